Context: an optimization exercise on an open-source flow, tuned for small area, a short achievable clock period and few clock cycles per item. The choices shown serve that exercise and are no tape-out recipe.
RTL that was checked went through simulation tests only; none was proved equivalent to the original.
The runs stand in the order in which they began. Some may have run side by side, so a run need not build on the results above it, and the first need not be the original design.
Not every run is shown, and edits may drop behaviour that the tests do not exercise.
The RTL of runs 4 to 8, 10 to 13, 15 to 17, 19, 21, 23, 31 and 34 to 37 was laid out without a check of its function.
No activity file was given, so power comes from the tool's default toggle rates.

$ cat flow/design.v
module hsv_front (
    input  [23:0] rgb,
    output [7:0]  max,
    output [7:0]  d,
    output [7:0]  x,
    output [1:0]  sel,    
    output        neg     
);
    wire [7:0] r = rgb[23:16];
    wire [7:0] g = rgb[15:8];
    wire [7:0] b = rgb[7:0];
    wire r_ge_g = r >= g;
    wire r_ge_b = r >= b;
    wire g_ge_b = g >= b;
    wire rmax = r_ge_g & r_ge_b;
    wire gmax = ~rmax & g_ge_b;
    assign max = rmax ? r : (gmax ? g : b);
    wire [7:0] min = (r <= g && r <= b) ? r : (g <= b ? g : b);
    assign d = max - min;
    assign x = rmax ? (g_ge_b ? g - b : b - g) :
               gmax ? (r_ge_b ? r - b : b - r) :
                      (r_ge_g ? r - g : g - r);
    assign sel = rmax ? 2'd0 : (gmax ? 2'd1 : 2'd2);
    assign neg = rmax ? ~g_ge_b : gmax ? r_ge_b & (r != b) : ~r_ge_g;
endmodule
module hsv_back (
    input  [7:0]  max,
    input  [7:0]  d,
    input  [7:0]  x,
    input  [1:0]  sel,
    input         neg,
    output [24:0] hsv
);
    reg [13:0] hr;
    reg [5:0]  hq;
    integer k;
    always @(*) begin
        hr = 14'd60 * x;
        for (k = 5; k >= 0; k = k - 1) begin
            hq[k] = 1'b0;
            if ((hr >> k) >= d) begin
                hr = hr - ({6'd0, d} << k);
                hq[k] = 1'b1;
            end
        end
    end
    reg [15:0] sr;
    reg [7:0]  sq;
    always @(*) begin
        sr = 16'd255 * d;
        for (k = 7; k >= 0; k = k - 1) begin
            sq[k] = 1'b0;
            if ((sr >> k) >= max) begin
                sr = sr - ({8'd0, max} << k);
                sq[k] = 1'b1;
            end
        end
    end
    wire nz = d != 8'd0;
    wire [8:0] base = sel == 2'd0 ? (neg ? 9'd360 : 9'd0) :
                      sel == 2'd1 ? 9'd120 : 9'd240;
    wire [8:0] h = neg ? base - {3'd0, hq} : base + {3'd0, hq};
    assign hsv = {nz ? h : 9'd0, nz ? sq : 8'd0, max};
endmodule
module rgb2hsv_clk (
    input pclk,
    input rst,  
    input enable,  
    input[23:0] RGB24,
    output[24:0] HSV25,
    output reg hsv_done
);
wire [7:0] f_max, f_d, f_x;
wire [1:0] f_sel;
wire       f_neg;
hsv_front u_front (
    .rgb(RGB24), .max(f_max), .d(f_d), .x(f_x), .sel(f_sel), .neg(f_neg)
);
reg [7:0] max_q, d_q, x_q;
reg [1:0] sel_q;
reg       neg_q;
always @(posedge pclk) begin
    max_q <= f_max;
    d_q   <= f_d;
    x_q   <= f_x;
    sel_q <= f_sel;
    neg_q <= f_neg;
    hsv_done <= enable & ~rst;
end
hsv_back u_back (
    .max(max_q), .d(d_q), .x(x_q), .sel(sel_q), .neg(neg_q), .hsv(HSV25)
);
endmodule
$ cat flow/run.sh
#!/bin/bash
# synth_recipe.tcl (not shown) runs the flow's synth.tcl, then flattens the netlist and writes it again
# the make line also repeats each setting of config.mk as NAME=value (left out here)
make -C /OpenROAD-flow-scripts/flow DESIGN_CONFIG=/design/flow/config.mk WORK_HOME=/design/flow/orfs CLKGATE_MAP_FILE= SYNTH_SCRIPT=/design/flow/synth_recipe.tcl finish
$ cat flow/config.mk
export PLATFORM = sky130hd
export DESIGN_NAME = rgb2hsv_clk
export DESIGN_NICKNAME = rgb2hsv_clk
export VERILOG_FILES = /design/flow/design.v
export SDC_FILE = /design/flow/constraint.sdc
export NUM_CORES = 4
export LEC_CHECK = 0
export CAP_MARGIN = 20
export CORE_MARGIN = 2
export CORE_UTILIZATION = 40
export SLEW_MARGIN = 20
$ cat flow/constraint.sdc
create_clock -name core_clock -period 8.0 [get_ports {pclk}]
set_input_delay 1.6000 -clock core_clock [delete_from_list [all_inputs] [get_ports {pclk}]]
set_output_delay 1.6000 -clock core_clock [all_outputs]
set_load 0.01 [all_outputs]
==> run summary, run 1 <==
- The run finished, with violations left.
- The layout checks failed on setup timing.
- The repair_antennas step left the layout with diodes totalling 0.
- The via count is 15200.
- The most instantiated flip-flop cell in the synthesis netlist is sky130_fd_sc_hd__dfxtp_1.
- The net count after synthesis is 1981.
- The area enclosed by the die boundary is 33400 sq um.
- The Yosys step of the flow raised 2 warnings.
- The number of global-route vias before repair was between 15000 and 20000.
- Based on the critical path, the design can be clocked at up to between 0.04 and 0.05 GHz.
- The cell repeated most along the worst path is sky130_fd_sc_hd__buf_4.
- The worst hold slack after final layout is approximately 1900 ps.
- The first global-routing pass estimated 72200 microns of wire.
- The effective utilization at floorplan is about 41%.
- Setup violations remaining at the end of the flow were counted as 16.
- Summed over all layers, the global routing overflow is 0.
- The total instance count after detailed placement is 2648.
- The synthesized netlist occupies a cell area of 12800 sq um.
- The worst path in the final design needs a cycle of 20290 ps, including I/O delays and setup.
- For this run, asynchronously set or reset flops after synthesis account for 0%.
- The multi-input combinational cells in the finished layout cover a total of 12800 sq um.
- The worst pin sits at a relative slew slack of 21.0%.
- The netlist uses slightly above 90 different library cells.
- The pin slew with the least headroom to its limit is 1190 ps.
- The pin count of the biggest net entering global routing is 37.
- The critical path in this run is classified as flip-flop to output pin.
- The initial antenna violation count is 0.
- After filler insertion, the fill cell instance count of the layout stands at ~2500.
- The count of antenna-violating nets left after detailed routing is 0.
- The detailed-route wire length per cell is 15.7 microns.
- The startpoint class of the critical path is a flip-flop.
- The first detailed-routing pass took 5 iterations.
- The maximum fanout along the worst path is 6.
- The boundary pin count is between 50 and 60.
- The total count of hold-check failures in the final report was 0.
- At the worst endpoint, the arrival time is around 19000 ps.
- At the placement stage, the worst setup path has a slack of -12550 ps.
- In this run the tool buffered the top-level ports with 52 buffer cells.
- The largest individual stage delay along the critical path comes from the cell sky130_fd_sc_hd__fa_2.
- After synthesis the netlist holds a flip-flop and latch count of 28.
- The starting DRC count in detailed routing is about 600.
- Once layout is complete, the cells apart from fillers number 2864.
- Of the cells placed in the final design, the portion with a size suffix greater than 1 is 42.6%.
- The placed wire-length estimate is about 34000 microns.
- The share of the synthesized area in the top cell type is a little over a fifth.
- Yosys attributes the largest share of cell area to sky130_fd_sc_hd__ha_1 (22%), sky130_fd_sc_hd__fa_1 (8.8%), sky130_fd_sc_hd__xnor2_1 (5.2%), sky130_fd_sc_hd__o21ai_0 (4.9%), sky130_fd_sc_hd__inv_1 (4.8%).
- The horizontal die dimension is 183 microns.
- After layout, the worst path uses 254% of the clock period.
- At the end of routability-driven placement, the weighted congestion stood at roughly 0.95.
- In the post-route analysis, the smallest setup slack over all paths is -12290 ps.
- The commonest cells after synthesis are sky130_fd_sc_hd__ha_1 (222), sky130_fd_sc_hd__inv_1 (165), sky130_fd_sc_hd__nand2_1 (137).
- Summed over all layers, the routed wires come to 45000 microns.
- Summing the sequential cell areas from Yosys gives 4.38% of the chip area.
- Global routing used 25.9% of the available tracks.
- The max-slew violation count was 0.
- The worst min-delay path class is primary input to flip-flop.
- The clock tree from TritonCTS is yes.
- The library cell with the highest instance count after synthesis is sky130_fd_sc_hd__ha_1.
- Setup repair after global routing could not meet its margin everywhere.
- Dividing the detail-routed via count by the number of cells gives 5.29.
- The total core area is 31600 sq um.
- The vertical extent of the die is 183 microns.
- The sequential standard cell area is 578 sq um.
- STA classifies the critical path endpoint as an output pin.
- The area growth from synthesis to final layout is 64.1%.
- In this run the number of H-tree levels came out at 1.
- No sink is reached through more buffers than the 2 on the longest clock path.
- A synthesized cell averages ~7.6 sq um.
- The number of synthesized flops with an enable pin is 0.
- The cell accounting for the most synthesized area is sky130_fd_sc_hd__ha_1.
- Clock-pin slew was measured on the worst setup and hold paths at around 70 ps.
- The required time of the worst setup path is 6400 ps.
- In the routed design, unresolved DRC markers number 0.
- On the worst path, the slowest cell contributes a delay of 600 ps.
- In the final design database the tool counted 2768 nets.
- Max-cap violations in this run came to 0.
- The clock tree root driver cell is sky130_fd_sc_hd__clkbuf_16.
- The cell count after synthesis came out at between 1500 and 2000.
- The clock buffer count from CTS is 3.
- The total clock sinks is 28.
- The number of standard-cell rows in the floorplan is 65.
## sequential cells by signal (all words and copies together) (netlist names)
register / count
max_q: 8
x_q: 8
d_q: 8
neg_q: 1
hsv_done: 1
sel_q: 2
## metrics by stage
step,utilization [%],instance area (sq um),TNS (ps)
2_1_floorplan,-,13300,-121450
3_3_place_gp,58.0,18300,-123740
3_5_place_dp,58.0,18300,-128760
4_1_cts,63.9,20200,-117890
5_1_grt,66.5,21000,-133110
6_report,66.5,21000,-123300
## critical path: cells and delay by family (launching register included)
kind | cells | cell delay (ps)
AND/OR/NAND/NOR | 28 | 4010
flip-flops | 1 | 330
AO/OA/AOI/OAI | 37 | 5420
buffers and inverters | 25 | 2920
adder cells (fa/ha/maj) | 12 | 4020
XOR/XNOR | 1 | 140
multiplexers | 5 | 1510
## timing repair
action,CTS,global route
gates resized for setup,182,125
buffers inserted,176,45
hold buffers,0,0
cloned,3,0
pin swaps,104,97
setup endpoints to repair,16,16
## cells by family after synthesis
kind of cell	after synthesis	synth area share, %
buffers and inverters	196	5.86
AND/OR/NAND/NOR	507	20.5
AO/OA/AOI/OAI	458	23.2
XOR/XNOR	125	8.56
flip-flops	28	4.38
multiplexers	84	6.98
adder cells (fa/ha/maj)	278	30.5
## per-layer routing
| metal | vias to the layer above | GRT usage (%) | share of wire (%) |
|---|---|---|---|
| li1 | 7554 | - | - |
| met5 | - | 0 | 0 |
| met4 | 0 | 9.25 | 3.3 |
| met3 | 112 | 1.47 | 2.6 |
| met2 | 352 | 48.7 | 52 |
| met1 | 7136 | 31.1 | 43 |
## area by class of cell
class | instances | area share [%]
Inverter | 165 | 2.99
Clock buffer | 3 | 0.358
Sequential cell | 28 | 2.75
Tap cell | 402 | 2.40
Clock inverter | 1 | 0.143
Timing Repair Buffer | 812 | 30.4
Multi-Input combinational cell | 1453 | 61.0
## path summary, 6_finish.rpt
| kind | from | to | slack, ps | cells after the start |
|---|---|---|---|---|
| setup / recovery | d_q[6] | HSV25[8] | -12290 | 108 |
| hold / removal | rst | hsv_done | 1850 | 2 |
## layout by cell type (no fill, tap or decap), types with 33 or more instances in the layout
master	synthesis	routed
sky130_fd_sc_hd__fa_1	56	48
sky130_fd_sc_hd__a21oi_1	116	90
sky130_fd_sc_hd__clkdlybuf4s50_1	0	36
sky130_fd_sc_hd__buf_6	1	48
sky130_fd_sc_hd__mux2i_1	51	48
sky130_fd_sc_hd__xnor2_1	76	66
sky130_fd_sc_hd__o21ai_0	125	86
sky130_fd_sc_hd__nor2b_1	57	48
sky130_fd_sc_hd__xor2_1	49	47
sky130_fd_sc_hd__buf_4	1	714
sky130_fd_sc_hd__nand2b_1	33	33
sky130_fd_sc_hd__nand2_1	137	130
sky130_fd_sc_hd__nor2_1	109	92
sky130_fd_sc_hd__ha_1	222	195
sky130_fd_sc_hd__nand4_1	33	33
sky130_fd_sc_hd__a21o_1	59	58
sky130_fd_sc_hd__inv_1	165	148
Testbench counts, summed over its fixed seeds: cycles 4,792, items 2,400.
Power of run 1 is left out: the tool's default activity adds up to more than one toggle a clock period on the data nets, which glitch-free logic cannot reach.
==> run 2: changes to the inputs <==
==> flow/design.v (replaced) <==
module div_step #(
    parameter R = 8,
    parameter L = 8,
    parameter M1 = 0
) (
    input  [R+L-1:0] rq,       
    input  [R-1:0]   dv,       
    output [R+L-1:0] rq_next
);
    wire [R:0]   t    = rq[R+L-1:L-1];        
    wire [R+1:0] diff = {1'b0, t} + {2'b11, ~dv} + (M1 ? 1'b0 : 1'b1);    
    wire         ge   = ~diff[R+1];
    wire [R-1:0] rem  = ge ? diff[R-1:0] : t[R-1:0];
    assign rq_next = {rem, rq[L-2:0], ge};
endmodule
module rgb2hsv_clk (
    input pclk,
    input rst,  
    input enable,  
    input[23:0] RGB24,
    output[24:0] HSV25,
    output reg hsv_done
);
localparam LAST = 4'd9;
reg [23:0] rgb_q;
reg [3:0]  cnt;
reg [7:0]  vmax;      
reg [7:0]  dm1;       
reg [15:0] srq;       
reg [13:0] hrq;       
reg [1:0]  sel;       
reg        neg;       
always @(posedge pclk) begin
    rgb_q <= RGB24;
    if (rst) begin
        cnt <= 4'd0;
        hsv_done <= 1'b0;
    end else begin
        if (enable)
            cnt <= 4'd1;
        else if (cnt == LAST)
            cnt <= 4'd0;
        else if (cnt != 4'd0)
            cnt <= cnt + 4'd1;
        hsv_done <= cnt == LAST;
    end
end
wire [7:0] r = rgb_q[23:16];
wire [7:0] g = rgb_q[15:8];
wire [7:0] b = rgb_q[7:0];
wire r_ge_g = r >= g;
wire r_ge_b = r >= b;
wire g_ge_b = g >= b;
wire rmax = r_ge_g & r_ge_b;
wire gmax = ~rmax & g_ge_b;
wire [7:0] mx  = rmax ? r : (gmax ? g : b);
wire [7:0] mid = rmax ? (g_ge_b ? g : b) : gmax ? (r_ge_b ? r : b) : (r_ge_g ? r : g);
wire [7:0] mn  = rmax ? (g_ge_b ? b : g) : gmax ? (r_ge_b ? b : r) : (r_ge_g ? g : r);
wire [7:0] f_dm1 = mx + ~mn;
wire [7:0] f_x   = mid - mn;
wire [1:0] f_sel = rmax ? 2'd0 : (gmax ? 2'd1 : 2'd2);
wire f_neg = rmax ? ~g_ge_b : gmax ? r_ge_b & (r != b) : ~r_ge_g;
wire [15:0] s_next;
div_step #(.R(8), .L(8)) u_s (.rq(srq), .dv(vmax), .rq_next(s_next));
wire [13:0] h_next;
div_step #(.R(8), .L(6), .M1(1)) u_h (.rq(hrq), .dv(dm1), .rq_next(h_next));
wire [13:0] h60 = {hrq[7:0], 6'd0} - {4'd0, hrq[7:0], 2'd0};
wire [5:0]  hq = hrq[5:0];
wire [8:0]  base = sel == 2'd0 ? (neg ? 9'd360 : 9'd0) :
                   sel == 2'd1 ? 9'd120 : 9'd240;
wire [8:0]  hue = neg ? base - {3'd0, hq} : base + {3'd0, hq};
always @(posedge pclk) begin
    if (cnt == 4'd1) begin
        vmax <= mx;
        dm1  <= f_dm1;
        sel  <= f_sel;
        neg  <= f_neg;
        srq  <= {f_dm1, ~f_dm1};
        hrq  <= {6'd0, f_x};
    end else begin
        srq <= s_next;
        if (cnt == 4'd2)
            hrq <= h60;
        else if (cnt == LAST)
            hrq <= {5'd0, hue};
        else
            hrq <= h_next;
    end
end
wire nz = ~&dm1;
assign HSV25 = {hrq[8:0], srq[7:0] & {8{nz}}, vmax};
endmodule
==> run 2 against run 1 <==
Compared with the run above: now clean on timing, DRC and antenna; non-clock buffer count is 758 lower; first-iteration DRC count is 42% lower; area after synthesis shrank 54%; maximum frequency grew to 4.4 times the previous value; final area is 68% lower; critical path depth decreased by 94; flip-flop and latch count rose by 50; wire length fell by 66%; critical endpoint is now srq[6]; largest cell class unchanged.
==> run summary, run 2 <==
- The flow ran to the end and the layout has no timing, DRC or antenna violations.
- The root buffer cell chosen for the clock tree is sky130_fd_sc_hd__clkbuf_16.
- The level count of the clock H-tree is 3 (+2).
- The startpoint-to-endpoint class of the critical path is flip-flop to flip-flop.
- The final worst-path setup slack is 3420 ps (+15710 ps).
- The synthesized netlist cell count was 694 (-59%).
- The final cell area excluding filler cells is 6820 sq um (-68%).
- The placed wire-length estimate was 12200 microns (-64%).
- The pin slew with the least headroom to its limit is 987 ps (-199 ps).
- The critical path buffer and inverter count is 2 (-92%).
- The compound-gate portion of the synthesized area was 23.6% (+0.41 points).
- The starting DRC count in detailed routing was 349 (-42%).
- The worst-case vdd ir drop is 127 uV.
- The global-route wire length before repair is 25100 microns (-65%).
- The worst max-slew margin expressed relative to the limit is 34.2% (+13 points).
- sky130_fd_sc_hd__dfxtp_1 takes more of the synthesized area than any other cell.
- The total clock sinks came to 78 (+180%).
- The pin count of the biggest net entering global routing is 37 (unchanged).
- The total routing usage reported by global routing is 19.8% (-6.1 points).
- The buffers inserted during post-CTS setup optimization was 0 (-100%).
- The total core area was 14500 sq um (-54%).
- The number of input and output port buffers inserted is 52 (unchanged).
- In this run the power density over the cells is 335 nW/um^2.
- TritonCTS built the clock tree.
- For this design the static power due to leakage is 2.92 nW.
- In the post-synthesis netlist, the cell with the most instances is sky130_fd_sc_hd__ha_1.
- The dominant combinational cell family by area after synthesis is compound AO/OA/AOI/OAI gates.
- The post-place setup slack is 3520 ps (+16080 ps).
- The layout cell share with drive strength beyond 1 came to 6.88% (-36 points).
- The worst register-to-register path ends at srq[6].
- The clock buffer count from CTS is 9 (+6).
- The post-cts repair resize count is 0 (-100%).
- In this run the critical register-to-register path is launched from rgb_q[1].
- The worst min-delay path class is flip-flop to flip-flop.
- The leading cell type in the layout, fill and taps excluded is sky130_fd_sc_hd__ha_1.
- The number of synthesized flops with an enable pin is 20 (+20).
- For this design, the slowest cell found on the critical path is sky130_fd_sc_hd__o21ai_2.
- The max-slew violation count came to 0 (unchanged).
- The worst-case clock buffer depth is 2 (unchanged).
- By area the synthesized netlist is led by sky130_fd_sc_hd__dfxtp_1 (20%), sky130_fd_sc_hd__ha_1 (14%), sky130_fd_sc_hd__edfxtp_1 (10%), sky130_fd_sc_hd__xnor2_1 (4.7%), sky130_fd_sc_hd__nor2_1 (3.9%).
- The worst setup path is launched from a flip-flop.
- The boundary pin count came to 53 (unchanged).
- The initial antenna violation count was 0 (unchanged).
- The total count of hold-check failures in the final report was 0 (unchanged).
- The count of synthesis-stage warnings from yosys is 1 (-1).
- The detailed-route wire length per cell is 16.9 microns (+7.8%).
- The library cells used most frequently in the layout, excluding fill and tap cells, are sky130_fd_sc_hd__ha_1 (66), sky130_fd_sc_hd__nor2_1 (62), sky130_fd_sc_hd__inv_1 (59).
- The horizontal die dimension is 126 microns (-31%).
- The post-synthesis share of cell area spent on and, or, nand and nor gates is 14.7% (-5.8 points).
- The count of final setup violators came to 0 (-16).
- The area enclosed by the die boundary is 15900 sq um (-53%).
- The kind of cell with the highest combined delay along the critical path is compound AO/OA/AOI/OAI gates.
- The final weighted congestion in routability-driven placement is 0.996 (+4.5%).
- The final worst-path cycle share is 57.3% (-200 points).
- The worst reg-to-reg setup slack is 3420 ps.
- The share of the synthesized netlist area taken by xor and xnor gates is 7.07% (-1.5 points).
- The register bank with the most flops is rgb_q.
- Walking the worst path, the cells encountered are inv_1 > ha_1 > nor2b_1 > o211ai_2 > a31oi_2 > o21ai_2 > o21ai_0 > a222oi_1 > inv_1 > ha_1 > o21ai_0 > a31oi_2 > mux2_2 > a211o_1.
- The data arrival at the endpoint of the critical path is 4810 ps (-13880 ps).
- The effective utilization at floorplan is 40.9% (+0.38 points).
- The startpoint of the most critical hold path is srq[1].
- The number of global-route vias before repair is 5019 (-67%).
- The length of the first detailed-routing pass in iterations is 5 (unchanged).
- The area of the mapped netlist came to 5940 sq um (-54%).
- The number of standard-cell rows in the floorplan came to 44 (-32%).
- The fmax was 0.218 GHz (+340%).
- The hold-fix buffer count after cts was 0 (unchanged).
- The met1 layer usage reported by global route is 24.2% (-6.9 points).
- The detail-routed via count per cell came to 5.69 (+7.6%).
- The count of antenna-violating nets left after detailed routing came to 0 (unchanged).
- The antenna diode count is 0 (unchanged).
- The detailed-route DRC error count is 0 (unchanged).
- The fraction of synthesized area in multiplexers is 3.66% (-3.3 points).
- The via count was 5188 (-66%).
- The final setup skew is between 5 and 6 ps.
- The final net count is 817 (-70%).
- The final-layout fill cell count is 1436 (-43%).
- The time the final worst path needs with I/O delays and setup is 4580 ps (-15710 ps).
- The instance count along the most critical hold path came to 1 (-1).
- The number of distinct standard cells referenced by the synthesized netlist is 74 (-19%).
- The register bit total from synthesis was 78 (+180%).
- The cell area after placement is 6530 sq um (-64%).
- The required time of the worst setup path came to 8230 ps (+1830 ps).
- The fraction of registers with async set or reset after synthesis is 0% (unchanged).
- The largest registers in the layout are rgb_q: 24 flops, srq: 16 flops, hrq: 14 flops.
- The maximum fanout along the worst path is 21 (+15).
- The path depth of the worst reg2reg path is 14.
- The met2 capacity usage during global routing is 33.8% (-15 points).
- The leftover overflow at the end of global routing is 0 (unchanged).
- The most instantiated flip-flop cell in the synthesis netlist is sky130_fd_sc_hd__dfxtp_1.
- The share of the synthesized area in the top cell type is 19.5% (-2.2 points).
- The critical path capture point type is a flip-flop.
- The routed wire length came to 15400 microns (-66%).
- The sequential fraction of the synthesis area is 29.6% (+25 points).
- The register with the most flip-flops in the layout has 24 of them.
- The clock transition at the registers of the reported paths is 60 ps (about the same).
- The maximum single-stage delay on the critical path is 700 ps (+100 ps).
- The commonest cells after synthesis are sky130_fd_sc_hd__ha_1 (66), sky130_fd_sc_hd__nor2_1 (62), sky130_fd_sc_hd__inv_1 (59).
- The post-synthesis share of cell area spent on full adders, half adders and majority gates is 14.6% (-16 points).
- The met3 track demand over resource in global routing is 4.33% (+2.9 points).
- The post-route core utilization is 46.9% (-20 points).
- The vertical extent of the die is 126 microns (-31%).
- For hold timing, the worst endpoint is srq[2].
- The area growth from synthesis to final layout is 14.7%.
- The number of max-cap violations is 0 (unchanged).
- The clock latency reported for the late side of the worst-skew pair is 340 ps.
- The net count after synthesis is 789 (-60%).
- The final sum of negative setup slack came to 0 ps (+123300 ps).
- Setup repair after global routing left no endpoint under its margin.
- The average cell area after synthesis is 8.57 sq um (+12%).
- The total power of the final layout is 0.00229 W.
- The peak-usage layer in the global routing report is met2.
## run 2: worst max path at each step
stage	startpoint	to	slack [ps]	cells past startpoint
finish	rgb_q[1]	srq[6]	3420	14
global route	rgb_q[1]	hrq[7]	3070	14
CTS	rgb_q[1]	srq[6]	3480	14
detailed placement	rgb_q[1]	srq[6]	3520	14
global placement	rgb_q[1]	srq[6]	3580	14
floorplan	rgb_q[1]	hrq[7]	4100	16
## run 2: cell families (layout without fill, tap and decap cells)
group	count (synthesis)	count (layout)
DFF	78	78
AOI/OAI and AO/OA	200	200
xor gates and xnor gates	48	48
muxes	20	20
buffers and inverters	96	129
and+or+nand+nor	184	184
adders and majority gates	68	68
## run 2: final cells by class
type	count	area (sq um)	area share (%)
multi-input cells	520	3780	55.4
flip-flops and latches	78	1760	25.8
repair buffers	54	536	7.85
well taps	184	230	3.38
clock buffers	10	229	3.36
inverters	59	221	3.25
clock inverters	6	61.3	0.899
## run 2: worst register-to-register path: cells and delay by family, from the launching register on
family | cells | cell delay [ps]
compound gates | 8 | 2610
fa+ha+maj | 2 | 570
buf+inv | 2 | 280
flops | 1 | 550
mux | 1 | 310
simple gates | 1 | 140
## run 2: metrics by stage
| step | cells | hold WS, ps |
|---|---|---|
| 2_1_floorplan | 694 | 417 |
| 3_3_place_gp | 895 | 437 |
| 3_5_place_dp | 895 | 434 |
| 4_1_cts | 911 | 452 |
| 5_1_grt | 911 | 462 |
| 6_report | 911 | 451 |
## run 2: power by group
part	total, W	switching (W)	internal [W]
logic	0.00126	0.000645	0.000610
registers	0.000628	0.000108	0.000520
clock network	0.000404	0.000163	0.000241
total	0.00229	0.000917	0.00137
## run 2: per-layer routing
layer,part of all wire [%],routed length (microns),up-vias
li1,-,-,2549
met1,44,6720,2442
met2,48,7440,163
met3,5.2,799,34
met4,3.0,470,0
met5,0,0,-
Testbench counts for the RTL of run 2, summed over its fixed seeds: cycles 26,392, items 2,400.
==> run 3: changes to the inputs <==
--- a/flow/config.mk
+++ b/flow/config.mk
@@ -9,3 +9,4 @@
 export CORE_MARGIN = 2
 export CORE_UTILIZATION = 40
+export SETUP_SLACK_MARGIN = 5.0
 export SLEW_MARGIN = 20
==> run 3 against run 2 <==
Compared with the run above: wire length grew 19%; maximum frequency rose by 30%; worst hold slack got worse by 2.4 ps; highest routed layer unchanged; final cell count increased by 11%; power up 19%; flip-flop and latch count unchanged; core utilization grew 13 points; synthesized cell count unchanged.
==> run summary, run 3 <==
- The flow ran to the end and the layout has no timing, DRC or antenna violations.
- The routed wire length came to 18400 microns (+19%).
- The max-slew violation count is 0 (unchanged).
- The clock transition at the registers of the reported paths is 60 ps (about the same).
- The effective utilization at floorplan is 40.9% (unchanged).
- The fraction of registers with async set or reset after synthesis is 0% (unchanged).
- The net count after synthesis is 789 (unchanged).
- The internal power consumption is 0.00164 W (+20%).
- The count of antenna-violating nets left after detailed routing is 0 (unchanged).
- The hold-fix buffer count after cts was 0 (unchanged).
- The boundary pin count is 53 (unchanged).
- TritonCTS built the clock tree.
- The leakage power is 3.62 nW (+24%).
- The placed wire-length estimate was 12200 microns (+0.43%).
- The startpoint-to-endpoint class of the critical path is flip-flop to flip-flop.
- The synthesized netlist cell count came to 694 (unchanged).
- The required time of the worst setup path is 8270 ps (+40 ps).
- The switching portion of total power is 39.7% (-0.34 points).
- The count of synthesis-stage warnings from yosys is 1 (unchanged).
- The peak-usage layer in the global routing report is met2.
- The library cell with the highest instance count after synthesis is sky130_fd_sc_hd__ha_1.
- By area the synthesized netlist is led by sky130_fd_sc_hd__dfxtp_1 (20%), sky130_fd_sc_hd__ha_1 (14%), sky130_fd_sc_hd__edfxtp_1 (10%), sky130_fd_sc_hd__xnor2_1 (4.7%), sky130_fd_sc_hd__nor2_1 (3.9%).
- The total clock sinks was 78 (unchanged).
- The power per cell area came to 314 nW/um^2 (-6.5%).
- After synthesis, the most frequently instantiated cells are sky130_fd_sc_hd__ha_1 (66), sky130_fd_sc_hd__nor2_1 (62), sky130_fd_sc_hd__inv_1 (59).
- The global-route wire length before repair was 27800 microns (+11%).
- The final sum of negative setup slack is 0 ps (unchanged).
- The via count came to 5758 (+11%).
- The worst max-slew margin expressed relative to the limit was 50.8% (+17 points).
- In the layout the commonest cells are sky130_fd_sc_hd__buf_4 (80), sky130_fd_sc_hd__nor2_1 (53), sky130_fd_sc_hd__inv_1 (47).
- The clock latency reported for the late side of the worst-skew pair is 350 ps (about the same).
- The biggest area contributor in the post-synthesis netlist is sky130_fd_sc_hd__dfxtp_1.
- STA classifies the critical path startpoint as a flip-flop.
- The most instantiated flip-flop cell in the synthesis netlist is sky130_fd_sc_hd__dfxtp_1.
- The final net count is 916 (+12%).
- The initial antenna violation count is 0 (unchanged).
- The met3 track demand over resource in global routing was 4.25% (-0.085 points).
- The total count of hold-check failures in the final report was 0 (unchanged).
- The pin slew with the least headroom to its limit is 737 ps (-250 ps).
- The length of the first detailed-routing pass in iterations is 5 (unchanged).
- The leftover overflow at the end of global routing was 0 (unchanged).
- The maximum fanout along the worst path is 8 (-62%).
- The starting DRC count in detailed routing is 386 (+11%).
- The detailed-route DRC error count is 0 (unchanged).
- The fmax is 0.285 GHz (+30%).
- The reported net switching power is 0.00108 W (+18%).
- The level count of the clock H-tree was 3 (unchanged).
- The antenna diode count came to 0 (unchanged).
- The final setup skew was 6.15 ps (+0.617 ps).
- The average cell area after synthesis is 8.57 sq um (unchanged).
- The sequential fraction of the synthesis area is 29.6% (unchanged).
- The critical path capture point type is a flip-flop.
- The worst-case clock buffer depth is 2 (unchanged).
- The total core area is 14500 sq um (unchanged).
- The pin count of the biggest net entering global routing was 37 (unchanged).
- The time the final worst path needs with I/O delays and setup was 3510 ps (-1070 ps).
- The met2 capacity usage during global routing came to 37.4% (+3.6 points).
- The number of max-cap violations is 0 (unchanged).
- The layout cell share with drive strength beyond 1 is 36.9% (+30 points).
- The number of input and output port buffers inserted is 52 (unchanged).
- The combinational power share was 59.8% (+4.9 points).
- Relative to the synthesized area, the layout overhead comes to 46.1%.
- The met1 layer usage reported by global route is 25.9% (+1.6 points).
- The number of standard-cell rows in the floorplan was 44 (unchanged).
- The count of final setup violators came to 0 (unchanged).
- The total power of the final layout is 0.00272 W (+19%).
- The data arrival at the endpoint of the critical path is 3780 ps (-1030 ps).
- The number of global-route vias before repair was 5516 (+9.9%).
- Setup repair after global routing could not meet its margin everywhere.
- The total routing usage reported by global routing was 21.7% (+1.9 points).
- The clock network fraction of total power is 16.3% (-1.4 points).
- Leaving out fill and tap cells, the most frequent cell in the layout is sky130_fd_sc_hd__buf_4.
- The relative contribution of sequential cells to total power is 23.8% (-3.7 points).
- The final weighted congestion in routability-driven placement is 0.903 (-9.3%).
- The area of the mapped netlist was 5940 sq um (unchanged).
- The horizontal die dimension is 126 microns (unchanged).
- The clock buffer count from CTS is 9 (unchanged).
- The number of distinct standard cells referenced by the synthesized netlist is 74 (unchanged).
- The share of the synthesized area in the top cell type was 19.5% (unchanged).
- The largest registers in the layout are rgb_q: 24 flops, srq: 16 flops, hrq: 14 flops.
- The vertical extent of the die is 126 microns (unchanged).
- The clock tree root driver cell is sky130_fd_sc_hd__clkbuf_16.
- The detailed-route wire length per cell was 18.2 microns (+7.3%).
- The worst-case vdd ir drop is 135 uV (+6.3%).
- The register bit total from synthesis was 78 (unchanged).
- The number of synthesized flops with an enable pin is 20 (unchanged).
- The final worst-path cycle share came to 43.9% (-13 points).
- Ranked by flip-flop count, first place goes to rgb_q.
- The detail-routed via count per cell is 5.70 (+0.11%).
- The area enclosed by the die boundary is 15900 sq um (unchanged).
- In this run the worst hold path is classified as flip-flop to flip-flop.
- The number of flip-flops in the largest register came to 24 (unchanged).
- The post-route core utilization is 59.7% (+13 points).
-- run 3: cell counts after synthesis --
No cell type changed its count.
-- run 3: stage by stage --
stage                     setup WS (ps)  hold slack, ps  cells  area [sq um]
after global placement             3590             433    895          6760
after detailed placement           3430             433    895          6760
after global routing               4350             478   1010          8680
after CTS                          4560             450    962          7930
final                              4490             449   1010          8680
after floorplan                    4700             417    694          6260
-- run 3: timing repair --
action / in CTS / in global routing
resized for setup: 130 / 100
endpoints found under the setup margin: 54 / 43
gates cloned: 1 / 0
pin swaps: 36 / 64
buffers inserted: 50 / 48
-- run 3: cells by family (layout without fill, tap and decap cells) --
family | Yosys count | in the layout | share of synthesized area (%)
and+or+nand+nor | 184 | 184 | 14.7
DFF | 78 | 78 | 29.6
xor gates and xnor gates | 48 | 48 | 7.07
adders and majority gates | 68 | 68 | 14.6
buffers and inverters | 96 | 227 | 6.76
muxes | 20 | 20 | 3.66
AOI/OAI and AO/OA | 200 | 201 | 23.6
-- run 3: worst max-delay path, stage by stage (launching register included) --
cell,delay [ps]
sky130_fd_sc_hd__dfxtp_4,420
sky130_fd_sc_hd__inv_2,100
sky130_fd_sc_hd__ha_1,290
sky130_fd_sc_hd__nand2_1,50
sky130_fd_sc_hd__o21ai_1,190
sky130_fd_sc_hd__a21o_2,250
sky130_fd_sc_hd__nand3_1,170
sky130_fd_sc_hd__o22a_2,320
sky130_fd_sc_hd__o22ai_1,260
sky130_fd_sc_hd__a21oi_2,50
sky130_fd_sc_hd__ha_1,360
sky130_fd_sc_hd__and2_1,200
sky130_fd_sc_hd__a32oi_2,250
sky130_fd_sc_hd__o21ai_2,100
sky130_fd_sc_hd__o2111a_1,250
sky130_fd_sc_hd__nor3_2,170
-- run 3: power groups by stage --
stage	logic [W]	clock network (W)	registers [W]
after floorplan	0.00104	0	0.000583
after global placement	0.00126	0	0.000639
after detailed placement	0.00128	0	0.000640
after CTS	0.00143	0.000454	0.000637
after global routing	0.00178	0.000468	0.000660
final	0.00163	0.000445	0.000648
-- run 3: area by class of cell --
| cell class | instances | area, sq um |
|---|---|---|
| clock buffers | 9 | 225 |
| clock inverters | 7 | 96.3 |
| fillers | 1208 | 5850 |
| inverters | 59 | 236 |
| multi-input cells | 521 | 4700 |
| flip-flops and latches | 78 | 1840 |
| well taps | 184 | 230 |
| repair buffers | 152 | 1360 |
-- run 3: path summary, 6_finish.rpt --
kind	startpoint	to	slack [ps]	cells past startpoint
worst max-delay path	rgb_q[9]	hrq[7]	4490	15
worst min-delay path	srq[2]	srq[3]	450	1
worst max register to register	rgb_q[9]	hrq[7]	4490	15
worst min register to register	srq[2]	srq[3]	450	1
-- run 3: layer usage --
layer | up-vias | part of all wire [%]
li1 | 2759 | -
met1 | 2755 | 41
met2 | 196 | 51
met3 | 48 | 4.4
met4 | 0 | 3.6
met5 | - | 0
==> run 4: changes to the inputs <==
--- a/flow/design.v
+++ b/flow/design.v
@@ -22,5 +22,5 @@
     output reg hsv_done
 );
-localparam LAST = 4'd9;
+localparam LAST = 4'd10;
 reg [23:0] rgb_q;
 reg [3:0]  cnt;
@@ -57,8 +57,8 @@
 wire [7:0] mid = rmax ? (g_ge_b ? g : b) : gmax ? (r_ge_b ? r : b) : (r_ge_g ? r : g);
 wire [7:0] mn  = rmax ? (g_ge_b ? b : g) : gmax ? (r_ge_b ? b : r) : (r_ge_g ? g : r);
-wire [7:0] f_dm1 = mx + ~mn;
-wire [7:0] f_x   = mid - mn;
 wire [1:0] f_sel = rmax ? 2'd0 : (gmax ? 2'd1 : 2'd2);
 wire f_neg = rmax ? ~g_ge_b : gmax ? r_ge_b & (r != b) : ~r_ge_g;
+wire [7:0] f_dm1 = vmax + ~srq[15:8];
+wire [7:0] f_x   = srq[7:0] - srq[15:8];
 wire [15:0] s_next;
 div_step #(.R(8), .L(8)) u_s (.rq(srq), .dv(vmax), .rq_next(s_next));
@@ -73,18 +73,21 @@
     if (cnt == 4'd1) begin
         vmax <= mx;
-        dm1  <= f_dm1;
         sel  <= f_sel;
         neg  <= f_neg;
+        srq  <= {mn, mid};
+    end else if (cnt == 4'd2) begin
+        dm1  <= f_dm1;
         srq  <= {f_dm1, ~f_dm1};
-        hrq  <= {6'd0, f_x};
     end else begin
         srq <= s_next;
-        if (cnt == 4'd2)
-            hrq <= h60;
-        else if (cnt == LAST)
-            hrq <= {5'd0, hue};
-        else
-            hrq <= h_next;
     end
+    if (cnt == 4'd2)
+        hrq <= {6'd0, f_x};
+    else if (cnt == 4'd3)
+        hrq <= h60;
+    else if (cnt == LAST)
+        hrq <= {5'd0, hue};
+    else
+        hrq <= h_next;
 end
 wire nz = ~&dm1;
--- a/flow/config.mk
+++ b/flow/config.mk
@@ -9,4 +9,4 @@
 export CORE_MARGIN = 2
 export CORE_UTILIZATION = 40
-export SETUP_SLACK_MARGIN = 5.0
+export SETUP_SLACK_MARGIN = 4.5
 export SLEW_MARGIN = 20
==> run 4 against run 3 <==
Compared with the run above: clock power down 15%; highest routed layer unchanged; via count shrank 15%; power is 6.9% lower; maximum frequency grew 6.5%.
==> run summary, run 4 <==
- The number of global-route vias before repair is 4748 (-14%).
- The required time of the worst setup path is 6400 ps (-1870 ps).
- The average cell area after synthesis came to 8.60 sq um (+0.40%).
- The effective utilization at floorplan is 41.1% (+0.18 points).
- The switching portion of total power was 42.6% (+2.8 points).
- The total clock sinks is 78 (unchanged).
- The number of logic stages on the critical path including buffering was 4 (-11).
- The antenna diode count is 0 (unchanged).
- The number of input and output port buffers inserted came to 52 (unchanged).
- The initial antenna violation count is 0 (unchanged).
- After synthesis, the cell types taking the most area are sky130_fd_sc_hd__dfxtp_1 (20%), sky130_fd_sc_hd__ha_1 (15%), sky130_fd_sc_hd__edfxtp_1 (11%), sky130_fd_sc_hd__a21oi_1 (5.1%), sky130_fd_sc_hd__xnor2_1 (5.1%).
- The count of antenna-violating nets left after detailed routing came to 0 (unchanged).
- The startpoint class of the critical path is a flip-flop.
- The library cell used most frequently in the layout, excluding fill and tap cells, is sky130_fd_sc_hd__nor2_1.
- The signal on the critical path passes through nand4_1 > nor2_4 > nor2b_1 > clkdlybuf4s50_1.
- The worst max-slew margin expressed relative to the limit is 31.6% (-19 points).
- The end point of the critical path is HSV25[11].
- The reported net switching power is 0.00108 W (-0.28%).
- The final worst-path setup slack is 4700 ps (+214 ps).
- The hold-fix buffer count after cts is 0 (unchanged).
- Tracing the worst setup path back leads to its startpoint at dm1[7].
- The number of max-cap violations is 0 (unchanged).
- The total routing usage reported by global routing came to 19.4% (-2.3 points).
- The placed wire-length estimate is 11200 microns (-8.0%).
- The clock tree from TritonCTS is yes.
- The number of standard-cell rows in the floorplan came to 43 (-2.3%).
- The cell type group with the largest total delay on the critical path is simple AND/OR/NAND/NOR gates.
- sky130_fd_sc_hd__dfxtp_1 takes more of the synthesized area than any other cell.
- The detailed-route DRC error count is 0 (unchanged).
- The detail-routed via count per cell is 5.53 (-3.0%).
- The net count after synthesis was 762 (-3.4%).
- The number of flip-flops in the largest register is 24 (unchanged).
- The fmax is 0.303 GHz (+6.5%).
- The fraction of registers with async set or reset after synthesis is 0% (unchanged).
- In the layout the commonest cells are sky130_fd_sc_hd__nor2_1 (70), sky130_fd_sc_hd__ha_1 (68), sky130_fd_sc_hd__inv_1 (62).
- The tightest min-delay check is of the flip-flop to flip-flop type.
- In the final layout, the registers with the most flip-flops are rgb_q: 24 flops, srq: 16 flops, hrq: 14 flops.
- The count of synthesis-stage warnings from yosys was 1 (unchanged).
- The horizontal die dimension is 123 microns (-2.0%).
- The critical path buffer and inverter count came to 1 (unchanged).
- The final worst-path cycle share was 41.2% (-2.7 points).
- The synthesized netlist cell count was 663 (-4.5%).
- The clock transition at the registers of the reported paths is 60 ps (about the same).
- The total count of hold-check failures in the final report is 0 (unchanged).
- The routed wire length was 14100 microns (-23%).
- The power per cell area is 384 nW/um^2 (+22%).
- The boundary pin count came to 53 (unchanged).
- The worst-case clock buffer depth is 2 (unchanged).
- The length of the first detailed-routing pass in iterations is 5 (unchanged).
- The final-layout fill cell count is 1330 (+10%).
- The data arrival at the endpoint of the critical path is 1700 ps (-2080 ps).
- The area growth from synthesis to final layout is 15.7%.
- The run finished with no timing, DRC or antenna violations.
- The final sum of negative setup slack is 0 ps (unchanged).
- The final net count came to 800 (-13%).
- The worst register-to-register path begins at hrq[0].
- The vertical extent of the die is 123 microns (-2.0%).
- The pin slew with the least headroom to its limit came to 1020 ps (+286 ps).
- The level count of the clock H-tree came to 3 (unchanged).
- The register bit total from synthesis is 78 (unchanged).
- The number of distinct standard cells referenced by the synthesized netlist was 69 (-6.8%).
- The worst-case vdd ir drop is 156 uV (+16%).
- The clock latency reported for the late side of the worst-skew pair is 340 ps (about the same).
- The path depth of the worst reg2reg path is 12 (-3).
- The area of the mapped netlist is 5700 sq um (-4.1%).
- The internal power consumption was 0.00145 W (-11%).
- The area enclosed by the die boundary is 15200 sq um (-4.0%).
- The global-route wire length before repair is 23000 microns (-17%).
- The max-slew violation count was 0 (unchanged).
- The maximum single-stage delay on the critical path is 490 ps (+70 ps).
- The startpoint-to-endpoint class of the critical path is flip-flop to output pin.
- The relative contribution of sequential cells to total power is 25.9% (+2.1 points).
- The maximum fanout along the worst path is 8 (unchanged).
- The clock network fraction of total power is 15.0% (-1.3 points).
- The combinational power share is 59.2% (-0.6 points).
- The time the final worst path needs with I/O delays and setup is 3300 ps (-214 ps).
- The root buffer cell chosen for the clock tree is sky130_fd_sc_hd__clkbuf_16.
- The clock buffer count from CTS is 9 (unchanged).
- Among all flip-flop cells after synthesis, the most frequent one is sky130_fd_sc_hd__dfxtp_1.
- The final setup skew is 5.78 ps (-0.368 ps).
- The pin count of the biggest net entering global routing is 32 (-14%).
- The starting DRC count in detailed routing is 277 (-28%).
- The sequential fraction of the synthesis area is 30.9% (+1.3 points).
- The via count was 4899 (-15%).
- The slowest stage of the critical path is the sky130_fd_sc_hd__clkdlybuf4s50_1 cell.
- The post-place setup slack is 4680 ps (+1250 ps).
- The share of the synthesized area in the top cell type came to 20.4% (+0.83 points).
- The leftover overflow at the end of global routing is 0 (unchanged).
- The total core area came to 13900 sq um (-4.5%).
- The critical path capture point type is an output pin.
- Setup repair after global routing left no endpoint under its margin.
- The commonest cells after synthesis are sky130_fd_sc_hd__nor2_1 (71), sky130_fd_sc_hd__ha_1 (68), sky130_fd_sc_hd__inv_1 (62).
- In this run the critical register-to-register path is captured at hrq[7].
- The detailed-route wire length per cell was 15.9 microns (-12%).
- The worst reg-to-reg setup slack is 4810 ps (+320 ps).
- The layout cell share with drive strength beyond 1 was 4.25% (-33 points).
- The count of final setup violators came to 0 (unchanged).
- The number of synthesized flops with an enable pin was 20 (unchanged).
- The final weighted congestion in routability-driven placement is 0.837 (-7.3%).
- By instance count, the leading cell after synthesis is sky130_fd_sc_hd__nor2_1.
- The leakage power is 2.87 nW (-21%).
- Ranked by flip-flop count, first place goes to rgb_q.
[run 4: cell count changes after synthesis, sizes merged, moves of 6 or more]
| cell | delta |
|---|---|
| clkbuf | -11 |
| o22ai | +11 |
| a22oi | -6 |
| nor2 | +9 |
| mux2 | -8 |
| nand2 | -16 |
| nand2b | +8 |
| nor3 | -6 |
| xor2 | -7 |
| a21oi | +15 |
| a21o | -6 |
| a31oi | -10 |
[run 4: cell families after synthesis]
kind of cell / count (synthesis) / share of synthesized area, %
compound gates: 199 / 22.8
simple gates: 166 / 13.8
buf+inv: 89 / 6.71
flops: 78 / 30.9
fa+ha+maj: 72 / 16.3
xor+xnor: 42 / 6.45
mux: 17 / 3.05
[run 4: area by class of cell]
class / instances / area [sq um] / area share, %
clock inverters: 5 / 32.5 / 0.493
inverters: 63 / 236 / 3.58
multi-input cells: 496 / 3570 / 54.1
clock buffers: 11 / 243 / 3.68
well taps: 180 / 225 / 3.41
repair buffers: 53 / 528 / 8.00
flip-flops and latches: 78 / 1760 / 26.7
[run 4: worst min-delay path by stage]
stage / depth (start not counted) / startpoint / to
2_1_floorplan: 2 / rgb_q[14] / srq[6]
3_3_place_gp: 2 / rgb_q[11] / srq[3]
3_5_place_dp: 2 / rgb_q[12] / srq[4]
4_1_cts: 2 / rgb_q[12] / srq[4]
5_1_grt: 2 / rgb_q[12] / srq[4]
6_report: 2 / rgb_q[12] / srq[4]
[run 4: worst reg2reg max path, cell delays in order, from the launching register on]
cell                       delay (ps)
sky130_fd_sc_hd__edfxtp_1         560
sky130_fd_sc_hd__inv_1            120
sky130_fd_sc_hd__ha_1             270
sky130_fd_sc_hd__nor3b_1          390
sky130_fd_sc_hd__nor2_1           100
sky130_fd_sc_hd__xnor2_1          140
sky130_fd_sc_hd__ha_1             340
sky130_fd_sc_hd__nand2_1           70
sky130_fd_sc_hd__o311ai_1         400
sky130_fd_sc_hd__nor3_1            90
sky130_fd_sc_hd__a21oi_1          180
sky130_fd_sc_hd__xor2_1           120
sky130_fd_sc_hd__a211o_1          290
[run 4: power groups by stage]
stage                     clock network [W]  logic (W)  registers, W
final                              0.000379    0.00150      0.000655
after global routing               0.000403    0.00168      0.000667
after detailed placement                  0    0.00149      0.000662
after CTS                          0.000387    0.00150      0.000655
after floorplan                           0    0.00119      0.000601
after global placement                    0    0.00147      0.000662
[run 4: routing by layer]
metal | wire length, microns | vias to the layer above | part of all wire [%] | global-route usage (%)
met5 | 0 | - | 0 | 0
li1 | - | 2445 | - | -
met1 | 6220 | 2293 | 44 | 23.7
met3 | 673 | 26 | 4.8 | 3.64
met2 | 6840 | 135 | 48 | 33.8
met4 | 379 | 0 | 2.7 | 7.03
[run 4: timing repair]
| action | CTS | global route |
|---|---|---|
| endpoints found under the setup margin | 8 | 14 |
| gates resized for setup | 1 | 2 |
| buffers inserted | 0 | 0 |
[run 4: per-stage QoR]
stage          power (W)  util (%)  hold slack (ps)  instances  area, sq um
2_1_floorplan    0.00179         -              461        663         5700
3_3_place_gp     0.00213      45.4              498        870         6310
3_5_place_dp     0.00215      45.4              497        870         6310
4_1_cts          0.00254      47.4              503        886         6590
5_1_grt          0.00275      47.5              519        886         6600
6_report         0.00253      47.5              504        886         6600
==> run 5: changes to the inputs <==
==> flow/design.v (replaced) <==
module div_step #(
    parameter R = 8,
    parameter L = 8,
    parameter M1 = 0
) (
    input  [R+L-1:0] rq,       
    input  [R-1:0]   dv,       
    output [R+L-1:0] rq_next
);
    wire [R:0]   t    = rq[R+L-1:L-1];        
    wire [R+1:0] diff = {1'b0, t} + {2'b11, ~dv} + (M1 ? 1'b0 : 1'b1);    
    wire         ge   = ~diff[R+1];
    wire [R-1:0] rem  = ge ? diff[R-1:0] : t[R-1:0];
    assign rq_next = {rem, rq[L-2:0], ge};
endmodule
module rgb2hsv_clk (
    input pclk,
    input rst,  
    input enable,  
    input[23:0] RGB24,
    output[24:0] HSV25,
    output reg hsv_done
);
localparam LAST = 3'd5;
reg [23:0] rgb_q;
reg [2:0]  cnt;
reg [7:0]  vmax;      
reg [7:0]  dm1;       
reg [15:0] srq;       
reg [13:0] hrq;       
reg [1:0]  sel;       
reg        neg;       
always @(posedge pclk) begin
    rgb_q <= RGB24;
    if (rst) begin
        cnt <= 3'd0;
        hsv_done <= 1'b0;
    end else begin
        if (enable)
            cnt <= 3'd1;
        else if (cnt == LAST)
            cnt <= 3'd0;
        else if (cnt != 3'd0)
            cnt <= cnt + 3'd1;
        hsv_done <= cnt == LAST;
    end
end
wire [7:0] r = rgb_q[23:16];
wire [7:0] g = rgb_q[15:8];
wire [7:0] b = rgb_q[7:0];
wire r_ge_g = r >= g;
wire r_ge_b = r >= b;
wire g_ge_b = g >= b;
wire rmax = r_ge_g & r_ge_b;
wire gmax = ~rmax & g_ge_b;
wire [7:0] mx  = rmax ? r : (gmax ? g : b);
wire [7:0] mid = rmax ? (g_ge_b ? g : b) : gmax ? (r_ge_b ? r : b) : (r_ge_g ? r : g);
wire [7:0] mn  = rmax ? (g_ge_b ? b : g) : gmax ? (r_ge_b ? b : r) : (r_ge_g ? g : r);
wire [7:0] f_dm1 = mx + ~mn;
wire [7:0] f_x   = mid - mn;
wire [1:0] f_sel = rmax ? 2'd0 : (gmax ? 2'd1 : 2'd2);
wire f_neg = rmax ? ~g_ge_b : gmax ? r_ge_b & (r != b) : ~r_ge_g;
wire [15:0] s_mid, s_next;
div_step #(.R(8), .L(8)) u_s0 (.rq(srq),   .dv(vmax), .rq_next(s_mid));
div_step #(.R(8), .L(8)) u_s1 (.rq(s_mid), .dv(vmax), .rq_next(s_next));
wire [13:0] h_mid, h_next;
div_step #(.R(8), .L(6), .M1(1)) u_h0 (.rq(hrq),   .dv(dm1), .rq_next(h_mid));
div_step #(.R(8), .L(6), .M1(1)) u_h1 (.rq(h_mid), .dv(dm1), .rq_next(h_next));
wire [13:0] h60 = {hrq[7:0], 6'd0} - {4'd0, hrq[7:0], 2'd0};
always @(posedge pclk) begin
    if (cnt == 3'd1) begin
        vmax <= mx;
        dm1  <= f_dm1;
        sel  <= f_sel;
        neg  <= f_neg;
        srq  <= {f_dm1, ~f_dm1};
        hrq  <= {6'd0, f_x};
    end else begin
        srq <= s_next;
        if (cnt == 3'd2)
            hrq <= h60;
        else
            hrq <= h_next;
    end
end
wire [5:0] hq = hrq[5:0];
wire [8:0] base = sel == 2'd0 ? (neg ? 9'd360 : 9'd0) :
                  sel == 2'd1 ? 9'd120 : 9'd240;
wire [8:0] hue = neg ? base - {3'd0, hq} : base + {3'd0, hq};
wire nz = ~&dm1;
assign HSV25 = {hue, srq[7:0] & {8{nz}}, vmax};
endmodule
==> run 5 against run 4 <==
Compared with the run above: clock power increased by 16%; first-iteration DRC count increased by 110%; worst hold slack worse by 55 ps; power grew 83%; maximum frequency down 23%; core utilization increased by 17 points; worst setup slack worse by 1000 ps; critical path depth rose by 8; wire length up 61%; clock skew up 1.2 ps; final area increased by 57%; sequential share of layout area shrank 9.1 points; critical endpoint is now HSV25[23].
==> run summary, run 5 <==
- The number of input and output port buffers inserted is 52 (unchanged).
- The worst-case vdd ir drop was 224 uV (+43%).
- The final setup skew was 6.96 ps (+1.17 ps).
- The total clock sinks came to 77 (-1.3%).
- The horizontal die dimension came to 132 microns (+7.1%).
- The sequential fraction of the synthesis area is 26.4% (-4.5 points).
- The area of the mapped netlist was 6570 sq um (+15%).
- The number of max-cap violations is 0 (unchanged).
- The detail-routed via count per cell is 5.80 (+4.8%).
- The via count came to 6954 (+42%).
- The final standard cell count with taps included and fillers excluded is 1200 (+35%).
- In this run the critical register-to-register path is captured at srq[15].
- The total core area is 15900 sq um (+15%).
- The register bit total from synthesis came to 77 (-1.3%).
- The count of final setup violators is 0 (unchanged).
- The routed wire length is 22800 microns (+61%).
- The instance count along the most critical hold path is 2 (unchanged).
- By area the synthesized netlist is led by sky130_fd_sc_hd__dfxtp_1 (18%), sky130_fd_sc_hd__ha_1 (15%), sky130_fd_sc_hd__edfxtp_1 (8.7%), sky130_fd_sc_hd__a21oi_1 (5.1%), sky130_fd_sc_hd__xnor2_1 (4.4%).
- The footprint of the multi-input gates is 5740 sq um (+61%).
- Traced cell by cell, the critical path runs through or3_4 > nand2_2 > xor2_1 > ha_1 > buf_4 > buf_6 > a21o_1 > a21oi_2 > o21bai_1 > a21oi_1 > xnor2_1 > buf_2.
- The worst min-delay path class is flip-flop to flip-flop.
- The area growth from synthesis to final layout is 57.3%.
- The clock buffer count from CTS is 9 (unchanged).
- The synthesized netlist cell count is 773 (+17%).
- The number of global-route vias before repair is 6867 (+45%).
- The time the final worst path needs with I/O delays and setup is 4310 ps (+1010 ps).
- The vertical extent of the die is 132 microns (+7.1%).
- The data arrival at the endpoint of the critical path came to 2710 ps (+1010 ps).
- The leftover overflow at the end of global routing is 0 (unchanged).
- The fraction of registers with async set or reset after synthesis is 0% (unchanged).
- The power per cell area came to 449 nW/um^2 (+17%).
- The clock tree root driver cell is sky130_fd_sc_hd__clkbuf_16.
- The boundary pin count is 53 (unchanged).
- The clock transition at the registers of the reported paths is 70 ps (about the same).
- The critical path in this run is classified as flip-flop to output pin.
- The area enclosed by the die boundary was 17500 sq um (+15%).
- The pin slew with the least headroom to its limit is 723 ps (-301 ps).
- The starting DRC count in detailed routing is 594 (+110%).
- The largest registers in the layout are rgb_q: 24 flops, srq: 16 flops, hrq: 14 flops.
- The worst max-slew margin expressed relative to the limit is 51.8% (+20 points).
- After synthesis, the most frequently instantiated cells are sky130_fd_sc_hd__ha_1 (81), sky130_fd_sc_hd__nor2_1 (75), sky130_fd_sc_hd__inv_1 (68).
- The number of standard-cell rows in the floorplan was 46 (+7.0%).
- The critical path capture point type is an output pin.
- The clock latency reported for the late side of the worst-skew pair is 340 ps (about the same).
- The required time of the worst setup path came to 6400 ps (about the same).
- The final worst-path cycle share is 53.9% (+13 points).
- The detailed-route wire length per cell is 19.0 microns (+19%).
- The maximum single-stage delay on the critical path is 390 ps (-100 ps).
- The flow ran to the end and the layout has no timing, DRC or antenna violations.
- The number of synthesized flops with an enable pin is 19 (-5.0%).
- Counting flops per register, the top entry is rgb_q.
- The net count after synthesis was 887 (+16%).
- The cell type group with the largest total delay on the critical path is compound AO/OA/AOI/OAI gates.
- The pin count of the biggest net entering global routing came to 32 (unchanged).
- The fmax is 0.232 GHz (-23%).
- The final weighted congestion in routability-driven placement was 0.927 (+11%).
- The launch point of the worst reg-to-reg path is srq[8].
- The number of flip-flops in the largest register came to 24 (unchanged).
- The largest individual stage delay along the critical path comes from the cell sky130_fd_sc_hd__or3_4.
- The effective utilization at floorplan is 41.2% (+0.10 points).
- The final sum of negative setup slack is 0 ps (unchanged).
- The leakage power was 4.33 nW (+51%).
- The final-layout fill cell count is 1212 (-8.9%).
- The total count of hold-check failures in the final report is 0 (unchanged).
- The worst setup path is launched from a flip-flop.
- The biggest area contributor in the post-synthesis netlist is sky130_fd_sc_hd__dfxtp_1.
- The critical path buffer and inverter count was 3 (+2).
- The detailed-route DRC error count is 0 (unchanged).
- The layout cell share with drive strength beyond 1 is 42.7% (+38 points).
- The library cell with the highest instance count after synthesis is sky130_fd_sc_hd__ha_1.
- The antenna diode count was 0 (unchanged).
- The number of distinct standard cells referenced by the synthesized netlist is 81 (+17%).
- The final net count is 1093 (+37%).
- The average cell area after synthesis is 8.49 sq um (-1.2%).
- The maximum fanout along the worst path is 4 (-4).
- In this run the most critical hold path is launched from srq[2].
- The count of antenna-violating nets left after detailed routing is 0 (unchanged).
- The placed wire-length estimate is 13400 microns (+19%).
- The count of synthesis-stage warnings from yosys is 1 (unchanged).
- TritonCTS built the clock tree.
- Leaving out fill and tap cells, the most frequent cells in the layout are sky130_fd_sc_hd__buf_4 (136), sky130_fd_sc_hd__nor2_1 (62), sky130_fd_sc_hd__inv_1 (48), sky130_fd_sc_hd__ha_1 (48), sky130_fd_sc_hd__a21oi_1 (42).
- The sequential standard cell area is 1810 sq um (+3.0%).
- The total routing usage reported by global routing was 24.1% (+4.7 points).
- The path depth of the worst reg2reg path is 17 (+5).
- The initial antenna violation count is 0 (unchanged).
- The length of the first detailed-routing pass in iterations came to 5 (unchanged).
- The worst min-delay path endpoint is srq[4].
- Setup repair after global routing could not meet its margin everywhere.
- The total instance count after detailed placement is 1021 (+17%).
- The level count of the clock H-tree is 3 (unchanged).
- The global-route wire length before repair is 34000 microns (+48%).
- The worst reg-to-reg setup slack is 3870 ps (-940 ps).
- The max-slew violation count is 0 (unchanged).
- The share of the synthesized area in the top cell type is 17.7% (-2.7 points).
- The most instantiated flip-flop cell in the synthesis netlist is sky130_fd_sc_hd__dfxtp_1.
- The worst-case clock buffer depth is 2 (unchanged).
- The number of logic stages on the critical path including buffering is 12 (+8).
- The leading cell type in the layout, fill and taps excluded is sky130_fd_sc_hd__buf_4.
-- run 5: cell types whose count changed after synthesis, moves of 7 or more --
cell,change
sky130_fd_sc_hd__ha_1,+13
sky130_fd_sc_hd__o22ai_1,-12
sky130_fd_sc_hd__nand2_1,+10
sky130_fd_sc_hd__xor2_1,+10
sky130_fd_sc_hd__a21oi_1,+9
sky130_fd_sc_hd__buf_4,-8
sky130_fd_sc_hd__a211oi_1,+7
sky130_fd_sc_hd__a21o_1,+7
sky130_fd_sc_hd__nor2b_1,+7
-- run 5: cell families after synthesis --
| family | share of synthesized area (%) |
|---|---|
| flops | 26.4 |
| buf+inv | 5.68 |
| fa+ha+maj | 17.3 |
| simple gates | 14.8 |
| mux | 3.05 |
| xor+xnor | 6.94 |
| compound gates | 25.9 |
-- run 5: timing repair --
action / 4_1_cts / 5_1_grt
setup endpoints to repair: 52 / 46
gates cloned: 1 / 2
hold buffers: 0 / 0
setup buffers: 118 / 42
hold endpoints to repair: 0 / 0
pin swaps: 83 / 77
gates resized for setup: 194 / 124
-- run 5: worst max path at each step --
stage / startpoint / endpoint
6_report: hrq[1] / HSV25[23]
4_1_cts: hrq[1] / HSV25[24]
3_3_place_gp: dm1[1] / hrq[6]
3_5_place_dp: dm1[1] / hrq[6]
5_1_grt: hrq[1] / HSV25[24]
2_1_floorplan: vmax[1] / srq[15]
-- run 5: through the flow --
| step | cell area (sq um) | utilization [%] | power, W | setup slack (ps) | hold slack (ps) |
|---|---|---|---|---|---|
| 4_1_cts | 9400 | 59.0 | 0.00413 | 3670 | 455 |
| 2_1_floorplan | 6780 | - | 0.00259 | 3760 | 417 |
| 6_report | 10300 | 64.8 | 0.00464 | 3690 | 449 |
| 5_1_grt | 10300 | 64.8 | 0.00498 | 3550 | 479 |
| 3_3_place_gp | 7450 | 46.7 | 0.00307 | 3220 | 429 |
| 3_5_place_dp | 7450 | 46.7 | 0.00313 | 3110 | 440 |
-- run 5: tightest hold or removal path, delay by kind of cell (launching register included) --
| family | cells | cell delay (ps) |
|---|---|---|
| compound gates | 1 | 50 |
| simple gates | 1 | 50 |
| flops | 1 | 310 |
-- run 5: cell type report --
type / count / share of cell area (%)
Multi-Input combinational cell: 604 / 55.6
Tap cell: 216 / 2.62
Timing Repair Buffer: 217 / 18.3
Clock inverter: 3 / 0.194
Clock buffer: 13 / 2.94
Sequential cell: 77 / 17.6
Inverter: 70 / 2.71
-- run 5: metal layers --
layer	track usage (%)	wire [microns]	vias to the layer above
met4	11.2	1240	0
met5	0	0	-
met2	42.2	11200	334
met1	28.6	9100	3294
met3	4.42	1230	115
li1	-	-	3211
-- run 5: power breakdown --
group | total [W] | leakage (nW) | internal, W | switching, W
sequential | 0.000641 | 0.676 | 0.000533 | 0.000108
combinational | 0.00356 | 3.50 | 0.00182 | 0.00174
clock | 0.000438 | 0.155 | 0.000267 | 0.000171
==> run 6: changes to the inputs <==
--- a/flow/config.mk
+++ b/flow/config.mk
@@ -9,4 +9,4 @@
 export CORE_MARGIN = 2
 export CORE_UTILIZATION = 40
-export SETUP_SLACK_MARGIN = 4.5
+export SETUP_SLACK_MARGIN = 4.0
 export SLEW_MARGIN = 20
==> run 6 against run 5 <==
Compared with the run above: still clean; critical path depth did not move; sequential share of layout area increased by 2.5 points; final area shrank 14%; clock skew rose by 1.0 ps; synthesized cell count unchanged; register-to-register slack about the same; first-iteration DRC count is 37% lower; non-clock buffer count is 81 lower; die area unchanged; via count is 11% lower; global-route usage is 3.8 points lower; area after synthesis did not move; critical endpoint is now HSV25[24].
==> run summary, run 6 <==
- The net count after synthesis is 887 (unchanged).
- The total length of routed met3 wires came to 894 microns (-27%).
- The area of the mapped netlist is 6570 sq um (unchanged).
- The library cell with the highest instance count after synthesis is sky130_fd_sc_hd__ha_1.
- The number of standard-cell rows in the floorplan is 46 (unchanged).
- The fraction of synthesized area in multiplexers was 3.05% (unchanged).
- The layout cell share with drive strength beyond 1 is 28.2% (-14 points).
- The total clock sinks is 77 (unchanged).
- The final sum of negative setup slack is 0 ps (unchanged).
- The number of flip-flops in the largest register is 24 (unchanged).
- The final net count is 1012 (-7.4%).
- The global-route wire length before repair was 29000 microns (-15%).
- The worst register-to-register path begins at vmax[1].
- The worst reg-to-reg setup slack is 3860 ps (about the same).
- The count of antenna-violating nets left after detailed routing was 0 (unchanged).
- The number of input and output port buffers inserted is 52 (unchanged).
- The compound-gate portion of the synthesized area is 25.9% (unchanged).
- The required time of the worst setup path came to 6400 ps (about the same).
- The fraction of registers with async set or reset after synthesis is 0% (unchanged).
- The routed wire length is 18600 microns (-19%).
- In the synthesized netlist, the cells that appear most often are sky130_fd_sc_hd__ha_1 (81), sky130_fd_sc_hd__nor2_1 (75), sky130_fd_sc_hd__inv_1 (68).
- Setup repair after global routing could not meet its margin everywhere.
- The sequential fraction of the synthesis area came to 26.4% (unchanged).
- The vertical extent of the die is 132 microns (unchanged).
- The maximum fanout along the worst path is 4 (unchanged).
- The synthesized netlist cell count is 773 (unchanged).
- The total routing usage reported by global routing was 20.3% (-3.8 points).
- The fmax is 0.231 GHz (-0.54%).
- The max-slew violation count was 0 (unchanged).
- The cell accounting for the most synthesized area is sky130_fd_sc_hd__dfxtp_1.
- Relative to the synthesized area, the layout overhead comes to 35.7%.
- The area enclosed by the die boundary was 17500 sq um (unchanged).
- After synthesis, the largest family of logic cells by area is compound AO/OA/AOI/OAI gates.
- The detailed-route DRC error count is 0 (unchanged).
- The worst register-to-register path ends at srq[15].
- The via count is 6209 (-11%).
- The instance count along the most critical hold path was 2 (unchanged).
- The clock tree from TritonCTS is yes.
- The startpoint-to-endpoint class of the critical path is flip-flop to output pin.
- The clock buffer count from CTS is 9 (unchanged).
- The final weighted congestion in routability-driven placement came to 0.905 (-2.3%).
- The cell area after placement came to 7340 sq um (-1.4%).
- The post-synthesis share of cell area spent on and, or, nand and nor gates came to 14.8% (unchanged).
- The worst-case clock buffer depth is 2 (unchanged).
- Signal routing reaches up to met4.
- The time the final worst path needs with I/O delays and setup was 4330 ps (+23.3 ps).
- The placed wire-length estimate came to 13000 microns (-2.4%).
- The number of distinct standard cells referenced by the synthesized netlist was 81 (unchanged).
- The level count of the clock H-tree is 3 (unchanged).
- The leftover overflow at the end of global routing is 0 (unchanged).
- The clock latency reported for the late side of the worst-skew pair is 340 ps (about the same).
- Leaving out fill and tap cells, the most frequent cell in the layout is sky130_fd_sc_hd__buf_4.
- The worst hold path belongs to the class flip-flop to flip-flop.
- The worst min-delay path endpoint is srq[6].
- The pin count of the biggest net entering global routing is 31 (-3.1%).
- The total core area is 15900 sq um (unchanged).
- For this run, the leading register cell type out of synthesis is sky130_fd_sc_hd__dfxtp_1.
- The share of the synthesized area in the top cell type is 17.7% (unchanged).
- The share of the synthesized netlist area taken by xor and xnor gates is 6.94% (unchanged).
- The antenna diode count came to 0 (unchanged).
- The length of the first detailed-routing pass in iterations is 7 (+2).
- The starting DRC count in detailed routing was 373 (-37%).
- The critical path capture point type is an output pin.
- The data arrival at the endpoint of the critical path is 2730 ps (+20 ps).
- The flow ran to the end and the layout has no timing, DRC or antenna violations.
- The worst max-slew margin expressed relative to the limit came to 56.8% (+5.0 points).
- The met2 layer wire length in the routed design came to 9180 microns (-18%).
- The boundary pin count is 53 (unchanged).
- The clock transition at the registers of the reported paths was 60 ps (about the same).
- The wire length on met1 is 8030 microns (-12%).
- The number of synthesized flops with an enable pin came to 19 (unchanged).
- The horizontal die dimension is 132 microns (unchanged).
- The path depth of the worst reg2reg path is 20 (+3).
- The final worst-path cycle share is 54.1% (+0.29 points).
- The detailed-route wire length per cell is 16.6 microns (-13%).
- The pin slew with the least headroom to its limit is 648 ps (-74.8 ps).
- The average cell area after synthesis is 8.49 sq um (unchanged).
- The library cells used most frequently in the layout, excluding fill and tap cells, are sky130_fd_sc_hd__buf_4 (74), sky130_fd_sc_hd__nor2_1 (70), sky130_fd_sc_hd__ha_1 (67).
- The detail-routed via count per cell is 5.55 (-4.3%).
- STA classifies the critical path startpoint as a flip-flop.
- The effective utilization at floorplan is 41.2% (unchanged).
- The number of max-cap violations is 0 (unchanged).
- The largest registers in the layout are rgb_q: 24 flops, srq: 16 flops, hrq: 14 flops.
- The final setup skew is 7.98 ps (+1.02 ps).
- The final-layout fill cell count was 1402 (+16%).
- The register bit total from synthesis was 77 (unchanged).
- The count of synthesis-stage warnings from yosys is 1 (unchanged).
- The clock tree root driver cell is sky130_fd_sc_hd__clkbuf_16.
- The post-synthesis share of cell area spent on full adders, half adders and majority gates came to 17.3% (unchanged).
- Sorting the synthesized cells by area gives the leading types as sky130_fd_sc_hd__dfxtp_1 (18%), sky130_fd_sc_hd__ha_1 (15%), sky130_fd_sc_hd__edfxtp_1 (8.7%), sky130_fd_sc_hd__a21oi_1 (5.1%), sky130_fd_sc_hd__xnor2_1 (4.4%).
- The count of final setup violators is 0 (unchanged).
- The initial antenna violation count came to 0 (unchanged).
- rgb_q holds more flip-flops than any other register.
- The final cell area excluding filler cells is 8910 sq um (-14%).
- The startpoint of the most critical hold path is srq[4].
- The total count of hold-check failures in the final report is 0 (unchanged).
- The number of global-route vias before repair is 5880 (-14%).
run 6: how the worst max path moves through the flow:
stage / depth (start not counted) / endpoint / from / slack (ps)
5_1_grt: 14 / HSV25[24] / hrq[0] / 3520
2_1_floorplan: 20 / srq[15] / vmax[1] / 3760
6_report: 12 / HSV25[24] / hrq[1] / 3670
3_5_place_dp: 21 / hrq[6] / dm1[1] / 2930
3_3_place_gp: 21 / hrq[6] / dm1[1] / 3120
4_1_cts: 12 / HSV25[24] / hrq[1] / 3700
run 6: cell type report:
| class | count | area (sq um) | share of cell area (%) |
|---|---|---|---|
| clock buffers | 13 | 282 | 3.16 |
| clock inverters | 3 | 16.3 | 0.183 |
| inverters | 70 | 269 | 3.02 |
| multi-input cells | 604 | 5100 | 57.3 |
| flip-flops and latches | 77 | 1790 | 20.0 |
| well taps | 216 | 270 | 3.03 |
| repair buffers | 136 | 1180 | 13.3 |
run 6: kinds of logic (layout without fill, tap and decap cells):
logic type               Yosys count  in the layout
adder cells (fa/ha/maj)           87             87
flip-flops                        77             77
AO/OA/AOI/OAI                    242            243
XOR/XNOR                          52             52
buffers and inverters             93            222
multiplexers                      19             19
AND/OR/NAND/NOR                  203            203
run 6: per-layer routing:
layer	vias to the layer above	track usage [%]
met4	0	5.74
li1	3050	-
met1	2916	25.4
met3	39	3.84
met2	204	35.4
met5	-	0
run 6: stage by stage:
| stage | hold slack (ps) | instances | util (%) | worst slack (ps) |
|---|---|---|---|---|
| after CTS | 468 | 1073 | 50.9 | 3700 |
| after detailed placement | 454 | 1021 | 46.1 | 2930 |
| after floorplan | 417 | 773 | - | 3760 |
| after global placement | 431 | 1021 | 46.1 | 3120 |
| final | 460 | 1119 | 55.9 | 3670 |
| after global routing | 478 | 1119 | 55.9 | 3520 |
run 6: repair_timing:
| item | 4_1_cts | 5_1_grt |
|---|---|---|
| hold buffers | 0 | 0 |
| buffers inserted | 34 | 46 |
| pin swaps | 40 | 57 |
| gates cloned | 2 | 0 |
| gates resized for setup | 77 | 103 |
| setup endpoints to repair | 40 | 33 |
run 6: worst max-delay path: stages, from the launching register on:
cell and delay, ps:
sky130_fd_sc_hd__dfxtp_4 360, sky130_fd_sc_hd__or3_4 400, sky130_fd_sc_hd__nand2_4 90, sky130_fd_sc_hd__xor2_2 170, sky130_fd_sc_hd__ha_4 230, sky130_fd_sc_hd__a31oi_2 210
sky130_fd_sc_hd__nor2b_1 70, sky130_fd_sc_hd__o21ai_1 150, sky130_fd_sc_hd__nand2b_1 100, sky130_fd_sc_hd__a21o_1 180, sky130_fd_sc_hd__a21oi_2 140, sky130_fd_sc_hd__xor2_1 140
sky130_fd_sc_hd__buf_2 140
Power of run 6 is not shown: the default activity estimate is doubtful for this run.
==> run 7: changes to the inputs <==
==> flow/design.v (replaced) <==
module div_step #(
    parameter R = 8,
    parameter L = 8,
    parameter M1 = 0
) (
    input  [R+L-1:0] rq,       
    input  [R-1:0]   dv,       
    input            qinv,
    output [R+L-1:0] rq_next
);
    wire [R:0]   t    = rq[R+L-1:L-1];        
    wire [R+1:0] diff = {1'b0, t} + {2'b11, ~dv} + (M1 ? 1'b0 : 1'b1);    
    wire         ge   = ~diff[R+1];
    wire [R-1:0] rem  = ge ? diff[R-1:0] : t[R-1:0];
    assign rq_next = {rem, rq[L-2:0], ge ^ qinv};
endmodule
module rgb2hsv_clk (
    input pclk,
    input rst,  
    input enable,  
    input[23:0] RGB24,
    output[24:0] HSV25,
    output reg hsv_done
);
localparam LAST = 4'd10;
reg [23:0] rgb_q;
reg [3:0]  cnt;
reg [7:0]  vmax;      
reg [7:0]  dm1;       
reg [15:0] srq;       
reg [13:0] hrq;       
reg [1:0]  sel;       
reg        neg;       
reg        nz;        
always @(posedge pclk) begin
    rgb_q <= RGB24;
    if (rst) begin
        cnt <= 4'd0;
        hsv_done <= 1'b0;
    end else begin
        if (enable)
            cnt <= 4'd1;
        else if (cnt == LAST)
            cnt <= 4'd0;
        else if (cnt != 4'd0)
            cnt <= cnt + 4'd1;
        hsv_done <= cnt == LAST;
    end
end
wire [7:0] r = rgb_q[23:16];
wire [7:0] g = rgb_q[15:8];
wire [7:0] b = rgb_q[7:0];
wire r_ge_g = r >= g;
wire r_ge_b = r >= b;
wire g_ge_b = g >= b;
wire rmax = r_ge_g & r_ge_b;
wire gmax = ~rmax & g_ge_b;
wire [7:0] mx  = rmax ? r : (gmax ? g : b);
wire [7:0] mid = rmax ? (g_ge_b ? g : b) : gmax ? (r_ge_b ? r : b) : (r_ge_g ? r : g);
wire [7:0] mn  = rmax ? (g_ge_b ? b : g) : gmax ? (r_ge_b ? b : r) : (r_ge_g ? g : r);
wire [1:0] f_sel = rmax ? 2'd0 : (gmax ? 2'd1 : 2'd2);
wire f_neg = rmax ? ~g_ge_b : gmax ? r_ge_b & (r != b) : ~r_ge_g;
wire [7:0] f_dm1 = vmax + ~srq[15:8];
wire [7:0] f_x   = srq[7:0] - srq[15:8];
wire [15:0] s_next;
div_step #(.R(8), .L(8)) u_s (.rq(srq), .dv(vmax), .qinv(1'b0), .rq_next(s_next));
wire [13:0] h_next;
div_step #(.R(8), .L(6), .M1(1)) u_h (.rq(hrq), .dv(dm1), .qinv(neg), .rq_next(h_next));
wire [13:0] h60 = {hrq[7:0], 6'd0} - {4'd0, hrq[7:0], 2'd0};
wire [5:0]  hq = hrq[5:0];
wire [8:0]  base = sel == 2'd0 ? (neg ? 9'd297 : 9'd0) :
                   sel == 2'd1 ? (neg ? 9'd57 : 9'd120) :
                                 (neg ? 9'd177 : 9'd240);
wire [8:0]  hue = base + {3'd0, hq};
always @(posedge pclk) begin
    if (cnt == 4'd1) begin
        vmax <= mx;
        sel  <= f_sel;
        neg  <= f_neg;
        srq  <= {mn, mid};
    end else if (cnt == 4'd2) begin
        dm1  <= f_dm1;
        nz   <= ~&f_dm1;
        srq  <= {f_dm1, ~f_dm1};
    end else begin
        srq <= s_next;
    end
    if (cnt == 4'd2)
        hrq <= {6'd0, f_x};
    else if (cnt == 4'd3)
        hrq <= h60;
    else if (cnt == LAST)
        hrq <= {5'd0, hue};
    else
        hrq <= h_next;
end
assign HSV25 = {hrq[8:0], srq[7:0] & {8{nz}}, vmax};
endmodule
--- a/flow/config.mk
+++ b/flow/config.mk
@@ -9,4 +9,4 @@
 export CORE_MARGIN = 2
 export CORE_UTILIZATION = 40
-export SETUP_SLACK_MARGIN = 4.0
+export SETUP_SLACK_MARGIN = 4.5
 export SLEW_MARGIN = 20
==> run 7 against run 6 <==
Compared with the run above: flip-flop and latch count is 2 higher; critical path depth fell by 10; worst hold slack better by 73 ps.
==> run summary, run 7 <==
- The total core area is 13800 sq um (-13%).
- The required time of the worst setup path is 6400 ps (about the same).
- The final weighted congestion in routability-driven placement is 0.896 (-1.0%).
- The post-place setup slack is 5120 ps (+2190 ps).
- The length of the first detailed-routing pass in iterations was 5 (-2).
- The count of final setup violators is 0 (unchanged).
- The area of the mapped netlist came to 5630 sq um (-14%).
- The cell type group with the largest total delay on the critical path is buffers and inverters.
- The level count of the clock H-tree is 3 (unchanged).
- The leftover overflow at the end of global routing came to 0 (unchanged).
- Sorting the synthesized cells by area gives the leading types as sky130_fd_sc_hd__dfxtp_1 (21%), sky130_fd_sc_hd__ha_1 (15%), sky130_fd_sc_hd__edfxtp_1 (11%), sky130_fd_sc_hd__a21oi_1 (6.0%), sky130_fd_sc_hd__inv_1 (4.1%).
- The worst-case clock buffer depth was 2 (unchanged).
- The antenna diode count is 0 (unchanged).
- The total routing usage reported by global routing is 20.2% (about the same).
- The clock buffer count from CTS was 9 (unchanged).
- The count of synthesis-stage warnings from yosys is 1 (unchanged).
- The area growth from synthesis to final layout is 16.0%.
- The slowest stage cell on the critical path is sky130_fd_sc_hd__clkdlybuf4s50_1.
- The fraction of registers with async set or reset after synthesis is 0% (unchanged).
- The average cell area after synthesis was 8.65 sq um (+1.9%).
- The worst hold slack after final layout was 533 ps (+73.1 ps).
- The synthesized netlist cell count was 651 (-16%).
- The layout cell share with drive strength beyond 1 is 4.45% (-24 points).
- The maximum fanout along the worst path is 8 (+4).
- The time the final worst path needs with I/O delays and setup came to 3210 ps (-1120 ps).
- Overall power consumption after layout is estimated at 0.00244 W.
- The number of flip-flops in the largest register was 24 (unchanged).
- The data arrival at the endpoint of the critical path is 1610 ps (-1120 ps).
- The final net count is 791 (-22%).
- The number of distinct standard cells referenced by the synthesized netlist is 69 (-15%).
- The startpoint class of the critical path is a flip-flop.
- The worst min-delay path class is flip-flop to flip-flop.
- rgb_q holds more flip-flops than any other register.
- The number of standard-cell rows in the floorplan is 43 (-6.5%).
- The worst max-slew margin expressed relative to the limit is 31.8% (-25 points).
- The detailed-route wire length per cell is 16.1 microns (-2.7%).
- The clock transition at the registers of the reported paths is 60 ps (about the same).
- The hold-fix buffer count after cts is 0 (unchanged).
- The total clock sinks was 79 (+2.6%).
- sky130_fd_sc_hd__ha_1 is the most common cell in the netlist.
- Setup repair after global routing left no endpoint under its margin.
- The number of input and output port buffers inserted is 52 (unchanged).
- The number of synthesized flops with an enable pin was 20 (+1).
- The pin count of the biggest net entering global routing is 25 (-19%).
- The final worst-path setup slack was 4790 ps (+1120 ps).
- The placed wire-length estimate is 11100 microns (-15%).
- The buffers inserted during post-CTS setup optimization is 0 (-100%).
- STA classifies the critical path endpoint as an output pin.
- The boundary pin count was 53 (unchanged).
- The final worst-path cycle share is 40.2% (-14 points).
- The sequential fraction of the synthesis area is 31.6% (+5.3 points).
- The startpoint-to-endpoint class of the critical path is flip-flop to output pin.
- In the layout the commonest cells are sky130_fd_sc_hd__ha_1 (68), sky130_fd_sc_hd__a21oi_1 (67), sky130_fd_sc_hd__inv_1 (61), sky130_fd_sc_hd__nor2_1 (61), sky130_fd_sc_hd__dfxtp_1 (59).
- The pin slew with the least headroom to its limit is 1020 ps (+370 ps).
- The vertical extent of the die is 123 microns (-7.2%).
- Leaving out fill and tap cells, the most frequent cell in the layout is sky130_fd_sc_hd__ha_1.
- Dividing total power by cell area gives a power density of 373 nW/um^2.
- The register bit total from synthesis was 79 (+2.6%).
- The detail-routed via count per cell came to 5.50 (-0.85%).
- The clock latency reported for the late side of the worst-skew pair is 360 ps (+20 ps).
- The effective utilization at floorplan is 40.7% (-0.45 points).
- The initial antenna violation count is 0 (unchanged).
- Traced cell by cell, the critical path runs through and2_1 > clkdlybuf4s50_1.
- The via count came to 4825 (-22%).
- The maximum single-stage delay on the critical path is 550 ps (+150 ps).
- The commonest cells after synthesis are sky130_fd_sc_hd__ha_1 (68), sky130_fd_sc_hd__a21oi_1 (67), sky130_fd_sc_hd__inv_1 (61), sky130_fd_sc_hd__nor2_1 (61), sky130_fd_sc_hd__dfxtp_1 (59).
- TritonCTS built the clock tree.
- The detailed-route DRC error count is 0 (unchanged).
- Across the VDD grid, the largest voltage drop is 130 uV.
- The starting DRC count in detailed routing is 286 (-23%).
- The number of max-cap violations is 0 (unchanged).
- The net count after synthesis is 750 (-15%).
- In the final layout, the registers with the most flip-flops are rgb_q: 24 flops, srq: 16 flops, hrq: 14 flops.
- The cell accounting for the most synthesized area is sky130_fd_sc_hd__dfxtp_1.
- The post-cts repair resize count is 0 (-100%).
- The number of global-route vias before repair is 4889 (-17%).
- The critical path buffer and inverter count is 1 (unchanged).
- The final sum of negative setup slack came to 0 ps (unchanged).
- The fmax was 0.311 GHz (+35%).
- The final setup skew was 9.76 ps (+1.77 ps).
- The count of antenna-violating nets left after detailed routing was 0 (unchanged).
- The global-route wire length before repair came to 23700 microns (-18%).
- The share of the synthesized area in the top cell type is 21.0% (+3.3 points).
- The horizontal die dimension was 123 microns (-7.2%).
- For this design the static power due to leakage is 2.82 nW.
- The run finished with no timing, DRC or antenna violations.
- The routed wire length is 14100 microns (-24%).
- The total count of hold-check failures in the final report is 0 (unchanged).
- The most used flip-flop cell after synthesis is sky130_fd_sc_hd__dfxtp_1.
- The area enclosed by the die boundary is 15000 sq um (-14%).
- The clock tree root driver cell is sky130_fd_sc_hd__clkbuf_16.
- The max-slew violation count is 0 (unchanged).
-- run 7: changes by cell type in the layout (fill, tap and decap cells not counted), sizes merged, moves of 7 or more --
cell   before  now
nor2b      18    8
nor2       76   63
mux2        8    1
buf        88    1
xnor2      33   26
nand2      45   37
and2        1   10
nor3       16    5
a31oi       6   13
inv        69   61
ha         81   68
-- run 7: per-stage QoR --
| stage | utilization (%) | instances | instance area [sq um] |
|---|---|---|---|
| after floorplan | - | 651 | 5630 |
| after global placement | 45.2 | 861 | 6250 |
| after detailed placement | 45.2 | 861 | 6250 |
| after CTS | 47.2 | 877 | 6530 |
| after global routing | 47.2 | 877 | 6530 |
| final | 47.2 | 877 | 6530 |
-- run 7: final timing paths --
kind         startpoint  depth (start not counted)  slack [ps]        end
max                  nz                          2        4790  HSV25[14]
min              cnt[1]                          2         530     cnt[1]
max reg2reg      cnt[3]                          6        5080    srq[15]
min reg2reg      cnt[1]                          2         530     cnt[1]
-- run 7: worst register-to-register path: cells and delay by family, from the launching register on --
kind,cells,cell delay (ps)
simple gates,4,1480
flops,1,360
buf+inv,1,860
compound gates,1,90
-- run 7: cell families after synthesis --
group,synth area share (%)
XOR/XNOR,6.07
AND/OR/NAND/NOR,12.8
adder cells (fa/ha/maj),16.5
multiplexers,1.87
flip-flops,31.6
AO/OA/AOI/OAI,24.6
buffers and inverters,6.53
-- run 7: final cells by class --
cell class                 instances  area (sq um)
fill                            1345          7290
multi-input combinational        488          3480
sequential                        79          1780
timing repair buffer              53           528
clock buffer                      13           240
inverter                          61           229
tap                              180           225
clock inverter                     3          46.3
-- run 7: report_power, final --
part           total [W]  internal (W)  switching [W]
clock           0.000402      0.000242       0.000159
combinational    0.00138      0.000650       0.000733
sequential      0.000652      0.000527       0.000125
-- run 7: routing by layer --
metal / GRT usage, % / wire length [microns] / up-vias
li1: - / - / 2418
met5: 0 / 0 / -
met4: 8.12 / 294 / 0
met1: 23.7 / 6100 / 2247
met2: 36.1 / 7040 / 137
met3: 4.04 / 710 / 23
==> run 8: changes to the inputs <==
--- a/flow/config.mk
+++ b/flow/config.mk
@@ -9,4 +9,4 @@
 export CORE_MARGIN = 2
 export CORE_UTILIZATION = 40
-export SETUP_SLACK_MARGIN = 4.5
+export SETUP_SLACK_MARGIN = 5.0
 export SLEW_MARGIN = 20
==> run 8 against run 7 <==
Compared with the run above: die area is the same; largest power group unchanged; synthesized cell count stayed put; clock power barely moved; sequential power up 0.9%; highest routed layer unchanged; worst hold slack got worse by 1.7 ps; worst setup slack better by 250 ps; wire length rose by 0.52%; flip-flop and latch count is the same; global-route usage is 0.069 points higher; critical path type unchanged.
==> run summary, run 8 <==
- The run finished with no timing, DRC or antenna violations.
- The worst min-delay path class is flip-flop to flip-flop.
- The max-slew violation count was 0 (unchanged).
- The post-route core utilization is 47.7% (+0.46 points).
- The count of synthesis-stage warnings from yosys is 1 (unchanged).
- The startpoint class of the critical path is a flip-flop.
- The capturing point of the worst reg2reg path is srq[15].
- The total routing usage reported by global routing was 20.3% (+0.069 points).
- The clock transition at the registers of the reported paths was 60 ps (about the same).
- The detailed-route DRC error count is 0 (unchanged).
- The initial antenna violation count is 0 (unchanged).
- The instance count along the most critical hold path came to 2 (unchanged).
- The net count after synthesis came to 750 (unchanged).
- The worst reg-to-reg setup slack is 5210 ps (+130 ps).
- The number of synthesized flops with an enable pin is 20 (unchanged).
- Traced cell by cell, the critical path runs through buf_4 > and2_1 > dlygate4sd2_1.
- The fmax was 0.337 GHz (+8.3%).
- The root buffer cell chosen for the clock tree is sky130_fd_sc_hd__clkbuf_16.
- The placed wire-length estimate is 11100 microns (unchanged).
- The average cell area after synthesis was 8.65 sq um (unchanged).
- Counting flops per register, the top entry is rgb_q.
- By area the synthesized netlist is led by sky130_fd_sc_hd__dfxtp_1 (21%), sky130_fd_sc_hd__ha_1 (15%), sky130_fd_sc_hd__edfxtp_1 (11%), sky130_fd_sc_hd__a21oi_1 (6.0%), sky130_fd_sc_hd__inv_1 (4.1%).
- The layout cell share with drive strength beyond 1 is 6.41% (+2.0 points).
- The boundary pin count is 53 (unchanged).
- The required time of the worst setup path is 6400 ps (about the same).
- The maximum fanout along the worst path was 2 (-6).
- The final worst-path setup slack is 5030 ps (+247 ps).
- The startpoint of the most critical hold path is cnt[1].
- The worst-case clock buffer depth is 2 (unchanged).
- The final sum of negative setup slack is 0 ps (unchanged).
- The most instantiated flip-flop cell in the synthesis netlist is sky130_fd_sc_hd__dfxtp_1.
- The antenna diode count is 0 (unchanged).
- The final weighted congestion in routability-driven placement is 0.896 (unchanged).
- The post-place setup slack is 5120 ps (unchanged).
- The clock latency reported for the late side of the worst-skew pair is 350 ps (about the same).
- The total count of hold-check failures in the final report is 0 (unchanged).
- The total core area was 13800 sq um (unchanged).
- The number of max-cap violations was 0 (unchanged).
- The final setup skew is 7.00 ps (-2.75 ps).
- The hold-fix buffer count after cts is 0 (unchanged).
- The horizontal die dimension is 123 microns (unchanged).
- The global-route wire length before repair is 23700 microns (+0.26%).
- The level count of the clock H-tree was 3 (unchanged).
- The number of standard-cell rows in the floorplan came to 43 (unchanged).
- The total clock sinks is 79 (unchanged).
- Setup repair after global routing could not meet its margin everywhere.
- The detailed-route wire length per cell was 16.1 microns (about the same).
- The cell accounting for the most synthesized area is sky130_fd_sc_hd__dfxtp_1.
- The via count came to 4861 (+0.75%).
- The length of the first detailed-routing pass in iterations is 5 (unchanged).
- The library cell used most frequently in the layout, excluding fill and tap cells, is sky130_fd_sc_hd__ha_1.
- The library cell with the highest instance count after synthesis is sky130_fd_sc_hd__ha_1.
- The path depth of the worst reg2reg path was 6 (unchanged).
- The number of input and output port buffers inserted is 52 (unchanged).
- The worst-case vdd ir drop came to 132 uV (+1.6%).
- The effective utilization at floorplan is 40.7% (unchanged).
- The launch point of the worst reg-to-reg path is cnt[3].
- The cell type group with the largest total delay on the critical path is buffers and inverters.
- The worst setup path is captured at an output pin.
- The power per cell area is 371 nW/um^2 (-0.63%).
- The starting DRC count in detailed routing was 238 (-17%).
- The area of the mapped netlist was 5630 sq um (unchanged).
- The number of distinct standard cells referenced by the synthesized netlist is 69 (unchanged).
- The path with the worst hold slack has its endpoint at cnt[1].
- The maximum single-stage delay on the critical path is 430 ps (-120 ps).
- The time the final worst path needs with I/O delays and setup is 2970 ps (-247 ps).
- The clock buffer count from CTS came to 9 (unchanged).
- The register bit total from synthesis is 79 (unchanged).
- The slowest stage cell on the critical path is sky130_fd_sc_hd__edfxtp_1.
- The sequential fraction of the synthesis area was 31.6% (unchanged).
- The final net count is 796 (+0.63%).
- In the layout the commonest cells are sky130_fd_sc_hd__ha_1 (68), sky130_fd_sc_hd__a21oi_1 (67), sky130_fd_sc_hd__inv_1 (61).
- The area enclosed by the die boundary was 15000 sq um (unchanged).
- The critical path buffer and inverter count is 2 (+1).
- The worst max-slew margin expressed relative to the limit was 38.9% (+7.1 points).
- The number of flip-flops in the largest register is 24 (unchanged).
- The pin count of the biggest net entering global routing is 25 (unchanged).
- The routed wire length is 14200 microns (+0.52%).
- The final worst-path cycle share is 37.1% (-3.1 points).
- The detail-routed via count per cell is 5.51 (+0.17%).
- The leakage power is 2.85 nW (+1.3%).
- The leftover overflow at the end of global routing is 0 (unchanged).
- The vertical extent of the die is 123 microns (unchanged).
- The data arrival at the endpoint of the critical path came to 1370 ps (-240 ps).
- The share of the synthesized area in the top cell type was 21.0% (unchanged).
- The largest registers in the layout are rgb_q: 24 flops, srq: 16 flops, hrq: 14 flops.
- The fraction of registers with async set or reset after synthesis is 0% (unchanged).
- The count of final setup violators is 0 (unchanged).
- The pin slew with the least headroom to its limit is 915 ps (-103 ps).
- Sorting the synthesized cells by how often they occur yields sky130_fd_sc_hd__ha_1 (68), sky130_fd_sc_hd__a21oi_1 (67), sky130_fd_sc_hd__inv_1 (61), sky130_fd_sc_hd__nor2_1 (61), sky130_fd_sc_hd__dfxtp_1 (59).
- The area growth from synthesis to final layout is 17.1%.
- The startpoint-to-endpoint class of the critical path is flip-flop to output pin.
- The count of antenna-violating nets left after detailed routing is 0 (unchanged).
- The number of global-route vias before repair is 4889 (unchanged).
- TritonCTS built the clock tree.
- The synthesized netlist cell count came to 651 (unchanged).
run 8: repair_timing:
item	4_1_cts	5_1_grt
pin swaps	0	1
endpoints found under the setup margin	16	23
buffers inserted	3	2
gates resized for setup	16	7
run 8: worst max path at each step:
stage | slack (ps) | end | depth (start not counted) | start
finish | 5030 | HSV25[13] | 3 | nz
detailed placement | 5120 | dm1[7] | 5 | cnt[1]
global placement | 5140 | HSV25[13] | 2 | nz
global route | 4990 | HSV25[13] | 3 | nz
CTS | 5020 | HSV25[3] | 1 | vmax[3]
floorplan | 5540 | hrq[7] | 10 | sel[1]
run 8: final cells by class:
type | count | area [sq um]
inverter | 61 | 229
tap | 180 | 225
sequential | 79 | 1800
multi-input combinational | 488 | 3490
clock buffer | 13 | 240
clock inverter | 3 | 46.3
fill | 1340 | 7230
timing repair buffer | 58 | 573
run 8: where the power goes:
part           leakage (nW)  internal (W)  switching (W)
clock network         0.134      0.000242       0.000157
registers             0.680      0.000534       0.000124
logic                  2.04      0.000651       0.000736
run 8: worst reg2reg max path: cells and delay by family, from the launching register on:
family / cells / cell delay [ps]
AOI/OAI and AO/OA: 1 / 90
buffers and inverters: 1 / 890
DFF: 1 / 360
and+or+nand+nor: 4 / 1320
run 8: metrics by stage:
stage	hold WS [ps]	area, sq um	total power, W	std cells
3_5_place_dp	530	6250	0.00203	861
6_report	531	6600	0.00244	882
4_1_cts	537	6570	0.00244	880
2_1_floorplan	480	5630	0.00169	651
5_1_grt	573	6600	0.00266	882
3_3_place_gp	512	6250	0.00201	861
run 8: cell families (layout without fill, tap and decap cells):
logic type	count (synthesis)	in the layout	synth area share, %
AO/OA/AOI/OAI	211	211	24.6
XOR/XNOR	39	39	6.07
adder cells (fa/ha/maj)	72	72	16.5
buffers and inverters	84	135	6.53
flip-flops	79	79	31.6
multiplexers	10	10	1.87
AND/OR/NAND/NOR	156	156	12.8
run 8: per-layer routing:
metal | vias up | global-route usage (%) | part of all wire [%]
li1 | 2426 | - | -
met1 | 2260 | 23.6 | 43
met2 | 149 | 36.6 | 50
met3 | 26 | 4.04 | 4.4
met4 | 0 | 7.83 | 2.4
met5 | - | 0 | 0
==> run 9: changes to the inputs <==
--- a/flow/design.v
+++ b/flow/design.v
@@ -6,4 +6,5 @@
     input  [R+L-1:0] rq,       
     input  [R-1:0]   dv,       
+    input            qen,
     input            qinv,
     output [R+L-1:0] rq_next
@@ -13,5 +14,5 @@
     wire         ge   = ~diff[R+1];
     wire [R-1:0] rem  = ge ? diff[R-1:0] : t[R-1:0];
-    assign rq_next = {rem, rq[L-2:0], ge ^ qinv};
+    assign rq_next = {rem, rq[L-2:0], (ge & qen) ^ qinv};
 endmodule
 module rgb2hsv_clk (
@@ -25,5 +26,6 @@
 localparam LAST = 4'd10;
 reg [23:0] rgb_q;
-reg [3:0]  cnt;
+reg [3:0]  cnt;       
+reg        c1, c2, c3, c10;    
 reg [7:0]  vmax;      
 reg [7:0]  dm1;       
@@ -35,4 +37,8 @@
 always @(posedge pclk) begin
     rgb_q <= RGB24;
+    c1  <= enable;
+    c2  <= c1;
+    c3  <= c2;
+    c10 <= cnt == LAST - 4'd1;
     if (rst) begin
         cnt <= 4'd0;
@@ -64,7 +70,7 @@
 wire [7:0] f_x   = srq[7:0] - srq[15:8];
 wire [15:0] s_next;
-div_step #(.R(8), .L(8)) u_s (.rq(srq), .dv(vmax), .qinv(1'b0), .rq_next(s_next));
+div_step #(.R(8), .L(8)) u_s (.rq(srq), .dv(vmax), .qen(nz), .qinv(1'b0), .rq_next(s_next));
 wire [13:0] h_next;
-div_step #(.R(8), .L(6), .M1(1)) u_h (.rq(hrq), .dv(dm1), .qinv(neg), .rq_next(h_next));
+div_step #(.R(8), .L(6), .M1(1)) u_h (.rq(hrq), .dv(dm1), .qen(1'b1), .qinv(neg), .rq_next(h_next));
 wire [13:0] h60 = {hrq[7:0], 6'd0} - {4'd0, hrq[7:0], 2'd0};
 wire [5:0]  hq = hrq[5:0];
@@ -74,10 +80,10 @@
 wire [8:0]  hue = base + {3'd0, hq};
 always @(posedge pclk) begin
-    if (cnt == 4'd1) begin
+    if (c1) begin
         vmax <= mx;
         sel  <= f_sel;
         neg  <= f_neg;
         srq  <= {mn, mid};
-    end else if (cnt == 4'd2) begin
+    end else if (c2) begin
         dm1  <= f_dm1;
         nz   <= ~&f_dm1;
@@ -86,13 +92,13 @@
         srq <= s_next;
     end
-    if (cnt == 4'd2)
+    if (c2)
         hrq <= {6'd0, f_x};
-    else if (cnt == 4'd3)
+    else if (c3)
         hrq <= h60;
-    else if (cnt == LAST)
+    else if (c10)
         hrq <= {5'd0, hue};
     else
         hrq <= h_next;
 end
-assign HSV25 = {hrq[8:0], srq[7:0] & {8{nz}}, vmax};
+assign HSV25 = {hrq[8:0], srq[7:0], vmax};
 endmodule
==> run 9 against run 8 <==
Compared with the run above: area after synthesis grew 3.8%; wire length grew 6.1%; clock-buffer cell count shrank 2; global-route usage shrank 0.74 points; critical path depth shrank 2; register-to-register slack lost 20 ps; combinational power is essentially flat; final area grew 2.9%; non-clock buffer count shrank 3; maximum frequency shrank 0.34%; critical path type unchanged.
==> run summary, run 9 <==
- By area the synthesized netlist is led by sky130_fd_sc_hd__dfxtp_1 (22%), sky130_fd_sc_hd__ha_1 (15%), sky130_fd_sc_hd__edfxtp_1 (10%), sky130_fd_sc_hd__inv_1 (4.4%), sky130_fd_sc_hd__nor2_1 (4.2%).
- The final worst-path cycle share is 37.2% (+0.13 points).
- The synthesized netlist cell count is 663 (+1.8%).
- The count of antenna-violating nets left after detailed routing is 0 (unchanged).
- The share of the synthesized netlist area taken by xor and xnor gates came to 4.64% (-1.4 points).
- The clock latency reported for the late side of the worst-skew pair was 350 ps (about the same).
- The worst-case clock buffer depth is 2 (unchanged).
- The required time of the worst setup path is 6400 ps (about the same).
- The maximum single-stage delay on the critical path came to 580 ps (+150 ps).
- After synthesis, the most frequently instantiated cells are sky130_fd_sc_hd__inv_1 (69), sky130_fd_sc_hd__ha_1 (68), sky130_fd_sc_hd__nor2_1 (65).
- The starting DRC count in detailed routing came to 360 (+51%).
- The pin count of the biggest net entering global routing is 37 (+48%).
- The hold-fix buffer count after cts is 0 (unchanged).
- The final setup skew was 6.64 ps (-0.359 ps).
- The final weighted congestion in routability-driven placement is 0.909 (+1.5%).
- The worst max-slew margin expressed relative to the limit is 28.1% (-11 points).
- The library cell with the highest instance count after synthesis is sky130_fd_sc_hd__inv_1.
- The path depth of the worst reg2reg path is 8 (+2).
- The time the final worst path needs with I/O delays and setup was 2980 ps (+10.1 ps).
- The number of logic stages on the critical path including buffering is 1 (-2).
- The cell type group with the largest total delay on the critical path is buffers and inverters.
- The count of final setup violators is 0 (unchanged).
- The effective utilization at floorplan was 40.5% (-0.18 points).
- The tree is rooted in a sky130_fd_sc_hd__clkbuf_16.
- The fraction of synthesized area in multiplexers is 2.50% (+0.64 points).
- The length of the first detailed-routing pass in iterations is 5 (unchanged).
- The critical path buffer and inverter count is 1 (-1).
- The boundary pin count was 53 (unchanged).
- The average cell area after synthesis was 8.82 sq um (+2.0%).
- The number of distinct standard cells referenced by the synthesized netlist is 76 (+10%).
- The final net count was 795 (-0.13%).
- The fmax is 0.336 GHz (-0.34%).
- The area enclosed by the die boundary is 15600 sq um (+3.7%).
- The routed wire length is 15100 microns (+6.1%).
- The number of synthesized flops with an enable pin was 20 (unchanged).
- The post-synthesis share of cell area spent on full adders, half adders and majority gates is 15.9% (-0.61 points).
- The clock buffer count from CTS is 9 (unchanged).
- From synthesis to final layout, the design area changed by 16.1%.
- The level count of the clock H-tree was 3 (unchanged).
- TritonCTS built the clock tree.
- The top cell types in the final layout, fill and taps aside, are sky130_fd_sc_hd__inv_1 (69), sky130_fd_sc_hd__ha_1 (68), sky130_fd_sc_hd__nor2_1 (65).
- The number of max-cap violations came to 0 (unchanged).
- The total power of the final layout is 0.00252 W (+3.2%).
- The data arrival at the endpoint of the critical path came to 1380 ps (about the same).
- The antenna diode count is 0 (unchanged).
- In the final layout, the registers with the most flip-flops are rgb_q: 24 flops, srq: 16 flops, hrq: 14 flops.
- The pin slew with the least headroom to its limit came to 1070 ps (+160 ps).
- The startpoint-to-endpoint class of the critical path is flip-flop to output pin.
- The startpoint of the most critical hold path is cnt[2].
- The sequential fraction of the synthesis area was 31.8% (+0.20 points).
- The run finished with no timing, DRC or antenna violations.
- The share of the synthesized area in the top cell type is 21.6% (+0.59 points).
- The worst reg-to-reg setup slack came to 5190 ps (-20 ps).
- The number of standard-cell rows in the floorplan came to 44 (+2.3%).
- In the synthesized netlist the dominant register cell turns out to be sky130_fd_sc_hd__dfxtp_1.
- The total clock sinks is 83 (+5.1%).
- The maximum fanout along the worst path is 3 (+1).
- The total count of hold-check failures in the final report was 0 (unchanged).
- The leakage power is 2.91 nW (+2.1%).
- The compound-gate portion of the synthesized area is 24.1% (-0.42 points).
- The register bank with the most flops is rgb_q.
- The max-slew violation count came to 0 (unchanged).
- The number of global-route vias before repair is 4844 (-0.92%).
- The area of the mapped netlist is 5850 sq um (+3.8%).
- The register bit total from synthesis is 83 (+5.1%).
- The layout cell share with drive strength beyond 1 is 6.56% (+0.15 points).
- The net count after synthesis is 762 (+1.6%).
- The startpoint class of the critical path is a flip-flop.
- The leftover overflow at the end of global routing is 0 (unchanged).
- The fraction of registers with async set or reset after synthesis is 0% (unchanged).
- The final sum of negative setup slack was 0 ps (unchanged).
- The placed wire-length estimate came to 11700 microns (+5.8%).
- The detailed-route wire length per cell was 17.0 microns (+5.7%).
- The post-synthesis share of cell area spent on and, or, nand and nor gates is 13.3% (+0.45 points).
- The total routing usage reported by global routing came to 19.6% (-0.74 points).
- The global-route wire length before repair came to 24700 microns (+3.8%).
- The capturing point of the worst reg2reg path is vmax[7].
- The clock transition at the registers of the reported paths is 70 ps (about the same).
- The path with the worst hold slack has its endpoint at hsv_done.
- In this run the critical register-to-register path is launched from rgb_q[1].
- Setup repair after global routing left no endpoint under its margin.
- After synthesis, the largest family of logic cells by area is compound AO/OA/AOI/OAI gates.
- Of all cell types, the one taking the most synthesized area is sky130_fd_sc_hd__dfxtp_1.
- The power per cell area is 371 nW/um^2 (+0.26%).
- The worst-case vdd ir drop is 123 uV (-6.6%).
- The critical path capture point type is an output pin.
- The instance count along the most critical hold path is 1 (-1).
- The number of input and output port buffers inserted is 52 (unchanged).
- The post-route core utilization is 47.1% (-0.63 points).
- The horizontal die dimension is 125 microns (+1.8%).
- The total core area is 14400 sq um (+4.3%).
- Traced cell by cell, the critical path runs through clkdlybuf4s50_1.
- The library cell used most frequently in the layout, excluding fill and tap cells, is sky130_fd_sc_hd__inv_1.
- The initial antenna violation count is 0 (unchanged).
- The slowest stage of the critical path is the sky130_fd_sc_hd__clkdlybuf4s50_1 cell.
- The vertical extent of the die came to 125 microns (+1.8%).
- The detailed-route DRC error count is 0 (unchanged).
- The min-delay analysis places its worst path in the category flip-flop to flip-flop.
- The count of synthesis-stage warnings from yosys is 1 (unchanged).
- The number of flip-flops in the largest register came to 24 (unchanged).
- The detail-routed via count per cell came to 5.64 (+2.4%).
- The via count is 4993 (+2.7%).
run 9: cell types whose count changed after synthesis, sizes merged, moves of 5 or more:
| cell | previous run | this run |
|---|---|---|
| nand2 | 37 | 31 |
| a31oi | 13 | 7 |
| inv | 61 | 69 |
| a21oi | 69 | 41 |
| clkbuf | 7 | 13 |
| a211oi | 12 | 17 |
| o21bai | 7 | 2 |
| xor2 | 13 | 8 |
| nand3 | 9 | 16 |
run 9: report_power, final:
group | switching (W) | internal, W | leakage [nW] | total [W]
Clock | 0.000181 | 0.000302 | 0.169 | 0.000482
Sequential | 0.000117 | 0.000550 | 0.718 | 0.000667
Combinational | 0.000759 | 0.000614 | 2.03 | 0.00137
run 9: area by class of cell:
| class | instances | area, sq um |
|---|---|---|
| Inverter | 69 | 259 |
| Multi-Input combinational cell | 478 | 3540 |
| Clock inverter | 5 | 81.3 |
| Fill cell | 1419 | 7630 |
| Sequential cell | 83 | 1870 |
| Timing Repair Buffer | 55 | 548 |
| Clock buffer | 11 | 264 |
| Tap cell | 184 | 230 |
run 9: through the flow:
step / worst slack [ps] / area, sq um / hold WS, ps / cells
after floorplan: 5560 / 5850 / 329 / 663
after global placement: 5270 / 6420 / 492 / 868
after detailed placement: 5240 / 6420 / 509 / 868
after CTS: 5010 / 6780 / 518 / 885
after global routing: 5000 / 6790 / 540 / 885
final: 5020 / 6790 / 512 / 885
run 9: per-layer routing:
layer | part of all wire, % | track usage (%) | wire length [microns] | vias up
li1 | - | - | - | 2450
met1 | 44 | 25.3 | 6680 | 2354
met2 | 48 | 33.4 | 7230 | 167
met3 | 5.5 | 2.66 | 835 | 22
met4 | 2.2 | 7.45 | 326 | 0
met5 | 0 | 0 | 0 | -
run 9: logic make-up (layout without fill, tap and decap cells):
family	Yosys count	in the layout
AOI/OAI and AO/OA	200	200
xor gates and xnor gates	31	31
adders and majority gates	72	72
buffers and inverters	102	140
DFF	83	83
muxes	14	14
and+or+nand+nor	161	161
run 9: how the worst max path moves through the flow:
stage | start | end | slack (ps)
6_report | vmax[3] | HSV25[3] | 5020
5_1_grt | rgb_q[1] | vmax[1] | 5000
4_1_cts | hrq[3] | HSV25[19] | 5010
3_5_place_dp | rgb_q[1] | vmax[7] | 5240
3_3_place_gp | hrq[2] | HSV25[18] | 5270
2_1_floorplan | neg | hrq[7] | 5560
run 9: timing repair:
item / 4_1_cts / 5_1_grt
pin swaps: 0 / 0
resized for setup: 5 / 4
setup buffers: 1 / 0
setup endpoints to repair: 6 / 4
Testbench counts for the RTL of run 9, summed over its fixed seeds: cycles 28,792, items 2,400.
==> run 10: changes to the inputs <==
--- a/flow/design.v
+++ b/flow/design.v
@@ -6,5 +6,4 @@
     input  [R+L-1:0] rq,       
     input  [R-1:0]   dv,       
-    input            qen,
     input            qinv,
     output [R+L-1:0] rq_next
@@ -14,5 +13,5 @@
     wire         ge   = ~diff[R+1];
     wire [R-1:0] rem  = ge ? diff[R-1:0] : t[R-1:0];
-    assign rq_next = {rem, rq[L-2:0], (ge & qen) ^ qinv};
+    assign rq_next = {rem, rq[L-2:0], ge ^ qinv};
 endmodule
 module rgb2hsv_clk (
@@ -26,6 +25,5 @@
 localparam LAST = 4'd10;
 reg [23:0] rgb_q;
-reg [3:0]  cnt;       
-reg        c1, c2, c3, c10;    
+reg [3:0]  cnt;
 reg [7:0]  vmax;      
 reg [7:0]  dm1;       
@@ -37,8 +35,4 @@
 always @(posedge pclk) begin
     rgb_q <= RGB24;
-    c1  <= enable;
-    c2  <= c1;
-    c3  <= c2;
-    c10 <= cnt == LAST - 4'd1;
     if (rst) begin
         cnt <= 4'd0;
@@ -70,7 +64,7 @@
 wire [7:0] f_x   = srq[7:0] - srq[15:8];
 wire [15:0] s_next;
-div_step #(.R(8), .L(8)) u_s (.rq(srq), .dv(vmax), .qen(nz), .qinv(1'b0), .rq_next(s_next));
+div_step #(.R(8), .L(8)) u_s (.rq(srq), .dv(vmax), .qinv(1'b0), .rq_next(s_next));
 wire [13:0] h_next;
-div_step #(.R(8), .L(6), .M1(1)) u_h (.rq(hrq), .dv(dm1), .qen(1'b1), .qinv(neg), .rq_next(h_next));
+div_step #(.R(8), .L(6), .M1(1)) u_h (.rq(hrq), .dv(dm1), .qinv(neg), .rq_next(h_next));
 wire [13:0] h60 = {hrq[7:0], 6'd0} - {4'd0, hrq[7:0], 2'd0};
 wire [5:0]  hq = hrq[5:0];
@@ -80,10 +74,10 @@
 wire [8:0]  hue = base + {3'd0, hq};
 always @(posedge pclk) begin
-    if (c1) begin
+    if (cnt == 4'd1) begin
         vmax <= mx;
         sel  <= f_sel;
         neg  <= f_neg;
         srq  <= {mn, mid};
-    end else if (c2) begin
+    end else if (cnt == 4'd2) begin
         dm1  <= f_dm1;
         nz   <= ~&f_dm1;
@@ -92,13 +86,13 @@
         srq <= s_next;
     end
-    if (c2)
+    if (cnt == 4'd2)
         hrq <= {6'd0, f_x};
-    else if (c3)
+    else if (cnt == 4'd3)
         hrq <= h60;
-    else if (c10)
+    else if (cnt == LAST)
         hrq <= {5'd0, hue};
     else
         hrq <= h_next;
 end
-assign HSV25 = {hrq[8:0], srq[7:0], vmax};
+assign HSV25 = {hrq[8:0], srq[7:0] & {8{nz}}, vmax};
 endmodule
==> flow/flow/run.sh (new file) <==
#!/bin/bash
# Layout flow: the standard ORFS flow, with the ORFS variables listed in
# flow/make_args.txt added to its make command line (e.g. a tighter
# SETUP_SLACK_MARGIN for the timing repair).  If flow/abc.script exists,
# synthesis uses it as ABC's mapping script; everything else, and every
# later step, is the standard flow.  Each step's full output goes to a log
# file in this folder; ORFS's own logs stay under orfs/logs.
set -euo pipefail
ARGS=$(grep -v '^#' flow/make_args.txt | tr '\n' ' ')
if [[ -f flow/abc.script ]]; then
  mkdir -p scripts_abc
  for f in "$FLOW_HOME"/scripts/*; do ln -sf "$f" scripts_abc/; done
  rm -f scripts_abc/abc_speed.script
  cp flow/abc.script scripts_abc/abc_speed.script
  bash standard.sh SCRIPTS_DIR="$PWD/scripts_abc" $ARGS synth > synth.log 2>&1
fi
bash standard.sh $ARGS finish > finish.log 2>&1
==> flow/flow/make_args.txt (new file) <==
SETUP_SLACK_MARGIN=6.0
==> flow/standard.sh (new file) <==
#!/bin/bash
# synth_recipe.tcl (not shown) runs the flow's synth.tcl, then flattens the netlist and writes it again
# the make line also repeats each setting of config.mk as NAME=value (left out here)
make -C /OpenROAD-flow-scripts/flow DESIGN_CONFIG=/design/flow/config.mk WORK_HOME=/design/flow/orfs CLKGATE_MAP_FILE= SYNTH_SCRIPT=/design/flow/synth_recipe.tcl "${@:-finish}"
--- a/flow/config.mk
+++ b/flow/config.mk
@@ -9,4 +9,3 @@
 export CORE_MARGIN = 2
 export CORE_UTILIZATION = 40
-export SETUP_SLACK_MARGIN = 5.0
 export SLEW_MARGIN = 20
removed: flow/run.sh
==> run 10 against run 9 <==
Compared with the run above: register-to-register slack improved by 280 ps; die area fell by 3.6%; worst setup slack improved by 170 ps; clock power fell by 15%; final cell count rose by 13%; final area rose by 28%; clock-buffer cell count rose by 3; largest power group unchanged; core utilization rose by 16 points; flip-flop and latch count fell by 4; worst hold slack improved by 7.4 ps; maximum frequency rose by 6.2%; via count rose by 11%; still clean; largest cell class unchanged.
==> run summary, run 10 <==
- In the layout the commonest cells are sky130_fd_sc_hd__buf_4 (83), sky130_fd_sc_hd__buf_6 (50), sky130_fd_sc_hd__inv_1 (46).
- The cell area after placement is 6510 sq um (+1.3%).
- The total routing usage reported by global routing was 22.7% (+3.1 points).
- The via count is 5562 (+11%).
- The boundary pin count came to 53 (unchanged).
- The initial antenna violation count is 1 (+1).
- The final net count came to 910 (+14%).
- The detailed-route DRC error count is 0 (unchanged).
- STA classifies the critical path endpoint as an output pin.
- The library cell used most frequently in the layout, excluding fill and tap cells, is sky130_fd_sc_hd__buf_4.
- The worst-case vdd ir drop is 159 uV (+29%).
- The clock latency reported for the late side of the worst-skew pair is 350 ps (about the same).
- Setup repair after global routing could not meet its margin everywhere.
- The clock transition at the registers of the reported paths is 60 ps (about the same).
- The worst min-delay path class is flip-flop to flip-flop.
- The sequential fraction of the synthesis area was 31.6% (-0.20 points).
- The register bank with the most flops is rgb_q.
- The instance count along the most critical hold path was 2 (+1).
- The placed wire-length estimate is 11100 microns (-5.3%).
- The max-slew violation count came to 0 (unchanged).
- The startpoint of the most critical hold path is hrq[12].
- The worst max-slew margin expressed relative to the limit came to 59.6% (+31 points).
- The global-route wire length before repair was 26400 microns (+7.1%).
- The detail-routed via count per cell is 5.58 (-1.0%).
- The fmax is 0.357 GHz (+6.2%).
- The leakage power came to 3.65 nW (+25%).
- The area of the mapped netlist is 5630 sq um (-3.7%).
- The data arrival at the endpoint of the critical path is 1200 ps (-180 ps).
- The largest registers in the layout are rgb_q: 24 flops, srq: 16 flops, hrq: 14 flops.
- The final worst-path setup slack is 5200 ps (+173 ps).
- The final setup skew is 5.78 ps (-0.864 ps).
- The final worst-path cycle share is 35.0% (-2.2 points).
- The total power of the final layout is 0.00320 W (+27%).
- The library cell with the highest instance count after synthesis is sky130_fd_sc_hd__ha_1.
- The total clock sinks is 79 (-4.8%).
- The tree is rooted in a sky130_fd_sc_hd__clkbuf_16.
- The number of global-route vias before repair is 5425 (+12%).
- Yosys attributes the largest share of cell area to sky130_fd_sc_hd__dfxtp_1 (21%), sky130_fd_sc_hd__ha_1 (15%), sky130_fd_sc_hd__edfxtp_1 (11%), sky130_fd_sc_hd__a21oi_1 (6.0%), sky130_fd_sc_hd__inv_1 (4.1%).
- The total core area is 13800 sq um (-4.1%).
- The count of antenna-violating nets left after detailed routing is 0 (unchanged).
- The count of synthesis-stage warnings from yosys is 1 (unchanged).
- The time the final worst path needs with I/O delays and setup is 2800 ps (-173 ps).
- The number of flip-flops in the largest register is 24 (unchanged).
- The area enclosed by the die boundary came to 15000 sq um (-3.6%).
- The average cell area after synthesis is 8.65 sq um (-1.9%).
- The clock buffer count from CTS is 9 (unchanged).
- The starting DRC count in detailed routing was 369 (+2.5%).
- The power per cell area was 369 nW/um^2 (-0.61%).
- The maximum fanout along the worst path is 5 (+2).
- The final weighted congestion in routability-driven placement is 0.838 (-7.9%).
- The register bit total from synthesis is 79 (-4.8%).
- The number of distinct standard cells referenced by the synthesized netlist is 69 (-9.2%).
- The pin count of the biggest net entering global routing is 25 (-32%).
- The effective utilization at floorplan is 40.7% (+0.18 points).
- The capturing point of the worst reg2reg path is hrq[7].
- The net count after synthesis is 750 (-1.6%).
- The share of the synthesized area in the top cell type came to 21.0% (-0.59 points).
- The most instantiated flip-flop cell in the synthesis netlist is sky130_fd_sc_hd__dfxtp_1.
- The detailed-route wire length per cell was 17.5 microns (+2.8%).
- The post-route core utilization is 62.7% (+16 points).
- The horizontal die dimension is 123 microns (-1.8%).
- The number of input and output port buffers inserted came to 52 (unchanged).
- The post-place setup slack came to 5040 ps (-209 ps).
- The startpoint-to-endpoint class of the critical path is flip-flop to output pin.
- The final sum of negative setup slack is 0 ps (unchanged).
- The worst-case clock buffer depth is 2 (unchanged).
- The path depth of the worst reg2reg path was 10 (+2).
- The level count of the clock H-tree is 3 (unchanged).
- The length of the first detailed-routing pass in iterations is 5 (unchanged).
- The cell accounting for the most synthesized area is sky130_fd_sc_hd__dfxtp_1.
- The number of max-cap violations is 0 (unchanged).
- The worst reg-to-reg setup slack came to 5470 ps (+280 ps).
- The hold-fix buffer count after cts came to 0 (unchanged).
- The vertical extent of the die was 123 microns (-1.8%).
- The routed wire length is 17400 microns (+16%).
- The number of standard-cell rows in the floorplan came to 43 (-2.3%).
- The fraction of registers with async set or reset after synthesis is 0% (unchanged).
- The required time of the worst setup path is 6400 ps (about the same).
- The clock tree from TritonCTS is yes.
- The commonest cells after synthesis are sky130_fd_sc_hd__ha_1 (68), sky130_fd_sc_hd__a21oi_1 (67), sky130_fd_sc_hd__inv_1 (61), sky130_fd_sc_hd__nor2_1 (61), sky130_fd_sc_hd__dfxtp_1 (59).
- The pin slew with the least headroom to its limit came to 604 ps (-471 ps).
- STA classifies the critical path startpoint as a flip-flop.
- The total count of hold-check failures in the final report was 0 (unchanged).
- The area growth from synthesis to final layout is 54.0%.
- The leftover overflow at the end of global routing is 0 (unchanged).
- The final cell area excluding filler cells is 8670 sq um (+28%).
- The worst min-delay path endpoint is hrq[13].
- The number of synthesized flops with an enable pin came to 20 (unchanged).
- The synthesized netlist cell count is 651 (-1.8%).
- The startpoint identified for the worst register-to-register timing path is neg.
- The run finished with no timing, DRC or antenna violations.
- The layout cell share with drive strength beyond 1 is 46.4% (+40 points).
- The count of final setup violators was 0 (unchanged).
- The antenna diode count came to 0 (unchanged).
-- run 10: cell count changes in the layout (fill, tap and decap cells not counted), moves of 15 or more --
| cell | change |
|---|---|
| sky130_fd_sc_hd__a211oi_1 | -16 |
| sky130_fd_sc_hd__a21oi_2 | +27 |
| sky130_fd_sc_hd__buf_4 | +80 |
| sky130_fd_sc_hd__buf_6 | +50 |
| sky130_fd_sc_hd__clkdlybuf4s50_1 | -26 |
| sky130_fd_sc_hd__dfxtp_1 | -30 |
| sky130_fd_sc_hd__ha_1 | -27 |
| sky130_fd_sc_hd__ha_4 | +20 |
| sky130_fd_sc_hd__inv_1 | -23 |
| sky130_fd_sc_hd__nor2_1 | -21 |
| sky130_fd_sc_hd__o21ai_0 | -15 |
-- run 10: routing by layer --
layer / global-route usage, % / wire [microns]
met3: 4.65 / 775
met2: 41.6 / 9090
met4: 7.04 / 592
met5: 0 / 8
met1: 26.3 / 6970
-- run 10: worst max path at each step --
stage,to,cells past startpoint,slack [ps],start
after floorplan,hrq[7],10,5570,sel[1]
after global placement,HSV25[8],2,5040,nz
after detailed placement,HSV25[11],2,5040,nz
after CTS,HSV25[10],3,5190,nz
after global routing,HSV25[15],3,5160,nz
final,HSV25[10],3,5200,nz
-- run 10: timing repair --
action | CTS | global route
setup buffers | 88 | 27
cloned | 1 | 1
gates resized for setup | 284 | 77
endpoints found under the setup margin | 90 | 88
pin swaps | 77 | 54
endpoints found under the hold margin | 0 | 0
-- run 10: logic make-up (layout without fill, tap and decap cells) --
| logic type | count (synthesis) | count (layout) | synth area share [%] |
|---|---|---|---|
| XOR/XNOR | 39 | 39 | 6.07 |
| AND/OR/NAND/NOR | 156 | 156 | 12.8 |
| flip-flops | 79 | 79 | 31.6 |
| buffers and inverters | 84 | 249 | 6.53 |
| AO/OA/AOI/OAI | 211 | 211 | 24.6 |
| adder cells (fa/ha/maj) | 72 | 72 | 16.5 |
| multiplexers | 10 | 10 | 1.87 |
-- run 10: layout make-up --
type / count / area, sq um
clock buffers: 14 / 285
inverters: 61 / 239
well taps: 180 / 225
fillers: 1094 / 5150
clock inverters: 2 / 12.5
repair buffers: 172 / 1550
flip-flops and latches: 79 / 1860
multi-input cells: 488 / 4500
-- run 10: power breakdown --
group / switching [W] / leakage [nW] / internal, W
combinational: 0.00103 / 2.82 / 0.00113
sequential: 0.0000949 / 0.685 / 0.000541
clock: 0.000163 / 0.144 / 0.000246
total: 0.00129 / 3.65 / 0.00192
-- run 10: critical path: stages, from the launching register on --
cell and delay [ps]:
sky130_fd_sc_hd__edfxtp_1 440, sky130_fd_sc_hd__buf_12 170, sky130_fd_sc_hd__and2_4 130, sky130_fd_sc_hd__buf_6 110
-- run 10: per-stage QoR --
stage                     hold WS (ps)  std cells
after global placement             511        863
after detailed placement           518        863
after CTS                          528        968
final                              519        996
after floorplan                    480        651
after global routing               551        996
==> run 11: changes to the inputs <==
==> flow/flow/make_args.txt (replaced) <==
SETUP_SLACK_MARGIN=5.5
==> run 11 against run 10 <==
Compared with the run above: via count fell by 8.1%; maximum frequency shrank 0.81%; register-to-register slack better by 50 ps; clock power down 2%; critical path depth is the same; area after synthesis unchanged; clock skew grew 3.3 ps.
==> run summary, run 11 <==
- The flow ran to the end and the layout has no timing, DRC or antenna violations.
- The final worst-path cycle share came to 35.3% (+0.29 points).
- The clock latency reported for the late side of the worst-skew pair is 350 ps (about the same).
- The maximum single-stage delay on the critical path is 440 ps (about the same).
- The total count of hold-check failures in the final report is 0 (unchanged).
- The launch point of the critical path is nz.
- The boundary pin count is 53 (unchanged).
- The hold-fix buffer count after cts is 0 (unchanged).
- The count of synthesis-stage warnings from yosys is 1 (unchanged).
- The library cell with the highest instance count after synthesis is sky130_fd_sc_hd__ha_1.
- The total routing usage reported by global routing is 21.1% (-1.6 points).
- The horizontal die dimension was 123 microns (unchanged).
- The final-layout fill cell count is 1275 (+17%).
- The leftover overflow at the end of global routing was 0 (unchanged).
- The final net count is 841 (-7.6%).
- The pin slew with the least headroom to its limit is 698 ps (+93.5 ps).
- The detailed-route DRC error count is 0 (unchanged).
- The worst reg-to-reg setup slack came to 5520 ps (+50 ps).
- The clock tree root driver cell is sky130_fd_sc_hd__clkbuf_16.
- The data arrival at the endpoint of the critical path is 1230 ps (+30 ps).
- The count of antenna-violating nets left after detailed routing was 0 (unchanged).
- By area, the combinational part of the netlist is dominated by compound AO/OA/AOI/OAI gates.
- The fmax was 0.354 GHz (-0.81%).
- The antenna diode count came to 0 (unchanged).
- The effective utilization at floorplan is 40.7% (unchanged).
- The routed wire length is 15200 microns (-13%).
- The area of the mapped netlist came to 5630 sq um (unchanged).
- The sequential standard cell area is 1820 sq um (-2.3%).
- The startpoint identified for the worst register-to-register timing path is vmax[1].
- The leakage power came to 3.16 nW (-13%).
- The final standard cell count with taps included and fillers excluded is 927 (-6.9%).
- The clock transition at the registers of the reported paths was 60 ps (about the same).
- The placed wire-length estimate is 11100 microns (-0.21%).
- The number of flip-flops in the largest register is 24 (unchanged).
- The top cell types in the final layout, fill and taps aside, are sky130_fd_sc_hd__ha_1 (64), sky130_fd_sc_hd__a21oi_1 (61), sky130_fd_sc_hd__inv_1 (59).
- The global-route wire length before repair is 24600 microns (-7.0%).
- The worst setup path is of the flip-flop to output pin kind.
- The startpoint of the most critical hold path is cnt[1].
- The vertical extent of the die came to 123 microns (unchanged).
- The instance count along the most critical hold path is 2 (unchanged).
- The endpoint identified for the worst register-to-register timing path is srq[0].
- The post-synthesis share of cell area spent on full adders, half adders and majority gates is 16.5% (unchanged).
- The clock buffer count from CTS is 9 (unchanged).
- The leading cell type in the layout, fill and taps excluded is sky130_fd_sc_hd__ha_1.
- The footprint of the multi-input gates came to 3750 sq um (-17%).
- The number of global-route vias before repair is 5061 (-6.7%).
- The startpoint class of the critical path is a flip-flop.
- In the final layout, the registers with the most flip-flops are rgb_q: 24 flops, srq: 16 flops, hrq: 14 flops.
- The number of standard-cell rows in the floorplan is 43 (unchanged).
- The number of max-cap violations is 0 (unchanged).
- The number of input and output port buffers inserted came to 52 (unchanged).
- The total clock sinks came to 79 (unchanged).
- TritonCTS built the clock tree.
- The worst hold slack after final layout is 531 ps (+11.7 ps).
- The final setup skew came to 9.11 ps (+3.33 ps).
- The worst min-delay path endpoint is cnt[1].
- The post-synthesis share of cell area spent on and, or, nand and nor gates was 12.8% (unchanged).
- The average cell area after synthesis is 8.65 sq um (unchanged).
- The number of synthesized flops with an enable pin is 20 (unchanged).
- The starting DRC count in detailed routing came to 261 (-29%).
- The sequential fraction of the synthesis area was 31.6% (unchanged).
- Setup repair after global routing could not meet its margin everywhere.
- The final cell area excluding filler cells is 7210 sq um (-17%).
- Walking the worst path, the cells encountered are buf_12 > and2_4 > buf_6.
- The worst-case clock buffer depth is 2 (unchanged).
- The pin count of the biggest net entering global routing is 25 (unchanged).
- The count of final setup violators is 0 (unchanged).
- The fraction of registers with async set or reset after synthesis is 0% (unchanged).
- The length of the first detailed-routing pass in iterations is 5 (unchanged).
- rgb_q holds more flip-flops than any other register.
- The fraction of synthesized area in multiplexers is 1.87% (unchanged).
- The synthesized netlist cell count is 651 (unchanged).
- The power per cell area was 372 nW/um^2 (+0.65%).
- The worst setup path is captured at an output pin.
- The share of the synthesized area in the top cell type is 21.0% (unchanged).
- The detail-routed via count per cell is 5.51 (-1.3%).
- The required time of the worst setup path is 6400 ps (about the same).
- Ranked by total cell area, the synthesized netlist is headed by sky130_fd_sc_hd__dfxtp_1 (21%), sky130_fd_sc_hd__ha_1 (15%), sky130_fd_sc_hd__edfxtp_1 (11%), sky130_fd_sc_hd__a21oi_1 (6.0%), sky130_fd_sc_hd__inv_1 (4.1%).
- The final weighted congestion in routability-driven placement is 0.896 (+6.9%).
- The worst-case vdd ir drop was 131 uV (-18%).
- The share of the synthesized netlist area taken by xor and xnor gates came to 6.07% (unchanged).
- The path depth of the worst reg2reg path is 11 (+1).
- The most used flip-flop cell after synthesis is sky130_fd_sc_hd__dfxtp_1.
- The total instance count after detailed placement came to 861 (-0.23%).
- The area enclosed by the die boundary is 15000 sq um (unchanged).
- The cell accounting for the most synthesized area is sky130_fd_sc_hd__dfxtp_1.
- The max-slew violation count is 0 (unchanged).
- The compound-gate portion of the synthesized area was 24.6% (unchanged).
- The final sum of negative setup slack is 0 ps (unchanged).
- The worst min-delay path class is flip-flop to flip-flop.
- The area growth from synthesis to layout is 28.0%.
- The slowest stage of the critical path belongs to the cell sky130_fd_sc_hd__edfxtp_1.
- The register bit total from synthesis was 79 (unchanged).
- The maximum fanout along the worst path is 6 (+1).
- The detailed-route wire length per cell is 16.4 microns (-6.3%).
- The net count after synthesis is 750 (unchanged).
- The number of distinct standard cells referenced by the synthesized netlist came to 69 (unchanged).
- The total power of the final layout was 0.00268 W (-16%).
- The commonest cells after synthesis are sky130_fd_sc_hd__ha_1 (68), sky130_fd_sc_hd__a21oi_1 (67), sky130_fd_sc_hd__inv_1 (61), sky130_fd_sc_hd__nor2_1 (61), sky130_fd_sc_hd__dfxtp_1 (59).
- The via count is 5110 (-8.1%).
- The level count of the clock H-tree is 3 (unchanged).
- The cell area after placement was 6250 sq um (-4.0%).
- The layout cell share with drive strength beyond 1 is 21.8% (-25 points).
- The initial antenna violation count came to 0 (-1).
- The total core area is 13800 sq um (unchanged).
- The time the final worst path needs with I/O delays and setup is 2830 ps (+22.9 ps).
- The worst max-slew margin expressed relative to the limit is 53.5% (-6.1 points).
==> run 11: layout make-up <==
class                      count  area share, %
clock buffer                  13           3.33
clock inverter                 3          0.642
inverter                      61           3.30
multi-input combinational    488           52.0
sequential                    79           25.2
tap                          180           3.12
timing repair buffer         102           12.3
timing repair inverter         1         0.0694
==> run 11: kinds of logic (layout without fill, tap and decap cells) <==
kind of cell / Yosys count / count (layout)
AO/OA/AOI/OAI: 211 / 211
XOR/XNOR: 39 / 39
adder cells (fa/ha/maj): 72 / 72
buffers and inverters: 84 / 180
flip-flops: 79 / 79
multiplexers: 10 / 10
AND/OR/NAND/NOR: 156 / 156
==> run 11: worst max path at each step <==
| stage | end | depth (start not counted) |
|---|---|---|
| after floorplan | hrq[7] | 10 |
| after detailed placement | dm1[7] | 5 |
| after CTS | HSV25[15] | 3 |
| final | HSV25[8] | 3 |
| after global routing | HSV25[11] | 3 |
| after global placement | HSV25[13] | 2 |
==> run 11: routing by layer <==
| layer | track usage [%] | vias up | wire (microns) |
|---|---|---|---|
| met5 | 0 | - | 0 |
| met4 | 9.20 | 0 | 408 |
| met3 | 4.28 | 31 | 825 |
| met2 | 37.5 | 181 | 7590 |
| met1 | 24.3 | 2379 | 6390 |
| li1 | - | 2519 | - |
==> run 11: power breakdown <==
part / internal [W] / switching, W
clock: 0.000242 / 0.000157
combinational: 0.000793 / 0.000862
sequential: 0.000541 / 0.0000845
total: 0.00158 / 0.00110
==> run 11: critical path: cells and delay by family (launching register included) <==
| kind | cells | cell delay [ps] |
|---|---|---|
| simple gates | 1 | 150 |
| buf+inv | 2 | 280 |
| flops | 1 | 440 |
==> run 11: what timing repair did <==
| action | in CTS | in global routing |
|---|---|---|
| setup endpoints to repair | 62 | 37 |
| resized for setup | 162 | 42 |
| gates cloned | 1 | 0 |
| pin swaps | 7 | 21 |
| setup buffers | 24 | 25 |
==> run 11: per-stage QoR <==
| step | worst slack [ps] | util, % |
|---|---|---|
| after floorplan | 5540 | - |
| after global placement | 5140 | 45.2 |
| after detailed placement | 5120 | 45.2 |
| after CTS | 5160 | 49.5 |
| after global routing | 5140 | 52.1 |
| final | 5170 | 52.1 |
==> run 12: changes to the inputs <==
==> flow/flow/abc.script (new file) <==
&get -n
&st
&syn2
&dch -f
&nf -R 1000
&put
==> flow/flow/make_args.txt (replaced) <==
SETUP_SLACK_MARGIN=5.0
ADDER_MAP_FILE=
==> run 12 against run 11 <==
Compared with the run above: synthesized cell count down 2.6%; die area down 11%; final area down 14%; highest routed layer unchanged; critical endpoint is now HSV25[13]; clock skew down 6.9 ps; wire length down 9.0%; power down 16%.
==> run summary, run 12 <==
- The run finished with no timing, DRC or antenna violations.
- On the critical path, the stage with the largest delay is an instance of sky130_fd_sc_hd__edfxtp_1.
- The length of the first detailed-routing pass in iterations was 5 (unchanged).
- The clock tree from TritonCTS is yes.
- The worst max-slew margin expressed relative to the limit came to 36.5% (-17 points).
- The worst-case vdd ir drop is 139 uV (+5.9%).
- The data arrival at the endpoint of the critical path is 1400 ps (+170 ps).
- The number of synthesized flops with an enable pin came to 20 (unchanged).
- The post-place setup slack was 4390 ps (-730 ps).
- The fmax is 0.333 GHz (-5.8%).
- The power per cell area is 362 nW/um^2 (-2.5%).
- The placed wire-length estimate is 10200 microns (-7.9%).
- The average cell area after synthesis was 7.85 sq um (-9.3%).
- The antenna diode count is 0 (unchanged).
- The count of final setup violators was 0 (unchanged).
- The final worst-path setup slack was 5000 ps (-173 ps).
- The final sum of negative setup slack is 0 ps (unchanged).
- The boundary pin count is 53 (unchanged).
- The number of flip-flops in the largest register was 24 (unchanged).
- The total routing usage reported by global routing was 21.6% (+0.52 points).
- The initial antenna violation count is 0 (unchanged).
- The net count after synthesis is 661 (-12%).
- The register bit total from synthesis is 79 (unchanged).
- The share of the synthesized area in the top cell type is 23.7% (+2.8 points).
- The global-route wire length before repair came to 22700 microns (-7.8%).
- The total count of hold-check failures in the final report is 0 (unchanged).
- The area of the mapped netlist is 4980 sq um (-12%).
- By count the netlist is led by sky130_fd_sc_hd__nor2_1 (80), sky130_fd_sc_hd__a21oi_1 (69), sky130_fd_sc_hd__dfxtp_1 (59).
- The leftover overflow at the end of global routing is 0 (unchanged).
- Yosys attributes the largest share of cell area to sky130_fd_sc_hd__dfxtp_1 (24%), sky130_fd_sc_hd__edfxtp_1 (12%), sky130_fd_sc_hd__xnor2_1 (9.0%), sky130_fd_sc_hd__a21oi_1 (6.9%), sky130_fd_sc_hd__nor2_1 (6.0%).
- The final worst-path cycle share is 37.5% (+2.2 points).
- The final setup skew is 2.25 ps (-6.86 ps).
- The count of synthesis-stage warnings from yosys is 1 (unchanged).
- The footprint of the multi-input gates came to 3030 sq um (-19%).
- The most instantiated flip-flop cell in the synthesis netlist is sky130_fd_sc_hd__dfxtp_1.
- The horizontal die dimension is 116 microns (-5.8%).
- The cell repeated most along the worst path is sky130_fd_sc_hd__buf_4.
- The maximum fanout along the worst path is 3 (-3).
- The max-slew violation count is 0 (unchanged).
- Relative to the synthesized area, the layout overhead comes to 24.6%.
- The worst-case clock buffer depth is 2 (unchanged).
- The largest registers in the layout are rgb_q: 24 flops, srq: 16 flops, hrq: 14 flops.
- The detailed-route wire length per cell is 15.6 microns (-4.8%).
- The total power of the final layout is 0.00225 W (-16%).
- The final-layout fill cell count is 1187 (-6.9%).
- The detailed-route DRC error count is 0 (unchanged).
- The time the final worst path needs with I/O delays and setup is 3000 ps (+173 ps).
- The total core area was 12100 sq um (-13%).
- The effective utilization at floorplan is 41.3% (+0.53 points).
- The number of standard-cell rows in the floorplan is 40 (-7.0%).
- The count of antenna-violating nets left after detailed routing is 0 (unchanged).
- The fraction of registers with async set or reset after synthesis came to 0% (unchanged).
- The worst setup path is launched from a flip-flop.
- The clock latency reported for the late side of the worst-skew pair is 340 ps (about the same).
- Leaving out fill and tap cells, the most frequent cell in the layout is sky130_fd_sc_hd__nor2_1.
- The number of global-route vias before repair was 4680 (-7.5%).
- STA classifies the critical path endpoint as an output pin.
- The routed wire length is 13800 microns (-9.0%).
- In the layout the commonest cells are sky130_fd_sc_hd__nor2_1 (80), sky130_fd_sc_hd__a21oi_1 (68), sky130_fd_sc_hd__o21ai_0 (52).
- By instance count, the leading cell after synthesis is sky130_fd_sc_hd__nor2_1.
- The clock buffer count from CTS was 9 (unchanged).
- The critical path buffer and inverter count came to 3 (+1).
- The setup path with the least slack is of type flip-flop to output pin.
- Among cell families on the critical path, the largest total delay comes from buffers and inverters.
- The total clock sinks is 79 (unchanged).
- The leakage power is 2.23 nW (-29%).
- The starting DRC count in detailed routing is 307 (+18%).
- Setup repair after global routing could not meet its margin everywhere.
- The clock tree root driver cell is sky130_fd_sc_hd__clkbuf_16.
- The final weighted congestion in routability-driven placement is 0.915 (+2.1%).
- The number of max-cap violations is 0 (unchanged).
- The layout cell share with drive strength beyond 1 is 9.61% (-12 points).
- The synthesized netlist cell count is 634 (-2.6%).
- The sequential standard cell area was 1810 sq um (-0.55%).
- The worst min-delay path class is flip-flop to flip-flop.
- The number of input and output port buffers inserted was 52 (unchanged).
- The vertical extent of the die is 116 microns (-5.8%).
- The pin count of the biggest net entering global routing came to 35 (+40%).
- The detail-routed via count per cell is 5.57 (+1.1%).
- The required time of the worst setup path is 6400 ps (about the same).
- The level count of the clock H-tree is 3 (unchanged).
- The register bank with the most flops is rgb_q.
- The hold-fix buffer count after cts is 0 (unchanged).
- The clock transition at the registers of the reported paths was 60 ps (about the same).
- The via count came to 4937 (-3.4%).
- The number of distinct standard cells referenced by the synthesized netlist is 45 (-35%).
- The maximum single-stage delay on the critical path is 410 ps (-30 ps).
- The critical path goes through buf_4 > buf_4 > and2_0 > clkdlybuf4s15_1.
- The area enclosed by the die boundary is 13300 sq um (-11%).
- The pin slew with the least headroom to its limit is 946 ps (+248 ps).
- The final net count came to 740 (-12%).
- The sequential fraction of the synthesis area is 35.8% (+4.2 points).
- The synthesized design spends more area on one cell type than any other, namely sky130_fd_sc_hd__dfxtp_1.
[run 12: metrics by stage]
step	hold slack (ps)	utilization, %	std cells	area (sq um)
2_1_floorplan	494	-	634	4980
3_3_place_gp	539	46.9	847	5660
3_5_place_dp	537	46.9	847	5660
4_1_cts	546	50.2	872	6050
5_1_grt	599	51.4	886	6200
6_report	550	51.4	886	6200
[run 12: cell families after synthesis]
family	Yosys count	synth area share, %
XOR/XNOR	77	13.6
flip-flops	79	35.8
AO/OA/AOI/OAI	207	25.0
AND/OR/NAND/NOR	213	19.8
buffers and inverters	52	4.60
adder cells (fa/ha/maj)	6	1.21
[run 12: cell type report]
type	instances	share of cell area [%]
multi-input combinational	503	48.9
clock buffer	9	3.63
inverter	43	2.64
clock inverter	7	0.888
sequential	79	29.1
tap	168	3.39
timing repair buffer	77	11.5
[run 12: what timing repair did]
item | in CTS | in global routing
setup buffers | 9 | 14
pin swaps | 2 | 3
resized for setup | 35 | 26
setup endpoints to repair | 40 | 36
[run 12: path summary, 6_finish.rpt]
check	start	end	slack, ps	cells after the start
setup / recovery	nz	HSV25[13]	5000	4
hold / removal	srq[0]	srq[1]	550	2
setup reg to reg	rgb_q[10]	srq[1]	5060	12
hold reg to reg	srq[0]	srq[1]	550	2
[run 12: power by group]
group / leakage (nW) / internal, W / total, W / switching (W)
registers: 0.679 / 0.000534 / 0.000705 / 0.000172
clock network: 0.133 / 0.000213 / 0.000389 / 0.000176
logic: 1.42 / 0.000547 / 0.00115 / 0.000605
total: 2.23 / 0.00129 / 0.00225 / 0.000953
[run 12: layer usage]
layer	GRT usage, %	part of all wire [%]	vias up
li1	-	-	2424
met1	25.7	42	2295
met5	0	0	-
met2	38.1	50	184
met4	9.80	3.0	0
met3	3.61	5.1	34
[run 12: worst register-to-register path, cell delays in order (launching register included)]
cell and delay [ps]:
sky130_fd_sc_hd__dfxtp_1 400, sky130_fd_sc_hd__clkinv_1 180, sky130_fd_sc_hd__a22o_1 260, sky130_fd_sc_hd__a2111oi_1 420
sky130_fd_sc_hd__a31oi_1 160, sky130_fd_sc_hd__o31ai_2 230, sky130_fd_sc_hd__buf_4 180, sky130_fd_sc_hd__nand2_2 110
sky130_fd_sc_hd__nand2b_2 190, sky130_fd_sc_hd__nand2_1 220, sky130_fd_sc_hd__o22a_1 260, sky130_fd_sc_hd__o21ai_0 80
sky130_fd_sc_hd__a22oi_1 80
==> run 13: changes to the inputs <==
==> flow/flow/make_args.txt (replaced) <==
SETUP_SLACK_MARGIN=5.0
==> run 13 against run 12 <==
Compared with the run above: still clean on timing, DRC and antenna; clock-buffer cell count increased by 4; combinational power is 12% higher; clock power grew about 10%; via count is 6.2% lower; maximum frequency decreased by 1.5%; worst hold slack got worse by 11 ps; first-iteration DRC count down 33%; final cell count fell by 4.3%; final area grew 2.4%; highest routed layer unchanged.
==> run summary, run 13 <==
- The initial antenna violation count was 0 (unchanged).
- Setup repair after global routing could not meet its margin everywhere.
- After synthesis, the largest family of logic cells by area is compound AO/OA/AOI/OAI gates.
- The layout cell share with drive strength beyond 1 is 8.43% (-1.2 points).
- The total length of routed met3 wires is 637 microns (-9.1%).
- The number of synthesized flops with an enable pin is 20 (unchanged).
- The detail-routed via count per cell came to 5.46 (-2.0%).
- The clock buffer count from CTS came to 9 (unchanged).
- The final worst-path cycle share is 38.1% (+0.59 points).
- The area of the mapped netlist is 5200 sq um (+4.5%).
- The number of max-cap violations is 0 (unchanged).
- The register bit total from synthesis is 79 (unchanged).
- In this run the worst setup path begins at nz.
- The global-route wire length before repair was 22400 microns (-1.1%).
- The number of distinct standard cells referenced by the synthesized netlist is 41 (-8.9%).
- The total count of hold-check failures in the final report is 0 (unchanged).
- The number of flip-flops in the largest register is 24 (unchanged).
- The data arrival at the endpoint of the critical path is 1450 ps (+50 ps).
- The most used flip-flop cell after synthesis is sky130_fd_sc_hd__dfxtp_1.
- The boundary pin count is 53 (unchanged).
- The antenna diode count came to 0 (unchanged).
- The total routing usage reported by global routing is 19.9% (-1.7 points).
- The worst reg-to-reg setup slack is 5200 ps (+140 ps).
- The total instance count after detailed placement is 818 (-3.4%).
- The sequential fraction of the synthesis area came to 34.3% (-1.5 points).
- The path depth of the worst reg2reg path is 12 (unchanged).
- The effective utilization at floorplan is 41.0% (-0.23 points).
- The commonest cells after synthesis are sky130_fd_sc_hd__a21oi_1 (78), sky130_fd_sc_hd__ha_1 (68), sky130_fd_sc_hd__clkinv_1 (59), sky130_fd_sc_hd__dfxtp_1 (59), sky130_fd_sc_hd__nor2_1 (50).
- The final sum of negative setup slack is 0 ps (unchanged).
- The largest registers in the layout are rgb_q: 24 flops, srq: 16 flops, hrq: 14 flops.
- The average cell area after synthesis is 8.66 sq um (+10%).
- The compound-gate portion of the synthesized area was 23.2% (-1.8 points).
- The worst-case vdd ir drop is 150 uV (+8.1%).
- The via count came to 4631 (-6.2%).
- The max-slew violation count is 0 (unchanged).
- The leakage power is 2.58 nW (+15%).
- The worst setup path is captured at an output pin.
- The final net count is 770 (+4.1%).
- The time the final worst path needs with I/O delays and setup was 3050 ps (+47.2 ps).
- The worst max-slew margin expressed relative to the limit is 34.9% (-1.7 points).
- The clock transition at the registers of the reported paths was 60 ps (about the same).
- The run finished with no timing, DRC or antenna violations.
- The met2 layer wire length in the routed design was 6720 microns (-2.3%).
- The number of standard-cell rows in the floorplan is 41 (+2.5%).
- TritonCTS built the clock tree.
- The fmax is 0.328 GHz (-1.5%).
- The startpoint identified for the worst register-to-register timing path is rgb_q[7].
- The number of global-route vias before repair is 4727 (+1.0%).
- The post-synthesis share of cell area spent on full adders, half adders and majority gates came to 17.9% (+17 points).
- The end point of the critical path is HSV25[10].
- The net count after synthesis is 699 (+5.7%).
- The power per cell area was 374 nW/um^2 (+3.3%).
- The count of antenna-violating nets left after detailed routing is 0 (unchanged).
- The synthesized netlist cell count was 600 (-5.4%).
- The count of final setup violators is 0 (unchanged).
- The leading cell type in the layout, fill and taps excluded is sky130_fd_sc_hd__a21oi_1.
- The total clock sinks is 79 (unchanged).
- The final standard cell count with taps included and fillers excluded is 848 (-4.3%).
- The fraction of registers with async set or reset after synthesis came to 0% (unchanged).
- The fraction of synthesized area in multiplexers came to 0% (unchanged).
- The share of the synthesized area in the top cell type is 22.7% (-1.0 points).
- In this run the critical register-to-register path is captured at vmax[7].
- In the layout the commonest cells are sky130_fd_sc_hd__a21oi_1 (78), sky130_fd_sc_hd__ha_1 (68), sky130_fd_sc_hd__clkinv_1 (58).
- The share of the synthesized netlist area taken by xor and xnor gates is 7.08% (-6.5 points).
- The final setup skew is 5.54 ps (+3.29 ps).
- The total core area is 12700 sq um (+5.1%).
- The vertical extent of the die was 118 microns (+2.1%).
- The startpoint-to-endpoint class of the critical path is flip-flop to output pin.
- The placed wire-length estimate is 10400 microns (+1.4%).
- The library cell with the highest instance count after synthesis is sky130_fd_sc_hd__a21oi_1.
- The required time of the worst setup path is 6400 ps (about the same).
- The length of the first detailed-routing pass in iterations is 5 (unchanged).
- The detailed-route wire length per cell is 15.9 microns (+2.0%).
- The detailed-route DRC error count is 0 (unchanged).
- The leftover overflow at the end of global routing is 0 (unchanged).
- From synthesis to final layout, the design area changed by 22.1%.
- The worst hold path belongs to the class flip-flop to flip-flop.
- The clock tree root driver cell is sky130_fd_sc_hd__clkbuf_16.
- In the post-synthesis netlist, the biggest area contributors are sky130_fd_sc_hd__dfxtp_1 (23%), sky130_fd_sc_hd__ha_1 (16%), sky130_fd_sc_hd__edfxtp_1 (12%), sky130_fd_sc_hd__a21oi_1 (7.5%), sky130_fd_sc_hd__clkinv_1 (4.3%).
- The pin slew with the least headroom to its limit is 976 ps (+30.4 ps).
- The wire length on met1 is 5800 microns (-0.75%).
- The worst-case clock buffer depth is 2 (unchanged).
- The count of synthesis-stage warnings from yosys is 1 (unchanged).
- The pin count of the biggest net entering global routing is 32 (-8.6%).
- The final weighted congestion in routability-driven placement came to 0.939 (+2.6%).
- The horizontal die dimension was 118 microns (+2.1%).
- The routed wire length is 13500 microns (-2.4%).
- The cell accounting for the most synthesized area is sky130_fd_sc_hd__dfxtp_1.
- Routed signal wires occupy layers up through met4.
- The register bank with the most flops is rgb_q.
- The clock latency reported for the late side of the worst-skew pair is 340 ps (about the same).
- The number of input and output port buffers inserted is 52 (unchanged).
- The worst hold slack after final layout came to 539 ps (-10.7 ps).
- The starting DRC count in detailed routing came to 206 (-33%).
- The maximum fanout along the worst path is 4 (+1).
- The area enclosed by the die boundary is 13900 sq um (+4.3%).
- The level count of the clock H-tree is 3 (unchanged).
- The startpoint class of the critical path is a flip-flop.
- The post-synthesis share of cell area spent on and, or, nand and nor gates is 12.0% (-7.8 points).
==> run 13: worst min path at each step <==
stage	from	to	slack, ps	cells past startpoint
floorplan	srq[3]	srq[4]	480	2
global placement	cnt[1]	cnt[1]	520	2
detailed placement	cnt[3]	cnt[3]	530	2
CTS	cnt[1]	cnt[1]	540	2
global route	cnt[3]	cnt[3]	580	2
finish	cnt[3]	cnt[3]	540	2
==> run 13: worst max-delay path, cell delays in order, from the launching register on <==
cell	delay [ps]
sky130_fd_sc_hd__edfxtp_1	400
sky130_fd_sc_hd__buf_4	160
sky130_fd_sc_hd__buf_4	140
sky130_fd_sc_hd__and2_0	140
sky130_fd_sc_hd__dlygate4sd2_1	280
==> run 13: through the flow <==
step	util [%]	setup WS (ps)	instance area (sq um)	power, W
6_report	50.1	4950	6350	0.00238
3_5_place_dp	46.5	4530	5900	0.00192
4_1_cts	49.5	4890	6270	0.00237
3_3_place_gp	46.5	4680	5900	0.00189
2_1_floorplan	-	5080	5210	0.00159
5_1_grt	50.1	4900	6350	0.00257
==> run 13: where the power goes <==
group,internal (W),switching [W],total (W)
clock network,0.000270,0.000159,0.000429
registers,0.000530,0.000122,0.000652
logic,0.000596,0.000698,0.00129
total,0.00140,0.000980,0.00238
==> run 13: timing repair <==
| item | in CTS | in global routing |
|---|---|---|
| hold buffers | 0 | 0 |
| resized for setup | 24 | 26 |
| pin swaps | 0 | 2 |
| buffers inserted | 5 | 9 |
| endpoints found under the setup margin | 36 | 26 |
==> run 13: metal layers <==
metal	vias to the layer above	track usage [%]
met5	-	0
met4	0	7.15
met3	33	4.89
met2	136	35.5
met1	2146	23.0
li1	2316	-
==> run 13: area by class of cell <==
class                   count  area [sq um]
fillers                  1236          6320
multi-input cells         453          3180
flip-flops and latches     79          1790
repair buffers             69           617
clock buffers              13           272
inverters                  59           225
well taps                 172           215
clock inverters             3          45.0
==> run 13: cells by family (layout without fill, tap and decap cells) <==
logic type                 Yosys count  in the layout
AOI/OAI and AO/OA                  199            199
and+or+nand+nor                    140            140
DFF                                 79             79
adders and majority gates           72             72
xor gates and xnor gates            42             42
buffers and inverters               68            144
==> run 14: changes to the inputs <==
--- a/flow/design.v
+++ b/flow/design.v
@@ -6,4 +6,5 @@
     input  [R+L-1:0] rq,       
     input  [R-1:0]   dv,       
+    input            qen,
     input            qinv,
     output [R+L-1:0] rq_next
@@ -13,5 +14,5 @@
     wire         ge   = ~diff[R+1];
     wire [R-1:0] rem  = ge ? diff[R-1:0] : t[R-1:0];
-    assign rq_next = {rem, rq[L-2:0], ge ^ qinv};
+    assign rq_next = {rem, rq[L-2:0], (ge & qen) ^ qinv};
 endmodule
 module rgb2hsv_clk (
@@ -25,5 +26,6 @@
 localparam LAST = 4'd10;
 reg [23:0] rgb_q;
-reg [3:0]  cnt;
+reg [3:0]  cnt;       
+reg        c1, c2, c3, c10;    
 reg [7:0]  vmax;      
 reg [7:0]  dm1;       
@@ -35,4 +37,8 @@
 always @(posedge pclk) begin
     rgb_q <= RGB24;
+    c1  <= enable;
+    c2  <= c1;
+    c3  <= c2;
+    c10 <= cnt == LAST - 4'd1;
     if (rst) begin
         cnt <= 4'd0;
@@ -64,7 +70,7 @@
 wire [7:0] f_x   = srq[7:0] - srq[15:8];
 wire [15:0] s_next;
-div_step #(.R(8), .L(8)) u_s (.rq(srq), .dv(vmax), .qinv(1'b0), .rq_next(s_next));
+div_step #(.R(8), .L(8)) u_s (.rq(srq), .dv(vmax), .qen(nz), .qinv(1'b0), .rq_next(s_next));
 wire [13:0] h_next;
-div_step #(.R(8), .L(6), .M1(1)) u_h (.rq(hrq), .dv(dm1), .qinv(neg), .rq_next(h_next));
+div_step #(.R(8), .L(6), .M1(1)) u_h (.rq(hrq), .dv(dm1), .qen(1'b1), .qinv(neg), .rq_next(h_next));
 wire [13:0] h60 = {hrq[7:0], 6'd0} - {4'd0, hrq[7:0], 2'd0};
 wire [5:0]  hq = hrq[5:0];
@@ -74,10 +80,10 @@
 wire [8:0]  hue = base + {3'd0, hq};
 always @(posedge pclk) begin
-    if (cnt == 4'd1) begin
+    if (c1) begin
         vmax <= mx;
         sel  <= f_sel;
         neg  <= f_neg;
         srq  <= {mn, mid};
-    end else if (cnt == 4'd2) begin
+    end else if (c2) begin
         dm1  <= f_dm1;
         nz   <= ~&f_dm1;
@@ -86,13 +92,13 @@
         srq <= s_next;
     end
-    if (cnt == 4'd2)
+    if (c2)
         hrq <= {6'd0, f_x};
-    else if (cnt == 4'd3)
+    else if (c3)
         hrq <= h60;
-    else if (cnt == LAST)
+    else if (c10)
         hrq <= {5'd0, hue};
     else
         hrq <= h_next;
 end
-assign HSV25 = {hrq[8:0], srq[7:0] & {8{nz}}, vmax};
+assign HSV25 = {hrq[8:0], srq[7:0], vmax};
 endmodule
==> flow/flow/run.sh (replaced) <==
#!/bin/bash
# Layout flow: the standard ORFS flow, with the ORFS variables listed in
# flow/make_args.txt (one VAR=value per line) added to its make command line,
# e.g. a tighter SETUP_SLACK_MARGIN for the timing repair.  If flow/abc.script
# exists, synthesis uses it as ABC's mapping script; everything else, and
# every later step, is the standard flow.  Each step's full output goes to a
# log file in this folder; ORFS's own logs stay under orfs/logs.
set -euo pipefail
ARGS=()
while IFS= read -r line; do
  [[ -z "$line" || "$line" == \#* ]] && continue
  ARGS+=("$line")
done < flow/make_args.txt
if [[ -f flow/abc.script ]]; then
  mkdir -p scripts_abc
  for f in "$FLOW_HOME"/scripts/*; do ln -sf "$f" scripts_abc/; done
  rm -f scripts_abc/abc_speed.script
  cp flow/abc.script scripts_abc/abc_speed.script
  bash standard.sh SCRIPTS_DIR="$PWD/scripts_abc" "${ARGS[@]}" synth > synth.log 2>&1
fi
bash standard.sh "${ARGS[@]}" finish > finish.log 2>&1
==> flow/flow/make_args.txt (replaced) <==
SETUP_SLACK_MARGIN=5.0
ADDER_MAP_FILE=
BUFFER_PORTS_ARGS=-buffer_cell sky130_fd_sc_hd__buf_1
==> run 14 against run 13 <==
Compared with the run above: worst hold slack worse by 36 ps; die area fell by 2.4%; flip-flop and latch count increased by 4; register-to-register slack got worse by 70 ps; maximum frequency rose by 6.0%; first-iteration DRC count is 74% higher; final cell count increased by 2.4%; worst setup slack improved by 170 ps; largest power group unchanged.
==> run summary, run 14 <==
- The max-slew violation count is 0 (unchanged).
- The peak-usage layer in the global routing report is met2.
- The initial antenna violation count came to 1 (+1).
- The library cell used most frequently in the layout, excluding fill and tap cells, is sky130_fd_sc_hd__nor2_1.
- After synthesis, the largest family of logic cells by area is compound AO/OA/AOI/OAI gates.
- The final worst-path setup slack is 5130 ps (+171 ps).
- The hold-fix buffer count after cts is 0 (unchanged).
- The worst-case clock buffer depth is 2 (unchanged).
- The leftover overflow at the end of global routing is 0 (unchanged).
- The pin slew with the least headroom to its limit came to 774 ps (-203 ps).
- The average cell area after synthesis is 7.96 sq um (-8.1%).
- The final weighted congestion in routability-driven placement is 0.893 (-4.9%).
- The maximum fanout along the worst path is 9 (+5).
- The cell type group with the largest total delay on the critical path is compound AO/OA/AOI/OAI gates.
- The area of the mapped netlist is 5070 sq um (-2.4%).
- The met3 track demand over resource in global routing is 4.93% (+0.037 points).
- The share of the synthesized area in the top cell type is 24.9% (+2.1 points).
- The length of the first detailed-routing pass in iterations came to 5 (unchanged).
- The run finished with no timing, DRC or antenna violations.
- The fraction of registers with async set or reset after synthesis came to 0% (unchanged).
- The worst max-slew margin expressed relative to the limit is 48.3% (+13 points).
- Walking the worst path, the cells encountered are nor2b_1 > a21o_1 > nand2_1 > nand3_1 > nand2_1 > maj3_1 > a21oi_1 > a21oi_1 > nor3_4 > buf_12 > nor2_1 > xor2_1 > a21boi_0 > o22ai_1.
- The clock latency reported for the late side of the worst-skew pair is 350 ps (about the same).
- The most instantiated flip-flop cell in the synthesis netlist is sky130_fd_sc_hd__dfxtp_1.
- The total clock sinks is 83 (+5.1%).
- The tree is rooted in a sky130_fd_sc_hd__clkbuf_16.
- Setup repair after global routing could not meet its margin everywhere.
- The leakage power was 2.02 nW (-22%).
- The maximum single-stage delay on the critical path is 440 ps (+40 ps).
- The effective utilization at floorplan is 40.5% (-0.51 points).
- The power per cell area came to 368 nW/um^2 (-1.6%).
- The vertical extent of the die is 117 microns (-1.2%).
- The time the final worst path needs with I/O delays and setup was 2870 ps (-171 ps).
- The fraction of synthesized area in multiplexers is 0% (unchanged).
- The final setup skew was 6.83 ps (+1.29 ps).
- The startpoint identified for the worst hold timing path is cnt[1].
- The worst min-delay path class is flip-flop to flip-flop.
- The layout cell share with drive strength beyond 1 is 5.17% (-3.3 points).
- The register bit total from synthesis is 83 (+5.1%).
- The number of distinct standard cells referenced by the synthesized netlist came to 47 (+15%).
- The synthesized netlist cell count is 637 (+6.2%).
- The number of input and output port buffers inserted is 52 (unchanged).
- After synthesis, the most frequently instantiated cells are sky130_fd_sc_hd__nor2_1 (83), sky130_fd_sc_hd__dfxtp_1 (63), sky130_fd_sc_hd__nand2_1 (56).
- The total core area is 12500 sq um (-1.2%).
- The detail-routed via count per cell is 5.53 (+1.3%).
- The detailed-route wire length per cell came to 15.3 microns (-4.0%).
- The total routing usage reported by global routing was 20.2% (+0.27 points).
- The final net count is 719 (-6.6%).
- Among all cell types in the netlist, the one instantiated most often is sky130_fd_sc_hd__nor2_1.
- The register bank with the most flops is rgb_q.
- The launch point of the critical path is vmax[0].
- The number of max-cap violations is 0 (unchanged).
- The area enclosed by the die boundary was 13600 sq um (-2.4%).
- The met2 capacity usage during global routing is 34.0% (-1.6 points).
- The required time of the worst setup path is 8210 ps (+1810 ps).
- The top cell types in the final layout, fill and taps aside, are sky130_fd_sc_hd__nor2_1 (83), sky130_fd_sc_hd__dfxtp_1 (62), sky130_fd_sc_hd__o21ai_0 (53).
- The data arrival at the endpoint of the critical path came to 3080 ps (+1630 ps).
- The clock tree from TritonCTS is yes.
- By area the synthesized netlist is led by sky130_fd_sc_hd__dfxtp_1 (25%), sky130_fd_sc_hd__edfxtp_1 (12%), sky130_fd_sc_hd__xnor2_1 (8.6%), sky130_fd_sc_hd__nor2_1 (6.1%), sky130_fd_sc_hd__o21ai_0 (5.3%).
- The total count of hold-check failures in the final report came to 0 (unchanged).
- The compound-gate portion of the synthesized area is 23.8% (+0.60 points).
- The sequential fraction of the synthesis area was 36.7% (+2.4 points).
- The final sum of negative setup slack came to 0 ps (unchanged).
- The startpoint-to-endpoint class of the critical path is flip-flop to flip-flop.
- The slowest stage cell on the critical path is sky130_fd_sc_hd__maj3_1.
- The largest registers in the layout are rgb_q: 24 flops, srq: 16 flops, hrq: 14 flops.
- The launch point of the worst reg-to-reg path is vmax[0].
- The net count after synthesis is 664 (-5.0%).
- Summed over all instances, the cell type with the most area after synthesis is sky130_fd_sc_hd__dfxtp_1.
- The global-route wire length before repair is 21300 microns (-4.9%).
- The level count of the clock H-tree is 3 (unchanged).
- The count of final setup violators came to 0 (unchanged).
- The area growth from synthesis to final layout is 13.8%.
- The number of flip-flops in the largest register is 24 (unchanged).
- The clock buffer count from CTS is 9 (unchanged).
- The via count is 4802 (+3.7%).
- The clock transition at the registers of the reported paths is 60 ps (about the same).
- The total power of the final layout came to 0.00213 W (-11%).
- The count of antenna-violating nets left after detailed routing came to 0 (unchanged).
- The post-place setup slack was 4490 ps (-39.7 ps).
- The post-synthesis share of cell area spent on full adders, half adders and majority gates is 1.58% (-16 points).
- The placed wire-length estimate is 9850 microns (-4.9%).
- The number of synthesized flops with an enable pin was 20 (unchanged).
- The starting DRC count in detailed routing is 358 (+74%).
- The horizontal die dimension is 117 microns (-1.2%).
- The pin count of the biggest net entering global routing came to 41 (+28%).
- The number of global-route vias before repair is 4369 (-7.6%).
- The count of synthesis-stage warnings from yosys is 1 (unchanged).
- The critical path capture point type is a flip-flop.
- The share of the synthesized netlist area taken by xor and xnor gates is 12.8% (+5.7 points).
- The fmax is 0.348 GHz (+6.0%).
- The critical path buffer and inverter count is 1 (-2).
- The antenna diode count is 0 (unchanged).
- The routed wire length is 13300 microns (-1.7%).
- The number of standard-cell rows in the floorplan is 41 (unchanged).
- The startpoint class of the critical path is a flip-flop.
- The final worst-path cycle share is 35.9% (-2.1 points).
- The post-synthesis share of cell area spent on and, or, nand and nor gates came to 19.5% (+7.5 points).
- The worst-case vdd ir drop is 155 uV (+3.5%).
- The detailed-route DRC error count was 0 (unchanged).
- The post-route core utilization is 46.1% (-4.0 points).
- The met1 layer usage reported by global route is 25.2% (+2.2 points).
- The boundary pin count is 53 (unchanged).
run 14: cell types whose count changed in the layout (fill, tap and decap cells not counted), sizes merged, moves of 27 or more:
cell / delta
xnor2: +27
ha: -68
clkdlybuf4s50: -44
buf: +44
nor2: +33
a21oi: -28
run 14: layout make-up:
class / instances / area, sq um
multi-input combinational: 495 / 2980
inverter: 42 / 161
clock inverter: 3 / 41.3
tap: 172 / 215
fill: 1268 / 6740
clock buffer: 12 / 236
sequential: 83 / 1860
timing repair buffer: 61 / 275
run 14: cell families (layout without fill, tap and decap cells):
logic type,Yosys count,in the layout
XOR/XNOR,74,74
buffers and inverters,59,118
flip-flops,83,83
AO/OA/AOI/OAI,196,196
AND/OR/NAND/NOR,217,217
adder cells (fa/ha/maj),8,8
run 14: worst register-to-register path: stages, from the launching register on:
cell and delay, ps:
sky130_fd_sc_hd__edfxtp_1 420, sky130_fd_sc_hd__nor2b_1 230, sky130_fd_sc_hd__a21o_1 140, sky130_fd_sc_hd__nand2_1 90, sky130_fd_sc_hd__nand3_1 90, sky130_fd_sc_hd__nand2_1 100, sky130_fd_sc_hd__maj3_1 440, sky130_fd_sc_hd__a21oi_1 250
sky130_fd_sc_hd__a21oi_1 110, sky130_fd_sc_hd__nor3_4 170, sky130_fd_sc_hd__buf_12 160, sky130_fd_sc_hd__nor2_1 60, sky130_fd_sc_hd__xor2_1 130, sky130_fd_sc_hd__a21boi_0 220, sky130_fd_sc_hd__o22ai_1 130
run 14: power by group:
group	internal [W]	switching, W
clock	0.000240	0.000160
combinational	0.000440	0.000579
sequential	0.000539	0.000169
run 14: timing repair:
action | in CTS | in global routing
gates cloned | 0 | 0
gates resized for setup | 8 | 10
endpoints found under the setup margin | 20 | 27
buffers inserted | 0 | 5
pin swaps | 0 | 3
run 14: worst paths after layout:
check                                to  slack, ps  depth (start not counted)
worst max-delay path            srq[14]       5130                         14
worst min-delay path                c10        500                          1
worst max register to register  srq[14]       5130                         14
worst min register to register      c10        500                          1
run 14: through the flow:
stage / hold slack (ps) / cells / cell area (sq um)
floorplan: 447 / 637 / 5070
global placement: 490 / 848 / 5390
detailed placement: 480 / 848 / 5390
CTS: 501 / 863 / 5690
global route: 555 / 868 / 5770
finish: 503 / 868 / 5770
run 14: metal layers:
metal  up-vias  part of all wire, %  wire length (microns)
met1      2241                   44                   5850
met4         2                  2.3                    299
li1       2386                    -                      -
met5         -                 0.12                     16
met2       145                   49                   6470
met3        28                  4.8                    644
Testbench counts for the RTL of run 14, summed over its fixed seeds: cycles 28,792, items 2,400.
==> run 15: changes to the inputs <==
--- a/flow/design.v
+++ b/flow/design.v
@@ -24,8 +24,6 @@
     output reg hsv_done
 );
-localparam LAST = 4'd10;
 reg [23:0] rgb_q;
-reg [3:0]  cnt;       
-reg        c1, c2, c3, c10;    
+reg [2:0]  cnt;       
 reg [7:0]  vmax;      
 reg [7:0]  dm1;       
@@ -37,19 +35,15 @@
 always @(posedge pclk) begin
     rgb_q <= RGB24;
-    c1  <= enable;
-    c2  <= c1;
-    c3  <= c2;
-    c10 <= cnt == LAST - 4'd1;
     if (rst) begin
-        cnt <= 4'd0;
+        cnt <= 3'd0;
         hsv_done <= 1'b0;
     end else begin
         if (enable)
-            cnt <= 4'd1;
-        else if (cnt == LAST)
-            cnt <= 4'd0;
-        else if (cnt != 4'd0)
-            cnt <= cnt + 4'd1;
-        hsv_done <= cnt == LAST;
+            cnt <= 3'd1;
+        else if (cnt == 3'd5)
+            cnt <= 3'd0;
+        else if (cnt != 3'd0)
+            cnt <= cnt + 3'd1;
+        hsv_done <= cnt == 3'd5;
     end
 end
@@ -67,12 +61,16 @@
 wire [1:0] f_sel = rmax ? 2'd0 : (gmax ? 2'd1 : 2'd2);
 wire f_neg = rmax ? ~g_ge_b : gmax ? r_ge_b & (r != b) : ~r_ge_g;
-wire [7:0] f_dm1 = vmax + ~srq[15:8];
-wire [7:0] f_x   = srq[7:0] - srq[15:8];
-wire [15:0] s_next;
-div_step #(.R(8), .L(8)) u_s (.rq(srq), .dv(vmax), .qen(nz), .qinv(1'b0), .rq_next(s_next));
-wire [13:0] h_next;
-div_step #(.R(8), .L(6), .M1(1)) u_h (.rq(hrq), .dv(dm1), .qen(1'b1), .qinv(neg), .rq_next(h_next));
+wire [7:0] f_dm1 = mx + ~mn;
+wire [7:0] f_x   = mid - mn;
+wire [15:0] s_mid, s_next;
+div_step #(.R(8), .L(8)) u_s0 (.rq(srq),   .dv(vmax), .qen(nz), .qinv(1'b0), .rq_next(s_mid));
+div_step #(.R(8), .L(8)) u_s1 (.rq(s_mid), .dv(vmax), .qen(nz), .qinv(1'b0), .rq_next(s_next));
+wire        hc2 = cnt == 3'd2;
 wire [13:0] h60 = {hrq[7:0], 6'd0} - {4'd0, hrq[7:0], 2'd0};
-wire [5:0]  hq = hrq[5:0];
+wire [13:0] h_in = hc2 ? h60 : hrq;
+wire [13:0] h_mid, h_next;
+div_step #(.R(8), .L(6), .M1(1)) u_h0 (.rq(h_in),  .dv(dm1), .qen(1'b1), .qinv(neg), .rq_next(h_mid));
+div_step #(.R(8), .L(6), .M1(1)) u_h1 (.rq(h_mid), .dv(dm1), .qen(1'b1), .qinv(neg), .rq_next(h_next));
+wire [5:0]  hq = h_mid[5:0];
 wire [8:0]  base = sel == 2'd0 ? (neg ? 9'd297 : 9'd0) :
                    sel == 2'd1 ? (neg ? 9'd57 : 9'd120) :
@@ -80,24 +78,21 @@
 wire [8:0]  hue = base + {3'd0, hq};
 always @(posedge pclk) begin
-    if (c1) begin
+    if (cnt == 3'd1) begin
         vmax <= mx;
         sel  <= f_sel;
         neg  <= f_neg;
-        srq  <= {mn, mid};
-    end else if (c2) begin
         dm1  <= f_dm1;
         nz   <= ~&f_dm1;
         srq  <= {f_dm1, ~f_dm1};
+        hrq  <= {6'd0, f_x};
     end else begin
         srq <= s_next;
+        if (hc2)
+            hrq <= h_mid;
+        else if (cnt == 3'd5)
+            hrq <= {5'd0, hue};
+        else
+            hrq <= h_next;
     end
-    if (c2)
-        hrq <= {6'd0, f_x};
-    else if (c3)
-        hrq <= h60;
-    else if (c10)
-        hrq <= {5'd0, hue};
-    else
-        hrq <= h_next;
 end
 assign HSV25 = {hrq[8:0], srq[7:0], vmax};
==> flow/flow/make_args.txt (replaced) <==
SETUP_SLACK_MARGIN=4.5
BUFFER_PORTS_ARGS=-buffer_cell sky130_fd_sc_hd__buf_1
CTS_BUF_LIST=sky130_fd_sc_hd__clkbuf_4 sky130_fd_sc_hd__clkbuf_8
removed: flow/flow/abc.script
==> run 15 against run 14 <==
Compared with the run above: final cell count rose by 27%; still clean; via count rose by 27%; critical path type unchanged; die area rose by 26%; clock skew rose by 3.3 ps; worst hold slack got worse by 32 ps; largest cell class unchanged; synthesized cell count rose by 19%; area after synthesis rose by 27%; core utilization rose by 9.2 points; wire length rose by 42%.
==> run summary, run 15 <==
- The initial antenna violation count is 0 (-1).
- The cell area after placement is 7060 sq um (+31%).
- The length of the first detailed-routing pass in iterations was 5 (unchanged).
- The number of distinct standard cells referenced by the synthesized netlist was 70 (+49%).
- By area the synthesized netlist is led by sky130_fd_sc_hd__dfxtp_1 (18%), sky130_fd_sc_hd__ha_1 (16%), sky130_fd_sc_hd__edfxtp_1 (9.3%), sky130_fd_sc_hd__a21oi_1 (4.4%), sky130_fd_sc_hd__inv_1 (3.9%).
- The clock tree root driver cell is sky130_fd_sc_hd__clkbuf_8.
- The final sum of negative setup slack came to 0 ps (unchanged).
- The antenna diode count came to 0 (unchanged).
- The number of standard-cell rows in the floorplan came to 46 (+12%).
- The number of max-cap violations was 0 (unchanged).
- The routed wire length is 18800 microns (+42%).
- The library cell used most frequently in the layout, excluding fill and tap cells, is sky130_fd_sc_hd__buf_4.
- The hold-fix buffer count after cts was 0 (unchanged).
- The layout cell share with drive strength beyond 1 is 33.9% (+29 points).
- The total core area was 15800 sq um (+26%).
- The number of flip-flops in the largest register is 24 (unchanged).
- The area enclosed by the die boundary is 17200 sq um (+26%).
- The fraction of registers with async set or reset after synthesis came to 0% (unchanged).
- The count of antenna-violating nets left after detailed routing is 0 (unchanged).
- The effective utilization at floorplan is 40.8% (+0.32 points).
- The final setup skew is 10.1 ps (+3.29 ps).
- The flow ran to the end and the layout has no timing, DRC or antenna violations.
- TritonCTS built the clock tree.
- The fmax is 0.198 GHz (-43%).
- The vertical extent of the die was 131 microns (+12%).
- rgb_q holds more flip-flops than any other register.
- The time the final worst path needs with I/O delays and setup was 5050 ps (+2180 ps).
- The final cell area excluding filler cells is 8760 sq um (+52%).
- The area of the mapped netlist is 6460 sq um (+27%).
- By instance count, the leading cell after synthesis is sky130_fd_sc_hd__ha_1.
- Setup repair after global routing could not meet its margin everywhere.
- The placed wire-length estimate is 12900 microns (+31%).
- The boundary pin count is 53 (unchanged).
- The final worst-path cycle share is 63.2% (+27 points).
- The count of synthesis-stage warnings from yosys was 1 (unchanged).
- The number of global-route vias before repair is 6124 (+40%).
- The worst-case clock buffer depth is 2 (unchanged).
- The average cell area after synthesis is 8.52 sq um (+7.0%).
- The synthesized netlist cell count is 759 (+19%).
- The total routing usage reported by global routing is 21.6% (+1.4 points).
- The share of the synthesized area in the top cell type is 18.0% (-6.9 points).
- The data arrival at the endpoint of the critical path is 5290 ps (+2210 ps).
- The critical path in this run is classified as flip-flop to flip-flop.
- The net count after synthesis is 876 (+32%).
- The register bit total from synthesis is 78 (-6.0%).
- The count of final setup violators came to 0 (unchanged).
- The sequential fraction of the synthesis area is 27.2% (-9.5 points).
- The clock buffer count from CTS came to 9 (unchanged).
- The leftover overflow at the end of global routing is 0 (unchanged).
- The horizontal die dimension is 131 microns (+12%).
- The starting DRC count in detailed routing is 383 (+7.0%).
- The detail-routed via count per cell is 5.53 (about the same).
- The total count of hold-check failures in the final report is 0 (unchanged).
- The library cells used most frequently in the layout, excluding fill and tap cells, are sky130_fd_sc_hd__buf_4 (84), sky130_fd_sc_hd__nor2_1 (61), sky130_fd_sc_hd__ha_1 (61).
- The maximum fanout along the worst path is 6 (-3).
- The total instance count after detailed placement is 992 (+17%).
- The number of synthesized flops with an enable pin is 20 (unchanged).
- The clock latency reported for the late side of the worst-skew pair is 380 ps (+30 ps).
- The required time of the worst setup path is 8240 ps (+30 ps).
- For this run, the leading register cell type out of synthesis is sky130_fd_sc_hd__dfxtp_1.
- The pin slew with the least headroom to its limit was 948 ps (+174 ps).
- The pin count of the biggest net entering global routing was 42 (+2.4%).
- The final net count came to 999 (+39%).
- Relative to the synthesized area, the layout overhead comes to 35.5%.
- The detailed-route DRC error count came to 0 (unchanged).
- The largest registers in the layout are rgb_q: 24 flops, srq: 16 flops, hrq: 14 flops.
- The cell accounting for the most synthesized area is sky130_fd_sc_hd__dfxtp_1.
- The number of input and output port buffers inserted is 52 (unchanged).
- The max-slew violation count is 0 (unchanged).
- The worst min-delay path class is flip-flop to flip-flop.
- The global-route wire length before repair is 30200 microns (+42%).
- The detailed-route wire length per cell is 17.1 microns (+11%).
- STA classifies the critical path startpoint as a flip-flop.
- The via count is 6098 (+27%).
- The final standard cell count with taps included and fillers excluded came to 1103 (+27%).
- The worst max-slew margin expressed relative to the limit came to 36.8% (-12 points).
- The level count of the clock H-tree is 3 (unchanged).
- STA classifies the critical path endpoint as a flip-flop.
- The final weighted congestion in routability-driven placement is 0.880 (-1.5%).
- Ranked by instance count, the synthesized netlist is headed by sky130_fd_sc_hd__ha_1 (84), sky130_fd_sc_hd__inv_1 (68), sky130_fd_sc_hd__nor2_1 (68).
- The clock transition at the registers of the reported paths was 90 ps (+30 ps).
- The total clock sinks is 78 (-6.0%).
[run 15: changes by cell type after synthesis, sizes merged, moves of 9 or more]
cell    before  now
ha           0   84
inv          0   69
clkinv      42    0
xnor2       50   29
clkbuf       0   18
o21a         0   16
a21o         2   17
nor2        83   68
o22ai       27   13
xor2        24   11
mux2         0   12
mux2i        0   12
o221ai      11    2
[run 15: area by class of cell]
cell class                 instances  area, sq um
tap                              216          270
multi-input combinational        575         5190
clock inverter                     6         93.8
clock buffer                      10          131
timing repair buffer             149          972
sequential                        78         1830
inverter                          69          272
fill                            1421         7070
[run 15: final timing paths]
kind	from	end	slack, ps	cells past startpoint
worst min register to register	srq[0]	srq[2]	470	1
worst max-delay path	hrq[6]	hrq[13]	2950	26
worst min-delay path	srq[0]	srq[2]	470	1
worst max register to register	hrq[6]	hrq[13]	2950	26
[run 15: cells by family after synthesis]
logic type	synth area share, %
AOI/OAI and AO/OA	24.0
and+or+nand+nor	14.0
buffers and inverters	7.26
adders and majority gates	18.1
DFF	27.2
xor gates and xnor gates	5.42
muxes	4.01
[run 15: through the flow]
stage / hold WS (ps) / utilization, % / setup WS [ps]
after floorplan: 442 / - / 3270
after global placement: 462 / 44.6 / 2560
after detailed placement: 452 / 44.6 / 2430
after CTS: 473 / 52.4 / 3050
after global routing: 504 / 55.4 / 2680
final: 470 / 55.4 / 2950
[run 15: timing repair]
item                                    CTS  global route
resized for setup                       111            69
endpoints found under the setup margin   37            32
gates cloned                              1             0
pin swaps                                60            38
buffers inserted                         74            20
[run 15: per-layer routing]
layer	track usage, %	up-vias	wire length, microns
met5	0	-	0
met4	9.48	0	527
met3	3.70	36	753
met2	37.6	159	9540
met1	26.1	2929	8000
li1	-	2974	-
[run 15: critical path: stages (launching register included)]
cell                       delay (ps)
sky130_fd_sc_hd__dfxtp_4          380
sky130_fd_sc_hd__inv_4             40
sky130_fd_sc_hd__ha_4             140
sky130_fd_sc_hd__or3_4            380
sky130_fd_sc_hd__a21o_4           210
sky130_fd_sc_hd__a311oi_2         300
sky130_fd_sc_hd__xnor2_1          160
sky130_fd_sc_hd__o21ai_1          100
sky130_fd_sc_hd__ha_1             350
sky130_fd_sc_hd__a21oi_2          180
sky130_fd_sc_hd__o211ai_1         130
sky130_fd_sc_hd__and3_4           170
sky130_fd_sc_hd__nand4b_4         240
sky130_fd_sc_hd__clkinv_4         130
sky130_fd_sc_hd__mux2i_4          250
sky130_fd_sc_hd__inv_2             70
sky130_fd_sc_hd__ha_4             230
sky130_fd_sc_hd__a211oi_4         230
sky130_fd_sc_hd__o21ai_2          100
sky130_fd_sc_hd__nand2_1           80
sky130_fd_sc_hd__a21oi_2           70
sky130_fd_sc_hd__a211oi_4         270
sky130_fd_sc_hd__buf_4            180
sky130_fd_sc_hd__buf_6            120
sky130_fd_sc_hd__nor2_2            40
sky130_fd_sc_hd__a211oi_1         270
sky130_fd_sc_hd__nor3_1            80
Power of run 15 is not shown: the default activity estimate is doubtful for this run.
==> run 16: changes to the inputs <==
==> flow/design.v (replaced) <==
module div_step #(
    parameter R = 8,
    parameter L = 8,
    parameter M1 = 0
) (
    input  [R+L-1:0] rq,       
    input  [R-1:0]   dv,       
    input            qen,
    input            qinv,
    output [R+L-1:0] rq_next
);
    wire [R:0]   t    = rq[R+L-1:L-1];        
    wire [R+1:0] diff = {1'b0, t} + {2'b11, ~dv} + (M1 ? 1'b0 : 1'b1);    
    wire         ge   = ~diff[R+1];
    wire [R-1:0] rem  = ge ? diff[R-1:0] : t[R-1:0];
    assign rq_next = {rem, rq[L-2:0], (ge & qen) ^ qinv};
endmodule
module rgb2hsv_clk (
    input pclk,
    input rst,  
    input enable,  
    input[23:0] RGB24,
    output[24:0] HSV25,
    output reg hsv_done
);
localparam LAST = 4'd10;
reg [3:0]  cnt;       
reg        c1, c2;    
reg [7:0]  vmax;      
reg [7:0]  dm1;       
reg [15:0] srq;       
reg [13:0] hrq;       
reg [1:0]  sel;       
reg        neg;       
reg        nz;        
always @(posedge pclk) begin
    c1 <= enable;
    c2 <= c1;
    if (rst) begin
        cnt <= 4'd0;
        hsv_done <= 1'b0;
    end else begin
        if (enable)
            cnt <= 4'd1;
        else if (cnt == LAST)
            cnt <= 4'd0;
        else if (cnt != 4'd0)
            cnt <= cnt + 4'd1;
        hsv_done <= cnt == LAST;
    end
end
wire [7:0] r = srq[15:8];
wire [7:0] g = srq[7:0];
wire [7:0] b = hrq[7:0];
wire r_ge_g = r >= g;
wire r_ge_b = r >= b;
wire g_ge_b = g >= b;
wire rmax = r_ge_g & r_ge_b;
wire gmax = ~rmax & g_ge_b;
wire [7:0] mx  = rmax ? r : (gmax ? g : b);
wire [7:0] mid = rmax ? (g_ge_b ? g : b) : gmax ? (r_ge_b ? r : b) : (r_ge_g ? r : g);
wire [7:0] mn  = rmax ? (g_ge_b ? b : g) : gmax ? (r_ge_b ? b : r) : (r_ge_g ? g : r);
wire [1:0] f_sel = rmax ? 2'd0 : (gmax ? 2'd1 : 2'd2);
wire f_neg = rmax ? ~g_ge_b : gmax ? r_ge_b & (r != b) : ~r_ge_g;
wire [7:0] f_dm1 = vmax + ~srq[15:8];
wire [7:0] f_x   = srq[7:0] - srq[15:8];
wire [15:0] s_next;
div_step #(.R(8), .L(8)) u_s (.rq(srq), .dv(vmax), .qen(nz), .qinv(1'b0), .rq_next(s_next));
wire [13:0] h_next;
div_step #(.R(8), .L(6), .M1(1)) u_h (.rq(hrq), .dv(dm1), .qen(1'b1), .qinv(neg), .rq_next(h_next));
wire [13:0] h60 = {hrq[7:0], 6'd0} - {4'd0, hrq[7:0], 2'd0};
wire [5:0]  hq = hrq[5:0];
wire [8:0]  base = sel == 2'd0 ? (neg ? 9'd297 : 9'd0) :
                   sel == 2'd1 ? (neg ? 9'd57 : 9'd120) :
                                 (neg ? 9'd177 : 9'd240);
wire [8:0]  hue = base + {3'd0, hq};
always @(posedge pclk) begin
    if (enable) begin
        srq  <= RGB24[23:8];
    end else if (c1) begin
        vmax <= mx;
        sel  <= f_sel;
        neg  <= f_neg;
        srq  <= {mn, mid};
    end else if (c2) begin
        dm1  <= f_dm1;
        nz   <= ~&f_dm1;
        srq  <= {f_dm1, ~f_dm1};
    end else begin
        srq <= s_next;
    end
    if (enable)
        hrq <= {6'd0, RGB24[7:0]};
    else if (c2)
        hrq <= {6'd0, f_x};
    else if (cnt == 4'd3)
        hrq <= h60;
    else if (cnt == LAST)
        hrq <= {5'd0, hue};
    else
        hrq <= h_next;
end
assign HSV25 = {hrq[8:0], srq[7:0], vmax};
endmodule
==> flow/flow/make_args.txt (replaced) <==
SETUP_SLACK_MARGIN=5.0
BUFFER_PORTS_ARGS=-buffer_cell sky130_fd_sc_hd__buf_1
CTS_BUF_LIST=sky130_fd_sc_hd__clkbuf_4 sky130_fd_sc_hd__clkbuf_8
==> run 16 against run 15 <==
Compared with the run above: final area down 31%; register-to-register slack improved by 2100 ps; worst setup slack improved by 2100 ps; critical endpoint is now srq[0]; first-iteration DRC count rose by 15%; clock skew grew 2.8 ps; critical path type is now primary input to flip-flop; still clean on timing, DRC and antenna.
==> run summary, run 16 <==
- The count of synthesis-stage warnings from yosys is 1 (unchanged).
- In the layout the commonest cells are sky130_fd_sc_hd__nor2_1 (70), sky130_fd_sc_hd__ha_1 (60), sky130_fd_sc_hd__a21oi_1 (54).
- The clock buffer count from CTS is 9 (unchanged).
- The detail-routed via count per cell is 5.84 (+5.6%).
- The worst min-delay path class is flip-flop to flip-flop.
- The horizontal die dimension is 119 microns (-9.4%).
- The clock latency reported for the late side of the worst-skew pair is 360 ps (-20 ps).
- The number of max-cap violations was 0 (unchanged).
- The net count after synthesis is 714 (-18%).
- The final setup skew was 12.9 ps (+2.81 ps).
- The data arrival at the endpoint of the critical path was 3030 ps (-2260 ps).
- The maximum single-stage delay on the critical path is 300 ps (-80 ps).
- The slowest stage cell on the critical path is sky130_fd_sc_hd__a221o_1.
- The largest registers in the layout are srq: 16 flops, hrq: 14 flops.
- The boundary pin count was 53 (unchanged).
- The area enclosed by the die boundary is 14100 sq um (-18%).
- The endpoint identified for the worst register-to-register timing path is srq[0].
- The number of flip-flops in the largest register is 16 (-33%).
- The final-layout fill cell count is 1306 (-8.1%).
- The run finished with no timing, DRC or antenna violations.
- The cell area after placement came to 5550 sq um (-21%).
- The total count of hold-check failures in the final report was 0 (unchanged).
- The worst max-slew margin expressed relative to the limit was 49.3% (+13 points).
- The pin count of the biggest net entering global routing came to 38 (-9.5%).
- The cell accounting for the most synthesized area is sky130_fd_sc_hd__edfxtp_1.
- By area the synthesized netlist is led by sky130_fd_sc_hd__edfxtp_1 (21%), sky130_fd_sc_hd__ha_1 (14%), sky130_fd_sc_hd__dfxtp_1 (8.0%), sky130_fd_sc_hd__a21oi_1 (5.4%), sky130_fd_sc_hd__nor2_1 (5.0%).
- The count of antenna-violating nets left after detailed routing was 0 (unchanged).
- The critical path capture point type is a flip-flop.
- The vertical extent of the die is 119 microns (-9.4%).
- Walking the worst path, the cells encountered are clkbuf_8 > inv_1 > nand2_4 > clkinvlp_4 > buf_4 > a221o_1.
- The pin slew with the least headroom to its limit came to 757 ps (-191 ps).
- The length of the first detailed-routing pass in iterations is 5 (unchanged).
- The footprint of the multi-input gates is 3490 sq um (-33%).
- The sequential standard cell area is 1510 sq um (-17%).
- Among all flip-flop cells after synthesis, the most frequent one is sky130_fd_sc_hd__edfxtp_1.
- The max-slew violation count is 0 (unchanged).
- The setup path with the least slack is of type primary input to flip-flop.
- The number of global-route vias before repair is 4831 (-21%).
- By count the netlist is led by sky130_fd_sc_hd__nor2_1 (70), sky130_fd_sc_hd__ha_1 (60), sky130_fd_sc_hd__a21oi_1 (57).
- The hold-fix buffer count after cts is 0 (unchanged).
- The share of the synthesized area in the top cell type is 20.5% (+2.5 points).
- The sequential fraction of the synthesis area was 28.5% (+1.2 points).
- The leading cell type in the layout, fill and taps excluded is sky130_fd_sc_hd__nor2_1.
- The launch point of the worst reg-to-reg path is hrq[6].
- Ranked by flip-flop count, first place goes to srq.
- By instance count, the leading cell after synthesis is sky130_fd_sc_hd__nor2_1.
- The path depth of the worst reg2reg path is 10 (-62%).
- The number of input and output port buffers inserted was 52 (unchanged).
- The post-route core utilization is 47.7% (-7.7 points).
- The number of synthesized flops with an enable pin came to 36 (+80%).
- The worst hold path begins at c1.
- For hold timing, the worst endpoint is c2.
- The instance count along the most critical hold path is 0 (-1).
- The starting DRC count in detailed routing was 442 (+15%).
- The register bit total from synthesis came to 57 (-27%).
- The worst-case clock buffer depth is 2 (unchanged).
- The antenna diode count is 0 (unchanged).
- The leftover overflow at the end of global routing is 0 (unchanged).
- The initial antenna violation count is 0 (unchanged).
- The number of distinct standard cells referenced by the synthesized netlist is 62 (-11%).
- The final sum of negative setup slack was 0 ps (unchanged).
- The fraction of registers with async set or reset after synthesis was 0% (unchanged).
- The global-route wire length before repair is 25500 microns (-16%).
- The time the final worst path needs with I/O delays and setup is 2940 ps (-2120 ps).
- The total core area is 12700 sq um (-20%).
- The final weighted congestion in routability-driven placement came to 0.902 (+2.6%).
- The fmax was 0.341 GHz (+72%).
- The maximum fanout along the worst path is 37 (+31).
- The count of final setup violators is 0 (unchanged).
- The worst setup path is launched from a primary input.
- The detailed-route wire length per cell is 19.4 microns (+14%).
- The routed wire length was 16700 microns (-11%).
- The average cell area after synthesis is 8.46 sq um (-0.64%).
- The total clock sinks is 57 (-27%).
- The total routing usage reported by global routing is 23.2% (+1.6 points).
- The detailed-route DRC error count is 0 (unchanged).
- The final worst-path cycle share is 36.7% (-26 points).
- The worst reg-to-reg setup slack is 5090 ps (+2140 ps).
- The clock tree root driver cell is sky130_fd_sc_hd__clkbuf_8.
- The final cell area excluding filler cells is 6070 sq um (-31%).
- The final net count is 773 (-23%).
- From synthesis to final layout, the design area changed by 15.1%.
- The number of standard-cell rows in the floorplan is 41 (-11%).
- The effective utilization at floorplan came to 41.4% (+0.60 points).
- The placed wire-length estimate is 12200 microns (-5.1%).
- The required time of the worst setup path was 8100 ps (-140 ps).
- TritonCTS built the clock tree.
- Setup repair after global routing left no endpoint under its margin.
- The clock transition at the registers of the reported paths is 80 ps (about the same).
- The synthesized netlist cell count is 623 (-18%).
- The via count is 5015 (-18%).
- The layout cell share with drive strength beyond 1 is 11.6% (-22 points).
- The level count of the clock H-tree was 3 (unchanged).
- The area of the mapped netlist came to 5270 sq um (-18%).
run 16: cell types whose count changed in the layout (fill, tap and decap cells not counted), sizes merged, moves of 11 or more:
cell    before  now
dfxtp       58   21
edfxtp      20   36
buf        149   78
nand2       49   32
ha          84   60
a21o        17    6
inv         70   51
run 16: logic make-up (layout without fill, tap and decap cells):
kind of cell    Yosys count  after routing  share of synthesized area (%)
simple gates            181            181                           16.8
fa+ha+maj                64             64                           15.8
compound gates          183            183                           22.4
buf+inv                  85            149                           6.86
mux                      22             22                           4.53
flops                    57             57                           28.5
xor+xnor                 31             31                           5.15
run 16: stage by stage:
| step | cells | hold WS [ps] | setup slack, ps |
|---|---|---|---|
| 2_1_floorplan | 623 | 401 | 4900 |
| 3_3_place_gp | 818 | 470 | 3910 |
| 3_5_place_dp | 818 | 462 | 3740 |
| 4_1_cts | 843 | 495 | 5000 |
| 5_1_grt | 859 | 534 | 5010 |
| 6_report | 859 | 518 | 5060 |
run 16: critical path: cells and delay by family:
kind	cells	cell delay, ps
buf+inv	4	920
compound gates	1	300
simple gates	1	200
run 16: routing by layer:
| layer | vias up | part of all wire (%) | track usage, % |
|---|---|---|---|
| met5 | - | 0 | 0 |
| met4 | 0 | 2.1 | 7.07 |
| met3 | 24 | 7.0 | 4.17 |
| met2 | 194 | 46 | 38.1 |
| met1 | 2414 | 45 | 30.9 |
| li1 | 2383 | - | - |
run 16: how the worst max path moves through the flow:
| stage | cells after the start | slack (ps) | startpoint | endpoint |
|---|---|---|---|---|
| floorplan | 6 | 4900 | enable | srq[0] |
| global placement | 5 | 3910 | enable | srq[14] |
| detailed placement | 5 | 3740 | enable | srq[14] |
| CTS | 11 | 5000 | hrq[6] | srq[0] |
| global route | 10 | 5010 | hrq[6] | srq[0] |
| finish | 6 | 5060 | enable | srq[0] |
run 16: final cells by class:
cell class                      instances  area share, %
Inverter                               53           3.44
Timing Repair Buffer                   79           7.14
Clock inverter                          6           1.11
Timing Repair inverter                  1         0.0825
Sequential cell                        57           24.9
Tap cell                              172           3.55
Clock buffer                           10           2.27
Multi-Input combinational cell        481           57.5
run 16: repair_timing:
| action | 4_1_cts | 5_1_grt |
|---|---|---|
| resized for setup | 20 | 10 |
| endpoints found under the setup margin | 45 | 45 |
| pin swaps | 1 | 3 |
| setup buffers | 8 | 16 |
| gates cloned | 1 | 0 |
Power of run 16 is not shown: the default activity estimate is doubtful for this run.
==> run 17: changes to the inputs <==
==> flow/flow/abc.script (new file) <==
&get -n
&st
&syn2
&dch -f
&nf -R 1000
&put
==> flow/flow/make_args.txt (replaced) <==
SETUP_SLACK_MARGIN=5.0
ADDER_MAP_FILE=
BUFFER_PORTS_ARGS=-buffer_cell sky130_fd_sc_hd__buf_1
CTS_BUF_LIST=sky130_fd_sc_hd__clkbuf_4 sky130_fd_sc_hd__clkbuf_8
==> run 17 against run 16 <==
Compared with the run above: still clean; critical path depth is 9 higher; wire length shrank 4.7%; via count down 2.5%; global-route usage increased by 3.2 points; die area is 15% lower; non-clock buffer count increased by 28; clock-buffer cell count unchanged; first-iteration DRC count grew 6.3%; area after synthesis shrank 15%.
==> run summary, run 17 <==
- The run finished with no timing, DRC or antenna violations.
- The footprint of the multi-input gates is 3070 sq um (-12%).
- The routed wire length is 15900 microns (-4.7%).
- The boundary pin count is 53 (unchanged).
- The leading cell type in the layout, fill and taps excluded is sky130_fd_sc_hd__nand2_1.
- The worst max-slew margin expressed relative to the limit is 23.3% (-26 points).
- In this run the worst hold path is classified as flip-flop to flip-flop.
- The count of final setup violators is 0 (unchanged).
- The time the final worst path needs with I/O delays and setup is 3170 ps (+235 ps).
- The signal on the critical path passes through nor2b_2 > maj3_2 > a21boi_2 > a21oi_2 > o21ai_2 > o21ai_2 > maj3_2 > a221oi_4 > a21oi_2 > a211oi_4 > buf_12 > nor2_4 > xnor2_2 > o21ai_1 > a221o_1.
- The clock buffer count from CTS is 9 (unchanged).
- The maximum fanout along the worst path is 8 (-78%).
- TritonCTS built the clock tree.
- The pin slew with the least headroom to its limit is 1140 ps (+387 ps).
- The data arrival at the endpoint of the critical path is 3270 ps (+240 ps).
- The number of max-cap violations is 0 (unchanged).
- The initial antenna violation count is 0 (unchanged).
- The slowest stage cell on the critical path is sky130_fd_sc_hd__edfxtp_1.
- The starting DRC count in detailed routing is 470 (+6.3%).
- The number of standard-cell rows in the floorplan is 38 (-7.3%).
- The sequential standard cell area is 1520 sq um (+0.75%).
- The largest registers in the layout are srq: 16 flops, hrq: 14 flops.
- Counting instances in the post-synthesis netlist gives the leading cell types as sky130_fd_sc_hd__nand2_1 (64), sky130_fd_sc_hd__a21oi_1 (61), sky130_fd_sc_hd__nor2_1 (52).
- The number of input and output port buffers inserted is 52 (unchanged).
- The area enclosed by the die boundary came to 12100 sq um (-15%).
- The detail-routed via count per cell is 6.00 (+2.9%).
- In the layout the commonest cells are sky130_fd_sc_hd__nand2_1 (62), sky130_fd_sc_hd__buf_4 (52), sky130_fd_sc_hd__buf_1 (51).
- The cell accounting for the most synthesized area is sky130_fd_sc_hd__edfxtp_1.
- The worst setup path is launched from a flip-flop.
- The register bit total from synthesis is 57 (unchanged).
- Among all cell types in the netlist, the one instantiated most often is sky130_fd_sc_hd__nand2_1.
- The final net count is 696 (-10%).
- The effective utilization at floorplan is 41.1% (-0.30 points).
- The level count of the clock H-tree was 3 (unchanged).
- The layout cell share with drive strength beyond 1 is 23.1% (+12 points).
- The number of global-route vias before repair is 4590 (-5.0%).
- The antenna diode count is 0 (unchanged).
- The total core area was 10900 sq um (-14%).
- The final weighted congestion in routability-driven placement was 0.908 (+0.68%).
- The final-layout fill cell count is 1048 (-20%).
- The leftover overflow at the end of global routing is 0 (unchanged).
- The sequential fraction of the synthesis area came to 33.5% (+5.0 points).
- The most instantiated flip-flop cell in the synthesis netlist is sky130_fd_sc_hd__edfxtp_1.
- In the post-synthesis netlist, the biggest area contributors are sky130_fd_sc_hd__edfxtp_1 (24%), sky130_fd_sc_hd__dfxtp_1 (9.4%), sky130_fd_sc_hd__xnor2_1 (9.0%), sky130_fd_sc_hd__a21oi_1 (6.8%), sky130_fd_sc_hd__o21ai_0 (5.6%).
- The vertical extent of the die is 110 microns (-7.6%).
- srq holds more flip-flops than any other register.
- The count of synthesis-stage warnings from yosys is 1 (unchanged).
- Setup repair after global routing could not meet its margin everywhere.
- The number of distinct standard cells referenced by the synthesized netlist is 47 (-24%).
- The pin count of the biggest net entering global routing is 41 (+7.9%).
- The worst-case clock buffer depth is 2 (unchanged).
- Compared with the post-synthesis result, the final layout area differs by 29.4%.
- The share of the synthesized area in the top cell type was 24.1% (+3.6 points).
- The placed wire-length estimate is 10400 microns (-15%).
- The number of flip-flops in the largest register was 16 (unchanged).
- The fmax is 0.315 GHz (-7.4%).
- The detailed-route wire length per cell is 19.5 microns (+0.60%).
- The worst setup path is of the flip-flop to flip-flop kind.
- The length of the first detailed-routing pass in iterations is 8 (+3).
- The total clock sinks is 57 (unchanged).
- The synthesized netlist cell count is 559 (-10%).
- The max-slew violation count is 0 (unchanged).
- The final setup skew is 14.7 ps (+1.77 ps).
- The average cell area after synthesis came to 8.01 sq um (-5.3%).
- The fraction of registers with async set or reset after synthesis is 0% (unchanged).
- The required time of the worst setup path is 8100 ps (about the same).
- The clock transition at the registers of the reported paths is 80 ps (about the same).
- The via count is 4888 (-2.5%).
- The final sum of negative setup slack is 0 ps (unchanged).
- The number of synthesized flops with an enable pin is 36 (unchanged).
- The final worst-path cycle share is 39.6% (+2.9 points).
- The net count after synthesis is 586 (-18%).
- The count of antenna-violating nets left after detailed routing was 0 (unchanged).
- The maximum single-stage delay on the critical path is 440 ps (+140 ps).
- The total routing usage reported by global routing came to 26.4% (+3.2 points).
- The total count of hold-check failures in the final report is 0 (unchanged).
- STA classifies the critical path endpoint as a flip-flop.
- The area of the mapped netlist is 4480 sq um (-15%).
- The horizontal die dimension is 110 microns (-7.6%).
- The cell sitting at the root of the clock tree is a sky130_fd_sc_hd__clkbuf_8.
- The global-route wire length before repair is 24000 microns (-5.7%).
- The clock latency reported for the late side of the worst-skew pair is 360 ps (about the same).
- The detailed-route DRC error count came to 0 (unchanged).
run 17: cell count changes after synthesis, moves of 10 or more:
cell / before / now
sky130_fd_sc_hd__xnor2_1: 21 / 46
sky130_fd_sc_hd__o211ai_1: 3 / 15
sky130_fd_sc_hd__a211oi_1: 16 / 6
sky130_fd_sc_hd__clkbuf_1: 18 / 0
sky130_fd_sc_hd__xor2_1: 10 / 28
sky130_fd_sc_hd__mux2i_1: 16 / 5
sky130_fd_sc_hd__nand2_1: 32 / 64
sky130_fd_sc_hd__ha_1: 60 / 0
sky130_fd_sc_hd__inv_1: 52 / 0
sky130_fd_sc_hd__clkinv_1: 0 / 41
sky130_fd_sc_hd__nor2_1: 70 / 52
run 17: metrics by stage:
step | hold slack, ps | setup WS [ps] | std cells | area [sq um] | utilization [%]
floorplan | 365 | 4830 | 559 | 4530 | -
global placement | 393 | 3940 | 744 | 4850 | 44.6
detailed placement | 380 | 3850 | 744 | 4850 | 44.6
CTS | 435 | 4790 | 795 | 5420 | 49.8
global route | 463 | 4710 | 814 | 5800 | 53.2
finish | 448 | 4830 | 814 | 5800 | 53.2
run 17: cell type report:
class                           count  share of cell area (%)
Inverter                           41                    3.17
Tap cell                          140                    3.02
Multi-Input combinational cell    453                    52.9
Timing Repair Buffer              107                    11.0
Clock buffer                       10                    2.27
Clock inverter                      6                    1.45
Sequential cell                    57                    26.2
run 17: cells by family after synthesis:
group,share of synthesized area [%]
AO/OA/AOI/OAI,26.5
XOR/XNOR,14.5
adder cells (fa/ha/maj),2.01
buffers and inverters,4.94
flip-flops,33.5
multiplexers,1.37
AND/OR/NAND/NOR,17.2
run 17: final timing paths:
check | endpoint | startpoint | slack, ps | cells after the start
worst min register to register | c2 | c1 | 450 | 0
worst min-delay path | c2 | c1 | 450 | 0
worst max-delay path | srq[12] | srq[7] | 4830 | 15
worst max register to register | srq[12] | srq[7] | 4830 | 15
run 17: what timing repair did:
| item | in CTS | in global routing |
|---|---|---|
| setup endpoints to repair | 73 | 50 |
| buffers inserted | 35 | 18 |
| gates cloned | 0 | 1 |
| gates resized for setup | 37 | 61 |
| hold buffers | 0 | 0 |
| pin swaps | 21 | 39 |
run 17: layer usage:
| layer | wire length (microns) | global-route usage [%] | up-vias | share of wire (%) |
|---|---|---|---|---|
| met5 | 0 | 0 | - | 0 |
| met4 | 512 | 9.31 | 0 | 3.2 |
| met3 | 1370 | 5.33 | 45 | 8.6 |
| met2 | 7550 | 43.2 | 250 | 48 |
| met1 | 6450 | 34.3 | 2320 | 41 |
| li1 | - | - | 2273 | - |
run 17: worst max-delay path, delay by kind of cell, from the launching register on:
family | cells | cell delay (ps)
XOR/XNOR | 1 | 130
flip-flops | 1 | 440
buffers and inverters | 1 | 180
adder cells (fa/ha/maj) | 2 | 560
AO/OA/AOI/OAI | 9 | 1380
AND/OR/NAND/NOR | 2 | 210
Power of run 17 is not shown: the default activity estimate is doubtful for this run.
==> run 18: changes to the inputs <==
--- a/flow/design.v
+++ b/flow/design.v
@@ -25,6 +25,7 @@
 );
 localparam LAST = 4'd10;
+reg [23:0] rgb_q;
 reg [3:0]  cnt;       
-reg        c1, c2;    
+reg        c1, c2, c3, c10;    
 reg [7:0]  vmax;      
 reg [7:0]  dm1;       
@@ -35,6 +36,9 @@
 reg        nz;        
 always @(posedge pclk) begin
-    c1 <= enable;
-    c2 <= c1;
+    rgb_q <= RGB24;
+    c1  <= enable;
+    c2  <= c1;
+    c3  <= c2;
+    c10 <= cnt == LAST - 4'd1;
     if (rst) begin
         cnt <= 4'd0;
@@ -50,7 +54,7 @@
     end
 end
-wire [7:0] r = srq[15:8];
-wire [7:0] g = srq[7:0];
-wire [7:0] b = hrq[7:0];
+wire [7:0] r = rgb_q[23:16];
+wire [7:0] g = rgb_q[15:8];
+wire [7:0] b = rgb_q[7:0];
 wire r_ge_g = r >= g;
 wire r_ge_b = r >= b;
@@ -76,7 +80,5 @@
 wire [8:0]  hue = base + {3'd0, hq};
 always @(posedge pclk) begin
-    if (enable) begin
-        srq  <= RGB24[23:8];
-    end else if (c1) begin
+    if (c1) begin
         vmax <= mx;
         sel  <= f_sel;
@@ -90,11 +92,9 @@
         srq <= s_next;
     end
-    if (enable)
-        hrq <= {6'd0, RGB24[7:0]};
-    else if (c2)
+    if (c2)
         hrq <= {6'd0, f_x};
-    else if (cnt == 4'd3)
+    else if (c3)
         hrq <= h60;
-    else if (cnt == LAST)
+    else if (c10)
         hrq <= {5'd0, hue};
     else
==> run 18 against run 17 <==
Compared with the run above: still clean; maximum frequency rose by 10%; non-clock buffer count decreased by 45; clock-buffer cell count increased by 2; final area fell by 2.1%; worst setup slack better by 300 ps; critical path type unchanged; critical endpoint is now srq[14].
==> run summary, run 18 <==
- Dividing total power by cell area gives a power density of 356 nW/um^2.
- The run finished with no timing, DRC or antenna violations.
- The initial antenna violation count is 0 (unchanged).
- The register bit total from synthesis is 83 (+46%).
- The end point of the critical path is srq[14].
- The final weighted congestion in routability-driven placement came to 0.893 (-1.7%).
- The total core area is 12500 sq um (+15%).
- The worst max-slew margin expressed relative to the limit is 48.6% (+25 points).
- The global-route wire length before repair is 21200 microns (-12%).
- The pin count of the biggest net entering global routing was 41 (unchanged).
- For this design the static power due to leakage is 1.99 nW.
- TritonCTS built the clock tree.
- The maximum fanout along the worst path is 5 (-3).
- In the final layout, the registers with the most flip-flops are rgb_q: 24 flops, srq: 16 flops, hrq: 14 flops.
- Leaving out fill and tap cells, the most frequent cells in the layout are sky130_fd_sc_hd__nor2_1 (83), sky130_fd_sc_hd__dfxtp_1 (62), sky130_fd_sc_hd__o21ai_0 (53).
- The level count of the clock H-tree is 3 (unchanged).
- The count of synthesis-stage warnings from yosys is 1 (unchanged).
- The cell area after placement is 5390 sq um (+11%).
- In the synthesized netlist, the cells that appear most often are sky130_fd_sc_hd__nor2_1 (83), sky130_fd_sc_hd__dfxtp_1 (63), sky130_fd_sc_hd__nand2_1 (56).
- The final net count came to 720 (+3.4%).
- The count of antenna-violating nets left after detailed routing was 0 (unchanged).
- The library cell with the highest instance count after synthesis is sky130_fd_sc_hd__nor2_1.
- CTS placed an instance of sky130_fd_sc_hd__clkbuf_8 at the clock tree root.
- The sequential fraction of the synthesis area is 36.7% (+3.2 points).
- The final setup skew is 9.71 ps (-4.99 ps).
- The internal power consumption is 0.00113 W.
- The worst reg-to-reg setup slack is 5130 ps (+300 ps).
- The final worst-path cycle share is 35.9% (-3.7 points).
- Setup repair after global routing could not meet its margin everywhere.
- In this run, flip-flops and latches consume 35.0% of the power.
- The layout cell share with drive strength beyond 1 came to 5.45% (-18 points).
- The average cell area after synthesis was 7.96 sq um (-0.63%).
- The number of synthesized flops with an enable pin is 20 (-44%).
- The number of standard-cell rows in the floorplan came to 41 (+7.9%).
- The clock latency reported for the late side of the worst-skew pair was 370 ps (about the same).
- The vertical extent of the die is 117 microns (+6.2%).
- The endpoint identified for the worst register-to-register timing path is srq[14].
- The antenna diode count was 0 (unchanged).
- The critical path is of the flip-flop to flip-flop type.
- The path depth of the worst reg2reg path is 14 (-1).
- The reported net switching power is 0.000891 W.
- STA classifies the critical path startpoint as a flip-flop.
- The required time of the worst setup path is 8230 ps (+130 ps).
- The number of global-route vias before repair is 4373 (-4.7%).
- The total routing usage reported by global routing is 20.0% (-6.4 points).
- In this run the critical register-to-register path is launched from vmax[0].
- The leftover overflow at the end of global routing was 0 (unchanged).
- The cell accounting for the most synthesized area is sky130_fd_sc_hd__dfxtp_1.
- The detail-routed via count per cell is 5.44 (-9.4%).
- The clock buffer count from CTS is 9 (unchanged).
- Tracing the worst setup path back leads to its startpoint at vmax[0].
- The worst-case vdd ir drop is 138 uV.
- The boundary pin count is 53 (unchanged).
- The pin slew with the least headroom to its limit is 771 ps (-374 ps).
- The total count of hold-check failures in the final report is 0 (unchanged).
- The clock network fraction of total power is between 10% and 20%.
- By area the synthesized netlist is led by sky130_fd_sc_hd__dfxtp_1 (25%), sky130_fd_sc_hd__edfxtp_1 (12%), sky130_fd_sc_hd__xnor2_1 (8.6%), sky130_fd_sc_hd__nor2_1 (6.1%), sky130_fd_sc_hd__o21ai_0 (5.3%).
- The count of final setup violators is 0 (unchanged).
- The horizontal die dimension is 117 microns (+6.2%).
- The total clock sinks was 83 (+46%).
- The data arrival at the endpoint of the critical path was 3100 ps (-170 ps).
- The effective utilization at floorplan came to 40.5% (-0.62 points).
- The final sum of negative setup slack is 0 ps (unchanged).
- The detailed-route wire length per cell is 15.2 microns (-22%).
- The fraction of registers with async set or reset after synthesis is 0% (unchanged).
- The number of flip-flops in the largest register was 24 (+8).
- The starting DRC count in detailed routing came to 261 (-44%).
- The net count after synthesis is 664 (+13%).
- The synthesized netlist cell count was 637 (+14%).
- The number of input and output port buffers inserted is 52 (unchanged).
- The detailed-route DRC error count is 0 (unchanged).
- The path class of the tightest hold or removal check is flip-flop to flip-flop.
- The final cell area excluding filler cells is 5670 sq um (-2.1%).
- The clock transition at the registers of the reported paths is 80 ps (about the same).
- The number of max-cap violations is 0 (unchanged).
- The via count came to 4729 (-3.3%).
- The area enclosed by the die boundary is 13600 sq um (+13%).
- The max-slew violation count came to 0 (unchanged).
- The worst-case clock buffer depth is 2 (unchanged).
- The share of total power dissipated in combinational logic is around 50%.
- The area of the mapped netlist is 5070 sq um (+13%).
- STA classifies the critical path endpoint as a flip-flop.
- The routed wire length came to 13200 microns (-17%).
- The switching portion of total power is 44.1%.
- The hold-fix buffer count after cts came to 0 (unchanged).
- The time the final worst path needs with I/O delays and setup is 2870 ps (-299 ps).
- The share of the synthesized area in the top cell type is 24.9% (+0.73 points).
- The library cell used most frequently in the layout, excluding fill and tap cells, is sky130_fd_sc_hd__nor2_1.
- The area growth from synthesis to layout is 11.8%.
- The length of the first detailed-routing pass in iterations came to 4 (-4).
- The placed wire-length estimate was 9850 microns (-5.0%).
- The number of distinct standard cells referenced by the synthesized netlist is 47 (unchanged).
- The fmax is 0.348 GHz (+10%).
- The register with the most flip-flops in the final layout is rgb_q.
- Among all flip-flop cells after synthesis, the most frequent one is sky130_fd_sc_hd__dfxtp_1.
## run 18: changes by cell type after synthesis, moves of 7 or more
cell / delta
sky130_fd_sc_hd__dfxtp_1: +42
sky130_fd_sc_hd__nor2_1: +31
sky130_fd_sc_hd__o22ai_1: +20
sky130_fd_sc_hd__edfxtp_1: -16
sky130_fd_sc_hd__o211ai_1: -12
sky130_fd_sc_hd__a21oi_1: -11
sky130_fd_sc_hd__nor2b_1: +10
sky130_fd_sc_hd__o221ai_1: +9
sky130_fd_sc_hd__buf_4: +8
sky130_fd_sc_hd__nand2_1: -8
sky130_fd_sc_hd__a221oi_1: -7
sky130_fd_sc_hd__a222oi_1: -7
## run 18: repair_timing
item                       in CTS  in global routing
buffers inserted                0                  6
hold endpoints to repair        0                  0
setup endpoints to repair      19                 27
pin swaps                       0                  2
gates resized for setup         8                  9
## run 18: layer usage
metal	vias up	GRT usage, %	wire (microns)
met4	0	8.16	286
met3	23	4.31	583
li1	2383	-	-
met1	2184	25.0	5940
met2	139	33.5	6400
met5	-	0	0
## run 18: area by class of cell
type,count,area [sq um]
clock buffer,12,146
clock inverter,3,41.3
fill,1277,6840
inverter,42,158
multi-input combinational,495,2980
sequential,83,1870
tap,172,215
timing repair buffer,62,270
## run 18: how the worst min path moves through the flow
stage               slack, ps  endpoint  cells past startpoint    from
floorplan                 450       c10                      1  cnt[1]
global placement          490       c10                      1  cnt[1]
finish                    510       c10                      1  cnt[1]
global route              560       c10                      1  cnt[1]
detailed placement        480       c10                      1  cnt[1]
CTS                       510       c10                      1  cnt[1]
## run 18: cell families after synthesis
family,count (synthesis),share of synthesized area [%]
AO/OA/AOI/OAI,196,23.8
XOR/XNOR,74,12.8
adder cells (fa/ha/maj),8,1.58
buffers and inverters,59,5.62
flip-flops,83,36.7
AND/OR/NAND/NOR,217,19.5
## run 18: per-stage QoR
step / std cells / util (%) / hold slack [ps] / total power, W / setup slack (ps)
after global routing: 869 / 45.3 / 560 / 0.00218 / 4880
after CTS: 863 / 44.7 / 506 / 0.00200 / 4980
after floorplan: 637 / - / 447 / 0.00147 / 5190
after detailed placement: 848 / 43.0 / 480 / 0.00169 / 4490
after global placement: 848 / 43.0 / 490 / 0.00168 / 4510
final: 869 / 45.3 / 507 / 0.00202 / 5130
## run 18: power by group through the flow
stage | registers, W | clock network [W] | logic [W]
4_1_cts | 0.000704 | 0.000306 | 0.000991
2_1_floorplan | 0.000666 | 0 | 0.000805
3_5_place_dp | 0.000712 | 0 | 0.000979
3_3_place_gp | 0.000707 | 0 | 0.000973
5_1_grt | 0.000725 | 0.000322 | 0.00113
6_report | 0.000707 | 0.000297 | 0.00102
## run 18: critical path, cell delays in order, from the launching register on
cell,delay [ps]
sky130_fd_sc_hd__edfxtp_1,430
sky130_fd_sc_hd__nor2b_1,230
sky130_fd_sc_hd__a21o_1,140
sky130_fd_sc_hd__nand2_1,90
sky130_fd_sc_hd__nand3_1,80
sky130_fd_sc_hd__nand2_1,110
sky130_fd_sc_hd__maj3_1,440
sky130_fd_sc_hd__a21oi_1,250
sky130_fd_sc_hd__a21oi_1,110
sky130_fd_sc_hd__nor3_4,170
sky130_fd_sc_hd__buf_4,140
sky130_fd_sc_hd__nor2_1,40
sky130_fd_sc_hd__xor2_1,130
sky130_fd_sc_hd__a21boi_0,230
sky130_fd_sc_hd__o22ai_1,130
Testbench counts for the RTL of run 18, summed over its fixed seeds: cycles 28,792, items 2,400.
==> run 19: changes to the inputs <==
--- a/flow/design.v
+++ b/flow/design.v
@@ -24,8 +24,8 @@
     output reg hsv_done
 );
-localparam LAST = 4'd10;
-reg [23:0] rgb_q;
+localparam LAST = 4'd9;
 reg [3:0]  cnt;       
-reg        c1, c2, c3, c10;    
+reg        c1;        
+reg        r_ge_g, r_ge_b, g_ge_b;    
 reg [7:0]  vmax;      
 reg [7:0]  dm1;       
@@ -34,11 +34,9 @@
 reg [1:0]  sel;       
 reg        neg;       
-reg        nz;        
 always @(posedge pclk) begin
-    rgb_q <= RGB24;
-    c1  <= enable;
-    c2  <= c1;
-    c3  <= c2;
-    c10 <= cnt == LAST - 4'd1;
+    c1 <= enable;
+    r_ge_g <= RGB24[23:16] >= RGB24[15:8];
+    r_ge_b <= RGB24[23:16] >= RGB24[7:0];
+    g_ge_b <= RGB24[15:8] >= RGB24[7:0];
     if (rst) begin
         cnt <= 4'd0;
@@ -54,10 +52,7 @@
     end
 end
-wire [7:0] r = rgb_q[23:16];
-wire [7:0] g = rgb_q[15:8];
-wire [7:0] b = rgb_q[7:0];
-wire r_ge_g = r >= g;
-wire r_ge_b = r >= b;
-wire g_ge_b = g >= b;
+wire [7:0] r = srq[15:8];
+wire [7:0] g = srq[7:0];
+wire [7:0] b = hrq[7:0];
 wire rmax = r_ge_g & r_ge_b;
 wire gmax = ~rmax & g_ge_b;
@@ -67,6 +62,7 @@
 wire [1:0] f_sel = rmax ? 2'd0 : (gmax ? 2'd1 : 2'd2);
 wire f_neg = rmax ? ~g_ge_b : gmax ? r_ge_b & (r != b) : ~r_ge_g;
-wire [7:0] f_dm1 = vmax + ~srq[15:8];
-wire [7:0] f_x   = srq[7:0] - srq[15:8];
+wire [7:0] f_dm1 = mx + ~mn;
+wire [7:0] f_x   = mid - mn;
+wire nz = ~&dm1;
 wire [15:0] s_next;
 div_step #(.R(8), .L(8)) u_s (.rq(srq), .dv(vmax), .qen(nz), .qinv(1'b0), .rq_next(s_next));
@@ -80,21 +76,22 @@
 wire [8:0]  hue = base + {3'd0, hq};
 always @(posedge pclk) begin
-    if (c1) begin
+    if (enable) begin
+        srq  <= RGB24[23:8];
+    end else if (c1) begin
         vmax <= mx;
         sel  <= f_sel;
         neg  <= f_neg;
-        srq  <= {mn, mid};
-    end else if (c2) begin
         dm1  <= f_dm1;
-        nz   <= ~&f_dm1;
         srq  <= {f_dm1, ~f_dm1};
     end else begin
         srq <= s_next;
     end
-    if (c2)
+    if (enable)
+        hrq <= {6'd0, RGB24[7:0]};
+    else if (c1)
         hrq <= {6'd0, f_x};
-    else if (c3)
+    else if (cnt == 4'd2)
         hrq <= h60;
-    else if (c10)
+    else if (cnt == LAST)
         hrq <= {5'd0, hue};
     else
==> flow/flow/make_args.txt (replaced) <==
SETUP_SLACK_MARGIN=5.0
BUFFER_PORTS_ARGS=-buffer_cell sky130_fd_sc_hd__buf_1
CTS_BUF_LIST=sky130_fd_sc_hd__clkbuf_4 sky130_fd_sc_hd__clkbuf_8
removed: flow/flow/abc.script
==> run 19 against run 18 <==
Compared with the run above: still clean on timing, DRC and antenna; synthesized cell count increased by 17%; global-route usage increased by 5.6 points; maximum frequency decreased by 3.6%; clock-buffer cell count unchanged; final cell count increased by 11%; first-iteration DRC count increased by 120%; largest power group unchanged; highest routed layer unchanged.
==> run summary, run 19 <==
- The flow ran to the end and the layout has no timing, DRC or antenna violations.
- The data arrival at the endpoint of the critical path is 3220 ps (+120 ps).
- The count of final setup violators came to 0 (unchanged).
- The critical path capture point type is a flip-flop.
- The max-slew violation count is 0 (unchanged).
- The most instantiated flip-flop cell in the synthesis netlist is sky130_fd_sc_hd__dfxtp_1.
- The layout cell share with drive strength beyond 1 came to 10.8% (+5.3 points).
- The final sum of negative setup slack is 0 ps (unchanged).
- The total clock sinks is 58 (-30%).
- The tree is rooted in a sky130_fd_sc_hd__clkbuf_8.
- The average cell area after synthesis is 7.96 sq um (about the same).
- The sequential fraction of the synthesis area was 22.9% (-14 points).
- The final-layout fill cell count is 1490 (+17%).
- The area of the mapped netlist is 5910 sq um (+17%).
- The total routing usage reported by global routing is 25.6% (+5.6 points).
- The fmax came to 0.336 GHz (-3.6%).
- The total core area is 14500 sq um (+16%).
- In this run the critical register-to-register path is launched from g_ge_b.
- The register bit total from synthesis came to 58 (-30%).
- The hold-fix buffer count after cts is 0 (unchanged).
- The count of antenna-violating nets left after detailed routing is 0 (unchanged).
- The worst reg-to-reg setup slack was 5020 ps (-110 ps).
- The combinational power share came to 62.4% (+12 points).
- The leftover overflow at the end of global routing came to 0 (unchanged).
- The worst-case clock buffer depth is 2 (unchanged).
- The level count of the clock H-tree came to 3 (unchanged).
- The detailed-route wire length per cell is 21.0 microns (+38%).
- The effective utilization at floorplan is 40.8% (+0.30 points).
- The number of input and output port buffers inserted is 52 (unchanged).
- The required time of the worst setup path came to 8240 ps (about the same).
- The switching portion of total power is 49.4% (+5.3 points).
- The length of the first detailed-routing pass in iterations came to 5 (+1).
- Leaving out fill and tap cells, the most frequent cells in the layout are sky130_fd_sc_hd__ha_1 (65), sky130_fd_sc_hd__inv_1 (58), sky130_fd_sc_hd__nor2_1 (57).
- The worst setup path is of the flip-flop to flip-flop kind.
- The pin count of the biggest net entering global routing is 28 (-32%).
- The path depth of the worst reg2reg path is 12 (-2).
- The antenna diode count came to 0 (unchanged).
- The boundary pin count was 53 (unchanged).
- The initial antenna violation count was 0 (unchanged).
- The total count of hold-check failures in the final report is 0 (unchanged).
- The placed wire-length estimate is 15200 microns (+54%).
- The horizontal die dimension was 126 microns (+7.7%).
- The final setup skew is 9.91 ps (+0.204 ps).
- The count of synthesis-stage warnings from yosys is 1 (unchanged).
- The number of max-cap violations was 0 (unchanged).
- The worst hold slack after final layout is 592 ps (+85.5 ps).
- In the post-synthesis netlist, the cell with the most instances is sky130_fd_sc_hd__ha_1.
- The clock transition at the registers of the reported paths was 70 ps (about the same).
- The routed wire length was 20300 microns (+54%).
- The leakage power came to 2.81 nW (+41%).
- The internal power consumption was 0.00126 W (+11%).
- The number of flip-flops in the largest register was 16 (-33%).
- Sorting the synthesized cells by area gives the leading types as sky130_fd_sc_hd__ha_1 (14%), sky130_fd_sc_hd__dfxtp_1 (13%), sky130_fd_sc_hd__edfxtp_1 (9.7%), sky130_fd_sc_hd__a21oi_1 (5.0%), sky130_fd_sc_hd__xnor2_1 (4.7%).
- The number of standard-cell rows in the floorplan is 44 (+7.3%).
- The register bank with the most flops is srq.
- The via count came to 5856 (+24%).
- The clock tree from TritonCTS is yes.
- In the synthesized netlist, the cells that appear most often are sky130_fd_sc_hd__ha_1 (67), sky130_fd_sc_hd__nor2_1 (61), sky130_fd_sc_hd__a21oi_1 (59), sky130_fd_sc_hd__inv_1 (59).
- The final weighted congestion in routability-driven placement is 0.927 (+3.8%).
- The time the final worst path needs with I/O delays and setup is 2980 ps (+106 ps).
- The leading cell type in the layout, fill and taps excluded is sky130_fd_sc_hd__ha_1.
- The total power of the final layout was 0.00249 W (+23%).
- The worst setup path is launched from a flip-flop.
- The starting DRC count in detailed routing was 574 (+120%).
- The end point of the critical path is srq[15].
- The global-route wire length before repair came to 31400 microns (+48%).
- The clock buffer count from CTS was 9 (unchanged).
- The reported net switching power is 0.00123 W (+38%).
- The synthesized netlist cell count is 743 (+17%).
- The maximum fanout along the worst path was 9 (+4).
- The fraction of registers with async set or reset after synthesis is 0% (unchanged).
- The area growth from synthesis to final layout is 13.5%.
- The post-route core utilization was 46.3% (+1.0 points).
- The pin slew with the least headroom to its limit came to 870 ps (+99.6 ps).
- The net count after synthesis is 839 (+26%).
- The detail-routed via count per cell is 6.07 (+12%).
- The clock latency reported for the late side of the worst-skew pair is 360 ps (about the same).
- The worst min-delay path class is flip-flop to flip-flop.
- The share of the synthesized area in the top cell type was 14.2% (-11 points).
- The final net count is 871 (+21%).
- The worst-case vdd ir drop is 157 uV (+14%).
- The area enclosed by the die boundary came to 15800 sq um (+16%).
- The number of synthesized flops with an enable pin is 19 (-5.0%).
- The clock network fraction of total power is 11.2% (-3.5 points).
- The relative contribution of sequential cells to total power came to 26.4% (-8.6 points).
- The most critical setup path has its startpoint at g_ge_b.
- The number of distinct standard cells referenced by the synthesized netlist was 76 (+62%).
- The final worst-path cycle share is 37.2% (+1.3 points).
- Setup repair after global routing could not meet its margin everywhere.
- The power per cell area is 371 nW/um^2 (+4.1%).
- The detailed-route DRC error count came to 0 (unchanged).
- The vertical extent of the die is 126 microns (+7.7%).
- The number of global-route vias before repair is 5683 (+30%).
- The worst max-slew margin expressed relative to the limit came to 42.0% (-6.6 points).
- The cell accounting for the most synthesized area is sky130_fd_sc_hd__ha_1.
- In the final layout, the registers with the most flip-flops are srq: 16 flops, hrq: 14 flops.
- The worst register-to-register path ends at srq[15].
==> run 19: changes by cell type after synthesis, sizes merged, moves of 12 or more <==
cell / before / now
ha: 0 / 67
dfxtp: 63 / 39
inv: 0 / 61
xnor2: 50 / 32
clkbuf: 0 / 32
nand2: 56 / 39
o22ai: 27 / 8
a21o: 2 / 21
xor2: 24 / 12
nor2: 83 / 61
mux2i: 0 / 15
clkinv: 42 / 0
==> run 19: layer usage <==
metal	vias up	GRT usage, %	share of wire, %
met5	-	0	0
met4	0	10.5	3.6
met3	46	4.84	6.8
met2	230	41.6	46
met1	2804	33.4	43
li1	2776	-	-
==> run 19: cells by family (layout without fill, tap and decap cells) <==
logic type	Yosys count	count (layout)	share of synthesized area, %
xor gates and xnor gates	44	44	6.52
adders and majority gates	69	69	14.9
muxes	15	15	2.54
buffers and inverters	108	145	7.54
DFF	58	58	22.9
and+or+nand+nor	209	209	18.1
AOI/OAI and AO/OA	240	240	27.6
==> run 19: worst min path at each step <==
stage | start | endpoint | slack [ps] | cells past startpoint
CTS | hrq[10] | hrq[11] | 600 | 2
global route | hrq[10] | hrq[11] | 630 | 2
finish | hrq[10] | hrq[11] | 590 | 2
floorplan | hrq[10] | hrq[11] | 510 | 2
global placement | hrq[9] | hrq[10] | 580 | 2
detailed placement | hrq[10] | hrq[11] | 580 | 2
==> run 19: critical path, cell delays in order (launching register included) <==
cell and delay [ps]:
sky130_fd_sc_hd__dfxtp_4 400, sky130_fd_sc_hd__buf_12 140, sky130_fd_sc_hd__nand2b_4 160, sky130_fd_sc_hd__o22a_1 150, sky130_fd_sc_hd__o21ai_2 90, sky130_fd_sc_hd__ha_4 310
sky130_fd_sc_hd__inv_1 70, sky130_fd_sc_hd__a211oi_2 240, sky130_fd_sc_hd__a2111oi_4 130, sky130_fd_sc_hd__or4b_4 570, sky130_fd_sc_hd__a31oi_4 200, sky130_fd_sc_hd__xnor2_2 90
sky130_fd_sc_hd__a221o_1 310
==> run 19: area by class of cell <==
| cell class | count | area (sq um) | area share (%) |
|---|---|---|---|
| clock buffers | 12 | 146 | 2.18 |
| clock inverters | 4 | 42.5 | 0.634 |
| inverters | 61 | 240 | 3.58 |
| multi-input cells | 577 | 4300 | 64.1 |
| flip-flops and latches | 58 | 1370 | 20.5 |
| well taps | 184 | 230 | 3.43 |
| repair buffers | 67 | 365 | 5.45 |
| repair inverters | 1 | 7.51 | 0.112 |
==> run 19: timing repair <==
| action | CTS | global route |
|---|---|---|
| pin swaps | 2 | 7 |
| cloned | 2 | 1 |
| gates resized for setup | 33 | 33 |
| setup endpoints to repair | 47 | 22 |
| setup buffers | 3 | 7 |
==> run 19: through the flow <==
step,area (sq um),cells,setup WS (ps)
5_1_grt,6710,964,4950
4_1_cts,6510,956,4880
2_1_floorplan,5950,743,4940
3_5_place_dp,6150,935,3780
3_3_place_gp,6150,935,4010
6_report,6710,964,5020
==> run 19: power groups by stage <==
stage | Clock (W) | Sequential (W) | Combinational, W
6_report | 0.000278 | 0.000658 | 0.00155
2_1_floorplan | 0 | 0.000497 | 0.00119
3_3_place_gp | 0 | 0.000648 | 0.00140
5_1_grt | 0.000293 | 0.000672 | 0.00171
4_1_cts | 0.000283 | 0.000647 | 0.00146
3_5_place_dp | 0 | 0.000650 | 0.00143
==> run 20: changes to the inputs <==
--- a/flow/design.v
+++ b/flow/design.v
@@ -24,8 +24,8 @@
     output reg hsv_done
 );
-localparam LAST = 4'd9;
+localparam LAST = 4'd10;
+reg [23:0] rgb_q;
 reg [3:0]  cnt;       
-reg        c1;        
-reg        r_ge_g, r_ge_b, g_ge_b;    
+reg        c1, c2, c3, c10;    
 reg [7:0]  vmax;      
 reg [7:0]  dm1;       
@@ -34,9 +34,11 @@
 reg [1:0]  sel;       
 reg        neg;       
+reg        nz;        
 always @(posedge pclk) begin
-    c1 <= enable;
-    r_ge_g <= RGB24[23:16] >= RGB24[15:8];
-    r_ge_b <= RGB24[23:16] >= RGB24[7:0];
-    g_ge_b <= RGB24[15:8] >= RGB24[7:0];
+    rgb_q <= RGB24;
+    c1  <= enable;
+    c2  <= c1;
+    c3  <= c2;
+    c10 <= cnt == LAST - 4'd1;
     if (rst) begin
         cnt <= 4'd0;
@@ -52,7 +54,10 @@
     end
 end
-wire [7:0] r = srq[15:8];
-wire [7:0] g = srq[7:0];
-wire [7:0] b = hrq[7:0];
+wire [7:0] r = rgb_q[23:16];
+wire [7:0] g = rgb_q[15:8];
+wire [7:0] b = rgb_q[7:0];
+wire r_ge_g = r >= g;
+wire r_ge_b = r >= b;
+wire g_ge_b = g >= b;
 wire rmax = r_ge_g & r_ge_b;
 wire gmax = ~rmax & g_ge_b;
@@ -62,7 +67,6 @@
 wire [1:0] f_sel = rmax ? 2'd0 : (gmax ? 2'd1 : 2'd2);
 wire f_neg = rmax ? ~g_ge_b : gmax ? r_ge_b & (r != b) : ~r_ge_g;
-wire [7:0] f_dm1 = mx + ~mn;
-wire [7:0] f_x   = mid - mn;
-wire nz = ~&dm1;
+wire [7:0] f_dm1 = vmax + ~srq[15:8];
+wire [7:0] f_x   = srq[7:0] - srq[15:8];
 wire [15:0] s_next;
 div_step #(.R(8), .L(8)) u_s (.rq(srq), .dv(vmax), .qen(nz), .qinv(1'b0), .rq_next(s_next));
@@ -76,22 +80,21 @@
 wire [8:0]  hue = base + {3'd0, hq};
 always @(posedge pclk) begin
-    if (enable) begin
-        srq  <= RGB24[23:8];
-    end else if (c1) begin
+    if (c1) begin
         vmax <= mx;
         sel  <= f_sel;
         neg  <= f_neg;
+        srq  <= {mn, mid};
+    end else if (c2) begin
         dm1  <= f_dm1;
+        nz   <= ~&f_dm1;
         srq  <= {f_dm1, ~f_dm1};
     end else begin
         srq <= s_next;
     end
-    if (enable)
-        hrq <= {6'd0, RGB24[7:0]};
-    else if (c1)
+    if (c2)
         hrq <= {6'd0, f_x};
-    else if (cnt == 4'd2)
+    else if (c3)
         hrq <= h60;
-    else if (cnt == LAST)
+    else if (c10)
         hrq <= {5'd0, hue};
     else
==> flow/flow/abc.script (new file) <==
&get -n
&st
&syn2
&dch -f
&nf -R 1000
&put
buffer -c
upsize -c
dnsize -c
==> flow/flow/make_args.txt (replaced) <==
SETUP_SLACK_MARGIN=5.0
ADDER_MAP_FILE=
BUFFER_PORTS_ARGS=-buffer_cell sky130_fd_sc_hd__buf_1
CTS_BUF_LIST=sky130_fd_sc_hd__clkbuf_4 sky130_fd_sc_hd__clkbuf_8
==> run 20 against run 19 <==
Compared with the run above: still clean; worst hold slack got worse by 82 ps; maximum frequency increased by 6.2%; sequential power rose by 7.8%; final cell count fell by 10%; register-to-register slack improved by 220 ps; final area shrank 15%; core utilization shrank 2.9 points; die area shrank 8.9%; first-iteration DRC count decreased by 52%; critical path type is now flip-flop to output pin.
==> run summary, run 20 <==
- The count of synthesis-stage warnings from yosys is 1 (unchanged).
- The final sum of negative setup slack came to 0 ps (unchanged).
- The number of logic stages on the critical path including buffering came to 1 (-11).
- The synthesized netlist cell count came to 675 (-9.2%).
- In the final layout, the registers with the most flip-flops are rgb_q: 24 flops, srq: 16 flops, hrq: 14 flops.
- Counting flops per register, the top entry is rgb_q.
- The pin count of the biggest net entering global routing is 41 (+46%).
- The total core area is 13200 sq um (-8.9%).
- The time the final worst path needs with I/O delays and setup is 2800 ps (-173 ps).
- In the layout the commonest cells are sky130_fd_sc_hd__nor2_1 (82), sky130_fd_sc_hd__dfxtp_1 (62), sky130_fd_sc_hd__buf_1 (52).
- The placed wire-length estimate was 10100 microns (-34%).
- The antenna diode count came to 0 (unchanged).
- The total routing usage reported by global routing was 19.4% (-6.2 points).
- The number of standard-cell rows in the floorplan is 42 (-4.5%).
- The worst reg-to-reg setup slack was 5240 ps (+220 ps).
- The end point of the critical path is HSV25[18].
- The horizontal die dimension came to 120 microns (-4.6%).
- The count of antenna-violating nets left after detailed routing is 0 (unchanged).
- The compound-gate portion of the synthesized area was 23.3% (-4.2 points).
- The area growth from synthesis to layout is 6.81%.
- The share of the synthesized netlist area taken by xor and xnor gates is 12.1% (+5.6 points).
- STA classifies the critical path startpoint as a flip-flop.
- The final net count was 713 (-18%).
- Walking the worst path, the cells encountered are buf_1.
- The fraction of registers with async set or reset after synthesis is 0% (unchanged).
- The detailed-route wire length per cell is 15.3 microns (-27%).
- After synthesis, the cell types taking the most area are sky130_fd_sc_hd__dfxtp_1 (23%), sky130_fd_sc_hd__edfxtp_1 (11%), sky130_fd_sc_hd__xnor2_1 (8.2%), sky130_fd_sc_hd__nor2_1 (5.7%), sky130_fd_sc_hd__o21ai_0 (4.8%).
- The layout cell share with drive strength beyond 1 was 7.96% (-2.8 points).
- The total instance count after detailed placement is 851 (-9.0%).
- The post-route core utilization came to 43.5% (-2.9 points).
- The capturing point of the worst reg2reg path is srq[2].
- The total count of hold-check failures in the final report is 0 (unchanged).
- The post-synthesis share of cell area spent on and, or, nand and nor gates was 19.9% (+1.8 points).
- The worst-case vdd ir drop is 165 uV (+5.1%).
- The share of the synthesized area in the top cell type was 23.5% (+9.3 points).
- The pin slew with the least headroom to its limit is 867 ps (-3.52 ps).
- The maximum fanout along the worst path came to 12 (+3).
- The leftover overflow at the end of global routing is 0 (unchanged).
- The level count of the clock H-tree is 3 (unchanged).
- The library cell with the highest instance count after synthesis is sky130_fd_sc_hd__nor2_1.
- The critical path capture point type is an output pin.
- By count the netlist is led by sky130_fd_sc_hd__nor2_1 (82), sky130_fd_sc_hd__dfxtp_1 (63), sky130_fd_sc_hd__o21ai_0 (51).
- The maximum single-stage delay on the critical path was 610 ps (+40 ps).
- The register bit total from synthesis is 83 (+43%).
- The total clock sinks came to 83 (+43%).
- The area of the mapped netlist came to 5370 sq um (-9.2%).
- The starting DRC count in detailed routing is 273 (-52%).
- The number of global-route vias before repair was 4582 (-19%).
- The net count after synthesis is 702 (-16%).
- The routed wire length came to 13300 microns (-34%).
- The final setup skew is 12.4 ps (+2.44 ps).
- The launch point of the critical path is hrq[2].
- The average cell area after synthesis is 7.95 sq um (about the same).
- The post-place setup slack came to 5100 ps (+1320 ps).
- The fraction of synthesized area in multiplexers is 0% (-2.5 points).
- The most used flip-flop cell after synthesis is sky130_fd_sc_hd__dfxtp_1.
- Setup repair after global routing left no endpoint under its margin.
- The post-synthesis share of cell area spent on full adders, half adders and majority gates is 1.59% (-13 points).
- The number of input and output port buffers inserted is 52 (unchanged).
- The slowest stage cell on the critical path is sky130_fd_sc_hd__dfxtp_1.
- The clock latency reported for the late side of the worst-skew pair is 390 ps (+30 ps).
- The final standard cell count with taps included and fillers excluded is 867 (-10%).
- The required time of the worst setup path is 6400 ps (-1840 ps).
- After synthesis, the largest family of logic cells by area is compound AO/OA/AOI/OAI gates.
- The run finished with no timing, DRC or antenna violations.
- The detail-routed via count per cell is 5.41 (-11%).
- The sequential fraction of the synthesis area was 34.7% (+12 points).
- The count of final setup violators was 0 (unchanged).
- The final worst-path cycle share is 35.1% (-2.2 points).
- The effective utilization at floorplan is 40.7% (-0.13 points).
- The number of distinct standard cells referenced by the synthesized netlist is 72 (-5.3%).
- The clock tree from TritonCTS is yes.
- The worst-case clock buffer depth is 2 (unchanged).
- The worst max-slew margin expressed relative to the limit is 42.1% (+0.16 points).
- The global-route wire length before repair is 22300 microns (-29%).
- The startpoint-to-endpoint class of the critical path is flip-flop to output pin.
- The cell family contributing the most delay on the critical path is flip-flops.
- The buffers inserted during post-CTS setup optimization was 0 (-3).
- The area enclosed by the die boundary was 14400 sq um (-8.9%).
- The launch point of the worst reg-to-reg path is rgb_q[7].
- The tree is rooted in a sky130_fd_sc_hd__clkbuf_8.
- The number of max-cap violations was 0 (unchanged).
- The data arrival at the endpoint of the critical path is 1200 ps (-2020 ps).
- The vertical extent of the die is 120 microns (-4.6%).
- In this run the worst hold path is classified as flip-flop to flip-flop.
- The fmax is 0.357 GHz (+6.2%).
- The final worst-path setup slack is 5200 ps (+173 ps).
- The leakage power is 2.14 nW (-24%).
- The detailed-route DRC error count is 0 (unchanged).
- The final weighted congestion in routability-driven placement came to 0.973 (+5.1%).
- The clock buffer count from CTS was 9 (unchanged).
- The library cell used most frequently in the layout, excluding fill and tap cells, is sky130_fd_sc_hd__nor2_1.
- The path depth of the worst reg2reg path came to 12 (unchanged).
- The initial antenna violation count is 0 (unchanged).
- The cell accounting for the most synthesized area is sky130_fd_sc_hd__dfxtp_1.
- The via count is 4693 (-20%).
- The critical path buffer and inverter count is 1 (-1).
- The number of flip-flops in the largest register was 24 (+8).
- The number of synthesized flops with an enable pin came to 20 (+1).
- The length of the first detailed-routing pass in iterations is 5 (unchanged).
- The boundary pin count was 53 (unchanged).
- The power per cell area is 359 nW/um^2 (-3.1%).
- The clock transition at the registers of the reported paths is 90 ps (+20 ps).
- The max-slew violation count was 0 (unchanged).
## run 20: layer usage
| layer | GRT usage, % | vias up | part of all wire [%] |
|---|---|---|---|
| met5 | 0 | - | 0 |
| met4 | 6.69 | 0 | 2.5 |
| met3 | 3.90 | 29 | 4.0 |
| met2 | 32.8 | 119 | 49 |
| met1 | 24.7 | 2184 | 44 |
| li1 | - | 2361 | - |
## run 20: area by class of cell
class                           count  area, sq um
Clock buffer                        9          124
Clock inverter                      7         92.6
Fill cell                        1334         7460
Inverter                           42          158
Multi-Input combinational cell    495         3060
Sequential cell                    83         1860
Tap cell                          176          220
Timing Repair Buffer               55          218
## run 20: power by group
group / total [W] / switching (W) / internal, W
Clock: 0.000331 / 0.000178 / 0.000153
Sequential: 0.000709 / 0.000171 / 0.000537
Combinational: 0.00102 / 0.000577 / 0.000443
Total: 0.00206 / 0.000927 / 0.00113
## run 20: stage by stage
step | area (sq um) | power [W] | hold WS [ps]
2_1_floorplan | 5370 | 0.00155 | 329
5_1_grt | 5730 | 0.00224 | 549
4_1_cts | 5730 | 0.00207 | 517
6_report | 5730 | 0.00206 | 510
3_5_place_dp | 5510 | 0.00173 | 492
3_3_place_gp | 5510 | 0.00172 | 502
## run 20: worst reg2reg max path, delay by kind of cell, from the launching register on
kind                   cells  cell delay [ps]
DFF                        1              440
and+or+nand+nor            4              910
AOI/OAI and AO/OA          7             1190
buffers and inverters      1              110
## run 20: cell families after synthesis
group	after synthesis
xor+xnor	74
simple gates	217
flops	83
fa+ha+maj	8
compound gates	196
buf+inv	97
## run 20: timing repair
action | CTS | global route
hold buffers | 0 | 0
setup endpoints to repair | 0 | 11
gates resized for setup | 0 | 2
## run 20: worst min-delay path by stage
stage	cells after the start	start	to
3_3_place_gp	1	cnt[1]	c10
3_5_place_dp	1	cnt[1]	c10
2_1_floorplan	0	c2	c3
5_1_grt	1	cnt[0]	hsv_done
6_report	1	cnt[1]	c10
4_1_cts	1	cnt[1]	c10
Testbench counts for the RTL of run 20, summed over its fixed seeds: cycles 28,792, items 2,400.
==> run 21: changes to the inputs <==
--- a/flow/design.v
+++ b/flow/design.v
@@ -24,8 +24,8 @@
     output reg hsv_done
 );
-localparam LAST = 4'd10;
-reg [23:0] rgb_q;
+localparam LAST = 4'd9;
 reg [3:0]  cnt;       
-reg        c1, c2, c3, c10;    
+reg        c1;        
+reg        r_ge_g, r_ge_b, g_ge_b;    
 reg [7:0]  vmax;      
 reg [7:0]  dm1;       
@@ -34,11 +34,9 @@
 reg [1:0]  sel;       
 reg        neg;       
-reg        nz;        
 always @(posedge pclk) begin
-    rgb_q <= RGB24;
-    c1  <= enable;
-    c2  <= c1;
-    c3  <= c2;
-    c10 <= cnt == LAST - 4'd1;
+    c1 <= enable;
+    r_ge_g <= RGB24[23:16] >= RGB24[15:8];
+    r_ge_b <= RGB24[23:16] >= RGB24[7:0];
+    g_ge_b <= RGB24[15:8] >= RGB24[7:0];
     if (rst) begin
         cnt <= 4'd0;
@@ -54,10 +52,7 @@
     end
 end
-wire [7:0] r = rgb_q[23:16];
-wire [7:0] g = rgb_q[15:8];
-wire [7:0] b = rgb_q[7:0];
-wire r_ge_g = r >= g;
-wire r_ge_b = r >= b;
-wire g_ge_b = g >= b;
+wire [7:0] r = srq[15:8];
+wire [7:0] g = srq[7:0];
+wire [7:0] b = hrq[7:0];
 wire rmax = r_ge_g & r_ge_b;
 wire gmax = ~rmax & g_ge_b;
@@ -67,6 +62,7 @@
 wire [1:0] f_sel = rmax ? 2'd0 : (gmax ? 2'd1 : 2'd2);
 wire f_neg = rmax ? ~g_ge_b : gmax ? r_ge_b & (r != b) : ~r_ge_g;
-wire [7:0] f_dm1 = vmax + ~srq[15:8];
-wire [7:0] f_x   = srq[7:0] - srq[15:8];
+wire [7:0] f_dm1 = mx + ~mn;
+wire [7:0] f_x   = mid - mn;
+wire nz = ~&dm1;
 wire [15:0] s_next;
 div_step #(.R(8), .L(8)) u_s (.rq(srq), .dv(vmax), .qen(nz), .qinv(1'b0), .rq_next(s_next));
@@ -80,21 +76,22 @@
 wire [8:0]  hue = base + {3'd0, hq};
 always @(posedge pclk) begin
-    if (c1) begin
+    if (enable) begin
+        srq  <= RGB24[23:8];
+    end else if (c1) begin
         vmax <= mx;
         sel  <= f_sel;
         neg  <= f_neg;
-        srq  <= {mn, mid};
-    end else if (c2) begin
         dm1  <= f_dm1;
-        nz   <= ~&f_dm1;
         srq  <= {f_dm1, ~f_dm1};
     end else begin
         srq <= s_next;
     end
-    if (c2)
+    if (enable)
+        hrq <= {6'd0, RGB24[7:0]};
+    else if (c1)
         hrq <= {6'd0, f_x};
-    else if (c3)
+    else if (cnt == 4'd2)
         hrq <= h60;
-    else if (c10)
+    else if (cnt == LAST)
         hrq <= {5'd0, hue};
     else
==> flow/flow/abc.script (replaced) <==
&get -n
&st
&syn2
&dch -f
&nf -R 1000
&put
==> run 21 against run 20 <==
Compared with the run above: sequential share of layout area down 9.8 points; worst hold slack better by 60 ps; worst setup slack worse by 190 ps; power up 2.2%; critical path type is now flip-flop to flip-flop; largest cell class unchanged; highest routed layer unchanged.
==> run summary, run 21 <==
- The cell accounting for the most synthesized area is sky130_fd_sc_hd__dfxtp_1.
- The total count of hold-check failures in the final report is 0 (unchanged).
- The time the final worst path needs with I/O delays and setup came to 2990 ps (+185 ps).
- The via count is 5599 (+19%).
- The critical path buffer and inverter count is 4 (+3).
- The antenna diode count is 0 (unchanged).
- The path depth of the worst reg2reg path was 14 (+2).
- The clock latency reported for the late side of the worst-skew pair came to 380 ps (about the same).
- The detailed-route wire length per cell is 18.9 microns (+23%).
- The detailed-route DRC error count is 0 (unchanged).
- Setup repair after global routing could not meet its margin everywhere.
- The max-slew violation count is 0 (unchanged).
- The fraction of synthesized area in multiplexers is 0.829% (+0.83 points).
- The register bit total from synthesis is 58 (-30%).
- In the final layout, the registers with the most flip-flops are srq: 16 flops, hrq: 14 flops.
- The run finished with no timing, DRC or antenna violations.
- The number of synthesized flops with an enable pin is 19 (-5.0%).
- The compound-gate portion of the synthesized area came to 27.6% (+4.3 points).
- The vertical extent of the die came to 116 microns (-3.6%).
- The count of final setup violators is 0 (unchanged).
- The maximum single-stage delay on the critical path is 430 ps (-180 ps).
- The cell area after placement was 5380 sq um (-2.4%).
- The level count of the clock H-tree is 3 (unchanged).
- The sequential fraction of the synthesis area is 27.1% (-7.5 points).
- The clock buffer count from CTS is 9 (unchanged).
- Ranked by instance count, the synthesized netlist is headed by sky130_fd_sc_hd__nor2_1 (95), sky130_fd_sc_hd__nand2_1 (75), sky130_fd_sc_hd__a21oi_1 (65).
- The share of the synthesized area in the top cell type is 15.7% (-7.8 points).
- The clock transition at the registers of the reported paths is 80 ps (about the same).
- The final setup skew is 14.9 ps (+2.58 ps).
- The routed wire length was 18000 microns (+35%).
- The count of antenna-violating nets left after detailed routing came to 0 (unchanged).
- The number of input and output port buffers inserted came to 52 (unchanged).
- The slowest stage cell on the critical path is sky130_fd_sc_hd__dfxtp_4.
- The number of flip-flops in the largest register came to 16 (-33%).
- The leftover overflow at the end of global routing is 0 (unchanged).
- The starting DRC count in detailed routing was 606 (+120%).
- The pin count of the biggest net entering global routing is 43 (+4.9%).
- The leakage power is 2.09 nW (-2.3%).
- The number of distinct standard cells referenced by the synthesized netlist was 52 (-28%).
- The library cell used most frequently in the layout, excluding fill and tap cells, is sky130_fd_sc_hd__nor2_1.
- The number of global-route vias before repair was 5208 (+14%).
- The post-route core utilization came to 50.8% (+7.3 points).
- The clock tree root driver cell is sky130_fd_sc_hd__clkbuf_8.
- The final net count is 804 (+13%).
- The worst hold path begins at srq[6].
- The cell type group with the largest total delay on the critical path is compound AO/OA/AOI/OAI gates.
- The critical path capture point type is a flip-flop.
- In this run the critical register-to-register path is captured at dm1[7].
- The final sum of negative setup slack was 0 ps (unchanged).
- The launch point of the worst reg-to-reg path is r_ge_b.
- The synthesized netlist cell count is 688 (+1.9%).
- STA classifies the critical path startpoint as a flip-flop.
- The net count after synthesis was 715 (+1.9%).
- The worst min-delay path class is flip-flop to flip-flop.
- The post-synthesis share of cell area spent on full adders, half adders and majority gates came to 1.01% (-0.58 points).
- The hold-fix buffer count after cts is 0 (unchanged).
- The most instantiated flip-flop cell in the synthesis netlist is sky130_fd_sc_hd__dfxtp_1.
- The boundary pin count was 53 (unchanged).
- The worst reg-to-reg setup slack is 5010 ps (-230 ps).
- Traced cell by cell, the critical path runs through buf_4 > clkinv_1 > nor2_1 > nor2_1 > nor3_1 > a311oi_2 > o221a_1 > o31ai_4 > nor2b_4 > a311oi_4 > o311ai_2 > xor2_1 > buf_4 > clkinv_1.
- The share of the synthesized netlist area taken by xor and xnor gates is 14.1% (+2.0 points).
- The final cell area excluding filler cells is 6120 sq um (+6.8%).
- The number of standard-cell rows in the floorplan is 40 (-4.8%).
- The total core area is 12100 sq um (-8.6%).
- The dominant combinational cell family by area after synthesis is compound AO/OA/AOI/OAI gates.
- The maximum fanout along the worst path is 7 (-5).
- The final worst-path cycle share is 37.4% (+2.3 points).
- TritonCTS built the clock tree.
- The data arrival at the endpoint of the critical path is 3130 ps (+1930 ps).
- The area enclosed by the die boundary is 13400 sq um (-7.0%).
- Counting flops per register, the top entry is srq.
- The critical path is of the flip-flop to flip-flop type.
- The horizontal die dimension is 116 microns (-3.6%).
- The global-route wire length before repair is 27400 microns (+22%).
- The fmax was 0.335 GHz (-6.2%).
- The worst min-delay path endpoint is srq[7].
- The worst-case vdd ir drop came to 140 uV (-15%).
- The length of the first detailed-routing pass in iterations was 5 (unchanged).
- The layout cell share with drive strength beyond 1 was 16.2% (+8.3 points).
- The initial antenna violation count came to 0 (unchanged).
- The number of max-cap violations came to 0 (unchanged).
- The power per cell area is 344 nW/um^2 (-4.3%).
- The worst-case clock buffer depth is 2 (unchanged).
- The area of the mapped netlist is 4980 sq um (-7.2%).
- The average cell area after synthesis is 7.24 sq um (-9.0%).
- The area growth from synthesis to final layout is 23.0%.
- The required time of the worst setup path was 8140 ps (+1740 ps).
- The post-synthesis share of cell area spent on and, or, nand and nor gates is 24.6% (+4.7 points).
- The instance count along the most critical hold path is 2 (+1).
- The total clock sinks came to 58 (-30%).
- By area the synthesized netlist is led by sky130_fd_sc_hd__dfxtp_1 (16%), sky130_fd_sc_hd__edfxtp_1 (11%), sky130_fd_sc_hd__xnor2_1 (7.9%), sky130_fd_sc_hd__nor2_1 (7.2%), sky130_fd_sc_hd__a21oi_1 (6.5%).
- The fraction of registers with async set or reset after synthesis is 0% (unchanged).
- The worst max-slew margin expressed relative to the limit came to 41.3% (-0.81 points).
- The detail-routed via count per cell was 5.89 (+8.9%).
- The top cell types in the final layout, fill and taps aside, are sky130_fd_sc_hd__nor2_1 (81), sky130_fd_sc_hd__nand2_1 (68), sky130_fd_sc_hd__a21oi_1 (60).
- The library cell with the highest instance count after synthesis is sky130_fd_sc_hd__nor2_1.
- The count of synthesis-stage warnings from yosys is 1 (unchanged).
- The placed wire-length estimate is 12500 microns (+24%).
- The pin slew with the least headroom to its limit is 880 ps (+12.9 ps).
- The effective utilization at floorplan came to 41.3% (+0.58 points).
- The final weighted congestion in routability-driven placement is 0.997 (+2.4%).
- The total routing usage reported by global routing is 26.9% (+7.5 points).
run 21: changes by cell type in the layout (fill, tap and decap cells not counted), moves of 6 or more:
cell / before / now
sky130_fd_sc_hd__clkinv_1: 0 / 40
sky130_fd_sc_hd__inv_1: 39 / 0
sky130_fd_sc_hd__dfxtp_1: 62 / 25
sky130_fd_sc_hd__buf_4: 3 / 32
sky130_fd_sc_hd__nand2_1: 48 / 68
sky130_fd_sc_hd__nor3_1: 10 / 27
sky130_fd_sc_hd__a21oi_1: 47 / 60
sky130_fd_sc_hd__xor2_1: 24 / 35
sky130_fd_sc_hd__nor2_2: 1 / 11
sky130_fd_sc_hd__o21ai_0: 51 / 42
sky130_fd_sc_hd__dfxtp_4: 0 / 8
sky130_fd_sc_hd__a31oi_1: 8 / 14
sky130_fd_sc_hd__nor2b_1: 13 / 19
sky130_fd_sc_hd__o221ai_1: 11 / 5
run 21: power breakdown:
group | internal, W | switching, W | leakage (nW) | total [W]
Combinational | 0.000537 | 0.000715 | 1.49 | 0.00125
Sequential | 0.000403 | 0.000173 | 0.507 | 0.000576
Clock | 0.000142 | 0.000136 | 0.0889 | 0.000279
Total | 0.00108 | 0.00102 | 2.09 | 0.00211
run 21: tightest hold or removal path: cells and delay by family (launching register included):
family          cells  cell delay (ps)
flops               1              370
simple gates        1               90
compound gates      1               70
run 21: layer usage:
layer  GRT usage, %  up-vias  part of all wire (%)
met3           5.70       52                   8.3
met1           35.3     2604                    42
met4           13.6        0                   3.9
met5              0        -                     0
met2           41.8      284                    46
li1               -     2659                     -
run 21: layout make-up:
class / count / area (sq um)
fill: 1213 / 5940
multi-input combinational: 577 / 3690
sequential: 58 / 1390
timing repair buffer: 87 / 465
tap: 168 / 210
inverter: 44 / 179
clock buffer: 9 / 124
clock inverter: 7 / 70.1
run 21: repair_timing:
item	CTS	global route
gates cloned	0	0
setup endpoints to repair	50	43
setup buffers	18	13
resized for setup	58	38
pin swaps	10	33
run 21: cell families (layout without fill, tap and decap cells):
| family | after synthesis | in the layout |
|---|---|---|
| XOR/XNOR | 80 | 80 |
| multiplexers | 4 | 4 |
| AND/OR/NAND/NOR | 268 | 268 |
| buffers and inverters | 53 | 147 |
| adder cells (fa/ha/maj) | 5 | 5 |
| AO/OA/AOI/OAI | 220 | 220 |
| flip-flops | 58 | 58 |
run 21: how the worst max path moves through the flow:
stage	cells after the start	from	to	slack, ps
floorplan	17	hrq[5]	hrq[6]	5020
global placement	5	enable	vmax[4]	4150
detailed placement	5	enable	vmax[2]	3970
CTS	15	r_ge_b	srq[15]	4990
global route	13	r_ge_b	hrq[6]	4850
finish	14	r_ge_b	dm1[7]	5010
run 21: stage by stage:
stage	cells	total power, W	hold slack (ps)	worst slack [ps]
4_1_cts	937	0.00196	571	4990
6_report	950	0.00211	570	5010
3_5_place_dp	903	0.00159	570	3970
2_1_floorplan	688	0.00131	529	5020
3_3_place_gp	903	0.00157	559	4150
5_1_grt	950	0.00224	620	4850
==> run 22: changes to the inputs <==
--- a/flow/design.v
+++ b/flow/design.v
@@ -24,8 +24,8 @@
     output reg hsv_done
 );
-localparam LAST = 4'd9;
+localparam LAST = 4'd10;
+reg [23:0] rgb_q;
 reg [3:0]  cnt;       
-reg        c1;        
-reg        r_ge_g, r_ge_b, g_ge_b;    
+reg        c1, c2;    
 reg [7:0]  vmax;      
 reg [7:0]  dm1;       
@@ -35,8 +35,7 @@
 reg        neg;       
 always @(posedge pclk) begin
-    c1 <= enable;
-    r_ge_g <= RGB24[23:16] >= RGB24[15:8];
-    r_ge_b <= RGB24[23:16] >= RGB24[7:0];
-    g_ge_b <= RGB24[15:8] >= RGB24[7:0];
+    rgb_q <= RGB24;
+    c1  <= enable;
+    c2  <= c1;
     if (rst) begin
         cnt <= 4'd0;
@@ -52,7 +51,10 @@
     end
 end
-wire [7:0] r = srq[15:8];
-wire [7:0] g = srq[7:0];
-wire [7:0] b = hrq[7:0];
+wire [7:0] r = rgb_q[23:16];
+wire [7:0] g = rgb_q[15:8];
+wire [7:0] b = rgb_q[7:0];
+wire r_ge_g = r >= g;
+wire r_ge_b = r >= b;
+wire g_ge_b = g >= b;
 wire rmax = r_ge_g & r_ge_b;
 wire gmax = ~rmax & g_ge_b;
@@ -62,6 +64,6 @@
 wire [1:0] f_sel = rmax ? 2'd0 : (gmax ? 2'd1 : 2'd2);
 wire f_neg = rmax ? ~g_ge_b : gmax ? r_ge_b & (r != b) : ~r_ge_g;
-wire [7:0] f_dm1 = mx + ~mn;
-wire [7:0] f_x   = mid - mn;
+wire [7:0] f_dm1 = vmax + ~srq[15:8];
+wire [7:0] f_x   = srq[7:0] - srq[15:8];
 wire nz = ~&dm1;
 wire [15:0] s_next;
@@ -76,10 +78,10 @@
 wire [8:0]  hue = base + {3'd0, hq};
 always @(posedge pclk) begin
-    if (enable) begin
-        srq  <= RGB24[23:8];
-    end else if (c1) begin
+    if (c1) begin
         vmax <= mx;
         sel  <= f_sel;
         neg  <= f_neg;
+        srq  <= {mn, mid};
+    end else if (c2) begin
         dm1  <= f_dm1;
         srq  <= {f_dm1, ~f_dm1};
@@ -87,9 +89,7 @@
         srq <= s_next;
     end
-    if (enable)
-        hrq <= {6'd0, RGB24[7:0]};
-    else if (c1)
+    if (c2)
         hrq <= {6'd0, f_x};
-    else if (cnt == 4'd2)
+    else if (cnt == 4'd3)
         hrq <= h60;
     else if (cnt == LAST)
==> flow/flow/abc.script (replaced) <==
&get -n
&st
&syn2
&dch -f
&nf -R 1000
&put
buffer -c
upsize -c
dnsize -c
==> run 22 against run 21 <==
Compared with the run above: highest routed layer unchanged; worst setup slack better by 140 ps; first-iteration DRC count down 55%; critical path type is now flip-flop to output pin; critical endpoint is now HSV25[21]; via count down 17%; area after synthesis up 6.6%; largest power group unchanged.
==> run summary, run 22 <==
- The number of global-route vias before repair was 4509 (-13%).
- The pin count of the biggest net entering global routing is 40 (-7.0%).
- The leakage power was 2.08 nW (-0.63%).
- The combinational power share came to 49.3% (-10 points).
- The required time of the worst setup path is 6400 ps (-1740 ps).
- From synthesis to final layout, the design area changed by 7.03%.
- The initial antenna violation count was 0 (unchanged).
- The clock transition at the registers of the reported paths is 80 ps (about the same).
- The total instance count after detailed placement is 843 (-6.6%).
- The global-route wire length before repair is 21400 microns (-22%).
- The power per cell area came to 347 nW/um^2 (+1.0%).
- The count of antenna-violating nets left after detailed routing came to 0 (unchanged).
- The most instantiated flip-flop cell in the synthesis netlist is sky130_fd_sc_hd__dfxtp_1.
- Setup repair after global routing left no endpoint under its margin.
- TritonCTS built the clock tree.
- The worst max-slew margin expressed relative to the limit was 46.6% (+5.2 points).
- The number of flip-flops in the largest register was 24 (+8).
- The final net count is 705 (-12%).
- The hold-fix buffer count after cts is 0 (unchanged).
- The area enclosed by the die boundary is 14200 sq um (+6.4%).
- The max-slew violation count is 0 (unchanged).
- The final setup skew is 17.9 ps (+2.96 ps).
- The number of distinct standard cells referenced by the synthesized netlist was 67 (+29%).
- The total count of hold-check failures in the final report is 0 (unchanged).
- The detail-routed via count per cell is 5.43 (-7.9%).
- The worst min-delay path class is flip-flop to flip-flop.
- The synthesized netlist cell count is 665 (-3.3%).
- The fraction of registers with async set or reset after synthesis is 0% (unchanged).
- The maximum single-stage delay on the critical path is 660 ps (+230 ps).
- The data arrival at the endpoint of the critical path is 1250 ps (-1880 ps).
- The sequential standard cell area is 1790 sq um (+29%).
- The clock tree root driver cell is sky130_fd_sc_hd__clkbuf_8.
- The total routing usage reported by global routing is 18.8% (-8.1 points).
- In the post-synthesis netlist, the biggest area contributors are sky130_fd_sc_hd__dfxtp_1 (23%), sky130_fd_sc_hd__edfxtp_1 (11%), sky130_fd_sc_hd__xnor2_1 (7.9%), sky130_fd_sc_hd__xor2_1 (6.3%), sky130_fd_sc_hd__nor2_1 (5.8%).
- The area of the mapped netlist is 5310 sq um (+6.6%).
- The total clock sinks was 80 (+38%).
- The clock buffer count from CTS is 9 (unchanged).
- The library cells used most frequently in the layout, excluding fill and tap cells, are sky130_fd_sc_hd__nor2_1 (82), sky130_fd_sc_hd__dfxtp_1 (61), sky130_fd_sc_hd__buf_1 (52).
- The share of the synthesized area in the top cell type came to 23.0% (+7.3 points).
- The footprint of the multi-input gates came to 3130 sq um (-15%).
- The number of synthesized flops with an enable pin is 19 (unchanged).
- The time the final worst path needs with I/O delays and setup is 2850 ps (-142 ps).
- The library cell with the highest instance count after synthesis is sky130_fd_sc_hd__nor2_1.
- The met3 track demand over resource in global routing is 3.93% (-1.8 points).
- On the critical path the largest part of the delay comes from flip-flops.
- The met1 layer usage reported by global route was 23.3% (-12 points).
- The net count after synthesis is 692 (-3.2%).
- The worst-case clock buffer depth came to 2 (unchanged).
- The register bank with the most flops is rgb_q.
- The detailed-route wire length per cell is 15.3 microns (-19%).
- The horizontal die dimension is 119 microns (+3.1%).
- The number of input and output port buffers inserted is 52 (unchanged).
- The startpoint-to-endpoint class of the critical path is flip-flop to output pin.
- The boundary pin count was 53 (unchanged).
- The antenna diode count came to 0 (unchanged).
- met2 is the most crowded layer.
- The slowest stage cell on the critical path is sky130_fd_sc_hd__dfxtp_1.
- The maximum fanout along the worst path is 14 (+7).
- The cell accounting for the most synthesized area is sky130_fd_sc_hd__dfxtp_1.
- The routed wire length came to 13100 microns (-27%).
- The sequential fraction of the synthesis area is 33.8% (+6.6 points).
- The critical path buffer and inverter count is 1 (-3).
- The flow ran to the end and the layout has no timing, DRC or antenna violations.
- The placed wire-length estimate is 9950 microns (-20%).
- The reported net switching power is 0.000871 W (-15%).
- The number of max-cap violations is 0 (unchanged).
- The effective utilization at floorplan is 40.6% (-0.71 points).
- The clock network fraction of total power came to 15.9% (+2.7 points).
- The commonest cells after synthesis are sky130_fd_sc_hd__nor2_1 (82), sky130_fd_sc_hd__dfxtp_1 (61), sky130_fd_sc_hd__a21oi_1 (49), sky130_fd_sc_hd__nand2_1 (49), sky130_fd_sc_hd__xnor2_1 (48).
- The detailed-route DRC error count is 0 (unchanged).
- The met2 capacity usage during global routing was 32.3% (-9.5 points).
- The total core area is 13100 sq um (+8.5%).
- Traced cell by cell, the critical path runs through buf_1.
- The layout cell share with drive strength beyond 1 is 6.88% (-9.4 points).
- The final sum of negative setup slack is 0 ps (unchanged).
- The final standard cell count with taps included and fillers excluded is 859 (-9.6%).
- The length of the first detailed-routing pass in iterations came to 5 (unchanged).
- The post-cts repair resize count is 0 (-100%).
- The final weighted congestion in routability-driven placement is 0.909 (-8.8%).
- The fmax is 0.351 GHz (+5.0%).
- The buffers inserted during post-CTS setup optimization is 0 (-18).
- The switching portion of total power is 44.1% (-4.5 points).
- The average cell area after synthesis is 7.98 sq um (+10%).
- The count of final setup violators is 0 (unchanged).
- The level count of the clock H-tree is 3 (unchanged).
- The clock latency reported for the late side of the worst-skew pair is 390 ps (about the same).
- The pin slew with the least headroom to its limit was 802 ps (-78.1 ps).
- The count of synthesis-stage warnings from yosys is 1 (unchanged).
- The leading cell type in the layout, fill and taps excluded is sky130_fd_sc_hd__nor2_1.
- The final-layout fill cell count came to 1360 (+12%).
- The relative contribution of sequential cells to total power came to 34.7% (+7.4 points).
- The worst-case vdd ir drop is 133 uV (-4.4%).
- The final worst-path cycle share came to 35.6% (-1.8 points).
- The largest registers in the layout are rgb_q: 24 flops, srq: 16 flops, hrq: 14 flops.
- The via count is 4664 (-17%).
- The leftover overflow at the end of global routing is 0 (unchanged).
- The starting DRC count in detailed routing came to 273 (-55%).
- The vertical extent of the die was 119 microns (+3.1%).
- The critical path capture point type is an output pin.
- The number of standard-cell rows in the floorplan is 42 (+5.0%).
- The register bit total from synthesis is 80 (+38%).
- STA classifies the critical path startpoint as a flip-flop.
- The internal power consumption is 0.00110 W (+2.0%).
## run 22: cell count changes in the layout (fill, tap and decap cells not counted), moves of 11 or more
cell and change:
sky130_fd_sc_hd__a21oi_1 -11, sky130_fd_sc_hd__buf_4 -29, sky130_fd_sc_hd__clkinv_1 -40, sky130_fd_sc_hd__dfxtp_1 +36
sky130_fd_sc_hd__inv_1 +32, sky130_fd_sc_hd__nand2_1 -19, sky130_fd_sc_hd__nor3_1 -15
## run 22: final timing paths
| kind | end | slack, ps | startpoint | cells after the start |
|---|---|---|---|---|
| min reg2reg | srq[2] | 530 | srq[1] | 2 |
| max reg2reg | hrq[8] | 5250 | dm1[3] | 12 |
| max | HSV25[21] | 5150 | hrq[5] | 1 |
| min | srq[2] | 530 | srq[1] | 2 |
## run 22: area by class of cell
class | count | area share (%)
Multi-Input combinational cell | 499 | 55.0
Clock buffer | 10 | 2.31
Clock inverter | 6 | 1.21
Inverter | 33 | 2.20
Timing Repair Buffer | 55 | 3.83
Sequential cell | 80 | 31.5
Tap cell | 176 | 3.88
## run 22: routing by layer
metal  share of wire (%)  routed length, microns
met3                 4.7                     623
met1                  44                    5840
met5                   0                       0
met4                 1.3                     166
met2                  50                    6510
## run 22: power by group through the flow
stage / Combinational (W) / Sequential [W] / Clock (W)
2_1_floorplan: 0.000887 / 0.000604 / 0
3_3_place_gp: 0.000957 / 0.000688 / 0
3_5_place_dp: 0.000972 / 0.000695 / 0
4_1_cts: 0.000978 / 0.000685 / 0.000323
5_1_grt: 0.00109 / 0.000702 / 0.000336
6_report: 0.000974 / 0.000685 / 0.000315
## run 22: logic make-up after synthesis
logic type | after synthesis | share of synthesized area [%]
compound gates | 185 | 22.1
xor+xnor | 86 | 14.2
fa+ha+maj | 15 | 2.92
buf+inv | 86 | 7.57
flops | 80 | 33.8
simple gates | 213 | 19.5
## run 22: metrics by stage
stage | total power [W] | setup slack (ps) | instance area (sq um) | utilization (%) | hold WS (ps)
finish | 0.00197 | 5150 | 5680 | 43.4 | 533
global route | 0.00213 | 5040 | 5680 | 43.4 | 571
CTS | 0.00199 | 5140 | 5670 | 43.4 | 544
detailed placement | 0.00167 | 5260 | 5470 | 41.8 | 538
global placement | 0.00165 | 5330 | 5470 | 41.8 | 539
floorplan | 0.00149 | 5630 | 5310 | - | 491
Testbench counts for the RTL of run 22, summed over its fixed seeds: cycles 28,792, items 2,400.
==> run 23: changes to the inputs <==
--- a/flow/design.v
+++ b/flow/design.v
@@ -24,8 +24,8 @@
     output reg hsv_done
 );
-localparam LAST = 4'd10;
-reg [23:0] rgb_q;
+localparam LAST = 4'd9;
 reg [3:0]  cnt;       
-reg        c1, c2;    
+reg        c1;        
+reg        r_ge_g, r_ge_b, g_ge_b;    
 reg [7:0]  vmax;      
 reg [7:0]  dm1;       
@@ -35,7 +35,8 @@
 reg        neg;       
 always @(posedge pclk) begin
-    rgb_q <= RGB24;
-    c1  <= enable;
-    c2  <= c1;
+    c1 <= enable;
+    r_ge_g <= RGB24[23:16] >= RGB24[15:8];
+    r_ge_b <= RGB24[23:16] >= RGB24[7:0];
+    g_ge_b <= RGB24[15:8] >= RGB24[7:0];
     if (rst) begin
         cnt <= 4'd0;
@@ -51,10 +52,7 @@
     end
 end
-wire [7:0] r = rgb_q[23:16];
-wire [7:0] g = rgb_q[15:8];
-wire [7:0] b = rgb_q[7:0];
-wire r_ge_g = r >= g;
-wire r_ge_b = r >= b;
-wire g_ge_b = g >= b;
+wire [7:0] r = srq[15:8];
+wire [7:0] g = srq[7:0];
+wire [7:0] b = hrq[7:0];
 wire rmax = r_ge_g & r_ge_b;
 wire gmax = ~rmax & g_ge_b;
@@ -64,6 +62,6 @@
 wire [1:0] f_sel = rmax ? 2'd0 : (gmax ? 2'd1 : 2'd2);
 wire f_neg = rmax ? ~g_ge_b : gmax ? r_ge_b & (r != b) : ~r_ge_g;
-wire [7:0] f_dm1 = vmax + ~srq[15:8];
-wire [7:0] f_x   = srq[7:0] - srq[15:8];
+wire [7:0] f_dm1 = mx + ~mn;
+wire [7:0] f_x   = mid - mn;
 wire nz = ~&dm1;
 wire [15:0] s_next;
@@ -78,10 +76,10 @@
 wire [8:0]  hue = base + {3'd0, hq};
 always @(posedge pclk) begin
-    if (c1) begin
+    if (enable) begin
+        srq  <= RGB24[23:8];
+    end else if (c1) begin
         vmax <= mx;
         sel  <= f_sel;
         neg  <= f_neg;
-        srq  <= {mn, mid};
-    end else if (c2) begin
         dm1  <= f_dm1;
         srq  <= {f_dm1, ~f_dm1};
@@ -89,7 +87,9 @@
         srq <= s_next;
     end
-    if (c2)
+    if (enable)
+        hrq <= {6'd0, RGB24[7:0]};
+    else if (c1)
         hrq <= {6'd0, f_x};
-    else if (cnt == 4'd3)
+    else if (cnt == 4'd2)
         hrq <= h60;
     else if (cnt == LAST)
==> run 23 against run 22 <==
Compared with the run above: still clean on timing, DRC and antenna; power grew 7.6%; worst setup slack worse by 170 ps; worst hold slack improved by 55 ps; wire length grew 52%; flip-flop and latch count is 22 lower; sequential power is 16% lower; clock power is about 20% lower; via count grew 25%; critical path depth grew 16; non-clock buffer count is 50 higher; critical path type is now flip-flop to flip-flop; critical endpoint is now hrq[7]; highest routed layer unchanged.
==> run summary, run 23 <==
- The library cell used most frequently in the layout, excluding fill and tap cells, is sky130_fd_sc_hd__nor2_1.
- The pin slew with the least headroom to its limit is 1060 ps (+263 ps).
- The share of the synthesized area in the top cell type is 14.7% (-8.3 points).
- The clock latency reported for the late side of the worst-skew pair is 360 ps (-30 ps).
- The count of final setup violators is 0 (unchanged).
- The routed wire length came to 20000 microns (+52%).
- Counting flops per register, the top entry is srq.
- The data arrival at the endpoint of the critical path is 3260 ps (+2010 ps).
- The area enclosed by the die boundary came to 14200 sq um (-0.16%).
- The path depth of the worst reg2reg path was 17 (+5).
- The detailed-route wire length per cell is 20.5 microns (+34%).
- The worst-case vdd ir drop is 116 uV (-13%).
- In this run the critical register-to-register path is launched from dm1[0].
- The worst reg-to-reg setup slack came to 4980 ps (-270 ps).
- The signal on the critical path passes through nand2b_4 > a21o_1 > and2_4 > o221a_4 > a21oi_4 > nand2_1 > nand2_1 > o21ai_2 > nor4b_2 > a21oi_2 > a21oi_2 > nor3_4 > nor2_1 > xnor2_1 > a21oi_1 > o31ai_2 > a2bb2oi_1.
- The number of distinct standard cells referenced by the synthesized netlist is 74 (+10%).
- The final setup skew came to 9.78 ps (-8.12 ps).
- The global-route wire length before repair is 29300 microns (+37%).
- The via count is 5816 (+25%).
- The net count after synthesis is 766 (+11%).
- The total core area is 13100 sq um (unchanged).
- The total clock sinks is 58 (-28%).
- The footprint of the multi-input gates is 3720 sq um (+19%).
- The placed wire-length estimate was 14000 microns (+41%).
- The effective utilization at floorplan is 40.5% (-0.067 points).
- The starting DRC count in detailed routing is 522 (+91%).
- The critical path is of the flip-flop to flip-flop type.
- The power per cell area is 334 nW/um^2 (-3.8%).
- The worst hold slack after final layout came to 588 ps (+55.2 ps).
- The worst-case clock buffer depth is 2 (unchanged).
- The pin count of the biggest net entering global routing was 43 (+7.5%).
- The library cells used most frequently in the layout, excluding fill and tap cells, are sky130_fd_sc_hd__nor2_1 (86), sky130_fd_sc_hd__nand2_1 (70), sky130_fd_sc_hd__a21oi_1 (61).
- The layout cell share with drive strength beyond 1 is 18.0% (+11 points).
- The final-layout fill cell count is 1304 (-4.1%).
- The number of synthesized flops with an enable pin is 19 (unchanged).
- The maximum fanout along the worst path came to 5 (-9).
- The number of logic stages on the critical path including buffering was 17 (+16).
- By instance count, the leading cell after synthesis is sky130_fd_sc_hd__nor2_1.
- The area growth from synthesis to final layout is 20.0%.
- In the final layout, the registers with the most flip-flops are srq: 16 flops, hrq: 14 flops.
- The required time of the worst setup path is 8240 ps (+1840 ps).
- The boundary pin count is 53 (unchanged).
- The run finished with no timing, DRC or antenna violations.
- The maximum single-stage delay on the critical path is 420 ps (-240 ps).
- The number of max-cap violations is 0 (unchanged).
- The count of antenna-violating nets left after detailed routing is 0 (unchanged).
- The register bit total from synthesis was 58 (-28%).
- The endpoint identified for the worst register-to-register timing path is hrq[7].
- The time the final worst path needs with I/O delays and setup was 3020 ps (+171 ps).
- The leftover overflow at the end of global routing is 0 (unchanged).
- The final worst-path cycle share came to 37.7% (+2.1 points).
- The number of global-route vias before repair is 5253 (+17%).
- The clock tree from TritonCTS is yes.
- The number of input and output port buffers inserted is 52 (unchanged).
- The sequential fraction of the synthesis area is 25.5% (-8.3 points).
- The fmax was 0.331 GHz (-5.7%).
- The level count of the clock H-tree was 3 (unchanged).
- The critical path buffer and inverter count is 0 (-1).
- Setup repair after global routing could not meet its margin everywhere.
- The most instantiated flip-flop cell in the synthesis netlist is sky130_fd_sc_hd__dfxtp_1.
- The fraction of registers with async set or reset after synthesis is 0% (unchanged).
- The slowest stage cell on the critical path is sky130_fd_sc_hd__edfxtp_1.
- The total count of hold-check failures in the final report was 0 (unchanged).
- The leakage power is 2.37 nW (+14%).
- The worst max-slew margin expressed relative to the limit is 28.1% (-18 points).
- The vertical extent of the die is 119 microns (about the same).
- The antenna diode count came to 0 (unchanged).
- The final weighted congestion in routability-driven placement is 0.935 (+2.8%).
- The most critical setup path has its endpoint at hrq[7].
- The hold-fix buffer count after cts is 0 (unchanged).
- The detailed-route DRC error count is 0 (unchanged).
- The cell type group with the largest total delay on the critical path is compound AO/OA/AOI/OAI gates.
- The clock buffer count from CTS was 9 (unchanged).
- Sorting the synthesized cells by how often they occur yields sky130_fd_sc_hd__nor2_1 (92), sky130_fd_sc_hd__nand2_1 (71), sky130_fd_sc_hd__a21oi_1 (62).
- The startpoint class of the critical path is a flip-flop.
- The final sum of negative setup slack is 0 ps (unchanged).
- The average cell area after synthesis is 7.17 sq um (-10%).
- The synthesized netlist cell count is 739 (+11%).
- The clock transition at the registers of the reported paths came to 70 ps (about the same).
- In this run the clock root is driven by a sky130_fd_sc_hd__clkbuf_8.
- The horizontal die dimension is 119 microns (about the same).
- The total routing usage reported by global routing is 26.8% (+8.0 points).
- The sequential standard cell area was 1390 sq um (-23%).
- The count of synthesis-stage warnings from yosys is 1 (unchanged).
- The detail-routed via count per cell was 5.95 (+9.6%).
- The worst min-delay path class is flip-flop to flip-flop.
- The final net count came to 824 (+17%).
- The startpoint of the most critical hold path is srq[6].
- The max-slew violation count is 0 (unchanged).
- Of all cell types, the one taking the most synthesized area is sky130_fd_sc_hd__dfxtp_1.
- The initial antenna violation count was 1 (+1).
- The launch point of the critical path is dm1[0].
- The length of the first detailed-routing pass in iterations is 5 (unchanged).
- The critical path capture point type is a flip-flop.
- Yosys attributes the largest share of cell area to sky130_fd_sc_hd__dfxtp_1 (15%), sky130_fd_sc_hd__edfxtp_1 (11%), sky130_fd_sc_hd__xnor2_1 (7.4%), sky130_fd_sc_hd__nor2_1 (6.5%), sky130_fd_sc_hd__a21oi_1 (5.9%).
- The number of standard-cell rows in the floorplan is 42 (unchanged).
- The number of flip-flops in the largest register is 16 (-33%).
- The area of the mapped netlist came to 5300 sq um (-0.17%).
## run 23: where the power goes
| part | leakage, nW | internal [W] | switching [W] |
|---|---|---|---|
| registers | 0.506 | 0.000402 | 0.000171 |
| logic | 1.77 | 0.000558 | 0.000739 |
| clock network | 0.0934 | 0.000125 | 0.000128 |
| total | 2.37 | 0.00109 | 0.00104 |
## run 23: worst min-delay path: stages, from the launching register on
cell and delay (ps):
sky130_fd_sc_hd__dfxtp_1 370, sky130_fd_sc_hd__nand2b_1 100, sky130_fd_sc_hd__a31oi_1 70
## run 23: what timing repair did
| item | 4_1_cts | 5_1_grt |
|---|---|---|
| setup buffers | 11 | 33 |
| pin swaps | 3 | 31 |
| gates resized for setup | 34 | 42 |
| setup endpoints to repair | 51 | 45 |
| gates cloned | 0 | 3 |
## run 23: cells by family after synthesis
kind of cell / after synthesis / share of synthesized area, %
AO/OA/AOI/OAI: 220 / 26.9
XOR/XNOR: 80 / 13.2
adder cells (fa/ha/maj): 5 / 0.992
buffers and inverters: 104 / 8.69
flip-flops: 58 / 25.5
multiplexers: 4 / 0.779
AND/OR/NAND/NOR: 268 / 23.9
## run 23: stage by stage
step           area (sq um)  utilization (%)  instances  worst slack (ps)  power, W
2_1_floorplan          5300                -        739              5270   0.00138
3_3_place_gp           5480             41.9        915              4140   0.00166
3_5_place_dp           5480             41.9        915              4120   0.00166
4_1_cts                5880             44.9        941              4980   0.00197
5_1_grt                6360             48.6        977              4800   0.00226
6_report               6360             48.6        977              4980   0.00212
## run 23: area by class of cell
type | count | area share, %
Tap cell | 176 | 3.46
Inverter | 44 | 2.80
Clock inverter | 3 | 0.256
Sequential cell | 58 | 21.8
Timing Repair Buffer | 105 | 10.8
Clock buffer | 12 | 2.40
Multi-Input combinational cell | 579 | 58.5
## run 23: layer usage
metal	wire length, microns	track usage [%]
met4	511	8.63
met5	0	0
met2	9140	42.5
met1	8870	36.7
met3	1470	5.08
## run 23: how the worst min path moves through the flow
stage          endpoint  cells past startpoint
6_report         srq[7]                      2
5_1_grt          srq[7]                      2
4_1_cts          srq[7]                      2
3_5_place_dp     cnt[3]                      2
3_3_place_gp     cnt[3]                      2
2_1_floorplan    cnt[3]                      2
==> run 24: changes to the inputs <==
--- a/flow/design.v
+++ b/flow/design.v
@@ -24,8 +24,8 @@
     output reg hsv_done
 );
-localparam LAST = 4'd9;
+localparam LAST = 4'd10;
+reg [23:0] rgb_q;
 reg [3:0]  cnt;       
-reg        c1;        
-reg        r_ge_g, r_ge_b, g_ge_b;    
+reg        c1, c2;    
 reg [7:0]  vmax;      
 reg [7:0]  dm1;       
@@ -35,8 +35,7 @@
 reg        neg;       
 always @(posedge pclk) begin
-    c1 <= enable;
-    r_ge_g <= RGB24[23:16] >= RGB24[15:8];
-    r_ge_b <= RGB24[23:16] >= RGB24[7:0];
-    g_ge_b <= RGB24[15:8] >= RGB24[7:0];
+    rgb_q <= RGB24;
+    c1  <= enable;
+    c2  <= c1;
     if (rst) begin
         cnt <= 4'd0;
@@ -52,7 +51,10 @@
     end
 end
-wire [7:0] r = srq[15:8];
-wire [7:0] g = srq[7:0];
-wire [7:0] b = hrq[7:0];
+wire [7:0] r = rgb_q[23:16];
+wire [7:0] g = rgb_q[15:8];
+wire [7:0] b = rgb_q[7:0];
+wire r_ge_g = r >= g;
+wire r_ge_b = r >= b;
+wire g_ge_b = g >= b;
 wire rmax = r_ge_g & r_ge_b;
 wire gmax = ~rmax & g_ge_b;
@@ -62,6 +64,6 @@
 wire [1:0] f_sel = rmax ? 2'd0 : (gmax ? 2'd1 : 2'd2);
 wire f_neg = rmax ? ~g_ge_b : gmax ? r_ge_b & (r != b) : ~r_ge_g;
-wire [7:0] f_dm1 = mx + ~mn;
-wire [7:0] f_x   = mid - mn;
+wire [7:0] f_dm1 = vmax + ~srq[15:8];
+wire [7:0] f_x   = srq[7:0] - srq[15:8];
 wire nz = ~&dm1;
 wire [15:0] s_next;
@@ -76,10 +78,10 @@
 wire [8:0]  hue = base + {3'd0, hq};
 always @(posedge pclk) begin
-    if (enable) begin
-        srq  <= RGB24[23:8];
-    end else if (c1) begin
+    if (c1) begin
         vmax <= mx;
         sel  <= f_sel;
         neg  <= f_neg;
+        srq  <= {mn, mid};
+    end else if (c2) begin
         dm1  <= f_dm1;
         srq  <= {f_dm1, ~f_dm1};
@@ -87,9 +89,7 @@
         srq <= s_next;
     end
-    if (enable)
-        hrq <= {6'd0, RGB24[7:0]};
-    else if (c1)
+    if (c2)
         hrq <= {6'd0, f_x};
-    else if (cnt == 4'd2)
+    else if (cnt == 4'd3)
         hrq <= h60;
     else if (cnt == LAST)
==> flow/flow/make_args.txt (replaced) <==
SETUP_SLACK_MARGIN=5.0
ADDER_MAP_FILE=
CORE_UTILIZATION=55
BUFFER_PORTS_ARGS=-buffer_cell sky130_fd_sc_hd__buf_1
CTS_BUF_LIST=sky130_fd_sc_hd__clkbuf_4 sky130_fd_sc_hd__clkbuf_8
==> run 24 against run 23 <==
Compared with the run above: still clean; clock skew increased by 9.2 ps; clock-buffer cell count decreased by 2; die area decreased by 26%; combinational power decreased by 25%; via count decreased by 21%; worst hold slack got worse by 38 ps; maximum frequency increased by 7.4%; sequential share of layout area increased by 9.7 points; power decreased by 3.1%; flip-flop and latch count increased by 22; largest cell class unchanged; highest routed layer unchanged.
==> run summary, run 24 <==
- The run finished with no timing, DRC or antenna violations.
- The worst-case clock buffer depth is 2 (unchanged).
- More flip-flops sit in one register than any other, and that register is rgb_q.
- The endpoint identified for the worst register-to-register timing path is srq[14].
- The number of standard-cell rows in the floorplan was 35 (-17%).
- The clock tree from TritonCTS is yes.
- The worst hold slack after final layout came to 550 ps (-38.4 ps).
- The number of max-cap violations is 0 (unchanged).
- The area growth from synthesis to final layout is 7.33%.
- The clock transition at the registers of the reported paths came to 90 ps (+20 ps).
- The register bit total from synthesis is 80 (+38%).
- The sequential fraction of the synthesis area came to 33.8% (+8.3 points).
- The routed wire length is 12600 microns (-37%).
- The placed wire-length estimate came to 9550 microns (-32%).
- The detail-routed via count per cell was 5.64 (-5.2%).
- The antenna diode count came to 0 (unchanged).
- The cell type group with the largest total delay on the critical path is flip-flops.
- The number of distinct standard cells referenced by the synthesized netlist was 67 (-9.5%).
- The net count after synthesis is 692 (-9.7%).
- The path depth of the worst reg2reg path is 13 (-4).
- The area enclosed by the die boundary is 10500 sq um (-26%).
- The total core area is 9280 sq um (-29%).
- The leftover overflow at the end of global routing is 0 (unchanged).
- The global-route wire length before repair is 20800 microns (-29%).
- Leaving out fill and tap cells, the most frequent cells in the layout are sky130_fd_sc_hd__nor2_1 (82), sky130_fd_sc_hd__dfxtp_1 (61), sky130_fd_sc_hd__buf_1 (52).
- The final setup skew is 19.0 ps (+9.21 ps).
- The maximum single-stage delay on the critical path came to 660 ps (+240 ps).
- The critical path buffer and inverter count came to 1 (+1).
- The area of the mapped netlist was 5310 sq um (+0.17%).
- The time the final worst path needs with I/O delays and setup is 2810 ps (-208 ps).
- The vertical extent of the die is 102 microns (-14%).
- Setup repair after global routing left no endpoint under its margin.
- The worst setup path is launched from a flip-flop.
- The initial antenna violation count is 0 (-1).
- The leakage power was 2.12 nW (-10%).
- The maximum fanout along the worst path is 14 (+9).
- The total routing usage reported by global routing came to 25.3% (-1.6 points).
- The level count of the clock H-tree came to 3 (unchanged).
- The power per cell area is 361 nW/um^2 (+8.2%).
- The instance count along the most critical hold path was 2 (unchanged).
- The worst min-delay path class is flip-flop to flip-flop.
- The met2 layer wire length in the routed design is 6570 microns (-28%).
- The max-slew violation count is 0 (unchanged).
- The average cell area after synthesis is 7.98 sq um (+11%).
- The worst max-slew margin expressed relative to the limit is 47.3% (+19 points).
- The count of antenna-violating nets left after detailed routing is 0 (unchanged).
- The share of the synthesized area in the top cell type came to 23.0% (+8.3 points).
- The layout cell share with drive strength beyond 1 is 7.16% (-11 points).
- The number of flip-flops in the largest register is 24 (+8).
- By area the synthesized netlist is led by sky130_fd_sc_hd__dfxtp_1 (23%), sky130_fd_sc_hd__edfxtp_1 (11%), sky130_fd_sc_hd__xnor2_1 (7.9%), sky130_fd_sc_hd__xor2_1 (6.3%), sky130_fd_sc_hd__nor2_1 (5.8%).
- The leading cell type in the layout, fill and taps excluded is sky130_fd_sc_hd__nor2_1.
- The clock buffer count from CTS is 9 (unchanged).
- Among all cell types in the netlist, the one instantiated most often is sky130_fd_sc_hd__nor2_1.
- The final net count is 706 (-14%).
- The commonest cells after synthesis are sky130_fd_sc_hd__nor2_1 (82), sky130_fd_sc_hd__dfxtp_1 (61), sky130_fd_sc_hd__a21oi_1 (49), sky130_fd_sc_hd__nand2_1 (49), sky130_fd_sc_hd__xnor2_1 (48).
- The wire length on met1 came to 5360 microns (-40%).
- The most instantiated flip-flop cell in the synthesis netlist is sky130_fd_sc_hd__dfxtp_1.
- The fmax is 0.356 GHz (+7.4%).
- The effective utilization at floorplan is 57.2% (+17 points).
- The hold-fix buffer count after cts is 0 (unchanged).
- The required time of the worst setup path is 6400 ps (-1840 ps).
- The pin count of the biggest net entering global routing came to 40 (-7.0%).
- The horizontal die dimension is 102 microns (-14%).
- The signal on the critical path passes through buf_1.
- The critical path capture point type is an output pin.
- The worst-case vdd ir drop is 129 uV (+12%).
- The detailed-route wire length per cell is 15.5 microns (-24%).
- The buffers inserted during post-CTS setup optimization is 0 (-11).
- The count of synthesis-stage warnings from yosys was 1 (unchanged).
- The total clock sinks is 80 (+38%).
- The data arrival at the endpoint of the critical path is 1210 ps (-2050 ps).
- The pin slew with the least headroom to its limit was 790 ps (-274 ps).
- The detailed-route DRC error count is 0 (unchanged).
- The length of the first detailed-routing pass in iterations is 4 (-1).
- The final-layout fill cell count is 864 (-34%).
- The launch point of the worst reg-to-reg path is srq[7].
- The largest registers in the layout are rgb_q: 24 flops, srq: 16 flops, hrq: 14 flops.
- The final worst-path cycle share is 35.1% (-2.6 points).
- Among all stages on the critical path, the largest delay is contributed by sky130_fd_sc_hd__dfxtp_1.
- The boundary pin count is 53 (unchanged).
- The worst min-delay path endpoint is srq[2].
- The synthesized netlist cell count came to 665 (-10%).
- The number of input and output port buffers inserted was 52 (unchanged).
- The count of final setup violators is 0 (unchanged).
- The total count of hold-check failures in the final report is 0 (unchanged).
- The startpoint of the most critical hold path is srq[1].
- The via count is 4589 (-21%).
- The clock latency reported for the late side of the worst-skew pair is 360 ps (about the same).
- The critical path in this run is classified as flip-flop to output pin.
- The number of synthesized flops with an enable pin is 19 (unchanged).
- After detailed routing, no signal wire sits above met4.
- The total length of routed met3 wires is 444 microns (-70%).
- The starting DRC count in detailed routing came to 246 (-53%).
- The clock tree root driver cell is sky130_fd_sc_hd__clkbuf_8.
- The final weighted congestion in routability-driven placement was 0.878 (-6.1%).
- The cell accounting for the most synthesized area is sky130_fd_sc_hd__dfxtp_1.
- The number of global-route vias before repair is 4459 (-15%).
- The fraction of registers with async set or reset after synthesis is 0% (unchanged).
- The worst reg-to-reg setup slack is 5260 ps (+280 ps).
- The final sum of negative setup slack came to 0 ps (unchanged).
[run 24: cell count changes after synthesis, moves of 6 or more]
cell	delta
sky130_fd_sc_hd__buf_2	-7
sky130_fd_sc_hd__inv_1	-7
sky130_fd_sc_hd__nand2b_1	+6
sky130_fd_sc_hd__maj3_1	+8
sky130_fd_sc_hd__a31oi_1	-10
sky130_fd_sc_hd__buf_1	-7
sky130_fd_sc_hd__nor3_1	-14
sky130_fd_sc_hd__nor2b_1	-10
sky130_fd_sc_hd__nor2_1	-10
sky130_fd_sc_hd__o31ai_1	-8
sky130_fd_sc_hd__nand2_1	-22
sky130_fd_sc_hd__dfxtp_1	+22
sky130_fd_sc_hd__a21oi_1	-13
[run 24: timing repair]
item                                    4_1_cts  5_1_grt
endpoints found under the setup margin        0        1
gates resized for setup                       0        1
endpoints found under the hold margin         0        0
[run 24: cell type report]
type	count	area, sq um	area share (%)
Clock inverter	6	140	2.46
Inverter	33	125	2.20
Multi-Input combinational cell	499	3120	54.8
Tap cell	129	161	2.83
Timing Repair Buffer	56	225	3.95
Clock buffer	10	131	2.31
Sequential cell	80	1790	31.5
[run 24: cells by family after synthesis]
logic type	synth area share, %
AOI/OAI and AO/OA	22.1
xor gates and xnor gates	14.2
adders and majority gates	2.92
buffers and inverters	7.57
DFF	33.8
and+or+nand+nor	19.5
[run 24: metal layers]
layer / track usage, % / vias up
met5: 0 / -
met3: 3.97 / 23
met1: 29.3 / 2157
met4: 11.1 / 0
li1: - / 2309
met2: 46.0 / 100
[run 24: power breakdown]
group	switching [W]	internal, W	leakage (nW)
Clock	0.000155	0.000246	0.136
Sequential	0.000162	0.000520	0.695
Combinational	0.000541	0.000434	1.29
Total	0.000859	0.00120	2.12
[run 24: worst max-delay path by stage]
stage / cells after the start / startpoint / endpoint / slack [ps]
floorplan: 13 / vmax[0] / srq[14] / 5630
global placement: 12 / rgb_q[21] / srq[1] / 5290
detailed placement: 13 / rgb_q[16] / srq[1] / 5280
CTS: 1 / hrq[5] / HSV25[21] / 5180
global route: 13 / rgb_q[8] / srq[2] / 5020
finish: 1 / hrq[5] / HSV25[21] / 5190
[run 24: metrics by stage]
| stage | instance area [sq um] | worst slack [ps] | total power (W) | utilization, % | std cells |
|---|---|---|---|---|---|
| 2_1_floorplan | 5310 | 5630 | 0.00149 | - | 665 |
| 3_3_place_gp | 5420 | 5290 | 0.00164 | 58.4 | 797 |
| 3_5_place_dp | 5420 | 5280 | 0.00166 | 58.4 | 797 |
| 4_1_cts | 5690 | 5180 | 0.00206 | 61.3 | 813 |
| 5_1_grt | 5700 | 5020 | 0.00221 | 61.4 | 813 |
| 6_report | 5700 | 5190 | 0.00206 | 61.4 | 813 |
Testbench counts for the RTL of run 24, summed over its fixed seeds: cycles 28,792, items 2,400.
==> run 25: changes to the inputs <==
==> flow/flow/make_args.txt (replaced) <==
SETUP_SLACK_MARGIN=5.5
ADDER_MAP_FILE=
BUFFER_PORTS_ARGS=-buffer_cell sky130_fd_sc_hd__buf_1
CTS_BUF_LIST=sky130_fd_sc_hd__clkbuf_4 sky130_fd_sc_hd__clkbuf_8
==> run 25 against run 24 <==
Compared with the run above: sequential share of layout area is 2.9 points lower; still clean on timing, DRC and antenna; first-iteration DRC count is 37% higher; register-to-register slack better by 130 ps.
==> run summary, run 25 <==
- The count of final setup violators came to 0 (unchanged).
- The area enclosed by the die boundary is 14200 sq um (+36%).
- The worst setup path is launched from a flip-flop.
- The wire length on met1 is 6170 microns (+15%).
- Counting stages on the worst path, the most repeated cell is sky130_fd_sc_hd__buf_6.
- The final setup skew came to 17.4 ps (-1.55 ps).
- The initial antenna violation count is 0 (unchanged).
- The placed wire-length estimate was 9950 microns (+4.2%).
- The startpoint-to-endpoint class of the critical path is flip-flop to output pin.
- The number of distinct standard cells referenced by the synthesized netlist is 67 (unchanged).
- The clock buffer count from CTS was 9 (unchanged).
- The worst setup path is captured at an output pin.
- The boundary pin count is 53 (unchanged).
- The routed wire length is 14600 microns (+15%).
- The number of global-route vias before repair is 4720 (+5.9%).
- The total count of hold-check failures in the final report is 0 (unchanged).
- Yosys attributes the largest share of cell area to sky130_fd_sc_hd__dfxtp_1 (23%), sky130_fd_sc_hd__edfxtp_1 (11%), sky130_fd_sc_hd__xnor2_1 (7.9%), sky130_fd_sc_hd__xor2_1 (6.3%), sky130_fd_sc_hd__nor2_1 (5.8%).
- In the layout the commonest cells are sky130_fd_sc_hd__nor2_1 (78), sky130_fd_sc_hd__buf_4 (57), sky130_fd_sc_hd__nand2_1 (47), sky130_fd_sc_hd__a21oi_1 (47), sky130_fd_sc_hd__xnor2_1 (45).
- The slowest stage of the critical path belongs to the cell sky130_fd_sc_hd__edfxtp_1.
- The final weighted congestion in routability-driven placement came to 0.909 (+3.6%).
- The horizontal die dimension is 119 microns (+17%).
- For this run, the leading register cell type out of synthesis is sky130_fd_sc_hd__dfxtp_1.
- The relative contribution of sequential cells to total power came to 28.9% (-4.2 points).
- The total clock sinks was 80 (unchanged).
- The required time of the worst setup path is 6400 ps (about the same).
- The switching portion of total power is 42.6% (+0.90 points).
- The number of flip-flops in the largest register is 24 (unchanged).
- The largest registers in the layout are rgb_q: 24 flops, srq: 16 flops, hrq: 14 flops.
- The max-slew violation count is 0 (unchanged).
- The combinational power share is 57.2% (+9.8 points).
- The detailed-route DRC error count came to 0 (unchanged).
- The antenna diode count is 0 (unchanged).
- The final worst-path cycle share is 33.1% (-2.0 points).
- The length of the first detailed-routing pass in iterations is 5 (+1).
- The pin slew with the least headroom to its limit is 758 ps (-32.8 ps).
- The register bank with the most flops is rgb_q.
- Signal routing reaches up to met4.
- The worst-case clock buffer depth was 2 (unchanged).
- The pin count of the biggest net entering global routing is 40 (unchanged).
- The cell accounting for the most synthesized area is sky130_fd_sc_hd__dfxtp_1.
- The area of the mapped netlist was 5310 sq um (unchanged).
- By count the netlist is led by sky130_fd_sc_hd__nor2_1 (82), sky130_fd_sc_hd__dfxtp_1 (61), sky130_fd_sc_hd__a21oi_1 (49), sky130_fd_sc_hd__nand2_1 (49), sky130_fd_sc_hd__xnor2_1 (48).
- The sequential fraction of the synthesis area is 33.8% (unchanged).
- The total routing usage reported by global routing was 19.8% (-5.5 points).
- The signal on the critical path passes through buf_6 > buf_6.
- The global-route wire length before repair is 22400 microns (+7.5%).
- The run finished with no timing, DRC or antenna violations.
- The fraction of registers with async set or reset after synthesis came to 0% (unchanged).
- The power per cell area came to 345 nW/um^2 (-4.5%).
- The number of max-cap violations is 0 (unchanged).
- The net count after synthesis came to 692 (unchanged).
- The vertical extent of the die is 119 microns (+17%).
- The clock network fraction of total power is 13.9% (-5.6 points).
- The leakage power came to 2.54 nW (+20%).
- The worst max-slew margin expressed relative to the limit is 49.3% (+2.0 points).
- The clock tree root driver cell is sky130_fd_sc_hd__clkbuf_8.
- The met2 layer wire length in the routed design is 7310 microns (+11%).
- The maximum single-stage delay on the critical path is 420 ps (-240 ps).
- The maximum fanout along the worst path is 2 (-12).
- The level count of the clock H-tree is 3 (unchanged).
- The time the final worst path needs with I/O delays and setup came to 2650 ps (-160 ps).
- The area growth from synthesis to final layout is 23.2%.
- The number of synthesized flops with an enable pin is 19 (unchanged).
- The final sum of negative setup slack is 0 ps (unchanged).
- The total core area came to 13100 sq um (+41%).
- The final net count is 767 (+8.6%).
- The internal power consumption came to 0.00130 W (+8.0%).
- The clock tree from TritonCTS is yes.
- The layout cell share with drive strength beyond 1 is 25.4% (+18 points).
- The count of antenna-violating nets left after detailed routing is 0 (unchanged).
- The clock transition at the registers of the reported paths is 80 ps (about the same).
- The count of synthesis-stage warnings from yosys is 1 (unchanged).
- The reported net switching power was 0.000962 W (+12%).
- The average cell area after synthesis is 7.98 sq um (unchanged).
- The number of standard-cell rows in the floorplan is 42 (+20%).
- The worst-case vdd ir drop is 135 uV (+4.8%).
- The total length of routed met3 wires is 769 microns (+73%).
- The leftover overflow at the end of global routing is 0 (unchanged).
- The via count was 5023 (+9.5%).
- The synthesized netlist cell count is 665 (unchanged).
- The leading cell type in the layout, fill and taps excluded is sky130_fd_sc_hd__nor2_1.
- The worst min-delay path class is flip-flop to flip-flop.
- The number of input and output port buffers inserted is 52 (unchanged).
- The detail-routed via count per cell came to 5.45 (-3.4%).
- Setup repair after global routing could not meet its margin everywhere.
- The library cell with the highest instance count after synthesis is sky130_fd_sc_hd__nor2_1.
- The data arrival at the endpoint of the critical path is 1050 ps (-160 ps).
- The share of the synthesized area in the top cell type is 23.0% (unchanged).
- The starting DRC count in detailed routing is 337 (+37%).
- The effective utilization at floorplan is 40.6% (-17 points).
- The register bit total from synthesis is 80 (unchanged).
- The post-route core utilization is 50.0% (-11 points).
- The detailed-route wire length per cell is 15.8 microns (+1.7%).
- The fmax is 0.377 GHz (+6.0%).
- The clock latency reported for the late side of the worst-skew pair is 390 ps (+30 ps).
==> run 25: cell counts after synthesis <==
Identical to the previous run, type by type.
==> run 25: layout make-up <==
class                      count  area [sq um]
fill                        1249          6540
tap                          176           220
inverter                      33           125
sequential                    80          1870
clock inverter                 6          68.8
clock buffer                  10           131
multi-input combinational    501          3370
timing repair buffer         115           759
==> run 25: cell families after synthesis <==
kind of cell	after synthesis	synth area share (%)
DFF	80	33.8
buffers and inverters	86	7.57
AOI/OAI and AO/OA	185	22.1
xor gates and xnor gates	86	14.2
adders and majority gates	15	2.92
and+or+nand+nor	213	19.5
==> run 25: final timing paths <==
kind                   from  endpoint  slack (ps)  cells past startpoint
setup reg to reg     srq[7]    srq[8]        5390                     13
hold reg to reg   rgb_q[10]   srq[10]         590                      2
setup / recovery    vmax[2]  HSV25[2]        5350                      2
hold / removal    rgb_q[10]   srq[10]         590                      2
==> run 25: metrics by stage <==
step	worst slack [ps]	power, W	hold WS, ps	std cells	area (sq um)
2_1_floorplan	5630	0.00149	491	665	5310
3_3_place_gp	5330	0.00165	539	843	5470
3_5_place_dp	5260	0.00167	538	843	5470
4_1_cts	5380	0.00215	526	893	6130
5_1_grt	5290	0.00242	619	921	6540
6_report	5350	0.00226	586	921	6540
==> run 25: what timing repair did <==
action                                  4_1_cts  5_1_grt
pin swaps                                    12       34
hold endpoints to repair                      0        0
gates resized for setup                      74       53
buffers inserted                             33       27
endpoints found under the setup margin       50       35
cloned                                        1        1
hold buffers                                  0        0
==> run 25: power groups by stage <==
stage                     registers [W]  logic (W)  clock network, W
final                          0.000653    0.00129          0.000314
after global routing           0.000664    0.00142          0.000336
after CTS                      0.000655    0.00117          0.000323
after detailed placement       0.000695   0.000972                 0
after global placement         0.000688   0.000957                 0
after floorplan                0.000604   0.000887                 0
==> run 25: per-layer routing <==
| metal | vias up | global-route usage (%) |
|---|---|---|
| met3 | 27 | 3.98 |
| met2 | 183 | 34.5 |
| met5 | - | 0 |
| met4 | 0 | 7.74 |
| li1 | 2433 | - |
| met1 | 2380 | 23.8 |
==> run 25: critical path, delay by kind of cell, from the launching register on <==
family | cells | cell delay (ps)
buffers and inverters | 2 | 260
flip-flops | 1 | 420
==> run 26: changes to the inputs <==
==> flow/flow/make_args.txt (replaced) <==
SETUP_SLACK_MARGIN=5.75
ADDER_MAP_FILE=
BUFFER_PORTS_ARGS=-buffer_cell sky130_fd_sc_hd__buf_1
CTS_BUF_LIST=sky130_fd_sc_hd__clkbuf_4 sky130_fd_sc_hd__clkbuf_8
==> run 26 against run 25 <==
Compared with the run above: combinational power up 22%; worst hold slack got worse by 54 ps; final cell count increased by 3.3%; clock power up 2%; via count is 2.6% higher; sequential share of layout area decreased by 2.5 points; worst setup slack better by 68 ps; final area grew 11%; maximum frequency increased by 2.6%; core utilization is 5.5 points higher; largest cell class unchanged; largest power group unchanged.
==> run summary, run 26 <==
- The total length of routed met3 wires is 676 microns (-12%).
- The maximum fanout along the worst path was 2 (unchanged).
- TritonCTS built the clock tree.
- The final setup skew is 12.2 ps (-5.28 ps).
- The starting DRC count in detailed routing is 273 (-19%).
- The pin count of the biggest net entering global routing was 40 (unchanged).
- The footprint of the multi-input gates came to 3690 sq um (+9.5%).
- The synthesized netlist cell count is 665 (unchanged).
- The final standard cell count with taps included and fillers excluded came to 951 (+3.3%).
- The top routing layer in use is met4.
- The critical path capture point type is an output pin.
- The internal power consumption is 0.00148 W (+14%).
- The final-layout fill cell count was 1169 (-6.4%).
- The length of the first detailed-routing pass in iterations is 5 (unchanged).
- The number of max-cap violations is 0 (unchanged).
- The area enclosed by the die boundary was 14200 sq um (unchanged).
- In this run the worst hold path is classified as flip-flop to flip-flop.
- The final sum of negative setup slack was 0 ps (unchanged).
- The register bit total from synthesis was 80 (unchanged).
- The hold-fix buffer count after cts is 0 (unchanged).
- The total routing usage reported by global routing came to 21.2% (+1.4 points).
- The run finished with no timing, DRC or antenna violations.
- The startpoint class of the critical path is a flip-flop.
- The number of standard-cell rows in the floorplan came to 42 (unchanged).
- The layout cell share with drive strength beyond 1 is 37.9% (+13 points).
- The worst max-slew margin expressed relative to the limit is 54.9% (+5.6 points).
- The power per cell area came to 353 nW/um^2 (+2.2%).
- The net count after synthesis is 692 (unchanged).
- The final cell area excluding filler cells was 7260 sq um (+11%).
- The number of synthesized flops with an enable pin is 19 (unchanged).
- The clock transition at the registers of the reported paths is 90 ps (about the same).
- The total core area is 13100 sq um (unchanged).
- The leftover overflow at the end of global routing is 0 (unchanged).
- The data arrival at the endpoint of the critical path came to 980 ps (-70 ps).
- The time the final worst path needs with I/O delays and setup is 2580 ps (-67.9 ps).
- The area growth from synthesis to final layout is 36.7%.
- The count of synthesis-stage warnings from yosys is 1 (unchanged).
- The detail-routed via count per cell is 5.42 (-0.61%).
- The max-slew violation count is 0 (unchanged).
- The library cells used most frequently in the layout, excluding fill and tap cells, are sky130_fd_sc_hd__buf_4 (83), sky130_fd_sc_hd__nor2_1 (64), sky130_fd_sc_hd__nand2_1 (45).
- The largest registers in the layout are rgb_q: 24 flops, srq: 16 flops, hrq: 14 flops.
- The setup path with the least slack is of type flip-flop to output pin.
- The final worst-path cycle share is 32.3% (-0.85 points).
- The vertical extent of the die is 119 microns (unchanged).
- The placed wire-length estimate is 10000 microns (+0.88%).
- The horizontal die dimension is 119 microns (unchanged).
- The share of the synthesized area in the top cell type is 23.0% (unchanged).
- The average cell area after synthesis is 7.98 sq um (unchanged).
- The detailed-route DRC error count is 0 (unchanged).
- The effective utilization at floorplan is 40.6% (unchanged).
- The cell area after placement is 5490 sq um (+0.32%).
- The cell accounting for the most synthesized area is sky130_fd_sc_hd__dfxtp_1.
- The total clock sinks is 80 (unchanged).
- The met2 layer wire length in the routed design was 8100 microns (+11%).
- The required time of the worst setup path is 6400 ps (about the same).
- The sequential standard cell area was 1890 sq um (+1.3%).
- The maximum single-stage delay on the critical path is 440 ps (+20 ps).
- The worst-case vdd ir drop was 114 uV (-16%).
- The worst hold slack after final layout is 532 ps (-53.9 ps).
- The combinational power share is 61.8% (+4.6 points).
- Setup repair after global routing could not meet its margin everywhere.
- The leakage power is 2.81 nW (+11%).
- The final weighted congestion in routability-driven placement is 0.904 (-0.60%).
- The total instance count after detailed placement was 844 (+0.12%).
- The global-route wire length before repair is 24000 microns (+7.2%).
- The level count of the clock H-tree is 3 (unchanged).
- The boundary pin count was 53 (unchanged).
- sky130_fd_sc_hd__nor2_1 is the most common cell in the netlist.
- The cell type group with the largest total delay on the critical path is flip-flops.
- The number of input and output port buffers inserted is 52 (unchanged).
- The relative contribution of sequential cells to total power is 25.7% (-3.2 points).
- The clock network fraction of total power is 12.6% (-1.3 points).
- The number of global-route vias before repair is 4991 (+5.7%).
- The clock buffer count from CTS is 9 (unchanged).
- The commonest cells after synthesis are sky130_fd_sc_hd__nor2_1 (82), sky130_fd_sc_hd__dfxtp_1 (61), sky130_fd_sc_hd__a21oi_1 (49), sky130_fd_sc_hd__nand2_1 (49), sky130_fd_sc_hd__xnor2_1 (48).
- The count of antenna-violating nets left after detailed routing came to 0 (unchanged).
- The number of flip-flops in the largest register came to 24 (unchanged).
- The via count came to 5155 (+2.6%).
- The library cell used most frequently in the layout, excluding fill and tap cells, is sky130_fd_sc_hd__buf_4.
- The signal on the critical path passes through clkbuf_2.
- The wire length on met1 is 6520 microns (+5.6%).
- The fmax was 0.387 GHz (+2.6%).
- The number of distinct standard cells referenced by the synthesized netlist came to 67 (unchanged).
- The area of the mapped netlist was 5310 sq um (unchanged).
- The total count of hold-check failures in the final report is 0 (unchanged).
- The fraction of registers with async set or reset after synthesis is 0% (unchanged).
- The count of final setup violators is 0 (unchanged).
- The pin slew with the least headroom to its limit is 674 ps (-83.3 ps).
- The antenna diode count is 0 (unchanged).
- By area the synthesized netlist is led by sky130_fd_sc_hd__dfxtp_1 (23%), sky130_fd_sc_hd__edfxtp_1 (11%), sky130_fd_sc_hd__xnor2_1 (7.9%), sky130_fd_sc_hd__xor2_1 (6.3%), sky130_fd_sc_hd__nor2_1 (5.8%).
- The final net count is 797 (+3.9%).
- The routed wire length came to 15700 microns (+8.1%).
- The reported net switching power was 0.00108 W (+12%).
- The critical path buffer and inverter count is 1 (-1).
- The initial antenna violation count came to 0 (unchanged).
- The switching portion of total power is 42.3% (-0.34 points).
- The sequential fraction of the synthesis area is 33.8% (unchanged).
- The clock latency reported for the late side of the worst-skew pair came to 380 ps (about the same).
- The detailed-route wire length per cell is 16.5 microns (+4.6%).
- The clock tree root driver cell is sky130_fd_sc_hd__clkbuf_8.
- The slowest stage cell on the critical path is sky130_fd_sc_hd__edfxtp_1.
- The register bank with the most flops is rgb_q.
- The most used flip-flop cell after synthesis is sky130_fd_sc_hd__dfxtp_1.
- The worst-case clock buffer depth was 2 (unchanged).
## run 26: cell counts after synthesis
No cell type changed its count.
## run 26: final cells by class
| type | count | share of cell area (%) |
|---|---|---|
| inverters | 33 | 1.78 |
| clock buffers | 11 | 2.00 |
| well taps | 176 | 3.03 |
| repair buffers | 147 | 15.4 |
| multi-input cells | 499 | 50.9 |
| clock inverters | 5 | 0.862 |
| flip-flops and latches | 80 | 26.0 |
## run 26: power groups by stage
stage	clock network, W	logic [W]	registers (W)
after CTS	0.000326	0.00134	0.000649
final	0.000321	0.00158	0.000657
after global placement	0	0.000961	0.000692
after detailed placement	0	0.000974	0.000697
after floorplan	0	0.000890	0.000604
after global routing	0.000344	0.00171	0.000669
## run 26: kinds of logic after synthesis
logic type / synth area share (%)
flops: 33.8
xor+xnor: 14.2
simple gates: 19.5
fa+ha+maj: 2.92
buf+inv: 7.57
compound gates: 22.1
## run 26: final timing paths
path	start	to	slack, ps	depth (start not counted)
hold / removal	rgb_q[12]	srq[4]	530	2
setup / recovery	vmax[3]	HSV25[3]	5420	1
setup reg to reg	vmax[3]	srq[10]	5520	14
hold reg to reg	rgb_q[12]	srq[4]	530	2
## run 26: metal layers
| metal | global-route usage, % | vias to the layer above |
|---|---|---|
| met1 | 25.3 | 2467 |
| li1 | - | 2493 |
| met5 | 0 | - |
| met4 | 8.93 | 0 |
| met2 | 37.7 | 161 |
| met3 | 3.16 | 34 |
## run 26: metrics by stage
step                      utilization [%]  setup slack [ps]  power, W
after floorplan                         -              5730   0.00149
after global placement               42.0              5230   0.00165
after detailed placement             42.0              5260   0.00167
after CTS                            51.0              5400   0.00232
after global routing                 55.5              5380   0.00272
final                                55.5              5420   0.00256
## run 26: what timing repair did
action	in CTS	in global routing
gates cloned	1	1
pin swaps	34	67
gates resized for setup	136	112
setup buffers	65	24
hold endpoints to repair	0	0
endpoints found under the setup margin	59	60
## run 26: worst reg2reg max path, stage by stage, from the launching register on
cell and delay, ps:
sky130_fd_sc_hd__edfxtp_1 440, sky130_fd_sc_hd__buf_4 200, sky130_fd_sc_hd__xnor2_1 140, sky130_fd_sc_hd__nand3_2 80
sky130_fd_sc_hd__nand2_2 60, sky130_fd_sc_hd__maj3_2 350, sky130_fd_sc_hd__a21oi_4 180, sky130_fd_sc_hd__a21oi_2 60
sky130_fd_sc_hd__nor3_4 190, sky130_fd_sc_hd__buf_6 160, sky130_fd_sc_hd__buf_16 110, sky130_fd_sc_hd__nor2_1 50
sky130_fd_sc_hd__xnor2_1 120, sky130_fd_sc_hd__o21ai_1 130, sky130_fd_sc_hd__o21ai_0 90
==> run 27: changes to the inputs <==
==> flow/flow/make_args.txt (replaced) <==
SETUP_SLACK_MARGIN=5.25
ADDER_MAP_FILE=
BUFFER_PORTS_ARGS=-buffer_cell sky130_fd_sc_hd__buf_1
CTS_BUF_LIST=sky130_fd_sc_hd__clkbuf_4 sky130_fd_sc_hd__clkbuf_8
==> run 27 against run 26 <==
Compared with the run above: wire length is 16% lower; clock-buffer cell count is 1 lower; critical path type unchanged; combinational power is 36% lower; die area stayed put; register-to-register slack worse by 150 ps; synthesized cell count stayed put; sequential share of layout area is 5.1 points higher; clock skew is 5.9 ps higher; critical path depth stayed put; largest cell class unchanged; sequential power is 5.0% higher; core utilization is 11 points lower.
==> run summary, run 27 <==
- The fmax is 0.371 GHz (-4.2%).
- The final setup skew came to 18.0 ps (+5.89 ps).
- The final sum of negative setup slack came to 0 ps (unchanged).
- The maximum single-stage delay on the critical path came to 520 ps (+80 ps).
- The global-route wire length before repair came to 21500 microns (-10%).
- The peak-usage layer in the global routing report is met2.
- The count of synthesis-stage warnings from yosys is 1 (unchanged).
- The horizontal die dimension is 119 microns (unchanged).
- The share of the synthesized area in the top cell type came to 23.0% (unchanged).
- Setup repair after global routing could not meet its margin everywhere.
- The via count came to 4697 (-8.9%).
- Broken down by cell family, the worst path's largest delay share belongs to flip-flops.
- The internal power consumption came to 0.00113 W (-24%).
- The starting DRC count in detailed routing is 289 (+5.9%).
- The synthesized netlist cell count came to 665 (unchanged).
- The top cell types in the final layout, fill and taps aside, are sky130_fd_sc_hd__nor2_1 (82), sky130_fd_sc_hd__dfxtp_1 (53), sky130_fd_sc_hd__buf_1 (51).
- The area of the mapped netlist is 5310 sq um (unchanged).
- The total power of the final layout is 0.00201 W (-21%).
- The met2 capacity usage during global routing is 32.3% (-5.4 points).
- The total count of hold-check failures in the final report is 0 (unchanged).
- The pin slew with the least headroom to its limit is 740 ps (+66.0 ps).
- The most instantiated flip-flop cell in the synthesis netlist is sky130_fd_sc_hd__dfxtp_1.
- The placed wire-length estimate is 9950 microns (-0.87%).
- The startpoint-to-endpoint class of the critical path is flip-flop to output pin.
- The detailed-route DRC error count is 0 (unchanged).
- The critical path buffer and inverter count is 1 (unchanged).
- The sequential fraction of the synthesis area is 33.8% (unchanged).
- The leftover overflow at the end of global routing came to 0 (unchanged).
- On the critical path, the stage with the largest delay is an instance of sky130_fd_sc_hd__edfxtp_1.
- The final worst-path cycle share is 33.7% (+1.4 points).
- The detail-routed via count per cell was 5.42 (about the same).
- The data arrival at the endpoint of the critical path was 1090 ps (+110 ps).
- The worst max-slew margin expressed relative to the limit was 50.5% (-4.4 points).
- The fraction of registers with async set or reset after synthesis is 0% (unchanged).
- The worst setup path is captured at an output pin.
- By count the netlist is led by sky130_fd_sc_hd__nor2_1 (82), sky130_fd_sc_hd__dfxtp_1 (61), sky130_fd_sc_hd__a21oi_1 (49), sky130_fd_sc_hd__nand2_1 (49), sky130_fd_sc_hd__xnor2_1 (48).
- The average cell area after synthesis is 7.98 sq um (unchanged).
- TritonCTS built the clock tree.
- The worst-case vdd ir drop was 134 uV (+18%).
- The clock buffer count from CTS is 9 (unchanged).
- The level count of the clock H-tree is 3 (unchanged).
- The number of input and output port buffers inserted came to 52 (unchanged).
- The detailed-route wire length per cell is 15.3 microns (-7.7%).
- Sorting the synthesized cells by area gives the leading types as sky130_fd_sc_hd__dfxtp_1 (23%), sky130_fd_sc_hd__edfxtp_1 (11%), sky130_fd_sc_hd__xnor2_1 (7.9%), sky130_fd_sc_hd__xor2_1 (6.3%), sky130_fd_sc_hd__nor2_1 (5.8%).
- The total clock sinks came to 80 (unchanged).
- The number of synthesized flops with an enable pin is 19 (unchanged).
- The routed wire length came to 13200 microns (-16%).
- The pin count of the biggest net entering global routing is 40 (unchanged).
- The layout cell share with drive strength beyond 1 is 9.70% (-28 points).
- The required time of the worst setup path is 6400 ps (about the same).
- The startpoint class of the critical path is a flip-flop.
- The reported net switching power is 0.000883 W (-18%).
- The met3 track demand over resource in global routing is 3.93% (+0.77 points).
- The maximum fanout along the worst path is 5 (+3).
- The number of max-cap violations was 0 (unchanged).
- The leading cell type in the layout, fill and taps excluded is sky130_fd_sc_hd__nor2_1.
- The total core area is 13100 sq um (unchanged).
- The cell area after placement is 5470 sq um (-0.32%).
- By instance count, the leading cell after synthesis is sky130_fd_sc_hd__nor2_1.
- The relative contribution of sequential cells to total power came to 34.3% (+8.6 points).
- The total routing usage reported by global routing came to 18.9% (-2.3 points).
- The clock latency reported for the late side of the worst-skew pair is 390 ps (about the same).
- The switching portion of total power is 43.9% (+1.6 points).
- The clock network fraction of total power came to 15.7% (+3.1 points).
- The initial antenna violation count is 0 (unchanged).
- The effective utilization at floorplan is 40.6% (unchanged).
- The time the final worst path needs with I/O delays and setup is 2690 ps (+112 ps).
- The power per cell area is 347 nW/um^2 (-1.5%).
- The final weighted congestion in routability-driven placement is 0.909 (+0.61%).
- The length of the first detailed-routing pass in iterations is 5 (unchanged).
- The net count after synthesis is 692 (unchanged).
- The boundary pin count is 53 (unchanged).
- The number of global-route vias before repair is 4520 (-9.4%).
- The worst min-delay path class is flip-flop to flip-flop.
- The register bit total from synthesis is 80 (unchanged).
- The clock transition at the registers of the reported paths is 80 ps (about the same).
- The vertical extent of the die was 119 microns (unchanged).
- The signal on the critical path passes through clkbuf_2.
- The run finished with no timing, DRC or antenna violations.
- The antenna diode count is 0 (unchanged).
- The leakage power is 2.13 nW (-24%).
- The largest registers in the layout are rgb_q: 24 flops, srq: 16 flops, hrq: 14 flops.
- The final net count is 713 (-11%).
- The met1 layer usage reported by global route was 23.5% (-1.9 points).
- The cell accounting for the most synthesized area is sky130_fd_sc_hd__dfxtp_1.
- The number of flip-flops in the largest register is 24 (unchanged).
- The final cell area excluding filler cells was 5790 sq um (-20%).
- The register bank with the most flops is rgb_q.
- The worst-case clock buffer depth is 2 (unchanged).
- The tree is rooted in a sky130_fd_sc_hd__clkbuf_8.
- Relative to the synthesized area, the layout overhead comes to 9.10%.
- The number of distinct standard cells referenced by the synthesized netlist was 67 (unchanged).
- The area enclosed by the die boundary came to 14200 sq um (unchanged).
- The combinational power share is 50.0% (-12 points).
- The number of standard-cell rows in the floorplan is 42 (unchanged).
- The count of final setup violators was 0 (unchanged).
- The count of antenna-violating nets left after detailed routing was 0 (unchanged).
- The max-slew violation count is 0 (unchanged).
run 27: changes by cell type in the layout (fill, tap and decap cells not counted), moves of 13 or more:
cell and change:
sky130_fd_sc_hd__a21oi_1 +19, sky130_fd_sc_hd__buf_4 -72, sky130_fd_sc_hd__o21ai_1 -13, sky130_fd_sc_hd__dfxtp_1 +26, sky130_fd_sc_hd__buf_6 -26, sky130_fd_sc_hd__buf_1 +24
sky130_fd_sc_hd__dfxtp_4 -22, sky130_fd_sc_hd__a21oi_2 -18, sky130_fd_sc_hd__o21ai_0 +17, sky130_fd_sc_hd__nor2_1 +18
run 27: path summary, 6_finish.rpt:
path         startpoint        to  slack (ps)  depth (start not counted)
max             vmax[2]  HSV25[2]        5310                          1
min              srq[1]    srq[2]         530                          2
max reg2reg   rgb_q[20]    srq[1]        5370                         12
min reg2reg      srq[1]    srq[2]         530                          2
run 27: power groups by stage:
stage | Sequential [W] | Clock, W | Combinational [W]
global route | 0.000706 | 0.000336 | 0.00113
CTS | 0.000686 | 0.000323 | 0.000991
floorplan | 0.000604 | 0 | 0.000887
finish | 0.000690 | 0.000315 | 0.00101
global placement | 0.000688 | 0 | 0.000957
detailed placement | 0.000695 | 0 | 0.000972
run 27: cells by family (layout without fill, tap and decap cells):
logic type	count (synthesis)	after routing	share of synthesized area (%)
flops	80	80	33.8
compound gates	185	185	22.1
buf+inv	86	112	7.57
simple gates	213	213	19.5
fa+ha+maj	15	15	2.92
xor+xnor	86	86	14.2
run 27: stage by stage:
step / hold WS, ps / std cells / utilization [%] / setup slack (ps)
final: 534 / 867 / 44.3 / 5310
after global routing: 571 / 867 / 44.3 / 5190
after CTS: 544 / 862 / 43.7 / 5250
after detailed placement: 538 / 843 / 41.8 / 5260
after global placement: 539 / 843 / 41.8 / 5330
after floorplan: 491 / 665 / - / 5630
run 27: timing repair:
item                                    4_1_cts  5_1_grt
gates resized for setup                       5       10
pin swaps                                     0        4
endpoints found under the hold margin         0        0
buffers inserted                              3        5
hold buffers                                  0        0
endpoints found under the setup margin        7       20
run 27: metal layers:
| layer | wire, microns | part of all wire (%) |
|---|---|---|
| met5 | 0 | 0 |
| met4 | 200 | 1.5 |
| met3 | 558 | 4.2 |
| met2 | 6540 | 49 |
| met1 | 5940 | 45 |
run 27: area by class of cell:
type,instances,area (sq um)
fillers,1349,7290
well taps,176,220
clock buffers,10,131
multi-input cells,499,3160
repair buffers,63,279
flip-flops and latches,80,1800
clock inverters,6,68.8
inverters,33,125
==> run 28: changes to the inputs <==
--- a/flow/design.v
+++ b/flow/design.v
@@ -25,5 +25,4 @@
 );
 localparam LAST = 4'd10;
-reg [23:0] rgb_q;
 reg [3:0]  cnt;       
 reg        c1, c2;    
@@ -35,5 +34,4 @@
 reg        neg;       
 always @(posedge pclk) begin
-    rgb_q <= RGB24;
     c1  <= enable;
     c2  <= c1;
@@ -51,7 +49,7 @@
     end
 end
-wire [7:0] r = rgb_q[23:16];
-wire [7:0] g = rgb_q[15:8];
-wire [7:0] b = rgb_q[7:0];
+wire [7:0] r = srq[15:8];
+wire [7:0] g = srq[7:0];
+wire [7:0] b = hrq[7:0];
 wire r_ge_g = r >= g;
 wire r_ge_b = r >= b;
@@ -64,6 +62,6 @@
 wire [1:0] f_sel = rmax ? 2'd0 : (gmax ? 2'd1 : 2'd2);
 wire f_neg = rmax ? ~g_ge_b : gmax ? r_ge_b & (r != b) : ~r_ge_g;
-wire [7:0] f_dm1 = vmax + ~srq[15:8];
-wire [7:0] f_x   = srq[7:0] - srq[15:8];
+wire [7:0] f_dm1 = vmax + srq[15:8];
+wire [7:0] f_x   = srq[15:8] - srq[7:0];
 wire nz = ~&dm1;
 wire [15:0] s_next;
@@ -82,12 +80,20 @@
         sel  <= f_sel;
         neg  <= f_neg;
-        srq  <= {mn, mid};
-    end else if (c2) begin
-        dm1  <= f_dm1;
-        srq  <= {f_dm1, ~f_dm1};
-    end else begin
-        srq <= s_next;
     end
     if (c2)
+        dm1  <= f_dm1;
+end
+always @(posedge pclk) begin
+    if (enable)
+        srq <= RGB24[23:8];
+    else if (c1)
+        srq <= {~mn, ~mid};
+    else if (c2)
+        srq <= {f_dm1, ~f_dm1};
+    else
+        srq <= s_next;
+    if (enable)
+        hrq <= {6'd0, RGB24[7:0]};
+    else if (c2)
         hrq <= {6'd0, f_x};
     else if (cnt == 4'd3)
==> run 28 against run 27 <==
Compared with the run above: still clean; global-route usage is 5.6 points higher; area after synthesis is 13% lower; worst hold slack got worse by 180 ps; die area fell by 12%; register-to-register slack worse by 250 ps; wire length rose by 19%; final cell count decreased by 4.3%; maximum frequency down 6.6%; clock-buffer cell count is 5 lower; clock skew down 3.7 ps; critical path type is now flip-flop to flip-flop; critical endpoint is now srq[14].
==> run summary, run 28 <==
- The vertical extent of the die is 112 microns (-6.3%).
- The slowest stage cell on the critical path is sky130_fd_sc_hd__edfxtp_1.
- The effective utilization at floorplan is 40.8% (+0.20 points).
- The number of global-route vias before repair is 4581 (+1.3%).
- The leading cell type in the layout, fill and taps excluded is sky130_fd_sc_hd__nand2_1.
- The final weighted congestion in routability-driven placement came to 0.968 (+6.4%).
- The detailed-route wire length per cell is 19.0 microns (+25%).
- The fraction of registers with async set or reset after synthesis is 0% (unchanged).
- The register bank with the most flops is srq.
- In the final layout, the registers with the most flip-flops are srq: 16 flops, hrq: 14 flops.
- TritonCTS built the clock tree.
- The critical path buffer and inverter count is 1 (unchanged).
- The clock buffer count from CTS is 5 (-4).
- The average cell area after synthesis came to 7.24 sq um (-9.3%).
- The leftover overflow at the end of global routing was 0 (unchanged).
- The number of distinct standard cells referenced by the synthesized netlist came to 61 (-9.0%).
- The critical path capture point type is a flip-flop.
- The initial antenna violation count is 0 (unchanged).
- The final worst-path cycle share is 36.1% (+2.4 points).
- The time the final worst path needs with I/O delays and setup is 2880 ps (+190 ps).
- The share of the synthesized area in the top cell type was 16.0% (-7.0 points).
- The worst min-delay path class is flip-flop to flip-flop.
- The register bit total from synthesis is 56 (-30%).
- The synthesized netlist cell count is 640 (-3.8%).
- By startpoint and endpoint, the worst setup path is classified as flip-flop to flip-flop.
- The compound-gate portion of the synthesized area came to 28.9% (+6.8 points).
- The commonest cells after synthesis are sky130_fd_sc_hd__nor2_1 (72), sky130_fd_sc_hd__nand2_1 (66), sky130_fd_sc_hd__a21oi_1 (54).
- The clock latency reported for the late side of the worst-skew pair is 340 ps (-50 ps).
- The post-synthesis share of cell area spent on full adders, half adders and majority gates is 1.40% (-1.5 points).
- The clock transition at the registers of the reported paths came to 110 ps (+30 ps).
- The most used flip-flop cell after synthesis is sky130_fd_sc_hd__dfxtp_1.
- The run finished with no timing, DRC or antenna violations.
- The required time of the worst setup path came to 8220 ps (+1820 ps).
- The worst reg-to-reg setup slack was 5120 ps (-250 ps).
- The via count is 4926 (+4.9%).
- The worst max-slew margin expressed relative to the limit is 30.0% (-20 points).
- The total count of hold-check failures in the final report is 0 (unchanged).
- The dominant combinational cell family by area after synthesis is compound AO/OA/AOI/OAI gates.
- The net count after synthesis is 667 (-3.6%).
- The final-layout fill cell count came to 1155 (-14%).
- The total routing usage reported by global routing was 24.4% (+5.6 points).
- The boundary pin count was 53 (unchanged).
- The cell accounting for the most synthesized area is sky130_fd_sc_hd__dfxtp_1.
- The maximum single-stage delay on the critical path is 440 ps (-80 ps).
- The placed wire-length estimate is 10700 microns (+8.0%).
- The detailed-route DRC error count is 0 (unchanged).
- The final setup skew was 14.4 ps (-3.65 ps).
- The share of the synthesized netlist area taken by xor and xnor gates was 13.6% (-0.58 points).
- The maximum fanout along the worst path is 5 (unchanged).
- The horizontal die dimension is 112 microns (-6.3%).
- The area of the mapped netlist came to 4630 sq um (-13%).
- The global-route wire length before repair is 24300 microns (+13%).
- The number of flip-flops in the largest register is 16 (-33%).
- The data arrival at the endpoint of the critical path is 3100 ps (+2010 ps).
- The critical path goes through nor2b_4 > maj3_2 > o221a_4 > a21oi_4 > maj3_4 > a31oi_4 > a21oi_2 > o21ai_2 > and2_4 > buf_4 > nor2_4 > xnor2_1 > o21a_1 > o22ai_2 > o21ai_1.
- The count of synthesis-stage warnings from yosys is 1 (unchanged).
- The fmax is 0.347 GHz (-6.6%).
- Grouping stages by cell kind, the critical path spends the most delay in compound AO/OA/AOI/OAI gates.
- Setup repair after global routing could not meet its margin everywhere.
- The root buffer cell chosen for the clock tree is sky130_fd_sc_hd__clkbuf_8.
- The area enclosed by the die boundary came to 12500 sq um (-12%).
- The fraction of synthesized area in multiplexers is 0.459% (+0.46 points).
- The number of input and output port buffers inserted is 52 (unchanged).
- The antenna diode count was 0 (unchanged).
- The count of antenna-violating nets left after detailed routing is 0 (unchanged).
- In the layout the commonest cells are sky130_fd_sc_hd__nand2_1 (61), sky130_fd_sc_hd__nor2_1 (59), sky130_fd_sc_hd__buf_1 (51).
- The starting DRC count in detailed routing was 434 (+50%).
- The worst setup path is launched from a flip-flop.
- The total core area is 11400 sq um (-13%).
- The count of final setup violators is 0 (unchanged).
- By area the synthesized netlist is led by sky130_fd_sc_hd__dfxtp_1 (16%), sky130_fd_sc_hd__edfxtp_1 (12%), sky130_fd_sc_hd__xnor2_1 (8.9%), sky130_fd_sc_hd__a21oi_1 (5.8%), sky130_fd_sc_hd__nor2_1 (5.8%).
- The detail-routed via count per cell is 5.93 (+9.6%).
- The final sum of negative setup slack is 0 ps (unchanged).
- The pin count of the biggest net entering global routing is 55 (+38%).
- The pin slew with the least headroom to its limit is 1050 ps (+309 ps).
- Compared with the post-synthesis result, the final layout area differs by 20.7%.
- The routed wire length is 15800 microns (+19%).
- The level count of the clock H-tree is 2 (-1).
- The total clock sinks is 56 (-30%).
- The number of synthesized flops with an enable pin came to 19 (unchanged).
- The length of the first detailed-routing pass in iterations came to 5 (unchanged).
- The worst-case clock buffer depth is 2 (unchanged).
- The sequential fraction of the synthesis area came to 28.3% (-5.5 points).
- The post-synthesis share of cell area spent on and, or, nand and nor gates was 18.8% (-0.71 points).
- The layout cell share with drive strength beyond 1 is 19.4% (+9.7 points).
- The max-slew violation count came to 0 (unchanged).
- The library cell with the highest instance count after synthesis is sky130_fd_sc_hd__nor2_1.
- The final net count is 713 (unchanged).
- The number of max-cap violations is 0 (unchanged).
- The number of standard-cell rows in the floorplan is 39 (-7.1%).
run 28: changes by cell type after synthesis, sizes merged, moves of 8 or more:
cell / change
dfxtp: -24
o21ai: +15
xor2: -13
nand2: +12
nor2: -11
o22ai: +11
maj3: -9
nor3: -8
run 28: metrics by stage:
step	utilization, %	setup WS (ps)	hold slack, ps	area, sq um	instances
2_1_floorplan	-	5220	509	4640	640
3_3_place_gp	42.2	4660	336	4790	784
3_5_place_dp	42.2	4560	340	4790	784
4_1_cts	45.7	5130	356	5200	806
5_1_grt	49.2	5010	359	5590	830
6_report	49.2	5120	352	5590	830
run 28: logic make-up after synthesis:
family / Yosys count
compound gates: 218
simple gates: 194
buf+inv: 92
xor+xnor: 72
flops: 56
fa+ha+maj: 6
mux: 2
run 28: cell type report:
| class | count | area (sq um) | share of cell area (%) |
|---|---|---|---|
| clock buffers | 5 | 68.8 | 1.23 |
| clock inverters | 3 | 42.5 | 0.761 |
| inverters | 37 | 139 | 2.48 |
| multi-input cells | 493 | 3300 | 58.9 |
| flip-flops and latches | 56 | 1350 | 24.2 |
| well taps | 143 | 179 | 3.20 |
| repair buffers | 93 | 517 | 9.24 |
run 28: routing by layer:
layer / vias to the layer above / share of wire (%) / GRT usage, %
li1: 2334 / - / -
met1: 2311 / 42 / 31.7
met2: 235 / 48 / 41.1
met3: 46 / 6.3 / 3.32
met4: 0 / 3.6 / 9.79
met5: - / 0 / 0
run 28: timing repair:
action                     in CTS  in global routing
hold buffers                    0                  0
setup endpoints to repair      42                 37
pin swaps                      18                 25
resized for setup              56                 48
setup buffers                  13                 24
gates cloned                    1                  0
run 28: worst paths after layout:
path / start / cells past startpoint / to
max reg2reg: vmax[0] / 15 / srq[14]
max: vmax[0] / 15 / srq[14]
min: c1 / 0 / c2
min reg2reg: c1 / 0 / c2
Testbench counts for the RTL of run 28, summed over its fixed seeds: cycles 28,792, items 2,400.
Power of run 28 is not shown: the default activity estimate is doubtful for this run.
==> run 29: changes to the inputs <==
==> flow/flow/make_args.txt (replaced) <==
SETUP_SLACK_MARGIN=5.0
ADDER_MAP_FILE=
BUFFER_PORTS_ARGS=-buffer_cell sky130_fd_sc_hd__buf_1
CTS_BUF_LIST=sky130_fd_sc_hd__clkbuf_4 sky130_fd_sc_hd__clkbuf_8
==> run 29 against run 28 <==
Compared with the run above: final area down 8.3%; flip-flop and latch count unchanged; worst setup slack lost 40 ps; clock skew shrank 7.4 ps; critical path type unchanged; critical endpoint unchanged.
==> run summary, run 29 <==
- The level count of the clock H-tree is 2 (unchanged).
- The net count after synthesis came to 667 (unchanged).
- The number of input and output port buffers inserted is 52 (unchanged).
- The maximum single-stage delay on the critical path is 450 ps (about the same).
- The run finished with no timing, DRC or antenna violations.
- The total clock sinks is 56 (unchanged).
- The starting DRC count in detailed routing is 544 (+25%).
- The area enclosed by the die boundary is 12500 sq um (unchanged).
- The synthesized netlist cell count was 640 (unchanged).
- The worst setup path is of the flip-flop to flip-flop kind.
- The detail-routed via count per cell is 5.92 (-0.20%).
- The pin count of the biggest net entering global routing is 55 (unchanged).
- The largest registers in the layout are srq: 16 flops, hrq: 14 flops.
- The register bit total from synthesis came to 56 (unchanged).
- The number of synthesized flops with an enable pin is 19 (unchanged).
- The cell accounting for the most synthesized area is sky130_fd_sc_hd__dfxtp_1.
- The effective utilization at floorplan is 40.8% (unchanged).
- The required time of the worst setup path is 8200 ps (-20 ps).
- The clock buffer count from CTS is 5 (unchanged).
- The final net count is 691 (-3.1%).
- The slowest stage cell on the critical path is sky130_fd_sc_hd__edfxtp_1.
- The fraction of registers with async set or reset after synthesis is 0% (unchanged).
- The path depth of the worst reg2reg path is 14 (-1).
- sky130_fd_sc_hd__nor2_1 is the most common cell in the netlist.
- The number of flip-flops in the largest register is 16 (unchanged).
- The share of the synthesized area in the top cell type was 16.0% (unchanged).
- The layout cell share with drive strength beyond 1 was 11.6% (-7.8 points).
- The vertical extent of the die is 112 microns (unchanged).
- The total core area is 11400 sq um (unchanged).
- The routed wire length is 15000 microns (-5.3%).
- The count of antenna-violating nets left after detailed routing is 0 (unchanged).
- After synthesis, the cell types taking the most area are sky130_fd_sc_hd__dfxtp_1 (16%), sky130_fd_sc_hd__edfxtp_1 (12%), sky130_fd_sc_hd__xnor2_1 (8.9%), sky130_fd_sc_hd__a21oi_1 (5.8%), sky130_fd_sc_hd__nor2_1 (5.8%).
- Walking the worst path, the cells encountered are nor2b_4 > maj3_2 > o221a_4 > a21oi_4 > maj3_4 > a31oi_1 > a21oi_2 > o21ai_2 > and2_4 > nor2_1 > xnor2_1 > o21a_1 > o22ai_1 > o21ai_1.
- The time the final worst path needs with I/O delays and setup is 2920 ps (+40.4 ps).
- The number of global-route vias before repair is 4401 (-3.9%).
- The post-route core utilization came to 45.1% (-4.1 points).
- The initial antenna violation count is 0 (unchanged).
- The maximum fanout along the worst path came to 5 (unchanged).
- The count of final setup violators is 0 (unchanged).
- The worst hold slack after final layout came to 568 ps (+216 ps).
- The number of max-cap violations is 0 (unchanged).
- The total count of hold-check failures in the final report is 0 (unchanged).
- The antenna diode count is 0 (unchanged).
- From synthesis to final layout, the design area changed by 10.7%.
- The number of standard-cell rows in the floorplan was 39 (unchanged).
- The leading cell type in the layout, fill and taps excluded is sky130_fd_sc_hd__nor2_1.
- In the layout the commonest cells are sky130_fd_sc_hd__nor2_1 (70), sky130_fd_sc_hd__nand2_1 (62), sky130_fd_sc_hd__a21oi_1 (51), sky130_fd_sc_hd__buf_1 (51), sky130_fd_sc_hd__xnor2_1 (47).
- The sequential standard cell area came to 1340 sq um (-1.0%).
- The wire length on met1 is 6430 microns (-2.7%).
- The tightest min-delay check is of the flip-flop to flip-flop type.
- STA classifies the critical path endpoint as a flip-flop.
- The pin slew with the least headroom to its limit was 1030 ps (-20.3 ps).
- The boundary pin count came to 53 (unchanged).
- The final worst-path cycle share is 36.6% (+0.51 points).
- The max-slew violation count was 0 (unchanged).
- The met2 layer wire length in the routed design came to 7010 microns (-8.1%).
- More flip-flops sit in one register than any other, and that register is srq.
- The average cell area after synthesis is 7.24 sq um (unchanged).
- The hold-fix buffer count after cts is 0 (unchanged).
- The count of synthesis-stage warnings from yosys is 1 (unchanged).
- The leftover overflow at the end of global routing is 0 (unchanged).
- The number of distinct standard cells referenced by the synthesized netlist is 61 (unchanged).
- The final-layout fill cell count came to 1199 (+3.8%).
- The sequential fraction of the synthesis area is 28.3% (unchanged).
- The placed wire-length estimate is 10600 microns (-1.2%).
- The detailed-route wire length per cell is 18.5 microns (-2.7%).
- Setup repair after global routing could not meet its margin everywhere.
- The final sum of negative setup slack was 0 ps (unchanged).
- The data arrival at the endpoint of the critical path is 3130 ps (+30 ps).
- The worst-case clock buffer depth is 2 (unchanged).
- The most used flip-flop cell after synthesis is sky130_fd_sc_hd__dfxtp_1.
- The area of the mapped netlist is 4630 sq um (unchanged).
- The fmax is 0.342 GHz (-1.4%).
- Counting instances in the post-synthesis netlist gives the leading cell types as sky130_fd_sc_hd__nor2_1 (72), sky130_fd_sc_hd__nand2_1 (66), sky130_fd_sc_hd__a21oi_1 (54).
- The detailed-route DRC error count was 0 (unchanged).
- The global-route wire length before repair is 23200 microns (-4.8%).
- The footprint of the multi-input gates is 3050 sq um (-7.6%).
- The final setup skew is 6.97 ps (-7.42 ps).
- The clock tree from TritonCTS is yes.
- The clock latency reported for the late side of the worst-skew pair is 330 ps (about the same).
- The clock transition at the registers of the reported paths was 110 ps (about the same).
- The via count is 4786 (-2.8%).
- The instance count along the most critical hold path was 2 (+2).
- The total length of routed met3 wires is 1040 microns (+3.4%).
- The horizontal die dimension is 112 microns (unchanged).
- The final weighted congestion in routability-driven placement is 0.954 (-1.5%).
- The clock tree root driver cell is sky130_fd_sc_hd__clkbuf_8.
- STA classifies the critical path startpoint as a flip-flop.
- The worst max-slew margin expressed relative to the limit came to 31.4% (+1.4 points).
- The length of the first detailed-routing pass in iterations was 6 (+1).
- The total routing usage reported by global routing is 22.9% (-1.5 points).
- Signal routing reaches up to met4.
## run 29: cell counts after synthesis
Identical to the previous run, type by type.
## run 29: area by class of cell
class,instances,share of cell area [%]
Tap cell,143,3.49
Multi-Input combinational cell,493,59.4
Timing Repair Buffer,71,6.61
Sequential cell,56,26.1
Inverter,37,2.71
Clock inverter,1,0.0976
Clock buffer,7,1.63
## run 29: repair_timing
action	CTS	global route
resized for setup	24	21
buffers inserted	1	15
endpoints found under the setup margin	34	25
pin swaps	0	5
gates cloned	0	1
## run 29: cell families (layout without fill, tap and decap cells)
logic type      after synthesis  in the layout  share of synthesized area, %
compound gates              218            218                          28.9
simple gates                194            195                          18.8
buf+inv                      92            116                          8.56
xor+xnor                     72             72                          13.6
flops                        56             56                          28.3
fa+ha+maj                     6              6                          1.40
mux                           2              2                         0.459
## run 29: path summary, 6_finish.rpt
path / start / end / slack, ps
worst min-delay path: cnt[0] / cnt[1] / 570
worst max-delay path: vmax[0] / srq[14] / 5080
worst max register to register: vmax[0] / srq[14] / 5080
worst min register to register: cnt[0] / cnt[1] / 570
## run 29: worst max-delay path, delay by kind of cell, from the launching register on
kind | cells | cell delay [ps]
compound gates | 8 | 1180
xor+xnor | 1 | 90
fa+ha+maj | 2 | 530
flops | 1 | 450
simple gates | 3 | 530
## run 29: per-stage QoR
| stage | worst slack (ps) | std cells | cell area [sq um] |
|---|---|---|---|
| after floorplan | 5160 | 640 | 4630 |
| after global placement | 4660 | 783 | 4780 |
| after detailed placement | 4520 | 783 | 4780 |
| after CTS | 5010 | 792 | 4930 |
| after global routing | 4960 | 808 | 5130 |
| final | 5080 | 808 | 5130 |
## run 29: layer usage
| metal | vias to the layer above | global-route usage (%) |
|---|---|---|
| li1 | 2284 | - |
| met1 | 2248 | 30.6 |
| met2 | 212 | 38.3 |
| met3 | 42 | 3.05 |
| met4 | 0 | 8.07 |
| met5 | - | 0 |
Power of run 29 is not shown: the default activity estimate is doubtful for this run.
==> run 30: changes to the inputs <==
==> flow/flow/abc.script (replaced) <==
&get -n
&st
&syn2
&dch -f
&nf -R 1000
&st
&syn2
&dch -f
&nf -R 1000
&put
buffer -c
upsize -c
dnsize -c
==> run 30 against run 29 <==
Compared with the run above: register-to-register slack got worse by 380 ps; highest routed layer unchanged; clock-buffer cell count fell by 2; synthesized cell count fell by 6.3%; still clean on timing, DRC and antenna.
==> run summary, run 30 <==
- The flow ran to the end and the layout has no timing, DRC or antenna violations.
- The final standard cell count with taps included and fillers excluded is 861 (+6.6%).
- The clock tree root driver cell is sky130_fd_sc_hd__clkbuf_8.
- The number of global-route vias before repair is 4474 (+1.7%).
- The data arrival at the endpoint of the critical path is 3570 ps (+440 ps).
- The average cell area after synthesis is 7.52 sq um (+3.8%).
- The clock transition at the registers of the reported paths was 110 ps (about the same).
- The effective utilization at floorplan was 41.2% (+0.49 points).
- The fraction of synthesized area in multiplexers is 0.472% (+0.013 points).
- The peak-usage layer in the global routing report is met2.
- The startpoint class of the critical path is a flip-flop.
- The count of synthesis-stage warnings from yosys is 1 (unchanged).
- The number of distinct standard cells referenced by the synthesized netlist is 65 (+6.6%).
- The starting DRC count in detailed routing was 442 (-19%).
- The length of the first detailed-routing pass in iterations was 5 (-1).
- sky130_fd_sc_hd__dfxtp_1 takes more of the synthesized area than any other cell.
- The detailed-route DRC error count came to 0 (unchanged).
- The met3 track demand over resource in global routing is 3.59% (+0.54 points).
- The required time of the worst setup path is 8260 ps (+60 ps).
- The pin slew with the least headroom to its limit is 1040 ps (+12.5 ps).
- The startpoint-to-endpoint class of the critical path is flip-flop to flip-flop.
- The worst-case clock buffer depth is 2 (unchanged).
- The most used flip-flop cell after synthesis is sky130_fd_sc_hd__dfxtp_1.
- STA classifies the critical path endpoint as a flip-flop.
- The pin count of the biggest net entering global routing is 57 (+3.6%).
- In the layout the commonest cells are sky130_fd_sc_hd__buf_4 (87), sky130_fd_sc_hd__nor2_1 (53), sky130_fd_sc_hd__buf_1 (51).
- The number of max-cap violations is 0 (unchanged).
- The maximum fanout along the worst path was 5 (unchanged).
- The clock buffer count from CTS came to 5 (unchanged).
- The placed wire-length estimate is 9490 microns (-11%).
- Setup repair after global routing could not meet its margin everywhere.
- The boundary pin count came to 53 (unchanged).
- The level count of the clock H-tree is 2 (unchanged).
- The met1 layer usage reported by global route came to 30.5% (-0.094 points).
- The hold-fix buffer count after cts is 0 (unchanged).
- Sorting the synthesized cells by area gives the leading types as sky130_fd_sc_hd__dfxtp_1 (16%), sky130_fd_sc_hd__edfxtp_1 (13%), sky130_fd_sc_hd__xnor2_1 (8.7%), sky130_fd_sc_hd__o21ai_0 (5.8%), sky130_fd_sc_hd__nor2_1 (5.7%).
- The final setup skew came to 9.11 ps (+2.14 ps).
- The area enclosed by the die boundary was 12100 sq um (-2.6%).
- The number of input and output port buffers inserted was 52 (unchanged).
- The final sum of negative setup slack is 0 ps (unchanged).
- The number of synthesized flops with an enable pin came to 19 (unchanged).
- The vertical extent of the die is 110 microns (-1.3%).
- The total count of hold-check failures in the final report is 0 (unchanged).
- The largest registers in the layout are srq: 16 flops, hrq: 14 flops.
- The total core area is 10900 sq um (-3.8%).
- The post-synthesis share of cell area spent on and, or, nand and nor gates is 19.3% (+0.49 points).
- The met2 capacity usage during global routing is 43.3% (+5.0 points).
- The global-route wire length before repair is 22900 microns (-1.2%).
- The net count after synthesis was 627 (-6.0%).
- The post-synthesis share of cell area spent on full adders, half adders and majority gates is 2.47% (+1.1 points).
- The library cell with the highest instance count after synthesis is sky130_fd_sc_hd__nor2_1.
- The number of flip-flops in the largest register is 16 (unchanged).
- The initial antenna violation count is 0 (unchanged).
- The dominant combinational cell family by area after synthesis is compound AO/OA/AOI/OAI gates.
- The area growth from synthesis to final layout is 36.3%.
- The detail-routed via count per cell is 5.80 (-2.1%).
- The antenna diode count is 0 (unchanged).
- The final net count is 747 (+8.1%).
- The compound-gate portion of the synthesized area is 28.3% (-0.62 points).
- The clock latency reported for the late side of the worst-skew pair is 330 ps (about the same).
- The number of standard-cell rows in the floorplan is 38 (-2.6%).
- The fmax was 0.303 GHz (-11%).
- The fraction of registers with async set or reset after synthesis is 0% (unchanged).
- The layout cell share with drive strength beyond 1 is 33.8% (+22 points).
- The detailed-route wire length per cell is 18.3 microns (-1.1%).
- The time the final worst path needs with I/O delays and setup is 3300 ps (+378 ps).
- The synthesized netlist cell count was 600 (-6.3%).
- The worst min-delay path class is flip-flop to flip-flop.
- The total clock sinks was 56 (unchanged).
- The count of antenna-violating nets left after detailed routing is 0 (unchanged).
- The share of the synthesized area in the top cell type was 16.4% (+0.44 points).
- The horizontal die dimension is 110 microns (-1.3%).
- The via count is 4994 (+4.3%).
- The sequential fraction of the synthesis area is 29.1% (+0.78 points).
- The register bit total from synthesis is 56 (unchanged).
- The final worst-path cycle share is 41.3% (+4.7 points).
- The worst hold slack after final layout is 550 ps (-18.3 ps).
- The total routing usage reported by global routing is 24.5% (+1.6 points).
- The worst max-slew margin expressed relative to the limit is 29.8% (-1.6 points).
- The total instance count after detailed placement is 744 (-5.0%).
- The share of the synthesized netlist area taken by xor and xnor gates is 11.6% (-2.0 points).
- The area of the mapped netlist is 4510 sq um (-2.7%).
- The max-slew violation count is 0 (unchanged).
- The leftover overflow at the end of global routing is 0 (unchanged).
- The count of final setup violators is 0 (unchanged).
- The final weighted congestion in routability-driven placement is 0.958 (+0.45%).
- The routed wire length is 15800 microns (+5.4%).
- After synthesis, the most frequently instantiated cells are sky130_fd_sc_hd__nor2_1 (68), sky130_fd_sc_hd__nand2_1 (54), sky130_fd_sc_hd__o21ai_0 (52).
- More flip-flops sit in one register than any other, and that register is srq.
- TritonCTS built the clock tree.
- The library cell used most frequently in the layout, excluding fill and tap cells, is sky130_fd_sc_hd__buf_4.
run 30: path summary, 6_finish.rpt:
path	startpoint	cells after the start	slack, ps	to
worst max register to register	dm1[0]	19	4700	hrq[6]
worst max-delay path	dm1[0]	19	4700	hrq[6]
worst min register to register	hrq[9]	2	550	hrq[10]
worst min-delay path	hrq[9]	2	550	hrq[10]
run 30: through the flow:
stage,setup slack (ps),area [sq um],util (%)
5_1_grt,4530,6150,56.2
2_1_floorplan,4990,4530,-
3_5_place_dp,4080,4640,42.5
3_3_place_gp,4250,4640,42.5
6_report,4700,6150,56.2
4_1_cts,4740,5470,50.0
run 30: timing repair:
item | in CTS | in global routing
pin swaps | 32 | 44
cloned | 2 | 0
buffers inserted | 66 | 41
resized for setup | 62 | 91
endpoints found under the setup margin | 35 | 35
run 30: area by class of cell:
type                            count  area [sq um]
Fill cell                         982          4790
Multi-Input combinational cell    460          3260
Sequential cell                    56          1340
Timing Repair Buffer              161          1130
Tap cell                          140           175
Inverter                           36           146
Clock buffer                        5          68.8
Clock inverter                      3          26.3
run 30: cell families (layout without fill, tap and decap cells):
family,after synthesis,count (layout)
AO/OA/AOI/OAI,204,204
AND/OR/NAND/NOR,184,186
buffers and inverters,86,205
XOR/XNOR,58,58
flip-flops,56,56
adder cells (fa/ha/maj),10,10
multiplexers,2,2
run 30: worst max-delay path: stages (launching register included):
cell	delay [ps]
sky130_fd_sc_hd__edfxtp_1	420
sky130_fd_sc_hd__nand2b_4	160
sky130_fd_sc_hd__maj3_2	340
sky130_fd_sc_hd__nor2_4	130
sky130_fd_sc_hd__a21oi_2	50
sky130_fd_sc_hd__o21ai_2	70
sky130_fd_sc_hd__a21boi_4	200
sky130_fd_sc_hd__maj3_4	210
sky130_fd_sc_hd__nand2_2	50
sky130_fd_sc_hd__nand2_2	70
sky130_fd_sc_hd__o21ai_2	60
sky130_fd_sc_hd__o21ai_2	60
sky130_fd_sc_hd__a21boi_4	190
sky130_fd_sc_hd__maj3_2	230
sky130_fd_sc_hd__nor2_4	70
sky130_fd_sc_hd__buf_6	130
sky130_fd_sc_hd__or3_4	320
sky130_fd_sc_hd__a311oi_2	310
sky130_fd_sc_hd__a211oi_2	60
sky130_fd_sc_hd__a21oi_1	130
run 30: metal layers:
metal  routed length (microns)  share of wire [%]
met5                         0                  0
met3                      1050                6.6
met2                      7960                 50
met1                      6320                 40
met4                       449                2.8
Power of run 30 is not shown: the default activity estimate is doubtful for this run.
==> run 31: changes to the inputs <==
--- a/flow/design.v
+++ b/flow/design.v
@@ -26,5 +26,4 @@
 localparam LAST = 4'd10;
 reg [3:0]  cnt;       
-reg        c1, c2;    
 reg [7:0]  vmax;      
 reg [7:0]  dm1;       
@@ -34,6 +33,4 @@
 reg        neg;       
 always @(posedge pclk) begin
-    c1  <= enable;
-    c2  <= c1;
     if (rst) begin
         cnt <= 4'd0;
@@ -49,4 +46,6 @@
     end
 end
+wire c1 = cnt == 4'd1;
+wire c2 = cnt == 4'd2;
 wire [7:0] r = srq[15:8];
 wire [7:0] g = srq[7:0];
==> flow/flow/abc.script (replaced) <==
&get -n
&st
&syn2
&dch -f
&nf -R 1000
&put
buffer -c
upsize -c
dnsize -c
==> run 31 against run 30 <==
Compared with the run above: still clean; worst hold slack better by 91 ps; area after synthesis is 2.1% higher; global-route usage is 1.2 points lower; sequential share of layout area is 3.0 points higher; via count is 6.0% lower; flip-flop and latch count is 2 lower; non-clock buffer count is 88 lower; wire length is 6.4% lower; synthesized cell count is 6.7% higher; register-to-register slack better by 340 ps; highest routed layer unchanged.
==> run summary, run 31 <==
- The total routing usage reported by global routing is 23.3% (-1.2 points).
- The cell accounting for the most synthesized area is sky130_fd_sc_hd__dfxtp_1.
- The area of the mapped netlist is 4600 sq um (+2.1%).
- The routed wire length is 14800 microns (-6.4%).
- The pin count of the biggest net entering global routing is 54 (-5.3%).
- The final setup skew is 10.3 ps (+1.20 ps).
- The count of synthesis-stage warnings from yosys is 1 (unchanged).
- The final worst-path cycle share came to 37.0% (-4.3 points).
- The final-layout fill cell count is 1175 (+20%).
- The layout cell share with drive strength beyond 1 came to 13.4% (-20 points).
- The boundary pin count is 53 (unchanged).
- The area enclosed by the die boundary is 12400 sq um (+2.0%).
- The largest registers in the layout are srq: 16 flops, hrq: 14 flops.
- The path class of the tightest hold or removal check is flip-flop to flip-flop.
- The clock buffer count from CTS is 5 (unchanged).
- The length of the first detailed-routing pass in iterations is 5 (unchanged).
- The count of final setup violators is 0 (unchanged).
- The compound-gate portion of the synthesized area came to 26.8% (-1.4 points).
- The share of the synthesized area in the top cell type was 15.2% (-1.2 points).
- The total clock sinks is 54 (-3.6%).
- The starting DRC count in detailed routing is 373 (-16%).
- After synthesis, the largest family of logic cells by area is compound AO/OA/AOI/OAI gates.
- The power per cell area is approximately 380 nW/um^2.
- The detail-routed via count per cell is 5.77 (-0.48%).
- The startpoint-to-endpoint class of the critical path is flip-flop to flip-flop.
- The final net count is 696 (-6.8%).
- The placed wire-length estimate is 10300 microns (+8.7%).
- The pin slew with the least headroom to its limit is 973 ps (-69.1 ps).
- The vertical extent of the die is 111 microns (+0.98%).
- The number of synthesized flops with an enable pin is 19 (unchanged).
- The required time of the worst setup path is 8240 ps (-20 ps).
- The max-slew violation count is 0 (unchanged).
- The maximum fanout along the worst path came to 10 (+5).
- The antenna diode count is 0 (unchanged).
- The leftover overflow at the end of global routing was 0 (unchanged).
- The sequential standard cell area is 1300 sq um (-2.9%).
- The worst-case IR drop observed on VDD is about 150 uV.
- The clock latency reported for the late side of the worst-skew pair is 330 ps (about the same).
- The total count of hold-check failures in the final report is 0 (unchanged).
- The data arrival at the endpoint of the critical path is 3200 ps (-370 ps).
- The worst hold slack after final layout was 641 ps (+90.8 ps).
- TritonCTS built the clock tree.
- The flow ran to the end and the layout has no timing, DRC or antenna violations.
- The effective utilization at floorplan is 40.7% (-0.59 points).
- From synthesis to final layout, the design area changed by 14.2%.
- The post-synthesis share of cell area spent on and, or, nand and nor gates was 22.0% (+2.8 points).
- The number of distinct standard cells referenced by the synthesized netlist is 59 (-9.2%).
- Ranked by total cell area, the synthesized netlist is headed by sky130_fd_sc_hd__dfxtp_1 (15%), sky130_fd_sc_hd__edfxtp_1 (12%), sky130_fd_sc_hd__xnor2_1 (9.3%), sky130_fd_sc_hd__nand2_1 (6.4%), sky130_fd_sc_hd__o21ai_0 (6.3%).
- The detailed-route DRC error count came to 0 (unchanged).
- The number of global-route vias before repair is 4360 (-2.5%).
- The share of the synthesized netlist area taken by xor and xnor gates is 13.1% (+1.6 points).
- The level count of the clock H-tree came to 2 (unchanged).
- The footprint of the multi-input gates is 3190 sq um (-2.1%).
- In the layout the commonest cells are sky130_fd_sc_hd__nand2_1 (72), sky130_fd_sc_hd__nor2_1 (67), sky130_fd_sc_hd__a21oi_1 (54).
- The time the final worst path needs with I/O delays and setup is 2960 ps (-342 ps).
- The number of flip-flops in the largest register came to 16 (unchanged).
- The count of antenna-violating nets left after detailed routing is 0 (unchanged).
- The number of input and output port buffers inserted is 52 (unchanged).
- The detailed-route wire length per cell came to 18.2 microns (-0.85%).
- The final weighted congestion in routability-driven placement came to 0.904 (-5.7%).
- The number of standard-cell rows in the floorplan came to 39 (+2.6%).
- The leakage power is 1.90 nW.
- The instance count along the most critical hold path is 2 (unchanged).
- The path depth of the worst reg2reg path is 14 (-5).
- The worst max-slew margin expressed relative to the limit was 35.1% (+5.3 points).
- The commonest cells after synthesis are sky130_fd_sc_hd__nand2_1 (78), sky130_fd_sc_hd__nor2_1 (70), sky130_fd_sc_hd__o21ai_0 (58).
- The global-route wire length before repair is 23200 microns (+1.1%).
- The final sum of negative setup slack came to 0 ps (unchanged).
- The fraction of registers with async set or reset after synthesis is 0% (unchanged).
- The total core area is 11300 sq um (+3.5%).
- The fmax was 0.338 GHz (+12%).
- The startpoint class of the critical path is a flip-flop.
- CTS placed an instance of sky130_fd_sc_hd__clkbuf_8 at the clock tree root.
- STA classifies the critical path endpoint as a flip-flop.
- The net count after synthesis came to 667 (+6.4%).
- The worst-case clock buffer depth is 2 (unchanged).
- The post-synthesis share of cell area spent on full adders, half adders and majority gates came to 1.85% (-0.62 points).
- Leaving out fill and tap cells, the most frequent cell in the layout is sky130_fd_sc_hd__nand2_1.
- The number of max-cap violations is 0 (unchanged).
- The clock transition at the registers of the reported paths is 100 ps (about the same).
- The most common cell in the synthesized netlist is sky130_fd_sc_hd__nand2_1.
- The synthesized netlist cell count is 640 (+6.7%).
- The horizontal die dimension is 111 microns (+0.98%).
- The fraction of synthesized area in multiplexers is 0.245% (-0.23 points).
- The sequential fraction of the synthesis area is 27.6% (-1.5 points).
- The most instantiated flip-flop cell in the synthesis netlist is sky130_fd_sc_hd__dfxtp_1.
- The initial antenna violation count is 0 (unchanged).
- Setup repair after global routing could not meet its margin everywhere.
- The via count is 4693 (-6.0%).
- The register with the most flip-flops in the final layout is srq.
- The average cell area after synthesis is 7.19 sq um (-4.3%).
- The register bit total from synthesis is 54 (-3.6%).
run 31: per-stage QoR:
stage	cells	total power (W)	area, sq um	util [%]	worst slack (ps)
3_5_place_dp	785	0.00159	4740	41.9	4130
6_report	813	0.00200	5260	46.4	5040
5_1_grt	813	0.00214	5260	46.4	4940
3_3_place_gp	785	0.00158	4740	41.9	4250
2_1_floorplan	640	0.00134	4600	-	5220
4_1_cts	799	0.00182	4940	43.7	5010
run 31: area by class of cell:
class / instances / share of cell area, %
Multi-Input combinational cell: 501 / 60.7
Clock inverter: 2 / 0.167
Inverter: 34 / 2.43
Clock buffer: 6 / 1.45
Sequential cell: 54 / 24.8
Tap cell: 143 / 3.40
Timing Repair Buffer: 73 / 7.05
run 31: metal layers:
layer / GRT usage (%) / up-vias / share of wire [%]
li1: - / 2286 / -
met1: 32.5 / 2221 / 45
met2: 36.8 / 166 / 47
met3: 4.05 / 20 / 5.8
met4: 7.57 / 0 / 2.2
met5: 0 / - / 0
run 31: path summary, 6_finish.rpt:
kind | slack (ps) | to | startpoint
max | 5040 | srq[13] | srq[7]
min | 640 | cnt[3] | cnt[3]
max reg2reg | 5040 | srq[13] | srq[7]
min reg2reg | 640 | cnt[3] | cnt[3]
run 31: critical path, stage by stage, from the launching register on:
cell and delay [ps]:
sky130_fd_sc_hd__dfxtp_4 410, sky130_fd_sc_hd__nor2b_4 130, sky130_fd_sc_hd__maj3_4 200, sky130_fd_sc_hd__o221a_4 190
sky130_fd_sc_hd__a21oi_4 40, sky130_fd_sc_hd__maj3_2 360, sky130_fd_sc_hd__a221oi_2 270, sky130_fd_sc_hd__a21oi_2 100
sky130_fd_sc_hd__buf_4 160, sky130_fd_sc_hd__a211oi_4 380, sky130_fd_sc_hd__buf_4 180, sky130_fd_sc_hd__nand2_1 50
sky130_fd_sc_hd__o211ai_1 110, sky130_fd_sc_hd__a21oi_1 90, sky130_fd_sc_hd__o31ai_1 200
run 31: what timing repair did:
action	4_1_cts	5_1_grt
cloned	1	0
buffers inserted	5	14
endpoints found under the setup margin	35	28
hold buffers	0	0
resized for setup	26	47
pin swaps	3	19
run 31: cell families after synthesis:
logic type,Yosys count
buf+inv,86
xor+xnor,69
flops,54
simple gates,221
fa+ha+maj,8
compound gates,201
mux,1
run 31: power breakdown:
group          internal (W)  switching, W  leakage (nW)  total [W]
Sequential         0.000385      0.000172         0.469   0.000558
Combinational      0.000551      0.000730          1.39    0.00128
Clock             0.0000640     0.0000959        0.0460   0.000160
Total               0.00100      0.000998          1.90    0.00200
==> run 32: changes to the inputs <==
--- a/flow/design.v
+++ b/flow/design.v
@@ -26,4 +26,5 @@
 localparam LAST = 4'd10;
 reg [3:0]  cnt;       
+reg        c1, c2;    
 reg [7:0]  vmax;      
 reg [7:0]  dm1;       
@@ -33,4 +34,6 @@
 reg        neg;       
 always @(posedge pclk) begin
+    c1  <= enable;
+    c2  <= c1;
     if (rst) begin
         cnt <= 4'd0;
@@ -46,6 +49,4 @@
     end
 end
-wire c1 = cnt == 4'd1;
-wire c2 = cnt == 4'd2;
 wire [7:0] r = srq[15:8];
 wire [7:0] g = srq[7:0];
==> flow/flow/make_args.txt (replaced) <==
SETUP_SLACK_MARGIN=4.8
ADDER_MAP_FILE=
GPL_TIMING_DRIVEN=0
BUFFER_PORTS_ARGS=-buffer_cell sky130_fd_sc_hd__buf_1
CTS_BUF_LIST=sky130_fd_sc_hd__clkbuf_4 sky130_fd_sc_hd__clkbuf_8
==> run 32 against run 31 <==
Compared with the run above: wire length is 5.5% higher; first-iteration DRC count is 47% higher; maximum frequency fell by 1.5%; flip-flop and latch count up 2; worst hold slack lost 89 ps; sequential share of layout area up 0.27 points; worst setup slack got worse by 46 ps; clock skew increased by 2.6 ps; area after synthesis up 0.68%; die area is 0.66% higher.
==> run summary, run 32 <==
- The top cell types in the final layout, fill and taps aside, are sky130_fd_sc_hd__nor2_1 (71), sky130_fd_sc_hd__nand2_1 (63), sky130_fd_sc_hd__buf_1 (54).
- The average cell area after synthesis is 7.24 sq um (+0.68%).
- The clock tree root driver cell is sky130_fd_sc_hd__clkbuf_8.
- Setup repair after global routing left no endpoint under its margin.
- The number of flip-flops in the largest register is 16 (unchanged).
- The level count of the clock H-tree came to 2 (unchanged).
- The routed wire length is 15600 microns (+5.5%).
- The area enclosed by the die boundary is 12500 sq um (+0.66%).
- The register bit total from synthesis is 56 (+3.7%).
- The initial antenna violation count is 0 (unchanged).
- The via count is 4902 (+4.5%).
- The sequential fraction of the synthesis area is 28.3% (+0.68 points).
- The detailed-route wire length per cell was 18.4 microns (+1.2%).
- The detail-routed via count per cell is 5.78 (+0.14%).
- The count of final setup violators is 0 (unchanged).
- The worst setup path is captured at a flip-flop.
- The net count after synthesis is 667 (unchanged).
- The number of distinct standard cells referenced by the synthesized netlist is 61 (+3.4%).
- The largest registers in the layout are srq: 16 flops, hrq: 14 flops.
- The final setup skew was 12.9 ps (+2.56 ps).
- The most instantiated flip-flop cell in the synthesis netlist is sky130_fd_sc_hd__dfxtp_1.
- The final net count is 731 (+5.0%).
- The startpoint class of the critical path is a flip-flop.
- Sorting the synthesized cells by area gives the leading types as sky130_fd_sc_hd__dfxtp_1 (16%), sky130_fd_sc_hd__edfxtp_1 (12%), sky130_fd_sc_hd__xnor2_1 (8.9%), sky130_fd_sc_hd__a21oi_1 (5.8%), sky130_fd_sc_hd__nor2_1 (5.8%).
- The detailed-route DRC error count was 0 (unchanged).
- The leading cell type in the layout, fill and taps excluded is sky130_fd_sc_hd__nor2_1.
- The layout cell share with drive strength beyond 1 is 8.94% (-4.5 points).
- The starting DRC count in detailed routing is 548 (+47%).
- The number of max-cap violations is 0 (unchanged).
- The maximum fanout along the worst path was 10 (unchanged).
- The length of the first detailed-routing pass in iterations came to 5 (unchanged).
- The boundary pin count came to 53 (unchanged).
- The antenna diode count came to 0 (unchanged).
- The clock buffer count from CTS is 5 (unchanged).
- The required time of the worst setup path is 8260 ps (+20 ps).
- The startpoint-to-endpoint class of the critical path is flip-flop to flip-flop.
- The total clock sinks was 56 (+3.7%).
- The area of the mapped netlist came to 4630 sq um (+0.68%).
- The total core area is 11400 sq um (+0.43%).
- The count of synthesis-stage warnings from yosys came to 1 (unchanged).
- The number of global-route vias before repair is 4432 (+1.7%).
- The worst-case clock buffer depth is 2 (unchanged).
- The synthesized netlist cell count is 640 (unchanged).
- The run finished with no timing, DRC or antenna violations.
- The data arrival at the endpoint of the critical path is 3270 ps (+70 ps).
- The area growth from synthesis to final layout is 13.2%.
- The number of input and output port buffers inserted came to 52 (unchanged).
- The clock tree from TritonCTS is yes.
- The min-delay analysis places its worst path in the category flip-flop to flip-flop.
- The most common cell in the synthesized netlist is sky130_fd_sc_hd__nor2_1.
- The global-route wire length before repair is 24100 microns (+4.1%).
- The placed wire-length estimate came to 12000 microns (+16%).
- The number of standard-cell rows in the floorplan is 39 (unchanged).
- The share of the synthesized area in the top cell type came to 16.0% (+0.76 points).
- The clock transition at the registers of the reported paths is 110 ps (about the same).
- The total count of hold-check failures in the final report is 0 (unchanged).
- The final weighted congestion in routability-driven placement is 0.976 (+8.1%).
- The effective utilization at floorplan is 40.8% (+0.10 points).
- The register bank with the most flops is srq.
- The max-slew violation count came to 0 (unchanged).
- The clock latency reported for the late side of the worst-skew pair is 330 ps (about the same).
- The final worst-path cycle share is 37.6% (+0.58 points).
- The vertical extent of the die is 112 microns (+0.33%).
- The final sum of negative setup slack is 0 ps (unchanged).
- The worst max-slew margin expressed relative to the limit is 43.4% (+8.3 points).
- The pin slew with the least headroom to its limit came to 847 ps (-125 ps).
- The commonest cells after synthesis are sky130_fd_sc_hd__nor2_1 (72), sky130_fd_sc_hd__nand2_1 (66), sky130_fd_sc_hd__a21oi_1 (54).
- The fmax is 0.333 GHz (-1.5%).
- The fraction of registers with async set or reset after synthesis is 0% (unchanged).
- The count of antenna-violating nets left after detailed routing is 0 (unchanged).
- The time the final worst path needs with I/O delays and setup was 3010 ps (+46.0 ps).
- The total routing usage reported by global routing came to 24.3% (+0.92 points).
- The pin count of the biggest net entering global routing was 19 (-65%).
- The horizontal die dimension was 112 microns (+0.33%).
- The cell accounting for the most synthesized area is sky130_fd_sc_hd__dfxtp_1.
- The leftover overflow at the end of global routing is 0 (unchanged).
- The number of synthesized flops with an enable pin is 19 (unchanged).
==> run 32: routing by layer <==
layer | share of wire, % | track usage [%]
met1 | 43 | 33.2
met2 | 46 | 38.7
met3 | 6.7 | 3.21
met4 | 3.4 | 10.2
met5 | 0 | 0
==> run 32: final timing paths <==
kind                              start  endpoint  slack [ps]  cells past startpoint
worst max-delay path            vmax[0]    srq[8]        4990                     16
worst min-delay path             cnt[0]    cnt[1]         550                      2
worst max register to register  vmax[0]    srq[8]        4990                     16
worst min register to register   cnt[0]    cnt[1]         550                      2
==> run 32: area by class of cell <==
type / count / area (sq um)
clock inverter: 3 / 47.5
sequential: 56 / 1310
inverter: 37 / 139
timing repair buffer: 57 / 233
fill: 1205 / 6120
buffer: 55 / 268
clock buffer: 5 / 68.8
tap: 143 / 179
multi-input combinational: 492 / 3000
==> run 32: critical path: stages (launching register included) <==
cell and delay [ps]:
sky130_fd_sc_hd__edfxtp_1 430, sky130_fd_sc_hd__nor2b_2 190, sky130_fd_sc_hd__maj3_2 360, sky130_fd_sc_hd__o221a_4 240
sky130_fd_sc_hd__a21oi_4 130, sky130_fd_sc_hd__maj3_4 220, sky130_fd_sc_hd__a31oi_1 100, sky130_fd_sc_hd__a21oi_2 150
sky130_fd_sc_hd__o21ai_1 80, sky130_fd_sc_hd__and2_1 140, sky130_fd_sc_hd__buf_6 150, sky130_fd_sc_hd__nor2b_1 130
sky130_fd_sc_hd__xnor2_1 130, sky130_fd_sc_hd__nor2_1 50, sky130_fd_sc_hd__a21oi_1 180, sky130_fd_sc_hd__o22ai_2 130
sky130_fd_sc_hd__o21ai_1 120
==> run 32: kinds of logic (layout without fill, tap and decap cells) <==
group           count (synthesis)  after routing  share of synthesized area, %
buf+inv                        92            157                          8.56
compound gates                218            218                          28.9
mux                             2              2                         0.459
simple gates                  194            194                          18.8
flops                          56             56                          28.3
fa+ha+maj                       6              6                          1.40
xor+xnor                       72             72                          13.6
==> run 32: stage by stage <==
| stage | utilization [%] | cell area (sq um) | worst slack [ps] | cells | hold WS [ps] |
|---|---|---|---|---|---|
| floorplan | - | 4630 | 5160 | 640 | 509 |
| global placement | 44.1 | 5010 | 4600 | 835 | 520 |
| detailed placement | 44.1 | 5010 | 4590 | 835 | 536 |
| CTS | 45.2 | 5140 | 4800 | 843 | 553 |
| global route | 46.1 | 5250 | 4810 | 848 | 595 |
| finish | 46.1 | 5250 | 4990 | 848 | 551 |
==> run 32: what timing repair did <==
action                                  4_1_cts  5_1_grt
pin swaps                                     0        2
endpoints found under the setup margin        9       21
buffers inserted                              0        5
hold buffers                                  0        0
gates resized for setup                       6       21
Testbench counts for the RTL of run 32, summed over its fixed seeds: cycles 28,792, items 2,400.
Power of run 32 is not shown: the default activity estimate is doubtful for this run.
==> run 33: changes to the inputs <==
==> flow/flow/make_args.txt (replaced) <==
SETUP_SLACK_MARGIN=4.8
ADDER_MAP_FILE=
CORE_UTILIZATION=60
BUFFER_PORTS_ARGS=-buffer_cell sky130_fd_sc_hd__buf_1
CTS_BUF_LIST=sky130_fd_sc_hd__clkbuf_4 sky130_fd_sc_hd__clkbuf_8
==> run 33 against run 32 <==
Compared with the run above: core utilization is 18 points higher; non-clock buffer count is 57 lower; wire length is 16% lower; critical path type unchanged; final area is 6.8% lower; critical endpoint is now srq[15]; via count is 6.3% lower; final cell count is 12% lower.
==> run summary, run 33 <==
- The run finished with no timing, DRC or antenna violations.
- The worst reg-to-reg setup slack is 4980 ps (-20 ps).
- The commonest cells after synthesis are sky130_fd_sc_hd__nor2_1 (72), sky130_fd_sc_hd__nand2_1 (66), sky130_fd_sc_hd__a21oi_1 (54).
- The final worst-path cycle share is 37.8% (+0.19 points).
- The most instantiated flip-flop cell in the synthesis netlist is sky130_fd_sc_hd__dfxtp_1.
- The layout cell share with drive strength beyond 1 came to 7.72% (-1.2 points).
- The global-route wire length before repair came to 21300 microns (-12%).
- The leftover overflow at the end of global routing is 0 (unchanged).
- The number of distinct standard cells referenced by the synthesized netlist is 61 (unchanged).
- The post-synthesis share of cell area spent on full adders, half adders and majority gates is 1.40% (unchanged).
- The final sum of negative setup slack is 0 ps (unchanged).
- The length of the first detailed-routing pass in iterations was 8 (+3).
- The routed wire length came to 13000 microns (-16%).
- The area growth from synthesis to layout is 5.48%.
- The startpoint-to-endpoint class of the critical path is flip-flop to flip-flop.
- The total core area was 7610 sq um (-33%).
- The library cell used most frequently in the layout, excluding fill and tap cells, is sky130_fd_sc_hd__nor2_1.
- The clock tree root driver cell is sky130_fd_sc_hd__clkbuf_8.
- The boundary pin count was 53 (unchanged).
- The number of max-cap violations was 0 (unchanged).
- The time the final worst path needs with I/O delays and setup is 3020 ps (+15.0 ps).
- The sequential fraction of the synthesis area came to 28.3% (unchanged).
- The area of the mapped netlist is 4630 sq um (unchanged).
- The slowest stage cell on the critical path is sky130_fd_sc_hd__edfxtp_1.
- The effective utilization at floorplan is 60.9% (+20 points).
- The register bit total from synthesis came to 56 (unchanged).
- The cell repeated most along the worst path is sky130_fd_sc_hd__o21ai_1.
- The final setup skew is 13.3 ps (+0.393 ps).
- The number of flip-flops in the largest register is 16 (unchanged).
- The detailed-route wire length per cell is 17.4 microns (-5.6%).
- By area the synthesized netlist is led by sky130_fd_sc_hd__dfxtp_1 (16%), sky130_fd_sc_hd__edfxtp_1 (12%), sky130_fd_sc_hd__xnor2_1 (8.9%), sky130_fd_sc_hd__a21oi_1 (5.8%), sky130_fd_sc_hd__nor2_1 (5.8%).
- The level count of the clock H-tree came to 2 (unchanged).
- The number of global-route vias before repair came to 4362 (-1.6%).
- The data arrival at the endpoint of the critical path is 3270 ps (about the same).
- The via count is 4595 (-6.3%).
- The total count of hold-check failures in the final report is 0 (unchanged).
- The share of the synthesized area in the top cell type is 16.0% (unchanged).
- The fmax came to 0.331 GHz (-0.50%).
- The worst-case clock buffer depth is 2 (unchanged).
- The worst max-slew margin expressed relative to the limit is 31.5% (-12 points).
- The post-synthesis share of cell area spent on and, or, nand and nor gates is 18.8% (unchanged).
- The clock latency reported for the late side of the worst-skew pair came to 310 ps (-20 ps).
- Summed over all instances, the cell type with the most area after synthesis is sky130_fd_sc_hd__dfxtp_1.
- Among all cell types in the netlist, the one instantiated most often is sky130_fd_sc_hd__nor2_1.
- The maximum single-stage delay on the critical path is 460 ps (+30 ps).
- The initial antenna violation count is 0 (unchanged).
- The total routing usage reported by global routing is 31.1% (+6.9 points).
- The pin count of the biggest net entering global routing is 55 (+36).
- Leaving out fill and tap cells, the most frequent cells in the layout are sky130_fd_sc_hd__nor2_1 (72), sky130_fd_sc_hd__nand2_1 (63), sky130_fd_sc_hd__a21oi_1 (52).
- Walking the worst path, the cells encountered are nor2b_2 > maj3_2 > o221a_4 > a21oi_4 > maj3_4 > a31oi_1 > a21oi_2 > o21ai_1 > and2_4 > or3_1 > a22oi_1 > o22ai_1 > o21ai_1.
- The maximum fanout along the worst path is 10 (unchanged).
- The horizontal die dimension is 91.9 microns (-18%).
- The clock transition at the registers of the reported paths is 110 ps (about the same).
- The net count after synthesis is 667 (unchanged).
- The vertical extent of the die is 91.9 microns (-18%).
- The share of the synthesized netlist area taken by xor and xnor gates is 13.6% (unchanged).
- The synthesized netlist cell count is 640 (unchanged).
- The count of synthesis-stage warnings from yosys is 1 (unchanged).
- The detail-routed via count per cell was 6.13 (+6.0%).
- The detailed-route DRC error count was 0 (unchanged).
- The post-place setup slack came to 4540 ps (-43.8 ps).
- The compound-gate portion of the synthesized area came to 28.9% (unchanged).
- The required time of the worst setup path was 8250 ps (about the same).
- STA classifies the critical path startpoint as a flip-flop.
- The clock buffer count from CTS is 5 (unchanged).
- The number of input and output port buffers inserted came to 52 (unchanged).
- Ranked by flip-flop count, first place goes to srq.
- The total clock sinks was 56 (unchanged).
- The placed wire-length estimate is 9290 microns (-22%).
- The final weighted congestion in routability-driven placement came to 0.961 (-1.6%).
- The min-delay analysis places its worst path in the category flip-flop to flip-flop.
- The count of final setup violators was 0 (unchanged).
- The starting DRC count in detailed routing came to 263 (-52%).
- Setup repair after global routing left no endpoint under its margin.
- The antenna diode count came to 0 (unchanged).
- The number of standard-cell rows in the floorplan is 32 (-18%).
- The max-slew violation count came to 0 (unchanged).
- The fraction of synthesized area in multiplexers came to 0.459% (unchanged).
- The critical path capture point type is a flip-flop.
- The final net count is 674 (-7.8%).
- The count of antenna-violating nets left after detailed routing is 0 (unchanged).
- The final worst-path setup slack was 4980 ps (-15.0 ps).
- The dominant combinational cell family by area after synthesis is compound AO/OA/AOI/OAI gates.
- The area enclosed by the die boundary is 8440 sq um (-32%).
- The pin slew with the least headroom to its limit is 1030 ps (+180 ps).
- In the final layout, the registers with the most flip-flops are srq: 16 flops, hrq: 14 flops.
- The fraction of registers with async set or reset after synthesis is 0% (unchanged).
- The clock tree from TritonCTS is yes.
- The number of synthesized flops with an enable pin is 19 (unchanged).
- The average cell area after synthesis is 7.24 sq um (unchanged).
[run 33: layout make-up]
cell class	count	area (sq um)
flip-flops and latches	56	1330
well taps	102	128
inverters	37	139
repair buffers	55	219
clock buffers	7	83.8
multi-input cells	492	2980
clock inverters	1	8.76
fillers	699	2720
[run 33: worst max-delay path: cells and delay by family, from the launching register on]
kind,cells,cell delay (ps)
simple gates,3,750
flops,1,460
compound gates,8,1180
fa+ha+maj,2,580
[run 33: logic make-up (layout without fill, tap and decap cells)]
kind of cell / count (synthesis) / count (layout)
AOI/OAI and AO/OA: 218 / 218
DFF: 56 / 56
adders and majority gates: 6 / 6
buffers and inverters: 92 / 100
muxes: 2 / 2
and+or+nand+nor: 194 / 194
xor gates and xnor gates: 72 / 72
[run 33: final timing paths]
| path | startpoint | end | depth (start not counted) |
|---|---|---|---|
| max | vmax[0] | srq[15] | 13 |
| min | cnt[0] | cnt[1] | 2 |
| max reg2reg | vmax[0] | srq[15] | 13 |
| min reg2reg | cnt[0] | cnt[1] | 2 |
[run 33: metrics by stage]
| stage | hold WS [ps] | instance area (sq um) | utilization [%] | cells |
|---|---|---|---|---|
| floorplan | 509 | 4630 | - | 640 |
| global placement | 531 | 4720 | 62.1 | 741 |
| detailed placement | 541 | 4720 | 62.1 | 741 |
| CTS | 562 | 4830 | 63.5 | 750 |
| global route | 640 | 4890 | 64.3 | 750 |
| finish | 568 | 4890 | 64.3 | 750 |
[run 33: layer usage]
metal | track usage [%] | part of all wire (%) | vias to the layer above
li1 | - | - | 2248
met1 | 40.2 | 42 | 2112
met2 | 54.1 | 48 | 210
met3 | 4.27 | 7.2 | 25
met4 | 9.45 | 2.1 | 0
met5 | 0 | 0 | -
[run 33: what timing repair did]
action,CTS,global route
gates cloned,0,0
pin swaps,0,1
resized for setup,5,21
buffers inserted,1,0
hold buffers,0,0
endpoints found under the setup margin,20,28
Power of run 33 is not shown: the default activity estimate is doubtful for this run.
==> run 34: changes to the inputs <==
--- a/flow/design.v
+++ b/flow/design.v
@@ -24,7 +24,6 @@
     output reg hsv_done
 );
-localparam LAST = 4'd10;
+localparam LAST = 4'd9;
 reg [3:0]  cnt;       
-reg        c1, c2;    
 reg [7:0]  vmax;      
 reg [7:0]  dm1;       
@@ -34,6 +33,4 @@
 reg        neg;       
 always @(posedge pclk) begin
-    c1  <= enable;
-    c2  <= c1;
     if (rst) begin
         cnt <= 4'd0;
@@ -49,4 +46,5 @@
     end
 end
+wire c1 = cnt == 4'd1;
 wire [7:0] r = srq[15:8];
 wire [7:0] g = srq[7:0];
@@ -62,6 +60,6 @@
 wire [1:0] f_sel = rmax ? 2'd0 : (gmax ? 2'd1 : 2'd2);
 wire f_neg = rmax ? ~g_ge_b : gmax ? r_ge_b & (r != b) : ~r_ge_g;
-wire [7:0] f_dm1 = vmax + srq[15:8];
-wire [7:0] f_x   = srq[15:8] - srq[7:0];
+wire [7:0] f_dm1 = mx + ~mn;
+wire [7:0] f_x   = mid - mn;
 wire nz = ~&dm1;
 wire [15:0] s_next;
@@ -80,7 +78,6 @@
         sel  <= f_sel;
         neg  <= f_neg;
+        dm1  <= f_dm1;
     end
-    if (c2)
-        dm1  <= f_dm1;
 end
 always @(posedge pclk) begin
@@ -88,6 +85,4 @@
         srq <= RGB24[23:8];
     else if (c1)
-        srq <= {~mn, ~mid};
-    else if (c2)
         srq <= {f_dm1, ~f_dm1};
     else
@@ -95,7 +90,7 @@
     if (enable)
         hrq <= {6'd0, RGB24[7:0]};
-    else if (c2)
+    else if (c1)
         hrq <= {6'd0, f_x};
-    else if (cnt == 4'd3)
+    else if (cnt == 4'd2)
         hrq <= h60;
     else if (cnt == LAST)
==> flow/flow/make_args.txt (replaced) <==
SETUP_SLACK_MARGIN=4.6
ADDER_MAP_FILE=
BUFFER_PORTS_ARGS=-buffer_cell sky130_fd_sc_hd__buf_1
CTS_BUF_LIST=sky130_fd_sc_hd__clkbuf_4 sky130_fd_sc_hd__clkbuf_8
==> run 34 against run 33 <==
Compared with the run above: global-route usage decreased by 4.1 points; flip-flop and latch count shrank 2; first-iteration DRC count up 140%; clock-buffer cell count down 1; critical path depth is 4 higher; worst hold slack improved by 40 ps; non-clock buffer count up 73; maximum frequency decreased by 19%; final area rose by 34%; core utilization is 12 points lower; register-to-register slack worse by 730 ps; critical endpoint is now dm1[6].
==> run summary, run 34 <==
- The area of the mapped netlist is 5080 sq um (+9.7%).
- The clock buffer count from CTS is 5 (unchanged).
- The register bank with the most flops is srq.
- The count of final setup violators came to 0 (unchanged).
- The level count of the clock H-tree was 2 (unchanged).
- The endpoint identified for the worst register-to-register timing path is dm1[6].
- The clock tree from TritonCTS is yes.
- The initial antenna violation count was 0 (unchanged).
- The number of synthesized flops with an enable pin is 19 (unchanged).
- The cell that appears most often on the critical path is sky130_fd_sc_hd__maj3_2.
- The critical path goes through buf_12 > nor2b_4 > maj3_2 > maj3_2 > maj3_2 > o21bai_4 > inv_4 > nor2_2 > nand2_2 > nand2_2 > a32oi_1 > nand2_1 > a21o_1 > nand2_1 > a31oi_2 > xnor2_2 > buf_4.
- The number of flip-flops in the largest register is 16 (unchanged).
- The number of input and output port buffers inserted is 52 (unchanged).
- The vertical extent of the die was 117 microns (+27%).
- The number of distinct standard cells referenced by the synthesized netlist is 79 (+30%).
- The clock latency reported for the late side of the worst-skew pair came to 340 ps (+30 ps).
- The library cell used most frequently in the layout, excluding fill and tap cells, is sky130_fd_sc_hd__nor2_1.
- Relative to the synthesized area, the layout overhead comes to 28.8%.
- The leftover overflow at the end of global routing is 0 (unchanged).
- The total routing usage reported by global routing came to 27.0% (-4.1 points).
- The fraction of registers with async set or reset after synthesis was 0% (unchanged).
- The worst setup path is launched from a flip-flop.
- The antenna diode count is 0 (unchanged).
- The count of synthesis-stage warnings from yosys is 1 (unchanged).
- The final worst-path setup slack is 4250 ps (-727 ps).
- The detailed-route wire length per cell is 19.9 microns (+14%).
- The average cell area after synthesis is 7.39 sq um (+2.0%).
- The area enclosed by the die boundary is 13600 sq um (+61%).
- The horizontal die dimension is 117 microns (+27%).
- The library cell with the highest instance count after synthesis is sky130_fd_sc_hd__nor2_1.
- The pin slew with the least headroom to its limit was 1160 ps (+130 ps).
- The final net count is 797 (+18%).
- The number of max-cap violations was 0 (unchanged).
- The global-route wire length before repair is 28100 microns (+32%).
- The layout cell share with drive strength beyond 1 was 29.4% (+22 points).
- The register bit total from synthesis is 54 (-3.6%).
- The total clock sinks is 54 (-3.6%).
- The launch point of the worst reg-to-reg path is hrq[4].
- Leaving out fill and tap cells, the most frequent cells in the layout are sky130_fd_sc_hd__nor2_1 (70), sky130_fd_sc_hd__nand2_1 (67), sky130_fd_sc_hd__buf_4 (63).
- The final weighted congestion in routability-driven placement came to 0.984 (+2.4%).
- The final worst-path cycle share is 46.9% (+9.1 points).
- In this run the worst hold path is classified as flip-flop to flip-flop.
- The critical path buffer and inverter count is 3 (+3).
- On the critical path, the stage with the largest delay is an instance of sky130_fd_sc_hd__dfxtp_4.
- The worst setup path is of the flip-flop to flip-flop kind.
- The cell accounting for the most synthesized area is sky130_fd_sc_hd__dfxtp_1.
- The clock transition at the registers of the reported paths is 110 ps (about the same).
- After synthesis, the most frequently instantiated cells are sky130_fd_sc_hd__nor2_1 (83), sky130_fd_sc_hd__nand2_1 (73), sky130_fd_sc_hd__a21oi_1 (55), sky130_fd_sc_hd__xnor2_1 (55), sky130_fd_sc_hd__o21ai_0 (48).
- In this run the clock root is driven by a sky130_fd_sc_hd__clkbuf_8.
- The time the final worst path needs with I/O delays and setup is 3750 ps (+727 ps).
- The worst-case clock buffer depth is 2 (unchanged).
- The worst reg-to-reg setup slack is 4250 ps (-730 ps).
- The boundary pin count is 53 (unchanged).
- The maximum single-stage delay on the critical path was 380 ps (-80 ps).
- The length of the first detailed-routing pass in iterations is 5 (-3).
- The cell area after placement is 5260 sq um (+11%).
- The starting DRC count in detailed routing came to 624 (+140%).
- The number of standard-cell rows in the floorplan is 41 (+28%).
- The detailed-route DRC error count is 0 (unchanged).
- The post-place setup slack is 3130 ps (-1410 ps).
- The sequential fraction of the synthesis area is 25.0% (-3.3 points).
- The final cell area excluding filler cells was 6550 sq um (+34%).
- The instance count along the most critical hold path is 2 (unchanged).
- The data arrival at the endpoint of the critical path is 3860 ps (+590 ps).
- The path depth of the worst reg2reg path is 17 (+4).
- The synthesized netlist cell count is 688 (+7.5%).
- The effective utilization at floorplan was 40.6% (-20 points).
- The maximum fanout along the worst path is 6 (-4).
- STA classifies the critical path endpoint as a flip-flop.
- The worst max-slew margin expressed relative to the limit is 22.7% (-8.9 points).
- The count of antenna-violating nets left after detailed routing came to 0 (unchanged).
- The max-slew violation count is 0 (unchanged).
- The post-route core utilization is 52.3% (-12 points).
- The final setup skew was 8.82 ps (-4.44 ps).
- The detail-routed via count per cell is 5.95 (-2.8%).
- The most instantiated flip-flop cell in the synthesis netlist is sky130_fd_sc_hd__dfxtp_1.
- The placed wire-length estimate is 11900 microns (+29%).
- The required time of the worst setup path is 8110 ps (-140 ps).
- The worst min-delay path endpoint is cnt[3].
- The total count of hold-check failures in the final report came to 0 (unchanged).
- The run finished with no timing, DRC or antenna violations.
- The largest registers in the layout are srq: 16 flops, hrq: 14 flops.
- The fmax is 0.267 GHz (-19%).
- The routed wire length is 18700 microns (+44%).
- After synthesis, the cell types taking the most area are sky130_fd_sc_hd__dfxtp_1 (14%), sky130_fd_sc_hd__edfxtp_1 (11%), sky130_fd_sc_hd__xnor2_1 (9.5%), sky130_fd_sc_hd__nor2_1 (6.1%), sky130_fd_sc_hd__a21oi_1 (5.4%).
- Setup repair after global routing could not meet its margin everywhere.
- The total core area is 12500 sq um (+65%).
- The via count is 5615 (+22%).
- The number of global-route vias before repair is 5123 (+17%).
- The net count after synthesis is 715 (+7.2%).
- The pin count of the biggest net entering global routing is 40 (-27%).
- The share of the synthesized area in the top cell type is 13.8% (-2.2 points).
- The cell type group with the largest total delay on the critical path is adder cells.
- The final sum of negative setup slack is 0 ps (unchanged).
- The startpoint identified for the worst hold timing path is cnt[3].
[run 34: cell count changes in the layout (fill, tap and decap cells not counted), moves of 11 or more]
cell / change
sky130_fd_sc_hd__o22ai_1: -18
sky130_fd_sc_hd__nor3_1: +12
sky130_fd_sc_hd__o21ai_2: +15
sky130_fd_sc_hd__o21ai_1: -20
sky130_fd_sc_hd__inv_1: -12
sky130_fd_sc_hd__buf_4: +60
sky130_fd_sc_hd__dfxtp_4: +11
[run 34: layout make-up]
cell class	count	area (sq um)
fillers	1227	5970
multi-input cells	548	3910
flip-flops and latches	54	1320
repair buffers	128	850
well taps	172	215
inverters	33	134
clock buffers	6	76.3
clock inverters	2	37.5
[run 34: what timing repair did]
item | 4_1_cts | 5_1_grt
hold buffers | 0 | 0
resized for setup | 78 | 79
setup buffers | 40 | 30
pin swaps | 27 | 58
gates cloned | 3 | 1
hold endpoints to repair | 0 | 0
endpoints found under the setup margin | 44 | 34
[run 34: per-layer routing]
layer | track usage (%) | up-vias | wire, microns
met3 | 4.83 | 48 | 1400
met5 | 0 | - | 0
met4 | 8.94 | 0 | 563
met1 | 35.8 | 2677 | 7940
li1 | - | 2593 | -
met2 | 44.5 | 297 | 8830
[run 34: worst max path at each step]
stage,start,cells after the start,to
after global placement,hrq[1],19,srq[6]
after detailed placement,hrq[1],19,srq[6]
after global routing,hrq[4],18,srq[15]
after floorplan,srq[12],20,srq[6]
final,hrq[4],17,dm1[6]
after CTS,hrq[4],20,srq[6]
[run 34: metrics by stage]
| step | hold slack [ps] | cells |
|---|---|---|
| global route | 625 | 943 |
| finish | 608 | 943 |
| detailed placement | 593 | 861 |
| global placement | 582 | 861 |
| CTS | 608 | 912 |
| floorplan | 560 | 688 |
[run 34: logic make-up after synthesis]
kind of cell / share of synthesized area, %
adders and majority gates: 2.93
DFF: 25.0
AOI/OAI and AO/OA: 29.1
buffers and inverters: 8.03
muxes: 0.615
and+or+nand+nor: 21.4
xor gates and xnor gates: 12.9
[run 34: worst register-to-register path: stages, from the launching register on]
cell and delay (ps):
sky130_fd_sc_hd__dfxtp_4 380, sky130_fd_sc_hd__buf_12 110, sky130_fd_sc_hd__nor2b_4 40, sky130_fd_sc_hd__maj3_2 290, sky130_fd_sc_hd__maj3_2 310, sky130_fd_sc_hd__maj3_2 320
sky130_fd_sc_hd__o21bai_4 250, sky130_fd_sc_hd__inv_4 130, sky130_fd_sc_hd__nor2_2 80, sky130_fd_sc_hd__nand2_2 150, sky130_fd_sc_hd__nand2_2 150, sky130_fd_sc_hd__a32oi_1 230
sky130_fd_sc_hd__nand2_1 260, sky130_fd_sc_hd__a21o_1 290, sky130_fd_sc_hd__nand2_1 100, sky130_fd_sc_hd__a31oi_2 110, sky130_fd_sc_hd__xnor2_2 170, sky130_fd_sc_hd__buf_4 140
Power of run 34 is not shown: default switching activity piles up to over one toggle a cycle in this logic, so the estimate is an artifact.
==> run 35: changes to the inputs <==
==> flow/flow/make_args.txt (replaced) <==
SETUP_SLACK_MARGIN=4.8
ADDER_MAP_FILE=
BUFFER_PORTS_ARGS=-buffer_cell sky130_fd_sc_hd__buf_1
CTS_BUF_LIST=sky130_fd_sc_hd__clkbuf_4 sky130_fd_sc_hd__clkbuf_8
==> run 35 against run 34 <==
Compared with the run above: still clean on timing, DRC and antenna; wire length up 0.83%; critical path depth up 1; via count up 1.9%; sequential share of layout area down 0.051 points; clock-buffer cell count unchanged; critical path type unchanged; highest routed layer unchanged.
==> run summary, run 35 <==
- The flow ran to the end and the layout has no timing, DRC or antenna violations.
- The antenna diode count is 0 (unchanged).
- The effective utilization at floorplan came to 40.6% (unchanged).
- The met3 track demand over resource in global routing is 4.05% (-0.78 points).
- The slowest stage cell on the critical path is sky130_fd_sc_hd__dfxtp_4.
- The worst max-slew margin expressed relative to the limit was 23.4% (+0.79 points).
- The number of standard-cell rows in the floorplan is 41 (unchanged).
- The maximum single-stage delay on the critical path is 370 ps (about the same).
- The number of input and output port buffers inserted came to 52 (unchanged).
- The count of synthesis-stage warnings from yosys is 1 (unchanged).
- The total count of hold-check failures in the final report is 0 (unchanged).
- The startpoint-to-endpoint class of the critical path is flip-flop to flip-flop.
- The met2 capacity usage during global routing is 45.6% (+1.1 points).
- The initial antenna violation count was 0 (unchanged).
- The sequential fraction of the synthesis area is 25.0% (unchanged).
- The top cell types in the final layout, fill and taps aside, are sky130_fd_sc_hd__buf_4 (67), sky130_fd_sc_hd__nand2_1 (65), sky130_fd_sc_hd__nor2_1 (65).
- The detail-routed via count per cell is 6.04 (+1.4%).
- In the final layout, the registers with the most flip-flops are srq: 16 flops, hrq: 14 flops.
- The total core area is 12500 sq um (unchanged).
- The maximum fanout along the worst path is 6 (unchanged).
- The number of distinct standard cells referenced by the synthesized netlist came to 79 (unchanged).
- Setup repair after global routing could not meet its margin everywhere.
- The pin count of the biggest net entering global routing was 39 (-2.5%).
- The number of flip-flops in the largest register was 16 (unchanged).
- The pin slew with the least headroom to its limit came to 1150 ps (-11.8 ps).
- The final net count is 802 (+0.63%).
- Walking the worst path, the cells encountered are nor2b_4 > maj3_2 > maj3_2 > maj3_2 > o21bai_4 > buf_8 > buf_6 > buf_4 > a32oi_2 > o32ai_2 > a211o_2 > a31o_1 > nand2_2 > nand3_4 > a21oi_2 > xnor2_1 > a21oi_1 > a21oi_1.
- The met1 layer usage reported by global route is 36.2% (+0.37 points).
- The global-route wire length before repair is 28500 microns (+1.5%).
- The boundary pin count was 53 (unchanged).
- Counting stages on the worst path, the most repeated cell is sky130_fd_sc_hd__maj3_2.
- The routed wire length came to 18900 microns (+0.83%).
- The worst-case clock buffer depth is 2 (unchanged).
- The layout cell share with drive strength beyond 1 is 31.1% (+1.6 points).
- The critical path buffer and inverter count is 3 (unchanged).
- The worst min-delay path class is flip-flop to flip-flop.
- The vertical extent of the die is 117 microns (unchanged).
- The register bit total from synthesis is 54 (unchanged).
- The peak-usage layer in the global routing report is met2.
- The starting DRC count in detailed routing came to 719 (+15%).
- The hold-fix buffer count after cts is 0 (unchanged).
- The total routing usage reported by global routing is 27.6% (+0.56 points).
- The clock latency reported for the late side of the worst-skew pair is 350 ps (about the same).
- The data arrival at the endpoint of the critical path came to 4010 ps (+150 ps).
- Counting flops per register, the top entry is srq.
- The area of the mapped netlist came to 5080 sq um (unchanged).
- The post-place setup slack is 2910 ps (-217 ps).
- In the post-synthesis netlist, the biggest area contributors are sky130_fd_sc_hd__dfxtp_1 (14%), sky130_fd_sc_hd__edfxtp_1 (11%), sky130_fd_sc_hd__xnor2_1 (9.5%), sky130_fd_sc_hd__nor2_1 (6.1%), sky130_fd_sc_hd__a21oi_1 (5.4%).
- The sequential standard cell area is 1330 sq um (+0.57%).
- The worst setup path is launched from a flip-flop.
- The cell area after placement was 5250 sq um (-0.17%).
- The area growth from synthesis to final layout is 29.8%.
- The total instance count after detailed placement came to 859 (-0.23%).
- The number of max-cap violations is 0 (unchanged).
- Among cell families on the critical path, the largest total delay comes from compound AO/OA/AOI/OAI gates.
- The count of antenna-violating nets left after detailed routing is 0 (unchanged).
- The total clock sinks was 54 (unchanged).
- The average cell area after synthesis is 7.39 sq um (unchanged).
- TritonCTS built the clock tree.
- The leftover overflow at the end of global routing is 0 (unchanged).
- The fraction of registers with async set or reset after synthesis is 0% (unchanged).
- By count the netlist is led by sky130_fd_sc_hd__nor2_1 (83), sky130_fd_sc_hd__nand2_1 (73), sky130_fd_sc_hd__a21oi_1 (55), sky130_fd_sc_hd__xnor2_1 (55), sky130_fd_sc_hd__o21ai_0 (48).
- The level count of the clock H-tree is 2 (unchanged).
- The count of final setup violators is 0 (unchanged).
- The share of the synthesized area in the top cell type was 13.8% (unchanged).
- The placed wire-length estimate is 11600 microns (-2.8%).
- The clock buffer count from CTS came to 5 (unchanged).
- The critical path capture point type is a flip-flop.
- The area enclosed by the die boundary came to 13600 sq um (unchanged).
- The footprint of the multi-input gates is 3890 sq um (-0.48%).
- The number of global-route vias before repair came to 5218 (+1.9%).
- The final weighted congestion in routability-driven placement is 1.00 (+1.7%).
- The final setup skew is 11.8 ps (+2.97 ps).
- The fmax was 0.267 GHz (+0.26%).
- The detailed-route DRC error count is 0 (unchanged).
- The horizontal die dimension is 117 microns (unchanged).
- The tree is rooted in a sky130_fd_sc_hd__clkbuf_8.
- The final sum of negative setup slack is 0 ps (unchanged).
- The synthesized netlist cell count came to 688 (unchanged).
- The final standard cell count with taps included and fillers excluded is 948 (+0.53%).
- In the synthesized netlist the dominant register cell turns out to be sky130_fd_sc_hd__dfxtp_1.
- The clock transition at the registers of the reported paths was 100 ps (about the same).
- The final worst-path cycle share is 46.7% (-0.12 points).
- The cell accounting for the most synthesized area is sky130_fd_sc_hd__dfxtp_1.
- The final worst-path setup slack is 4260 ps (+9.64 ps).
- The net count after synthesis is 715 (unchanged).
- The final cell area excluding filler cells came to 6600 sq um (+0.82%).
- The final-layout fill cell count is 1222 (-0.41%).
- The number of synthesized flops with an enable pin came to 19 (unchanged).
- The required time of the worst setup path was 8270 ps (+160 ps).
- The via count is 5722 (+1.9%).
- The max-slew violation count came to 0 (unchanged).
- The time the final worst path needs with I/O delays and setup is 3740 ps (-9.64 ps).
- The detailed-route wire length per cell is 19.9 microns (+0.30%).
- The leading cell type in the layout, fill and taps excluded is sky130_fd_sc_hd__buf_4.
- The length of the first detailed-routing pass in iterations is 7 (+2).
- Among all cell types in the netlist, the one instantiated most often is sky130_fd_sc_hd__nor2_1.
==> run 35: cell counts after synthesis <==
Identical to the previous run, type by type.
==> run 35: timing repair <==
item	CTS	global route
resized for setup	89	75
gates cloned	1	0
pin swaps	31	53
endpoints found under the setup margin	47	35
buffers inserted	47	33
==> run 35: per-layer routing <==
layer  part of all wire, %  up-vias  wire [microns]
li1                      -     2604               -
met1                    40     2669            7640
met2                    47      363            8850
met3                   8.6       86            1620
met4                   4.1        0             779
met5                     0        -               0
==> run 35: cell families after synthesis <==
logic type      count (synthesis)  share of synthesized area, %
flops                          54                          25.0
mux                             3                         0.615
compound gates                222                          29.1
buf+inv                        89                          8.03
simple gates                  232                          21.4
fa+ha+maj                      14                          2.93
xor+xnor                       74                          12.9
==> run 35: through the flow <==
stage               utilization (%)  hold slack, ps
finish                         52.7             614
global route                   52.7             640
CTS                            48.1             622
detailed placement             42.0             625
global placement               42.0             592
floorplan                         -             560
==> run 35: worst paths after layout <==
check        depth (start not counted)  endpoint  slack, ps     from
max reg2reg                         18    hrq[6]       4260  srq[12]
min                                  2    srq[6]        610   srq[5]
max                                 18    hrq[6]       4260  srq[12]
min reg2reg                          2    srq[6]        610   srq[5]
==> run 35: worst min-delay path, cell delays in order (launching register included) <==
cell                      delay, ps
sky130_fd_sc_hd__dfxtp_2        390
sky130_fd_sc_hd__o21ai_2        150
sky130_fd_sc_hd__o21ai_2         40
==> run 35: layout make-up <==
class	instances	area share (%)
Clock buffer	6	1.16
Tap cell	172	3.26
Clock inverter	2	0.228
Inverter	33	2.45
Sequential cell	54	20.2
Multi-Input combinational cell	546	58.9
Timing Repair Buffer	135	13.8
Power of run 35 is left out for the same reason.
==> run 36: changes to the inputs <==
--- a/flow/design.v
+++ b/flow/design.v
@@ -24,6 +24,7 @@
     output reg hsv_done
 );
-localparam LAST = 4'd9;
+localparam LAST = 4'd10;
 reg [3:0]  cnt;       
+reg        c1, c2;    
 reg [7:0]  vmax;      
 reg [7:0]  dm1;       
@@ -33,4 +34,6 @@
 reg        neg;       
 always @(posedge pclk) begin
+    c1  <= enable;
+    c2  <= c1;
     if (rst) begin
         cnt <= 4'd0;
@@ -46,5 +49,4 @@
     end
 end
-wire c1 = cnt == 4'd1;
 wire [7:0] r = srq[15:8];
 wire [7:0] g = srq[7:0];
@@ -60,6 +62,6 @@
 wire [1:0] f_sel = rmax ? 2'd0 : (gmax ? 2'd1 : 2'd2);
 wire f_neg = rmax ? ~g_ge_b : gmax ? r_ge_b & (r != b) : ~r_ge_g;
-wire [7:0] f_dm1 = mx + ~mn;
-wire [7:0] f_x   = mid - mn;
+wire [7:0] f_dm1 = vmax + dm1;
+wire [7:0] f_x   = dm1 - hrq[7:0];
 wire nz = ~&dm1;
 wire [15:0] s_next;
@@ -78,11 +80,14 @@
         sel  <= f_sel;
         neg  <= f_neg;
+    end
+    if (c1)
+        dm1  <= ~mn;
+    else if (c2)
         dm1  <= f_dm1;
-    end
 end
 always @(posedge pclk) begin
     if (enable)
         srq <= RGB24[23:8];
-    else if (c1)
+    else if (c2)
         srq <= {f_dm1, ~f_dm1};
     else
@@ -91,6 +96,8 @@
         hrq <= {6'd0, RGB24[7:0]};
     else if (c1)
+        hrq <= {6'd0, ~mid};
+    else if (c2)
         hrq <= {6'd0, f_x};
-    else if (cnt == 4'd2)
+    else if (cnt == 4'd3)
         hrq <= h60;
     else if (cnt == LAST)
==> flow/flow/make_args.txt (replaced) <==
SETUP_SLACK_MARGIN=5.0
ADDER_MAP_FILE=
BUFFER_PORTS_ARGS=-buffer_cell sky130_fd_sc_hd__buf_1
CTS_BUF_LIST=sky130_fd_sc_hd__clkbuf_4 sky130_fd_sc_hd__clkbuf_8
==> run 36 against run 35 <==
Compared with the run above: first-iteration DRC count shrank 43%; worst setup slack improved by 890 ps; via count down 12%; critical path type unchanged; highest routed layer unchanged.
==> run summary, run 36 <==
- The run finished with no timing, DRC or antenna violations.
- The fmax is 0.351 GHz (+31%).
- The required time of the worst setup path is 8200 ps (-70 ps).
- STA classifies the critical path startpoint as a flip-flop.
- The maximum single-stage delay on the critical path was 460 ps (+90 ps).
- The maximum fanout along the worst path came to 12 (+6).
- The number of flip-flops in the largest register came to 16 (unchanged).
- The cell type group with the largest total delay on the critical path is compound AO/OA/AOI/OAI gates.
- The post-place setup slack is 4320 ps (+1410 ps).
- The number of global-route vias before repair is 4656 (-11%).
- The time the final worst path needs with I/O delays and setup was 2850 ps (-890 ps).
- The fraction of registers with async set or reset after synthesis is 0% (unchanged).
- The share of the synthesized netlist area taken by xor and xnor gates was 14.3% (+1.4 points).
- Setup repair after global routing could not meet its margin everywhere.
- The horizontal die dimension came to 115 microns (-1.9%).
- The share of the synthesized area in the top cell type was 15.2% (+1.4 points).
- The final-layout fill cell count is 1205 (-1.4%).
- The final setup skew is 6.53 ps (-5.26 ps).
- The instance count along the most critical hold path came to 1 (-1).
- The worst-case clock buffer depth was 2 (unchanged).
- The vertical extent of the die is 115 microns (-1.9%).
- The final worst-path cycle share was 35.6% (-11 points).
- The sequential standard cell area is 1340 sq um (+0.66%).
- The register bit total from synthesis is 56 (+3.7%).
- After synthesis, the cell types taking the most area are sky130_fd_sc_hd__dfxtp_1 (15%), sky130_fd_sc_hd__edfxtp_1 (12%), sky130_fd_sc_hd__xnor2_1 (11%), sky130_fd_sc_hd__a21oi_1 (7.7%), sky130_fd_sc_hd__o21ai_0 (5.7%).
- The most instantiated flip-flop cell in the synthesis netlist is sky130_fd_sc_hd__dfxtp_1.
- The met2 layer wire length in the routed design was 7260 microns (-18%).
- The final sum of negative setup slack is 0 ps (unchanged).
- The leftover overflow at the end of global routing was 0 (unchanged).
- The post-synthesis share of cell area spent on and, or, nand and nor gates was 19.8% (-1.7 points).
- The number of max-cap violations was 0 (unchanged).
- The worst hold slack after final layout is 561 ps (-53.4 ps).
- The final worst-path setup slack is 5150 ps (+890 ps).
- The number of input and output port buffers inserted is 52 (unchanged).
- The signal on the critical path passes through nor2_1 > a21oi_1 > a21oi_1 > maj3_1 > maj3_1 > a31o_2 > a21oi_4 > inv_1 > nand2_2 > o21ai_0 > o22ai_1 > o21ai_0.
- The clock latency reported for the late side of the worst-skew pair is 320 ps (-30 ps).
- More flip-flops sit in one register than any other, and that register is srq.
- The slowest stage cell on the critical path is sky130_fd_sc_hd__dfxtp_4.
- In the layout the commonest cells are sky130_fd_sc_hd__a21oi_1 (74), sky130_fd_sc_hd__nor2_1 (66), sky130_fd_sc_hd__xnor2_1 (59).
- The global-route wire length before repair came to 24800 microns (-13%).
- The launch point of the critical path is hrq[5].
- The worst reg-to-reg setup slack came to 5150 ps (+890 ps).
- In this run the worst hold path is classified as flip-flop to flip-flop.
- The top routing layer in use is met4.
- The number of standard-cell rows in the floorplan is 40 (-2.4%).
- The launch point of the worst reg-to-reg path is hrq[5].
- By instance count, the leading cell after synthesis is sky130_fd_sc_hd__a21oi_1.
- The total count of hold-check failures in the final report was 0 (unchanged).
- The total clock sinks was 56 (+3.7%).
- The net count after synthesis is 698 (-2.4%).
- The number of logic stages on the critical path including buffering is 12 (-6).
- The initial antenna violation count is 0 (unchanged).
- The end point of the critical path is hrq[3].
- The count of synthesis-stage warnings from yosys is 1 (unchanged).
- The detailed-route DRC error count is 0 (unchanged).
- Sorting the synthesized cells by how often they occur yields sky130_fd_sc_hd__a21oi_1 (75), sky130_fd_sc_hd__nor2_1 (67), sky130_fd_sc_hd__nand2_1 (59), sky130_fd_sc_hd__xnor2_1 (59), sky130_fd_sc_hd__o21ai_0 (56).
- The pin slew with the least headroom to its limit is 993 ps (-153 ps).
- TritonCTS built the clock tree.
- The average cell area after synthesis was 7.28 sq um (-1.4%).
- The pin count of the biggest net entering global routing is 50 (+28%).
- In this run the critical register-to-register path is captured at hrq[3].
- The path depth of the worst reg2reg path is 12 (-6).
- The starting DRC count in detailed routing is 410 (-43%).
- The layout cell share with drive strength beyond 1 is 11.4% (-20 points).
- The detailed-route wire length per cell was 18.8 microns (-5.8%).
- The antenna diode count is 0 (unchanged).
- The area of the mapped netlist is 4890 sq um (-3.8%).
- The fraction of synthesized area in multiplexers is 0.205% (-0.41 points).
- The worst max-slew margin expressed relative to the limit is 33.6% (+10 points).
- The clock buffer count from CTS was 5 (unchanged).
- The largest registers in the layout are srq: 16 flops, hrq: 14 flops.
- The critical path buffer and inverter count is 1 (-2).
- The total routing usage reported by global routing is 24.2% (-3.4 points).
- The routed wire length is 15800 microns (-16%).
- The count of antenna-violating nets left after detailed routing is 0 (unchanged).
- The length of the first detailed-routing pass in iterations is 5 (-2).
- The detail-routed via count per cell is 5.98 (-0.95%).
- The sequential fraction of the synthesis area is 26.8% (+1.8 points).
- The post-synthesis share of cell area spent on full adders, half adders and majority gates is 1.84% (-1.1 points).
- The total length of routed met3 wires is 1210 microns (-25%).
- The synthesized netlist cell count is 671 (-2.5%).
- The startpoint-to-endpoint class of the critical path is flip-flop to flip-flop.
- The level count of the clock H-tree is 2 (unchanged).
- The max-slew violation count is 0 (unchanged).
- The final net count was 721 (-10%).
- The boundary pin count is 53 (unchanged).
- The data arrival at the endpoint of the critical path was 3050 ps (-960 ps).
- The clock transition at the registers of the reported paths was 110 ps (about the same).
- The footprint of the multi-input gates is 3270 sq um (-16%).
- The effective utilization at floorplan is 40.9% (+0.25 points).
- The placed wire-length estimate is 11100 microns (-4.1%).
- The final weighted congestion in routability-driven placement came to 0.966 (-3.5%).
- Of all cell types, the one taking the most synthesized area is sky130_fd_sc_hd__dfxtp_1.
- The count of final setup violators is 0 (unchanged).
- The clock tree root driver cell is sky130_fd_sc_hd__clkbuf_8.
- The compound-gate portion of the synthesized area is 28.7% (-0.37 points).
- The area enclosed by the die boundary came to 13100 sq um (-3.7%).
- The number of synthesized flops with an enable pin came to 19 (unchanged).
- The wire length on met1 was 6660 microns (-13%).
- Leaving out fill and tap cells, the most frequent cell in the layout is sky130_fd_sc_hd__a21oi_1.
- The number of distinct standard cells referenced by the synthesized netlist was 59 (-25%).
- From synthesis to final layout, the design area changed by 11.5%.
- The via count is 5034 (-12%).
- The worst hold path begins at cnt[3].
- The dominant combinational cell family by area after synthesis is compound AO/OA/AOI/OAI gates.
- The total core area came to 12000 sq um (-4.4%).
- STA classifies the critical path endpoint as a flip-flop.
==> run 36: cell count changes after synthesis, sizes merged, moves of 6 or more <==
cell | before | now
a21oi | 59 | 78
nand2 | 79 | 61
nor2 | 85 | 67
nand2b | 9 | 21
o22ai | 22 | 32
a31oi | 15 | 7
nand3 | 10 | 2
clkbuf | 27 | 34
nor2b | 11 | 17
nor3 | 20 | 14
o22a | 10 | 4
==> run 36: area by class of cell <==
class,count,area share (%)
Clock buffer,6,1.40
Clock inverter,2,1.10
Inverter,35,2.41
Multi-Input combinational cell,520,59.9
Sequential cell,56,24.6
Tap cell,147,3.37
Timing Repair Buffer,76,7.21
==> run 36: cells by family after synthesis <==
kind of cell | count (synthesis)
AOI/OAI and AO/OA | 228
xor gates and xnor gates | 80
adders and majority gates | 9
buffers and inverters | 95
DFF | 56
muxes | 1
and+or+nand+nor | 202
==> run 36: timing repair <==
| action | 4_1_cts | 5_1_grt |
|---|---|---|
| hold buffers | 0 | 0 |
| resized for setup | 23 | 18 |
| setup buffers | 4 | 14 |
| setup endpoints to repair | 36 | 17 |
| pin swaps | 1 | 7 |
==> run 36: per-stage QoR <==
stage	utilization, %	area, sq um	cells
global route	45.6	5450	842
floorplan	-	4890	671
global placement	42.1	5040	816
CTS	44.2	5280	828
detailed placement	42.1	5040	816
finish	45.6	5450	842
==> run 36: worst min path at each step <==
stage               endpoint  slack [ps]
finish                cnt[3]         560
global placement      cnt[3]         510
CTS                   cnt[3]         550
detailed placement    cnt[3]         520
global route          cnt[3]         580
floorplan             cnt[3]         480
==> run 36: per-layer routing <==
layer,vias to the layer above,global-route usage (%)
met5,-,0
met1,2349,31.9
met2,245,39.0
li1,2381,-
met4,0,11.1
met3,59,3.55
Power of run 36 is not shown: the default activity estimate is doubtful for this run.
==> run 37: changes to the inputs <==
==> flow/flow/make_args.txt (replaced) <==
SETUP_SLACK_MARGIN=4.8
ADDER_MAP_FILE=
BUFFER_PORTS_ARGS=-buffer_cell sky130_fd_sc_hd__buf_1
CTS_BUF_LIST=sky130_fd_sc_hd__clkbuf_4 sky130_fd_sc_hd__clkbuf_8
==> run 37 against run 36 <==
Compared with the run above: highest routed layer unchanged; area after synthesis did not move; first-iteration DRC count fell by 23%; worst hold slack got worse by 7.4 ps; critical path type unchanged; final area fell by 2.5%.
==> run summary, run 37 <==
- The length of the first detailed-routing pass in iterations is 7 (+2).
- The time the final worst path needs with I/O delays and setup is 3030 ps (+183 ps).
- The flow ran to the end and the layout has no timing, DRC or antenna violations.
- The startpoint-to-endpoint class of the critical path is flip-flop to flip-flop.
- The area growth from synthesis to final layout is 8.76%.
- The total core area is 12000 sq um (unchanged).
- The total count of hold-check failures in the final report is 0 (unchanged).
- The clock buffer count from CTS was 5 (unchanged).
- The horizontal die dimension is 115 microns (unchanged).
- The worst setup path is captured at a flip-flop.
- The register bit total from synthesis is 56 (unchanged).
- The worst-case clock buffer depth came to 2 (unchanged).
- The fraction of registers with async set or reset after synthesis is 0% (unchanged).
- The worst max-slew margin expressed relative to the limit is 34.3% (+0.74 points).
- The layout cell share with drive strength beyond 1 was 8.73% (-2.6 points).
- The final setup skew came to 9.34 ps (+2.80 ps).
- In the synthesized netlist, the cells that appear most often are sky130_fd_sc_hd__a21oi_1 (75), sky130_fd_sc_hd__nor2_1 (67), sky130_fd_sc_hd__nand2_1 (59), sky130_fd_sc_hd__xnor2_1 (59), sky130_fd_sc_hd__o21ai_0 (56).
- Leaving out fill and tap cells, the most frequent cell in the layout is sky130_fd_sc_hd__a21oi_1.
- The number of standard-cell rows in the floorplan came to 40 (unchanged).
- The net count after synthesis came to 698 (unchanged).
- The synthesized netlist cell count was 671 (unchanged).
- TritonCTS built the clock tree.
- The clock latency reported for the late side of the worst-skew pair is 320 ps (about the same).
- Ranked by flip-flop count, first place goes to srq.
- The maximum fanout along the worst path was 22 (+10).
- The detailed-route wire length per cell is 18.6 microns (-0.82%).
- The number of synthesized flops with an enable pin came to 19 (unchanged).
- The leftover overflow at the end of global routing is 0 (unchanged).
- The tightest min-delay check is of the flip-flop to flip-flop type.
- The clock transition at the registers of the reported paths is 100 ps (about the same).
- The final sum of negative setup slack is 0 ps (unchanged).
- The final net count is 713 (-1.1%).
- The cell area after placement is 5040 sq um (unchanged).
- The number of max-cap violations was 0 (unchanged).
- In the layout the commonest cells are sky130_fd_sc_hd__a21oi_1 (74), sky130_fd_sc_hd__nor2_1 (67), sky130_fd_sc_hd__xnor2_1 (59).
- In this run the worst setup path terminates at hrq[3].
- The final weighted congestion in routability-driven placement is 0.966 (unchanged).
- The worst reg-to-reg setup slack is 4970 ps (-180 ps).
- The launch point of the critical path is hrq[5].
- The total clock sinks is 56 (unchanged).
- The count of antenna-violating nets left after detailed routing was 0 (unchanged).
- Summed over all instances, the cell type with the most area after synthesis is sky130_fd_sc_hd__dfxtp_1.
- The startpoint class of the critical path is a flip-flop.
- The pin count of the biggest net entering global routing is 50 (unchanged).
- The number of input and output port buffers inserted came to 52 (unchanged).
- The count of synthesis-stage warnings from yosys is 1 (unchanged).
- The effective utilization at floorplan is 40.9% (unchanged).
- The via count is 4951 (-1.6%).
- The average cell area after synthesis was 7.28 sq um (unchanged).
- The starting DRC count in detailed routing is 315 (-23%).
- Yosys instantiated no cell more often than sky130_fd_sc_hd__a21oi_1.
- The routed wire length came to 15500 microns (-1.8%).
- The final-layout fill cell count is 1224 (+1.6%).
- In the final layout, the registers with the most flip-flops are srq: 16 flops, hrq: 14 flops.
- The initial antenna violation count was 0 (unchanged).
- The number of distinct standard cells referenced by the synthesized netlist was 59 (unchanged).
- The number of flip-flops in the largest register is 16 (unchanged).
- The antenna diode count is 0 (unchanged).
- The level count of the clock H-tree is 2 (unchanged).
- The boundary pin count was 53 (unchanged).
- The final worst-path setup slack is 4970 ps (-183 ps).
- The fmax is 0.330 GHz (-6.0%).
- The clock tree root driver cell is sky130_fd_sc_hd__clkbuf_8.
- The required time of the worst setup path is 8190 ps (about the same).
- The post-place setup slack came to 4320 ps (unchanged).
- The total routing usage reported by global routing is 24.0% (-0.16 points).
- The global-route wire length before repair was 24600 microns (-0.50%).
- The data arrival at the endpoint of the critical path is 3220 ps (+170 ps).
- By area the synthesized netlist is led by sky130_fd_sc_hd__dfxtp_1 (15%), sky130_fd_sc_hd__edfxtp_1 (12%), sky130_fd_sc_hd__xnor2_1 (11%), sky130_fd_sc_hd__a21oi_1 (7.7%), sky130_fd_sc_hd__o21ai_0 (5.7%).
- The max-slew violation count is 0 (unchanged).
- The share of the synthesized area in the top cell type is 15.2% (unchanged).
- The launch point of the worst reg-to-reg path is hrq[5].
- In the synthesized netlist the dominant register cell turns out to be sky130_fd_sc_hd__dfxtp_1.
- The final cell area excluding filler cells came to 5320 sq um (-2.5%).
- The area enclosed by the die boundary is 13100 sq um (unchanged).
- The placed wire-length estimate is 11100 microns (unchanged).
- The area of the mapped netlist is 4890 sq um (unchanged).
- The vertical extent of the die is 115 microns (unchanged).
- The final worst-path cycle share is 37.9% (+2.3 points).
- The post-route core utilization is 44.4% (-1.1 points).
- The capturing point of the worst reg2reg path is hrq[3].
- The detail-routed via count per cell came to 5.94 (-0.71%).
- The number of global-route vias before repair is 4599 (-1.2%).
- The count of final setup violators is 0 (unchanged).
- The path depth of the worst reg2reg path was 12 (unchanged).
- Setup repair after global routing could not meet its margin everywhere.
- The detailed-route DRC error count was 0 (unchanged).
- The pin slew with the least headroom to its limit is 982 ps (-11.0 ps).
- The sequential fraction of the synthesis area came to 26.8% (unchanged).
-- run 37: cell counts after synthesis --
No cell type changed its count.
-- run 37: per-stage QoR --
| stage | std cells | hold slack (ps) |
|---|---|---|
| 2_1_floorplan | 671 | 477 |
| 3_3_place_gp | 816 | 505 |
| 3_5_place_dp | 816 | 523 |
| 4_1_cts | 824 | 548 |
| 5_1_grt | 834 | 577 |
| 6_report | 834 | 553 |
-- run 37: how the worst min path moves through the flow --
stage / endpoint / cells after the start / slack (ps) / startpoint
after detailed placement: cnt[3] / 1 / 520 / cnt[3]
after global placement: cnt[3] / 1 / 510 / cnt[3]
after CTS: cnt[3] / 1 / 550 / cnt[3]
after global routing: cnt[3] / 1 / 580 / cnt[3]
after floorplan: cnt[3] / 1 / 480 / cnt[3]
final: cnt[3] / 1 / 550 / cnt[3]
-- run 37: layout make-up --
cell class,count,area [sq um],area share (%)
clock inverter,2,60.1,1.13
clock buffer,6,76.3,1.44
multi-input combinational,520,3220,60.5
tap,147,184,3.46
inverter,35,131,2.47
timing repair buffer,68,317,5.96
sequential,56,1330,25.0
-- run 37: metal layers --
metal / up-vias / global-route usage (%) / wire [microns] / part of all wire, %
li1: 2359 / - / - / -
met1: 2321 / 32.0 / 6600 / 42
met2: 213 / 39.0 / 7150 / 46
met3: 58 / 3.18 / 1060 / 6.8
met4: 0 / 10.2 / 714 / 4.6
met5: - / 0 / 0 / 0
-- run 37: logic make-up after synthesis --
family	count (synthesis)	synth area share [%]
AO/OA/AOI/OAI	228	28.7
XOR/XNOR	80	14.3
adder cells (fa/ha/maj)	9	1.84
buffers and inverters	95	8.32
flip-flops	56	26.8
multiplexers	1	0.205
AND/OR/NAND/NOR	202	19.8
-- run 37: what timing repair did --
action | CTS | global route
hold buffers | 0 | 0
gates resized for setup | 6 | 17
setup buffers | 0 | 10
setup endpoints to repair | 24 | 19
pin swaps | 1 | 2
-- run 37: critical path, stage by stage, from the launching register on --
cell and delay [ps]:
sky130_fd_sc_hd__dfxtp_4 540, sky130_fd_sc_hd__nor2_1 110, sky130_fd_sc_hd__a21oi_1 170, sky130_fd_sc_hd__a21oi_1 60, sky130_fd_sc_hd__maj3_1 370, sky130_fd_sc_hd__maj3_1 350, sky130_fd_sc_hd__a31o_2 280, sky130_fd_sc_hd__a21oi_4 310
sky130_fd_sc_hd__inv_1 70, sky130_fd_sc_hd__nand2_1 220, sky130_fd_sc_hd__o21ai_0 130, sky130_fd_sc_hd__o22ai_1 200, sky130_fd_sc_hd__o21ai_0 90
Power of run 37 is not shown: the default activity estimate is doubtful for this run.
==> run 38: changes to the inputs <==
--- a/flow/design.v
+++ b/flow/design.v
@@ -62,6 +62,6 @@
 wire [1:0] f_sel = rmax ? 2'd0 : (gmax ? 2'd1 : 2'd2);
 wire f_neg = rmax ? ~g_ge_b : gmax ? r_ge_b & (r != b) : ~r_ge_g;
-wire [7:0] f_dm1 = vmax + dm1;
-wire [7:0] f_x   = dm1 - hrq[7:0];
+wire [7:0] f_dm1 = vmax + srq[15:8];
+wire [7:0] f_x   = srq[15:8] - srq[7:0];
 wire nz = ~&dm1;
 wire [15:0] s_next;
@@ -81,7 +81,5 @@
         neg  <= f_neg;
     end
-    if (c1)
-        dm1  <= ~mn;
-    else if (c2)
+    if (c2)
         dm1  <= f_dm1;
 end
@@ -89,4 +87,6 @@
     if (enable)
         srq <= RGB24[23:8];
+    else if (c1)
+        srq <= {~mn, ~mid};
     else if (c2)
         srq <= {f_dm1, ~f_dm1};
@@ -95,6 +95,4 @@
     if (enable)
         hrq <= {6'd0, RGB24[7:0]};
-    else if (c1)
-        hrq <= {6'd0, ~mid};
     else if (c2)
         hrq <= {6'd0, f_x};
==> flow/flow/make_args.txt (replaced) <==
SETUP_SLACK_MARGIN=4.6
ADDER_MAP_FILE=
BUFFER_PORTS_ARGS=-buffer_cell sky130_fd_sc_hd__buf_1
CTS_BUF_LIST=sky130_fd_sc_hd__clkbuf_4 sky130_fd_sc_hd__clkbuf_8
==> run 38 against run 37 <==
Compared with the run above: area after synthesis decreased by 5.2%; flip-flop and latch count unchanged; synthesized cell count decreased by 4.6%; worst hold slack improved by 14 ps; clock skew about the same; via count decreased by 5.7%; sequential share of layout area increased by 1.9 points; critical endpoint is now hrq[0]; non-clock buffer count decreased by 13; critical path depth increased by 2; maximum frequency decreased by 5.3%; register-to-register slack got worse by 170 ps.
==> run summary, run 38 <==
- Leaving out fill and tap cells, the most frequent cells in the layout are sky130_fd_sc_hd__nor2_1 (72), sky130_fd_sc_hd__nand2_1 (64), sky130_fd_sc_hd__a21oi_1 (53).
- The number of flip-flops in the largest register was 16 (unchanged).
- The starting DRC count in detailed routing came to 446 (+42%).
- The required time of the worst setup path was 8190 ps (about the same).
- The worst-case clock buffer depth was 2 (unchanged).
- The count of final setup violators is 0 (unchanged).
- The cell accounting for the most synthesized area is sky130_fd_sc_hd__dfxtp_1.
- The leading cell type in the layout, fill and taps excluded is sky130_fd_sc_hd__nor2_1.
- The clock buffer count from CTS is 5 (unchanged).
- The leftover overflow at the end of global routing is 0 (unchanged).
- After synthesis, the most frequently instantiated cells are sky130_fd_sc_hd__nor2_1 (72), sky130_fd_sc_hd__nand2_1 (66), sky130_fd_sc_hd__a21oi_1 (54).
- The startpoint of the most critical hold path is cnt[0].
- The number of synthesized flops with an enable pin was 19 (unchanged).
- The number of standard-cell rows in the floorplan was 39 (-2.5%).
- The sequential fraction of the synthesis area came to 28.3% (+1.5 points).
- The via count is 4669 (-5.7%).
- The placed wire-length estimate was 10600 microns (-4.5%).
- The clock latency reported for the late side of the worst-skew pair came to 320 ps (about the same).
- The total core area is 11400 sq um (-4.9%).
- The startpoint identified for the worst register-to-register timing path is hrq[6].
- The final sum of negative setup slack came to 0 ps (unchanged).
- The cell family contributing the most delay on the critical path is compound AO/OA/AOI/OAI gates.
- The critical path buffer and inverter count is 0 (-1).
- The fmax was 0.312 GHz (-5.3%).
- The post-synthesis share of cell area spent on and, or, nand and nor gates came to 18.8% (-0.97 points).
- The synthesized netlist cell count is 640 (-4.6%).
- The final-layout fill cell count is 1202 (-1.8%).
- The area enclosed by the die boundary is 12500 sq um (-5.0%).
- The time the final worst path needs with I/O delays and setup is 3200 ps (+170 ps).
- The fraction of synthesized area in multiplexers was 0.459% (+0.25 points).
- The total count of hold-check failures in the final report was 0 (unchanged).
- The layout cell share with drive strength beyond 1 came to 6.33% (-2.4 points).
- The final weighted congestion in routability-driven placement came to 0.954 (-1.3%).
- The final worst-path cycle share is 40.0% (+2.1 points).
- The share of the synthesized area in the top cell type is 16.0% (+0.83 points).
- The fraction of registers with async set or reset after synthesis was 0% (unchanged).
- Setup repair after global routing could not meet its margin everywhere.
- The pin slew with the least headroom to its limit is 1020 ps (+38.0 ps).
- The path with the worst hold slack has its endpoint at cnt[1].
- The final setup skew was 9.58 ps (+0.241 ps).
- After synthesis, the largest family of logic cells by area is compound AO/OA/AOI/OAI gates.
- The path depth of the worst reg2reg path was 14 (+2).
- The tree is rooted in a sky130_fd_sc_hd__clkbuf_8.
- The worst max-slew margin expressed relative to the limit is 32.0% (-2.3 points).
- The global-route wire length before repair was 23100 microns (-6.4%).
- The level count of the clock H-tree was 2 (unchanged).
- The vertical extent of the die is 112 microns (-2.5%).
- The area of the mapped netlist is 4630 sq um (-5.2%).
- The detailed-route wire length per cell is 18.3 microns (-1.6%).
- The most common cell in the synthesized netlist is sky130_fd_sc_hd__nor2_1.
- The maximum fanout along the worst path was 12 (-45%).
- The count of synthesis-stage warnings from yosys is 1 (unchanged).
- The instance count along the most critical hold path came to 2 (+1).
- The horizontal die dimension is 112 microns (-2.5%).
- The startpoint-to-endpoint class of the critical path is flip-flop to flip-flop.
- The maximum single-stage delay on the critical path is 700 ps (+160 ps).
- The path class of the tightest hold or removal check is flip-flop to flip-flop.
- The pin count of the biggest net entering global routing is 55 (+10%).
- The share of the synthesized netlist area taken by xor and xnor gates is 13.6% (-0.73 points).
- The effective utilization at floorplan was 40.8% (-0.096 points).
- The routed wire length is 14500 microns (-6.6%).
- The largest registers in the layout are srq: 16 flops, hrq: 14 flops.
- The number of distinct standard cells referenced by the synthesized netlist is 61 (+3.4%).
- The length of the first detailed-routing pass in iterations was 5 (-2).
- The post-synthesis share of cell area spent on full adders, half adders and majority gates was 1.40% (-0.44 points).
- The worst reg-to-reg setup slack was 4800 ps (-170 ps).
- The total routing usage reported by global routing is 22.8% (-1.2 points).
- In the synthesized netlist the dominant register cell turns out to be sky130_fd_sc_hd__dfxtp_1.
- The final net count came to 674 (-5.5%).
- The max-slew violation count is 0 (unchanged).
- The hold-fix buffer count after cts is 0 (unchanged).
- TritonCTS built the clock tree.
- The register bank with the most flops is srq.
- The detail-routed via count per cell is 5.90 (-0.57%).
- The clock transition at the registers of the reported paths is 110 ps (about the same).
- The flow ran to the end and the layout has no timing, DRC or antenna violations.
- The net count after synthesis is 667 (-4.4%).
- The number of max-cap violations is 0 (unchanged).
- STA classifies the critical path startpoint as a flip-flop.
- The number of global-route vias before repair is 4400 (-4.3%).
- The total clock sinks came to 56 (unchanged).
- STA classifies the critical path endpoint as a flip-flop.
- The slowest stage of the critical path is the sky130_fd_sc_hd__dfxtp_1 cell.
- The initial antenna violation count is 0 (unchanged).
- The number of input and output port buffers inserted was 52 (unchanged).
- Relative to the synthesized area, the layout overhead comes to 5.70%.
- The count of antenna-violating nets left after detailed routing came to 0 (unchanged).
- The data arrival at the endpoint of the critical path came to 3390 ps (+170 ps).
- By area the synthesized netlist is led by sky130_fd_sc_hd__dfxtp_1 (16%), sky130_fd_sc_hd__edfxtp_1 (12%), sky130_fd_sc_hd__xnor2_1 (8.9%), sky130_fd_sc_hd__a21oi_1 (5.8%), sky130_fd_sc_hd__nor2_1 (5.8%).
- The average cell area after synthesis is 7.24 sq um (-0.58%).
- The antenna diode count is 0 (unchanged).
- The boundary pin count is 53 (unchanged).
- The compound-gate portion of the synthesized area was 28.9% (+0.19 points).
- The detailed-route DRC error count is 0 (unchanged).
- The capturing point of the worst reg2reg path is hrq[0].
- The register bit total from synthesis was 56 (unchanged).
- Walking the worst path, the cells encountered are nand2b_1 > a21o_1 > o221a_2 > a21oi_2 > nand2_1 > nand2_1 > o21ai_1 > o31a_1 > a21oi_1 > nor3_2 > o21ai_1 > xnor2_1 > a221oi_1 > a21oi_1.
[run 38: cell count changes after synthesis, moves of 5 or more]
cell	change
sky130_fd_sc_hd__a21oi_1	-21
sky130_fd_sc_hd__o21ai_1	+22
sky130_fd_sc_hd__maj3_1	-5
sky130_fd_sc_hd__o21ai_0	-14
sky130_fd_sc_hd__buf_2	-8
sky130_fd_sc_hd__nor3_1	-8
sky130_fd_sc_hd__a221oi_1	+7
sky130_fd_sc_hd__nor2_1	+5
sky130_fd_sc_hd__xnor2_1	-12
sky130_fd_sc_hd__nand2_1	+7
sky130_fd_sc_hd__nor2b_1	-7
[run 38: through the flow]
stage / hold slack (ps) / util, % / cell area, sq um / cells / setup slack (ps)
global placement: 527 / 42.0 / 4780 / 783 / 4660
detailed placement: 540 / 42.0 / 4780 / 783 / 4520
floorplan: 509 / - / 4630 / 640 / 5160
CTS: 558 / 42.9 / 4880 / 791 / 4730
finish: 567 / 43.1 / 4900 / 791 / 4800
global route: 602 / 43.1 / 4900 / 791 / 4600
[run 38: cells by family after synthesis]
| kind of cell | Yosys count |
|---|---|
| multiplexers | 2 |
| flip-flops | 56 |
| adder cells (fa/ha/maj) | 6 |
| XOR/XNOR | 72 |
| buffers and inverters | 92 |
| AO/OA/AOI/OAI | 218 |
| AND/OR/NAND/NOR | 194 |
[run 38: routing by layer]
| layer | GRT usage [%] | up-vias | share of wire [%] |
|---|---|---|---|
| met5 | 0 | - | 0 |
| met4 | 7.33 | 0 | 2.6 |
| met3 | 3.27 | 32 | 5.8 |
| met2 | 38.4 | 191 | 47 |
| met1 | 30.2 | 2193 | 44 |
| li1 | - | 2253 | - |
[run 38: worst max-delay path by stage]
stage	cells past startpoint	slack (ps)	end	from
after floorplan	14	5160	srq[15]	vmax[0]
after global placement	15	4660	srq[4]	srq[8]
after detailed placement	15	4520	srq[5]	srq[8]
after CTS	13	4730	srq[3]	srq[10]
after global routing	16	4600	srq[3]	srq[0]
final	14	4800	hrq[0]	hrq[6]
[run 38: area by class of cell]
cell class	instances	area, sq um	share of cell area [%]
well taps	143	179	3.65
flip-flops and latches	56	1320	27.0
repair buffers	55	219	4.47
inverters	37	139	2.84
clock inverters	1	5.00	0.102
clock buffers	7	83.8	1.71
multi-input cells	492	2950	60.3
[run 38: worst register-to-register path: cells and delay by family, from the launching register on]
kind	cells	cell delay, ps
AOI/OAI and AO/OA	9	1820
xor gates and xnor gates	1	140
DFF	1	700
and+or+nand+nor	4	440
[run 38: what timing repair did]
action / in CTS / in global routing
resized for setup: 4 / 10
setup endpoints to repair: 8 / 14
buffers inserted: 0 / 0
Testbench counts for the RTL of run 38, summed over its fixed seeds: cycles 28,792, items 2,400.
Power of run 38 is not shown: the default activity estimate is doubtful for this run.
==> run 39: changes to the inputs <==
==> flow/flow/abc.script (replaced) <==
&get -n
&st
&syn2
&dch -f
&nf -R 1000
&put
==> flow/flow/make_args.txt (replaced) <==
SETUP_SLACK_MARGIN=4.8
ADDER_MAP_FILE=
BUFFER_PORTS_ARGS=-buffer_cell sky130_fd_sc_hd__buf_1
CTS_BUF_LIST=sky130_fd_sc_hd__clkbuf_4 sky130_fd_sc_hd__clkbuf_8
==> run 39 against run 38 <==
Compared with the run above: critical path depth is 1 lower; global-route usage is 0.60 points higher; area after synthesis down 5.0%; via count decreased by 0.30%; clock skew is essentially flat.
==> run summary, run 39 <==
- The required time of the worst setup path is 8250 ps (+60 ps).
- The register bit total from synthesis is 56 (unchanged).
- The critical path buffer and inverter count is 0 (unchanged).
- Ranked by total cell area, the synthesized netlist is headed by sky130_fd_sc_hd__dfxtp_1 (17%), sky130_fd_sc_hd__edfxtp_1 (13%), sky130_fd_sc_hd__xnor2_1 (9.4%), sky130_fd_sc_hd__o21ai_0 (7.8%), sky130_fd_sc_hd__a21oi_1 (6.5%).
- The met1 layer usage reported by global route is 30.7% (+0.53 points).
- The final setup skew came to 9.93 ps (+0.348 ps).
- The total clock sinks came to 56 (unchanged).
- The detail-routed via count per cell is 5.82 (-1.4%).
- The clock tree root driver cell is sky130_fd_sc_hd__clkbuf_8.
- The cell accounting for the most synthesized area is sky130_fd_sc_hd__dfxtp_1.
- The starting DRC count in detailed routing came to 329 (-26%).
- The startpoint of the most critical hold path is c1.
- The data arrival at the endpoint of the critical path was 3290 ps (-100 ps).
- The worst-case clock buffer depth is 2 (unchanged).
- The hold-fix buffer count after cts is 0 (unchanged).
- The critical path capture point type is a flip-flop.
- The via count is 4655 (-0.30%).
- The clock latency reported for the late side of the worst-skew pair is 320 ps (about the same).
- The final weighted congestion in routability-driven placement is 0.918 (-3.8%).
- The synthesized netlist cell count is 594 (-7.2%).
- The worst max-slew margin expressed relative to the limit is 31.6% (-0.37 points).
- The library cells used most frequently in the layout, excluding fill and tap cells, are sky130_fd_sc_hd__nor2_1 (71), sky130_fd_sc_hd__o21ai_0 (68), sky130_fd_sc_hd__nand2_1 (62).
- The post-place setup slack was 3920 ps (-599 ps).
- The share of the synthesized area in the top cell type is 16.8% (+0.85 points).
- The placed wire-length estimate is 9560 microns (-10%).
- The pin count of the biggest net entering global routing is 55 (unchanged).
- The global-route wire length before repair is 21700 microns (-5.9%).
- The number of global-route vias before repair is 4326 (-1.7%).
- The number of standard-cell rows in the floorplan came to 38 (-2.6%).
- The average cell area after synthesis came to 7.41 sq um (+2.3%).
- The effective utilization at floorplan is 40.8% (about the same).
- In the synthesized netlist the dominant register cell turns out to be sky130_fd_sc_hd__dfxtp_1.
- The clock buffer count from CTS is 5 (unchanged).
- The launch point of the worst reg-to-reg path is vmax[0].
- After synthesis, the most frequently instantiated cells are sky130_fd_sc_hd__nor2_1 (72), sky130_fd_sc_hd__o21ai_0 (69), sky130_fd_sc_hd__nand2_1 (67).
- Counting flops per register, the top entry is srq.
- The startpoint-to-endpoint class of the critical path is flip-flop to flip-flop.
- The library cell used most frequently in the layout, excluding fill and tap cells, is sky130_fd_sc_hd__nor2_1.
- The count of final setup violators was 0 (unchanged).
- The net count after synthesis was 621 (-6.9%).
- The met3 track demand over resource in global routing was 3.83% (+0.56 points).
- The initial antenna violation count is 0 (unchanged).
- The detailed-route wire length per cell is 17.1 microns (-6.4%).
- Broken down by cell family, the worst path's largest delay share belongs to compound AO/OA/AOI/OAI gates.
- The startpoint class of the critical path is a flip-flop.
- The boundary pin count is 53 (unchanged).
- TritonCTS built the clock tree.
- The total count of hold-check failures in the final report is 0 (unchanged).
- The maximum fanout along the worst path was 10 (-2).
- The level count of the clock H-tree is 2 (unchanged).
- The horizontal die dimension came to 109 microns (-2.5%).
- In the post-synthesis netlist, the cell with the most instances is sky130_fd_sc_hd__nor2_1.
- The pin slew with the least headroom to its limit is 1030 ps (+5.49 ps).
- The final net count is 686 (+1.8%).
- The total routing usage reported by global routing is 23.4% (+0.60 points).
- Traced cell by cell, the critical path runs through nor2b_1 > maj3_1 > o221a_1 > a21oi_2 > maj3_2 > a31oi_1 > a21oi_2 > o21ai_0 > and2_4 > or3_1 > a22oi_1 > o22ai_1 > o21ai_0.
- The number of synthesized flops with an enable pin is 19 (unchanged).
- The met2 capacity usage during global routing is 39.3% (+0.84 points).
- The routed wire length is 13700 microns (-5.3%).
- The total core area came to 10800 sq um (-5.1%).
- The worst reg-to-reg setup slack is 4960 ps (+160 ps).
- The area growth from synthesis to final layout is 14.5%.
- The final sum of negative setup slack is 0 ps (unchanged).
- The final worst-path setup slack was 4960 ps (+158 ps).
- The final standard cell count with taps included and fillers excluded came to 800 (+1.1%).
- The area of the mapped netlist is 4400 sq um (-5.0%).
- The slowest stage cell on the critical path is sky130_fd_sc_hd__edfxtp_1.
- The layout cell share with drive strength beyond 1 is 8.79% (+2.5 points).
- The clock transition at the registers of the reported paths came to 100 ps (about the same).
- The final worst-path cycle share was 38.1% (-2.0 points).
- The length of the first detailed-routing pass in iterations was 5 (unchanged).
- The maximum single-stage delay on the critical path was 440 ps (-260 ps).
- The sequential fraction of the synthesis area was 29.8% (+1.5 points).
- The count of synthesis-stage warnings from yosys is 1 (unchanged).
- The count of antenna-violating nets left after detailed routing is 0 (unchanged).
- The number of input and output port buffers inserted is 52 (unchanged).
- In this run the worst setup path begins at vmax[0].
- The peak-usage layer in the global routing report is met2.
- The max-slew violation count is 0 (unchanged).
- The vertical extent of the die was 109 microns (-2.5%).
- The time the final worst path needs with I/O delays and setup is 3040 ps (-158 ps).
- The number of flip-flops in the largest register was 16 (unchanged).
- The worst min-delay path class is flip-flop to flip-flop.
- The area enclosed by the die boundary is 11900 sq um (-4.8%).
- The antenna diode count was 0 (unchanged).
- The largest registers in the layout are srq: 16 flops, hrq: 14 flops.
- Setup repair after global routing left no endpoint under its margin.
- The total instance count after detailed placement is 780 (-0.38%).
- The detailed-route DRC error count is 0 (unchanged).
- The number of max-cap violations was 0 (unchanged).
- The number of distinct standard cells referenced by the synthesized netlist is 46 (-25%).
- The leftover overflow at the end of global routing is 0 (unchanged).
- The flow ran to the end and the layout has no timing, DRC or antenna violations.
- The fmax is 0.328 GHz (+5.2%).
- The fraction of registers with async set or reset after synthesis is 0% (unchanged).
run 39: worst paths after layout:
path | end | depth (start not counted)
setup / recovery | srq[15] | 13
hold / removal | c2 | 0
setup reg to reg | srq[15] | 13
hold reg to reg | c2 | 0
run 39: area by class of cell:
cell class,instances,area (sq um)
clock buffer,8,104
fill,1118,5750
inverter,37,139
multi-input combinational,492,2980
sequential,56,1340
tap,140,175
timing repair buffer,67,309
run 39: per-stage QoR:
step	cell area (sq um)	hold WS (ps)	utilization [%]
after detailed placement	4730	464	43.9
after global placement	4730	459	43.9
after global routing	5040	479	46.7
after CTS	4890	488	45.4
after floorplan	4400	508	-
final	5040	481	46.7
run 39: kinds of logic (layout without fill, tap and decap cells):
| family | count (synthesis) | count (layout) | share of synthesized area (%) |
|---|---|---|---|
| adders and majority gates | 6 | 6 | 1.36 |
| buffers and inverters | 46 | 112 | 4.69 |
| and+or+nand+nor | 194 | 194 | 19.6 |
| DFF | 56 | 56 | 29.8 |
| muxes | 2 | 2 | 0.483 |
| AOI/OAI and AO/OA | 218 | 218 | 29.8 |
| xor gates and xnor gates | 72 | 72 | 14.3 |
run 39: what timing repair did:
action,in CTS,in global routing
endpoints found under the setup margin,33,30
gates resized for setup,26,18
pin swaps,0,2
buffers inserted,1,11
run 39: routing by layer:
| layer | vias up | routed length (microns) |
|---|---|---|
| met5 | - | 0 |
| met4 | 0 | 241 |
| met3 | 19 | 922 |
| met2 | 188 | 6460 |
| met1 | 2167 | 6090 |
| li1 | 2281 | - |
run 39: worst register-to-register path: cells and delay by family (launching register included):
family,cells,cell delay (ps)
fa+ha+maj,2,660
simple gates,3,750
flops,1,440
compound gates,8,1120
Power of run 39 is not shown: the default activity estimate is doubtful for this run.
==> run 40: changes to the inputs <==
==> flow/flow/abc.script (replaced) <==
&get -n
&st
&syn2
&dch -f
&nf -R 1000
&put
buffer -c
upsize -c
dnsize -c
==> run 40 against run 39 <==
Compared with the run above: global-route usage decreased by 0.64 points; critical path type unchanged; largest cell class unchanged; critical path depth rose by 1; core utilization decreased by 3.1 points; critical endpoint is now srq[14]; highest routed layer unchanged.
==> run summary, run 40 <==
- The run finished with no timing, DRC or antenna violations.
- The worst max-slew margin expressed relative to the limit is 33.0% (+1.3 points).
- The commonest cells after synthesis are sky130_fd_sc_hd__nor2_1 (72), sky130_fd_sc_hd__nand2_1 (66), sky130_fd_sc_hd__a21oi_1 (54).
- The largest registers in the layout are srq: 16 flops, hrq: 14 flops.
- The area of the mapped netlist is 4630 sq um (+5.3%).
- The effective utilization at floorplan was 40.8% (about the same).
- The largest individual stage delay along the critical path comes from the cell sky130_fd_sc_hd__edfxtp_1.
- The clock tree root driver cell is sky130_fd_sc_hd__clkbuf_8.
- The count of synthesis-stage warnings from yosys is 1 (unchanged).
- The library cell with the highest instance count after synthesis is sky130_fd_sc_hd__nor2_1.
- The number of synthesized flops with an enable pin is 19 (unchanged).
- The most instantiated flip-flop cell in the synthesis netlist is sky130_fd_sc_hd__dfxtp_1.
- The count of final setup violators was 0 (unchanged).
- The capturing point of the worst reg2reg path is srq[14].
- The leading cell type in the layout, fill and taps excluded is sky130_fd_sc_hd__nor2_1.
- The initial antenna violation count came to 0 (unchanged).
- The cell repeated most along the worst path is sky130_fd_sc_hd__o21ai_1.
- The final sum of negative setup slack came to 0 ps (unchanged).
- The placed wire-length estimate is 10600 microns (+11%).
- Summed over all instances, the cell type with the most area after synthesis is sky130_fd_sc_hd__dfxtp_1.
- The number of distinct standard cells referenced by the synthesized netlist is 61 (+33%).
- The tightest min-delay check is of the flip-flop to flip-flop type.
- The average cell area after synthesis is 7.24 sq um (-2.3%).
- The final net count was 676 (-1.5%).
- The detail-routed via count per cell came to 5.88 (+0.97%).
- The clock transition at the registers of the reported paths came to 100 ps (about the same).
- TritonCTS built the clock tree.
- By area the synthesized netlist is led by sky130_fd_sc_hd__dfxtp_1 (16%), sky130_fd_sc_hd__edfxtp_1 (12%), sky130_fd_sc_hd__xnor2_1 (8.9%), sky130_fd_sc_hd__a21oi_1 (5.8%), sky130_fd_sc_hd__nor2_1 (5.8%).
- Setup repair after global routing could not meet its margin everywhere.
- The detailed-route wire length per cell came to 18.4 microns (+7.1%).
- The startpoint-to-endpoint class of the critical path is flip-flop to flip-flop.
- The area enclosed by the die boundary is 12500 sq um (+5.1%).
- The number of standard-cell rows in the floorplan is 39 (+2.6%).
- The most critical setup path has its startpoint at vmax[0].
- The hold-fix buffer count after cts was 0 (unchanged).
- The level count of the clock H-tree was 2 (unchanged).
- The required time of the worst setup path was 8200 ps (-50 ps).
- The fmax is 0.334 GHz (+1.7%).
- The vertical extent of the die is 112 microns (+2.5%).
- The data arrival at the endpoint of the critical path is 3190 ps (-100 ps).
- The total count of hold-check failures in the final report is 0 (unchanged).
- The fraction of synthesized area in multiplexers is 0.459% (-0.024 points).
- The final worst-path cycle share came to 37.4% (-0.65 points).
- The startpoint class of the critical path is a flip-flop.
- The number of global-route vias before repair is 4378 (+1.2%).
- The time the final worst path needs with I/O delays and setup is 2990 ps (-52.3 ps).
- The boundary pin count was 53 (unchanged).
- The leftover overflow at the end of global routing came to 0 (unchanged).
- The worst-case clock buffer depth was 2 (unchanged).
- The synthesized netlist cell count came to 640 (+7.7%).
- The total routing usage reported by global routing was 22.8% (-0.64 points).
- The top cell types in the final layout, fill and taps aside, are sky130_fd_sc_hd__nor2_1 (71), sky130_fd_sc_hd__nand2_1 (63), sky130_fd_sc_hd__a21oi_1 (52).
- The launch point of the worst reg-to-reg path is vmax[0].
- The fraction of registers with async set or reset after synthesis is 0% (unchanged).
- The starting DRC count in detailed routing came to 509 (+55%).
- The count of antenna-violating nets left after detailed routing is 0 (unchanged).
- The final-layout fill cell count came to 1200 (+7.3%).
- The compound-gate portion of the synthesized area came to 28.9% (-0.90 points).
- In this run the worst setup path terminates at srq[14].
- The pin count of the biggest net entering global routing is 55 (unchanged).
- The clock buffer count from CTS is 5 (unchanged).
- The path depth of the worst reg2reg path is 14 (+1).
- The sequential fraction of the synthesis area was 28.3% (-1.5 points).
- The routed wire length is 14600 microns (+6.1%).
- The signal on the critical path passes through nor2b_2 > maj3_2 > o221a_4 > a21oi_4 > maj3_4 > a31oi_1 > a21oi_2 > o21ai_1 > and2_4 > nor2_1 > xnor2_1 > o21a_1 > o22ai_1 > o21ai_1.
- The number of input and output port buffers inserted is 52 (unchanged).
- The length of the first detailed-routing pass in iterations is 5 (unchanged).
- The antenna diode count is 0 (unchanged).
- The total core area came to 11400 sq um (+5.3%).
- The net count after synthesis is 667 (+7.4%).
- The via count is 4659 (+0.086%).
- The critical path capture point type is a flip-flop.
- The maximum fanout along the worst path is 10 (unchanged).
- The final weighted congestion in routability-driven placement came to 0.954 (+3.9%).
- The dominant combinational cell family by area after synthesis is compound AO/OA/AOI/OAI gates.
- The clock latency reported for the late side of the worst-skew pair came to 320 ps (about the same).
- The post-synthesis share of cell area spent on and, or, nand and nor gates is 18.8% (-0.77 points).
- The number of flip-flops in the largest register is 16 (unchanged).
- The detailed-route DRC error count is 0 (unchanged).
- The post-synthesis share of cell area spent on full adders, half adders and majority gates came to 1.40% (+0.039 points).
- The layout cell share with drive strength beyond 1 was 8.15% (-0.63 points).
- The horizontal die dimension is 112 microns (+2.5%).
- The worst hold slack after final layout came to 561 ps (+80.2 ps).
- The global-route wire length before repair is 23000 microns (+6.0%).
- The final setup skew is 7.18 ps (-2.75 ps).
- The pin slew with the least headroom to its limit is 1010 ps (-20.0 ps).
- The max-slew violation count is 0 (unchanged).
- The total clock sinks is 56 (unchanged).
- The register bank with the most flops is srq.
- The area growth from synthesis to final layout is 6.88%.
- The maximum single-stage delay on the critical path is 480 ps (+40 ps).
- The worst reg-to-reg setup slack is 5010 ps (+50 ps).
- The share of the synthesized netlist area taken by xor and xnor gates is 13.6% (-0.72 points).
- The register bit total from synthesis is 56 (unchanged).
- The number of max-cap violations came to 0 (unchanged).
- The share of the synthesized area in the top cell type is 16.0% (-0.85 points).
-- run 40: metrics by stage --
stage / area [sq um] / utilization [%] / std cells / worst slack [ps]
floorplan: 4630 / - / 640 / 5160
global placement: 4780 / 42.0 / 783 / 4660
detailed placement: 4780 / 42.0 / 783 / 4520
CTS: 4880 / 43.0 / 791 / 4800
global route: 4950 / 43.6 / 793 / 4790
finish: 4950 / 43.6 / 793 / 5010
-- run 40: kinds of logic (layout without fill, tap and decap cells) --
logic type,count (synthesis),count (layout)
AOI/OAI and AO/OA,218,218
and+or+nand+nor,194,194
buffers and inverters,92,102
xor gates and xnor gates,72,72
DFF,56,56
adders and majority gates,6,6
muxes,2,2
-- run 40: worst min path at each step --
stage	startpoint	cells past startpoint	end	slack [ps]
floorplan	cnt[0]	2	cnt[1]	510
global placement	cnt[0]	2	cnt[1]	530
global route	cnt[0]	2	cnt[1]	600
CTS	cnt[0]	2	cnt[1]	560
detailed placement	cnt[0]	2	cnt[1]	540
finish	cnt[0]	2	cnt[1]	560
-- run 40: layout make-up --
type                    instances  area (sq um)  share of cell area, %
inverters                      37           139                   2.80
repair buffers                 57           234                   4.72
clock inverters                 1          5.00                  0.101
flip-flops and latches         56          1340                   27.0
well taps                     143           179                   3.61
clock buffers                   7          83.8                   1.69
multi-input cells             492          2980                   60.1
-- run 40: per-layer routing --
metal / wire length [microns] / global-route usage (%)
met5: 0 / 0
met4: 433 / 7.82
met3: 948 / 3.21
met2: 6820 / 38.0
met1: 6350 / 30.3
-- run 40: critical path: cells and delay by family (launching register included) --
kind	cells	cell delay [ps]
flip-flops	1	480
adder cells (fa/ha/maj)	2	570
AO/OA/AOI/OAI	8	1170
XOR/XNOR	1	90
AND/OR/NAND/NOR	3	560
-- run 40: repair_timing --
item,4_1_cts,5_1_grt
gates resized for setup,8,23
setup endpoints to repair,19,28
buffers inserted,0,2
Power of run 40 is not shown: the default activity estimate is doubtful for this run.
==> run 41: changes to the inputs <==
==> flow/flow/make_args.txt (replaced) <==
SETUP_SLACK_MARGIN=4.8
ADDER_MAP_FILE=
SLEW_MARGIN=0
CAP_MARGIN=0
BUFFER_PORTS_ARGS=-buffer_cell sky130_fd_sc_hd__buf_1
CTS_BUF_LIST=sky130_fd_sc_hd__clkbuf_4 sky130_fd_sc_hd__clkbuf_8
==> run 41 against run 40 <==
Compared with the run above: still clean; worst hold slack stayed put; sequential share of layout area is the same; core utilization unchanged; worst setup slack stayed put; register-to-register slack about the same; clock-buffer cell count is the same; non-clock buffer count is the same; die area is the same; maximum frequency is the same; clock skew stayed put; final area is the same.
==> run summary, run 41 <==
- The synthesized netlist cell count is 640 (unchanged).
- The startpoint class of the critical path is a flip-flop.
- The share of the synthesized area in the top cell type came to 16.0% (unchanged).
- The time the final worst path needs with I/O delays and setup is 2990 ps (unchanged).
- The final-layout fill cell count is 1200 (unchanged).
- The fmax is 0.334 GHz (unchanged).
- The root buffer cell chosen for the clock tree is sky130_fd_sc_hd__clkbuf_8.
- The clock buffer count from CTS was 5 (unchanged).
- The vertical extent of the die is 112 microns (unchanged).
- The routed wire length came to 14600 microns (unchanged).
- The worst min-delay path class is flip-flop to flip-flop.
- The total core area is 11400 sq um (unchanged).
- The count of synthesis-stage warnings from yosys came to 1 (unchanged).
- The antenna diode count is 0 (unchanged).
- The final net count is 676 (unchanged).
- The clock latency reported for the late side of the worst-skew pair is 320 ps (about the same).
- The initial antenna violation count is 0 (unchanged).
- The clock tree from TritonCTS is yes.
- The maximum fanout along the worst path is 10 (unchanged).
- The number of max-cap violations came to 0 (unchanged).
- The detailed-route wire length per cell is 18.4 microns (unchanged).
- The number of global-route vias before repair came to 4378 (unchanged).
- The cell type group with the largest total delay on the critical path is compound AO/OA/AOI/OAI gates.
- The library cell used most frequently in the layout, excluding fill and tap cells, is sky130_fd_sc_hd__nor2_1.
- The number of distinct standard cells referenced by the synthesized netlist is 61 (unchanged).
- The cell accounting for the most synthesized area is sky130_fd_sc_hd__dfxtp_1.
- Setup repair after global routing could not meet its margin everywhere.
- The number of standard-cell rows in the floorplan is 39 (unchanged).
- The placed wire-length estimate is 10600 microns (unchanged).
- The clock transition at the registers of the reported paths is 100 ps (about the same).
- The pin slew with the least headroom to its limit is 1010 ps (unchanged).
- The boundary pin count is 53 (unchanged).
- By area the synthesized netlist is led by sky130_fd_sc_hd__dfxtp_1 (16%), sky130_fd_sc_hd__edfxtp_1 (12%), sky130_fd_sc_hd__xnor2_1 (8.9%), sky130_fd_sc_hd__a21oi_1 (5.8%), sky130_fd_sc_hd__nor2_1 (5.8%).
- The worst-case clock buffer depth is 2 (unchanged).
- The final worst-path cycle share is 37.4% (unchanged).
- The layout cell share with drive strength beyond 1 was 8.15% (unchanged).
- The area enclosed by the die boundary is 12500 sq um (unchanged).
- The final sum of negative setup slack came to 0 ps (unchanged).
- The area of the mapped netlist came to 4630 sq um (unchanged).
- The cell repeated most along the worst path is sky130_fd_sc_hd__o21ai_1.
- The net count after synthesis is 667 (unchanged).
- The average cell area after synthesis came to 7.24 sq um (unchanged).
- The number of input and output port buffers inserted was 52 (unchanged).
- The register bit total from synthesis is 56 (unchanged).
- The via count is 4659 (unchanged).
- The length of the first detailed-routing pass in iterations is 5 (unchanged).
- The data arrival at the endpoint of the critical path is 3190 ps (about the same).
- The library cell with the highest instance count after synthesis is sky130_fd_sc_hd__nor2_1.
- The fraction of registers with async set or reset after synthesis is 0% (unchanged).
- The final weighted congestion in routability-driven placement is 0.954 (unchanged).
- The total clock sinks is 56 (unchanged).
- The sequential fraction of the synthesis area came to 28.3% (unchanged).
- The global-route wire length before repair came to 23000 microns (unchanged).
- Walking the worst path, the cells encountered are nor2b_2 > maj3_2 > o221a_4 > a21oi_4 > maj3_4 > a31oi_1 > a21oi_2 > o21ai_1 > and2_4 > nor2_1 > xnor2_1 > o21a_1 > o22ai_1 > o21ai_1.
- The maximum single-stage delay on the critical path is 480 ps (about the same).
- The total routing usage reported by global routing came to 22.8% (unchanged).
- The critical path capture point type is a flip-flop.
- The worst max-slew margin expressed relative to the limit is 33.0% (unchanged).
- In the synthesized netlist the dominant register cell turns out to be sky130_fd_sc_hd__dfxtp_1.
- The largest registers in the layout are srq: 16 flops, hrq: 14 flops.
- The effective utilization at floorplan is 40.8% (unchanged).
- The number of flip-flops in the largest register is 16 (unchanged).
- The startpoint-to-endpoint class of the critical path is flip-flop to flip-flop.
- The run finished with no timing, DRC or antenna violations.
- The starting DRC count in detailed routing was 509 (unchanged).
- The horizontal die dimension came to 112 microns (unchanged).
- The max-slew violation count is 0 (unchanged).
- The critical path buffer and inverter count is 0 (unchanged).
- The area growth from synthesis to final layout came to 6.88% (unchanged).
- The required time of the worst setup path is 8200 ps (about the same).
- The final setup skew is 7.18 ps (unchanged).
- The register bank with the most flops is srq.
- The total count of hold-check failures in the final report is 0 (unchanged).
- The commonest cells after synthesis are sky130_fd_sc_hd__nor2_1 (72), sky130_fd_sc_hd__nand2_1 (66), sky130_fd_sc_hd__a21oi_1 (54).
- The library cells used most frequently in the layout, excluding fill and tap cells, are sky130_fd_sc_hd__nor2_1 (71), sky130_fd_sc_hd__nand2_1 (63), sky130_fd_sc_hd__a21oi_1 (52).
- The leftover overflow at the end of global routing came to 0 (unchanged).
- The level count of the clock H-tree is 2 (unchanged).
- The number of synthesized flops with an enable pin is 19 (unchanged).
- The pin count of the biggest net entering global routing came to 55 (unchanged).
- The count of antenna-violating nets left after detailed routing is 0 (unchanged).
- The slowest stage cell on the critical path is sky130_fd_sc_hd__edfxtp_1.
- The detail-routed via count per cell is 5.88 (unchanged).
- The count of final setup violators is 0 (unchanged).
- The detailed-route DRC error count is 0 (unchanged).
==> run 41: cell families (layout without fill, tap and decap cells) <==
group / Yosys count / count (layout) / share of synthesized area, %
AOI/OAI and AO/OA: 218 / 218 / 28.9
and+or+nand+nor: 194 / 194 / 18.8
buffers and inverters: 92 / 102 / 8.56
xor gates and xnor gates: 72 / 72 / 13.6
DFF: 56 / 56 / 28.3
adders and majority gates: 6 / 6 / 1.40
muxes: 2 / 2 / 0.459
==> run 41: layer usage <==
layer	wire [microns]	up-vias	share of wire (%)	track usage, %
li1	-	2250	-	-
met1	6350	2166	44	30.3
met2	6820	204	47	38.0
met3	948	39	6.5	3.21
met4	433	0	3.0	7.82
met5	0	-	0	0
==> run 41: final cells by class <==
type | count | area, sq um | area share (%)
clock inverters | 1 | 5.00 | 0.101
inverters | 37 | 139 | 2.80
flip-flops and latches | 56 | 1340 | 27.0
clock buffers | 7 | 83.8 | 1.69
repair buffers | 57 | 234 | 4.72
well taps | 143 | 179 | 3.61
multi-input cells | 492 | 2980 | 60.1
==> run 41: repair_timing <==
| action | 4_1_cts | 5_1_grt |
|---|---|---|
| hold buffers | 0 | 0 |
| buffers inserted | 0 | 2 |
| resized for setup | 8 | 23 |
| setup endpoints to repair | 19 | 28 |
==> run 41: metrics by stage <==
step / cells / setup WS, ps / util [%] / instance area, sq um / hold WS [ps]
floorplan: 640 / 5160 / - / 4630 / 509
global placement: 783 / 4660 / 42.0 / 4780 / 527
detailed placement: 783 / 4520 / 42.0 / 4780 / 540
CTS: 791 / 4800 / 43.0 / 4880 / 558
global route: 793 / 4790 / 43.6 / 4950 / 602
finish: 793 / 5010 / 43.6 / 4950 / 561
==> run 41: worst reg2reg max path: stages (launching register included) <==
cell	delay, ps
sky130_fd_sc_hd__edfxtp_1	480
sky130_fd_sc_hd__nor2b_2	210
sky130_fd_sc_hd__maj3_2	350
sky130_fd_sc_hd__o221a_4	230
sky130_fd_sc_hd__a21oi_4	140
sky130_fd_sc_hd__maj3_4	220
sky130_fd_sc_hd__a31oi_1	90
sky130_fd_sc_hd__a21oi_2	140
sky130_fd_sc_hd__o21ai_1	90
sky130_fd_sc_hd__and2_4	210
sky130_fd_sc_hd__nor2_1	140
sky130_fd_sc_hd__xnor2_1	90
sky130_fd_sc_hd__o21a_1	180
sky130_fd_sc_hd__o22ai_1	220
sky130_fd_sc_hd__o21ai_1	80
==> run 41: worst paths after layout <==
| path | start | end | slack, ps | cells past startpoint |
|---|---|---|---|---|
| worst max-delay path | vmax[0] | srq[14] | 5010 | 14 |
| worst min-delay path | cnt[0] | cnt[1] | 560 | 2 |
| worst max register to register | vmax[0] | srq[14] | 5010 | 14 |
| worst min register to register | cnt[0] | cnt[1] | 560 | 2 |
Power of run 41 is not shown: the default activity estimate is doubtful for this run.
==> run 42: changes to the inputs <==
==> flow/flow/make_args.txt (replaced) <==
SETUP_SLACK_MARGIN=4.8
ADDER_MAP_FILE=
SKIP_GATE_CLONING=1
BUFFER_PORTS_ARGS=-buffer_cell sky130_fd_sc_hd__buf_1
CTS_BUF_LIST=sky130_fd_sc_hd__clkbuf_4 sky130_fd_sc_hd__clkbuf_8
==> run 42 against run 41 <==
Compared with the run above: final area is the same; critical path depth unchanged; clock-buffer cell count did not move; core utilization is the same; flip-flop and latch count is the same; worst setup slack did not move; die area did not move; wire length is the same; via count unchanged; final cell count unchanged; largest cell class unchanged; sequential share of layout area stayed put.
==> run summary, run 42 <==
- The detail-routed via count per cell was 5.88 (unchanged).
- The worst max-slew margin expressed relative to the limit is 33.0% (unchanged).
- The path depth of the worst reg2reg path is 14 (unchanged).
- The clock latency reported for the late side of the worst-skew pair is 320 ps (about the same).
- The area growth from synthesis to final layout came to 6.88% (unchanged).
- The leftover overflow at the end of global routing was 0 (unchanged).
- The detailed-route DRC error count is 0 (unchanged).
- The number of synthesized flops with an enable pin is 19 (unchanged).
- The startpoint identified for the worst register-to-register timing path is vmax[0].
- The routed wire length was 14600 microns (unchanged).
- The total clock sinks is 56 (unchanged).
- The library cells used most frequently in the layout, excluding fill and tap cells, are sky130_fd_sc_hd__nor2_1 (71), sky130_fd_sc_hd__nand2_1 (63), sky130_fd_sc_hd__a21oi_1 (52).
- The flow ran to the end and the layout has no timing, DRC or antenna violations.
- The final sum of negative setup slack is 0 ps (unchanged).
- The largest registers in the layout are srq: 16 flops, hrq: 14 flops.
- The met1 layer usage reported by global route was 30.3% (unchanged).
- The clock tree from TritonCTS is yes.
- The fraction of registers with async set or reset after synthesis was 0% (unchanged).
- The number of standard-cell rows in the floorplan was 39 (unchanged).
- Counting instances in the post-synthesis netlist gives the leading cell types as sky130_fd_sc_hd__nor2_1 (72), sky130_fd_sc_hd__nand2_1 (66), sky130_fd_sc_hd__a21oi_1 (54).
- The required time of the worst setup path is 8200 ps (about the same).
- The max-slew violation count is 0 (unchanged).
- The register bit total from synthesis is 56 (unchanged).
- The number of max-cap violations came to 0 (unchanged).
- The boundary pin count came to 53 (unchanged).
- The total routing usage reported by global routing is 22.8% (unchanged).
- The average cell area after synthesis is 7.24 sq um (unchanged).
- STA classifies the critical path startpoint as a flip-flop.
- The total count of hold-check failures in the final report is 0 (unchanged).
- The detailed-route wire length per cell is 18.4 microns (unchanged).
- The final net count is 676 (unchanged).
- The level count of the clock H-tree is 2 (unchanged).
- The maximum fanout along the worst path is 10 (unchanged).
- The number of input and output port buffers inserted is 52 (unchanged).
- The via count is 4659 (unchanged).
- The length of the first detailed-routing pass in iterations was 5 (unchanged).
- The cell family contributing the most delay on the critical path is compound AO/OA/AOI/OAI gates.
- STA classifies the critical path endpoint as a flip-flop.
- Yosys instantiated no cell more often than sky130_fd_sc_hd__nor2_1.
- The pin count of the biggest net entering global routing is 55 (unchanged).
- The synthesized netlist cell count came to 640 (unchanged).
- Among all stages on the critical path, the largest delay is contributed by sky130_fd_sc_hd__edfxtp_1.
- The instance count along the most critical hold path is 2 (unchanged).
- The number of flip-flops in the largest register is 16 (unchanged).
- The total core area is 11400 sq um (unchanged).
- The starting DRC count in detailed routing is 509 (unchanged).
- The vertical extent of the die came to 112 microns (unchanged).
- The startpoint identified for the worst hold timing path is cnt[0].
- The final weighted congestion in routability-driven placement is 0.954 (unchanged).
- The count of final setup violators is 0 (unchanged).
- The met2 capacity usage during global routing is 38.0% (unchanged).
- The sequential fraction of the synthesis area was 28.3% (unchanged).
- The data arrival at the endpoint of the critical path is 3190 ps (about the same).
- The clock tree root driver cell is sky130_fd_sc_hd__clkbuf_8.
- The register bank with the most flops is srq.
- The area enclosed by the die boundary is 12500 sq um (unchanged).
- The share of the synthesized area in the top cell type is 16.0% (unchanged).
- The layout cell share with drive strength beyond 1 is 8.15% (unchanged).
- The clock buffer count from CTS came to 5 (unchanged).
- The initial antenna violation count is 0 (unchanged).
- The cell repeated most along the worst path is sky130_fd_sc_hd__o21ai_1.
- The maximum single-stage delay on the critical path came to 480 ps (about the same).
- In the synthesized netlist the dominant register cell turns out to be sky130_fd_sc_hd__dfxtp_1.
- The worst min-delay path endpoint is cnt[1].
- Walking the worst path, the cells encountered are nor2b_2 > maj3_2 > o221a_4 > a21oi_4 > maj3_4 > a31oi_1 > a21oi_2 > o21ai_1 > and2_4 > nor2_1 > xnor2_1 > o21a_1 > o22ai_1 > o21ai_1.
- The count of antenna-violating nets left after detailed routing was 0 (unchanged).
- The time the final worst path needs with I/O delays and setup came to 2990 ps (unchanged).
- The startpoint-to-endpoint class of the critical path is flip-flop to flip-flop.
- The number of global-route vias before repair is 4378 (unchanged).
- The placed wire-length estimate was 10600 microns (unchanged).
- The met3 track demand over resource in global routing was 3.21% (unchanged).
- The number of distinct standard cells referenced by the synthesized netlist is 61 (unchanged).
- The worst-case clock buffer depth is 2 (unchanged).
- The critical path buffer and inverter count came to 0 (unchanged).
- The antenna diode count was 0 (unchanged).
- The horizontal die dimension was 112 microns (unchanged).
- The clock transition at the registers of the reported paths is 100 ps (about the same).
- The final setup skew is 7.18 ps (unchanged).
- The area of the mapped netlist is 4630 sq um (unchanged).
- Yosys attributes the largest share of cell area to sky130_fd_sc_hd__dfxtp_1 (16%), sky130_fd_sc_hd__edfxtp_1 (12%), sky130_fd_sc_hd__xnor2_1 (8.9%), sky130_fd_sc_hd__a21oi_1 (5.8%), sky130_fd_sc_hd__nor2_1 (5.8%).
- The effective utilization at floorplan was 40.8% (unchanged).
- The largest total area in the synthesized netlist belongs to sky130_fd_sc_hd__dfxtp_1.
- The library cell used most frequently in the layout, excluding fill and tap cells, is sky130_fd_sc_hd__nor2_1.
- The worst register-to-register path ends at srq[14].
- The net count after synthesis was 667 (unchanged).
- Setup repair after global routing could not meet its margin everywhere.
- The pin slew with the least headroom to its limit came to 1010 ps (unchanged).
- The worst reg-to-reg setup slack was 5010 ps (about the same).
- The global-route wire length before repair came to 23000 microns (unchanged).
- The final-layout fill cell count is 1200 (unchanged).
- The worst min-delay path class is flip-flop to flip-flop.
- The final worst-path cycle share came to 37.4% (unchanged).
- The fmax is 0.334 GHz (unchanged).
- The peak-usage layer in the global routing report is met2.
- The count of synthesis-stage warnings from yosys is 1 (unchanged).
## run 42: cell counts in the layout (fill, tap and decap cells not counted)
Identical to the previous run, type by type.
## run 42: how the worst max path moves through the flow
stage / startpoint / to / slack (ps) / cells after the start
final: vmax[0] / srq[14] / 5010 / 14
after global routing: srq[0] / srq[3] / 4790 / 16
after CTS: vmax[0] / srq[14] / 4800 / 14
after detailed placement: srq[8] / srq[5] / 4520 / 15
after global placement: srq[8] / srq[4] / 4660 / 15
after floorplan: vmax[0] / srq[15] / 5160 / 14
## run 42: per-layer routing
metal / vias to the layer above / share of wire [%]
li1: 2250 / -
met5: - / 0
met1: 2166 / 44
met3: 39 / 6.5
met2: 204 / 47
met4: 0 / 3.0
## run 42: final cells by class
cell class                      count  area (sq um)  share of cell area [%]
Clock inverter                      1          5.00                   0.101
Timing Repair Buffer               57           234                    4.72
Sequential cell                    56          1340                    27.0
Clock buffer                        7          83.8                    1.69
Tap cell                          143           179                    3.61
Inverter                           37           139                    2.80
Multi-Input combinational cell    492          2980                    60.1
## run 42: logic make-up after synthesis
logic type	synth area share [%]
fa+ha+maj	1.40
flops	28.3
compound gates	28.9
mux	0.459
xor+xnor	13.6
simple gates	18.8
buf+inv	8.56
## run 42: worst min-delay path, delay by kind of cell, from the launching register on
family,cells,cell delay [ps]
AO/OA/AOI/OAI,1,130
AND/OR/NAND/NOR,1,50
flip-flops,1,350
## run 42: repair_timing
action,in CTS,in global routing
setup endpoints to repair,19,28
hold endpoints to repair,0,0
hold buffers,0,0
gates resized for setup,8,23
pin swaps,0,0
buffers inserted,0,2
## run 42: per-stage QoR
step	setup slack [ps]	utilization, %	std cells	hold slack (ps)	area [sq um]
floorplan	5160	-	640	509	4630
global placement	4660	42.0	783	527	4780
detailed placement	4520	42.0	783	540	4780
CTS	4800	43.0	791	558	4880
global route	4790	43.6	793	602	4950
finish	5010	43.6	793	561	4950
Power of run 42 is not shown: the default activity estimate is doubtful for this run.

[afterwards: timing with drivers on the ports]
No port has a modelled driver above. Below, the same layouts with a new extraction and two added sets of constraints.
Step 1: set_driving_cell puts a clkbuf_16 on pclk and a buf_2 on each other input, an assumption about the parent block.
Step 2 moves the port delays by t, midway between the first and last clock arrival at a register: inputs arrive t later, outputs are due t later. That takes back most of the time a late clock gives input paths.
Three values: ideal, step 1, step 2; two values: the first two.
run	shift t [ns]	slack for setup (ns)	worst data-port slew with drivers (ns)	cell pins on the clock port's net
run 1	0.302	-12.289 / -12.323 / -12.021	0.03	1
run 2	0.378	3.418 / 3.418 / 3.418	0.04	1
run 3	0.384	4.487 / 4.487 / 4.487	0.03	1
run 4	0.377	4.700 / 4.657 / 4.806	0.03	1
run 5	0.383	3.691 / 3.651 / 3.866	0.03	1
run 6	0.379	3.668 / 3.628 / 3.862	0.04	1
run 7	0.391	4.786 / 4.746 / 5.083	0.03	1
run 8	0.387	5.033 / 4.994 / 5.206	0.03	1
run 9	0.394	5.023 / 4.981 / 5.187	0.03	1
run 10	0.384	5.197 / 5.157 / 5.471	0.03	1
run 11	0.385	5.174 / 5.135 / 5.516	0.03	1
run 12	0.382	5.001 / 4.961 / 5.064	0.03	1
run 13	0.381	4.954 / 4.915 / 5.204	0.04	1
run 14	0.379	5.125 / 5.125 / 5.125	0.03	1
run 15	0.415	2.947 / 2.947 / 2.947	0.03	1
run 16	0.387	5.065 / 5.047 / 4.661	0.05	1
run 17	0.389	4.830 / 4.830 / 4.708	0.04	1
run 18	0.397	5.129 / 5.129 / 5.129	0.03	1
run 19	0.390	5.023 / 5.023 / 4.671	0.03	1
run 20	0.415	5.196 / 5.162 / 5.237	0.03	1
run 21	0.405	5.011 / 5.011 / 4.666	0.03	1
run 22	0.418	5.153 / 5.117 / 5.253	0.03	1
run 23	0.396	4.981 / 4.981 / 4.697	0.03	1
run 24	0.377	5.190 / 5.159 / 5.256	0.03	1
run 25	0.415	5.350 / 5.313 / 5.392	0.03	1
run 26	0.415	5.417 / 5.376 / 5.517	0.03	1
run 27	0.417	5.305 / 5.270 / 5.374	0.03	1
run 28	0.368	5.116 / 5.116 / 5.116	0.04	1
run 29	0.356	5.075 / 5.075 / 5.075	0.04	1
run 30	0.360	4.697 / 4.697 / 4.697	0.03	1
run 31	0.355	5.039 / 5.039 / 5.039	0.03	1
run 32	0.356	4.993 / 4.993 / 4.993	0.04	1
run 33	0.341	4.978 / 4.978 / 4.978	0.04	1
run 34	0.373	4.250 / 4.250 / 4.250	0.03	1
run 35	0.377	4.260 / 4.260 / 4.260	0.04	1
run 36	0.353	5.150 / 5.128 / 5.150	0.05	1
run 37	0.354	4.967 / 4.967 / 4.967	0.05	1
run 38	0.354	4.797 / 4.797 / 4.797	0.04	1
run 39	0.351	4.955 / 4.955 / 4.955	0.03	1
run 40	0.353	5.008 / 5.008 / 5.008	0.04	1
run 41	0.353	5.008 / 5.008 / 5.008	0.04	1
run 42	0.353	5.008 / 5.008 / 5.008	0.04	1
The setup slack of run 16, which loses most, moves by -0.018 ns with the drivers and by -0.404 ns with both steps.
